Background: an optimization exercise with open tools, aiming at small area and a short achievable clock period. Do not read the settings as production practice.
At most, simulation tests tie the RTL to the original design; equivalence was not proved.
The runs stand in the order in which they began. Some may have run side by side, so a run need not build on the results above it, and the first need not be the original design.
Not every run is shown, and edits may drop behaviour that the tests do not exercise.
Only the layout flow was run in runs 2, 10, 13, 14, 17 to 19 and 22; the RTL was not checked for function there.
Power is estimated from default activity; no workload was simulated.

<file path="design/flow/design.v">
`timescale 1ns / 1ps
module mux(in0, in1, select, out);
    input wire select; 
    input wire [7:0] in0;
    input wire [7:0] in1;
    output reg[7:0] out;
    always @(*)
    begin
        if(select == 0)
        begin
            out <= in0;
        end
        else begin
            out <= in1;
        end
    end
endmodule
`timescale 1ns / 1ps
module mux32bit(in0, in1, select, out);
    input wire select; 
    input wire [31:0] in0;
    input wire [25:0] in1;
    output reg[31:0] out;
    always @(*)
    begin
        if(select == 0)
        begin
            out <= in0;
        end
        else begin
            out <= {{6{1'b0}},in1};
        end
    end
endmodule 
`timescale 1ns / 1ps
module mux64bit(in0, in1, select, out);
    input wire select; 
    input wire [63:0] in0;
    input wire [63:0] in1;
    output reg[63:0] out;
    always @(*)
    begin
        if(select == 0)
        begin
            out <= in0;
        end
        else begin
            out <= in1;
        end
    end
endmodule 
`timescale 1ns / 1ps
module control_unit(
    input [31:0] instruction,
    output reg 	     TypeDetect,  
    output reg       ALUSrc,     
    output reg       MemToReg,   
    output reg       MemToVecReg,  
    output reg       RegWriteEnable,   
    output reg       VecRegWriteEnable,  
    output reg       VecWrite,    
    output reg       MemWrite,   
    output reg       Branch,     
    output reg [5:0] ALUOp,      
    output reg       Jump        
);
wire [5:0] opcode;
assign opcode = instruction [31:26];
reg [15:0]  controlSignal;
always @(*)
begin
    case (opcode)
    6'b000000: controlSignal = 16'b0010010000000000;  
    6'b000001: controlSignal = 16'b0010010000000010;  
    6'b000010: controlSignal = 16'b0010010000000100;  
    6'b000100: controlSignal = 16'b0010010000001000;  
    6'b000101: controlSignal = 16'b0010010000001010;  
    6'b000110: controlSignal = 16'b0010010000001100;  
    6'b001000: controlSignal = 16'b0010010000010000;  
    6'b001001: controlSignal = 16'b0010010000010010;  
    6'b001010: controlSignal = 16'b0010010000010100;  
    6'b001011: controlSignal = 16'b0010010000010110;  
    6'b010000: controlSignal = 16'b0100000000100000;  
    6'b010001: controlSignal = 16'b0100000000100010;  
    6'b010010: controlSignal = 16'b0100000000100100;  
    6'b001101: controlSignal = 16'b0011010000000000;  
    6'b001110: controlSignal = 16'b0011010000001000;  
    6'b001111: controlSignal = 16'b0011010000001100;  
    6'b100011: controlSignal = 16'b0011000010010110;  
    6'b011111: controlSignal = 16'b0011000010010100;  
    6'b101101: controlSignal = 16'b1001000000000000;  
    6'b101110: controlSignal = 16'b0001000100000000;  
    6'b100101: controlSignal = 16'b0001100000000000;  
    6'b100110: controlSignal = 16'b0001001000000000;  
    6'b101000: controlSignal = 16'b0011010000010100;  
    6'b110000: controlSignal = 16'b0000000011100001;  
    6'b101100: controlSignal = 16'b0000001100000000;  
    6'b101111: controlSignal = 16'b1000100000000000;  
    default:   controlSignal = 16'b0000000000000000;  
    endcase
end
always @(*)
    begin
	MemToVecReg = controlSignal[15];
	VecRegWriteEnable = controlSignal[14];
	TypeDetect = controlSignal[13];
        ALUSrc   = controlSignal[12];
        MemToReg = controlSignal[11];
        RegWriteEnable = controlSignal[10];
        MemWrite = controlSignal[9];
        VecWrite  = controlSignal[8];
        Branch   = controlSignal[7];
        ALUOp    = controlSignal[6:1];
        Jump     = controlSignal[0];
    end
endmodule
`timescale 1ns / 1ps
module ProgramCounter(
    input clk,
    input reset,
    input zero,
    input branch,
    input jump,
    input [31:0] regAddress,
    output reg [31:0] pc 
);
    wire [31:0] pcPlus4;
    wire [1:0] pcControl;
    assign pcPlus4 = pc + 4;
    assign pcControl = (jump | (branch==1 & zero == 1)) ? 2'b01 : 2'b00;
    always @(posedge clk)
    begin
        if(reset == 1)
            pc <= 32'h00000000;
        else
        begin
            case(pcControl)
                2'b01: pc <= regAddress;                                                     
                default: pc <= pcPlus4;                                                      
            endcase
        end
    end
endmodule
`timescale 1ns / 1ps
module Register_File(
        clk,
        read_addr1,
        read_addr2,
        read_data1,
        read_data2,
        write_addr,
        write_data,
        write_enable
    );
input wire clk;
input wire [4:0]  read_addr1;
input wire [4:0]  read_addr2;
input wire [4:0]  write_addr;
input wire [7:0] write_data;
input wire        write_enable;
output reg [7:0] read_data1;
output reg [7:0] read_data2;
    reg [7:0] Register_File [30:0];  
always @(*)
    begin
    read_data1 = 8'b00000000;
    read_data2 = 8'b00000000;
    if (read_addr1 != 5'b11111) begin
        read_data1 = Register_File[read_addr1];
    end 
    if (read_addr2 != 5'b11111) begin
        read_data2 = Register_File[read_addr2]; 
    end
    end
always @(posedge(clk))
    begin
    if (write_enable) begin
        if (write_addr != 5'b11111) begin
            Register_File[write_addr] <= write_data;   
        end
    end
   end
endmodule
`timescale 1ns / 1ps
module VectorRegisterFile(
        clk,
        read_data1,
        read_data2,
	read_addr1,
	read_addr2,
        write_data,
	write_addr,
        write_enable
    );
input wire clk;
input wire [63:0] write_data;
input wire        write_enable;
input wire [4:0] write_addr;
input wire [4:0] read_addr1;
input wire [4:0] read_addr2;
output reg [63:0] read_data1;
output reg [63:0] read_data2;
reg [63:0] Register_File [2:0];  
always @(*)
    begin
     read_data1 = {64{1'b0}};
     read_data2 = {64{1'b0}};
     if (read_addr1 < 5'd3) begin
	    read_data1 = Register_File[read_addr1[1:0]];
    	end	
     if (read_addr2 < 5'd3) begin
    	read_data2 = Register_File[read_addr2[1:0]];	
    	end
end
always @(posedge(clk))
    begin
        if (write_enable) begin
    	    if (write_addr < 5'd3) begin
    	        Register_File[write_addr[1:0]] <= write_data;  
    	    end 
        end
    end
endmodule
`timescale 1ns / 1ps
module ALU(clk,a, b, alufn, enable, otp, zero, overflow);
    input wire clk;
    input wire [7:0] a;
    input wire [7:0] b;
    input wire [5:0] alufn;  
    input wire 	     enable;
    output reg [7:0] otp;
    output reg zero;  
    output reg overflow;
    always @(*)
    begin
	otp = {8{1'b0}};
	zero = 1'b0;
	overflow = 1'b0;
	if(enable) begin
        casex(alufn)
            6'b0000xx: begin
        if(alufn[1:0] == 2'b00)
            begin  
                otp = a + b;
                zero = (otp==0)?1:0;
                if ((a >= 0 && b >= 0 && otp < 0) || (a < 0 && b < 0 && otp >= 0))
                    overflow = 1;
                else
                    overflow = 0;
            end
        else if(alufn[1:0] == 2'b01)  
            begin
                otp = a-b;
                zero = (otp==0)?1:0;
                if ((a >= 0 && b < 0 && otp < 0) || (a < 0 && b >= 0 && otp > 0))
                    overflow = 1;
                else
                    overflow = 0;
            end
        else if (alufn[1:0] == 2'b10)  
            begin
                otp = a*b;
                zero = (otp==0)?1:0;
                overflow = 0;
            end
    end
            6'b0001xx: begin
        case (alufn[1:0])
        2'b00:  
            begin
                otp = a & b;
                overflow = 0;
                zero = (otp==0)?1:0;
            end
        2'b01:  
            begin
                otp = a | b;
                overflow = 0;
                zero = (otp==0)?1:0;
            end
        2'b10:   
                begin
                    otp = a ^ b;
                    overflow = 0;
                    zero = (otp==0)?1:0;
                end
        endcase
    end
            6'b0010xx: begin
        case(alufn[1:0])
        2'b00:  
            begin
                otp = a<<b;
                zero = (otp == 0)?1:0;
                overflow = 0;
            end
        2'b01:  
            begin
                otp = a>>b;
                zero = (otp == 0)?1:0;
                overflow = 0;
            end
        2'b10:  
            begin
                otp = (a<b)? 1:0;
                zero = (otp == 0 && a!=b)?1:0;
                overflow = 0;
            end
	2'b11:  
	    begin
		otp = (a==b)?1:0;
		zero = (otp==0)?1:0;
		overflow = 0;
	    end
        endcase
    end
            default:
            begin 
                otp = {8{1'b0}};
            end
        endcase
    end
    else begin
	otp = {8{1'b0}};
	end
end
endmodule
module VPU(
    input wire clk,
    input wire [63:0] a,
    input wire [63:0] b,
    input wire 	      enable,
    input wire [5:0] opCode,  
    output reg [63:0] out);
    reg [31:0] temp;
    always @(*) begin
	out = {64{1'b0}};
	temp = {32{1'b0}};
	if (enable) begin
	case(opCode)
	6'b010000: begin
	out[7:0] = a[7:0] + b[7:0];
	out[15:8] = a[15:8] + b[15:8];
	out[23:16] = a[23:16] + b[23:16];
	out[31:24] = a[31:24] + b[31:24];
	out[39:32] = a[39:32] + b[39:32];
	out[47:40] = a[47:40] + b[47:40];
	out[55:48] = a[55:48] + b[55:48];
	out[63:56] = a[63:56] + b[63:56];
	end
	6'b010001: begin
	out[7:0] = a[7:0] - b[7:0];
	out[15:8] = a[15:8] - b[15:8];
	out[23:16] = a[23:16] - b[23:16];
	out[31:24] = a[31:24] - b[31:24];
	out[39:32] = a[39:32] - b[39:32];
	out[47:40] = a[47:40] - b[47:40];
	out[55:48] = a[55:48] - b[55:48];
	out[63:56] = a[63:56] - b[63:56];
	end
	6'b010010: begin
	temp[15:0] = a[7:0]*b[7:0];
	temp[31:16] = temp[15:0];
	temp[15:0] = a[15:8]*b[15:8];
	temp[31:16] = temp[31:16] + temp[15:0];
	temp[15:0] = a[23:16]*b[23:16];
	temp[31:16] = temp[31:16] + temp[15:0];
	temp[15:0] = a[31:24]*b[31:24];
	temp[31:16] = temp[31:16] + temp[15:0];
	temp[15:0] = a[39:32]*b[39:32];
	temp[31:16] = temp[31:16] + temp[15:0];
	temp[15:0] = a[47:40]*b[47:40];
	temp[31:16] = temp[31:16] + temp[15:0];
	temp[15:0] = a[55:48]*b[55:48];
	temp[31:16] = temp[31:16] + temp[15:0];
	temp[15:0] = a[63:56]*b[63:56];
	temp[31:16] = temp[31:16] + temp[15:0];
	out[7:0] = temp[23:16];
	end
endcase
end
else begin
out = {64{1'b0}};
end
end
endmodule
`timescale 1ns / 1ps
module CPU( input clk,
	input rst,
	input wire [31:0] inst,
	input wire [63:0]	main_memory_input_data_path,
	output reg[63:0] main_memory_output_data_path,
	output wire[31:0] pc_inst_addr,
	output wire		Vector_Write_Access, 
	output wire		Memory_Write_Access,
	output wire		Load_Vector_Flag,
	output wire 		Load_Word_Flag,
	output wire[11:0]	Main_Memory_Address
	);
	wire[31:0]	instruction;
    	wire[31:0]	reg_data1;
	reg[31:0]	temp_reg_data1;
	wire[5:0]		Opcode;
	wire		Branch_Control;
	wire		Jump_Control;
	wire		Word_Reg_Write_Enable;
	wire		Vect_Reg_Write_Enable;
	wire		Vector_vs_Word;
	wire		Reg_Imm_Flag;
	wire[4:0]	destination_reg;
	wire[4:0] 	source_reg1;
	wire[4:0] 	source_reg2;
	wire[7:0] 	operand1;
	wire[7:0]	temp_operand2;
	wire[7:0] 	operand2;
	wire[7:0] 	alu_output_word;
	wire[7:0]	data_to_wordreg;
	wire[63:0] 	vect_operand1;
	wire[63:0]	vect_operand2;
	wire[63:0]	vpu_vec_output;
	wire[63:0]	data_to_vec_reg;
	wire 		zero;
	wire		overflow;
	wire[63:0] 	vector_output_memory;
	wire[7:0]	word_output_memory;
	wire[63:0]	vector_input_memory;
	wire[7:0]	word_input_memory;
	wire		Reg_Address_Read;
ProgramCounter prc(.clk(clk),
	.reset(rst),
	.zero(zero),
	.branch(Branch_Control),
	.jump(Jump_Control),
	.regAddress(reg_data1),
	.pc(pc_inst_addr)
);
assign instruction = inst;
control_unit control_signal(.instruction(instruction),
	.ALUOp(Opcode),
	.VecWrite(Vector_Write_Access),
	.MemWrite(Memory_Write_Access),
	.Branch(Branch_Control),
	.Jump(Jump_Control),
	.RegWriteEnable(Word_Reg_Write_Enable),
	.VecRegWriteEnable(Vect_Reg_Write_Enable),
	.MemToVecReg(Load_Vector_Flag),
	.MemToReg(Load_Word_Flag),
	.TypeDetect(Vector_vs_Word),
	.ALUSrc(Reg_Imm_Flag)
);
mux32bit RegAddselect(.select(Jump_Control),
	.in0(temp_reg_data1),
	.in1(instruction[25:0]),
	.out(reg_data1)
);
assign destination_reg = instruction[25:21];
assign source_reg1 = instruction[20:16];
assign source_reg2 = instruction[15:11];
assign word_output_memory = main_memory_input_data_path[7:0];
assign vector_output_memory = main_memory_input_data_path;
assign Reg_Address_Read = Load_Word_Flag & Load_Vector_Flag;
mux DataToReg(.select(Load_Word_Flag),
	.in0(alu_output_word),
	.in1(word_output_memory),
	.out(data_to_wordreg)
);
mux64bit VectToReg(.select(Load_Vector_Flag),
	.in0(vpu_vec_output),
	.in1(vector_output_memory),
	.out(data_to_vec_reg)
);
Register_File reg_value_retrival_And_Update(.clk(clk),
		.read_addr1(source_reg1),
		.read_addr2(source_reg2),
		.read_data1(operand1),
		.read_data2(temp_operand2),
		.write_addr(destination_reg),
		.write_data(data_to_wordreg),
		.write_enable(((Word_Reg_Write_Enable & !Vect_Reg_Write_Enable) | Load_Word_Flag) & !Reg_Address_Read)
);
mux decision_between_immediate_reg(.select(Reg_Imm_Flag),
	.in0(temp_operand2),
	.in1(instruction[15:8]),
	.out(operand2)
);
VectorRegisterFile vect_value_retrival_And_Update(.clk(clk),
		.read_addr1(source_reg1),
		.read_addr2(source_reg2),
		.read_data1(vect_operand1),
		.read_data2(vect_operand2),
		.write_addr(destination_reg),
		.write_data(data_to_vec_reg),
		.write_enable(((Vect_Reg_Write_Enable & !Word_Reg_Write_Enable) | Load_Vector_Flag) & !Reg_Address_Read)
);
ALU alu(.clk(clk),
	.a(operand1), 
	.b(operand2), 	
	.alufn(Opcode), 
	.enable(Vector_vs_Word), 
	.otp(alu_output_word), 
	.zero(zero), 
	.overflow(overflow)
);
VPU vpu(.clk(clk),
	.a(vect_operand1),
	.b(vect_operand2),
	.enable((!Vector_vs_Word) & (Vect_Reg_Write_Enable)),
	.opCode(Opcode),
	.out(vpu_vec_output)
);
assign vector_input_memory = vect_operand1;
assign word_input_memory = operand1;
always @(posedge clk) begin
	if (Load_Word_Flag & !Memory_Write_Access & Load_Vector_Flag & !Vector_Write_Access) begin
		temp_reg_data1 <= main_memory_input_data_path[31:0];
	end
end
always @(*) 
    begin
    main_memory_output_data_path = {64{1'b0}};
    if(!Load_Word_Flag & Memory_Write_Access & !Load_Vector_Flag & !Vector_Write_Access) begin
	main_memory_output_data_path[63:8] = 56'h00000000000000;
        main_memory_output_data_path[7:0] = word_input_memory;
    end 
    else if (!Load_Word_Flag & !Memory_Write_Access & !Load_Vector_Flag & Vector_Write_Access) begin
	main_memory_output_data_path = vector_input_memory;
    end
    else if ((!Load_Word_Flag & Memory_Write_Access & !Load_Vector_Flag & Vector_Write_Access)) begin
	main_memory_output_data_path[63:32] = 32'h00000000;
	main_memory_output_data_path[31:0] = pc_inst_addr;
	end
end
assign Main_Memory_Address = instruction[11:0];
endmodule
</file>
<file path="design/flow/run.sh">
#!/bin/bash
# synth_recipe.tcl (not shown) runs the flow's synth.tcl, then flattens the netlist and writes it again
# the make line also repeats each setting of config.mk as NAME=value (left out here)
make -C /OpenROAD-flow-scripts/flow DESIGN_CONFIG=/design/flow/config.mk WORK_HOME=/design/flow/orfs CLKGATE_MAP_FILE= SYNTH_SCRIPT=/design/flow/synth_recipe.tcl finish
</file>
<file path="design/flow/config.mk">
export PLATFORM = sky130hd
export DESIGN_NAME = CPU
export DESIGN_NICKNAME = CPU
export VERILOG_FILES = /design/flow/design.v
export SDC_FILE = /design/flow/constraint.sdc
export NUM_CORES = 4
export LEC_CHECK = 0
export CAP_MARGIN = 20
export CORE_MARGIN = 2
export CORE_UTILIZATION = 40
export SLEW_MARGIN = 20
</file>
<file path="design/flow/constraint.sdc">
create_clock -name core_clock -period 12.0 [get_ports {clk}]
set_input_delay 2.4000 -clock core_clock [delete_from_list [all_inputs] [get_ports {clk}]]
set_output_delay 2.4000 -clock core_clock [all_outputs]
set_load 0.01 [all_outputs]
</file>
==> summary.md, run 1 <==
| Metric | Value |
|---|---|
| Status | `finished clean` |
| Clock skew | `roughly 0.035 ns` |
| Die footprint | `slightly above 100000 µm²` |
| Placement Cell Area | `approximately 43000 µm²` |
| Cells after Synth | `around 3700` |
| Area delta synth->final | `14.2%` |
| Worst Setup End Kind | `register` |
| EDFF count, synth | `~470` |
| #FFs+latches synth | `approximately 500` |
| CP bufs+invs | `8` |
| Internal Power | `approximately 3.3 mW` |
| Via-per-instance ratio | `roughly 5.8` |
| Final Cycle Share | `90.7%` |
| DP HPWL | `101 mm` |
| Hold slack | `0.499 ns` |
| Buffers on Ports | `roughly 210` |
| CTS H-tree depth | `2` |
| Setup CP Type | `in2reg` |
| Hold Startpoint | `temp_reg_data1[30]` |
| Row cnt | `around 120` |
| Vias | `29800` |
| # setup viols final | `0` |
| Nets | `between 4000 and 5000` |
| First drt pass iteration count | `5` |
| Post-Route WL | `135 mm` |
| Total GRT Usage | `between 20% and 30%` |
| DRC | `0` |
| Register area share after synthesis | `around 37%` |
| Tot Pwr | `approximately 4.7 mW` |
| Fin area | `around 45000 µm²` |
| Post-CTS Hold Fix Bufs | `0` |
| PD cells | `roughly 100 nW/µm²` |
| Worst-path clk slew | `about 0.06 ns` |
| Endpoints failing hold | `0` |
| Area of the mapped netlist | `~40000 µm²` |
| Pin count of the biggest net entering global routing | `65` |
| Worst hold path class | `reg2reg` |
| Worst EP required | `between 10 and 15 ns` |
| Routed len/inst | `~26 µm` |
| Starting Density | `40.3%` |
| Worst setup SP type | `input pin` |
| Sw frac | `between 20% and 30%` |
| Sequential cell area | `14800 µm²` |
| Iter 0 DRT Violations | `3073` |
| Flop pwr share | `41.5%` |
| Warnings from Yosys | `10` |
| Fmax achieved | `just over 0.09 GHz` |
| I/O pins | `between 200 and 250` |
| CTS tree | `done` |
| Total grt overflow | `0` |
| CP most frequent cell | `fa_1` |
| CP Max Fanout | `a little over 50` |
| Worst VDD drop | `0.106 mV` |
| Lkg Pwr | `about 17 nW` |
| Synth cell types | `between 80 and 90` |
| Root Driver | `clkbuf_16` |
| CP max-delay cell | `fa_1` |
| Post-DRT Antenna Nets | `0` |
| Pre-CTS WS | `approximately 0.48 ns` |
| First-pass GRT wire length | `roughly 200 mm` |
| Mapped Nets | `about 4200` |
| Later-pin clock latency in the skew report | `roughly 0.68 ns` |
| Power share of the combinational group | `a little over a fifth` |
| Placer congestion estimate | `around 0.95` |
| Setup TNS | `0 ns` |
| Psw | `roughly 1.4 mW` |
| CTS Buffer Depth | `3` |
| Worst path arrival time | `~11 ns` |
| Top_reg_cell synth | `edfxtp_1` |
| Avg Cell Area, Syn | `~11 µm²` |
| Post-CTS Setup Bufs | `0` |
| Core Area | `between 90000 and 100000 µm²` |
| CTS Sinks | `just over 500` |
| RSZ-0062 raised after global routing | `false` |
| FILL cells | `roughly 9100` |
| Die W | `roughly 320 µm` |
| Vias in the first global route | `about 29000` |
| Chip height | `between 300 and 400 µm` |
| CTS buffer count | `55` |
| Max-Cap Viols | `0` |
| Post-synth ARST share | `0%` |
| Max-slew violation count | `0` |
| Slew HR | `about a quarter` |
| Clock power frac | `between 30 and 40%` |
| CP max stage delay | `0.61 ns` |
| Multi-input logic area | `22500 µm²` |
| Fin crit period | `10.89 ns` |
| Layout cells sized above 1 | `between 10% and 20%` |
| Setup crit start | `inst[20]` |
| Post-CTS Resized | `0` |
| Initial antenna violation count | `1` |
| Post-route setup slack | `1.11 ns` |
| CP top delay family | `adder cells` |
| Worst slew pin tran | `1.14 ns` |
sequential cells by signal (all words and copies together) (netlist names):
name / cells
reg_value_retrival_And_Update.Register_File: 248
vect_value_retrival_And_Update.Register_File: 192
prc.pc: 32
temp_reg_data1: 32
synthesized netlist by cell type, drive strengths merged, types with 17 or more instances:
master / number / area share (%)
nand2: 338 / 3.2
a21oi: 90 / 1.1
clkbuf: 79 / 0.75
a21o: 45 / 0.85
mux4: 119 / 6.9
nor3: 33 / 0.46
and3: 17 / 0.27
fa: 172 / 8.7
xor2: 92 / 2.0
a31oi: 20 / 0.32
o22ai: 18 / 0.28
nand2b: 92 / 1.5
edfxtp: 472 / 36
mux2: 68 / 1.9
dfxtp: 32 / 1.6
a211oi: 17 / 0.35
inv: 340 / 3.2
ha: 246 / 7.8
a22oi: 28 / 0.53
o211ai: 107 / 2.2
buf: 113 / 2.0
nor2: 376 / 3.6
nor2b: 37 / 0.59
nand3: 41 / 0.52
o21ai: 166 / 2.1
a2111oi: 17 / 0.49
xnor2: 184 / 4.1
mux2i: 126 / 3.2
per-stage QoR:
stage / instances / utilization [%]
after floorplan: 3655 / -
after global placement: 5074 / 44.1
after detailed placement: 5074 / 44.1
after CTS: 5178 / 46.0
after global routing: 5180 / 46.0
final: 5181 / 46.0
power groups by stage:
stage | clock, mW | sequential, mW | combinational, mW
floorplan | 0 | 2.00 | 0.647
global placement | 0 | 2.00 | 0.994
detailed placement | 0 | 2.00 | 0.996
CTS | 1.78 | 1.96 | 1.00
global route | 1.84 | 1.96 | 1.09
finish | 1.75 | 1.96 | 1.01
routing by layer:
| layer | global-route usage (%) | share of wire [%] | wire length [µm] | vias up |
|---|---|---|---|---|
| met5 | 0 | 0 | 0 | - |
| met4 | 7.21 | 2.7 | 3680 | 0 |
| met3 | 3.72 | 7.0 | 9410 | 164 |
| met2 | 41.1 | 45 | 60800 | 1275 |
| met1 | 37.6 | 45 | 60700 | 15100 |
| li1 | - | - | - | 13300 |
cell usage in the layout, fill, tap and decap left out, types with 28 or more instances in the layout:
cell type and count:
edfxtp_1 472, nor2_1 369, nand2_1 337, inv_1 334, ha_1 246, clkdlybuf4s50_1 203, xnor2_1 184, fa_1 172
o21ai_0 159, mux2i_1 126, buf_4 109, mux4_2 105, o211ai_1 93, nand2b_1 92, xor2_1 92, a21oi_1 89
mux2_2 68, clkbuf_16 55, a21o_1 45, nand3_1 41, nor2b_1 37, dfxtp_1 32, a22oi_1 28
final timing paths:
check	endpoint	slack, ns	cells past startpoint
hold reg to reg	prc.pc[30]	0.50	2
setup / recovery	vect_value_retrival_And_Update.Register_File[2][7]	1.11	30
setup reg to reg	vect_value_retrival_And_Update.Register_File[2][7]	3.63	26
hold / removal	prc.pc[30]	0.50	2
kinds of logic after synthesis:
| logic type | after synthesis | share of synthesized area (%) |
|---|---|---|
| AOI/OAI and AO/OA | 594 | 10.2 |
| DFF | 504 | 37.5 |
| adders and majority gates | 418 | 16.5 |
| muxes | 313 | 12.0 |
| buffers and inverters | 535 | 5.97 |
| and+or+nand+nor | 1011 | 11.4 |
| xor gates and xnor gates | 280 | 6.35 |
worst reg2reg max path: stages, from the launching register on:
cell	delay (ns)
edfxtp_1	0.38
mux2_2	0.29
o211ai_1	0.47
nor2_1	0.14
fa_1	0.57
inv_1	0.06
fa_1	0.50
fa_1	0.57
inv_1	0.06
fa_1	0.48
fa_1	0.62
fa_1	0.44
fa_1	0.51
fa_1	0.44
fa_1	0.49
inv_1	0.05
fa_1	0.48
inv_1	0.05
ha_1	0.32
a21o_1	0.18
a21oi_1	0.18
xnor2_1	0.15
xnor2_1	0.15
xnor2_1	0.15
xnor2_1	0.15
xnor2_1	0.15
o21ai_1	0.10
cell type report:
class,instances,area share (%)
inverters,343,2.85
clock buffers,68,3.20
repair buffers,325,6.73
flip-flops and latches,504,32.8
clock inverters,36,0.882
diodes,2,0.0111
well taps,1287,3.57
multi-input cells,2616,49.9
==> run 2, diff against run 1 <==
==> design/flow/design.v (replaced) <==
`timescale 1ns / 1ps
module smul(input wire [7:0] a, input wire [7:0] b, output wire [7:0] y);
  wire pp1 = a[0] & b[0];
  wire pp2 = a[0] & b[1];
  wire pp3 = a[0] & b[2];
  wire pp4 = a[0] & b[3];
  wire pp5 = a[0] & b[4];
  wire pp6 = a[0] & b[5];
  wire pp7 = a[0] & b[6];
  wire pp8 = a[0] & b[7];
  wire pp9 = a[1] & b[0];
  wire pp10 = a[1] & b[1];
  wire pp11 = a[1] & b[2];
  wire pp12 = a[1] & b[3];
  wire pp13 = a[1] & b[4];
  wire pp14 = a[1] & b[5];
  wire pp15 = a[1] & b[6];
  wire pp16 = a[2] & b[0];
  wire pp17 = a[2] & b[1];
  wire pp18 = a[2] & b[2];
  wire pp19 = a[2] & b[3];
  wire pp20 = a[2] & b[4];
  wire pp21 = a[2] & b[5];
  wire pp22 = a[3] & b[0];
  wire pp23 = a[3] & b[1];
  wire pp24 = a[3] & b[2];
  wire pp25 = a[3] & b[3];
  wire pp26 = a[3] & b[4];
  wire pp27 = a[4] & b[0];
  wire pp28 = a[4] & b[1];
  wire pp29 = a[4] & b[2];
  wire pp30 = a[4] & b[3];
  wire pp31 = a[5] & b[0];
  wire pp32 = a[5] & b[1];
  wire pp33 = a[5] & b[2];
  wire pp34 = a[6] & b[0];
  wire pp35 = a[6] & b[1];
  wire pp36 = a[7] & b[0];
  wire a37 = pp3 ^ pp10;
  wire s38 = a37 ^ pp16;
  wire o39 = a37 ? pp16 : pp3;
  wire a40 = pp4 ^ pp11;
  wire b41 = pp17 ^ pp22;
  wire q42 = a40 ^ b41;
  wire o44 = a40 ? pp17 : pp4;
  wire s43 = q42 ^ o39;
  wire y45 = q42 ? o39 : pp22;
  wire a46 = pp5 ^ pp12;
  wire b47 = pp18 ^ pp23;
  wire q48 = a46 ^ b47;
  wire o50 = a46 ? pp18 : pp5;
  wire s49 = q48 ^ pp27;
  wire y51 = q48 ? pp27 : pp23;
  wire a52 = o44 ^ y45;
  wire s53 = a52 ^ s49;
  wire o54 = a52 ? s49 : o44;
  wire a55 = pp6 ^ pp13;
  wire b56 = pp19 ^ pp24;
  wire q57 = a55 ^ b56;
  wire o59 = a55 ? pp19 : pp6;
  wire s58 = q57 ^ pp28;
  wire y60 = q57 ? pp28 : pp24;
  wire a61 = pp31 ^ o50;
  wire b62 = y51 ^ s58;
  wire q63 = a61 ^ b62;
  wire o65 = a61 ? y51 : pp31;
  wire s64 = q63 ^ o54;
  wire y66 = q63 ? o54 : s58;
  wire a67 = pp7 ^ pp14;
  wire b68 = pp20 ^ pp25;
  wire q69 = a67 ^ b68;
  wire o71 = a67 ? pp20 : pp7;
  wire s70 = q69 ^ pp29;
  wire y72 = q69 ? pp29 : pp25;
  wire a73 = pp32 ^ pp34;
  wire b74 = o59 ^ y60;
  wire q75 = a73 ^ b74;
  wire o77 = a73 ? o59 : pp32;
  wire s76 = q75 ^ s70;
  wire y78 = q75 ? s70 : y60;
  wire a79 = o65 ^ s76;
  wire s80 = a79 ^ y66;
  wire o81 = a79 ? y66 : o65;
  wire x82 = pp8 ^ pp15;
  wire x83 = pp21 ^ pp26;
  wire x84 = pp30 ^ pp33;
  wire x85 = pp35 ^ pp36;
  wire x86 = x82 ^ x83;
  wire x87 = x84 ^ x85;
  wire x88 = o71 ^ x86;
  wire x89 = x87 ^ o77;
  wire x90 = y72 ^ x88;
  wire x91 = x89 ^ x90;
  wire x92 = x91 ^ y78;
  wire x93 = x92 ^ o81;
  wire [7:0] rx = {x93, s80, s64, s53, s43, s38, pp2, pp1};
  wire [7:0] ry = {1'b0, 1'b0, 1'b0, 1'b0, 1'b0, 1'b0, pp9, 1'b0};
  assign y = rx + ry;
endmodule
module vdot_tree(input wire [63:0] a, input wire [63:0] b, output wire [7:0] y);
  wire pp1 = a[0] & b[0];
  wire pp2 = a[0] & b[1];
  wire pp3 = a[0] & b[2];
  wire pp4 = a[0] & b[3];
  wire pp5 = a[0] & b[4];
  wire pp6 = a[0] & b[5];
  wire pp7 = a[0] & b[6];
  wire pp8 = a[0] & b[7];
  wire pp9 = a[1] & b[0];
  wire pp10 = a[1] & b[1];
  wire pp11 = a[1] & b[2];
  wire pp12 = a[1] & b[3];
  wire pp13 = a[1] & b[4];
  wire pp14 = a[1] & b[5];
  wire pp15 = a[1] & b[6];
  wire pp16 = a[2] & b[0];
  wire pp17 = a[2] & b[1];
  wire pp18 = a[2] & b[2];
  wire pp19 = a[2] & b[3];
  wire pp20 = a[2] & b[4];
  wire pp21 = a[2] & b[5];
  wire pp22 = a[3] & b[0];
  wire pp23 = a[3] & b[1];
  wire pp24 = a[3] & b[2];
  wire pp25 = a[3] & b[3];
  wire pp26 = a[3] & b[4];
  wire pp27 = a[4] & b[0];
  wire pp28 = a[4] & b[1];
  wire pp29 = a[4] & b[2];
  wire pp30 = a[4] & b[3];
  wire pp31 = a[5] & b[0];
  wire pp32 = a[5] & b[1];
  wire pp33 = a[5] & b[2];
  wire pp34 = a[6] & b[0];
  wire pp35 = a[6] & b[1];
  wire pp36 = a[7] & b[0];
  wire pp37 = a[8] & b[8];
  wire pp38 = a[8] & b[9];
  wire pp39 = a[8] & b[10];
  wire pp40 = a[8] & b[11];
  wire pp41 = a[8] & b[12];
  wire pp42 = a[8] & b[13];
  wire pp43 = a[8] & b[14];
  wire pp44 = a[8] & b[15];
  wire pp45 = a[9] & b[8];
  wire pp46 = a[9] & b[9];
  wire pp47 = a[9] & b[10];
  wire pp48 = a[9] & b[11];
  wire pp49 = a[9] & b[12];
  wire pp50 = a[9] & b[13];
  wire pp51 = a[9] & b[14];
  wire pp52 = a[10] & b[8];
  wire pp53 = a[10] & b[9];
  wire pp54 = a[10] & b[10];
  wire pp55 = a[10] & b[11];
  wire pp56 = a[10] & b[12];
  wire pp57 = a[10] & b[13];
  wire pp58 = a[11] & b[8];
  wire pp59 = a[11] & b[9];
  wire pp60 = a[11] & b[10];
  wire pp61 = a[11] & b[11];
  wire pp62 = a[11] & b[12];
  wire pp63 = a[12] & b[8];
  wire pp64 = a[12] & b[9];
  wire pp65 = a[12] & b[10];
  wire pp66 = a[12] & b[11];
  wire pp67 = a[13] & b[8];
  wire pp68 = a[13] & b[9];
  wire pp69 = a[13] & b[10];
  wire pp70 = a[14] & b[8];
  wire pp71 = a[14] & b[9];
  wire pp72 = a[15] & b[8];
  wire pp73 = a[16] & b[16];
  wire pp74 = a[16] & b[17];
  wire pp75 = a[16] & b[18];
  wire pp76 = a[16] & b[19];
  wire pp77 = a[16] & b[20];
  wire pp78 = a[16] & b[21];
  wire pp79 = a[16] & b[22];
  wire pp80 = a[16] & b[23];
  wire pp81 = a[17] & b[16];
  wire pp82 = a[17] & b[17];
  wire pp83 = a[17] & b[18];
  wire pp84 = a[17] & b[19];
  wire pp85 = a[17] & b[20];
  wire pp86 = a[17] & b[21];
  wire pp87 = a[17] & b[22];
  wire pp88 = a[18] & b[16];
  wire pp89 = a[18] & b[17];
  wire pp90 = a[18] & b[18];
  wire pp91 = a[18] & b[19];
  wire pp92 = a[18] & b[20];
  wire pp93 = a[18] & b[21];
  wire pp94 = a[19] & b[16];
  wire pp95 = a[19] & b[17];
  wire pp96 = a[19] & b[18];
  wire pp97 = a[19] & b[19];
  wire pp98 = a[19] & b[20];
  wire pp99 = a[20] & b[16];
  wire pp100 = a[20] & b[17];
  wire pp101 = a[20] & b[18];
  wire pp102 = a[20] & b[19];
  wire pp103 = a[21] & b[16];
  wire pp104 = a[21] & b[17];
  wire pp105 = a[21] & b[18];
  wire pp106 = a[22] & b[16];
  wire pp107 = a[22] & b[17];
  wire pp108 = a[23] & b[16];
  wire pp109 = a[24] & b[24];
  wire pp110 = a[24] & b[25];
  wire pp111 = a[24] & b[26];
  wire pp112 = a[24] & b[27];
  wire pp113 = a[24] & b[28];
  wire pp114 = a[24] & b[29];
  wire pp115 = a[24] & b[30];
  wire pp116 = a[24] & b[31];
  wire pp117 = a[25] & b[24];
  wire pp118 = a[25] & b[25];
  wire pp119 = a[25] & b[26];
  wire pp120 = a[25] & b[27];
  wire pp121 = a[25] & b[28];
  wire pp122 = a[25] & b[29];
  wire pp123 = a[25] & b[30];
  wire pp124 = a[26] & b[24];
  wire pp125 = a[26] & b[25];
  wire pp126 = a[26] & b[26];
  wire pp127 = a[26] & b[27];
  wire pp128 = a[26] & b[28];
  wire pp129 = a[26] & b[29];
  wire pp130 = a[27] & b[24];
  wire pp131 = a[27] & b[25];
  wire pp132 = a[27] & b[26];
  wire pp133 = a[27] & b[27];
  wire pp134 = a[27] & b[28];
  wire pp135 = a[28] & b[24];
  wire pp136 = a[28] & b[25];
  wire pp137 = a[28] & b[26];
  wire pp138 = a[28] & b[27];
  wire pp139 = a[29] & b[24];
  wire pp140 = a[29] & b[25];
  wire pp141 = a[29] & b[26];
  wire pp142 = a[30] & b[24];
  wire pp143 = a[30] & b[25];
  wire pp144 = a[31] & b[24];
  wire pp145 = a[32] & b[32];
  wire pp146 = a[32] & b[33];
  wire pp147 = a[32] & b[34];
  wire pp148 = a[32] & b[35];
  wire pp149 = a[32] & b[36];
  wire pp150 = a[32] & b[37];
  wire pp151 = a[32] & b[38];
  wire pp152 = a[32] & b[39];
  wire pp153 = a[33] & b[32];
  wire pp154 = a[33] & b[33];
  wire pp155 = a[33] & b[34];
  wire pp156 = a[33] & b[35];
  wire pp157 = a[33] & b[36];
  wire pp158 = a[33] & b[37];
  wire pp159 = a[33] & b[38];
  wire pp160 = a[34] & b[32];
  wire pp161 = a[34] & b[33];
  wire pp162 = a[34] & b[34];
  wire pp163 = a[34] & b[35];
  wire pp164 = a[34] & b[36];
  wire pp165 = a[34] & b[37];
  wire pp166 = a[35] & b[32];
  wire pp167 = a[35] & b[33];
  wire pp168 = a[35] & b[34];
  wire pp169 = a[35] & b[35];
  wire pp170 = a[35] & b[36];
  wire pp171 = a[36] & b[32];
  wire pp172 = a[36] & b[33];
  wire pp173 = a[36] & b[34];
  wire pp174 = a[36] & b[35];
  wire pp175 = a[37] & b[32];
  wire pp176 = a[37] & b[33];
  wire pp177 = a[37] & b[34];
  wire pp178 = a[38] & b[32];
  wire pp179 = a[38] & b[33];
  wire pp180 = a[39] & b[32];
  wire pp181 = a[40] & b[40];
  wire pp182 = a[40] & b[41];
  wire pp183 = a[40] & b[42];
  wire pp184 = a[40] & b[43];
  wire pp185 = a[40] & b[44];
  wire pp186 = a[40] & b[45];
  wire pp187 = a[40] & b[46];
  wire pp188 = a[40] & b[47];
  wire pp189 = a[41] & b[40];
  wire pp190 = a[41] & b[41];
  wire pp191 = a[41] & b[42];
  wire pp192 = a[41] & b[43];
  wire pp193 = a[41] & b[44];
  wire pp194 = a[41] & b[45];
  wire pp195 = a[41] & b[46];
  wire pp196 = a[42] & b[40];
  wire pp197 = a[42] & b[41];
  wire pp198 = a[42] & b[42];
  wire pp199 = a[42] & b[43];
  wire pp200 = a[42] & b[44];
  wire pp201 = a[42] & b[45];
  wire pp202 = a[43] & b[40];
  wire pp203 = a[43] & b[41];
  wire pp204 = a[43] & b[42];
  wire pp205 = a[43] & b[43];
  wire pp206 = a[43] & b[44];
  wire pp207 = a[44] & b[40];
  wire pp208 = a[44] & b[41];
  wire pp209 = a[44] & b[42];
  wire pp210 = a[44] & b[43];
  wire pp211 = a[45] & b[40];
  wire pp212 = a[45] & b[41];
  wire pp213 = a[45] & b[42];
  wire pp214 = a[46] & b[40];
  wire pp215 = a[46] & b[41];
  wire pp216 = a[47] & b[40];
  wire pp217 = a[48] & b[48];
  wire pp218 = a[48] & b[49];
  wire pp219 = a[48] & b[50];
  wire pp220 = a[48] & b[51];
  wire pp221 = a[48] & b[52];
  wire pp222 = a[48] & b[53];
  wire pp223 = a[48] & b[54];
  wire pp224 = a[48] & b[55];
  wire pp225 = a[49] & b[48];
  wire pp226 = a[49] & b[49];
  wire pp227 = a[49] & b[50];
  wire pp228 = a[49] & b[51];
  wire pp229 = a[49] & b[52];
  wire pp230 = a[49] & b[53];
  wire pp231 = a[49] & b[54];
  wire pp232 = a[50] & b[48];
  wire pp233 = a[50] & b[49];
  wire pp234 = a[50] & b[50];
  wire pp235 = a[50] & b[51];
  wire pp236 = a[50] & b[52];
  wire pp237 = a[50] & b[53];
  wire pp238 = a[51] & b[48];
  wire pp239 = a[51] & b[49];
  wire pp240 = a[51] & b[50];
  wire pp241 = a[51] & b[51];
  wire pp242 = a[51] & b[52];
  wire pp243 = a[52] & b[48];
  wire pp244 = a[52] & b[49];
  wire pp245 = a[52] & b[50];
  wire pp246 = a[52] & b[51];
  wire pp247 = a[53] & b[48];
  wire pp248 = a[53] & b[49];
  wire pp249 = a[53] & b[50];
  wire pp250 = a[54] & b[48];
  wire pp251 = a[54] & b[49];
  wire pp252 = a[55] & b[48];
  wire pp253 = a[56] & b[56];
  wire pp254 = a[56] & b[57];
  wire pp255 = a[56] & b[58];
  wire pp256 = a[56] & b[59];
  wire pp257 = a[56] & b[60];
  wire pp258 = a[56] & b[61];
  wire pp259 = a[56] & b[62];
  wire pp260 = a[56] & b[63];
  wire pp261 = a[57] & b[56];
  wire pp262 = a[57] & b[57];
  wire pp263 = a[57] & b[58];
  wire pp264 = a[57] & b[59];
  wire pp265 = a[57] & b[60];
  wire pp266 = a[57] & b[61];
  wire pp267 = a[57] & b[62];
  wire pp268 = a[58] & b[56];
  wire pp269 = a[58] & b[57];
  wire pp270 = a[58] & b[58];
  wire pp271 = a[58] & b[59];
  wire pp272 = a[58] & b[60];
  wire pp273 = a[58] & b[61];
  wire pp274 = a[59] & b[56];
  wire pp275 = a[59] & b[57];
  wire pp276 = a[59] & b[58];
  wire pp277 = a[59] & b[59];
  wire pp278 = a[59] & b[60];
  wire pp279 = a[60] & b[56];
  wire pp280 = a[60] & b[57];
  wire pp281 = a[60] & b[58];
  wire pp282 = a[60] & b[59];
  wire pp283 = a[61] & b[56];
  wire pp284 = a[61] & b[57];
  wire pp285 = a[61] & b[58];
  wire pp286 = a[62] & b[56];
  wire pp287 = a[62] & b[57];
  wire pp288 = a[63] & b[56];
  wire a289 = pp1 ^ pp37;
  wire b290 = pp73 ^ pp109;
  wire q291 = a289 ^ b290;
  wire o293 = a289 ? pp73 : pp1;
  wire s292 = q291 ^ pp145;
  wire y294 = q291 ? pp145 : pp109;
  wire a295 = pp181 ^ pp217;
  wire s296 = a295 ^ pp253;
  wire o297 = a295 ? pp253 : pp181;
  wire a298 = pp2 ^ pp9;
  wire b299 = pp38 ^ pp45;
  wire q300 = a298 ^ b299;
  wire o302 = a298 ? pp38 : pp2;
  wire s301 = q300 ^ pp74;
  wire y303 = q300 ? pp74 : pp45;
  wire a304 = pp81 ^ pp110;
  wire b305 = pp117 ^ pp146;
  wire q306 = a304 ^ b305;
  wire o308 = a304 ? pp117 : pp81;
  wire s307 = q306 ^ pp153;
  wire y309 = q306 ? pp153 : pp146;
  wire a310 = pp182 ^ pp189;
  wire b311 = pp218 ^ pp225;
  wire q312 = a310 ^ b311;
  wire o314 = a310 ? pp218 : pp182;
  wire s313 = q312 ^ pp254;
  wire y315 = q312 ? pp254 : pp225;
  wire a316 = pp261 ^ o293;
  wire b317 = o297 ^ y294;
  wire q318 = a316 ^ b317;
  wire o320 = a316 ? o297 : pp261;
  wire s319 = q318 ^ s301;
  wire y321 = q318 ? s301 : y294;
  wire a322 = s307 ^ s313;
  wire s323 = a322 ^ s319;
  wire o324 = a322 ? s319 : s307;
  wire a325 = pp3 ^ pp10;
  wire b326 = pp16 ^ pp39;
  wire q327 = a325 ^ b326;
  wire o329 = a325 ? pp16 : pp3;
  wire s328 = q327 ^ pp46;
  wire y330 = q327 ? pp46 : pp39;
  wire a331 = pp52 ^ pp75;
  wire b332 = pp82 ^ pp88;
  wire q333 = a331 ^ b332;
  wire o335 = a331 ? pp82 : pp52;
  wire s334 = q333 ^ pp111;
  wire y336 = q333 ? pp111 : pp88;
  wire a337 = pp118 ^ pp124;
  wire b338 = pp147 ^ pp154;
  wire q339 = a337 ^ b338;
  wire o341 = a337 ? pp147 : pp118;
  wire s340 = q339 ^ pp160;
  wire y342 = q339 ? pp160 : pp154;
  wire a343 = pp183 ^ pp190;
  wire b344 = pp196 ^ pp219;
  wire q345 = a343 ^ b344;
  wire o347 = a343 ? pp196 : pp183;
  wire s346 = q345 ^ pp226;
  wire y348 = q345 ? pp226 : pp219;
  wire a349 = pp232 ^ pp255;
  wire b350 = pp262 ^ pp268;
  wire q351 = a349 ^ b350;
  wire o353 = a349 ? pp262 : pp232;
  wire s352 = q351 ^ o302;
  wire y354 = q351 ? o302 : pp268;
  wire a355 = o308 ^ o314;
  wire b356 = y303 ^ y309;
  wire q357 = a355 ^ b356;
  wire o359 = a355 ? y303 : o308;
  wire s358 = q357 ^ y315;
  wire y360 = q357 ? y315 : y309;
  wire a361 = s328 ^ s334;
  wire b362 = s340 ^ s346;
  wire q363 = a361 ^ b362;
  wire o365 = a361 ? s340 : s328;
  wire s364 = q363 ^ s352;
  wire y366 = q363 ? s352 : s346;
  wire a367 = o320 ^ y321;
  wire b368 = s358 ^ s364;
  wire q369 = a367 ^ b368;
  wire o371 = a367 ? s358 : o320;
  wire s370 = q369 ^ o324;
  wire y372 = q369 ? o324 : s364;
  wire a373 = pp4 ^ pp11;
  wire b374 = pp17 ^ pp22;
  wire q375 = a373 ^ b374;
  wire o377 = a373 ? pp17 : pp4;
  wire s376 = q375 ^ pp40;
  wire y378 = q375 ? pp40 : pp22;
  wire a379 = pp47 ^ pp53;
  wire b380 = pp58 ^ pp76;
  wire q381 = a379 ^ b380;
  wire o383 = a379 ? pp58 : pp47;
  wire s382 = q381 ^ pp83;
  wire y384 = q381 ? pp83 : pp76;
  wire a385 = pp89 ^ pp94;
  wire b386 = pp112 ^ pp119;
  wire q387 = a385 ^ b386;
  wire o389 = a385 ? pp112 : pp89;
  wire s388 = q387 ^ pp125;
  wire y390 = q387 ? pp125 : pp119;
  wire a391 = pp130 ^ pp148;
  wire b392 = pp155 ^ pp161;
  wire q393 = a391 ^ b392;
  wire o395 = a391 ? pp155 : pp130;
  wire s394 = q393 ^ pp166;
  wire y396 = q393 ? pp166 : pp161;
  wire a397 = pp184 ^ pp191;
  wire b398 = pp197 ^ pp202;
  wire q399 = a397 ^ b398;
  wire o401 = a397 ? pp197 : pp184;
  wire s400 = q399 ^ pp220;
  wire y402 = q399 ? pp220 : pp202;
  wire a403 = pp227 ^ pp233;
  wire b404 = pp238 ^ pp256;
  wire q405 = a403 ^ b404;
  wire o407 = a403 ? pp238 : pp227;
  wire s406 = q405 ^ pp263;
  wire y408 = q405 ? pp263 : pp256;
  wire a409 = pp269 ^ pp274;
  wire b410 = o329 ^ o335;
  wire q411 = a409 ^ b410;
  wire o413 = a409 ? o329 : pp269;
  wire s412 = q411 ^ o341;
  wire y414 = q411 ? o341 : o335;
  wire a415 = o347 ^ o353;
  wire b416 = y330 ^ y336;
  wire q417 = a415 ^ b416;
  wire o419 = a415 ? y330 : o347;
  wire s418 = q417 ^ y342;
  wire y420 = q417 ? y342 : y336;
  wire a421 = y348 ^ y354;
  wire b422 = s376 ^ s382;
  wire q423 = a421 ^ b422;
  wire o425 = a421 ? s376 : y348;
  wire s424 = q423 ^ s388;
  wire y426 = q423 ? s388 : s382;
  wire a427 = s394 ^ s400;
  wire b428 = s406 ^ o359;
  wire q429 = a427 ^ b428;
  wire o431 = a427 ? s406 : s394;
  wire s430 = q429 ^ s412;
  wire y432 = q429 ? s412 : o359;
  wire a433 = o365 ^ y360;
  wire b434 = s418 ^ y366;
  wire q435 = a433 ^ b434;
  wire o437 = a433 ? s418 : o365;
  wire s436 = q435 ^ s424;
  wire y438 = q435 ? s424 : y366;
  wire a439 = s430 ^ o371;
  wire s440 = a439 ^ y372;
  wire o441 = a439 ? y372 : s430;
  wire a442 = pp5 ^ pp12;
  wire b443 = pp18 ^ pp23;
  wire q444 = a442 ^ b443;
  wire o446 = a442 ? pp18 : pp5;
  wire s445 = q444 ^ pp27;
  wire y447 = q444 ? pp27 : pp23;
  wire a448 = pp41 ^ pp48;
  wire b449 = pp54 ^ pp59;
  wire q450 = a448 ^ b449;
  wire o452 = a448 ? pp54 : pp41;
  wire s451 = q450 ^ pp63;
  wire y453 = q450 ? pp63 : pp59;
  wire a454 = pp77 ^ pp84;
  wire b455 = pp90 ^ pp95;
  wire q456 = a454 ^ b455;
  wire o458 = a454 ? pp90 : pp77;
  wire s457 = q456 ^ pp99;
  wire y459 = q456 ? pp99 : pp95;
  wire a460 = pp113 ^ pp120;
  wire b461 = pp126 ^ pp131;
  wire q462 = a460 ^ b461;
  wire o464 = a460 ? pp126 : pp113;
  wire s463 = q462 ^ pp135;
  wire y465 = q462 ? pp135 : pp131;
  wire a466 = pp149 ^ pp156;
  wire b467 = pp162 ^ pp167;
  wire q468 = a466 ^ b467;
  wire o470 = a466 ? pp162 : pp149;
  wire s469 = q468 ^ pp171;
  wire y471 = q468 ? pp171 : pp167;
  wire a472 = pp185 ^ pp192;
  wire b473 = pp198 ^ pp203;
  wire q474 = a472 ^ b473;
  wire o476 = a472 ? pp198 : pp185;
  wire s475 = q474 ^ pp207;
  wire y477 = q474 ? pp207 : pp203;
  wire a478 = pp221 ^ pp228;
  wire b479 = pp234 ^ pp239;
  wire q480 = a478 ^ b479;
  wire o482 = a478 ? pp234 : pp221;
  wire s481 = q480 ^ pp243;
  wire y483 = q480 ? pp243 : pp239;
  wire a484 = pp257 ^ pp264;
  wire b485 = pp270 ^ pp275;
  wire q486 = a484 ^ b485;
  wire o488 = a484 ? pp270 : pp257;
  wire s487 = q486 ^ pp279;
  wire y489 = q486 ? pp279 : pp275;
  wire a490 = o377 ^ o383;
  wire b491 = o389 ^ o395;
  wire q492 = a490 ^ b491;
  wire o494 = a490 ? o389 : o377;
  wire s493 = q492 ^ o401;
  wire y495 = q492 ? o401 : o395;
  wire a496 = o407 ^ o413;
  wire b497 = y378 ^ y384;
  wire q498 = a496 ^ b497;
  wire o500 = a496 ? y378 : o407;
  wire s499 = q498 ^ y390;
  wire y501 = q498 ? y390 : y384;
  wire a502 = y396 ^ y402;
  wire b503 = y408 ^ s445;
  wire q504 = a502 ^ b503;
  wire o506 = a502 ? y408 : y396;
  wire s505 = q504 ^ s451;
  wire y507 = q504 ? s451 : s445;
  wire a508 = s457 ^ s463;
  wire b509 = s469 ^ s475;
  wire q510 = a508 ^ b509;
  wire o512 = a508 ? s469 : s457;
  wire s511 = q510 ^ s481;
  wire y513 = q510 ? s481 : s475;
  wire a514 = s487 ^ o419;
  wire b515 = y414 ^ o425;
  wire q516 = a514 ^ b515;
  wire o518 = a514 ? y414 : s487;
  wire s517 = q516 ^ s493;
  wire y519 = q516 ? s493 : o425;
  wire a520 = o431 ^ y420;
  wire b521 = s499 ^ y426;
  wire q522 = a520 ^ b521;
  wire o524 = a520 ? s499 : o431;
  wire s523 = q522 ^ s505;
  wire y525 = q522 ? s505 : y426;
  wire a526 = s511 ^ y432;
  wire b527 = o437 ^ s517;
  wire q528 = a526 ^ b527;
  wire o530 = a526 ? o437 : s511;
  wire s529 = q528 ^ y438;
  wire y531 = q528 ? y438 : s517;
  wire a532 = s523 ^ o441;
  wire s533 = a532 ^ s529;
  wire o534 = a532 ? s529 : s523;
  wire a535 = pp6 ^ pp13;
  wire b536 = pp19 ^ pp24;
  wire q537 = a535 ^ b536;
  wire o539 = a535 ? pp19 : pp6;
  wire s538 = q537 ^ pp28;
  wire y540 = q537 ? pp28 : pp24;
  wire a541 = pp31 ^ pp42;
  wire b542 = pp49 ^ pp55;
  wire q543 = a541 ^ b542;
  wire o545 = a541 ? pp49 : pp31;
  wire s544 = q543 ^ pp60;
  wire y546 = q543 ? pp60 : pp55;
  wire a547 = pp64 ^ pp67;
  wire b548 = pp78 ^ pp85;
  wire q549 = a547 ^ b548;
  wire o551 = a547 ? pp78 : pp64;
  wire s550 = q549 ^ pp91;
  wire y552 = q549 ? pp91 : pp85;
  wire a553 = pp96 ^ pp100;
  wire b554 = pp103 ^ pp114;
  wire q555 = a553 ^ b554;
  wire o557 = a553 ? pp103 : pp96;
  wire s556 = q555 ^ pp121;
  wire y558 = q555 ? pp121 : pp114;
  wire a559 = pp127 ^ pp132;
  wire b560 = pp136 ^ pp139;
  wire q561 = a559 ^ b560;
  wire o563 = a559 ? pp136 : pp127;
  wire s562 = q561 ^ pp150;
  wire y564 = q561 ? pp150 : pp139;
  wire a565 = pp157 ^ pp163;
  wire b566 = pp168 ^ pp172;
  wire q567 = a565 ^ b566;
  wire o569 = a565 ? pp168 : pp157;
  wire s568 = q567 ^ pp175;
  wire y570 = q567 ? pp175 : pp172;
  wire a571 = pp186 ^ pp193;
  wire b572 = pp199 ^ pp204;
  wire q573 = a571 ^ b572;
  wire o575 = a571 ? pp199 : pp186;
  wire s574 = q573 ^ pp208;
  wire y576 = q573 ? pp208 : pp204;
  wire a577 = pp211 ^ pp222;
  wire b578 = pp229 ^ pp235;
  wire q579 = a577 ^ b578;
  wire o581 = a577 ? pp229 : pp211;
  wire s580 = q579 ^ pp240;
  wire y582 = q579 ? pp240 : pp235;
  wire a583 = pp244 ^ pp247;
  wire b584 = pp258 ^ pp265;
  wire q585 = a583 ^ b584;
  wire o587 = a583 ? pp258 : pp244;
  wire s586 = q585 ^ pp271;
  wire y588 = q585 ? pp271 : pp265;
  wire a589 = pp276 ^ pp280;
  wire b590 = pp283 ^ o446;
  wire q591 = a589 ^ b590;
  wire o593 = a589 ? pp283 : pp276;
  wire s592 = q591 ^ o452;
  wire y594 = q591 ? o452 : o446;
  wire a595 = o458 ^ o464;
  wire b596 = o470 ^ o476;
  wire q597 = a595 ^ b596;
  wire o599 = a595 ? o470 : o458;
  wire s598 = q597 ^ o482;
  wire y600 = q597 ? o482 : o476;
  wire a601 = o488 ^ y447;
  wire b602 = y453 ^ y459;
  wire q603 = a601 ^ b602;
  wire o605 = a601 ? y453 : o488;
  wire s604 = q603 ^ y465;
  wire y606 = q603 ? y465 : y459;
  wire a607 = y471 ^ y477;
  wire b608 = y483 ^ y489;
  wire q609 = a607 ^ b608;
  wire o611 = a607 ? y483 : y471;
  wire s610 = q609 ^ s538;
  wire y612 = q609 ? s538 : y489;
  wire a613 = s544 ^ s550;
  wire b614 = s556 ^ s562;
  wire q615 = a613 ^ b614;
  wire o617 = a613 ? s556 : s544;
  wire s616 = q615 ^ s568;
  wire y618 = q615 ? s568 : s562;
  wire a619 = s574 ^ s580;
  wire b620 = s586 ^ o494;
  wire q621 = a619 ^ b620;
  wire o623 = a619 ? s586 : s574;
  wire s622 = q621 ^ o500;
  wire y624 = q621 ? o500 : o494;
  wire a625 = y495 ^ o506;
  wire b626 = s592 ^ s598;
  wire q627 = a625 ^ b626;
  wire o629 = a625 ? s592 : y495;
  wire s628 = q627 ^ o512;
  wire y630 = q627 ? o512 : s598;
  wire a631 = o518 ^ y501;
  wire b632 = s604 ^ s610;
  wire q633 = a631 ^ b632;
  wire o635 = a631 ? s604 : o518;
  wire s634 = q633 ^ y507;
  wire y636 = q633 ? y507 : s610;
  wire a637 = y513 ^ s616;
  wire b638 = s622 ^ y519;
  wire q639 = a637 ^ b638;
  wire o641 = a637 ? s622 : y513;
  wire s640 = q639 ^ o524;
  wire y642 = q639 ? o524 : y519;
  wire a643 = s628 ^ o530;
  wire b644 = y525 ^ s634;
  wire q645 = a643 ^ b644;
  wire o647 = a643 ? y525 : s628;
  wire s646 = q645 ^ y531;
  wire y648 = q645 ? y531 : s634;
  wire a649 = s640 ^ o534;
  wire s650 = a649 ^ s646;
  wire o651 = a649 ? s646 : s640;
  wire a652 = pp7 ^ pp14;
  wire b653 = pp20 ^ pp25;
  wire q654 = a652 ^ b653;
  wire o656 = a652 ? pp20 : pp7;
  wire s655 = q654 ^ pp29;
  wire y657 = q654 ? pp29 : pp25;
  wire a658 = pp32 ^ pp34;
  wire b659 = pp43 ^ pp50;
  wire q660 = a658 ^ b659;
  wire o662 = a658 ? pp43 : pp32;
  wire s661 = q660 ^ pp56;
  wire y663 = q660 ? pp56 : pp50;
  wire a664 = pp61 ^ pp65;
  wire b665 = pp68 ^ pp70;
  wire q666 = a664 ^ b665;
  wire o668 = a664 ? pp68 : pp61;
  wire s667 = q666 ^ pp79;
  wire y669 = q666 ? pp79 : pp70;
  wire a670 = pp86 ^ pp92;
  wire b671 = pp97 ^ pp101;
  wire q672 = a670 ^ b671;
  wire o674 = a670 ? pp97 : pp86;
  wire s673 = q672 ^ pp104;
  wire y675 = q672 ? pp104 : pp101;
  wire a676 = pp106 ^ pp115;
  wire b677 = pp122 ^ pp128;
  wire q678 = a676 ^ b677;
  wire o680 = a676 ? pp122 : pp106;
  wire s679 = q678 ^ pp133;
  wire y681 = q678 ? pp133 : pp128;
  wire a682 = pp137 ^ pp140;
  wire b683 = pp142 ^ pp151;
  wire q684 = a682 ^ b683;
  wire o686 = a682 ? pp142 : pp137;
  wire s685 = q684 ^ pp158;
  wire y687 = q684 ? pp158 : pp151;
  wire a688 = pp164 ^ pp169;
  wire b689 = pp173 ^ pp176;
  wire q690 = a688 ^ b689;
  wire o692 = a688 ? pp173 : pp164;
  wire s691 = q690 ^ pp178;
  wire y693 = q690 ? pp178 : pp176;
  wire a694 = pp187 ^ pp194;
  wire b695 = pp200 ^ pp205;
  wire q696 = a694 ^ b695;
  wire o698 = a694 ? pp200 : pp187;
  wire s697 = q696 ^ pp209;
  wire y699 = q696 ? pp209 : pp205;
  wire a700 = pp212 ^ pp214;
  wire b701 = pp223 ^ pp230;
  wire q702 = a700 ^ b701;
  wire o704 = a700 ? pp223 : pp212;
  wire s703 = q702 ^ pp236;
  wire y705 = q702 ? pp236 : pp230;
  wire a706 = pp241 ^ pp245;
  wire b707 = pp248 ^ pp250;
  wire q708 = a706 ^ b707;
  wire o710 = a706 ? pp248 : pp241;
  wire s709 = q708 ^ pp259;
  wire y711 = q708 ? pp259 : pp250;
  wire a712 = pp266 ^ pp272;
  wire b713 = pp277 ^ pp281;
  wire q714 = a712 ^ b713;
  wire o716 = a712 ? pp277 : pp266;
  wire s715 = q714 ^ pp284;
  wire y717 = q714 ? pp284 : pp281;
  wire a718 = pp286 ^ o539;
  wire b719 = o545 ^ o551;
  wire q720 = a718 ^ b719;
  wire o722 = a718 ? o545 : pp286;
  wire s721 = q720 ^ o557;
  wire y723 = q720 ? o557 : o551;
  wire a724 = o563 ^ o569;
  wire b725 = o575 ^ o581;
  wire q726 = a724 ^ b725;
  wire o728 = a724 ? o575 : o563;
  wire s727 = q726 ^ o587;
  wire y729 = q726 ? o587 : o581;
  wire a730 = o593 ^ y540;
  wire b731 = y546 ^ y552;
  wire q732 = a730 ^ b731;
  wire o734 = a730 ? y546 : o593;
  wire s733 = q732 ^ y558;
  wire y735 = q732 ? y558 : y552;
  wire a736 = y564 ^ y570;
  wire b737 = y576 ^ y582;
  wire q738 = a736 ^ b737;
  wire o740 = a736 ? y576 : y564;
  wire s739 = q738 ^ y588;
  wire y741 = q738 ? y588 : y582;
  wire a742 = s655 ^ s661;
  wire b743 = s667 ^ s673;
  wire q744 = a742 ^ b743;
  wire o746 = a742 ? s667 : s655;
  wire s745 = q744 ^ s679;
  wire y747 = q744 ? s679 : s673;
  wire a748 = s685 ^ s691;
  wire b749 = s697 ^ s703;
  wire q750 = a748 ^ b749;
  wire o752 = a748 ? s697 : s685;
  wire s751 = q750 ^ s709;
  wire y753 = q750 ? s709 : s703;
  wire a754 = s715 ^ o599;
  wire b755 = y594 ^ y600;
  wire q756 = a754 ^ b755;
  wire o758 = a754 ? y594 : s715;
  wire s757 = q756 ^ o605;
  wire y759 = q756 ? o605 : y600;
  wire a760 = o611 ^ s721;
  wire b761 = s727 ^ o617;
  wire q762 = a760 ^ b761;
  wire o764 = a760 ? s727 : o611;
  wire s763 = q762 ^ o623;
  wire y765 = q762 ? o623 : o617;
  wire a766 = y606 ^ y612;
  wire b767 = s733 ^ s739;
  wire q768 = a766 ^ b767;
  wire o770 = a766 ? s733 : y606;
  wire s769 = q768 ^ y618;
  wire y771 = q768 ? y618 : s739;
  wire a772 = s745 ^ s751;
  wire b773 = y624 ^ o629;
  wire q774 = a772 ^ b773;
  wire o776 = a772 ? y624 : s745;
  wire s775 = q774 ^ o635;
  wire y777 = q774 ? o635 : o629;
  wire a778 = y630 ^ s757;
  wire b779 = o641 ^ s763;
  wire q780 = a778 ^ b779;
  wire o782 = a778 ? o641 : y630;
  wire s781 = q780 ^ y636;
  wire y783 = q780 ? y636 : s763;
  wire a784 = s769 ^ s775;
  wire b785 = o647 ^ y642;
  wire q786 = a784 ^ b785;
  wire o788 = a784 ? o647 : s769;
  wire s787 = q786 ^ s781;
  wire y789 = q786 ? s781 : y642;
  wire a790 = y648 ^ s787;
  wire s791 = a790 ^ o651;
  wire o792 = a790 ? o651 : y648;
  wire x793 = pp8 ^ pp15;
  wire x794 = pp21 ^ pp26;
  wire x795 = pp30 ^ pp33;
  wire x796 = pp35 ^ pp36;
  wire x797 = pp44 ^ pp51;
  wire x798 = pp57 ^ pp62;
  wire x799 = pp66 ^ pp69;
  wire x800 = pp71 ^ pp72;
  wire x801 = pp80 ^ pp87;
  wire x802 = pp93 ^ pp98;
  wire x803 = pp102 ^ pp105;
  wire x804 = pp107 ^ pp108;
  wire x805 = pp116 ^ pp123;
  wire x806 = pp129 ^ pp134;
  wire x807 = pp138 ^ pp141;
  wire x808 = pp143 ^ pp144;
  wire x809 = pp152 ^ pp159;
  wire x810 = pp165 ^ pp170;
  wire x811 = pp174 ^ pp177;
  wire x812 = pp179 ^ pp180;
  wire x813 = pp188 ^ pp195;
  wire x814 = pp201 ^ pp206;
  wire x815 = pp210 ^ pp213;
  wire x816 = pp215 ^ pp216;
  wire x817 = pp224 ^ pp231;
  wire x818 = pp237 ^ pp242;
  wire x819 = pp246 ^ pp249;
  wire x820 = pp251 ^ pp252;
  wire x821 = pp260 ^ pp267;
  wire x822 = pp273 ^ pp278;
  wire x823 = pp282 ^ pp285;
  wire x824 = pp287 ^ pp288;
  wire x825 = x793 ^ x794;
  wire x826 = x795 ^ x796;
  wire x827 = x797 ^ x798;
  wire x828 = x799 ^ x800;
  wire x829 = x801 ^ x802;
  wire x830 = x803 ^ x804;
  wire x831 = x805 ^ x806;
  wire x832 = x807 ^ x808;
  wire x833 = x809 ^ x810;
  wire x834 = x811 ^ x812;
  wire x835 = x813 ^ x814;
  wire x836 = x815 ^ x816;
  wire x837 = x817 ^ x818;
  wire x838 = x819 ^ x820;
  wire x839 = x821 ^ x822;
  wire x840 = x823 ^ x824;
  wire x841 = o656 ^ o662;
  wire x842 = o668 ^ o674;
  wire x843 = o680 ^ o686;
  wire x844 = o692 ^ o698;
  wire x845 = o704 ^ o710;
  wire x846 = o716 ^ x825;
  wire x847 = x826 ^ x827;
  wire x848 = x828 ^ x829;
  wire x849 = x830 ^ x831;
  wire x850 = x832 ^ x833;
  wire x851 = x834 ^ x835;
  wire x852 = x836 ^ x837;
  wire x853 = x838 ^ x839;
  wire x854 = x840 ^ y657;
  wire x855 = y663 ^ y669;
  wire x856 = y675 ^ y681;
  wire x857 = y687 ^ y693;
  wire x858 = y699 ^ y705;
  wire x859 = y711 ^ y717;
  wire x860 = x841 ^ x842;
  wire x861 = x843 ^ x844;
  wire x862 = x845 ^ x846;
  wire x863 = x847 ^ x848;
  wire x864 = x849 ^ x850;
  wire x865 = x851 ^ x852;
  wire x866 = x853 ^ o722;
  wire x867 = o728 ^ x854;
  wire x868 = x855 ^ x856;
  wire x869 = x857 ^ x858;
  wire x870 = x859 ^ x860;
  wire x871 = x861 ^ x862;
  wire x872 = x863 ^ x864;
  wire x873 = x865 ^ y723;
  wire x874 = y729 ^ o734;
  wire x875 = o740 ^ x866;
  wire x876 = x867 ^ x868;
  wire x877 = x869 ^ x870;
  wire x878 = o746 ^ o752;
  wire x879 = x871 ^ x872;
  wire x880 = o758 ^ y735;
  wire x881 = y741 ^ x873;
  wire x882 = x874 ^ x875;
  wire x883 = x876 ^ x877;
  wire x884 = y747 ^ y753;
  wire x885 = x878 ^ x879;
  wire x886 = o764 ^ x880;
  wire x887 = x881 ^ x882;
  wire x888 = x883 ^ x884;
  wire x889 = x885 ^ y759;
  wire x890 = o770 ^ x886;
  wire x891 = x887 ^ y765;
  wire x892 = o776 ^ x888;
  wire x893 = x889 ^ x890;
  wire x894 = y771 ^ x891;
  wire x895 = x892 ^ y777;
  wire x896 = o782 ^ x893;
  wire x897 = x894 ^ x895;
  wire x898 = x896 ^ y783;
  wire x899 = o788 ^ x897;
  wire x900 = x898 ^ x899;
  wire x901 = y789 ^ x900;
  wire x902 = x901 ^ o792;
  wire [7:0] rx = {x902, s791, s650, s533, s436, s370, s323, s296};
  wire [7:0] ry = {1'b0, 1'b0, 1'b0, 1'b0, s440, 1'b0, 1'b0, s292};
  assign y = rx + ry;
endmodule
`timescale 1ns / 1ps
module CPU( input clk,
	input rst,
	input wire [31:0] inst,
	input wire [63:0]	main_memory_input_data_path,
	output reg[63:0] main_memory_output_data_path,
	output wire[31:0] pc_inst_addr,
	output wire		Vector_Write_Access,
	output wire		Memory_Write_Access,
	output wire		Load_Vector_Flag,
	output wire 		Load_Word_Flag,
	output wire[11:0]	Main_Memory_Address
	);
	wire [5:0] op  = inst[31:26];
	wire [4:0] rd  = inst[25:21];
	wire [4:0] rs1 = inst[20:16];
	wire [4:0] rs2 = inst[15:11];
	wire [7:0] imm = inst[15:8];
	wire [63:0] mem = main_memory_input_data_path;
	wire op_add  = op == 6'b000000;
	wire op_sub  = op == 6'b000001;
	wire op_mul  = op == 6'b000010;
	wire op_and  = op == 6'b000100;
	wire op_or   = op == 6'b000101;
	wire op_xor  = op == 6'b000110;
	wire op_sll  = op == 6'b001000;
	wire op_srl  = op == 6'b001001;
	wire op_slt  = op == 6'b001010;
	wire op_seq  = op == 6'b001011;
	wire op_addi = op == 6'b001101;
	wire op_andi = op == 6'b001110;
	wire op_xori = op == 6'b001111;
	wire op_slti = op == 6'b101000;
	wire op_vadd = op == 6'b010000;
	wire op_vsub = op == 6'b010001;
	wire op_vdot = op == 6'b010010;
	wire op_lw   = op == 6'b100101;
	wire op_lv   = op == 6'b101101;
	wire op_sw   = op == 6'b100110;
	wire op_sv   = op == 6'b101110;
	wire op_rar  = op == 6'b101111;
	wire op_raw  = op == 6'b101100;
	wire op_beq  = op == 6'b100011;
	wire op_bgt  = op == 6'b011111;
	wire op_jmp  = op == 6'b110000;
	assign Load_Word_Flag      = op_lw | op_rar;
	assign Load_Vector_Flag    = op_lv | op_rar;
	assign Memory_Write_Access = op_sw | op_raw;
	assign Vector_Write_Access = op_sv | op_raw;
	assign Main_Memory_Address = inst[11:0];
	wire imm_sel = op_addi | op_andi | op_xori | op_slti | op_beq | op_bgt;
	wire s_we = op_add | op_sub | op_mul | op_and | op_or | op_xor | op_sll | op_srl |
	            op_slt | op_seq | op_addi | op_andi | op_xori | op_slti | op_lw;
	wire v_we = op_vadd | op_vsub | op_vdot | op_lv;
	reg [7:0]  R [0:30];
	reg [63:0] V [0:2];
	reg [31:0] T;
	reg [31:0] PC;
	assign pc_inst_addr = PC;
	reg [7:0] A, B;
	integer i;
	always @(*) begin
		A = 8'd0;
		B = 8'd0;
		for (i = 0; i < 31; i = i + 1) begin
			A = A | (R[i] & {8{rs1 == i}});
			B = B | (R[i] & {8{rs2 == i}});
		end
	end
	wire nva = op_sw | op_raw;
	wire [63:0] VA = (V[0] & {64{rs1 == 5'd0 && !nva}}) |
	                 (V[1] & {64{rs1 == 5'd1 && !nva}}) |
	                 (V[2] & {64{rs1 == 5'd2 && !nva}});
	wire [63:0] VB = (V[0] & {64{rs2 == 5'd0}}) |
	                 (V[1] & {64{rs2 == 5'd1}}) |
	                 (V[2] & {64{rs2 == 5'd2}});
	always @(*) begin
		main_memory_output_data_path = VA;
		main_memory_output_data_path[7:0] = VA[7:0] | (A & {8{op_sw}}) | (PC[7:0] & {8{op_raw}});
		main_memory_output_data_path[31:8] = VA[31:8] | (PC[31:8] & {24{op_raw}});
	end
	wire [7:0] B2 = imm_sel ? imm : B;
	wire do_sub = !(op_add | op_addi);
	wire [9:0] dsum = {1'b0, A, 1'b1} + {1'b0, B2 ^ {8{do_sub}}, do_sub};
	wire [8:0] diff = dsum[9:1];
	wire lt = !diff[8];               
	wire eq = (A == B2);
	wire [7:0] prod;
	smul u_mul(.a(A), .b(B), .y(prod));
	wire [7:0] shl = (B[7:3] != 5'd0) ? 8'd0 : (A << B[2:0]);
	wire [7:0] shr = (B[7:3] != 5'd0) ? 8'd0 : (A >> B[2:0]);
	reg [7:0] alu;
	always @(*) begin
		alu = 8'd0;
		if (op_add | op_addi | op_sub) alu = diff[7:0];
		if (op_mul)                    alu = prod;
		if (op_and | op_andi)          alu = A & B2;
		if (op_or)                     alu = A | B2;
		if (op_xor | op_xori)          alu = A ^ B2;
		if (op_sll)                    alu = shl;
		if (op_srl)                    alu = shr;
		if (op_slt | op_slti)          alu = {7'd0, lt};
		if (op_seq)                    alu = {7'd0, eq};
	end
	wire [7:0] s_wdata = op_lw ? mem[7:0] : alu;
	reg [63:0] vaddsub;
	wire [7:0] dot;
	vdot_tree u_dot(.a(VA), .b(VB), .y(dot));
	reg [8:0] lsum;
	integer k;
	always @(*) begin
		for (k = 0; k < 8; k = k + 1) begin
			lsum = {VA[8*k +: 8], 1'b1} + {VB[8*k +: 8] ^ {8{op_vsub}}, op_vsub};
			vaddsub[8*k +: 8] = lsum[8:1];
		end
	end
	wire [63:0] v_wdata = op_lv ? mem : (op_vdot ? {56'd0, dot} : vaddsub);
	wire taken = (op_beq & !eq) | (op_bgt & !lt & !eq);
	always @(posedge clk) begin
		if (rst) PC <= 32'd0;
		else if (op_jmp) PC <= {6'd0, inst[25:0]};
		else if (taken) PC <= T;
		else PC <= PC + 32'd4;
	end
	always @(posedge clk)
		if (op_rar) T <= mem[31:0];
	integer j;
	always @(posedge clk) begin
		for (j = 0; j < 31; j = j + 1)
			if (s_we && rd == j) R[j] <= s_wdata;
		for (j = 0; j < 3; j = j + 1)
			if (v_we && rd == j) V[j] <= v_wdata;
	end
endmodule
==> design/flow/flow/run.sh (new file) <==
#!/bin/bash
set -euo pipefail
bash standard.sh "BUFFER_PORTS_ARGS=-buffer_cell sky130_fd_sc_hd__buf_2" finish > standard_flow.log 2>&1
==> design/flow/standard.sh (new file) <==
#!/bin/bash
# synth_recipe.tcl (not shown) runs the flow's synth.tcl, then flattens the netlist and writes it again
# the make line also repeats each setting of config.mk as NAME=value (left out here)
make -C /OpenROAD-flow-scripts/flow DESIGN_CONFIG=/design/flow/config.mk WORK_HOME=/design/flow/orfs CLKGATE_MAP_FILE= SYNTH_SCRIPT=/design/flow/synth_recipe.tcl "${@:-finish}"
--- a/design/flow/config.mk
+++ b/design/flow/config.mk
@@ -8,4 +8,6 @@
 export CAP_MARGIN = 20
 export CORE_MARGIN = 2
 export CORE_UTILIZATION = 40
+export CTS_BUF_LIST = sky130_fd_sc_hd__clkbuf_2 sky130_fd_sc_hd__clkbuf_4 sky130_fd_sc_hd__clkbuf_8
+export SETUP_SLACK_MARGIN = 5
 export SLEW_MARGIN = 20
removed: design/flow/run.sh
==> summary.md, run 2 <==
| Metric | Value |
|---|---|
| Worst path arrival time | `8.23 ns (was 11.30 ns)` |
| Clock power frac | `36.5% (was 37.1%)` |
| CTS buffer count | `89 (was 55)` |
| CTS Buffer Depth | `3 (unchanged)` |
| Multi-input logic area | `25900 µm² (was 22500 µm²)` |
| Top reg by flops | `R (was reg_value_retrival_And_Update.Register_File)` |
| Synth area leader | `edfxtp_1 (unchanged)` |
| Root Driver | `clkbuf_8 (was clkbuf_16)` |
| CTS Sinks | `504 (unchanged)` |
| CP most frequent cell | `xnor2_2 (was fa_1)` |
| # setup viols final | `0 (unchanged)` |
| Synth top area cells | `edfxtp_1, xnor2_1, xor2_1 (was edfxtp_1, fa_1, ha_1)` |
| Power share of the combinational group | `22.4% (was 21.4%)` |
| Die W | `320 µm (was 318 µm)` |
| Worst setup SP type | `input pin (unchanged)` |
| Total grt overflow | `0 (unchanged)` |
| Placer congestion estimate | `0.989 (was 0.950)` |
| Worst hold path class | `reg2reg (unchanged)` |
| Most frequent cells in the layout | `edfxtp_1, nand2_1, xnor2_1 (was edfxtp_1, nor2_1, nand2_1)` |
| CP max-delay cell | `xnor3_2 (was fa_1)` |
| Lkg Pwr | `19.1 nW (was 17.5 nW)` |
| Cells after Synth | `3939 (was 3655)` |
| CTS H-tree depth | `3 (was 2)` |
| Row cnt | `115 (unchanged)` |
| Flop pwr share | `41.1% (was 41.5%)` |
| Most frequent cell after synthesis | `edfxtp_1 (unchanged)` |
| RSZ-0062 raised after global routing | `true (was false)` |
| I/O pins | `210 (unchanged)` |
| Die footprint | `102000 µm² (was 101000 µm²)` |
| CTS tree | `done (unchanged)` |
| Nets | `4466 (was 4361)` |
| Worst r2r path cells | `19 (was 26)` |
| Psw | `1.51 mW (was 1.38 mW)` |
| Vias in the first global route | `35100 (was 29400)` |
| Iter 0 DRT Violations | `5615 (was 3073)` |
| Most frequent cells after synthesis | `edfxtp_1, xnor2_1, nand2_1, nand3_1, nor2_1 (was edfxtp_1, nor2_1, nand2_1, inv_1, ha_1)` |
| Post-Route WL | `189 mm (was 135 mm)` |
| FILL cells | `8865 (was 9149)` |
| Post-CTS Hold Fix Bufs | `0 (unchanged)` |
| Layout cells sized above 1 | `27.4% (was 11.8%)` |
| Tot Pwr | `4.76 mW (was 4.72 mW)` |
| Max-Cap Viols | `0 (unchanged)` |
| Fin crit period | `7.61 ns (was 10.89 ns)` |
| Post-DRT Antenna Nets | `0 (unchanged)` |
| Starting Density | `40.5% (was 40.3%)` |
| Max-slew violation count | `0 (unchanged)` |
| First drt pass iteration count | `8 (was 5)` |
| Worst-path clk slew | `0.07 ns (was 0.06 ns)` |
| CP Max Fanout | `36 (was 51)` |
| First-pass GRT wire length | `258 mm (was 197 mm)` |
| #FFs+latches synth | `504 (unchanged)` |
| Via-per-instance ratio | `6.70 (was 5.76)` |
| Top-area cell type share of the netlist area | `35.5% (was 35.9%)` |
| Setup CP Type | `in2reg (unchanged)` |
| Synth cell types | `110 (was 82)` |
| DP HPWL | `120 mm (was 101 mm)` |
| Area delta synth->final | `23.5% (was 14.2%)` |
| Register area share after synthesis | `37.1% (was 37.5%)` |
| Internal Power | `3.26 mW (was 3.34 mW)` |
| Slew HR | `18.0% (was 23.9%)` |
| Total GRT Usage | `35.1% (was 26.1%)` |
| Sequential cell area | `14800 µm² (unchanged)` |
| CP max stage delay | `0.49 ns (was 0.61 ns)` |
| Endpoints failing hold | `0 (unchanged)` |
| Setup crit start | `inst[13] (was inst[20])` |
| Post-synth ARST share | `0% (unchanged)` |
| Crit path capture | `V[0][7] (was vect_value_retrival_And_Update.Register_File[2][7])` |
| Core Area | `98600 µm² (was 98100 µm²)` |
| Final Cycle Share | `63.4% (was 90.7%)` |
| Buffers on Ports | `209 (unchanged)` |
| EDFF count, synth | `472 (unchanged)` |
| Warnings from Yosys | `3 (was 10)` |
| Initial antenna violation count | `10 (was 1)` |
| Pin count of the biggest net entering global routing | `65 (unchanged)` |
| Reg-to-reg endpoint | `V[0][7] (was vect_value_retrival_And_Update.Register_File[2][7])` |
| Worst VDD drop | `0.0877 mV (was 0.106 mV)` |
| PD cells | `96.7 nW/µm² (was 105 nW/µm²)` |
| Chip height | `320 µm (was 318 µm)` |
| Cell Chain, Critical Path | `buf_2 > buf_8 > nor3_4 > buf_12 > o21ai_2 > buf_6 > or3b_1 > xnor3_1 > xnor2_1 > xnor3_1 > xnor3_2 > xnor2_2 > xnor2_2 > maj3_2 > maj3_2 > xnor3_2 > xnor2_4 > nor3b_2 > xor3_1 > xnor2_2 > nand2_1 > a21oi_2` |
| Top Registers | `R (248), V (192) (was reg_value_retrival_And_Update.Register_File (248), vect_value_retrival_And_Update.Register_File (192))` |
| Largest register FFs | `248 (unchanged)` |
| Mapped Nets | `4123 (was 4171)` |
| Routed len/inst | `33.4 µm (was 26.0 µm)` |
| Sw frac | `31.6% (was 29.3%)` |
| Worst slew pin tran | `1.23 ns (was 1.14 ns)` |
| Avg Cell Area, Syn | `10.1 µm² (was 10.8 µm²)` |
| Worst Setup End Kind | `register (unchanged)` |
| Area of the mapped netlist | `39900 µm² (was 39500 µm²)` |
| Worst reg2reg setup slack | `6.15 ns (was 3.63 ns)` |
| Status | `finished clean (unchanged)` |
| Worst R2R Start | `V[0][35]` |
| DRC | `0 (unchanged)` |
| Worst EP required | `12.63 ns (was 12.41 ns)` |
| Top_reg_cell synth | `edfxtp_1 (unchanged)` |
| Clock skew | `0.0569 ns (was 0.0349 ns)` |
| Fmax achieved | `0.131 GHz (was 0.0919 GHz)` |
| Most common cell after layout, fill and taps aside | `edfxtp_1 (unchanged)` |
| Vias | `37800 (was 29800)` |
| Later-pin clock latency in the skew report | `0.80 ns (was 0.68 ns)` |
| Setup TNS | `0 ns (unchanged)` |
==> run 2: cell types whose count changed in the layout (fill, tap and decap cells not counted), moves of 104 or more <==
cell             previous run  this run
clkdlybuf4s50_1           203         0
mux4_2                    105         1
buf_2                       2       195
inv_1                     334        53
xnor2_1                   184       322
nor2_1                    369       165
ha_1                      246        86
nand3_1                    41       286
fa_1                      172         0
==> run 2: power groups by stage <==
stage / logic, mW / registers [mW] / clock network (mW)
global route: 1.09 / 1.96 / 1.81
finish: 1.07 / 1.96 / 1.74
global placement: 0.819 / 2.00 / 0
detailed placement: 0.822 / 2.00 / 0
CTS: 0.961 / 1.96 / 1.74
floorplan: 0.567 / 1.99 / 0
==> run 2: through the flow <==
stage,hold WS (ns),cells,utilization [%],area (µm²),setup WS [ns]
6_report,0.566,5643,50.0,49300,4.39
5_1_grt,0.591,5638,50.0,49300,4.32
4_1_cts,0.564,5575,48.5,47800,4.51
3_5_place_dp,0.549,5268,43.1,42500,2.42
3_3_place_gp,0.541,5268,43.1,42500,2.49
2_1_floorplan,0.524,3939,-,40700,4.36
==> run 2: cell families (layout without fill, tap and decap cells) <==
group	Yosys count	count (layout)	synth area share [%]
xor gates and xnor gates	658	658	17.7
and+or+nand+nor	1280	1285	16.0
adders and majority gates	238	238	6.57
other	0	8	0
muxes	140	140	3.70
DFF	504	504	37.1
buffers and inverters	325	727	3.98
AOI/OAI and AO/OA	794	796	14.9
==> run 2: worst max-delay path, delay by kind of cell <==
family / cells / cell delay (ns)
AOI/OAI and AO/OA: 2 / 0.32
adders and majority gates: 2 / 0.74
buffers and inverters: 4 / 0.72
xor gates and xnor gates: 10 / 2.95
and+or+nand+nor: 4 / 1.03
==> run 2: how the worst min path moves through the flow <==
stage	start	to	slack (ns)	cells after the start
2_1_floorplan	T[25]	PC[25]	0.52	2
3_3_place_gp	T[12]	PC[12]	0.54	2
3_5_place_dp	T[16]	PC[16]	0.55	2
4_1_cts	T[16]	PC[16]	0.56	2
5_1_grt	T[8]	PC[8]	0.59	2
6_report	T[4]	PC[4]	0.57	2
==> run 2: cell type report <==
type	instances	area share (%)
multi-input combinational	3117	52.5
inverter	57	0.467
tap	1287	3.27
timing repair buffer	513	9.85
clock inverter	40	0.833
clock buffer	117	2.93
sequential	504	30.1
antenna	8	0.0406
==> run 2: timing repair <==
item / in CTS / in global routing
setup endpoints to repair: 357 / 149
resized for setup: 366 / 182
pin swaps: 85 / 74
cloned: 28 / 7
setup buffers: 122 / 53
==> run 2: routing by layer <==
layer	global-route usage [%]	wire, µm	vias up
li1	-	-	15500
met1	46.1	70600	18400
met2	50.3	76900	3195
met3	12.1	28100	738
met4	19.6	12900	6
met5	0	111	-
==> run 3, diff against run 2 <==
==> design/flow/design.v (replaced) <==
`timescale 1ns / 1ps
module smul(input wire [7:0] a, input wire [7:0] b, output wire [7:0] y);
  wire pp1 = a[0] & b[0];
  wire pp2 = a[0] & b[1];
  wire pp3 = a[0] & b[2];
  wire pp4 = a[0] & b[3];
  wire pp5 = a[0] & b[4];
  wire pp6 = a[0] & b[5];
  wire pp7 = a[0] & b[6];
  wire pp8 = a[0] & b[7];
  wire pp9 = a[1] & b[0];
  wire pp10 = a[1] & b[1];
  wire pp11 = a[1] & b[2];
  wire pp12 = a[1] & b[3];
  wire pp13 = a[1] & b[4];
  wire pp14 = a[1] & b[5];
  wire pp15 = a[1] & b[6];
  wire pp16 = a[2] & b[0];
  wire pp17 = a[2] & b[1];
  wire pp18 = a[2] & b[2];
  wire pp19 = a[2] & b[3];
  wire pp20 = a[2] & b[4];
  wire pp21 = a[2] & b[5];
  wire pp22 = a[3] & b[0];
  wire pp23 = a[3] & b[1];
  wire pp24 = a[3] & b[2];
  wire pp25 = a[3] & b[3];
  wire pp26 = a[3] & b[4];
  wire pp27 = a[4] & b[0];
  wire pp28 = a[4] & b[1];
  wire pp29 = a[4] & b[2];
  wire pp30 = a[4] & b[3];
  wire pp31 = a[5] & b[0];
  wire pp32 = a[5] & b[1];
  wire pp33 = a[5] & b[2];
  wire pp34 = a[6] & b[0];
  wire pp35 = a[6] & b[1];
  wire pp36 = a[7] & b[0];
  wire h39 = pp3 ^ pp10;
  wire s37 = h39 ^ pp16;
  wire c38 = h39 ? pp16 : pp3;
  wire h42 = pp4 ^ pp11;
  wire s40 = h42 ^ pp17;
  wire c41 = h42 ? pp17 : pp4;
  wire h45 = pp22 ^ c38;
  wire s43 = h45 ^ s40;
  wire c44 = h45 ? s40 : pp22;
  wire h48 = pp5 ^ pp12;
  wire s46 = h48 ^ pp18;
  wire c47 = h48 ? pp18 : pp5;
  wire h51 = pp23 ^ pp27;
  wire s49 = h51 ^ c41;
  wire c50 = h51 ? c41 : pp23;
  wire h54 = s46 ^ c44;
  wire s52 = h54 ^ s49;
  wire c53 = h54 ? s49 : s46;
  wire h57 = pp6 ^ pp13;
  wire s55 = h57 ^ pp19;
  wire c56 = h57 ? pp19 : pp6;
  wire h60 = pp24 ^ pp28;
  wire s58 = h60 ^ pp31;
  wire c59 = h60 ? pp31 : pp24;
  wire h63 = c47 ^ s55;
  wire s61 = h63 ^ s58;
  wire c62 = h63 ? s58 : c47;
  wire h66 = c50 ^ s61;
  wire s64 = h66 ^ c53;
  wire c65 = h66 ? c53 : c50;
  wire h69 = pp7 ^ pp14;
  wire s67 = h69 ^ pp20;
  wire c68 = h69 ? pp20 : pp7;
  wire h72 = pp25 ^ pp29;
  wire s70 = h72 ^ pp32;
  wire c71 = h72 ? pp32 : pp25;
  wire h75 = pp34 ^ c56;
  wire s73 = h75 ^ c59;
  wire c74 = h75 ? c59 : pp34;
  wire h78 = s67 ^ s70;
  wire s76 = h78 ^ c62;
  wire c77 = h78 ? c62 : s67;
  wire h81 = s73 ^ s76;
  wire s79 = h81 ^ c65;
  wire c80 = h81 ? c65 : s73;
  wire x82 = pp8 ^ pp15;
  wire x83 = pp21 ^ pp26;
  wire x84 = pp30 ^ pp33;
  wire x85 = pp35 ^ pp36;
  wire x86 = x82 ^ x83;
  wire x87 = x84 ^ x85;
  wire x88 = c68 ^ c71;
  wire x89 = x86 ^ x87;
  wire x90 = x88 ^ x89;
  wire x91 = c74 ^ x90;
  wire x92 = x91 ^ c77;
  wire x93 = x92 ^ c80;
  wire [7:0] rx = {x93, s79, s64, s52, s43, s37, pp2, pp1};
  wire [7:0] ry = {1'b0, 1'b0, 1'b0, 1'b0, 1'b0, 1'b0, pp9, 1'b0};
  assign y = rx + ry;
endmodule
module vdot_tree(input wire [63:0] a, input wire [63:0] b, output wire [7:0] y);
  wire pp1 = a[0] & b[0];
  wire pp2 = a[0] & b[1];
  wire pp3 = a[0] & b[2];
  wire pp4 = a[0] & b[3];
  wire pp5 = a[0] & b[4];
  wire pp6 = a[0] & b[5];
  wire pp7 = a[0] & b[6];
  wire pp8 = a[0] & b[7];
  wire pp9 = a[1] & b[0];
  wire pp10 = a[1] & b[1];
  wire pp11 = a[1] & b[2];
  wire pp12 = a[1] & b[3];
  wire pp13 = a[1] & b[4];
  wire pp14 = a[1] & b[5];
  wire pp15 = a[1] & b[6];
  wire pp16 = a[2] & b[0];
  wire pp17 = a[2] & b[1];
  wire pp18 = a[2] & b[2];
  wire pp19 = a[2] & b[3];
  wire pp20 = a[2] & b[4];
  wire pp21 = a[2] & b[5];
  wire pp22 = a[3] & b[0];
  wire pp23 = a[3] & b[1];
  wire pp24 = a[3] & b[2];
  wire pp25 = a[3] & b[3];
  wire pp26 = a[3] & b[4];
  wire pp27 = a[4] & b[0];
  wire pp28 = a[4] & b[1];
  wire pp29 = a[4] & b[2];
  wire pp30 = a[4] & b[3];
  wire pp31 = a[5] & b[0];
  wire pp32 = a[5] & b[1];
  wire pp33 = a[5] & b[2];
  wire pp34 = a[6] & b[0];
  wire pp35 = a[6] & b[1];
  wire pp36 = a[7] & b[0];
  wire pp37 = a[8] & b[8];
  wire pp38 = a[8] & b[9];
  wire pp39 = a[8] & b[10];
  wire pp40 = a[8] & b[11];
  wire pp41 = a[8] & b[12];
  wire pp42 = a[8] & b[13];
  wire pp43 = a[8] & b[14];
  wire pp44 = a[8] & b[15];
  wire pp45 = a[9] & b[8];
  wire pp46 = a[9] & b[9];
  wire pp47 = a[9] & b[10];
  wire pp48 = a[9] & b[11];
  wire pp49 = a[9] & b[12];
  wire pp50 = a[9] & b[13];
  wire pp51 = a[9] & b[14];
  wire pp52 = a[10] & b[8];
  wire pp53 = a[10] & b[9];
  wire pp54 = a[10] & b[10];
  wire pp55 = a[10] & b[11];
  wire pp56 = a[10] & b[12];
  wire pp57 = a[10] & b[13];
  wire pp58 = a[11] & b[8];
  wire pp59 = a[11] & b[9];
  wire pp60 = a[11] & b[10];
  wire pp61 = a[11] & b[11];
  wire pp62 = a[11] & b[12];
  wire pp63 = a[12] & b[8];
  wire pp64 = a[12] & b[9];
  wire pp65 = a[12] & b[10];
  wire pp66 = a[12] & b[11];
  wire pp67 = a[13] & b[8];
  wire pp68 = a[13] & b[9];
  wire pp69 = a[13] & b[10];
  wire pp70 = a[14] & b[8];
  wire pp71 = a[14] & b[9];
  wire pp72 = a[15] & b[8];
  wire pp73 = a[16] & b[16];
  wire pp74 = a[16] & b[17];
  wire pp75 = a[16] & b[18];
  wire pp76 = a[16] & b[19];
  wire pp77 = a[16] & b[20];
  wire pp78 = a[16] & b[21];
  wire pp79 = a[16] & b[22];
  wire pp80 = a[16] & b[23];
  wire pp81 = a[17] & b[16];
  wire pp82 = a[17] & b[17];
  wire pp83 = a[17] & b[18];
  wire pp84 = a[17] & b[19];
  wire pp85 = a[17] & b[20];
  wire pp86 = a[17] & b[21];
  wire pp87 = a[17] & b[22];
  wire pp88 = a[18] & b[16];
  wire pp89 = a[18] & b[17];
  wire pp90 = a[18] & b[18];
  wire pp91 = a[18] & b[19];
  wire pp92 = a[18] & b[20];
  wire pp93 = a[18] & b[21];
  wire pp94 = a[19] & b[16];
  wire pp95 = a[19] & b[17];
  wire pp96 = a[19] & b[18];
  wire pp97 = a[19] & b[19];
  wire pp98 = a[19] & b[20];
  wire pp99 = a[20] & b[16];
  wire pp100 = a[20] & b[17];
  wire pp101 = a[20] & b[18];
  wire pp102 = a[20] & b[19];
  wire pp103 = a[21] & b[16];
  wire pp104 = a[21] & b[17];
  wire pp105 = a[21] & b[18];
  wire pp106 = a[22] & b[16];
  wire pp107 = a[22] & b[17];
  wire pp108 = a[23] & b[16];
  wire pp109 = a[24] & b[24];
  wire pp110 = a[24] & b[25];
  wire pp111 = a[24] & b[26];
  wire pp112 = a[24] & b[27];
  wire pp113 = a[24] & b[28];
  wire pp114 = a[24] & b[29];
  wire pp115 = a[24] & b[30];
  wire pp116 = a[24] & b[31];
  wire pp117 = a[25] & b[24];
  wire pp118 = a[25] & b[25];
  wire pp119 = a[25] & b[26];
  wire pp120 = a[25] & b[27];
  wire pp121 = a[25] & b[28];
  wire pp122 = a[25] & b[29];
  wire pp123 = a[25] & b[30];
  wire pp124 = a[26] & b[24];
  wire pp125 = a[26] & b[25];
  wire pp126 = a[26] & b[26];
  wire pp127 = a[26] & b[27];
  wire pp128 = a[26] & b[28];
  wire pp129 = a[26] & b[29];
  wire pp130 = a[27] & b[24];
  wire pp131 = a[27] & b[25];
  wire pp132 = a[27] & b[26];
  wire pp133 = a[27] & b[27];
  wire pp134 = a[27] & b[28];
  wire pp135 = a[28] & b[24];
  wire pp136 = a[28] & b[25];
  wire pp137 = a[28] & b[26];
  wire pp138 = a[28] & b[27];
  wire pp139 = a[29] & b[24];
  wire pp140 = a[29] & b[25];
  wire pp141 = a[29] & b[26];
  wire pp142 = a[30] & b[24];
  wire pp143 = a[30] & b[25];
  wire pp144 = a[31] & b[24];
  wire pp145 = a[32] & b[32];
  wire pp146 = a[32] & b[33];
  wire pp147 = a[32] & b[34];
  wire pp148 = a[32] & b[35];
  wire pp149 = a[32] & b[36];
  wire pp150 = a[32] & b[37];
  wire pp151 = a[32] & b[38];
  wire pp152 = a[32] & b[39];
  wire pp153 = a[33] & b[32];
  wire pp154 = a[33] & b[33];
  wire pp155 = a[33] & b[34];
  wire pp156 = a[33] & b[35];
  wire pp157 = a[33] & b[36];
  wire pp158 = a[33] & b[37];
  wire pp159 = a[33] & b[38];
  wire pp160 = a[34] & b[32];
  wire pp161 = a[34] & b[33];
  wire pp162 = a[34] & b[34];
  wire pp163 = a[34] & b[35];
  wire pp164 = a[34] & b[36];
  wire pp165 = a[34] & b[37];
  wire pp166 = a[35] & b[32];
  wire pp167 = a[35] & b[33];
  wire pp168 = a[35] & b[34];
  wire pp169 = a[35] & b[35];
  wire pp170 = a[35] & b[36];
  wire pp171 = a[36] & b[32];
  wire pp172 = a[36] & b[33];
  wire pp173 = a[36] & b[34];
  wire pp174 = a[36] & b[35];
  wire pp175 = a[37] & b[32];
  wire pp176 = a[37] & b[33];
  wire pp177 = a[37] & b[34];
  wire pp178 = a[38] & b[32];
  wire pp179 = a[38] & b[33];
  wire pp180 = a[39] & b[32];
  wire pp181 = a[40] & b[40];
  wire pp182 = a[40] & b[41];
  wire pp183 = a[40] & b[42];
  wire pp184 = a[40] & b[43];
  wire pp185 = a[40] & b[44];
  wire pp186 = a[40] & b[45];
  wire pp187 = a[40] & b[46];
  wire pp188 = a[40] & b[47];
  wire pp189 = a[41] & b[40];
  wire pp190 = a[41] & b[41];
  wire pp191 = a[41] & b[42];
  wire pp192 = a[41] & b[43];
  wire pp193 = a[41] & b[44];
  wire pp194 = a[41] & b[45];
  wire pp195 = a[41] & b[46];
  wire pp196 = a[42] & b[40];
  wire pp197 = a[42] & b[41];
  wire pp198 = a[42] & b[42];
  wire pp199 = a[42] & b[43];
  wire pp200 = a[42] & b[44];
  wire pp201 = a[42] & b[45];
  wire pp202 = a[43] & b[40];
  wire pp203 = a[43] & b[41];
  wire pp204 = a[43] & b[42];
  wire pp205 = a[43] & b[43];
  wire pp206 = a[43] & b[44];
  wire pp207 = a[44] & b[40];
  wire pp208 = a[44] & b[41];
  wire pp209 = a[44] & b[42];
  wire pp210 = a[44] & b[43];
  wire pp211 = a[45] & b[40];
  wire pp212 = a[45] & b[41];
  wire pp213 = a[45] & b[42];
  wire pp214 = a[46] & b[40];
  wire pp215 = a[46] & b[41];
  wire pp216 = a[47] & b[40];
  wire pp217 = a[48] & b[48];
  wire pp218 = a[48] & b[49];
  wire pp219 = a[48] & b[50];
  wire pp220 = a[48] & b[51];
  wire pp221 = a[48] & b[52];
  wire pp222 = a[48] & b[53];
  wire pp223 = a[48] & b[54];
  wire pp224 = a[48] & b[55];
  wire pp225 = a[49] & b[48];
  wire pp226 = a[49] & b[49];
  wire pp227 = a[49] & b[50];
  wire pp228 = a[49] & b[51];
  wire pp229 = a[49] & b[52];
  wire pp230 = a[49] & b[53];
  wire pp231 = a[49] & b[54];
  wire pp232 = a[50] & b[48];
  wire pp233 = a[50] & b[49];
  wire pp234 = a[50] & b[50];
  wire pp235 = a[50] & b[51];
  wire pp236 = a[50] & b[52];
  wire pp237 = a[50] & b[53];
  wire pp238 = a[51] & b[48];
  wire pp239 = a[51] & b[49];
  wire pp240 = a[51] & b[50];
  wire pp241 = a[51] & b[51];
  wire pp242 = a[51] & b[52];
  wire pp243 = a[52] & b[48];
  wire pp244 = a[52] & b[49];
  wire pp245 = a[52] & b[50];
  wire pp246 = a[52] & b[51];
  wire pp247 = a[53] & b[48];
  wire pp248 = a[53] & b[49];
  wire pp249 = a[53] & b[50];
  wire pp250 = a[54] & b[48];
  wire pp251 = a[54] & b[49];
  wire pp252 = a[55] & b[48];
  wire pp253 = a[56] & b[56];
  wire pp254 = a[56] & b[57];
  wire pp255 = a[56] & b[58];
  wire pp256 = a[56] & b[59];
  wire pp257 = a[56] & b[60];
  wire pp258 = a[56] & b[61];
  wire pp259 = a[56] & b[62];
  wire pp260 = a[56] & b[63];
  wire pp261 = a[57] & b[56];
  wire pp262 = a[57] & b[57];
  wire pp263 = a[57] & b[58];
  wire pp264 = a[57] & b[59];
  wire pp265 = a[57] & b[60];
  wire pp266 = a[57] & b[61];
  wire pp267 = a[57] & b[62];
  wire pp268 = a[58] & b[56];
  wire pp269 = a[58] & b[57];
  wire pp270 = a[58] & b[58];
  wire pp271 = a[58] & b[59];
  wire pp272 = a[58] & b[60];
  wire pp273 = a[58] & b[61];
  wire pp274 = a[59] & b[56];
  wire pp275 = a[59] & b[57];
  wire pp276 = a[59] & b[58];
  wire pp277 = a[59] & b[59];
  wire pp278 = a[59] & b[60];
  wire pp279 = a[60] & b[56];
  wire pp280 = a[60] & b[57];
  wire pp281 = a[60] & b[58];
  wire pp282 = a[60] & b[59];
  wire pp283 = a[61] & b[56];
  wire pp284 = a[61] & b[57];
  wire pp285 = a[61] & b[58];
  wire pp286 = a[62] & b[56];
  wire pp287 = a[62] & b[57];
  wire pp288 = a[63] & b[56];
  wire h291 = pp1 ^ pp37;
  wire s289 = h291 ^ pp73;
  wire c290 = h291 ? pp73 : pp1;
  wire h294 = pp109 ^ pp145;
  wire s292 = h294 ^ pp181;
  wire c293 = h294 ? pp181 : pp109;
  wire h297 = pp217 ^ pp253;
  wire s295 = h297 ^ s289;
  wire c296 = h297 ? s289 : pp217;
  wire h300 = pp2 ^ pp9;
  wire s298 = h300 ^ pp38;
  wire c299 = h300 ? pp38 : pp2;
  wire h303 = pp45 ^ pp74;
  wire s301 = h303 ^ pp81;
  wire c302 = h303 ? pp81 : pp45;
  wire h306 = pp110 ^ pp117;
  wire s304 = h306 ^ pp146;
  wire c305 = h306 ? pp146 : pp110;
  wire h309 = pp153 ^ pp182;
  wire s307 = h309 ^ pp189;
  wire c308 = h309 ? pp189 : pp153;
  wire h312 = pp218 ^ pp225;
  wire s310 = h312 ^ pp254;
  wire c311 = h312 ? pp254 : pp218;
  wire h315 = pp261 ^ c290;
  wire s313 = h315 ^ c293;
  wire c314 = h315 ? c293 : pp261;
  wire h318 = s298 ^ s301;
  wire s316 = h318 ^ s304;
  wire c317 = h318 ? s304 : s298;
  wire h321 = s307 ^ s310;
  wire s319 = h321 ^ c296;
  wire c320 = h321 ? c296 : s307;
  wire h324 = s313 ^ s316;
  wire s322 = h324 ^ s319;
  wire c323 = h324 ? s319 : s313;
  wire h327 = pp3 ^ pp10;
  wire s325 = h327 ^ pp16;
  wire c326 = h327 ? pp16 : pp3;
  wire h330 = pp39 ^ pp46;
  wire s328 = h330 ^ pp52;
  wire c329 = h330 ? pp52 : pp39;
  wire h333 = pp75 ^ pp82;
  wire s331 = h333 ^ pp88;
  wire c332 = h333 ? pp88 : pp75;
  wire h336 = pp111 ^ pp118;
  wire s334 = h336 ^ pp124;
  wire c335 = h336 ? pp124 : pp111;
  wire h339 = pp147 ^ pp154;
  wire s337 = h339 ^ pp160;
  wire c338 = h339 ? pp160 : pp147;
  wire h342 = pp183 ^ pp190;
  wire s340 = h342 ^ pp196;
  wire c341 = h342 ? pp196 : pp183;
  wire h345 = pp219 ^ pp226;
  wire s343 = h345 ^ pp232;
  wire c344 = h345 ? pp232 : pp219;
  wire h348 = pp255 ^ pp262;
  wire s346 = h348 ^ pp268;
  wire c347 = h348 ? pp268 : pp255;
  wire h351 = c299 ^ c302;
  wire s349 = h351 ^ c305;
  wire c350 = h351 ? c305 : c299;
  wire h354 = c308 ^ c311;
  wire s352 = h354 ^ s325;
  wire c353 = h354 ? s325 : c308;
  wire h357 = s328 ^ s331;
  wire s355 = h357 ^ s334;
  wire c356 = h357 ? s334 : s328;
  wire h360 = s337 ^ s340;
  wire s358 = h360 ^ s343;
  wire c359 = h360 ? s343 : s337;
  wire h363 = s346 ^ c314;
  wire s361 = h363 ^ c317;
  wire c362 = h363 ? c317 : s346;
  wire h366 = s349 ^ s352;
  wire s364 = h366 ^ s355;
  wire c365 = h366 ? s355 : s349;
  wire h369 = s358 ^ c320;
  wire s367 = h369 ^ s361;
  wire c368 = h369 ? s361 : s358;
  wire h372 = s364 ^ c323;
  wire s370 = h372 ^ s367;
  wire c371 = h372 ? s367 : s364;
  wire h375 = pp4 ^ pp11;
  wire s373 = h375 ^ pp17;
  wire c374 = h375 ? pp17 : pp4;
  wire h378 = pp22 ^ pp40;
  wire s376 = h378 ^ pp47;
  wire c377 = h378 ? pp47 : pp22;
  wire h381 = pp53 ^ pp58;
  wire s379 = h381 ^ pp76;
  wire c380 = h381 ? pp76 : pp53;
  wire h384 = pp83 ^ pp89;
  wire s382 = h384 ^ pp94;
  wire c383 = h384 ? pp94 : pp83;
  wire h387 = pp112 ^ pp119;
  wire s385 = h387 ^ pp125;
  wire c386 = h387 ? pp125 : pp112;
  wire h390 = pp130 ^ pp148;
  wire s388 = h390 ^ pp155;
  wire c389 = h390 ? pp155 : pp130;
  wire h393 = pp161 ^ pp166;
  wire s391 = h393 ^ pp184;
  wire c392 = h393 ? pp184 : pp161;
  wire h396 = pp191 ^ pp197;
  wire s394 = h396 ^ pp202;
  wire c395 = h396 ? pp202 : pp191;
  wire h399 = pp220 ^ pp227;
  wire s397 = h399 ^ pp233;
  wire c398 = h399 ? pp233 : pp220;
  wire h402 = pp238 ^ pp256;
  wire s400 = h402 ^ pp263;
  wire c401 = h402 ? pp263 : pp238;
  wire h405 = pp269 ^ pp274;
  wire s403 = h405 ^ c326;
  wire c404 = h405 ? c326 : pp269;
  wire h408 = c329 ^ c332;
  wire s406 = h408 ^ c335;
  wire c407 = h408 ? c335 : c329;
  wire h411 = c338 ^ c341;
  wire s409 = h411 ^ c344;
  wire c410 = h411 ? c344 : c338;
  wire h414 = c347 ^ s373;
  wire s412 = h414 ^ s376;
  wire c413 = h414 ? s376 : c347;
  wire h417 = s379 ^ s382;
  wire s415 = h417 ^ s385;
  wire c416 = h417 ? s385 : s379;
  wire h420 = s388 ^ s391;
  wire s418 = h420 ^ s394;
  wire c419 = h420 ? s394 : s388;
  wire h423 = s397 ^ s400;
  wire s421 = h423 ^ c350;
  wire c422 = h423 ? c350 : s397;
  wire h426 = c353 ^ c356;
  wire s424 = h426 ^ c359;
  wire c425 = h426 ? c359 : c353;
  wire h429 = s403 ^ s406;
  wire s427 = h429 ^ s409;
  wire c428 = h429 ? s409 : s403;
  wire h432 = s412 ^ s415;
  wire s430 = h432 ^ s418;
  wire c431 = h432 ? s418 : s412;
  wire h435 = c362 ^ s421;
  wire s433 = h435 ^ c365;
  wire c434 = h435 ? c365 : c362;
  wire h438 = s424 ^ s427;
  wire s436 = h438 ^ s430;
  wire c437 = h438 ? s430 : s424;
  wire h441 = c368 ^ s433;
  wire s439 = h441 ^ s436;
  wire c440 = h441 ? s436 : c368;
  wire h444 = pp5 ^ pp12;
  wire s442 = h444 ^ pp18;
  wire c443 = h444 ? pp18 : pp5;
  wire h447 = pp23 ^ pp27;
  wire s445 = h447 ^ pp41;
  wire c446 = h447 ? pp41 : pp23;
  wire h450 = pp48 ^ pp54;
  wire s448 = h450 ^ pp59;
  wire c449 = h450 ? pp59 : pp48;
  wire h453 = pp63 ^ pp77;
  wire s451 = h453 ^ pp84;
  wire c452 = h453 ? pp84 : pp63;
  wire h456 = pp90 ^ pp95;
  wire s454 = h456 ^ pp99;
  wire c455 = h456 ? pp99 : pp90;
  wire h459 = pp113 ^ pp120;
  wire s457 = h459 ^ pp126;
  wire c458 = h459 ? pp126 : pp113;
  wire h462 = pp131 ^ pp135;
  wire s460 = h462 ^ pp149;
  wire c461 = h462 ? pp149 : pp131;
  wire h465 = pp156 ^ pp162;
  wire s463 = h465 ^ pp167;
  wire c464 = h465 ? pp167 : pp156;
  wire h468 = pp171 ^ pp185;
  wire s466 = h468 ^ pp192;
  wire c467 = h468 ? pp192 : pp171;
  wire h471 = pp198 ^ pp203;
  wire s469 = h471 ^ pp207;
  wire c470 = h471 ? pp207 : pp198;
  wire h474 = pp221 ^ pp228;
  wire s472 = h474 ^ pp234;
  wire c473 = h474 ? pp234 : pp221;
  wire h477 = pp239 ^ pp243;
  wire s475 = h477 ^ pp257;
  wire c476 = h477 ? pp257 : pp239;
  wire h480 = pp264 ^ pp270;
  wire s478 = h480 ^ pp275;
  wire c479 = h480 ? pp275 : pp264;
  wire h483 = pp279 ^ c374;
  wire s481 = h483 ^ c377;
  wire c482 = h483 ? c377 : pp279;
  wire h486 = c380 ^ c383;
  wire s484 = h486 ^ c386;
  wire c485 = h486 ? c386 : c380;
  wire h489 = c389 ^ c392;
  wire s487 = h489 ^ c395;
  wire c488 = h489 ? c395 : c389;
  wire h492 = c398 ^ c401;
  wire s490 = h492 ^ s442;
  wire c491 = h492 ? s442 : c398;
  wire h495 = s445 ^ s448;
  wire s493 = h495 ^ s451;
  wire c494 = h495 ? s451 : s445;
  wire h498 = s454 ^ s457;
  wire s496 = h498 ^ s460;
  wire c497 = h498 ? s460 : s454;
  wire h501 = s463 ^ s466;
  wire s499 = h501 ^ s469;
  wire c500 = h501 ? s469 : s463;
  wire h504 = s472 ^ s475;
  wire s502 = h504 ^ s478;
  wire c503 = h504 ? s478 : s472;
  wire h507 = c404 ^ c407;
  wire s505 = h507 ^ c410;
  wire c506 = h507 ? c410 : c404;
  wire h510 = c413 ^ c416;
  wire s508 = h510 ^ c419;
  wire c509 = h510 ? c419 : c413;
  wire h513 = s481 ^ s484;
  wire s511 = h513 ^ s487;
  wire c512 = h513 ? s487 : s481;
  wire h516 = s490 ^ s493;
  wire s514 = h516 ^ s496;
  wire c515 = h516 ? s496 : s490;
  wire h519 = s499 ^ s502;
  wire s517 = h519 ^ c422;
  wire c518 = h519 ? c422 : s499;
  wire h522 = c425 ^ c428;
  wire s520 = h522 ^ s505;
  wire c521 = h522 ? s505 : c425;
  wire h525 = c431 ^ s508;
  wire s523 = h525 ^ s511;
  wire c524 = h525 ? s511 : c431;
  wire h528 = s514 ^ s517;
  wire s526 = h528 ^ c434;
  wire c527 = h528 ? c434 : s514;
  wire h531 = s520 ^ c437;
  wire s529 = h531 ^ s523;
  wire c530 = h531 ? s523 : s520;
  wire h534 = s526 ^ s529;
  wire s532 = h534 ^ c440;
  wire c533 = h534 ? c440 : s526;
  wire h537 = pp6 ^ pp13;
  wire s535 = h537 ^ pp19;
  wire c536 = h537 ? pp19 : pp6;
  wire h540 = pp24 ^ pp28;
  wire s538 = h540 ^ pp31;
  wire c539 = h540 ? pp31 : pp24;
  wire h543 = pp42 ^ pp49;
  wire s541 = h543 ^ pp55;
  wire c542 = h543 ? pp55 : pp42;
  wire h546 = pp60 ^ pp64;
  wire s544 = h546 ^ pp67;
  wire c545 = h546 ? pp67 : pp60;
  wire h549 = pp78 ^ pp85;
  wire s547 = h549 ^ pp91;
  wire c548 = h549 ? pp91 : pp78;
  wire h552 = pp96 ^ pp100;
  wire s550 = h552 ^ pp103;
  wire c551 = h552 ? pp103 : pp96;
  wire h555 = pp114 ^ pp121;
  wire s553 = h555 ^ pp127;
  wire c554 = h555 ? pp127 : pp114;
  wire h558 = pp132 ^ pp136;
  wire s556 = h558 ^ pp139;
  wire c557 = h558 ? pp139 : pp132;
  wire h561 = pp150 ^ pp157;
  wire s559 = h561 ^ pp163;
  wire c560 = h561 ? pp163 : pp150;
  wire h564 = pp168 ^ pp172;
  wire s562 = h564 ^ pp175;
  wire c563 = h564 ? pp175 : pp168;
  wire h567 = pp186 ^ pp193;
  wire s565 = h567 ^ pp199;
  wire c566 = h567 ? pp199 : pp186;
  wire h570 = pp204 ^ pp208;
  wire s568 = h570 ^ pp211;
  wire c569 = h570 ? pp211 : pp204;
  wire h573 = pp222 ^ pp229;
  wire s571 = h573 ^ pp235;
  wire c572 = h573 ? pp235 : pp222;
  wire h576 = pp240 ^ pp244;
  wire s574 = h576 ^ pp247;
  wire c575 = h576 ? pp247 : pp240;
  wire h579 = pp258 ^ pp265;
  wire s577 = h579 ^ pp271;
  wire c578 = h579 ? pp271 : pp258;
  wire h582 = pp276 ^ pp280;
  wire s580 = h582 ^ pp283;
  wire c581 = h582 ? pp283 : pp276;
  wire h585 = c443 ^ c446;
  wire s583 = h585 ^ c449;
  wire c584 = h585 ? c449 : c443;
  wire h588 = c452 ^ c455;
  wire s586 = h588 ^ c458;
  wire c587 = h588 ? c458 : c452;
  wire h591 = c461 ^ c464;
  wire s589 = h591 ^ c467;
  wire c590 = h591 ? c467 : c461;
  wire h594 = c470 ^ c473;
  wire s592 = h594 ^ c476;
  wire c593 = h594 ? c476 : c470;
  wire h597 = c479 ^ s535;
  wire s595 = h597 ^ s538;
  wire c596 = h597 ? s538 : c479;
  wire h600 = s541 ^ s544;
  wire s598 = h600 ^ s547;
  wire c599 = h600 ? s547 : s541;
  wire h603 = s550 ^ s553;
  wire s601 = h603 ^ s556;
  wire c602 = h603 ? s556 : s550;
  wire h606 = s559 ^ s562;
  wire s604 = h606 ^ s565;
  wire c605 = h606 ? s565 : s559;
  wire h609 = s568 ^ s571;
  wire s607 = h609 ^ s574;
  wire c608 = h609 ? s574 : s568;
  wire h612 = s577 ^ s580;
  wire s610 = h612 ^ c482;
  wire c611 = h612 ? c482 : s577;
  wire h615 = c485 ^ c488;
  wire s613 = h615 ^ c491;
  wire c614 = h615 ? c491 : c485;
  wire h618 = c494 ^ c497;
  wire s616 = h618 ^ c500;
  wire c617 = h618 ? c500 : c494;
  wire h621 = c503 ^ s583;
  wire s619 = h621 ^ s586;
  wire c620 = h621 ? s586 : c503;
  wire h624 = s589 ^ s592;
  wire s622 = h624 ^ s595;
  wire c623 = h624 ? s595 : s589;
  wire h627 = s598 ^ s601;
  wire s625 = h627 ^ s604;
  wire c626 = h627 ? s604 : s598;
  wire h630 = s607 ^ c506;
  wire s628 = h630 ^ c509;
  wire c629 = h630 ? c509 : s607;
  wire h633 = c512 ^ s610;
  wire s631 = h633 ^ c515;
  wire c632 = h633 ? c515 : c512;
  wire h636 = s613 ^ s616;
  wire s634 = h636 ^ s619;
  wire c635 = h636 ? s619 : s613;
  wire h639 = s622 ^ s625;
  wire s637 = h639 ^ c518;
  wire c638 = h639 ? c518 : s622;
  wire h642 = c521 ^ c524;
  wire s640 = h642 ^ s628;
  wire c641 = h642 ? s628 : c521;
  wire h645 = s631 ^ s634;
  wire s643 = h645 ^ s637;
  wire c644 = h645 ? s637 : s631;
  wire h648 = c527 ^ s640;
  wire s646 = h648 ^ c530;
  wire c647 = h648 ? c530 : c527;
  wire h651 = s643 ^ s646;
  wire s649 = h651 ^ c533;
  wire c650 = h651 ? c533 : s643;
  wire h654 = pp7 ^ pp14;
  wire s652 = h654 ^ pp20;
  wire c653 = h654 ? pp20 : pp7;
  wire h657 = pp25 ^ pp29;
  wire s655 = h657 ^ pp32;
  wire c656 = h657 ? pp32 : pp25;
  wire h660 = pp34 ^ pp43;
  wire s658 = h660 ^ pp50;
  wire c659 = h660 ? pp50 : pp34;
  wire h663 = pp56 ^ pp61;
  wire s661 = h663 ^ pp65;
  wire c662 = h663 ? pp65 : pp56;
  wire h666 = pp68 ^ pp70;
  wire s664 = h666 ^ pp79;
  wire c665 = h666 ? pp79 : pp68;
  wire h669 = pp86 ^ pp92;
  wire s667 = h669 ^ pp97;
  wire c668 = h669 ? pp97 : pp86;
  wire h672 = pp101 ^ pp104;
  wire s670 = h672 ^ pp106;
  wire c671 = h672 ? pp106 : pp101;
  wire h675 = pp115 ^ pp122;
  wire s673 = h675 ^ pp128;
  wire c674 = h675 ? pp128 : pp115;
  wire h678 = pp133 ^ pp137;
  wire s676 = h678 ^ pp140;
  wire c677 = h678 ? pp140 : pp133;
  wire h681 = pp142 ^ pp151;
  wire s679 = h681 ^ pp158;
  wire c680 = h681 ? pp158 : pp142;
  wire h684 = pp164 ^ pp169;
  wire s682 = h684 ^ pp173;
  wire c683 = h684 ? pp173 : pp164;
  wire h687 = pp176 ^ pp178;
  wire s685 = h687 ^ pp187;
  wire c686 = h687 ? pp187 : pp176;
  wire h690 = pp194 ^ pp200;
  wire s688 = h690 ^ pp205;
  wire c689 = h690 ? pp205 : pp194;
  wire h693 = pp209 ^ pp212;
  wire s691 = h693 ^ pp214;
  wire c692 = h693 ? pp214 : pp209;
  wire h696 = pp223 ^ pp230;
  wire s694 = h696 ^ pp236;
  wire c695 = h696 ? pp236 : pp223;
  wire h699 = pp241 ^ pp245;
  wire s697 = h699 ^ pp248;
  wire c698 = h699 ? pp248 : pp241;
  wire h702 = pp250 ^ pp259;
  wire s700 = h702 ^ pp266;
  wire c701 = h702 ? pp266 : pp250;
  wire h705 = pp272 ^ pp277;
  wire s703 = h705 ^ pp281;
  wire c704 = h705 ? pp281 : pp272;
  wire h708 = pp284 ^ pp286;
  wire s706 = h708 ^ c536;
  wire c707 = h708 ? c536 : pp284;
  wire h711 = c539 ^ c542;
  wire s709 = h711 ^ c545;
  wire c710 = h711 ? c545 : c539;
  wire h714 = c548 ^ c551;
  wire s712 = h714 ^ c554;
  wire c713 = h714 ? c554 : c548;
  wire h717 = c557 ^ c560;
  wire s715 = h717 ^ c563;
  wire c716 = h717 ? c563 : c557;
  wire h720 = c566 ^ c569;
  wire s718 = h720 ^ c572;
  wire c719 = h720 ? c572 : c566;
  wire h723 = c575 ^ c578;
  wire s721 = h723 ^ c581;
  wire c722 = h723 ? c581 : c575;
  wire h726 = s652 ^ s655;
  wire s724 = h726 ^ s658;
  wire c725 = h726 ? s658 : s652;
  wire h729 = s661 ^ s664;
  wire s727 = h729 ^ s667;
  wire c728 = h729 ? s667 : s661;
  wire h732 = s670 ^ s673;
  wire s730 = h732 ^ s676;
  wire c731 = h732 ? s676 : s670;
  wire h735 = s679 ^ s682;
  wire s733 = h735 ^ s685;
  wire c734 = h735 ? s685 : s679;
  wire h738 = s688 ^ s691;
  wire s736 = h738 ^ s694;
  wire c737 = h738 ? s694 : s688;
  wire h741 = s697 ^ s700;
  wire s739 = h741 ^ s703;
  wire c740 = h741 ? s703 : s697;
  wire h744 = c584 ^ c587;
  wire s742 = h744 ^ c590;
  wire c743 = h744 ? c590 : c584;
  wire h747 = c593 ^ c596;
  wire s745 = h747 ^ c599;
  wire c746 = h747 ? c599 : c593;
  wire h750 = c602 ^ c605;
  wire s748 = h750 ^ c608;
  wire c749 = h750 ? c608 : c602;
  wire h753 = s706 ^ s709;
  wire s751 = h753 ^ s712;
  wire c752 = h753 ? s712 : s706;
  wire h756 = s715 ^ s718;
  wire s754 = h756 ^ s721;
  wire c755 = h756 ? s721 : s715;
  wire h759 = s724 ^ s727;
  wire s757 = h759 ^ s730;
  wire c758 = h759 ? s730 : s724;
  wire h762 = s733 ^ s736;
  wire s760 = h762 ^ s739;
  wire c761 = h762 ? s739 : s733;
  wire h765 = c611 ^ c614;
  wire s763 = h765 ^ c617;
  wire c764 = h765 ? c617 : c611;
  wire h768 = c620 ^ s742;
  wire s766 = h768 ^ c623;
  wire c767 = h768 ? c623 : c620;
  wire h771 = c626 ^ s745;
  wire s769 = h771 ^ s748;
  wire c770 = h771 ? s748 : c626;
  wire h774 = s751 ^ s754;
  wire s772 = h774 ^ s757;
  wire c773 = h774 ? s757 : s751;
  wire h777 = s760 ^ c629;
  wire s775 = h777 ^ c632;
  wire c776 = h777 ? c632 : s760;
  wire h780 = c635 ^ s763;
  wire s778 = h780 ^ s766;
  wire c779 = h780 ? s766 : c635;
  wire h783 = s769 ^ s772;
  wire s781 = h783 ^ c638;
  wire c782 = h783 ? c638 : s769;
  wire h786 = c641 ^ s775;
  wire s784 = h786 ^ s778;
  wire c785 = h786 ? s778 : c641;
  wire h789 = c644 ^ s781;
  wire s787 = h789 ^ c647;
  wire c788 = h789 ? c647 : c644;
  wire h792 = s784 ^ s787;
  wire s790 = h792 ^ c650;
  wire c791 = h792 ? c650 : s784;
  wire x793 = pp8 ^ pp15;
  wire x794 = pp21 ^ pp26;
  wire x795 = pp30 ^ pp33;
  wire x796 = pp35 ^ pp36;
  wire x797 = pp44 ^ pp51;
  wire x798 = pp57 ^ pp62;
  wire x799 = pp66 ^ pp69;
  wire x800 = pp71 ^ pp72;
  wire x801 = pp80 ^ pp87;
  wire x802 = pp93 ^ pp98;
  wire x803 = pp102 ^ pp105;
  wire x804 = pp107 ^ pp108;
  wire x805 = pp116 ^ pp123;
  wire x806 = pp129 ^ pp134;
  wire x807 = pp138 ^ pp141;
  wire x808 = pp143 ^ pp144;
  wire x809 = pp152 ^ pp159;
  wire x810 = pp165 ^ pp170;
  wire x811 = pp174 ^ pp177;
  wire x812 = pp179 ^ pp180;
  wire x813 = pp188 ^ pp195;
  wire x814 = pp201 ^ pp206;
  wire x815 = pp210 ^ pp213;
  wire x816 = pp215 ^ pp216;
  wire x817 = pp224 ^ pp231;
  wire x818 = pp237 ^ pp242;
  wire x819 = pp246 ^ pp249;
  wire x820 = pp251 ^ pp252;
  wire x821 = pp260 ^ pp267;
  wire x822 = pp273 ^ pp278;
  wire x823 = pp282 ^ pp285;
  wire x824 = pp287 ^ pp288;
  wire x825 = x793 ^ x794;
  wire x826 = x795 ^ x796;
  wire x827 = x797 ^ x798;
  wire x828 = x799 ^ x800;
  wire x829 = x801 ^ x802;
  wire x830 = x803 ^ x804;
  wire x831 = x805 ^ x806;
  wire x832 = x807 ^ x808;
  wire x833 = x809 ^ x810;
  wire x834 = x811 ^ x812;
  wire x835 = x813 ^ x814;
  wire x836 = x815 ^ x816;
  wire x837 = x817 ^ x818;
  wire x838 = x819 ^ x820;
  wire x839 = x821 ^ x822;
  wire x840 = x823 ^ x824;
  wire x841 = c653 ^ c656;
  wire x842 = c659 ^ c662;
  wire x843 = c665 ^ c668;
  wire x844 = c671 ^ c674;
  wire x845 = c677 ^ c680;
  wire x846 = c683 ^ c686;
  wire x847 = c689 ^ c692;
  wire x848 = c695 ^ c698;
  wire x849 = c701 ^ c704;
  wire x850 = x825 ^ x826;
  wire x851 = x827 ^ x828;
  wire x852 = x829 ^ x830;
  wire x853 = x831 ^ x832;
  wire x854 = x833 ^ x834;
  wire x855 = x835 ^ x836;
  wire x856 = x837 ^ x838;
  wire x857 = x839 ^ x840;
  wire x858 = x841 ^ x842;
  wire x859 = x843 ^ x844;
  wire x860 = x845 ^ x846;
  wire x861 = x847 ^ x848;
  wire x862 = x849 ^ x850;
  wire x863 = x851 ^ x852;
  wire x864 = x853 ^ x854;
  wire x865 = x855 ^ x856;
  wire x866 = x857 ^ c707;
  wire x867 = c710 ^ c713;
  wire x868 = c716 ^ c719;
  wire x869 = c722 ^ c725;
  wire x870 = c728 ^ c731;
  wire x871 = c734 ^ c737;
  wire x872 = c740 ^ x858;
  wire x873 = x859 ^ x860;
  wire x874 = x861 ^ x862;
  wire x875 = x863 ^ x864;
  wire x876 = x865 ^ x866;
  wire x877 = x867 ^ x868;
  wire x878 = x869 ^ x870;
  wire x879 = x871 ^ x872;
  wire x880 = x873 ^ x874;
  wire x881 = x875 ^ c743;
  wire x882 = c746 ^ c749;
  wire x883 = c752 ^ c755;
  wire x884 = x876 ^ x877;
  wire x885 = c758 ^ c761;
  wire x886 = x878 ^ x879;
  wire x887 = x880 ^ x881;
  wire x888 = x882 ^ x883;
  wire x889 = x884 ^ x885;
  wire x890 = x886 ^ c764;
  wire x891 = x887 ^ c767;
  wire x892 = c770 ^ x888;
  wire x893 = c773 ^ x889;
  wire x894 = x890 ^ x891;
  wire x895 = x892 ^ x893;
  wire x896 = c776 ^ x894;
  wire x897 = c779 ^ x895;
  wire x898 = x896 ^ x897;
  wire x899 = c782 ^ c785;
  wire x900 = x898 ^ x899;
  wire x901 = c788 ^ x900;
  wire x902 = x901 ^ c791;
  wire [7:0] rx = {x902, s790, s649, s532, c371, s370, s322, s292};
  wire [7:0] ry = {1'b0, 1'b0, 1'b0, 1'b0, s439, 1'b0, 1'b0, s295};
  assign y = rx + ry;
endmodule
`timescale 1ns / 1ps
module CPU( input clk,
	input rst,
	input wire [31:0] inst,
	input wire [63:0]	main_memory_input_data_path,
	output reg[63:0] main_memory_output_data_path,
	output wire[31:0] pc_inst_addr,
	output wire		Vector_Write_Access,
	output wire		Memory_Write_Access,
	output wire		Load_Vector_Flag,
	output wire 		Load_Word_Flag,
	output wire[11:0]	Main_Memory_Address
	);
	wire [5:0] op  = inst[31:26];
	wire [4:0] rd  = inst[25:21];
	wire [4:0] rs1 = inst[20:16];
	wire [4:0] rs2 = inst[15:11];
	wire [7:0] imm = inst[15:8];
	wire [63:0] mem = main_memory_input_data_path;
	wire op_add  = op == 6'b000000;
	wire op_sub  = op == 6'b000001;
	wire op_mul  = op == 6'b000010;
	wire op_and  = op == 6'b000100;
	wire op_or   = op == 6'b000101;
	wire op_xor  = op == 6'b000110;
	wire op_sll  = op == 6'b001000;
	wire op_srl  = op == 6'b001001;
	wire op_slt  = op == 6'b001010;
	wire op_seq  = op == 6'b001011;
	wire op_addi = op == 6'b001101;
	wire op_andi = op == 6'b001110;
	wire op_xori = op == 6'b001111;
	wire op_slti = op == 6'b101000;
	wire op_vadd = op == 6'b010000;
	wire op_vsub = op == 6'b010001;
	wire op_vdot = op == 6'b010010;
	wire op_lw   = op == 6'b100101;
	wire op_lv   = op == 6'b101101;
	wire op_sw   = op == 6'b100110;
	wire op_sv   = op == 6'b101110;
	wire op_rar  = op == 6'b101111;
	wire op_raw  = op == 6'b101100;
	wire op_beq  = op == 6'b100011;
	wire op_bgt  = op == 6'b011111;
	wire op_jmp  = op == 6'b110000;
	assign Load_Word_Flag      = op_lw | op_rar;
	assign Load_Vector_Flag    = op_lv | op_rar;
	assign Memory_Write_Access = op_sw | op_raw;
	assign Vector_Write_Access = op_sv | op_raw;
	assign Main_Memory_Address = inst[11:0];
	wire imm_sel = op_addi | op_andi | op_xori | op_slti | op_beq | op_bgt;
	wire s_we = op_add | op_sub | op_mul | op_and | op_or | op_xor | op_sll | op_srl |
	            op_slt | op_seq | op_addi | op_andi | op_xori | op_slti | op_lw;
	wire v_we = op_vadd | op_vsub | op_vdot | op_lv;
	reg [7:0]  R [0:30];
	reg [63:0] V [0:2];
	reg [31:0] T;
	reg [31:0] PC;
	assign pc_inst_addr = PC;
	reg [7:0] A, B;
	integer i;
	always @(*) begin
		A = 8'd0;
		B = 8'd0;
		for (i = 0; i < 31; i = i + 1) begin
			A = A | (R[i] & {8{rs1 == i}});
			B = B | (R[i] & {8{rs2 == i}});
		end
	end
	wire nva = op_sw | op_raw;
	wire [63:0] VA = (V[0] & {64{rs1 == 5'd0 && !nva}}) |
	                 (V[1] & {64{rs1 == 5'd1 && !nva}}) |
	                 (V[2] & {64{rs1 == 5'd2 && !nva}});
	wire [63:0] VB = (V[0] & {64{rs2 == 5'd0}}) |
	                 (V[1] & {64{rs2 == 5'd1}}) |
	                 (V[2] & {64{rs2 == 5'd2}});
	always @(*) begin
		main_memory_output_data_path = VA;
		main_memory_output_data_path[7:0] = VA[7:0] | (A & {8{op_sw}}) | (PC[7:0] & {8{op_raw}});
		main_memory_output_data_path[31:8] = VA[31:8] | (PC[31:8] & {24{op_raw}});
	end
	wire [7:0] B2 = imm_sel ? imm : B;
	wire do_sub = !(op_add | op_addi);
	wire [7:0] b2x = B2 ^ {8{do_sub}};
	reg [8:0] dc;
	reg [7:0] diff;
	integer d;
	always @(*) begin
		dc[0] = do_sub;
		for (d = 0; d < 8; d = d + 1) begin
			diff[d] = A[d] ^ b2x[d] ^ dc[d];
			dc[d+1] = (A[d] ^ b2x[d]) ? dc[d] : A[d];
		end
	end
	wire lt = !dc[8];                 
	wire eq = (A == B2);
	wire [7:0] prod;
	smul u_mul(.a(A), .b(B), .y(prod));
	wire [7:0] shl = (B[7:3] != 5'd0) ? 8'd0 : (A << B[2:0]);
	wire [7:0] shr = (B[7:3] != 5'd0) ? 8'd0 : (A >> B[2:0]);
	reg [7:0] alu;
	always @(*) begin
		alu = 8'd0;
		if (op_add | op_addi | op_sub) alu = diff;
		if (op_mul)                    alu = prod;
		if (op_and | op_andi)          alu = A & B2;
		if (op_or)                     alu = A | B2;
		if (op_xor | op_xori)          alu = A ^ B2;
		if (op_sll)                    alu = shl;
		if (op_srl)                    alu = shr;
		if (op_slt | op_slti)          alu = {7'd0, lt};
		if (op_seq)                    alu = {7'd0, eq};
	end
	wire [7:0] s_wdata = op_lw ? mem[7:0] : alu;
	reg [63:0] vaddsub;
	wire [7:0] dot;
	vdot_tree u_dot(.a(VA), .b(VB), .y(dot));
	integer k, m;
	reg [8:0] cy;
	reg [7:0] bb;
	always @(*) begin
		for (k = 0; k < 8; k = k + 1) begin
			bb = VB[8*k +: 8] ^ {8{op_vsub}};
			cy[0] = op_vsub;
			for (m = 0; m < 8; m = m + 1) begin
				vaddsub[8*k+m] = VA[8*k+m] ^ bb[m] ^ cy[m];
				cy[m+1] = (VA[8*k+m] ^ bb[m]) ? cy[m] : VA[8*k+m];
			end
		end
	end
	wire [63:0] v_wdata = op_lv ? mem : (op_vdot ? {56'd0, dot} : vaddsub);
	wire taken = (op_beq & !eq) | (op_bgt & !lt & !eq);
	always @(posedge clk) begin
		if (rst) PC <= 32'd0;
		else if (op_jmp) PC <= {6'd0, inst[25:0]};
		else if (taken) PC <= T;
		else PC <= PC + 32'd4;
	end
	always @(posedge clk)
		if (op_rar) T <= mem[31:0];
	integer j;
	always @(posedge clk) begin
		for (j = 0; j < 31; j = j + 1)
			if (s_we && rd == j) R[j] <= s_wdata;
		for (j = 0; j < 3; j = j + 1)
			if (v_we && rd == j) V[j] <= v_wdata;
	end
endmodule
--- a/design/flow/config.mk
+++ b/design/flow/config.mk
@@ -11,3 +11,4 @@
 export CTS_BUF_LIST = sky130_fd_sc_hd__clkbuf_2 sky130_fd_sc_hd__clkbuf_4 sky130_fd_sc_hd__clkbuf_8
 export SETUP_SLACK_MARGIN = 5
 export SLEW_MARGIN = 20
+export SYNTH_HIERARCHICAL = 1
==> summary.md, run 3 <==
| Metric | Value |
|---|---|
| Status | `finished clean (unchanged)` |
| Register area share after synthesis | `39.6% (was 37.1%)` |
| EDFF count, synth | `472 (unchanged)` |
| First drt pass iteration count | `7 (was 8)` |
| Max-Cap Viols | `0 (unchanged)` |
| DRC | `0 (unchanged)` |
| Starting Density | `40.2% (was 40.5%)` |
| FILL cells | `8389 (was 8865)` |
| Placer congestion estimate | `1.04 (was 0.989)` |
| Post-route setup slack | `4.26 ns (was 4.39 ns)` |
| DP HPWL | `116 mm (was 120 mm)` |
| Max-slew violation count | `0 (unchanged)` |
| Vias in the first global route | `32200 (was 35100)` |
| Nets | `4369 (was 4466)` |
| Top-area cell type share of the netlist area | `37.9% (was 35.5%)` |
| CP Max Fanout | `9 (was 36)` |
| Lkg Pwr | `18.6 nW (was 19.1 nW)` |
| Most frequent cell after synthesis | `nand2_1 (was edfxtp_1)` |
| Total GRT Usage | `35.3% (was 35.1%)` |
| PD cells | `99.4 nW/µm² (was 96.7 nW/µm²)` |
| Post-synth ARST share | `0% (unchanged)` |
| Vias | `36100 (was 37800)` |
| Most frequent cells in the layout | `nand2_1, edfxtp_1, buf_4 (was edfxtp_1, nand2_1, xnor2_1)` |
| Slew HR | `17.8% (was 18.0%)` |
| Core Area | `93000 µm² (was 98600 µm²)` |
| Fin crit period | `7.74 ns (was 7.61 ns)` |
| CTS tree | `done (unchanged)` |
| Avg Cell Area, Syn | `10.2 µm² (was 10.1 µm²)` |
| Row cnt | `112 (was 115)` |
| Synth area leader | `edfxtp_1 (unchanged)` |
| Most common cell after layout, fill and taps aside | `nand2_1 (was edfxtp_1)` |
| Setup TNS | `0 ns (unchanged)` |
| Buffers on Ports | `209 (unchanged)` |
| CTS H-tree depth | `3 (unchanged)` |
| Worst setup SP type | `input pin (unchanged)` |
| Pre-CTS WS | `2.19 ns (was 2.42 ns)` |
| #FFs+latches synth | `504 (unchanged)` |
| Post-Route WL | `179 mm (was 189 mm)` |
| Die footprint | `96000 µm² (was 102000 µm²)` |
| Final Cycle Share | `64.5% (was 63.4%)` |
| Top_reg_cell synth | `edfxtp_1 (unchanged)` |
| Clock skew | `0.0489 ns (was 0.0569 ns)` |
| CTS Buffer Depth | `3 (unchanged)` |
| Area delta synth->final | `27.5% (was 23.5%)` |
| Post-DRT Antenna Nets | `0 (unchanged)` |
| Final Util | `51.3% (was 50.0%)` |
| CP max stage delay | `0.49 ns (about the same)` |
| CP max-delay cell | `xnor3_1 (was xnor3_2)` |
| Worst hold path class | `reg2reg (unchanged)` |
| Top reg by flops | `R (unchanged)` |
| Pin count of the biggest net entering global routing | `65 (unchanged)` |
| Largest register FFs | `248 (unchanged)` |
| Via-per-instance ratio | `6.48 (was 6.70)` |
| Total grt overflow | `0 (unchanged)` |
| Later-pin clock latency in the skew report | `0.79 ns (was 0.80 ns)` |
| Root Driver | `clkbuf_8 (unchanged)` |
| Fmax achieved | `0.129 GHz (was 0.131 GHz)` |
| Routed len/inst | `32.2 µm (was 33.4 µm)` |
| Synth cell types | `98 (was 110)` |
| Chip height | `310 µm (was 320 µm)` |
| Layout cells sized above 1 | `29.1% (was 27.4%)` |
| RSZ-0062 raised after global routing | `true (unchanged)` |
| Cell Chain, Critical Path | `buf_8 > or3_4 > nor3_4 > buf_12 > buf_12 > buf_4 > a221o_2 > buf_4 > buf_4 > a22oi_1 > o21ai_1 > xnor3_1 > xnor3_1 > xnor3_2 > xor2_2 > xnor2_2 > xor2_2 > xnor2_2 > maj3_2 > a211oi_4 > xnor2_2 > nand2_1 > o31a_1 > o31ai_4 (was buf_2 > buf_8 > nor3_4 > buf_12 > o21ai_2 > buf_6 > or3b_1 > xnor3_1 > xnor2_1 > xnor3_1 > xnor3_2 > xnor2_2 > xnor2_2 > maj3_2 > maj3_2 > xnor3_2 > xnor2_4 > nor3b_2 > xor3_1 > xnor2_2 > nand2_1 > a21oi_2)` |
| Worst Setup End Kind | `register (unchanged)` |
| CP bufs+invs | `6 (was 4)` |
| Cells after Synth | `3674 (was 3939)` |
| CTS buffer count | `89 (unchanged)` |
| Die W | `310 µm (was 320 µm)` |
| Mapped Nets | `3798 (was 4123)` |
| Top Registers | `R (248), V (192) (unchanged)` |
| Worst path arrival time | `8.32 ns (was 8.23 ns)` |
| First-pass GRT wire length | `241 mm (was 258 mm)` |
| Worst EP required | `12.58 ns (was 12.63 ns)` |
| Worst-path clk slew | `0.06 ns (was 0.07 ns)` |
| Warnings from Yosys | `9 (was 3)` |
| Area of the mapped netlist | `37400 µm² (was 39900 µm²)` |
| Worst VDD drop | `0.0736 mV (was 0.0877 mV)` |
| Endpoints failing hold | `0 (unchanged)` |
| # setup viols final | `0 (unchanged)` |
| CTS Sinks | `504 (unchanged)` |
| Worst slew pin tran | `1.23 ns (about the same)` |
| Most frequent cells after synthesis | `nand2_1, edfxtp_1, xnor2_1, a22oi_1, nor2_1 (was edfxtp_1, xnor2_1, nand2_1, nand3_1, nor2_1)` |
| Initial antenna violation count | `16 (was 10)` |
| Synth top area cells | `edfxtp_1, xnor2_1, nand2_1 (was edfxtp_1, xnor2_1, xor2_1)` |
| Setup CP Type | `in2reg (unchanged)` |
| I/O pins | `210 (unchanged)` |
| Iter 0 DRT Violations | `6018 (was 5615)` |
| Tot Pwr | `4.74 mW (was 4.76 mW)` |
| CP top delay family | `XOR/XNOR gates (unchanged)` |
[run 3: kinds of logic after synthesis]
kind of cell	synth area share (%)
AND/OR/NAND/NOR	16.5
AO/OA/AOI/OAI	14.5
adder cells (fa/ha/maj)	5.98
multiplexers	1.32
buffers and inverters	3.96
XOR/XNOR	18.2
flip-flops	39.6
[run 3: cell type report]
class,instances,area (µm²),area share (%)
Antenna cell,10,25.0,0.0525
Tap cell,1254,1570,3.29
Clock inverter,41,343,0.719
Clock buffer,114,1440,3.01
Timing Repair inverter,1,5.00,0.0105
Sequential cell,504,14800,31.1
Timing Repair Buffer,691,6180,12.9
Inverter,96,427,0.895
Multi-Input combinational cell,2862,22900,48.0
[run 3: power breakdown]
part	switching [mW]	internal, mW
clock	0.797	0.878
combinational	0.648	0.459
sequential	0.0104	1.95
total	1.46	3.28
[run 3: per-stage QoR]
stage | hold WS (ns) | cell area [µm²] | std cells
5_1_grt | 0.481 | 47700 | 5567
3_3_place_gp | 0.453 | 40300 | 5034
3_5_place_dp | 0.458 | 40300 | 5034
2_1_floorplan | 0.448 | 38100 | 3674
6_report | 0.467 | 47700 | 5573
4_1_cts | 0.468 | 45600 | 5426
[run 3: final timing paths]
check	startpoint	to	depth (start not counted)	slack [ns]
min reg2reg	T[14]	PC[14]	1	0.47
min	T[14]	PC[14]	1	0.47
max reg2reg	R[27][2]	R[21][7]	18	6.48
max	inst[14]	V[2][7]	24	4.26
[run 3: routing by layer]
layer | track usage (%) | vias to the layer above | part of all wire, %
met2 | 50.1 | 3037 | 41
met3 | 12.2 | 691 | 15
met4 | 16.9 | 18 | 6.1
li1 | - | 14800 | -
met1 | 47.9 | 17500 | 38
met5 | 0 | - | 0.17
[run 3: timing repair]
action,in CTS,in global routing
pin swaps,117,88
cloned,22,14
setup endpoints to repair,330,270
gates resized for setup,298,194
hold endpoints to repair,0,0
buffers inserted,215,121
hold buffers,0,0
[run 3: modules after synthesis, one instance, submodules excluded]
module     flops+latches  cell area (µm²)  cells inside  copies in the design
CPU                  504            28600          2693                     1
smul                   0              931           112                     1
vdot_tree              0             7870           869                     1
==> run 4, diff against run 3 <==
--- a/design/flow/config.mk
+++ b/design/flow/config.mk
@@ -11,4 +11,3 @@
 export CTS_BUF_LIST = sky130_fd_sc_hd__clkbuf_2 sky130_fd_sc_hd__clkbuf_4 sky130_fd_sc_hd__clkbuf_8
 export SETUP_SLACK_MARGIN = 5
 export SLEW_MARGIN = 20
-export SYNTH_HIERARCHICAL = 1
==> summary.md, run 4 <==
| Metric | Value |
|---|---|
| Status | `finished clean (unchanged)` |
| CTS tree | `done (unchanged)` |
| CP Max Fanout | `43 (was 9)` |
| Buffers on Ports | `209 (unchanged)` |
| Worst path arrival time | `4.95 ns (was 8.32 ns)` |
| Worst hold path class | `reg2reg (unchanged)` |
| Clock power frac | `36.6% (was 35.3%)` |
| Top Registers | `R (248), V (192) (unchanged)` |
| Lkg Pwr | `18.1 nW (was 18.6 nW)` |
| Starting Density | `40.5% (was 40.2%)` |
| Top-area cell type share of the netlist area | `37.4% (was 37.9%)` |
| Post-Route WL | `181 mm (was 179 mm)` |
| Post-DRT Antenna Nets | `0 (unchanged)` |
| Layout cells sized above 1 | `29.9% (was 29.1%)` |
| Setup crit start | `inst[17] (was inst[14])` |
| CTS Sinks | `504 (unchanged)` |
| Sw frac | `30.4% (was 30.7%)` |
| #FFs+latches synth | `504 (unchanged)` |
| I/O pins | `210 (unchanged)` |
| EDFF count, synth | `472 (unchanged)` |
| DP HPWL | `113 mm (was 116 mm)` |
| Internal Power | `3.33 mW (was 3.28 mW)` |
| Iter 0 DRT Violations | `5763 (was 6018)` |
| CTS H-tree depth | `3 (unchanged)` |
| GR peak layer | `met2 (unchanged)` |
| Worst EP required | `9.60 ns (was 12.58 ns)` |
| # setup viols final | `0 (unchanged)` |
| Worst-path clk slew | `0.06 ns (about the same)` |
| Routed len/inst | `31.8 µm (was 32.2 µm)` |
| Area of the mapped netlist | `37900 µm² (was 37400 µm²)` |
| Pin count of the biggest net entering global routing | `71 (was 65)` |
| Total GRT Usage | `34.2% (was 35.3%)` |
| Area delta synth->final | `27.6% (was 27.5%)` |
| Flop pwr share | `40.9% (was 41.3%)` |
| Worst VDD drop | `0.104 mV (was 0.0736 mV)` |
| Fin crit period | `7.35 ns (was 7.74 ns)` |
| Worst hold path depth | `2 (was 1)` |
| Vias | `36700 (was 36100)` |
| Worst slew pin tran | `1.16 ns (was 1.23 ns)` |
| Worst setup SP type | `input pin (unchanged)` |
| FILL cells | `8440 (was 8389)` |
| DP Cell Count | `5137 (was 5034)` |
| Most frequent cells after synthesis | `nand2_1, xnor2_1, edfxtp_1, and3_1, maj3_1 (was nand2_1, edfxtp_1, xnor2_1, a22oi_1, nor2_1)` |
| Root Driver | `clkbuf_8 (unchanged)` |
| Nets | `4485 (was 4369)` |
| Synth cell types | `102 (was 98)` |
| Core Area | `93600 µm² (was 93000 µm²)` |
| Die W | `312 µm (was 310 µm)` |
| Top reg by flops | `R (unchanged)` |
| Mapped Nets | `3965 (was 3798)` |
| Most frequent cells in the layout | `nand2_1, edfxtp_1, xnor2_1 (was nand2_1, edfxtp_1, buf_4)` |
| Hold slack | `0.570 ns (was 0.467 ns)` |
| Post-synth ARST share | `0% (unchanged)` |
| Routing usage on met2 | `54.1% (was 50.1%)` |
| Top_reg_cell synth | `edfxtp_1 (unchanged)` |
| Placer congestion estimate | `1.03 (was 1.04)` |
| PD cells | `98.7 nW/µm² (was 99.4 nW/µm²)` |
| Power share of the combinational group | `22.5% (was 23.4%)` |
| Worst reg2reg setup slack | `6.65 ns (was 6.48 ns)` |
| Setup TNS | `0 ns (unchanged)` |
| Worst r2r path cells | `20 (was 18)` |
| Met3 track demand over resource | `8.03% (was 12.2%)` |
| Sequential cell area | `14800 µm² (unchanged)` |
| Max-Cap Viols | `0 (unchanged)` |
| Tot Pwr | `4.78 mW (was 4.74 mW)` |
| Synth top area cells | `edfxtp_1, xnor2_1, nand2_1 (unchanged)` |
| CTS Buffer Depth | `3 (unchanged)` |
| Vias in the first global route | `33800 (was 32200)` |
| Endpoints failing hold | `0 (unchanged)` |
| Synth area leader | `edfxtp_1 (unchanged)` |
| Largest register FFs | `248 (unchanged)` |
| First drt pass iteration count | `7 (unchanged)` |
| Final Cycle Share | `61.2% (was 64.5%)` |
| Most frequent cell after synthesis | `nand2_1 (unchanged)` |
| Grt met1 use | `42.5% (was 47.9%)` |
| Cell Count, Final, Fillers Out | `5698 (was 5573)` |
| Initial antenna violation count | `7 (was 16)` |
| Multi-input logic area | `23500 µm² (was 22900 µm²)` |
| RSZ-0062 raised after global routing | `true (unchanged)` |
| Die footprint | `97300 µm² (was 96000 µm²)` |
| Avg Cell Area, Syn | `9.86 µm² (was 10.2 µm²)` |
| Row cnt | `112 (unchanged)` |
| CTS buffer count | `88 (was 89)` |
| Hold Startpoint | `T[20] (was T[14])` |
| Worst Setup End Kind | `output port (was register)` |
| Most common cell after layout, fill and taps aside | `nand2_1 (unchanged)` |
| Worst hold endpoint | `PC[20] (was PC[14])` |
| Chip height | `312 µm (was 310 µm)` |
| Warnings from Yosys | `3 (was 9)` |
| Psw | `1.45 mW (was 1.46 mW)` |
| Slew HR | `22.7% (was 17.8%)` |
| Clock skew | `0.0649 ns (was 0.0489 ns)` |
| Reg-to-reg endpoint | `PC[10] (was R[21][7])` |
| First-pass GRT wire length | `243 mm (was 241 mm)` |
| Via-per-instance ratio | `6.45 (was 6.48)` |
| Register area share after synthesis | `39.1% (was 39.6%)` |
| Worst R2R Start | `R[14][3] (was R[27][2])` |
| Max-slew violation count | `0 (unchanged)` |
| Later-pin clock latency in the skew report | `0.76 ns (was 0.79 ns)` |
| Cells after Synth | `3845 (was 3674)` |
| Total grt overflow | `0 (unchanged)` |
| Fmax achieved | `0.136 GHz (was 0.129 GHz)` |
| Setup CP Type | `in2out (was in2reg)` |
| DRC | `0 (unchanged)` |
==> run 4: power by group through the flow <==
stage / logic (mW) / registers (mW) / clock network [mW]
4_1_cts: 0.880 / 1.95 / 1.74
3_5_place_dp: 0.769 / 1.99 / 0
3_3_place_gp: 0.766 / 1.99 / 0
2_1_floorplan: 0.518 / 1.99 / 0
5_1_grt: 1.11 / 1.96 / 1.82
6_report: 1.07 / 1.96 / 1.75
==> run 4: cells by family (layout without fill, tap and decap cells) <==
group                    count (synthesis)  count (layout)  share of synthesized area [%]
flip-flops                             504             504                           39.1
AND/OR/NAND/NOR                       1322            1330                           17.0
AO/OA/AOI/OAI                          682             684                           13.7
buffers and inverters                  361             946                           4.45
adder cells (fa/ha/maj)                236             236                           6.43
other                                    0               4                              0
multiplexers                            70              70                           2.01
XOR/XNOR                               670             670                           17.3
==> run 4: through the flow <==
stage | utilization (%) | worst slack [ns] | area, µm²
2_1_floorplan | - | 4.99 | 38100
3_3_place_gp | 43.0 | 2.79 | 40200
3_5_place_dp | 43.0 | 2.69 | 40200
4_1_cts | 48.4 | 4.73 | 45300
5_1_grt | 51.7 | 4.66 | 48400
6_report | 51.7 | 4.65 | 48400
==> run 4: area by class of cell <==
cell class              instances  area share, %
inverters                      91          0.721
clock buffers                 120           3.03
clock inverters                45          0.830
diodes                          4         0.0207
well taps                    1254           3.24
multi-input cells            2990           48.5
flip-flops and latches        504           30.6
repair buffers                690           13.0
==> run 4: worst max-delay path by stage <==
stage                                           end  slack (ns)  cells past startpoint
detailed placement                          R[5][7]        2.69                     20
global placement                            R[5][7]        2.79                     18
finish              main_memory_output_data_path[4]        4.65                      9
floorplan                                   V[0][7]        4.99                     22
global route        main_memory_output_data_path[4]        4.66                      9
CTS                 main_memory_output_data_path[4]        4.73                      9
==> run 4: routing by layer <==
layer | part of all wire, % | wire, µm
met5 | 0.012 | 22
met4 | 8.0 | 14600
met3 | 12 | 21500
met2 | 44 | 80300
met1 | 36 | 64600
==> run 4: repair_timing <==
| action | in CTS | in global routing |
|---|---|---|
| buffers inserted | 174 | 172 |
| setup endpoints to repair | 345 | 156 |
| gates cloned | 22 | 23 |
| hold buffers | 0 | 0 |
| resized for setup | 313 | 265 |
| pin swaps | 103 | 137 |
==> run 4: worst max-delay path: stages <==
cell and delay [ns]:
buf_12 0.21, nor2b_4 0.12, buf_12 0.18, and3_4 0.25, a2111oi_4 0.32, nand4_1 0.14, or4_4 0.69, a221o_1 0.35
buf_2 0.15
==> run 5, diff against run 4 <==
==> design/flow/flow/run.sh (replaced) <==
#!/bin/bash
set -euo pipefail
bash standard.sh "BUFFER_PORTS_ARGS=-buffer_cell sky130_fd_sc_hd__buf_2" \
  "CTS_ARGS=-sink_clustering_enable -repair_clock_nets -dont_use_dummy_load -buf_list {sky130_fd_sc_hd__clkbuf_2 sky130_fd_sc_hd__clkbuf_4 sky130_fd_sc_hd__clkbuf_8}" \
  finish > standard_flow.log 2>&1
==> summary.md, run 5 <==
| Metric | Value |
|---|---|
| Pin count of the biggest net entering global routing | `71 (unchanged)` |
| Clock skew | `0.0949 ns (was 0.0649 ns)` |
| Die W | `312 µm (unchanged)` |
| CP top delay family | `simple AND/OR/NAND/NOR gates (unchanged)` |
| Worst path arrival time | `4.80 ns (was 4.95 ns)` |
| Placer congestion estimate | `1.03 (unchanged)` |
| Synth area leader | `edfxtp_1 (unchanged)` |
| RSZ-0062 raised after global routing | `true (unchanged)` |
| Cell Chain, Critical Path | `buf_8 > or3_4 > buf_6 > nor2_4 > buf_12 > a2111oi_4 > nand4_1 > or3_4 > buf_12 > a221o_1 > buf_2 (was buf_12 > nor2b_4 > buf_12 > and3_4 > a2111oi_4 > nand4_1 > or4_4 > a221o_1 > buf_2)` |
| CP bufs+invs | `5 (was 3)` |
| CP max-delay cell | `or3_4 (was or4_4)` |
| CP max stage delay | `0.44 ns (was 0.69 ns)` |
| Buffers on Ports | `209 (unchanged)` |
| FILL cells | `8513 (was 8440)` |
| Worst slew pin tran | `1.21 ns (was 1.16 ns)` |
| Warnings from Yosys | `3 (unchanged)` |
| Post-synth ARST share | `0% (unchanged)` |
| First-pass GRT wire length | `244 mm (was 243 mm)` |
| Nets | `4454 (was 4485)` |
| #FFs+latches synth | `504 (unchanged)` |
| Most frequent cells after synthesis | `nand2_1, xnor2_1, edfxtp_1, and3_1, maj3_1 (unchanged)` |
| Avg Cell Area, Syn | `9.86 µm² (unchanged)` |
| Status | `finished clean (unchanged)` |
| # setup viols final | `0 (unchanged)` |
| Hold Startpoint | `T[20] (unchanged)` |
| Iter 0 DRT Violations | `5366 (was 5763)` |
| Routed len/inst | `32.2 µm (was 31.8 µm)` |
| Area of the mapped netlist | `37900 µm² (unchanged)` |
| Top reg by flops | `R (unchanged)` |
| Root Driver | `clkbuf_8 (unchanged)` |
| Post-CTS Hold Fix Bufs | `0 (unchanged)` |
| Worst hold path class | `reg2reg (unchanged)` |
| Fin area | `47500 µm² (was 48400 µm²)` |
| Cell Count, Final, Fillers Out | `5590 (was 5698)` |
| CTS Buffer Depth | `3 (unchanged)` |
| Placement Cell Area | `40200 µm² (unchanged)` |
| Worst VDD drop | `0.0731 mV (was 0.104 mV)` |
| Top Registers | `R (248), V (192) (unchanged)` |
| CTS H-tree depth | `3 (unchanged)` |
| Setup CP Type | `in2out (unchanged)` |
| Register area share after synthesis | `39.1% (unchanged)` |
| Worst EP required | `9.60 ns (about the same)` |
| Max-slew violation count | `0 (unchanged)` |
| Total grt overflow | `0 (unchanged)` |
| Row cnt | `112 (unchanged)` |
| Sw frac | `30.7% (was 30.4%)` |
| Most frequent cell after synthesis | `nand2_1 (unchanged)` |
| Worst-path clk slew | `0.06 ns (about the same)` |
| Synth top area cells | `edfxtp_1, xnor2_1, nand2_1 (unchanged)` |
| Lkg Pwr | `17.6 nW (was 18.1 nW)` |
| Slew HR | `19.1% (was 22.7%)` |
| Mapped Nets | `3965 (unchanged)` |
| Fmax achieved | `0.139 GHz (was 0.136 GHz)` |
| Max-Cap Viols | `0 (unchanged)` |
| Synth cell types | `102 (unchanged)` |
| Tot Pwr | `4.35 mW (was 4.78 mW)` |
| PD cells | `91.5 nW/µm² (was 98.7 nW/µm²)` |
| Setup TNS | `0 ns (unchanged)` |
| Largest register FFs | `248 (unchanged)` |
| Area delta synth->final | `25.3% (was 27.6%)` |
| Core Area | `93600 µm² (unchanged)` |
| Top_reg_cell synth | `edfxtp_1 (unchanged)` |
| CTS tree | `done (unchanged)` |
| Later-pin clock latency in the skew report | `0.75 ns (was 0.76 ns)` |
| Starting Density | `40.5% (unchanged)` |
| Layout cells sized above 1 | `29.0% (was 29.9%)` |
| Initial antenna violation count | `5 (was 7)` |
| Endpoints failing hold | `0 (unchanged)` |
| Post-DRT Antenna Nets | `0 (unchanged)` |
| Total GRT Usage | `34.4% (was 34.2%)` |
| Crit path depth | `11 (was 9)` |
| Cells after Synth | `3845 (unchanged)` |
| DRC | `0 (unchanged)` |
| Chip height | `312 µm (unchanged)` |
| EDFF count, synth | `472 (unchanged)` |
| Setup crit start | `inst[19] (was inst[17])` |
| DP HPWL | `113 mm (unchanged)` |
| Post-Route WL | `180 mm (was 181 mm)` |
| Worst hold path depth | `2 (unchanged)` |
| Worst r2r path cells | `20 (unchanged)` |
| Top-area cell type share of the netlist area | `37.4% (unchanged)` |
| Vias in the first global route | `33900 (was 33800)` |
| Flop pwr share | `45.0% (was 40.9%)` |
| Via-per-instance ratio | `6.50 (was 6.45)` |
| Fin crit period | `7.20 ns (was 7.35 ns)` |
| Worst R2R Start | `R[14][3] (unchanged)` |
| First drt pass iteration count | `8 (was 7)` |
| Most common cell after layout, fill and taps aside | `nand2_1 (unchanged)` |
| CP Max Fanout | `29 (was 43)` |
| Die footprint | `97300 µm² (unchanged)` |
| Vias | `36300 (was 36700)` |
| Final Cycle Share | `60.0% (was 61.2%)` |
| Most frequent cells in the layout | `nand2_1, edfxtp_1, xnor2_1 (unchanged)` |
| Worst setup SP type | `input pin (unchanged)` |
| Clock power frac | `30.8% (was 36.6%)` |
| Power share of the combinational group | `24.2% (was 22.5%)` |
| DP Cell Count | `5137 (unchanged)` |
| Internal Power | `3.01 mW (was 3.33 mW)` |
| CTS Sinks | `504 (unchanged)` |
| I/O pins | `210 (unchanged)` |
| Worst Setup End Kind | `output port (unchanged)` |
| CTS buffer count | `88 (unchanged)` |
| Psw | `1.33 mW (was 1.45 mW)` |
| Hold slack | `0.569 ns (was 0.570 ns)` |
==> run 5: cell counts after synthesis <==
Identical to the previous run, type by type.
==> run 5: power groups by stage <==
stage / registers, mW / logic [mW] / clock network [mW]
final: 1.96 / 1.05 / 1.34
after global routing: 1.96 / 1.08 / 1.40
after CTS: 1.96 / 0.895 / 1.33
after detailed placement: 1.99 / 0.769 / 0
after global placement: 1.99 / 0.766 / 0
after floorplan: 1.99 / 0.518 / 0
==> run 5: worst paths after layout <==
path | to | slack (ns)
setup / recovery | main_memory_output_data_path[1] | 4.80
hold / removal | PC[20] | 0.57
setup reg to reg | PC[31] | 6.70
hold reg to reg | PC[20] | 0.57
==> run 5: cells by family after synthesis <==
kind of cell               Yosys count  share of synthesized area (%)
muxes                               70                           2.01
buffers and inverters              361                           4.45
AOI/OAI and AO/OA                  682                           13.7
adders and majority gates          236                           6.43
xor gates and xnor gates           670                           17.3
DFF                                504                           39.1
and+or+nand+nor                   1322                           17.0
==> run 5: area by class of cell <==
class | instances | area, µm² | share of cell area (%)
Antenna cell | 4 | 10.0 | 0.0211
Timing Repair Buffer | 657 | 6060 | 12.8
Sequential cell | 504 | 14800 | 31.2
Multi-Input combinational cell | 2992 | 23500 | 49.5
Clock buffer | 88 | 1210 | 2.55
Inverter | 91 | 345 | 0.727
Tap cell | 1254 | 1570 | 3.30
==> run 5: through the flow <==
step	utilization, %	setup WS [ns]
floorplan	-	4.99
global placement	43.0	2.79
detailed placement	43.0	2.69
CTS	47.7	4.75
global route	50.7	4.78
finish	50.7	4.80
==> run 5: per-layer routing <==
layer,part of all wire [%],track usage (%)
met1,36,42.4
met5,0.027,0
met3,12,8.22
met4,8.2,21.6
met2,44,54.1
==> run 5: what timing repair did <==
action / CTS / global route
pin swaps: 103 / 112
setup buffers: 165 / 152
gates resized for setup: 345 / 243
hold endpoints to repair: 0 / 0
endpoints found under the setup margin: 348 / 153
gates cloned: 25 / 18
==> run 5: worst min-delay path, delay by kind of cell, from the launching register on <==
kind	cells	cell delay (ns)
flops	1	0.32
compound gates	2	0.21
==> run 6, diff against run 5 <==
==> design/flow/config.mk (replaced) <==
export PLATFORM = sky130hd
export DESIGN_NAME = CPU
export DESIGN_NICKNAME = CPU
export VERILOG_FILES = /design/flow/design.v
export SDC_FILE = /design/flow/constraint.sdc
export NUM_CORES = 4
export LEC_CHECK = 0
export ABC_AREA = 1
export CAP_MARGIN = 20
export CORE_MARGIN = 2
export CORE_UTILIZATION = 40
export SETUP_SLACK_MARGIN = 5
export SLEW_MARGIN = 20
==> summary.md, run 6 <==
| Metric | Value |
|---|---|
| First drt pass iteration count | `7 (was 8)` |
| Status | `finished clean (unchanged)` |
| Most common cell after layout, fill and taps aside | `nand2_1 (unchanged)` |
| Max-slew violation count | `0 (unchanged)` |
| Placement Cell Area | `43200 µm² (was 40200 µm²)` |
| CP Max Fanout | `6 (was 29)` |
| Worst EP required | `9.60 ns (about the same)` |
| Pre-CTS WS | `3.21 ns (was 2.69 ns)` |
| #FFs+latches synth | `504 (unchanged)` |
| Worst r2r path cells | `24 (was 20)` |
| Post-synth ARST share | `0% (unchanged)` |
| Later-pin clock latency in the skew report | `0.73 ns (was 0.75 ns)` |
| CP max-delay cell | `a211oi_2 (was or3_4)` |
| Area of the mapped netlist | `40700 µm² (was 37900 µm²)` |
| Row cnt | `117 (was 112)` |
| Worst slew pin tran | `1.20 ns (was 1.21 ns)` |
| Most frequent cells in the layout | `nand2_1, inv_1, edfxtp_1 (was nand2_1, edfxtp_1, xnor2_1)` |
| Pin count of the biggest net entering global routing | `86 (was 71)` |
| Worst path arrival time | `4.65 ns (was 4.80 ns)` |
| Post-Route WL | `195 mm (was 180 mm)` |
| Synth cell types | `71 (was 102)` |
| CTS H-tree depth | `3 (unchanged)` |
| Synth top area cells | `edfxtp_1, nand2_1, inv_1 (was edfxtp_1, xnor2_1, nand2_1)` |
| Worst reg2reg setup slack | `7.03 ns (was 6.70 ns)` |
| Vias | `43700 (was 36300)` |
| CTS Buffer Depth | `3 (unchanged)` |
| Worst R2R Start | `R[2][4] (was R[14][3])` |
| CP bufs+invs | `5 (unchanged)` |
| Fmax achieved | `0.142 GHz (was 0.139 GHz)` |
| Worst Setup End Kind | `output port (unchanged)` |
| EDFF count, synth | `472 (unchanged)` |
| Chip height | `323 µm (was 312 µm)` |
| CP top delay family | `buffers and inverters (was simple AND/OR/NAND/NOR gates)` |
| Mux contribution to synthesized area | `0.0768% (was 2.01%)` |
| Top Registers | `R (248), V (192) (unchanged)` |
| Largest register FFs | `248 (unchanged)` |
| Total grt overflow | `0 (unchanged)` |
| Placer congestion estimate | `1.05 (was 1.03)` |
| # setup viols final | `0 (unchanged)` |
| Clock skew | `0.0888 ns (was 0.0949 ns)` |
| Starting Density | `40.2% (was 40.5%)` |
| Die footprint | `104000 µm² (was 97300 µm²)` |
| Top reg by flops | `R (unchanged)` |
| Crit path depth | `13 (was 11)` |
| Buffers on Ports | `209 (unchanged)` |
| Cells after Synth | `5886 (was 3845)` |
| Worst setup SP type | `input pin (unchanged)` |
| Warnings from Yosys | `3 (unchanged)` |
| Worst VDD drop | `0.0737 mV (was 0.0731 mV)` |
| Largest family of logic cells by synthesized area | `simple AND/OR/NAND/NOR gates (was XOR/XNOR gates)` |
| Die W | `323 µm (was 312 µm)` |
| CTS tree | `done (unchanged)` |
| Post-Synth XOR/XNOR Area | `6.13% (was 17.3%)` |
| CTS buffer count | `89 (was 88)` |
| Synth Area in Compound Gates | `11.0% (was 13.7%)` |
| Avg Cell Area, Syn | `6.92 µm² (was 9.86 µm²)` |
| Endpoints failing hold | `0 (unchanged)` |
| Most frequent cell after synthesis | `nand2_1 (unchanged)` |
| Setup TNS | `0 ns (unchanged)` |
| Worst-path clk slew | `0.05 ns (was 0.06 ns)` |
| Total GRT Usage | `35.6% (was 34.4%)` |
| Crit path capture | `main_memory_output_data_path[2] (was main_memory_output_data_path[1])` |
| RSZ-0062 raised after global routing | `true (unchanged)` |
| Top_reg_cell synth | `edfxtp_1 (unchanged)` |
| Fin area | `48200 µm² (was 47500 µm²)` |
| Setup CP Type | `in2out (unchanged)` |
| Final Cycle Share | `58.7% (was 60.0%)` |
| Most frequent cells after synthesis | `nand2_1, inv_1, edfxtp_1, nand3_1, nor2_1 (was nand2_1, xnor2_1, edfxtp_1, and3_1, maj3_1)` |
| Reg-to-reg endpoint | `R[1][6] (was PC[31])` |
| CP max stage delay | `0.35 ns (was 0.44 ns)` |
| Initial antenna violation count | `6 (was 5)` |
| I/O pins | `210 (unchanged)` |
| Root Driver | `clkbuf_8 (unchanged)` |
| Mapped Nets | `6006 (was 3965)` |
| DRC | `0 (unchanged)` |
| Layout cells sized above 1 | `17.4% (was 29.0%)` |
| Top-area cell type share of the netlist area | `34.8% (was 37.4%)` |
| CTS Sinks | `504 (unchanged)` |
| Post-DRT Antenna Nets | `0 (unchanged)` |
| Iter 0 DRT Violations | `5725 (was 5366)` |
| Post-Synth Simple-Gate Area | `37.0% (was 17.0%)` |
| Nets | `6415 (was 4454)` |
| Register area share after synthesis | `36.4% (was 39.1%)` |
| Slew HR | `19.7% (was 19.1%)` |
| FILL cells | `10300 (was 8513)` |
| Area delta synth->final | `18.3% (was 25.3%)` |
| Cell Chain, Critical Path | `buf_4 > nor2_4 > buf_12 > nand3_4 > clkinvlp_4 > nand2_1 > nand4_1 > a211oi_2 > nand3_1 > buf_6 > a21oi_4 > o21ai_1 > buf_2 (was buf_8 > or3_4 > buf_6 > nor2_4 > buf_12 > a2111oi_4 > nand4_1 > or3_4 > buf_12 > a221o_1 > buf_2)` |
| Vias in the first global route | `38700 (was 33900)` |
| Core Area | `101000 µm² (was 93600 µm²)` |
| Worst hold path class | `reg2reg (unchanged)` |
| Via-per-instance ratio | `5.70 (was 6.50)` |
| Synth area leader | `edfxtp_1 (unchanged)` |
| DP HPWL | `145 mm (was 113 mm)` |
| Lkg Pwr | `22.3 nW (was 17.6 nW)` |
| Routed len/inst | `25.4 µm (was 32.2 µm)` |
| PD cells | `85.8 nW/µm² (was 91.5 nW/µm²)` |
| First-pass GRT wire length | `267 mm (was 244 mm)` |
| Fin crit period | `7.05 ns (was 7.20 ns)` |
| Setup crit start | `inst[19] (unchanged)` |
| Adder-cell share of the synthesized area | `0.676% (was 6.43%)` |
| Max-Cap Viols | `0 (unchanged)` |
| Post-route setup slack | `4.95 ns (was 4.80 ns)` |
run 6: cell count changes after synthesis, sizes merged, moves of 74 or more:
cell / before / now
nor2: 163 / 348
a21oi: 72 / 151
xnor2: 528 / 60
and3: 205 / 2
o21ai: 135 / 268
xor2: 95 / 215
nand2: 567 / 2472
a221o: 86 / 1
maj3: 214 / 0
nand4: 58 / 132
clkbuf: 125 / 33
nand3: 116 / 470
inv: 91 / 699
run 6: logic make-up (layout without fill, tap and decap cells):
kind of cell / after synthesis / count (layout)
AO/OA/AOI/OAI: 713 / 713
XOR/XNOR: 275 / 275
adder cells (fa/ha/maj): 22 / 22
buffers and inverters: 845 / 1246
flip-flops: 504 / 504
multiplexers: 3 / 3
other: 0 / 4
AND/OR/NAND/NOR: 3524 / 3530
run 6: area by class of cell:
type | instances | area (µm²) | area share [%]
Antenna cell | 4 | 10.0 | 0.0208
Timing Repair inverter | 2 | 16.3 | 0.0337
Tap cell | 1368 | 1710 | 3.55
Sequential cell | 504 | 14800 | 30.7
Timing Repair Buffer | 447 | 3410 | 7.08
Multi-Input combinational cell | 4543 | 24200 | 50.2
Inverter | 708 | 2810 | 5.84
Clock buffer | 89 | 1220 | 2.54
run 6: worst min path at each step:
stage                from  cells after the start  slack [ns]      to
floorplan           T[18]                      2        0.44  PC[18]
global placement    T[13]                      2        0.47  PC[13]
detailed placement  T[20]                      2        0.47  PC[20]
CTS                 T[13]                      2        0.48  PC[13]
global route        T[18]                      2        0.51  PC[18]
finish              T[13]                      2        0.48  PC[13]
run 6: per-layer routing:
metal  track usage [%]  part of all wire [%]
met5                 0                0.0056
met4              17.2                   5.5
met3              7.43                    11
met2              54.9                    43
met1              47.5                    40
run 6: power breakdown:
group / internal (mW) / switching (mW) / total, mW
Sequential: 1.96 / 0.00996 / 1.97
Combinational: 0.256 / 0.581 / 0.837
Clock: 0.649 / 0.683 / 1.33
run 6: per-stage QoR:
| stage | hold slack, ns | utilization, % | power, mW | instances |
|---|---|---|---|---|
| detailed placement | 0.472 | 42.5 | 2.71 | 7382 |
| CTS | 0.482 | 45.1 | 4.07 | 7535 |
| global route | 0.511 | 47.5 | 4.27 | 7661 |
| finish | 0.477 | 47.5 | 4.13 | 7665 |
| floorplan | 0.444 | - | 2.45 | 5886 |
| global placement | 0.471 | 42.5 | 2.71 | 7381 |
run 6: worst register-to-register path, cell delays in order, from the launching register on:
cell and delay [ns]:
edfxtp_1 0.54, a221oi_4 0.45, nand4_1 0.58, a211oi_2 0.41
nand2_2 0.19, buf_4 0.20, nand2_1 0.05, inv_1 0.05
or2_2 0.31, nand2_1 0.10, inv_1 0.04, nand2_1 0.08
nand2_1 0.06, nand3_1 0.08, nand3_1 0.11, nand2_1 0.11
inv_1 0.04, nand2_1 0.08, nand2_1 0.10, xor2_1 0.15
nand2_1 0.06, nand2_1 0.08, nor4_4 0.25, nand4_1 0.17
buf_6 0.25
run 6: timing repair:
| item | CTS | global route |
|---|---|---|
| endpoints found under the setup margin | 354 | 308 |
| hold buffers | 0 | 0 |
| setup buffers | 59 | 116 |
| pin swaps | 30 | 54 |
| cloned | 5 | 9 |
| resized for setup | 213 | 266 |
==> run 7, diff against run 6 <==
==> design/flow/flow/run.sh (replaced) <==
#!/bin/bash
set -euo pipefail
bash standard.sh "BUFFER_PORTS_ARGS=-buffer_cell sky130_fd_sc_hd__buf_2" \
  "CTS_ARGS=-sink_clustering_enable -repair_clock_nets -dont_use_dummy_load -buf_list {sky130_fd_sc_hd__clkbuf_2 sky130_fd_sc_hd__clkbuf_4 sky130_fd_sc_hd__clkbuf_8}" \
  SETUP_SLACK_MARGIN=6 finish > standard_flow.log 2>&1
==> summary.md, run 7 <==
| Metric | Value |
|---|---|
| Metal1 wirelength | `81.9 mm (was 78.4 mm)` |
| Chip height | `323 µm (unchanged)` |
| Mux contribution to synthesized area | `0.0768% (unchanged)` |
| Synth area leader | `edfxtp_1 (unchanged)` |
| Nets | `6834 (was 6415)` |
| Row cnt | `117 (unchanged)` |
| Worst-path clk slew | `0.06 ns (was 0.05 ns)` |
| Synth top area cells | `edfxtp_1, nand2_1, inv_1 (unchanged)` |
| CTS H-tree depth | `3 (unchanged)` |
| Psw | `1.46 mW (was 1.27 mW)` |
| Via-per-instance ratio | `5.85 (was 5.70)` |
| #FFs+latches synth | `504 (unchanged)` |
| Layout cells sized above 1 | `33.7% (was 17.4%)` |
| Tot Pwr | `4.51 mW (was 4.13 mW)` |
| Lkg Pwr | `26.2 nW (was 22.3 nW)` |
| Top_reg_cell synth | `edfxtp_1 (unchanged)` |
| Die W | `323 µm (unchanged)` |
| Worst EP required | `9.60 ns (about the same)` |
| Highest routed metal layer | `met5 (unchanged)` |
| Area of the mapped netlist | `40700 µm² (unchanged)` |
| Routed len/inst | `26.8 µm (was 25.4 µm)` |
| Sw frac | `32.3% (was 30.8%)` |
| Metal2 WL | `91.3 mm (was 84.6 mm)` |
| Most frequent cell after synthesis | `nand2_1 (unchanged)` |
| Worst VDD drop | `0.0733 mV (was 0.0737 mV)` |
| Slew HR | `24.8% (was 19.7%)` |
| Later-pin clock latency in the skew report | `0.76 ns (was 0.73 ns)` |
| Top Registers | `R (248), V (192) (unchanged)` |
| Pin count of the biggest net entering global routing | `65 (was 86)` |
| Vias in the first global route | `42300 (was 38700)` |
| Synth cell types | `71 (unchanged)` |
| Fmax achieved | `0.145 GHz (was 0.142 GHz)` |
| Post-Synth Simple-Gate Area | `37.0% (unchanged)` |
| Area delta synth->final | `41.8% (was 18.3%)` |
| Max-Cap Viols | `0 (unchanged)` |
| Placer congestion estimate | `1.06 (was 1.05)` |
| Most common cell after layout, fill and taps aside | `nand2_1 (unchanged)` |
| Fin crit period | `6.91 ns (was 7.05 ns)` |
| Clock skew | `0.110 ns (was 0.0888 ns)` |
| Top-area cell type share of the netlist area | `34.8% (unchanged)` |
| Flop pwr share | `43.5% (was 47.5%)` |
| # setup viols final | `0 (unchanged)` |
| Adder-cell share of the synthesized area | `0.676% (unchanged)` |
| Most frequent cells after synthesis | `nand2_1, inv_1, edfxtp_1, nand3_1, nor2_1 (unchanged)` |
| Endpoints failing hold | `0 (unchanged)` |
| Total GRT Usage | `39.1% (was 35.6%)` |
| CTS tree | `done (unchanged)` |
| Total grt overflow | `0 (unchanged)` |
| Final Cycle Share | `57.6% (was 58.7%)` |
| Root Driver | `clkbuf_8 (unchanged)` |
| Avg Cell Area, Syn | `6.92 µm² (unchanged)` |
| DRC | `0 (unchanged)` |
| Register area share after synthesis | `36.4% (unchanged)` |
| Mapped Nets | `6006 (unchanged)` |
| Largest register FFs | `248 (unchanged)` |
| Setup TNS | `0 ns (unchanged)` |
| CTS buffer count | `90 (was 89)` |
| Buffers on Ports | `209 (unchanged)` |
| PD cells | `78.1 nW/µm² (was 85.8 nW/µm²)` |
| Post-DRT Antenna Nets | `0 (unchanged)` |
| Worst slew pin tran | `1.13 ns (was 1.20 ns)` |
| Internal Power | `3.05 mW (was 2.86 mW)` |
| Initial antenna violation count | `8 (was 6)` |
| Worst setup SP type | `input pin (unchanged)` |
| Most frequent cells in the layout | `nand2_1, inv_1, edfxtp_1 (unchanged)` |
| CTS Sinks | `504 (unchanged)` |
| Iter 0 DRT Violations | `5783 (was 5725)` |
| Post-CTS Hold Fix Bufs | `0 (unchanged)` |
| Core Area | `101000 µm² (unchanged)` |
| Starting Density | `40.2% (unchanged)` |
| Cells after Synth | `5886 (unchanged)` |
| Worst hold path class | `reg2reg (unchanged)` |
| Clock power frac | `30.1% (was 32.2%)` |
| Post-Synth XOR/XNOR Area | `6.13% (unchanged)` |
| Worst Setup End Kind | `output port (unchanged)` |
| RSZ-0062 raised after global routing | `true (unchanged)` |
| CP Max Fanout | `5 (was 6)` |
| Warnings from Yosys | `3 (unchanged)` |
| Met3 wire len | `26.0 mm (was 21.1 mm)` |
| Status | `finished clean (unchanged)` |
| First-pass GRT wire length | `292 mm (was 267 mm)` |
| First drt pass iteration count | `6 (was 7)` |
| Largest family of logic cells by synthesized area | `simple AND/OR/NAND/NOR gates (unchanged)` |
| Setup CP Type | `in2out (unchanged)` |
| Worst path arrival time | `4.51 ns (was 4.65 ns)` |
| DP HPWL | `143 mm (was 145 mm)` |
| Post-Route WL | `217 mm (was 195 mm)` |
| EDFF count, synth | `472 (unchanged)` |
| Power share of the combinational group | `26.4% (was 20.3%)` |
| CTS Buffer Depth | `3 (unchanged)` |
| Post-synth ARST share | `0% (unchanged)` |
| Max-slew violation count | `0 (unchanged)` |
| Die footprint | `104000 µm² (unchanged)` |
| I/O pins | `210 (unchanged)` |
| Top reg by flops | `R (unchanged)` |
| Synth Area in Compound Gates | `11.0% (unchanged)` |
| Vias | `47300 (was 43700)` |
run 7: changes by cell type in the layout (fill, tap and decap cells not counted), moves of 56 or more:
cell	previous run	this run
nand2_4	9	108
nor2_1	304	248
buf_4	194	386
buf_6	12	181
buf_12	24	81
o21ai_0	191	117
nand2_2	72	339
nand3_1	336	279
nand2_1	2390	2017
run 7: what timing repair did:
| item | CTS | global route |
|---|---|---|
| cloned | 42 | 12 |
| pin swaps | 214 | 284 |
| endpoints found under the setup margin | 460 | 415 |
| resized for setup | 1016 | 744 |
| buffers inserted | 408 | 148 |
run 7: critical path: stages:
cell	delay, ns
buf_12	0.13
clkinv_8	0.05
nor2_4	0.04
buf_6	0.13
nand3_4	0.12
clkinvlp_4	0.18
a22o_1	0.26
a221oi_4	0.22
nand2_2	0.10
nor3_4	0.27
nand3_4	0.22
inv_2	0.12
o221ai_2	0.08
buf_2	0.16
run 7: layout make-up:
class	count	area [µm²]
fill	9290	43700
multi-input combinational	4562	28700
sequential	504	14800
timing repair buffer	844	8350
inverter	708	2930
tap	1368	1710
clock buffer	90	1240
timing repair inverter	4	45.0
antenna	5	12.5
run 7: final timing paths:
| check | cells after the start | slack, ns | startpoint | end |
|---|---|---|---|---|
| setup / recovery | 14 | 5.09 | inst[17] | main_memory_output_data_path[5] |
| hold / removal | 2 | 0.46 | T[17] | PC[17] |
| setup reg to reg | 25 | 7.33 | R[0][4] | R[15][4] |
| hold reg to reg | 2 | 0.46 | T[17] | PC[17] |
run 7: power groups by stage:
stage               logic (mW)  clock network, mW  registers (mW)
floorplan                0.468                  0            2.00
global placement         0.718                  0            2.00
detailed placement       0.718                  0            2.00
CTS                       1.01               1.36            1.96
global route              1.24               1.43            1.96
finish                    1.19               1.36            1.96
run 7: metrics by stage:
step | area (µm²) | utilization (%) | instances | setup slack (ns) | hold slack [ns]
finish | 57800 | 56.9 | 8085 | 5.09 | 0.463
global route | 57700 | 56.9 | 8080 | 5.07 | 0.496
CTS | 53500 | 52.7 | 7919 | 5.19 | 0.463
detailed placement | 43500 | 42.9 | 7379 | 3.16 | 0.467
global placement | 43500 | 42.8 | 7379 | 3.31 | 0.454
floorplan | 41200 | - | 5886 | 5.60 | 0.444
run 7: metal layers:
metal / up-vias / GRT usage [%]
li1: 21000 / -
met1: 22400 / 50.4
met2: 3066 / 59.2
met3: 847 / 8.82
met4: 8 / 24.6
met5: - / 0
run 7: kinds of logic after synthesis:
logic type	Yosys count
AO/OA/AOI/OAI	713
flip-flops	504
AND/OR/NAND/NOR	3524
adder cells (fa/ha/maj)	22
buffers and inverters	845
XOR/XNOR	275
multiplexers	3
==> run 8, diff against run 7 <==
==> design/flow/flow/run.sh (replaced) <==
#!/bin/bash
set -euo pipefail
bash standard.sh "BUFFER_PORTS_ARGS=-buffer_cell sky130_fd_sc_hd__buf_2" \
  "CTS_ARGS=-sink_clustering_enable -repair_clock_nets -dont_use_dummy_load -buf_list {sky130_fd_sc_hd__clkbuf_2 sky130_fd_sc_hd__clkbuf_4 sky130_fd_sc_hd__clkbuf_8}" \
  finish > standard_flow.log 2>&1
--- a/design/flow/config.mk
+++ b/design/flow/config.mk
@@ -8,6 +8,6 @@
 export ABC_AREA = 1
 export CAP_MARGIN = 20
 export CORE_MARGIN = 2
-export CORE_UTILIZATION = 40
+export CORE_UTILIZATION = 50
 export SETUP_SLACK_MARGIN = 5
 export SLEW_MARGIN = 20
==> summary.md, run 8 <==
| Metric | Value |
|---|---|
| Status | `finished clean (unchanged)` |
| Post-CTS Hold Fix Bufs | `0 (unchanged)` |
| Buffers on Ports | `209 (unchanged)` |
| Total grt overflow | `0 (unchanged)` |
| CTS Sinks | `504 (unchanged)` |
| Setup CP Type | `in2out (unchanged)` |
| Clock skew | `0.136 ns (was 0.110 ns)` |
| Routed len/inst | `26.1 µm (was 26.8 µm)` |
| Layout cells sized above 1 | `17.6% (was 33.7%)` |
| I/O pins | `210 (unchanged)` |
| Top_reg_cell synth | `edfxtp_1 (unchanged)` |
| Final Util | `59.5% (was 56.9%)` |
| Worst hold endpoint | `PC[18] (was PC[17])` |
| FILL cells | `7568 (was 9290)` |
| Worst slew pin tran | `1.19 ns (was 1.13 ns)` |
| Mapped Nets | `6006 (unchanged)` |
| Post-DRT Antenna Nets | `0 (unchanged)` |
| # setup viols final | `0 (unchanged)` |
| #FFs+latches synth | `504 (unchanged)` |
| Iter 0 DRT Violations | `6406 (was 5783)` |
| DRC | `0 (unchanged)` |
| Top-area cell type share of the netlist area | `34.8% (unchanged)` |
| Register area share after synthesis | `36.4% (unchanged)` |
| Worst hold path class | `reg2reg (unchanged)` |
| Sequential cell area | `14800 µm² (unchanged)` |
| First-pass GRT wire length | `259 mm (was 292 mm)` |
| Core Area | `80500 µm² (was 101000 µm²)` |
| Most frequent cell after synthesis | `nand2_1 (unchanged)` |
| Die footprint | `83800 µm² (was 104000 µm²)` |
| Row cnt | `104 (was 117)` |
| Area of the mapped netlist | `40700 µm² (unchanged)` |
| RSZ-0062 raised after global routing | `true (unchanged)` |
| Worst setup SP type | `input pin (unchanged)` |
| Most frequent cells in the layout | `nand2_1, inv_1, edfxtp_1 (unchanged)` |
| Cells after Synth | `5886 (unchanged)` |
| Die W | `289 µm (was 323 µm)` |
| CP max stage delay | `0.70 ns (was 0.27 ns)` |
| Hold slack | `0.481 ns (was 0.463 ns)` |
| Synth cell types | `71 (unchanged)` |
| Worst reg2reg setup slack | `7.06 ns (was 7.33 ns)` |
| CP bufs+invs | `4 (was 6)` |
| Worst EP required | `9.60 ns (about the same)` |
| DP Cell Count | `7082 (was 7379)` |
| Hold Startpoint | `T[18] (was T[17])` |
| Post-route setup slack | `4.94 ns (was 5.09 ns)` |
| CP max-delay cell | `nor3_4 (unchanged)` |
| Avg Cell Area, Syn | `6.92 µm² (unchanged)` |
| Most common cell after layout, fill and taps aside | `nand2_1 (unchanged)` |
| Cell Chain, Critical Path | `buf_4 > inv_4 > nand2_2 > nor3_4 > nand2_1 > o2111ai_1 > nor2_1 > nand4_1 > buf_6 > a21oi_4 > o21ai_0 > buf_2 (was buf_12 > clkinv_8 > nor2_4 > buf_6 > nand3_4 > clkinvlp_4 > a22o_1 > a221oi_4 > nand2_2 > nor3_4 > nand3_4 > inv_2 > o221ai_2 > buf_2)` |
| Fin crit period | `7.06 ns (was 6.91 ns)` |
| PD cells | `86.5 nW/µm² (was 78.1 nW/µm²)` |
| Nets | `6429 (was 6834)` |
| Chip height | `289 µm (was 323 µm)` |
| Reg-to-reg endpoint | `PC[12] (was R[15][4])` |
| Synth area leader | `edfxtp_1 (unchanged)` |
| Pin count of the biggest net entering global routing | `68 (was 65)` |
| Worst VDD drop | `0.0743 mV (was 0.0733 mV)` |
| Max-slew violation count | `0 (unchanged)` |
| Lkg Pwr | `22.4 nW (was 26.2 nW)` |
| Multi-input logic area | `24100 µm² (was 28700 µm²)` |
| CTS Buffer Depth | `3 (unchanged)` |
| Warnings from Yosys | `3 (unchanged)` |
| Endpoints failing hold | `0 (unchanged)` |
| Final Cycle Share | `58.8% (was 57.6%)` |
| Largest register FFs | `248 (unchanged)` |
| Total GRT Usage | `42.9% (was 39.1%)` |
| Post-synth ARST share | `0% (unchanged)` |
| CTS H-tree depth | `3 (unchanged)` |
| First drt pass iteration count | `8 (was 6)` |
| Vias in the first global route | `38800 (was 42300)` |
| Max-Cap Viols | `0 (unchanged)` |
| CP top delay family | `simple AND/OR/NAND/NOR gates (was buffers and inverters)` |
| Setup TNS | `0 ns (unchanged)` |
| Fmax achieved | `0.142 GHz (was 0.145 GHz)` |
| Worst-path clk slew | `0.05 ns (was 0.06 ns)` |
| Cell Count, Final, Fillers Out | `7373 (was 8085)` |
| CTS buffer count | `90 (unchanged)` |
| Post-Route WL | `193 mm (was 217 mm)` |
| CP Max Fanout | `13 (was 5)` |
| Via-per-instance ratio | `6.12 (was 5.85)` |
| Top Registers | `R (248), V (192) (unchanged)` |
| Worst r2r path cells | `24 (was 25)` |
| Root Driver | `clkbuf_8 (unchanged)` |
| Area delta synth->final | `17.7% (was 41.8%)` |
| EDFF count, synth | `472 (unchanged)` |
| Most frequent cells after synthesis | `nand2_1, inv_1, edfxtp_1, nand3_1, nor2_1 (unchanged)` |
| CTS tree | `done (unchanged)` |
| Worst hold path depth | `2 (unchanged)` |
| Pre-CTS WS | `3.00 ns (was 3.16 ns)` |
| Worst path arrival time | `4.66 ns (was 4.51 ns)` |
| Later-pin clock latency in the skew report | `0.76 ns (about the same)` |
| DP HPWL | `136 mm (was 143 mm)` |
| Placer congestion estimate | `1.09 (was 1.06)` |
| Synth top area cells | `edfxtp_1, nand2_1, inv_1 (unchanged)` |
| Slew HR | `20.2% (was 24.8%)` |
| Starting Density | `50.6% (was 40.2%)` |
| Worst R2R Start | `R[0][4] (unchanged)` |
| Top reg by flops | `R (unchanged)` |
| Worst Setup End Kind | `output port (unchanged)` |
| Vias | `45100 (was 47300)` |
| Initial antenna violation count | `7 (was 8)` |
[run 8: worst max path at each step]
stage              from                         endpoint  slack [ns]  cells after the start
2_1_floorplan  inst[20]                          R[0][6]        5.39                     24
3_3_place_gp   inst[12]                           PC[13]        2.76                     37
3_5_place_dp   inst[12]                           PC[13]        3.00                     37
4_1_cts        inst[16]  main_memory_output_data_path[6]        4.90                     14
5_1_grt        inst[19]                          V[1][7]        4.91                     37
6_report       inst[16]  main_memory_output_data_path[0]        4.94                     12
[run 8: worst register-to-register path, stage by stage, from the launching register on]
cell        delay, ns
edfxtp_1         0.54
a221oi_4         0.37
nand4_1          0.48
a211oi_2         0.37
nand2_2          0.19
buf_4            0.21
nand2_1          0.06
o21ai_2          0.09
xor2_1           0.19
or2_2            0.33
nand2_1          0.08
nand2_1          0.08
nand2_1          0.07
nand2_1          0.09
nand2_1          0.09
nand2_1          0.06
nand2_1          0.15
nand2_1          0.12
nand2_4          0.10
buf_12           0.15
clkinvlp_4       0.17
buf_4            0.20
buf_4            0.17
o21ai_0          0.32
o22ai_1          0.11
[run 8: area by class of cell]
cell class                      count  area share, %
Multi-Input combinational cell   4546           50.2
Sequential cell                   504           30.9
Clock buffer                       90           2.58
Tap cell                         1060           2.77
Timing Repair Buffer              458           7.61
Inverter                          708           5.86
Timing Repair inverter              1         0.0157
Antenna cell                        6         0.0313
[run 8: report_power, final]
| group | internal, mW | leakage [nW] | total [mW] | switching (mW) |
|---|---|---|---|---|
| registers | 1.95 | 4.60 | 1.96 | 0.00909 |
| logic | 0.253 | 17.1 | 0.834 | 0.581 |
| clock network | 0.656 | 0.647 | 1.35 | 0.693 |
[run 8: metal layers]
layer	track usage, %	wire (µm)	vias up
met2	62.5	78500	3448
met1	57.7	72400	20700
met3	11.4	27900	750
met4	24.4	14000	6
li1	-	-	20200
met5	0	28	-
[run 8: repair_timing]
| action | CTS | global route |
|---|---|---|
| setup endpoints to repair | 304 | 188 |
| pin swaps | 33 | 48 |
| gates cloned | 7 | 15 |
| resized for setup | 213 | 243 |
| setup buffers | 81 | 90 |
[run 8: cell families after synthesis]
family | count (synthesis) | share of synthesized area [%]
flip-flops | 504 | 36.4
adder cells (fa/ha/maj) | 22 | 0.676
AO/OA/AOI/OAI | 713 | 11.0
buffers and inverters | 845 | 8.71
XOR/XNOR | 275 | 6.13
AND/OR/NAND/NOR | 3524 | 37.0
multiplexers | 3 | 0.0768
[run 8: through the flow]
stage	total power, mW	cell area (µm²)
global route	4.25	47900
global placement	2.69	42800
finish	4.15	47900
floorplan	2.45	40700
CTS	4.05	45800
detailed placement	2.70	42800
==> run 9, diff against run 8 <==
--- a/design/flow/config.mk
+++ b/design/flow/config.mk
@@ -8,6 +8,6 @@
 export ABC_AREA = 1
 export CAP_MARGIN = 20
 export CORE_MARGIN = 2
-export CORE_UTILIZATION = 50
-export SETUP_SLACK_MARGIN = 5
+export CORE_UTILIZATION = 40
+export SETUP_SLACK_MARGIN = 4.5
 export SLEW_MARGIN = 20
==> summary.md, run 9 <==
| Metric | Value |
|---|---|
| Status | `finished clean (unchanged)` |
| Top reg by flops | `R (unchanged)` |
| Cells after Synth | `5886 (unchanged)` |
| CTS H-tree depth | `3 (unchanged)` |
| I/O pins | `210 (unchanged)` |
| Post-Route WL | `191 mm (was 193 mm)` |
| Largest family of logic cells by synthesized area | `simple AND/OR/NAND/NOR gates (unchanged)` |
| Most frequent cells after synthesis | `nand2_1, inv_1, edfxtp_1, nand3_1, nor2_1 (unchanged)` |
| Buffers on Ports | `209 (unchanged)` |
| Initial antenna violation count | `3 (was 7)` |
| CTS tree | `done (unchanged)` |
| Synth area leader | `edfxtp_1 (unchanged)` |
| Vias | `43000 (was 45100)` |
| Met3 track demand over resource | `7.00% (was 11.4%)` |
| Top-area cell type share of the netlist area | `34.8% (unchanged)` |
| Fin crit period | `7.53 ns (was 7.06 ns)` |
| GR peak layer | `met2 (unchanged)` |
| Most frequent cell after synthesis | `nand2_1 (unchanged)` |
| Area delta synth->final | `12.0% (was 17.7%)` |
| Clock skew | `0.0978 ns (was 0.136 ns)` |
| Setup CP Type | `in2out (unchanged)` |
| CTS Sinks | `504 (unchanged)` |
| Post-synth ARST share | `0% (unchanged)` |
| FILL cells | `10400 (was 7568)` |
| Worst hold path depth | `2 (unchanged)` |
| Mux contribution to synthesized area | `0.0768% (unchanged)` |
| Synth top area cells | `edfxtp_1, nand2_1, inv_1 (unchanged)` |
| Clock power frac | `32.7% (was 32.5%)` |
| Total GRT Usage | `35.3% (was 42.9%)` |
| Fin area | `45600 µm² (was 47900 µm²)` |
| Slew HR | `19.5% (was 20.2%)` |
| Max-slew violation count | `0 (unchanged)` |
| Later-pin clock latency in the skew report | `0.73 ns (was 0.76 ns)` |
| Power share of the combinational group | `19.0% (was 20.1%)` |
| Setup TNS | `0 ns (unchanged)` |
| DRC | `0 (unchanged)` |
| Sw frac | `30.6% (was 30.9%)` |
| Register area share after synthesis | `36.4% (unchanged)` |
| Die footprint | `104000 µm² (was 83800 µm²)` |
| First drt pass iteration count | `7 (was 8)` |
| DP HPWL | `145 mm (was 136 mm)` |
| Synth cell types | `71 (unchanged)` |
| CTS buffer count | `89 (was 90)` |
| Adder-cell share of the synthesized area | `0.676% (unchanged)` |
| Root Driver | `clkbuf_8 (unchanged)` |
| Final Cycle Share | `62.7% (was 58.8%)` |
| Worst EP required | `9.60 ns (about the same)` |
| Endpoints failing hold | `0 (unchanged)` |
| Die W | `323 µm (was 289 µm)` |
| Worst slew pin tran | `1.20 ns (was 1.19 ns)` |
| Top Registers | `R (248), V (192) (unchanged)` |
| PD cells | `89.1 nW/µm² (was 86.5 nW/µm²)` |
| Pin count of the biggest net entering global routing | `86 (was 68)` |
| #FFs+latches synth | `504 (unchanged)` |
| # setup viols final | `0 (unchanged)` |
| Mapped Nets | `6006 (unchanged)` |
| Lkg Pwr | `21.4 nW (was 22.4 nW)` |
| Fmax achieved | `0.133 GHz (was 0.142 GHz)` |
| Iter 0 DRT Violations | `5693 (was 6406)` |
| Hold slack | `0.480 ns (was 0.481 ns)` |
| First-pass GRT wire length | `265 mm (was 259 mm)` |
| Layout cells sized above 1 | `12.8% (was 17.6%)` |
| Most common cell after layout, fill and taps aside | `nand2_1 (unchanged)` |
| RSZ-0062 raised after global routing | `false (was true)` |
| Worst VDD drop | `0.0746 mV (was 0.0743 mV)` |
| Chip height | `323 µm (was 289 µm)` |
| Worst r2r path cells | `22 (was 24)` |
| EDFF count, synth | `472 (unchanged)` |
| Nets | `6281 (was 6429)` |
| Internal Power | `2.82 mW (was 2.86 mW)` |
| Max-Cap Viols | `0 (unchanged)` |
| Worst hold path class | `reg2reg (unchanged)` |
| Post-Synth Simple-Gate Area | `37.0% (unchanged)` |
| Placer congestion estimate | `1.05 (was 1.09)` |
| CTS Buffer Depth | `3 (unchanged)` |
| Synth Area in Compound Gates | `11.0% (unchanged)` |
| Post-CTS Hold Fix Bufs | `0 (unchanged)` |
| Flop pwr share | `48.3% (was 47.3%)` |
| Worst-path clk slew | `0.06 ns (was 0.05 ns)` |
| Worst Setup End Kind | `output port (unchanged)` |
| Placement Cell Area | `43200 µm² (was 42800 µm²)` |
| Post-Synth XOR/XNOR Area | `6.13% (unchanged)` |
| Routing usage on met2 | `54.6% (was 62.5%)` |
| Grt met1 use | `47.4% (was 57.7%)` |
| Total grt overflow | `0 (unchanged)` |
| Largest register FFs | `248 (unchanged)` |
| Worst path arrival time | `5.13 ns (was 4.66 ns)` |
| Row cnt | `117 (was 104)` |
| Avg Cell Area, Syn | `6.92 µm² (unchanged)` |
| Worst setup SP type | `input pin (unchanged)` |
| Routed len/inst | `25.3 µm (was 26.1 µm)` |
| DP Cell Count | `7382 (was 7082)` |
| Area of the mapped netlist | `40700 µm² (unchanged)` |
| CP Max Fanout | `5 (was 13)` |
| Starting Density | `40.2% (was 50.6%)` |
| Warnings from Yosys | `3 (unchanged)` |
| Post-DRT Antenna Nets | `0 (unchanged)` |
| Psw | `1.24 mW (was 1.28 mW)` |
| Core Area | `101000 µm² (was 80500 µm²)` |
| Cell Count, Final, Fillers Out | `7533 (was 7373)` |
| Vias in the first global route | `38400 (was 38800)` |
| Via-per-instance ratio | `5.71 (was 6.12)` |
| Most frequent cells in the layout | `nand2_1, inv_1, edfxtp_1 (unchanged)` |
| Top_reg_cell synth | `edfxtp_1 (unchanged)` |
run 9: cell counts after synthesis:
No cell type changed its count.
run 9: power groups by stage:
stage	sequential, mW	combinational [mW]	clock (mW)
floorplan	2.00	0.454	0
global placement	2.00	0.713	0
detailed placement	2.00	0.714	0
CTS	1.96	0.735	1.34
global route	1.96	0.833	1.41
finish	1.97	0.772	1.33
run 9: stage by stage:
step | utilization (%) | power (mW) | worst slack [ns]
2_1_floorplan | - | 2.45 | 5.39
3_3_place_gp | 42.5 | 2.71 | 3.23
3_5_place_dp | 42.5 | 2.71 | 3.21
4_1_cts | 44.2 | 4.04 | 4.49
5_1_grt | 45.0 | 4.20 | 4.48
6_report | 45.0 | 4.06 | 4.47
run 9: cell families (layout without fill, tap and decap cells):
kind of cell | after synthesis | after routing
adder cells (fa/ha/maj) | 22 | 22
XOR/XNOR | 275 | 275
flip-flops | 504 | 504
multiplexers | 3 | 3
other | 0 | 6
AO/OA/AOI/OAI | 713 | 713
AND/OR/NAND/NOR | 3524 | 3528
buffers and inverters | 845 | 1114
run 9: final timing paths:
check / startpoint / end / slack, ns
max: inst[16] / main_memory_output_data_path[4] / 4.47
min: T[18] / PC[18] / 0.48
max reg2reg: R[2][4] / R[1][6] / 6.92
min reg2reg: T[18] / PC[18] / 0.48
run 9: timing repair:
action                     4_1_cts  5_1_grt
pin swaps                        9       13
buffers inserted                20       30
cloned                           3        2
resized for setup               63      108
setup endpoints to repair      266      272
run 9: final cells by class:
cell class              count  area, µm²  share of cell area, %
multi-input cells        4541      23100                   50.5
flip-flops and latches    504      14800                   32.5
inverters                 708       2720                   5.95
repair buffers            316       2080                   4.55
well taps                1368       1710                   3.75
clock buffers              89       1220                   2.68
diodes                      6       15.0                 0.0329
repair inverters            1       7.51                 0.0165
run 9: worst max-delay path, cell delays in order:
cell and delay [ns]:
buf_2 0.18, inv_2 0.13, nand2_1 0.17, nor2_1 0.12
nand2_2 0.25, clkinvlp_4 0.29, a221oi_1 0.33, nand3_1 0.35
nor3_4 0.50, o221ai_1 0.21, buf_2 0.18
run 9: metal layers:
layer / routed length, µm / vias up
li1: - / 19800
met1: 78200 / 20300
met5: 11 / -
met4: 9800 / 2
met2: 83000 / 2384
met3: 19600 / 459
==> run 10, diff against run 9 <==
--- a/design/flow/design.v
+++ b/design/flow/design.v
@@ -1,41 +1,41 @@
 `timescale 1ns / 1ps
 module smul(input wire [7:0] a, input wire [7:0] b, output wire [7:0] y);
-  wire pp1 = a[0] & b[0];
-  wire pp2 = a[0] & b[1];
-  wire pp3 = a[0] & b[2];
-  wire pp4 = a[0] & b[3];
-  wire pp5 = a[0] & b[4];
-  wire pp6 = a[0] & b[5];
-  wire pp7 = a[0] & b[6];
-  wire pp8 = a[0] & b[7];
-  wire pp9 = a[1] & b[0];
-  wire pp10 = a[1] & b[1];
-  wire pp11 = a[1] & b[2];
-  wire pp12 = a[1] & b[3];
-  wire pp13 = a[1] & b[4];
-  wire pp14 = a[1] & b[5];
-  wire pp15 = a[1] & b[6];
-  wire pp16 = a[2] & b[0];
-  wire pp17 = a[2] & b[1];
-  wire pp18 = a[2] & b[2];
-  wire pp19 = a[2] & b[3];
-  wire pp20 = a[2] & b[4];
-  wire pp21 = a[2] & b[5];
-  wire pp22 = a[3] & b[0];
-  wire pp23 = a[3] & b[1];
-  wire pp24 = a[3] & b[2];
-  wire pp25 = a[3] & b[3];
-  wire pp26 = a[3] & b[4];
-  wire pp27 = a[4] & b[0];
-  wire pp28 = a[4] & b[1];
-  wire pp29 = a[4] & b[2];
-  wire pp30 = a[4] & b[3];
-  wire pp31 = a[5] & b[0];
-  wire pp32 = a[5] & b[1];
-  wire pp33 = a[5] & b[2];
-  wire pp34 = a[6] & b[0];
-  wire pp35 = a[6] & b[1];
-  wire pp36 = a[7] & b[0];
+  wire pp1 = ~(a[0] & b[0]);
+  wire pp2 = ~(a[0] & b[1]);
+  wire pp3 = ~(a[0] & b[2]);
+  wire pp4 = ~(a[0] & b[3]);
+  wire pp5 = ~(a[0] & b[4]);
+  wire pp6 = ~(a[0] & b[5]);
+  wire pp7 = ~(a[0] & b[6]);
+  wire pp8 = ~(a[0] & b[7]);
+  wire pp9 = ~(a[1] & b[0]);
+  wire pp10 = ~(a[1] & b[1]);
+  wire pp11 = ~(a[1] & b[2]);
+  wire pp12 = ~(a[1] & b[3]);
+  wire pp13 = ~(a[1] & b[4]);
+  wire pp14 = ~(a[1] & b[5]);
+  wire pp15 = ~(a[1] & b[6]);
+  wire pp16 = ~(a[2] & b[0]);
+  wire pp17 = ~(a[2] & b[1]);
+  wire pp18 = ~(a[2] & b[2]);
+  wire pp19 = ~(a[2] & b[3]);
+  wire pp20 = ~(a[2] & b[4]);
+  wire pp21 = ~(a[2] & b[5]);
+  wire pp22 = ~(a[3] & b[0]);
+  wire pp23 = ~(a[3] & b[1]);
+  wire pp24 = ~(a[3] & b[2]);
+  wire pp25 = ~(a[3] & b[3]);
+  wire pp26 = ~(a[3] & b[4]);
+  wire pp27 = ~(a[4] & b[0]);
+  wire pp28 = ~(a[4] & b[1]);
+  wire pp29 = ~(a[4] & b[2]);
+  wire pp30 = ~(a[4] & b[3]);
+  wire pp31 = ~(a[5] & b[0]);
+  wire pp32 = ~(a[5] & b[1]);
+  wire pp33 = ~(a[5] & b[2]);
+  wire pp34 = ~(a[6] & b[0]);
+  wire pp35 = ~(a[6] & b[1]);
+  wire pp36 = ~(a[7] & b[0]);
   wire h39 = pp3 ^ pp10;
   wire s37 = h39 ^ pp16;
   wire c38 = h39 ? pp16 : pp3;
@@ -93,299 +93,299 @@
   wire x91 = c74 ^ x90;
   wire x92 = x91 ^ c77;
   wire x93 = x92 ^ c80;
-  wire [7:0] rx = {x93, s79, s64, s52, s43, s37, pp2, pp1};
-  wire [7:0] ry = {1'b0, 1'b0, 1'b0, 1'b0, 1'b0, 1'b0, pp9, 1'b0};
+  wire [7:0] rx = {~x93, ~s79, ~s64, ~s52, ~s43, ~s37, ~pp2, ~pp1};
+  wire [7:0] ry = {1'b0, 1'b0, 1'b0, 1'b0, 1'b0, 1'b0, ~pp9, 1'b0};
   assign y = rx + ry;
 endmodule
 module vdot_tree(input wire [63:0] a, input wire [63:0] b, output wire [7:0] y);
-  wire pp1 = a[0] & b[0];
-  wire pp2 = a[0] & b[1];
-  wire pp3 = a[0] & b[2];
-  wire pp4 = a[0] & b[3];
-  wire pp5 = a[0] & b[4];
-  wire pp6 = a[0] & b[5];
-  wire pp7 = a[0] & b[6];
-  wire pp8 = a[0] & b[7];
-  wire pp9 = a[1] & b[0];
-  wire pp10 = a[1] & b[1];
-  wire pp11 = a[1] & b[2];
-  wire pp12 = a[1] & b[3];
-  wire pp13 = a[1] & b[4];
-  wire pp14 = a[1] & b[5];
-  wire pp15 = a[1] & b[6];
-  wire pp16 = a[2] & b[0];
-  wire pp17 = a[2] & b[1];
-  wire pp18 = a[2] & b[2];
-  wire pp19 = a[2] & b[3];
-  wire pp20 = a[2] & b[4];
-  wire pp21 = a[2] & b[5];
-  wire pp22 = a[3] & b[0];
-  wire pp23 = a[3] & b[1];
-  wire pp24 = a[3] & b[2];
-  wire pp25 = a[3] & b[3];
-  wire pp26 = a[3] & b[4];
-  wire pp27 = a[4] & b[0];
-  wire pp28 = a[4] & b[1];
-  wire pp29 = a[4] & b[2];
-  wire pp30 = a[4] & b[3];
-  wire pp31 = a[5] & b[0];
-  wire pp32 = a[5] & b[1];
-  wire pp33 = a[5] & b[2];
-  wire pp34 = a[6] & b[0];
-  wire pp35 = a[6] & b[1];
-  wire pp36 = a[7] & b[0];
-  wire pp37 = a[8] & b[8];
-  wire pp38 = a[8] & b[9];
-  wire pp39 = a[8] & b[10];
-  wire pp40 = a[8] & b[11];
-  wire pp41 = a[8] & b[12];
-  wire pp42 = a[8] & b[13];
-  wire pp43 = a[8] & b[14];
-  wire pp44 = a[8] & b[15];
-  wire pp45 = a[9] & b[8];
-  wire pp46 = a[9] & b[9];
-  wire pp47 = a[9] & b[10];
-  wire pp48 = a[9] & b[11];
-  wire pp49 = a[9] & b[12];
-  wire pp50 = a[9] & b[13];
-  wire pp51 = a[9] & b[14];
-  wire pp52 = a[10] & b[8];
-  wire pp53 = a[10] & b[9];
-  wire pp54 = a[10] & b[10];
-  wire pp55 = a[10] & b[11];
-  wire pp56 = a[10] & b[12];
-  wire pp57 = a[10] & b[13];
-  wire pp58 = a[11] & b[8];
-  wire pp59 = a[11] & b[9];
-  wire pp60 = a[11] & b[10];
-  wire pp61 = a[11] & b[11];
-  wire pp62 = a[11] & b[12];
-  wire pp63 = a[12] & b[8];
-  wire pp64 = a[12] & b[9];
-  wire pp65 = a[12] & b[10];
-  wire pp66 = a[12] & b[11];
-  wire pp67 = a[13] & b[8];
-  wire pp68 = a[13] & b[9];
-  wire pp69 = a[13] & b[10];
-  wire pp70 = a[14] & b[8];
-  wire pp71 = a[14] & b[9];
-  wire pp72 = a[15] & b[8];
-  wire pp73 = a[16] & b[16];
-  wire pp74 = a[16] & b[17];
-  wire pp75 = a[16] & b[18];
-  wire pp76 = a[16] & b[19];
-  wire pp77 = a[16] & b[20];
-  wire pp78 = a[16] & b[21];
-  wire pp79 = a[16] & b[22];
-  wire pp80 = a[16] & b[23];
-  wire pp81 = a[17] & b[16];
-  wire pp82 = a[17] & b[17];
-  wire pp83 = a[17] & b[18];
-  wire pp84 = a[17] & b[19];
-  wire pp85 = a[17] & b[20];
-  wire pp86 = a[17] & b[21];
-  wire pp87 = a[17] & b[22];
-  wire pp88 = a[18] & b[16];
-  wire pp89 = a[18] & b[17];
-  wire pp90 = a[18] & b[18];
-  wire pp91 = a[18] & b[19];
-  wire pp92 = a[18] & b[20];
-  wire pp93 = a[18] & b[21];
-  wire pp94 = a[19] & b[16];
-  wire pp95 = a[19] & b[17];
-  wire pp96 = a[19] & b[18];
-  wire pp97 = a[19] & b[19];
-  wire pp98 = a[19] & b[20];
-  wire pp99 = a[20] & b[16];
-  wire pp100 = a[20] & b[17];
-  wire pp101 = a[20] & b[18];
-  wire pp102 = a[20] & b[19];
-  wire pp103 = a[21] & b[16];
-  wire pp104 = a[21] & b[17];
-  wire pp105 = a[21] & b[18];
-  wire pp106 = a[22] & b[16];
-  wire pp107 = a[22] & b[17];
-  wire pp108 = a[23] & b[16];
-  wire pp109 = a[24] & b[24];
-  wire pp110 = a[24] & b[25];
-  wire pp111 = a[24] & b[26];
-  wire pp112 = a[24] & b[27];
-  wire pp113 = a[24] & b[28];
-  wire pp114 = a[24] & b[29];
-  wire pp115 = a[24] & b[30];
-  wire pp116 = a[24] & b[31];
-  wire pp117 = a[25] & b[24];
-  wire pp118 = a[25] & b[25];
-  wire pp119 = a[25] & b[26];
-  wire pp120 = a[25] & b[27];
-  wire pp121 = a[25] & b[28];
-  wire pp122 = a[25] & b[29];
-  wire pp123 = a[25] & b[30];
-  wire pp124 = a[26] & b[24];
-  wire pp125 = a[26] & b[25];
-  wire pp126 = a[26] & b[26];
-  wire pp127 = a[26] & b[27];
-  wire pp128 = a[26] & b[28];
-  wire pp129 = a[26] & b[29];
-  wire pp130 = a[27] & b[24];
-  wire pp131 = a[27] & b[25];
-  wire pp132 = a[27] & b[26];
-  wire pp133 = a[27] & b[27];
-  wire pp134 = a[27] & b[28];
-  wire pp135 = a[28] & b[24];
-  wire pp136 = a[28] & b[25];
-  wire pp137 = a[28] & b[26];
-  wire pp138 = a[28] & b[27];
-  wire pp139 = a[29] & b[24];
-  wire pp140 = a[29] & b[25];
-  wire pp141 = a[29] & b[26];
-  wire pp142 = a[30] & b[24];
-  wire pp143 = a[30] & b[25];
-  wire pp144 = a[31] & b[24];
-  wire pp145 = a[32] & b[32];
-  wire pp146 = a[32] & b[33];
-  wire pp147 = a[32] & b[34];
-  wire pp148 = a[32] & b[35];
-  wire pp149 = a[32] & b[36];
-  wire pp150 = a[32] & b[37];
-  wire pp151 = a[32] & b[38];
-  wire pp152 = a[32] & b[39];
-  wire pp153 = a[33] & b[32];
-  wire pp154 = a[33] & b[33];
-  wire pp155 = a[33] & b[34];
-  wire pp156 = a[33] & b[35];
-  wire pp157 = a[33] & b[36];
-  wire pp158 = a[33] & b[37];
-  wire pp159 = a[33] & b[38];
-  wire pp160 = a[34] & b[32];
-  wire pp161 = a[34] & b[33];
-  wire pp162 = a[34] & b[34];
-  wire pp163 = a[34] & b[35];
-  wire pp164 = a[34] & b[36];
-  wire pp165 = a[34] & b[37];
-  wire pp166 = a[35] & b[32];
-  wire pp167 = a[35] & b[33];
-  wire pp168 = a[35] & b[34];
-  wire pp169 = a[35] & b[35];
-  wire pp170 = a[35] & b[36];
-  wire pp171 = a[36] & b[32];
-  wire pp172 = a[36] & b[33];
-  wire pp173 = a[36] & b[34];
-  wire pp174 = a[36] & b[35];
-  wire pp175 = a[37] & b[32];
-  wire pp176 = a[37] & b[33];
-  wire pp177 = a[37] & b[34];
-  wire pp178 = a[38] & b[32];
-  wire pp179 = a[38] & b[33];
-  wire pp180 = a[39] & b[32];
-  wire pp181 = a[40] & b[40];
-  wire pp182 = a[40] & b[41];
-  wire pp183 = a[40] & b[42];
-  wire pp184 = a[40] & b[43];
-  wire pp185 = a[40] & b[44];
-  wire pp186 = a[40] & b[45];
-  wire pp187 = a[40] & b[46];
-  wire pp188 = a[40] & b[47];
-  wire pp189 = a[41] & b[40];
-  wire pp190 = a[41] & b[41];
-  wire pp191 = a[41] & b[42];
-  wire pp192 = a[41] & b[43];
-  wire pp193 = a[41] & b[44];
-  wire pp194 = a[41] & b[45];
-  wire pp195 = a[41] & b[46];
-  wire pp196 = a[42] & b[40];
-  wire pp197 = a[42] & b[41];
-  wire pp198 = a[42] & b[42];
-  wire pp199 = a[42] & b[43];
-  wire pp200 = a[42] & b[44];
-  wire pp201 = a[42] & b[45];
-  wire pp202 = a[43] & b[40];
-  wire pp203 = a[43] & b[41];
-  wire pp204 = a[43] & b[42];
-  wire pp205 = a[43] & b[43];
-  wire pp206 = a[43] & b[44];
-  wire pp207 = a[44] & b[40];
-  wire pp208 = a[44] & b[41];
-  wire pp209 = a[44] & b[42];
-  wire pp210 = a[44] & b[43];
-  wire pp211 = a[45] & b[40];
-  wire pp212 = a[45] & b[41];
-  wire pp213 = a[45] & b[42];
-  wire pp214 = a[46] & b[40];
-  wire pp215 = a[46] & b[41];
-  wire pp216 = a[47] & b[40];
-  wire pp217 = a[48] & b[48];
-  wire pp218 = a[48] & b[49];
-  wire pp219 = a[48] & b[50];
-  wire pp220 = a[48] & b[51];
-  wire pp221 = a[48] & b[52];
-  wire pp222 = a[48] & b[53];
-  wire pp223 = a[48] & b[54];
-  wire pp224 = a[48] & b[55];
-  wire pp225 = a[49] & b[48];
-  wire pp226 = a[49] & b[49];
-  wire pp227 = a[49] & b[50];
-  wire pp228 = a[49] & b[51];
-  wire pp229 = a[49] & b[52];
-  wire pp230 = a[49] & b[53];
-  wire pp231 = a[49] & b[54];
-  wire pp232 = a[50] & b[48];
-  wire pp233 = a[50] & b[49];
-  wire pp234 = a[50] & b[50];
-  wire pp235 = a[50] & b[51];
-  wire pp236 = a[50] & b[52];
-  wire pp237 = a[50] & b[53];
-  wire pp238 = a[51] & b[48];
-  wire pp239 = a[51] & b[49];
-  wire pp240 = a[51] & b[50];
-  wire pp241 = a[51] & b[51];
-  wire pp242 = a[51] & b[52];
-  wire pp243 = a[52] & b[48];
-  wire pp244 = a[52] & b[49];
-  wire pp245 = a[52] & b[50];
-  wire pp246 = a[52] & b[51];
-  wire pp247 = a[53] & b[48];
-  wire pp248 = a[53] & b[49];
-  wire pp249 = a[53] & b[50];
-  wire pp250 = a[54] & b[48];
-  wire pp251 = a[54] & b[49];
-  wire pp252 = a[55] & b[48];
-  wire pp253 = a[56] & b[56];
-  wire pp254 = a[56] & b[57];
-  wire pp255 = a[56] & b[58];
-  wire pp256 = a[56] & b[59];
-  wire pp257 = a[56] & b[60];
-  wire pp258 = a[56] & b[61];
-  wire pp259 = a[56] & b[62];
-  wire pp260 = a[56] & b[63];
-  wire pp261 = a[57] & b[56];
-  wire pp262 = a[57] & b[57];
-  wire pp263 = a[57] & b[58];
-  wire pp264 = a[57] & b[59];
-  wire pp265 = a[57] & b[60];
-  wire pp266 = a[57] & b[61];
-  wire pp267 = a[57] & b[62];
-  wire pp268 = a[58] & b[56];
-  wire pp269 = a[58] & b[57];
-  wire pp270 = a[58] & b[58];
-  wire pp271 = a[58] & b[59];
-  wire pp272 = a[58] & b[60];
-  wire pp273 = a[58] & b[61];
-  wire pp274 = a[59] & b[56];
-  wire pp275 = a[59] & b[57];
-  wire pp276 = a[59] & b[58];
-  wire pp277 = a[59] & b[59];
-  wire pp278 = a[59] & b[60];
-  wire pp279 = a[60] & b[56];
-  wire pp280 = a[60] & b[57];
-  wire pp281 = a[60] & b[58];
-  wire pp282 = a[60] & b[59];
-  wire pp283 = a[61] & b[56];
-  wire pp284 = a[61] & b[57];
-  wire pp285 = a[61] & b[58];
-  wire pp286 = a[62] & b[56];
-  wire pp287 = a[62] & b[57];
-  wire pp288 = a[63] & b[56];
+  wire pp1 = ~(a[0] & b[0]);
+  wire pp2 = ~(a[0] & b[1]);
+  wire pp3 = ~(a[0] & b[2]);
+  wire pp4 = ~(a[0] & b[3]);
+  wire pp5 = ~(a[0] & b[4]);
+  wire pp6 = ~(a[0] & b[5]);
+  wire pp7 = ~(a[0] & b[6]);
+  wire pp8 = ~(a[0] & b[7]);
+  wire pp9 = ~(a[1] & b[0]);
+  wire pp10 = ~(a[1] & b[1]);
+  wire pp11 = ~(a[1] & b[2]);
+  wire pp12 = ~(a[1] & b[3]);
+  wire pp13 = ~(a[1] & b[4]);
+  wire pp14 = ~(a[1] & b[5]);
+  wire pp15 = ~(a[1] & b[6]);
+  wire pp16 = ~(a[2] & b[0]);
+  wire pp17 = ~(a[2] & b[1]);
+  wire pp18 = ~(a[2] & b[2]);
+  wire pp19 = ~(a[2] & b[3]);
+  wire pp20 = ~(a[2] & b[4]);
+  wire pp21 = ~(a[2] & b[5]);
+  wire pp22 = ~(a[3] & b[0]);
+  wire pp23 = ~(a[3] & b[1]);
+  wire pp24 = ~(a[3] & b[2]);
+  wire pp25 = ~(a[3] & b[3]);
+  wire pp26 = ~(a[3] & b[4]);
+  wire pp27 = ~(a[4] & b[0]);
+  wire pp28 = ~(a[4] & b[1]);
+  wire pp29 = ~(a[4] & b[2]);
+  wire pp30 = ~(a[4] & b[3]);
+  wire pp31 = ~(a[5] & b[0]);
+  wire pp32 = ~(a[5] & b[1]);
+  wire pp33 = ~(a[5] & b[2]);
+  wire pp34 = ~(a[6] & b[0]);
+  wire pp35 = ~(a[6] & b[1]);
+  wire pp36 = ~(a[7] & b[0]);
+  wire pp37 = ~(a[8] & b[8]);
+  wire pp38 = ~(a[8] & b[9]);
+  wire pp39 = ~(a[8] & b[10]);
+  wire pp40 = ~(a[8] & b[11]);
+  wire pp41 = ~(a[8] & b[12]);
+  wire pp42 = ~(a[8] & b[13]);
+  wire pp43 = ~(a[8] & b[14]);
+  wire pp44 = ~(a[8] & b[15]);
+  wire pp45 = ~(a[9] & b[8]);
+  wire pp46 = ~(a[9] & b[9]);
+  wire pp47 = ~(a[9] & b[10]);
+  wire pp48 = ~(a[9] & b[11]);
+  wire pp49 = ~(a[9] & b[12]);
+  wire pp50 = ~(a[9] & b[13]);
+  wire pp51 = ~(a[9] & b[14]);
+  wire pp52 = ~(a[10] & b[8]);
+  wire pp53 = ~(a[10] & b[9]);
+  wire pp54 = ~(a[10] & b[10]);
+  wire pp55 = ~(a[10] & b[11]);
+  wire pp56 = ~(a[10] & b[12]);
+  wire pp57 = ~(a[10] & b[13]);
+  wire pp58 = ~(a[11] & b[8]);
+  wire pp59 = ~(a[11] & b[9]);
+  wire pp60 = ~(a[11] & b[10]);
+  wire pp61 = ~(a[11] & b[11]);
+  wire pp62 = ~(a[11] & b[12]);
+  wire pp63 = ~(a[12] & b[8]);
+  wire pp64 = ~(a[12] & b[9]);
+  wire pp65 = ~(a[12] & b[10]);
+  wire pp66 = ~(a[12] & b[11]);
+  wire pp67 = ~(a[13] & b[8]);
+  wire pp68 = ~(a[13] & b[9]);
+  wire pp69 = ~(a[13] & b[10]);
+  wire pp70 = ~(a[14] & b[8]);
+  wire pp71 = ~(a[14] & b[9]);
+  wire pp72 = ~(a[15] & b[8]);
+  wire pp73 = ~(a[16] & b[16]);
+  wire pp74 = ~(a[16] & b[17]);
+  wire pp75 = ~(a[16] & b[18]);
+  wire pp76 = ~(a[16] & b[19]);
+  wire pp77 = ~(a[16] & b[20]);
+  wire pp78 = ~(a[16] & b[21]);
+  wire pp79 = ~(a[16] & b[22]);
+  wire pp80 = ~(a[16] & b[23]);
+  wire pp81 = ~(a[17] & b[16]);
+  wire pp82 = ~(a[17] & b[17]);
+  wire pp83 = ~(a[17] & b[18]);
+  wire pp84 = ~(a[17] & b[19]);
+  wire pp85 = ~(a[17] & b[20]);
+  wire pp86 = ~(a[17] & b[21]);
+  wire pp87 = ~(a[17] & b[22]);
+  wire pp88 = ~(a[18] & b[16]);
+  wire pp89 = ~(a[18] & b[17]);
+  wire pp90 = ~(a[18] & b[18]);
+  wire pp91 = ~(a[18] & b[19]);
+  wire pp92 = ~(a[18] & b[20]);
+  wire pp93 = ~(a[18] & b[21]);
+  wire pp94 = ~(a[19] & b[16]);
+  wire pp95 = ~(a[19] & b[17]);
+  wire pp96 = ~(a[19] & b[18]);
+  wire pp97 = ~(a[19] & b[19]);
+  wire pp98 = ~(a[19] & b[20]);
+  wire pp99 = ~(a[20] & b[16]);
+  wire pp100 = ~(a[20] & b[17]);
+  wire pp101 = ~(a[20] & b[18]);
+  wire pp102 = ~(a[20] & b[19]);
+  wire pp103 = ~(a[21] & b[16]);
+  wire pp104 = ~(a[21] & b[17]);
+  wire pp105 = ~(a[21] & b[18]);
+  wire pp106 = ~(a[22] & b[16]);
+  wire pp107 = ~(a[22] & b[17]);
+  wire pp108 = ~(a[23] & b[16]);
+  wire pp109 = ~(a[24] & b[24]);
+  wire pp110 = ~(a[24] & b[25]);
+  wire pp111 = ~(a[24] & b[26]);
+  wire pp112 = ~(a[24] & b[27]);
+  wire pp113 = ~(a[24] & b[28]);
+  wire pp114 = ~(a[24] & b[29]);
+  wire pp115 = ~(a[24] & b[30]);
+  wire pp116 = ~(a[24] & b[31]);
+  wire pp117 = ~(a[25] & b[24]);
+  wire pp118 = ~(a[25] & b[25]);
+  wire pp119 = ~(a[25] & b[26]);
+  wire pp120 = ~(a[25] & b[27]);
+  wire pp121 = ~(a[25] & b[28]);
+  wire pp122 = ~(a[25] & b[29]);
+  wire pp123 = ~(a[25] & b[30]);
+  wire pp124 = ~(a[26] & b[24]);
+  wire pp125 = ~(a[26] & b[25]);
+  wire pp126 = ~(a[26] & b[26]);
+  wire pp127 = ~(a[26] & b[27]);
+  wire pp128 = ~(a[26] & b[28]);
+  wire pp129 = ~(a[26] & b[29]);
+  wire pp130 = ~(a[27] & b[24]);
+  wire pp131 = ~(a[27] & b[25]);
+  wire pp132 = ~(a[27] & b[26]);
+  wire pp133 = ~(a[27] & b[27]);
+  wire pp134 = ~(a[27] & b[28]);
+  wire pp135 = ~(a[28] & b[24]);
+  wire pp136 = ~(a[28] & b[25]);
+  wire pp137 = ~(a[28] & b[26]);
+  wire pp138 = ~(a[28] & b[27]);
+  wire pp139 = ~(a[29] & b[24]);
+  wire pp140 = ~(a[29] & b[25]);
+  wire pp141 = ~(a[29] & b[26]);
+  wire pp142 = ~(a[30] & b[24]);
+  wire pp143 = ~(a[30] & b[25]);
+  wire pp144 = ~(a[31] & b[24]);
+  wire pp145 = ~(a[32] & b[32]);
+  wire pp146 = ~(a[32] & b[33]);
+  wire pp147 = ~(a[32] & b[34]);
+  wire pp148 = ~(a[32] & b[35]);
+  wire pp149 = ~(a[32] & b[36]);
+  wire pp150 = ~(a[32] & b[37]);
+  wire pp151 = ~(a[32] & b[38]);
+  wire pp152 = ~(a[32] & b[39]);
+  wire pp153 = ~(a[33] & b[32]);
+  wire pp154 = ~(a[33] & b[33]);
+  wire pp155 = ~(a[33] & b[34]);
+  wire pp156 = ~(a[33] & b[35]);
+  wire pp157 = ~(a[33] & b[36]);
+  wire pp158 = ~(a[33] & b[37]);
+  wire pp159 = ~(a[33] & b[38]);
+  wire pp160 = ~(a[34] & b[32]);
+  wire pp161 = ~(a[34] & b[33]);
+  wire pp162 = ~(a[34] & b[34]);
+  wire pp163 = ~(a[34] & b[35]);
+  wire pp164 = ~(a[34] & b[36]);
+  wire pp165 = ~(a[34] & b[37]);
+  wire pp166 = ~(a[35] & b[32]);
+  wire pp167 = ~(a[35] & b[33]);
+  wire pp168 = ~(a[35] & b[34]);
+  wire pp169 = ~(a[35] & b[35]);
+  wire pp170 = ~(a[35] & b[36]);
+  wire pp171 = ~(a[36] & b[32]);
+  wire pp172 = ~(a[36] & b[33]);
+  wire pp173 = ~(a[36] & b[34]);
+  wire pp174 = ~(a[36] & b[35]);
+  wire pp175 = ~(a[37] & b[32]);
+  wire pp176 = ~(a[37] & b[33]);
+  wire pp177 = ~(a[37] & b[34]);
+  wire pp178 = ~(a[38] & b[32]);
+  wire pp179 = ~(a[38] & b[33]);
+  wire pp180 = ~(a[39] & b[32]);
+  wire pp181 = ~(a[40] & b[40]);
+  wire pp182 = ~(a[40] & b[41]);
+  wire pp183 = ~(a[40] & b[42]);
+  wire pp184 = ~(a[40] & b[43]);
+  wire pp185 = ~(a[40] & b[44]);
+  wire pp186 = ~(a[40] & b[45]);
+  wire pp187 = ~(a[40] & b[46]);
+  wire pp188 = ~(a[40] & b[47]);
+  wire pp189 = ~(a[41] & b[40]);
+  wire pp190 = ~(a[41] & b[41]);
+  wire pp191 = ~(a[41] & b[42]);
+  wire pp192 = ~(a[41] & b[43]);
+  wire pp193 = ~(a[41] & b[44]);
+  wire pp194 = ~(a[41] & b[45]);
+  wire pp195 = ~(a[41] & b[46]);
+  wire pp196 = ~(a[42] & b[40]);
+  wire pp197 = ~(a[42] & b[41]);
+  wire pp198 = ~(a[42] & b[42]);
+  wire pp199 = ~(a[42] & b[43]);
+  wire pp200 = ~(a[42] & b[44]);
+  wire pp201 = ~(a[42] & b[45]);
+  wire pp202 = ~(a[43] & b[40]);
+  wire pp203 = ~(a[43] & b[41]);
+  wire pp204 = ~(a[43] & b[42]);
+  wire pp205 = ~(a[43] & b[43]);
+  wire pp206 = ~(a[43] & b[44]);
+  wire pp207 = ~(a[44] & b[40]);
+  wire pp208 = ~(a[44] & b[41]);
+  wire pp209 = ~(a[44] & b[42]);
+  wire pp210 = ~(a[44] & b[43]);
+  wire pp211 = ~(a[45] & b[40]);
+  wire pp212 = ~(a[45] & b[41]);
+  wire pp213 = ~(a[45] & b[42]);
+  wire pp214 = ~(a[46] & b[40]);
+  wire pp215 = ~(a[46] & b[41]);
+  wire pp216 = ~(a[47] & b[40]);
+  wire pp217 = ~(a[48] & b[48]);
+  wire pp218 = ~(a[48] & b[49]);
+  wire pp219 = ~(a[48] & b[50]);
+  wire pp220 = ~(a[48] & b[51]);
+  wire pp221 = ~(a[48] & b[52]);
+  wire pp222 = ~(a[48] & b[53]);
+  wire pp223 = ~(a[48] & b[54]);
+  wire pp224 = ~(a[48] & b[55]);
+  wire pp225 = ~(a[49] & b[48]);
+  wire pp226 = ~(a[49] & b[49]);
+  wire pp227 = ~(a[49] & b[50]);
+  wire pp228 = ~(a[49] & b[51]);
+  wire pp229 = ~(a[49] & b[52]);
+  wire pp230 = ~(a[49] & b[53]);
+  wire pp231 = ~(a[49] & b[54]);
+  wire pp232 = ~(a[50] & b[48]);
+  wire pp233 = ~(a[50] & b[49]);
+  wire pp234 = ~(a[50] & b[50]);
+  wire pp235 = ~(a[50] & b[51]);
+  wire pp236 = ~(a[50] & b[52]);
+  wire pp237 = ~(a[50] & b[53]);
+  wire pp238 = ~(a[51] & b[48]);
+  wire pp239 = ~(a[51] & b[49]);
+  wire pp240 = ~(a[51] & b[50]);
+  wire pp241 = ~(a[51] & b[51]);
+  wire pp242 = ~(a[51] & b[52]);
+  wire pp243 = ~(a[52] & b[48]);
+  wire pp244 = ~(a[52] & b[49]);
+  wire pp245 = ~(a[52] & b[50]);
+  wire pp246 = ~(a[52] & b[51]);
+  wire pp247 = ~(a[53] & b[48]);
+  wire pp248 = ~(a[53] & b[49]);
+  wire pp249 = ~(a[53] & b[50]);
+  wire pp250 = ~(a[54] & b[48]);
+  wire pp251 = ~(a[54] & b[49]);
+  wire pp252 = ~(a[55] & b[48]);
+  wire pp253 = ~(a[56] & b[56]);
+  wire pp254 = ~(a[56] & b[57]);
+  wire pp255 = ~(a[56] & b[58]);
+  wire pp256 = ~(a[56] & b[59]);
+  wire pp257 = ~(a[56] & b[60]);
+  wire pp258 = ~(a[56] & b[61]);
+  wire pp259 = ~(a[56] & b[62]);
+  wire pp260 = ~(a[56] & b[63]);
+  wire pp261 = ~(a[57] & b[56]);
+  wire pp262 = ~(a[57] & b[57]);
+  wire pp263 = ~(a[57] & b[58]);
+  wire pp264 = ~(a[57] & b[59]);
+  wire pp265 = ~(a[57] & b[60]);
+  wire pp266 = ~(a[57] & b[61]);
+  wire pp267 = ~(a[57] & b[62]);
+  wire pp268 = ~(a[58] & b[56]);
+  wire pp269 = ~(a[58] & b[57]);
+  wire pp270 = ~(a[58] & b[58]);
+  wire pp271 = ~(a[58] & b[59]);
+  wire pp272 = ~(a[58] & b[60]);
+  wire pp273 = ~(a[58] & b[61]);
+  wire pp274 = ~(a[59] & b[56]);
+  wire pp275 = ~(a[59] & b[57]);
+  wire pp276 = ~(a[59] & b[58]);
+  wire pp277 = ~(a[59] & b[59]);
+  wire pp278 = ~(a[59] & b[60]);
+  wire pp279 = ~(a[60] & b[56]);
+  wire pp280 = ~(a[60] & b[57]);
+  wire pp281 = ~(a[60] & b[58]);
+  wire pp282 = ~(a[60] & b[59]);
+  wire pp283 = ~(a[61] & b[56]);
+  wire pp284 = ~(a[61] & b[57]);
+  wire pp285 = ~(a[61] & b[58]);
+  wire pp286 = ~(a[62] & b[56]);
+  wire pp287 = ~(a[62] & b[57]);
+  wire pp288 = ~(a[63] & b[56]);
   wire h291 = pp1 ^ pp37;
   wire s289 = h291 ^ pp73;
   wire c290 = h291 ? pp73 : pp1;
@@ -1000,8 +1000,8 @@
   wire x900 = x898 ^ x899;
   wire x901 = c788 ^ x900;
   wire x902 = x901 ^ c791;
-  wire [7:0] rx = {x902, s790, s649, s532, c371, s370, s322, s292};
-  wire [7:0] ry = {1'b0, 1'b0, 1'b0, 1'b0, s439, 1'b0, 1'b0, s295};
+  wire [7:0] rx = {~x902, ~s790, ~s649, ~s532, ~c371, ~s370, ~s322, ~s292};
+  wire [7:0] ry = {1'b0, 1'b0, 1'b0, 1'b0, ~s439, 1'b0, 1'b0, ~s295};
   assign y = rx + ry;
 endmodule
 `timescale 1ns / 1ps
--- a/design/flow/config.mk
+++ b/design/flow/config.mk
@@ -9,5 +9,5 @@
 export CAP_MARGIN = 20
 export CORE_MARGIN = 2
 export CORE_UTILIZATION = 40
-export SETUP_SLACK_MARGIN = 4.5
+export SETUP_SLACK_MARGIN = 5
 export SLEW_MARGIN = 20
==> summary.md, run 10 <==
| Metric | Value |
|---|---|
| Die footprint | `105000 µm² (was 104000 µm²)` |
| Post-Synth XOR/XNOR Area | `6.07% (was 6.13%)` |
| Max-Cap Viols | `0 (unchanged)` |
| Post-Synth Simple-Gate Area | `37.6% (was 37.0%)` |
| Buffers on Ports | `209 (unchanged)` |
| Cells after Synth | `5960 (was 5886)` |
| FILL cells | `10300 (was 10400)` |
| EDFF count, synth | `472 (unchanged)` |
| Lkg Pwr | `23.0 nW (was 21.4 nW)` |
| Top Registers | `R (248), V (192) (unchanged)` |
| Most frequent cells after synthesis | `nand2_1, inv_1, edfxtp_1, nand3_1, nor2_1 (unchanged)` |
| Die W | `324 µm (was 323 µm)` |
| Setup CP Type | `in2out (unchanged)` |
| Worst path arrival time | `4.63 ns (was 5.13 ns)` |
| Max-slew violation count | `0 (unchanged)` |
| Via-per-instance ratio | `5.75 (was 5.71)` |
| Largest register FFs | `248 (unchanged)` |
| Final Cycle Share | `58.6% (was 62.7%)` |
| Vias | `44600 (was 43000)` |
| Status | `finished clean (unchanged)` |
| Most common cell after layout, fill and taps aside | `nand2_1 (unchanged)` |
| Synth top area cells | `edfxtp_1, nand2_1, inv_1 (unchanged)` |
| Mux contribution to synthesized area | `0.0489% (was 0.0768%)` |
| Final Util | `48.5% (was 45.0%)` |
| Row cnt | `117 (unchanged)` |
| CP Max Fanout | `10 (was 5)` |
| Slew HR | `18.8% (was 19.5%)` |
| Placer congestion estimate | `1.06 (was 1.05)` |
| I/O pins | `210 (unchanged)` |
| Pin count of the biggest net entering global routing | `65 (was 86)` |
| DP HPWL | `145 mm (about the same)` |
| Layout cells sized above 1 | `18.8% (was 12.8%)` |
| Post-Route WL | `200 mm (was 191 mm)` |
| Clock skew | `0.0940 ns (was 0.0978 ns)` |
| Vias in the first global route | `39800 (was 38400)` |
| Total GRT Usage | `36.3% (was 35.3%)` |
| CTS tree | `done (unchanged)` |
| Worst slew pin tran | `1.21 ns (was 1.20 ns)` |
| Root Driver | `clkbuf_8 (unchanged)` |
| Core Area | `102000 µm² (was 101000 µm²)` |
| Iter 0 DRT Violations | `5650 (was 5693)` |
| Area delta synth->final | `20.3% (was 12.0%)` |
| Avg Cell Area, Syn | `6.87 µm² (was 6.92 µm²)` |
| Worst hold path class | `reg2reg (unchanged)` |
| Hold slack | `0.465 ns (was 0.480 ns)` |
| CTS buffer count | `87 (was 89)` |
| Mapped Nets | `6080 (was 6006)` |
| Top reg by flops | `R (unchanged)` |
| Top-area cell type share of the netlist area | `34.6% (was 34.8%)` |
| Top_reg_cell synth | `edfxtp_1 (unchanged)` |
| Fin crit period | `7.03 ns (was 7.53 ns)` |
| Adder-cell share of the synthesized area | `0.673% (was 0.676%)` |
| Synth area leader | `edfxtp_1 (unchanged)` |
| Post-CTS Hold Fix Bufs | `0 (unchanged)` |
| Post-DRT Antenna Nets | `0 (unchanged)` |
| Warnings from Yosys | `3 (unchanged)` |
| RSZ-0062 raised after global routing | `true (was false)` |
| Chip height | `324 µm (was 323 µm)` |
| Later-pin clock latency in the skew report | `0.74 ns (was 0.73 ns)` |
| CTS H-tree depth | `3 (unchanged)` |
| Initial antenna violation count | `5 (was 3)` |
| Worst-path clk slew | `0.05 ns (was 0.06 ns)` |
| Synth cell types | `72 (was 71)` |
| Worst Setup End Kind | `output port (unchanged)` |
| CTS Sinks | `504 (unchanged)` |
| Synth Area in Compound Gates | `10.7% (was 11.0%)` |
| Worst setup SP type | `input pin (unchanged)` |
| Pre-CTS WS | `3.16 ns (was 3.21 ns)` |
| First-pass GRT wire length | `274 mm (was 265 mm)` |
| Fmax achieved | `0.142 GHz (was 0.133 GHz)` |
| First drt pass iteration count | `7 (unchanged)` |
| Sequential cell area | `14800 µm² (unchanged)` |
| Multi-input logic area | `24700 µm² (was 23100 µm²)` |
| PD cells | `83.4 nW/µm² (was 89.1 nW/µm²)` |
| Starting Density | `40.3% (was 40.2%)` |
| Endpoints failing hold | `0 (unchanged)` |
| Setup TNS | `0 ns (unchanged)` |
| Register area share after synthesis | `36.2% (was 36.4%)` |
| Largest family of logic cells by synthesized area | `simple AND/OR/NAND/NOR gates (unchanged)` |
| Most frequent cell after synthesis | `nand2_1 (unchanged)` |
| Most frequent cells in the layout | `nand2_1, inv_1, edfxtp_1 (unchanged)` |
| Post-synth ARST share | `0% (unchanged)` |
| # setup viols final | `0 (unchanged)` |
| Total grt overflow | `0 (unchanged)` |
| Nets | `6514 (was 6281)` |
| Worst EP required | `9.60 ns (about the same)` |
| Area of the mapped netlist | `40900 µm² (was 40700 µm²)` |
| Routed len/inst | `25.7 µm (was 25.3 µm)` |
| #FFs+latches synth | `504 (unchanged)` |
| Worst VDD drop | `0.0712 mV (was 0.0746 mV)` |
| DRC | `0 (unchanged)` |
| CTS Buffer Depth | `3 (unchanged)` |
| Post-route setup slack | `4.97 ns (was 4.47 ns)` |
[run 10: cell types whose count changed in the layout (fill, tap and decap cells not counted), moves of 18 or more]
cell     previous run  this run
nand3_2            84        59
nand3_1           364       330
a21oi_2            20        46
nand2_2            44       104
nand2_1          2425      2379
inv_1             612       573
nand3_4            22        73
a21oi_4             0        18
buf_4              87       212
[run 10: area by class of cell]
cell class	count	share of cell area (%)
multi-input cells	4604	50.2
flip-flops and latches	504	30.1
repair buffers	480	7.91
inverters	715	5.84
well taps	1368	3.48
clock buffers	87	2.43
repair inverters	2	0.0356
diodes	4	0.0203
[run 10: logic make-up (layout without fill, tap and decap cells)]
logic type | Yosys count | after routing
mux | 2 | 2
flops | 504 | 504
xor+xnor | 281 | 281
compound gates | 708 | 708
simple gates | 3585 | 3591
fa+ha+maj | 22 | 22
other cells | 0 | 4
buf+inv | 858 | 1284
[run 10: per-stage QoR]
stage | power (mW) | cell area (µm²) | std cells
3_3_place_gp | 2.67 | 43300 | 7446
4_1_cts | 4.03 | 46700 | 7628
2_1_floorplan | 2.43 | 40900 | 5960
5_1_grt | 4.23 | 49200 | 7761
3_5_place_dp | 2.67 | 43300 | 7446
6_report | 4.11 | 49200 | 7764
[run 10: repair_timing]
item | in CTS | in global routing
buffers inserted | 84 | 125
gates cloned | 11 | 7
pin swaps | 42 | 65
gates resized for setup | 249 | 297
setup endpoints to repair | 337 | 294
[run 10: path summary, 6_finish.rpt]
path | from | endpoint | slack, ns | cells past startpoint
worst max-delay path | inst[20] | main_memory_output_data_path[1] | 4.97 | 16
worst min-delay path | T[8] | PC[8] | 0.47 | 2
worst max register to register | R[3][2] | R[3][3] | 7.20 | 22
worst min register to register | T[8] | PC[8] | 0.47 | 2
[run 10: power breakdown]
group / internal [mW] / switching [mW]
Clock: 0.636 / 0.682
Combinational: 0.254 / 0.567
Sequential: 1.96 / 0.0106
Total: 2.85 / 1.26
[run 10: metal layers]
metal | track usage [%] | up-vias | wire length [µm] | part of all wire [%]
li1 | - | 20400 | - | -
met1 | 49.8 | 21000 | 81300 | 41
met2 | 54.8 | 2653 | 83800 | 42
met3 | 8.03 | 523 | 24300 | 12
met4 | 16.0 | 4 | 10100 | 5.0
met5 | 0 | - | 22 | 0.011
[run 10: critical path, cell delays in order]
cell and delay (ns):
buf_16 0.12, buf_4 0.13, nor2_4 0.05, nand2_1 0.08, buf_6 0.17, clkinvlp_4 0.17
a22oi_2 0.24, o221ai_1 0.14, inv_1 0.07, nand2_1 0.07, nor3_2 0.21, nand3b_1 0.12
buf_6 0.17, clkinvlp_4 0.14, o221ai_4 0.16, buf_6 0.16
==> run 11, diff against run 10 <==
--- a/design/flow/design.v
+++ b/design/flow/design.v
@@ -1,41 +1,41 @@
 `timescale 1ns / 1ps
 module smul(input wire [7:0] a, input wire [7:0] b, output wire [7:0] y);
-  wire pp1 = ~(a[0] & b[0]);
-  wire pp2 = ~(a[0] & b[1]);
-  wire pp3 = ~(a[0] & b[2]);
-  wire pp4 = ~(a[0] & b[3]);
-  wire pp5 = ~(a[0] & b[4]);
-  wire pp6 = ~(a[0] & b[5]);
-  wire pp7 = ~(a[0] & b[6]);
-  wire pp8 = ~(a[0] & b[7]);
-  wire pp9 = ~(a[1] & b[0]);
-  wire pp10 = ~(a[1] & b[1]);
-  wire pp11 = ~(a[1] & b[2]);
-  wire pp12 = ~(a[1] & b[3]);
-  wire pp13 = ~(a[1] & b[4]);
-  wire pp14 = ~(a[1] & b[5]);
-  wire pp15 = ~(a[1] & b[6]);
-  wire pp16 = ~(a[2] & b[0]);
-  wire pp17 = ~(a[2] & b[1]);
-  wire pp18 = ~(a[2] & b[2]);
-  wire pp19 = ~(a[2] & b[3]);
-  wire pp20 = ~(a[2] & b[4]);
-  wire pp21 = ~(a[2] & b[5]);
-  wire pp22 = ~(a[3] & b[0]);
-  wire pp23 = ~(a[3] & b[1]);
-  wire pp24 = ~(a[3] & b[2]);
-  wire pp25 = ~(a[3] & b[3]);
-  wire pp26 = ~(a[3] & b[4]);
-  wire pp27 = ~(a[4] & b[0]);
-  wire pp28 = ~(a[4] & b[1]);
-  wire pp29 = ~(a[4] & b[2]);
-  wire pp30 = ~(a[4] & b[3]);
-  wire pp31 = ~(a[5] & b[0]);
-  wire pp32 = ~(a[5] & b[1]);
-  wire pp33 = ~(a[5] & b[2]);
-  wire pp34 = ~(a[6] & b[0]);
-  wire pp35 = ~(a[6] & b[1]);
-  wire pp36 = ~(a[7] & b[0]);
+  wire pp1 = a[0] & b[0];
+  wire pp2 = a[0] & b[1];
+  wire pp3 = a[0] & b[2];
+  wire pp4 = a[0] & b[3];
+  wire pp5 = a[0] & b[4];
+  wire pp6 = a[0] & b[5];
+  wire pp7 = a[0] & b[6];
+  wire pp8 = a[0] & b[7];
+  wire pp9 = a[1] & b[0];
+  wire pp10 = a[1] & b[1];
+  wire pp11 = a[1] & b[2];
+  wire pp12 = a[1] & b[3];
+  wire pp13 = a[1] & b[4];
+  wire pp14 = a[1] & b[5];
+  wire pp15 = a[1] & b[6];
+  wire pp16 = a[2] & b[0];
+  wire pp17 = a[2] & b[1];
+  wire pp18 = a[2] & b[2];
+  wire pp19 = a[2] & b[3];
+  wire pp20 = a[2] & b[4];
+  wire pp21 = a[2] & b[5];
+  wire pp22 = a[3] & b[0];
+  wire pp23 = a[3] & b[1];
+  wire pp24 = a[3] & b[2];
+  wire pp25 = a[3] & b[3];
+  wire pp26 = a[3] & b[4];
+  wire pp27 = a[4] & b[0];
+  wire pp28 = a[4] & b[1];
+  wire pp29 = a[4] & b[2];
+  wire pp30 = a[4] & b[3];
+  wire pp31 = a[5] & b[0];
+  wire pp32 = a[5] & b[1];
+  wire pp33 = a[5] & b[2];
+  wire pp34 = a[6] & b[0];
+  wire pp35 = a[6] & b[1];
+  wire pp36 = a[7] & b[0];
   wire h39 = pp3 ^ pp10;
   wire s37 = h39 ^ pp16;
   wire c38 = h39 ? pp16 : pp3;
@@ -93,299 +93,299 @@
   wire x91 = c74 ^ x90;
   wire x92 = x91 ^ c77;
   wire x93 = x92 ^ c80;
-  wire [7:0] rx = {~x93, ~s79, ~s64, ~s52, ~s43, ~s37, ~pp2, ~pp1};
-  wire [7:0] ry = {1'b0, 1'b0, 1'b0, 1'b0, 1'b0, 1'b0, ~pp9, 1'b0};
+  wire [7:0] rx = {x93, s79, s64, s52, s43, s37, pp2, pp1};
+  wire [7:0] ry = {1'b0, 1'b0, 1'b0, 1'b0, 1'b0, 1'b0, pp9, 1'b0};
   assign y = rx + ry;
 endmodule
 module vdot_tree(input wire [63:0] a, input wire [63:0] b, output wire [7:0] y);
-  wire pp1 = ~(a[0] & b[0]);
-  wire pp2 = ~(a[0] & b[1]);
-  wire pp3 = ~(a[0] & b[2]);
-  wire pp4 = ~(a[0] & b[3]);
-  wire pp5 = ~(a[0] & b[4]);
-  wire pp6 = ~(a[0] & b[5]);
-  wire pp7 = ~(a[0] & b[6]);
-  wire pp8 = ~(a[0] & b[7]);
-  wire pp9 = ~(a[1] & b[0]);
-  wire pp10 = ~(a[1] & b[1]);
-  wire pp11 = ~(a[1] & b[2]);
-  wire pp12 = ~(a[1] & b[3]);
-  wire pp13 = ~(a[1] & b[4]);
-  wire pp14 = ~(a[1] & b[5]);
-  wire pp15 = ~(a[1] & b[6]);
-  wire pp16 = ~(a[2] & b[0]);
-  wire pp17 = ~(a[2] & b[1]);
-  wire pp18 = ~(a[2] & b[2]);
-  wire pp19 = ~(a[2] & b[3]);
-  wire pp20 = ~(a[2] & b[4]);
-  wire pp21 = ~(a[2] & b[5]);
-  wire pp22 = ~(a[3] & b[0]);
-  wire pp23 = ~(a[3] & b[1]);
-  wire pp24 = ~(a[3] & b[2]);
-  wire pp25 = ~(a[3] & b[3]);
-  wire pp26 = ~(a[3] & b[4]);
-  wire pp27 = ~(a[4] & b[0]);
-  wire pp28 = ~(a[4] & b[1]);
-  wire pp29 = ~(a[4] & b[2]);
-  wire pp30 = ~(a[4] & b[3]);
-  wire pp31 = ~(a[5] & b[0]);
-  wire pp32 = ~(a[5] & b[1]);
-  wire pp33 = ~(a[5] & b[2]);
-  wire pp34 = ~(a[6] & b[0]);
-  wire pp35 = ~(a[6] & b[1]);
-  wire pp36 = ~(a[7] & b[0]);
-  wire pp37 = ~(a[8] & b[8]);
-  wire pp38 = ~(a[8] & b[9]);
-  wire pp39 = ~(a[8] & b[10]);
-  wire pp40 = ~(a[8] & b[11]);
-  wire pp41 = ~(a[8] & b[12]);
-  wire pp42 = ~(a[8] & b[13]);
-  wire pp43 = ~(a[8] & b[14]);
-  wire pp44 = ~(a[8] & b[15]);
-  wire pp45 = ~(a[9] & b[8]);
-  wire pp46 = ~(a[9] & b[9]);
-  wire pp47 = ~(a[9] & b[10]);
-  wire pp48 = ~(a[9] & b[11]);
-  wire pp49 = ~(a[9] & b[12]);
-  wire pp50 = ~(a[9] & b[13]);
-  wire pp51 = ~(a[9] & b[14]);
-  wire pp52 = ~(a[10] & b[8]);
-  wire pp53 = ~(a[10] & b[9]);
-  wire pp54 = ~(a[10] & b[10]);
-  wire pp55 = ~(a[10] & b[11]);
-  wire pp56 = ~(a[10] & b[12]);
-  wire pp57 = ~(a[10] & b[13]);
-  wire pp58 = ~(a[11] & b[8]);
-  wire pp59 = ~(a[11] & b[9]);
-  wire pp60 = ~(a[11] & b[10]);
-  wire pp61 = ~(a[11] & b[11]);
-  wire pp62 = ~(a[11] & b[12]);
-  wire pp63 = ~(a[12] & b[8]);
-  wire pp64 = ~(a[12] & b[9]);
-  wire pp65 = ~(a[12] & b[10]);
-  wire pp66 = ~(a[12] & b[11]);
-  wire pp67 = ~(a[13] & b[8]);
-  wire pp68 = ~(a[13] & b[9]);
-  wire pp69 = ~(a[13] & b[10]);
-  wire pp70 = ~(a[14] & b[8]);
-  wire pp71 = ~(a[14] & b[9]);
-  wire pp72 = ~(a[15] & b[8]);
-  wire pp73 = ~(a[16] & b[16]);
-  wire pp74 = ~(a[16] & b[17]);
-  wire pp75 = ~(a[16] & b[18]);
-  wire pp76 = ~(a[16] & b[19]);
-  wire pp77 = ~(a[16] & b[20]);
-  wire pp78 = ~(a[16] & b[21]);
-  wire pp79 = ~(a[16] & b[22]);
-  wire pp80 = ~(a[16] & b[23]);
-  wire pp81 = ~(a[17] & b[16]);
-  wire pp82 = ~(a[17] & b[17]);
-  wire pp83 = ~(a[17] & b[18]);
-  wire pp84 = ~(a[17] & b[19]);
-  wire pp85 = ~(a[17] & b[20]);
-  wire pp86 = ~(a[17] & b[21]);
-  wire pp87 = ~(a[17] & b[22]);
-  wire pp88 = ~(a[18] & b[16]);
-  wire pp89 = ~(a[18] & b[17]);
-  wire pp90 = ~(a[18] & b[18]);
-  wire pp91 = ~(a[18] & b[19]);
-  wire pp92 = ~(a[18] & b[20]);
-  wire pp93 = ~(a[18] & b[21]);
-  wire pp94 = ~(a[19] & b[16]);
-  wire pp95 = ~(a[19] & b[17]);
-  wire pp96 = ~(a[19] & b[18]);
-  wire pp97 = ~(a[19] & b[19]);
-  wire pp98 = ~(a[19] & b[20]);
-  wire pp99 = ~(a[20] & b[16]);
-  wire pp100 = ~(a[20] & b[17]);
-  wire pp101 = ~(a[20] & b[18]);
-  wire pp102 = ~(a[20] & b[19]);
-  wire pp103 = ~(a[21] & b[16]);
-  wire pp104 = ~(a[21] & b[17]);
-  wire pp105 = ~(a[21] & b[18]);
-  wire pp106 = ~(a[22] & b[16]);
-  wire pp107 = ~(a[22] & b[17]);
-  wire pp108 = ~(a[23] & b[16]);
-  wire pp109 = ~(a[24] & b[24]);
-  wire pp110 = ~(a[24] & b[25]);
-  wire pp111 = ~(a[24] & b[26]);
-  wire pp112 = ~(a[24] & b[27]);
-  wire pp113 = ~(a[24] & b[28]);
-  wire pp114 = ~(a[24] & b[29]);
-  wire pp115 = ~(a[24] & b[30]);
-  wire pp116 = ~(a[24] & b[31]);
-  wire pp117 = ~(a[25] & b[24]);
-  wire pp118 = ~(a[25] & b[25]);
-  wire pp119 = ~(a[25] & b[26]);
-  wire pp120 = ~(a[25] & b[27]);
-  wire pp121 = ~(a[25] & b[28]);
-  wire pp122 = ~(a[25] & b[29]);
-  wire pp123 = ~(a[25] & b[30]);
-  wire pp124 = ~(a[26] & b[24]);
-  wire pp125 = ~(a[26] & b[25]);
-  wire pp126 = ~(a[26] & b[26]);
-  wire pp127 = ~(a[26] & b[27]);
-  wire pp128 = ~(a[26] & b[28]);
-  wire pp129 = ~(a[26] & b[29]);
-  wire pp130 = ~(a[27] & b[24]);
-  wire pp131 = ~(a[27] & b[25]);
-  wire pp132 = ~(a[27] & b[26]);
-  wire pp133 = ~(a[27] & b[27]);
-  wire pp134 = ~(a[27] & b[28]);
-  wire pp135 = ~(a[28] & b[24]);
-  wire pp136 = ~(a[28] & b[25]);
-  wire pp137 = ~(a[28] & b[26]);
-  wire pp138 = ~(a[28] & b[27]);
-  wire pp139 = ~(a[29] & b[24]);
-  wire pp140 = ~(a[29] & b[25]);
-  wire pp141 = ~(a[29] & b[26]);
-  wire pp142 = ~(a[30] & b[24]);
-  wire pp143 = ~(a[30] & b[25]);
-  wire pp144 = ~(a[31] & b[24]);
-  wire pp145 = ~(a[32] & b[32]);
-  wire pp146 = ~(a[32] & b[33]);
-  wire pp147 = ~(a[32] & b[34]);
-  wire pp148 = ~(a[32] & b[35]);
-  wire pp149 = ~(a[32] & b[36]);
-  wire pp150 = ~(a[32] & b[37]);
-  wire pp151 = ~(a[32] & b[38]);
-  wire pp152 = ~(a[32] & b[39]);
-  wire pp153 = ~(a[33] & b[32]);
-  wire pp154 = ~(a[33] & b[33]);
-  wire pp155 = ~(a[33] & b[34]);
-  wire pp156 = ~(a[33] & b[35]);
-  wire pp157 = ~(a[33] & b[36]);
-  wire pp158 = ~(a[33] & b[37]);
-  wire pp159 = ~(a[33] & b[38]);
-  wire pp160 = ~(a[34] & b[32]);
-  wire pp161 = ~(a[34] & b[33]);
-  wire pp162 = ~(a[34] & b[34]);
-  wire pp163 = ~(a[34] & b[35]);
-  wire pp164 = ~(a[34] & b[36]);
-  wire pp165 = ~(a[34] & b[37]);
-  wire pp166 = ~(a[35] & b[32]);
-  wire pp167 = ~(a[35] & b[33]);
-  wire pp168 = ~(a[35] & b[34]);
-  wire pp169 = ~(a[35] & b[35]);
-  wire pp170 = ~(a[35] & b[36]);
-  wire pp171 = ~(a[36] & b[32]);
-  wire pp172 = ~(a[36] & b[33]);
-  wire pp173 = ~(a[36] & b[34]);
-  wire pp174 = ~(a[36] & b[35]);
-  wire pp175 = ~(a[37] & b[32]);
-  wire pp176 = ~(a[37] & b[33]);
-  wire pp177 = ~(a[37] & b[34]);
-  wire pp178 = ~(a[38] & b[32]);
-  wire pp179 = ~(a[38] & b[33]);
-  wire pp180 = ~(a[39] & b[32]);
-  wire pp181 = ~(a[40] & b[40]);
-  wire pp182 = ~(a[40] & b[41]);
-  wire pp183 = ~(a[40] & b[42]);
-  wire pp184 = ~(a[40] & b[43]);
-  wire pp185 = ~(a[40] & b[44]);
-  wire pp186 = ~(a[40] & b[45]);
-  wire pp187 = ~(a[40] & b[46]);
-  wire pp188 = ~(a[40] & b[47]);
-  wire pp189 = ~(a[41] & b[40]);
-  wire pp190 = ~(a[41] & b[41]);
-  wire pp191 = ~(a[41] & b[42]);
-  wire pp192 = ~(a[41] & b[43]);
-  wire pp193 = ~(a[41] & b[44]);
-  wire pp194 = ~(a[41] & b[45]);
-  wire pp195 = ~(a[41] & b[46]);
-  wire pp196 = ~(a[42] & b[40]);
-  wire pp197 = ~(a[42] & b[41]);
-  wire pp198 = ~(a[42] & b[42]);
-  wire pp199 = ~(a[42] & b[43]);
-  wire pp200 = ~(a[42] & b[44]);
-  wire pp201 = ~(a[42] & b[45]);
-  wire pp202 = ~(a[43] & b[40]);
-  wire pp203 = ~(a[43] & b[41]);
-  wire pp204 = ~(a[43] & b[42]);
-  wire pp205 = ~(a[43] & b[43]);
-  wire pp206 = ~(a[43] & b[44]);
-  wire pp207 = ~(a[44] & b[40]);
-  wire pp208 = ~(a[44] & b[41]);
-  wire pp209 = ~(a[44] & b[42]);
-  wire pp210 = ~(a[44] & b[43]);
-  wire pp211 = ~(a[45] & b[40]);
-  wire pp212 = ~(a[45] & b[41]);
-  wire pp213 = ~(a[45] & b[42]);
-  wire pp214 = ~(a[46] & b[40]);
-  wire pp215 = ~(a[46] & b[41]);
-  wire pp216 = ~(a[47] & b[40]);
-  wire pp217 = ~(a[48] & b[48]);
-  wire pp218 = ~(a[48] & b[49]);
-  wire pp219 = ~(a[48] & b[50]);
-  wire pp220 = ~(a[48] & b[51]);
-  wire pp221 = ~(a[48] & b[52]);
-  wire pp222 = ~(a[48] & b[53]);
-  wire pp223 = ~(a[48] & b[54]);
-  wire pp224 = ~(a[48] & b[55]);
-  wire pp225 = ~(a[49] & b[48]);
-  wire pp226 = ~(a[49] & b[49]);
-  wire pp227 = ~(a[49] & b[50]);
-  wire pp228 = ~(a[49] & b[51]);
-  wire pp229 = ~(a[49] & b[52]);
-  wire pp230 = ~(a[49] & b[53]);
-  wire pp231 = ~(a[49] & b[54]);
-  wire pp232 = ~(a[50] & b[48]);
-  wire pp233 = ~(a[50] & b[49]);
-  wire pp234 = ~(a[50] & b[50]);
-  wire pp235 = ~(a[50] & b[51]);
-  wire pp236 = ~(a[50] & b[52]);
-  wire pp237 = ~(a[50] & b[53]);
-  wire pp238 = ~(a[51] & b[48]);
-  wire pp239 = ~(a[51] & b[49]);
-  wire pp240 = ~(a[51] & b[50]);
-  wire pp241 = ~(a[51] & b[51]);
-  wire pp242 = ~(a[51] & b[52]);
-  wire pp243 = ~(a[52] & b[48]);
-  wire pp244 = ~(a[52] & b[49]);
-  wire pp245 = ~(a[52] & b[50]);
-  wire pp246 = ~(a[52] & b[51]);
-  wire pp247 = ~(a[53] & b[48]);
-  wire pp248 = ~(a[53] & b[49]);
-  wire pp249 = ~(a[53] & b[50]);
-  wire pp250 = ~(a[54] & b[48]);
-  wire pp251 = ~(a[54] & b[49]);
-  wire pp252 = ~(a[55] & b[48]);
-  wire pp253 = ~(a[56] & b[56]);
-  wire pp254 = ~(a[56] & b[57]);
-  wire pp255 = ~(a[56] & b[58]);
-  wire pp256 = ~(a[56] & b[59]);
-  wire pp257 = ~(a[56] & b[60]);
-  wire pp258 = ~(a[56] & b[61]);
-  wire pp259 = ~(a[56] & b[62]);
-  wire pp260 = ~(a[56] & b[63]);
-  wire pp261 = ~(a[57] & b[56]);
-  wire pp262 = ~(a[57] & b[57]);
-  wire pp263 = ~(a[57] & b[58]);
-  wire pp264 = ~(a[57] & b[59]);
-  wire pp265 = ~(a[57] & b[60]);
-  wire pp266 = ~(a[57] & b[61]);
-  wire pp267 = ~(a[57] & b[62]);
-  wire pp268 = ~(a[58] & b[56]);
-  wire pp269 = ~(a[58] & b[57]);
-  wire pp270 = ~(a[58] & b[58]);
-  wire pp271 = ~(a[58] & b[59]);
-  wire pp272 = ~(a[58] & b[60]);
-  wire pp273 = ~(a[58] & b[61]);
-  wire pp274 = ~(a[59] & b[56]);
-  wire pp275 = ~(a[59] & b[57]);
-  wire pp276 = ~(a[59] & b[58]);
-  wire pp277 = ~(a[59] & b[59]);
-  wire pp278 = ~(a[59] & b[60]);
-  wire pp279 = ~(a[60] & b[56]);
-  wire pp280 = ~(a[60] & b[57]);
-  wire pp281 = ~(a[60] & b[58]);
-  wire pp282 = ~(a[60] & b[59]);
-  wire pp283 = ~(a[61] & b[56]);
-  wire pp284 = ~(a[61] & b[57]);
-  wire pp285 = ~(a[61] & b[58]);
-  wire pp286 = ~(a[62] & b[56]);
-  wire pp287 = ~(a[62] & b[57]);
-  wire pp288 = ~(a[63] & b[56]);
+  wire pp1 = a[0] & b[0];
+  wire pp2 = a[0] & b[1];
+  wire pp3 = a[0] & b[2];
+  wire pp4 = a[0] & b[3];
+  wire pp5 = a[0] & b[4];
+  wire pp6 = a[0] & b[5];
+  wire pp7 = a[0] & b[6];
+  wire pp8 = a[0] & b[7];
+  wire pp9 = a[1] & b[0];
+  wire pp10 = a[1] & b[1];
+  wire pp11 = a[1] & b[2];
+  wire pp12 = a[1] & b[3];
+  wire pp13 = a[1] & b[4];
+  wire pp14 = a[1] & b[5];
+  wire pp15 = a[1] & b[6];
+  wire pp16 = a[2] & b[0];
+  wire pp17 = a[2] & b[1];
+  wire pp18 = a[2] & b[2];
+  wire pp19 = a[2] & b[3];
+  wire pp20 = a[2] & b[4];
+  wire pp21 = a[2] & b[5];
+  wire pp22 = a[3] & b[0];
+  wire pp23 = a[3] & b[1];
+  wire pp24 = a[3] & b[2];
+  wire pp25 = a[3] & b[3];
+  wire pp26 = a[3] & b[4];
+  wire pp27 = a[4] & b[0];
+  wire pp28 = a[4] & b[1];
+  wire pp29 = a[4] & b[2];
+  wire pp30 = a[4] & b[3];
+  wire pp31 = a[5] & b[0];
+  wire pp32 = a[5] & b[1];
+  wire pp33 = a[5] & b[2];
+  wire pp34 = a[6] & b[0];
+  wire pp35 = a[6] & b[1];
+  wire pp36 = a[7] & b[0];
+  wire pp37 = a[8] & b[8];
+  wire pp38 = a[8] & b[9];
+  wire pp39 = a[8] & b[10];
+  wire pp40 = a[8] & b[11];
+  wire pp41 = a[8] & b[12];
+  wire pp42 = a[8] & b[13];
+  wire pp43 = a[8] & b[14];
+  wire pp44 = a[8] & b[15];
+  wire pp45 = a[9] & b[8];
+  wire pp46 = a[9] & b[9];
+  wire pp47 = a[9] & b[10];
+  wire pp48 = a[9] & b[11];
+  wire pp49 = a[9] & b[12];
+  wire pp50 = a[9] & b[13];
+  wire pp51 = a[9] & b[14];
+  wire pp52 = a[10] & b[8];
+  wire pp53 = a[10] & b[9];
+  wire pp54 = a[10] & b[10];
+  wire pp55 = a[10] & b[11];
+  wire pp56 = a[10] & b[12];
+  wire pp57 = a[10] & b[13];
+  wire pp58 = a[11] & b[8];
+  wire pp59 = a[11] & b[9];
+  wire pp60 = a[11] & b[10];
+  wire pp61 = a[11] & b[11];
+  wire pp62 = a[11] & b[12];
+  wire pp63 = a[12] & b[8];
+  wire pp64 = a[12] & b[9];
+  wire pp65 = a[12] & b[10];
+  wire pp66 = a[12] & b[11];
+  wire pp67 = a[13] & b[8];
+  wire pp68 = a[13] & b[9];
+  wire pp69 = a[13] & b[10];
+  wire pp70 = a[14] & b[8];
+  wire pp71 = a[14] & b[9];
+  wire pp72 = a[15] & b[8];
+  wire pp73 = a[16] & b[16];
+  wire pp74 = a[16] & b[17];
+  wire pp75 = a[16] & b[18];
+  wire pp76 = a[16] & b[19];
+  wire pp77 = a[16] & b[20];
+  wire pp78 = a[16] & b[21];
+  wire pp79 = a[16] & b[22];
+  wire pp80 = a[16] & b[23];
+  wire pp81 = a[17] & b[16];
+  wire pp82 = a[17] & b[17];
+  wire pp83 = a[17] & b[18];
+  wire pp84 = a[17] & b[19];
+  wire pp85 = a[17] & b[20];
+  wire pp86 = a[17] & b[21];
+  wire pp87 = a[17] & b[22];
+  wire pp88 = a[18] & b[16];
+  wire pp89 = a[18] & b[17];
+  wire pp90 = a[18] & b[18];
+  wire pp91 = a[18] & b[19];
+  wire pp92 = a[18] & b[20];
+  wire pp93 = a[18] & b[21];
+  wire pp94 = a[19] & b[16];
+  wire pp95 = a[19] & b[17];
+  wire pp96 = a[19] & b[18];
+  wire pp97 = a[19] & b[19];
+  wire pp98 = a[19] & b[20];
+  wire pp99 = a[20] & b[16];
+  wire pp100 = a[20] & b[17];
+  wire pp101 = a[20] & b[18];
+  wire pp102 = a[20] & b[19];
+  wire pp103 = a[21] & b[16];
+  wire pp104 = a[21] & b[17];
+  wire pp105 = a[21] & b[18];
+  wire pp106 = a[22] & b[16];
+  wire pp107 = a[22] & b[17];
+  wire pp108 = a[23] & b[16];
+  wire pp109 = a[24] & b[24];
+  wire pp110 = a[24] & b[25];
+  wire pp111 = a[24] & b[26];
+  wire pp112 = a[24] & b[27];
+  wire pp113 = a[24] & b[28];
+  wire pp114 = a[24] & b[29];
+  wire pp115 = a[24] & b[30];
+  wire pp116 = a[24] & b[31];
+  wire pp117 = a[25] & b[24];
+  wire pp118 = a[25] & b[25];
+  wire pp119 = a[25] & b[26];
+  wire pp120 = a[25] & b[27];
+  wire pp121 = a[25] & b[28];
+  wire pp122 = a[25] & b[29];
+  wire pp123 = a[25] & b[30];
+  wire pp124 = a[26] & b[24];
+  wire pp125 = a[26] & b[25];
+  wire pp126 = a[26] & b[26];
+  wire pp127 = a[26] & b[27];
+  wire pp128 = a[26] & b[28];
+  wire pp129 = a[26] & b[29];
+  wire pp130 = a[27] & b[24];
+  wire pp131 = a[27] & b[25];
+  wire pp132 = a[27] & b[26];
+  wire pp133 = a[27] & b[27];
+  wire pp134 = a[27] & b[28];
+  wire pp135 = a[28] & b[24];
+  wire pp136 = a[28] & b[25];
+  wire pp137 = a[28] & b[26];
+  wire pp138 = a[28] & b[27];
+  wire pp139 = a[29] & b[24];
+  wire pp140 = a[29] & b[25];
+  wire pp141 = a[29] & b[26];
+  wire pp142 = a[30] & b[24];
+  wire pp143 = a[30] & b[25];
+  wire pp144 = a[31] & b[24];
+  wire pp145 = a[32] & b[32];
+  wire pp146 = a[32] & b[33];
+  wire pp147 = a[32] & b[34];
+  wire pp148 = a[32] & b[35];
+  wire pp149 = a[32] & b[36];
+  wire pp150 = a[32] & b[37];
+  wire pp151 = a[32] & b[38];
+  wire pp152 = a[32] & b[39];
+  wire pp153 = a[33] & b[32];
+  wire pp154 = a[33] & b[33];
+  wire pp155 = a[33] & b[34];
+  wire pp156 = a[33] & b[35];
+  wire pp157 = a[33] & b[36];
+  wire pp158 = a[33] & b[37];
+  wire pp159 = a[33] & b[38];
+  wire pp160 = a[34] & b[32];
+  wire pp161 = a[34] & b[33];
+  wire pp162 = a[34] & b[34];
+  wire pp163 = a[34] & b[35];
+  wire pp164 = a[34] & b[36];
+  wire pp165 = a[34] & b[37];
+  wire pp166 = a[35] & b[32];
+  wire pp167 = a[35] & b[33];
+  wire pp168 = a[35] & b[34];
+  wire pp169 = a[35] & b[35];
+  wire pp170 = a[35] & b[36];
+  wire pp171 = a[36] & b[32];
+  wire pp172 = a[36] & b[33];
+  wire pp173 = a[36] & b[34];
+  wire pp174 = a[36] & b[35];
+  wire pp175 = a[37] & b[32];
+  wire pp176 = a[37] & b[33];
+  wire pp177 = a[37] & b[34];
+  wire pp178 = a[38] & b[32];
+  wire pp179 = a[38] & b[33];
+  wire pp180 = a[39] & b[32];
+  wire pp181 = a[40] & b[40];
+  wire pp182 = a[40] & b[41];
+  wire pp183 = a[40] & b[42];
+  wire pp184 = a[40] & b[43];
+  wire pp185 = a[40] & b[44];
+  wire pp186 = a[40] & b[45];
+  wire pp187 = a[40] & b[46];
+  wire pp188 = a[40] & b[47];
+  wire pp189 = a[41] & b[40];
+  wire pp190 = a[41] & b[41];
+  wire pp191 = a[41] & b[42];
+  wire pp192 = a[41] & b[43];
+  wire pp193 = a[41] & b[44];
+  wire pp194 = a[41] & b[45];
+  wire pp195 = a[41] & b[46];
+  wire pp196 = a[42] & b[40];
+  wire pp197 = a[42] & b[41];
+  wire pp198 = a[42] & b[42];
+  wire pp199 = a[42] & b[43];
+  wire pp200 = a[42] & b[44];
+  wire pp201 = a[42] & b[45];
+  wire pp202 = a[43] & b[40];
+  wire pp203 = a[43] & b[41];
+  wire pp204 = a[43] & b[42];
+  wire pp205 = a[43] & b[43];
+  wire pp206 = a[43] & b[44];
+  wire pp207 = a[44] & b[40];
+  wire pp208 = a[44] & b[41];
+  wire pp209 = a[44] & b[42];
+  wire pp210 = a[44] & b[43];
+  wire pp211 = a[45] & b[40];
+  wire pp212 = a[45] & b[41];
+  wire pp213 = a[45] & b[42];
+  wire pp214 = a[46] & b[40];
+  wire pp215 = a[46] & b[41];
+  wire pp216 = a[47] & b[40];
+  wire pp217 = a[48] & b[48];
+  wire pp218 = a[48] & b[49];
+  wire pp219 = a[48] & b[50];
+  wire pp220 = a[48] & b[51];
+  wire pp221 = a[48] & b[52];
+  wire pp222 = a[48] & b[53];
+  wire pp223 = a[48] & b[54];
+  wire pp224 = a[48] & b[55];
+  wire pp225 = a[49] & b[48];
+  wire pp226 = a[49] & b[49];
+  wire pp227 = a[49] & b[50];
+  wire pp228 = a[49] & b[51];
+  wire pp229 = a[49] & b[52];
+  wire pp230 = a[49] & b[53];
+  wire pp231 = a[49] & b[54];
+  wire pp232 = a[50] & b[48];
+  wire pp233 = a[50] & b[49];
+  wire pp234 = a[50] & b[50];
+  wire pp235 = a[50] & b[51];
+  wire pp236 = a[50] & b[52];
+  wire pp237 = a[50] & b[53];
+  wire pp238 = a[51] & b[48];
+  wire pp239 = a[51] & b[49];
+  wire pp240 = a[51] & b[50];
+  wire pp241 = a[51] & b[51];
+  wire pp242 = a[51] & b[52];
+  wire pp243 = a[52] & b[48];
+  wire pp244 = a[52] & b[49];
+  wire pp245 = a[52] & b[50];
+  wire pp246 = a[52] & b[51];
+  wire pp247 = a[53] & b[48];
+  wire pp248 = a[53] & b[49];
+  wire pp249 = a[53] & b[50];
+  wire pp250 = a[54] & b[48];
+  wire pp251 = a[54] & b[49];
+  wire pp252 = a[55] & b[48];
+  wire pp253 = a[56] & b[56];
+  wire pp254 = a[56] & b[57];
+  wire pp255 = a[56] & b[58];
+  wire pp256 = a[56] & b[59];
+  wire pp257 = a[56] & b[60];
+  wire pp258 = a[56] & b[61];
+  wire pp259 = a[56] & b[62];
+  wire pp260 = a[56] & b[63];
+  wire pp261 = a[57] & b[56];
+  wire pp262 = a[57] & b[57];
+  wire pp263 = a[57] & b[58];
+  wire pp264 = a[57] & b[59];
+  wire pp265 = a[57] & b[60];
+  wire pp266 = a[57] & b[61];
+  wire pp267 = a[57] & b[62];
+  wire pp268 = a[58] & b[56];
+  wire pp269 = a[58] & b[57];
+  wire pp270 = a[58] & b[58];
+  wire pp271 = a[58] & b[59];
+  wire pp272 = a[58] & b[60];
+  wire pp273 = a[58] & b[61];
+  wire pp274 = a[59] & b[56];
+  wire pp275 = a[59] & b[57];
+  wire pp276 = a[59] & b[58];
+  wire pp277 = a[59] & b[59];
+  wire pp278 = a[59] & b[60];
+  wire pp279 = a[60] & b[56];
+  wire pp280 = a[60] & b[57];
+  wire pp281 = a[60] & b[58];
+  wire pp282 = a[60] & b[59];
+  wire pp283 = a[61] & b[56];
+  wire pp284 = a[61] & b[57];
+  wire pp285 = a[61] & b[58];
+  wire pp286 = a[62] & b[56];
+  wire pp287 = a[62] & b[57];
+  wire pp288 = a[63] & b[56];
   wire h291 = pp1 ^ pp37;
   wire s289 = h291 ^ pp73;
   wire c290 = h291 ? pp73 : pp1;
@@ -1000,8 +1000,8 @@
   wire x900 = x898 ^ x899;
   wire x901 = c788 ^ x900;
   wire x902 = x901 ^ c791;
-  wire [7:0] rx = {~x902, ~s790, ~s649, ~s532, ~c371, ~s370, ~s322, ~s292};
-  wire [7:0] ry = {1'b0, 1'b0, 1'b0, 1'b0, ~s439, 1'b0, 1'b0, ~s295};
+  wire [7:0] rx = {x902, s790, s649, s532, c371, s370, s322, s292};
+  wire [7:0] ry = {1'b0, 1'b0, 1'b0, 1'b0, s439, 1'b0, 1'b0, s295};
   assign y = rx + ry;
 endmodule
 `timescale 1ns / 1ps
@@ -1063,16 +1063,38 @@
 	reg [31:0] T;
 	reg [31:0] PC;
 	assign pc_inst_addr = PC;
-	reg [7:0] A, B;
-	integer i;
-	always @(*) begin
-		A = 8'd0;
-		B = 8'd0;
-		for (i = 0; i < 31; i = i + 1) begin
-			A = A | (R[i] & {8{rs1 == i}});
-			B = B | (R[i] & {8{rs2 == i}});
+	wire [255:0] rf;
+	genvar g;
+	generate
+		for (g = 0; g < 31; g = g + 1) begin : rf_flat
+			assign rf[8*g +: 8] = R[g];
 		end
-	end
+	endgenerate
+	assign rf[255:248] = 8'd0;
+	function [7:0] rdmux(input [255:0] x, input [4:0] s);
+		reg [63:0] l1;
+		reg [15:0] l2;
+		integer q;
+		begin
+			for (q = 0; q < 8; q = q + 1)
+				case (s[1:0])
+					2'd0: l1[8*q +: 8] = x[32*q +: 8];
+					2'd1: l1[8*q +: 8] = x[32*q + 8 +: 8];
+					2'd2: l1[8*q +: 8] = x[32*q + 16 +: 8];
+					default: l1[8*q +: 8] = x[32*q + 24 +: 8];
+				endcase
+			for (q = 0; q < 2; q = q + 1)
+				case (s[3:2])
+					2'd0: l2[8*q +: 8] = l1[32*q +: 8];
+					2'd1: l2[8*q +: 8] = l1[32*q + 8 +: 8];
+					2'd2: l2[8*q +: 8] = l1[32*q + 16 +: 8];
+					default: l2[8*q +: 8] = l1[32*q + 24 +: 8];
+				endcase
+			rdmux = s[4] ? l2[15:8] : l2[7:0];
+		end
+	endfunction
+	wire [7:0] A = rdmux(rf, rs1);
+	wire [7:0] B = rdmux(rf, rs2);
 	wire nva = op_sw | op_raw;
 	wire [63:0] VA = (V[0] & {64{rs1 == 5'd0 && !nva}}) |
 	                 (V[1] & {64{rs1 == 5'd1 && !nva}}) |
==> design/flow/flow/run.sh (replaced) <==
#!/bin/bash
set -euo pipefail
bash standard.sh "BUFFER_PORTS_ARGS=-buffer_cell sky130_fd_sc_hd__buf_2" \
  "CTS_ARGS=-sink_clustering_enable -repair_clock_nets -dont_use_dummy_load -sink_clustering_size 16 -sink_clustering_max_diameter 50 -buf_list {sky130_fd_sc_hd__clkbuf_2 sky130_fd_sc_hd__clkbuf_4 sky130_fd_sc_hd__clkbuf_8}" \
  finish > standard_flow.log 2>&1
==> summary.md, run 11 <==
| Metric | Value |
|---|---|
| Pre-CTS WS | `2.53 ns (was 3.16 ns)` |
| Nets | `6140 (was 6514)` |
| Synth top area cells | `edfxtp_1, nand2_1, nand3_1 (was edfxtp_1, nand2_1, inv_1)` |
| Placer congestion estimate | `0.969 (was 1.06)` |
| Worst hold path class | `reg2reg (unchanged)` |
| DRC | `0 (unchanged)` |
| Top reg by flops | `R (unchanged)` |
| Avg Cell Area, Syn | `7.21 µm² (was 6.87 µm²)` |
| RSZ-0062 raised after global routing | `true (unchanged)` |
| Initial antenna violation count | `5 (unchanged)` |
| DP HPWL | `117 mm (was 145 mm)` |
| CP max stage delay | `0.41 ns (was 0.24 ns)` |
| Worst setup SP type | `input pin (unchanged)` |
| Register area share after synthesis | `36.7% (was 36.2%)` |
| Starting Density | `40.4% (was 40.3%)` |
| Pin count of the biggest net entering global routing | `84 (was 65)` |
| Final Util | `47.8% (was 48.5%)` |
| Via-per-instance ratio | `5.79 (was 5.75)` |
| Endpoints failing hold | `0 (unchanged)` |
| Setup TNS | `0 ns (unchanged)` |
| Row cnt | `116 (was 117)` |
| Post-synth ARST share | `0% (unchanged)` |
| Top_reg_cell synth | `edfxtp_1 (unchanged)` |
| Synth cell types | `68 (was 72)` |
| Setup CP Type | `in2out (unchanged)` |
| Max-slew violation count | `0 (unchanged)` |
| Final Cycle Share | `58.8% (was 58.6%)` |
| Post-Synth Simple-Gate Area | `34.9% (was 37.6%)` |
| Top Registers | `R (248), V (192) (unchanged)` |
| Post-CTS Hold Fix Bufs | `0 (unchanged)` |
| Die footprint | `103000 µm² (was 105000 µm²)` |
| Post-Synth XOR/XNOR Area | `7.07% (was 6.07%)` |
| Warnings from Yosys | `3 (unchanged)` |
| CTS H-tree depth | `2 (was 3)` |
| Cell Count, Final, Fillers Out | `7315 (was 7764)` |
| First drt pass iteration count | `7 (unchanged)` |
| Adder-cell share of the synthesized area | `0.930% (was 0.673%)` |
| Clock skew | `0.126 ns (was 0.0940 ns)` |
| Synth Area in Compound Gates | `11.8% (was 10.7%)` |
| Layout cells sized above 1 | `16.8% (was 18.8%)` |
| Slew HR | `24.0% (was 18.8%)` |
| Most frequent cells in the layout | `nand2_1, inv_1, edfxtp_1 (unchanged)` |
| Max-Cap Viols | `0 (unchanged)` |
| Total GRT Usage | `31.4% (was 36.3%)` |
| Most frequent cell after synthesis | `nand2_1 (unchanged)` |
| First-pass GRT wire length | `243 mm (was 274 mm)` |
| Iter 0 DRT Violations | `4882 (was 5650)` |
| Lkg Pwr | `21.5 nW (was 23.0 nW)` |
| Vias | `42400 (was 44600)` |
| CTS Buffer Depth | `3 (unchanged)` |
| Worst slew pin tran | `1.14 ns (was 1.21 ns)` |
| Area delta synth->final | `18.4% (was 20.3%)` |
| Most common cell after layout, fill and taps aside | `nand2_1 (unchanged)` |
| CTS Sinks | `504 (unchanged)` |
| CTS buffer count | `57 (was 87)` |
| Cell Chain, Critical Path | `buf_16 > buf_12 > inv_2 > nand2_4 > buf_4 > clkinv_2 > a221oi_1 > nand3_1 > o21ai_1 > nand2_1 > nand2_2 > o21ai_0 > buf_2 (was buf_16 > buf_4 > nor2_4 > nand2_1 > buf_6 > clkinvlp_4 > a22oi_2 > o221ai_1 > inv_1 > nand2_1 > nor3_2 > nand3b_1 > buf_6 > clkinvlp_4 > o221ai_4 > buf_6)` |
| Post-DRT Antenna Nets | `0 (unchanged)` |
| Fin crit period | `7.06 ns (was 7.03 ns)` |
| Largest register FFs | `248 (unchanged)` |
| Worst Setup End Kind | `output port (unchanged)` |
| Worst VDD drop | `0.0846 mV (was 0.0712 mV)` |
| # setup viols final | `0 (unchanged)` |
| CP Max Fanout | `13 (was 10)` |
| Most frequent cells after synthesis | `nand2_1, inv_1, nand3_1, edfxtp_1, o21ai_0 (was nand2_1, inv_1, edfxtp_1, nand3_1, nor2_1)` |
| Post-route setup slack | `4.94 ns (was 4.97 ns)` |
| Status | `finished clean (unchanged)` |
| Total grt overflow | `0 (unchanged)` |
| Fin area | `47800 µm² (was 49200 µm²)` |
| Buffers on Ports | `209 (unchanged)` |
| Post-Route WL | `174 mm (was 200 mm)` |
| Hold slack | `0.503 ns (was 0.465 ns)` |
| Fmax achieved | `0.142 GHz (about the same)` |
| CP bufs+invs | `6 (was 8)` |
| PD cells | `81.2 nW/µm² (was 83.4 nW/µm²)` |
| Mux contribution to synthesized area | `0.149% (was 0.0489%)` |
| Setup crit start | `inst[16] (was inst[20])` |
| Placement Cell Area | `42200 µm² (was 43300 µm²)` |
| Core Area | `100000 µm² (was 102000 µm²)` |
| Worst-path clk slew | `0.07 ns (was 0.05 ns)` |
| Hold Startpoint | `T[31] (was T[8])` |
| Vias in the first global route | `37800 (was 39800)` |
| Chip height | `322 µm (was 324 µm)` |
| CTS tree | `done (unchanged)` |
| Worst path arrival time | `4.66 ns (was 4.63 ns)` |
| I/O pins | `210 (unchanged)` |
| Worst R2R Start | `R[0][0] (was R[3][2])` |
| CP max-delay cell | `a221oi_1 (was a22oi_2)` |
| DP Cell Count | `6942 (was 7446)` |
| Routed len/inst | `23.7 µm (was 25.7 µm)` |
| Top-area cell type share of the netlist area | `35.1% (was 34.6%)` |
| Mapped Nets | `5726 (was 6080)` |
| Later-pin clock latency in the skew report | `0.78 ns (was 0.74 ns)` |
| Die W | `322 µm (was 324 µm)` |
| Synth area leader | `edfxtp_1 (unchanged)` |
| Tot Pwr | `3.88 mW (was 4.11 mW)` |
| Largest family of logic cells by synthesized area | `simple AND/OR/NAND/NOR gates (unchanged)` |
| Worst EP required | `9.60 ns (about the same)` |
| Root Driver | `clkbuf_8 (unchanged)` |
| EDFF count, synth | `472 (unchanged)` |
| CP top delay family | `buffers and inverters (unchanged)` |
| Cells after Synth | `5602 (was 5960)` |
| #FFs+latches synth | `504 (unchanged)` |
| Area of the mapped netlist | `40400 µm² (was 40900 µm²)` |
-- run 11: changes by cell type after synthesis, sizes merged, moves of 95 or more --
cell    previous run  this run
nand2           2500      2141
nor2             386       225
inv              699       546
o211ai            10       124
nand3            461       560
a21oi            192        97
-- run 11: worst paths after layout --
check	endpoint	slack [ns]	cells past startpoint
min	PC[31]	0.50	2
min reg2reg	PC[31]	0.50	2
max reg2reg	R[5][6]	7.23	30
max	main_memory_output_data_path[7]	4.94	13
-- run 11: cell type report --
cell class              instances  area, µm²
repair inverters                2       13.8
inverters                     554       2180
diodes                          3       7.51
multi-input cells            4344      23700
fillers                      9862      52200
clock buffers                  57        785
flip-flops and latches        504      14800
repair buffers                553       4710
well taps                    1298       1620
-- run 11: power breakdown --
group	internal, mW	total, mW	leakage [nW]	switching [mW]
combinational	0.284	0.891	16.4	0.606
clock	0.417	1.03	0.410	0.613
sequential	1.95	1.96	4.60	0.00885
total	2.65	3.88	21.5	1.23
-- run 11: cells by family (layout without fill, tap and decap cells) --
logic type                 Yosys count  count (layout)
and+or+nand+nor                   3213            3234
DFF                                504             504
adders and majority gates           28              28
AOI/OAI and AO/OA                  757             757
buffers and inverters              775            1166
xor gates and xnor gates           319             319
muxes                                6               6
other                                0               3
-- run 11: worst reg2reg max path: cells and delay by family (launching register included) --
family / cells / cell delay [ns]
and+or+nand+nor: 19 / 2.27
buffers and inverters: 5 / 0.59
AOI/OAI and AO/OA: 5 / 0.91
DFF: 1 / 0.40
xor gates and xnor gates: 1 / 0.18
-- run 11: repair_timing --
action | 4_1_cts | 5_1_grt
gates cloned | 24 | 20
setup buffers | 82 | 187
pin swaps | 31 | 108
resized for setup | 193 | 207
setup endpoints to repair | 393 | 202
-- run 11: per-layer routing --
| metal | up-vias | wire [µm] | track usage [%] |
|---|---|---|---|
| met5 | - | 27 | 0 |
| met4 | 4 | 12000 | 17.3 |
| met3 | 552 | 19100 | 5.67 |
| met2 | 2443 | 76500 | 50.3 |
| met1 | 19700 | 65900 | 40.2 |
| li1 | 19600 | - | - |
==> run 12, diff against run 11 <==
==> design/flow/flow/run.sh (replaced) <==
#!/bin/bash
set -euo pipefail
bash standard.sh "BUFFER_PORTS_ARGS=-buffer_cell sky130_fd_sc_hd__buf_2" \
  "CTS_ARGS=-sink_clustering_enable -repair_clock_nets -dont_use_dummy_load -buf_list {sky130_fd_sc_hd__clkbuf_2 sky130_fd_sc_hd__clkbuf_4 sky130_fd_sc_hd__clkbuf_8}" \
  finish > standard_flow.log 2>&1
==> summary.md, run 12 <==
| Metric | Value |
|---|---|
| Iter 0 DRT Violations | `4927 (was 4882)` |
| Worst hold path class | `reg2reg (unchanged)` |
| Top-area cell type share of the netlist area | `35.1% (unchanged)` |
| Routed len/inst | `23.6 µm (was 23.7 µm)` |
| Pre-CTS WS | `2.53 ns (unchanged)` |
| Worst-path clk slew | `0.06 ns (was 0.07 ns)` |
| Worst EP required | `9.60 ns (about the same)` |
| Post-synth ARST share | `0% (unchanged)` |
| Worst path arrival time | `4.63 ns (was 4.66 ns)` |
| Area delta synth->final | `18.9% (was 18.4%)` |
| CTS buffer count | `87 (was 57)` |
| Fmax achieved | `0.142 GHz (about the same)` |
| Avg Cell Area, Syn | `7.21 µm² (unchanged)` |
| Lkg Pwr | `21.5 nW (about the same)` |
| Later-pin clock latency in the skew report | `0.74 ns (was 0.78 ns)` |
| Max-slew violation count | `0 (unchanged)` |
| First drt pass iteration count | `8 (was 7)` |
| CTS Buffer Depth | `3 (unchanged)` |
| CTS H-tree depth | `3 (was 2)` |
| Worst R2R Start | `R[10][2] (was R[0][0])` |
| Hold slack | `0.472 ns (was 0.503 ns)` |
| I/O pins | `210 (unchanged)` |
| Area of the mapped netlist | `40400 µm² (unchanged)` |
| Row cnt | `116 (unchanged)` |
| Total grt overflow | `0 (unchanged)` |
| Pin count of the biggest net entering global routing | `84 (unchanged)` |
| Register area share after synthesis | `36.7% (unchanged)` |
| Mapped Nets | `5726 (unchanged)` |
| Via-per-instance ratio | `5.79 (about the same)` |
| Worst setup SP type | `input pin (unchanged)` |
| Die footprint | `103000 µm² (unchanged)` |
| Root Driver | `clkbuf_8 (unchanged)` |
| Top_reg_cell synth | `edfxtp_1 (unchanged)` |
| Worst reg2reg setup slack | `7.28 ns (was 7.23 ns)` |
| Max-Cap Viols | `0 (unchanged)` |
| Warnings from Yosys | `3 (unchanged)` |
| Final Util | `48.0% (was 47.8%)` |
| Cells after Synth | `5602 (unchanged)` |
| Initial antenna violation count | `7 (was 5)` |
| Synth top area cells | `edfxtp_1, nand2_1, nand3_1 (unchanged)` |
| PD cells | `86.6 nW/µm² (was 81.2 nW/µm²)` |
| Setup TNS | `0 ns (unchanged)` |
| RSZ-0062 raised after global routing | `true (unchanged)` |
| Buffers on Ports | `209 (unchanged)` |
| Slew HR | `25.4% (was 24.0%)` |
| Total GRT Usage | `31.8% (was 31.4%)` |
| CTS tree | `done (unchanged)` |
| Hold Startpoint | `T[25] (was T[31])` |
| DRC | `0 (unchanged)` |
| Worst hold path depth | `2 (unchanged)` |
| DP Cell Count | `6942 (unchanged)` |
| Layout cells sized above 1 | `17.0% (was 16.8%)` |
| Vias | `42400 (about the same)` |
| Post-DRT Antenna Nets | `0 (unchanged)` |
| Post-Route WL | `173 mm (was 174 mm)` |
| Most common cell after layout, fill and taps aside | `nand2_1 (unchanged)` |
| Setup CP Type | `in2out (unchanged)` |
| Worst slew pin tran | `1.12 ns (was 1.14 ns)` |
| Status | `finished clean (unchanged)` |
| Core Area | `100000 µm² (unchanged)` |
| # setup viols final | `0 (unchanged)` |
| Final Cycle Share | `58.6% (was 58.8%)` |
| Post-route setup slack | `4.97 ns (was 4.94 ns)` |
| Top reg by flops | `R (unchanged)` |
| Starting Density | `40.4% (unchanged)` |
| Most frequent cells in the layout | `nand2_1, inv_1, edfxtp_1 (unchanged)` |
| Largest register FFs | `248 (unchanged)` |
| EDFF count, synth | `472 (unchanged)` |
| Fin crit period | `7.03 ns (was 7.06 ns)` |
| Most frequent cells after synthesis | `nand2_1, inv_1, nand3_1, edfxtp_1, o21ai_0 (unchanged)` |
| Chip height | `322 µm (unchanged)` |
| Post-CTS Hold Fix Bufs | `0 (unchanged)` |
| Worst r2r path cells | `21 (was 30)` |
| CTS Sinks | `504 (unchanged)` |
| Synth area leader | `edfxtp_1 (unchanged)` |
| Cell Count, Final, Fillers Out | `7319 (was 7315)` |
| Worst VDD drop | `0.0726 mV (was 0.0846 mV)` |
| First-pass GRT wire length | `245 mm (was 243 mm)` |
| #FFs+latches synth | `504 (unchanged)` |
| Clock skew | `0.109 ns (was 0.126 ns)` |
| Worst hold endpoint | `PC[25] (was PC[31])` |
| Die W | `322 µm (unchanged)` |
| Synth cell types | `68 (unchanged)` |
| Vias in the first global route | `38100 (was 37800)` |
| Placer congestion estimate | `0.969 (unchanged)` |
| Reg-to-reg endpoint | `R[2][3] (was R[5][6])` |
| Most frequent cell after synthesis | `nand2_1 (unchanged)` |
| DP HPWL | `117 mm (unchanged)` |
| Top Registers | `R (248), V (192) (unchanged)` |
| Worst Setup End Kind | `output port (unchanged)` |
| CP Max Fanout | `15 (was 13)` |
| FILL cells | `9860 (was 9862)` |
| Nets | `6143 (was 6140)` |
| Endpoints failing hold | `0 (unchanged)` |
[run 12: cell counts after synthesis]
No cell type changed its count.
[run 12: where the power goes]
part	switching (mW)	total (mW)	internal, mW
Combinational	0.604	0.882	0.278
Sequential	0.00885	1.96	1.95
Clock	0.675	1.31	0.635
Total	1.29	4.15	2.87
[run 12: metrics by stage]
step	area (µm²)	total power, mW
2_1_floorplan	40400	2.49
3_3_place_gp	42200	2.74
3_5_place_dp	42200	2.74
4_1_cts	45500	4.08
5_1_grt	48000	4.29
6_report	48000	4.15
[run 12: worst max-delay path: stages]
cell       delay (ns)
buf_8            0.15
inv_4            0.15
nand2_8          0.13
inv_6            0.14
clkbuf_16        0.21
nand2_1          0.07
nand3_1          0.10
o211ai_1         0.09
nand3_1          0.20
o21ai_2          0.10
nand2_1          0.09
nand2_2          0.17
o21ai_0          0.40
buf_2            0.21
[run 12: area by class of cell]
class	instances	area [µm²]	share of cell area (%)
repair inverters	1	5.00	0.0104
inverters	554	2180	4.54
diodes	4	10.0	0.0209
flip-flops and latches	504	14800	30.9
multi-input cells	4344	23700	49.4
well taps	1298	1620	3.38
clock buffers	87	1200	2.50
repair buffers	527	4420	9.22
[run 12: what timing repair did]
action | in CTS | in global routing
pin swaps | 42 | 106
setup endpoints to repair | 392 | 199
setup buffers | 87 | 163
cloned | 24 | 12
resized for setup | 191 | 224
[run 12: worst max path at each step]
| stage | from | slack [ns] | endpoint |
|---|---|---|---|
| final | inst[17] | 4.97 | main_memory_output_data_path[7] |
| after global routing | inst[29] | 4.79 | V[0][7] |
| after CTS | inst[12] | 4.88 | V[0][7] |
| after detailed placement | inst[18] | 2.53 | V[2][7] |
| after global placement | inst[18] | 2.66 | V[0][7] |
| after floorplan | inst[11] | 5.11 | V[0][7] |
[run 12: routing by layer]
metal	track usage (%)	vias up	part of all wire [%]
met5	0	-	0.027
met4	17.5	6	6.9
met3	5.85	570	11
met2	50.7	2499	44
met1	40.6	19700	38
li1	-	19600	-
[run 12: kinds of logic (layout without fill, tap and decap cells)]
group | count (synthesis) | after routing | synth area share [%]
DFF | 504 | 504 | 36.7
and+or+nand+nor | 3213 | 3234 | 34.9
xor gates and xnor gates | 319 | 319 | 7.07
adders and majority gates | 28 | 28 | 0.930
muxes | 6 | 6 | 0.149
other | 0 | 4 | 0
buffers and inverters | 775 | 1169 | 8.41
AOI/OAI and AO/OA | 757 | 757 | 11.8
--- run 13: outline of the changes from run 12 ---
design/flow/design.v: 1176 -> 1038 lines; modules unchanged: 2
  vdot_tree: edited, 907 -> 769 lines, shown in part
==> module vdot_tree as of run 13, first 63 of 769 lines <==
module vdot_tree(input wire [63:0] a, input wire [63:0] b, output wire [7:0] y);
  wire pp1 = a[0] & b[0];
  wire pp2 = a[0] & b[1];
  wire pp3 = a[0] & b[2];
  wire pp4 = a[0] & b[3];
  wire pp5 = a[0] & b[4];
  wire pp6 = a[0] & b[5];
  wire pp7 = a[0] & b[6];
  wire pp8 = a[0] & b[7];
  wire pp9 = a[1] & b[0];
  wire pp10 = a[1] & b[1];
  wire pp11 = a[1] & b[2];
  wire pp12 = a[1] & b[3];
  wire pp13 = a[1] & b[4];
  wire pp14 = a[1] & b[5];
  wire pp15 = a[1] & b[6];
  wire pp16 = a[2] & b[0];
  wire pp17 = a[2] & b[1];
  wire pp18 = a[2] & b[2];
  wire pp19 = a[2] & b[3];
  wire pp20 = a[2] & b[4];
  wire pp21 = a[2] & b[5];
  wire pp22 = a[3] & b[0];
  wire pp23 = a[3] & b[1];
  wire pp24 = a[3] & b[2];
  wire pp25 = a[3] & b[3];
  wire pp26 = a[3] & b[4];
  wire pp27 = a[4] & b[0];
  wire pp28 = a[4] & b[1];
  wire pp29 = a[4] & b[2];
  wire pp30 = a[4] & b[3];
  wire pp31 = a[5] & b[0];
  wire pp32 = a[5] & b[1];
  wire pp33 = a[5] & b[2];
  wire pp34 = a[6] & b[0];
  wire pp35 = a[6] & b[1];
  wire pp36 = a[7] & b[0];
  wire pp37 = a[8] & b[8];
  wire pp38 = a[8] & b[9];
  wire pp39 = a[8] & b[10];
  wire pp40 = a[8] & b[11];
  wire pp41 = a[8] & b[12];
  wire pp42 = a[8] & b[13];
  wire pp43 = a[8] & b[14];
  wire pp44 = a[8] & b[15];
  wire pp45 = a[9] & b[8];
  wire pp46 = a[9] & b[9];
  wire pp47 = a[9] & b[10];
  wire pp48 = a[9] & b[11];
  wire pp49 = a[9] & b[12];
  wire pp50 = a[9] & b[13];
  wire pp51 = a[9] & b[14];
  wire pp52 = a[10] & b[8];
  wire pp53 = a[10] & b[9];
  wire pp54 = a[10] & b[10];
  wire pp55 = a[10] & b[11];
  wire pp56 = a[10] & b[12];
  wire pp57 = a[10] & b[13];
  wire pp58 = a[11] & b[8];
  wire pp59 = a[11] & b[9];
  wire pp60 = a[11] & b[10];
  wire pp61 = a[11] & b[11];
  wire pp62 = a[11] & b[12];
==> summary.md, run 13 <==
| Metric | Value |
|---|---|
| Status | `finished clean (unchanged)` |
| CTS Sinks | `504 (unchanged)` |
| Post-synth ARST share | `0% (unchanged)` |
| CP Max Fanout | `7 (was 15)` |
| Clock power frac | `32.3% (was 31.5%)` |
| CP max-delay cell | `fa_2 (was o21ai_0)` |
| Post-Synth XOR/XNOR Area | `7.09% (was 7.07%)` |
| Pre-CTS WS | `2.42 ns (was 2.53 ns)` |
| Flop pwr share | `47.2% (about the same)` |
| Crit path capture | `V[0][7] (was main_memory_output_data_path[7])` |
| Top reg by flops | `R (unchanged)` |
| CTS H-tree depth | `3 (unchanged)` |
| Later-pin clock latency in the skew report | `0.80 ns (was 0.74 ns)` |
| Synth area leader | `edfxtp_1 (unchanged)` |
| Worst r2r path cells | `31 (was 21)` |
| Vias | `35600 (was 42400)` |
| CTS tree | `done (unchanged)` |
| Die W | `310 µm (was 322 µm)` |
| Worst Setup End Kind | `register (was output port)` |
| Total grt overflow | `0 (unchanged)` |
| Vias in the first global route | `33900 (was 38100)` |
| Lkg Pwr | `20.3 nW (was 21.5 nW)` |
| First-pass GRT wire length | `222 mm (was 245 mm)` |
| Worst-path clk slew | `0.06 ns (about the same)` |
| Area of the mapped netlist | `37500 µm² (was 40400 µm²)` |
| DRC | `0 (unchanged)` |
| Setup CP Type | `in2reg (was in2out)` |
| CTS Buffer Depth | `3 (unchanged)` |
| Setup TNS | `0 ns (unchanged)` |
| Most common cell after layout, fill and taps aside | `nand2_1 (unchanged)` |
| Routed len/inst | `24.5 µm (was 23.6 µm)` |
| Avg Cell Area, Syn | `8.03 µm² (was 7.21 µm²)` |
| Clock skew | `0.129 ns (was 0.109 ns)` |
| PD cells | `92.1 nW/µm² (was 86.6 nW/µm²)` |
| Setup crit start | `inst[19] (was inst[17])` |
| Worst hold path class | `reg2reg (unchanged)` |
| Most frequent cells in the layout | `nand2_1, inv_1, edfxtp_1 (unchanged)` |
| FILL cells | `8902 (was 9860)` |
| Post-Route WL | `156 mm (was 173 mm)` |
| Psw | `1.28 mW (was 1.29 mW)` |
| CP max stage delay | `0.56 ns (was 0.40 ns)` |
| Worst slew pin tran | `1.13 ns (was 1.12 ns)` |
| CTS buffer count | `91 (was 87)` |
| I/O pins | `210 (unchanged)` |
| Most frequent cells after synthesis | `nand2_1, inv_1, edfxtp_1, nand3_1, nor2_1 (was nand2_1, inv_1, nand3_1, edfxtp_1, o21ai_0)` |
| Reg-to-reg endpoint | `V[0][7] (was R[2][3])` |
| Largest register FFs | `248 (unchanged)` |
| Final Cycle Share | `60.8% (was 58.6%)` |
| Row cnt | `112 (was 116)` |
| Core Area | `93200 µm² (was 100000 µm²)` |
| Post-Synth Simple-Gate Area | `26.9% (was 34.9%)` |
| Mux contribution to synthesized area | `0.0533% (was 0.149%)` |
| Tot Pwr | `4.16 mW (was 4.15 mW)` |
| Area delta synth->final | `20.4% (was 18.9%)` |
| First drt pass iteration count | `8 (unchanged)` |
| Top-area cell type share of the netlist area | `37.8% (was 35.1%)` |
| Max-Cap Viols | `0 (unchanged)` |
| Worst path arrival time | `7.84 ns (was 4.63 ns)` |
| Fmax achieved | `0.137 GHz (was 0.142 GHz)` |
| Top_reg_cell synth | `edfxtp_1 (unchanged)` |
| Starting Density | `40.3% (was 40.4%)` |
| Sw frac | `30.8% (was 31.0%)` |
| #FFs+latches synth | `504 (unchanged)` |
| Worst setup SP type | `input pin (unchanged)` |
| Layout cells sized above 1 | `20.0% (was 17.0%)` |
| Die footprint | `96300 µm² (was 103000 µm²)` |
| Max-slew violation count | `0 (unchanged)` |
| Synth Area in Compound Gates | `9.55% (was 11.8%)` |
| Endpoints failing hold | `0 (unchanged)` |
| Top Registers | `R (248), V (192) (unchanged)` |
| RSZ-0062 raised after global routing | `true (unchanged)` |
| Adder-cell share of the synthesized area | `8.20% (was 0.930%)` |
| Cell Count, Final, Fillers Out | `6361 (was 7319)` |
| Warnings from Yosys | `3 (unchanged)` |
| Worst EP required | `12.55 ns (was 9.60 ns)` |
| Root Driver | `clkbuf_8 (unchanged)` |
| Most frequent cell after synthesis | `nand2_1 (unchanged)` |
| Nets | `5362 (was 6143)` |
| Post-route setup slack | `4.70 ns (was 4.97 ns)` |
| Cells after Synth | `4674 (was 5602)` |
| Internal Power | `2.88 mW (was 2.87 mW)` |
| Pin count of the biggest net entering global routing | `67 (was 84)` |
| Largest family of logic cells by synthesized area | `simple AND/OR/NAND/NOR gates (unchanged)` |
| Synth cell types | `76 (was 68)` |
| Worst R2R Start | `V[2][25] (was R[10][2])` |
| Total GRT Usage | `31.7% (was 31.8%)` |
| Register area share after synthesis | `39.5% (was 36.7%)` |
| Buffers on Ports | `209 (unchanged)` |
| Chip height | `310 µm (was 322 µm)` |
| Post-DRT Antenna Nets | `0 (unchanged)` |
| Fin crit period | `7.30 ns (was 7.03 ns)` |
| Iter 0 DRT Violations | `4657 (was 4927)` |
| Via-per-instance ratio | `5.59 (was 5.79)` |
| DP Cell Count | `6013 (was 6942)` |
| Power share of the combinational group | `20.5% (was 21.2%)` |
| Slew HR | `24.5% (was 25.4%)` |
| # setup viols final | `0 (unchanged)` |
| Initial antenna violation count | `9 (was 7)` |
| Worst reg2reg setup slack | `6.86 ns (was 7.28 ns)` |
| Synth top area cells | `edfxtp_1, nand2_1, fa_1 (was edfxtp_1, nand2_1, nand3_1)` |
| EDFF count, synth | `472 (unchanged)` |
| DP HPWL | `101 mm (was 117 mm)` |
| Worst VDD drop | `0.0766 mV (was 0.0726 mV)` |
| Mapped Nets | `4932 (was 5726)` |
| Placer congestion estimate | `0.976 (was 0.969)` |
-- run 13: changes by cell type after synthesis, sizes merged, moves of 32 or more --
cell and delta:
xor2 -32, nand3 -220, nand2 -490, fa +134, nor2 +54, a21boi -51, o211ai -68, nand4 -192
buf -45
-- run 13: layer usage --
metal,global-route usage (%),vias up,part of all wire [%]
li1,-,16000,-
met1,39.2,16900,37
met2,51.0,2129,45
met3,7.05,509,11
met4,18.6,4,6.9
met5,0,-,0.014
-- run 13: power groups by stage --
stage	Combinational [mW]	Sequential, mW	Clock (mW)
2_1_floorplan	0.482	2.00	0
3_3_place_gp	0.707	2.00	0
3_5_place_dp	0.714	2.00	0
4_1_cts	0.802	1.96	1.35
5_1_grt	0.917	1.96	1.41
6_report	0.854	1.96	1.35
-- run 13: cell families (layout without fill, tap and decap cells) --
family / count (synthesis) / in the layout
AND/OR/NAND/NOR: 2369 / 2383
adder cells (fa/ha/maj): 164 / 164
other: 0 / 5
AO/OA/AOI/OAI: 599 / 599
buffers and inverters: 739 / 1153
multiplexers: 2 / 2
XOR/XNOR: 297 / 297
flip-flops: 504 / 504
-- run 13: through the flow --
step | util (%) | cell area [µm²] | hold slack (ns)
2_1_floorplan | - | 38000 | 0.456
3_3_place_gp | 42.8 | 39900 | 0.466
3_5_place_dp | 42.8 | 39900 | 0.472
4_1_cts | 47.6 | 44400 | 0.419
5_1_grt | 48.5 | 45200 | 0.459
6_report | 48.5 | 45200 | 0.434
-- run 13: worst min-delay path by stage --
stage | slack (ns) | start | cells after the start | endpoint
after floorplan | 0.46 | T[28] | 2 | PC[28]
after global placement | 0.47 | T[31] | 2 | PC[31]
after detailed placement | 0.47 | T[31] | 2 | PC[31]
after CTS | 0.42 | T[16] | 2 | PC[16]
after global routing | 0.46 | T[2] | 2 | PC[2]
final | 0.43 | T[31] | 2 | PC[31]
-- run 13: timing repair --
item                                    in CTS  in global routing
endpoints found under the setup margin     334                231
hold buffers                                 0                  0
pin swaps                                   90                 58
gates resized for setup                    290                104
buffers inserted                           174                 40
cloned                                      34                  4
-- run 13: worst max-delay path: cells and delay by family --
| family | cells | cell delay (ns) |
|---|---|---|
| XOR/XNOR | 3 | 0.52 |
| AO/OA/AOI/OAI | 2 | 0.31 |
| adder cells (fa/ha/maj) | 4 | 1.72 |
| AND/OR/NAND/NOR | 19 | 1.91 |
| buffers and inverters | 10 | 0.97 |
-- run 13: cell type report --
class | count | area, µm² | share of cell area, %
Multi-Input combinational cell | 3445 | 21100 | 46.6
Sequential cell | 504 | 14800 | 32.8
Timing Repair Buffer | 471 | 3880 | 8.58
Inverter | 576 | 2330 | 5.17
Tap cell | 1254 | 1570 | 3.47
Clock buffer | 91 | 1250 | 2.77
Timing Repair inverter | 15 | 280 | 0.620
Antenna cell | 5 | 12.5 | 0.0277
==> run 14: too many edits to list; what changed since run 13 <==
design/flow/design.v: 1038 -> 1024 lines; modules unchanged: 2
  vdot_tree: edited, 769 -> 755 lines, shown in part
==> module vdot_tree as of run 14, first 63 of 755 lines <==
module vdot_tree(input wire [63:0] a, input wire [63:0] b, output wire [7:0] y);
  wire pp1 = a[0] & b[0];
  wire pp2 = a[0] & b[1];
  wire pp3 = a[0] & b[2];
  wire pp4 = a[0] & b[3];
  wire pp5 = a[0] & b[4];
  wire pp6 = a[0] & b[5];
  wire pp7 = a[0] & b[6];
  wire pp8 = a[0] & b[7];
  wire pp9 = a[1] & b[0];
  wire pp10 = a[1] & b[1];
  wire pp11 = a[1] & b[2];
  wire pp12 = a[1] & b[3];
  wire pp13 = a[1] & b[4];
  wire pp14 = a[1] & b[5];
  wire pp15 = a[1] & b[6];
  wire pp16 = a[2] & b[0];
  wire pp17 = a[2] & b[1];
  wire pp18 = a[2] & b[2];
  wire pp19 = a[2] & b[3];
  wire pp20 = a[2] & b[4];
  wire pp21 = a[2] & b[5];
  wire pp22 = a[3] & b[0];
  wire pp23 = a[3] & b[1];
  wire pp24 = a[3] & b[2];
  wire pp25 = a[3] & b[3];
  wire pp26 = a[3] & b[4];
  wire pp27 = a[4] & b[0];
  wire pp28 = a[4] & b[1];
  wire pp29 = a[4] & b[2];
  wire pp30 = a[4] & b[3];
  wire pp31 = a[5] & b[0];
  wire pp32 = a[5] & b[1];
  wire pp33 = a[5] & b[2];
  wire pp34 = a[6] & b[0];
  wire pp35 = a[6] & b[1];
  wire pp36 = a[7] & b[0];
  wire pp37 = a[8] & b[8];
  wire pp38 = a[8] & b[9];
  wire pp39 = a[8] & b[10];
  wire pp40 = a[8] & b[11];
  wire pp41 = a[8] & b[12];
  wire pp42 = a[8] & b[13];
  wire pp43 = a[8] & b[14];
  wire pp44 = a[8] & b[15];
  wire pp45 = a[9] & b[8];
  wire pp46 = a[9] & b[9];
  wire pp47 = a[9] & b[10];
  wire pp48 = a[9] & b[11];
  wire pp49 = a[9] & b[12];
  wire pp50 = a[9] & b[13];
  wire pp51 = a[9] & b[14];
  wire pp52 = a[10] & b[8];
  wire pp53 = a[10] & b[9];
  wire pp54 = a[10] & b[10];
  wire pp55 = a[10] & b[11];
  wire pp56 = a[10] & b[12];
  wire pp57 = a[10] & b[13];
  wire pp58 = a[11] & b[8];
  wire pp59 = a[11] & b[9];
  wire pp60 = a[11] & b[10];
  wire pp61 = a[11] & b[11];
  wire pp62 = a[11] & b[12];
==> summary.md, run 14 <==
| Metric | Value |
|---|---|
| Die W | `307 µm (was 310 µm)` |
| Max-Cap Viols | `0 (unchanged)` |
| Most frequent cells in the layout | `nand2_1, inv_1, edfxtp_1 (unchanged)` |
| Post-CTS Hold Fix Bufs | `0 (unchanged)` |
| Synth area leader | `edfxtp_1 (unchanged)` |
| Max-slew violation count | `0 (unchanged)` |
| Later-pin clock latency in the skew report | `0.73 ns (was 0.80 ns)` |
| Most frequent cell after synthesis | `nand2_1 (unchanged)` |
| RSZ-0062 raised after global routing | `true (unchanged)` |
| Worst path arrival time | `8.32 ns (was 7.84 ns)` |
| Status | `finished clean (unchanged)` |
| Routed len/inst | `23.5 µm (was 24.5 µm)` |
| Fmax achieved | `0.127 GHz (was 0.137 GHz)` |
| Worst hold path depth | `2 (unchanged)` |
| Starting Density | `40.2% (was 40.3%)` |
| Worst r2r path cells | `31 (unchanged)` |
| Endpoints failing hold | `0 (unchanged)` |
| Top-area cell type share of the netlist area | `38.5% (was 37.8%)` |
| Tot Pwr | `4.12 mW (was 4.16 mW)` |
| CTS Sinks | `504 (unchanged)` |
| Top reg by flops | `R (unchanged)` |
| Total GRT Usage | `30.1% (was 31.7%)` |
| #FFs+latches synth | `504 (unchanged)` |
| Cells after Synth | `4578 (was 4674)` |
| Synth cell types | `64 (was 76)` |
| CP max-delay cell | `fa_2 (unchanged)` |
| Buffers on Ports | `209 (unchanged)` |
| Top Registers | `R (248), V (192) (unchanged)` |
| Hold slack | `0.459 ns (was 0.434 ns)` |
| Mapped Nets | `4850 (was 4932)` |
| Largest register FFs | `248 (unchanged)` |
| Via-per-instance ratio | `5.56 (was 5.59)` |
| Cell Count, Final, Fillers Out | `6151 (was 6361)` |
| Setup CP Type | `in2reg (unchanged)` |
| EDFF count, synth | `472 (unchanged)` |
| Top_reg_cell synth | `edfxtp_1 (unchanged)` |
| Fin crit period | `7.85 ns (was 7.30 ns)` |
| Pin count of the biggest net entering global routing | `67 (unchanged)` |
| Initial antenna violation count | `6 (was 9)` |
| Total grt overflow | `0 (unchanged)` |
| Most common cell after layout, fill and taps aside | `nand2_1 (unchanged)` |
| # setup viols final | `0 (unchanged)` |
| CTS Buffer Depth | `3 (unchanged)` |
| Vias | `34200 (was 35600)` |
| Row cnt | `111 (was 112)` |
| Area delta synth->final | `19.3% (was 20.4%)` |
| Post-Route WL | `144 mm (was 156 mm)` |
| Clock power frac | `31.5% (was 32.3%)` |
| Post-synth ARST share | `0% (unchanged)` |
| Warnings from Yosys | `3 (unchanged)` |
| Worst slew pin tran | `1.14 ns (was 1.13 ns)` |
| Worst-path clk slew | `0.06 ns (about the same)` |
| Die footprint | `94500 µm² (was 96300 µm²)` |
| Clock skew | `0.117 ns (was 0.129 ns)` |
| Area of the mapped netlist | `36800 µm² (was 37500 µm²)` |
| Placer congestion estimate | `0.934 (was 0.976)` |
| Lkg Pwr | `19.4 nW (was 20.3 nW)` |
| Final Cycle Share | `65.5% (was 60.8%)` |
| Worst EP required | `12.47 ns (was 12.55 ns)` |
| I/O pins | `210 (unchanged)` |
| Post-DRT Antenna Nets | `0 (unchanged)` |
| Worst setup SP type | `input pin (unchanged)` |
| Sw frac | `30.4% (was 30.8%)` |
| Root Driver | `clkbuf_8 (unchanged)` |
| Worst hold path class | `reg2reg (unchanged)` |
| Worst reg2reg setup slack | `6.32 ns (was 6.86 ns)` |
| CP max stage delay | `0.54 ns (was 0.56 ns)` |
| Avg Cell Area, Syn | `8.05 µm² (was 8.03 µm²)` |
| Flop pwr share | `47.7% (was 47.2%)` |
| Internal Power | `2.87 mW (was 2.88 mW)` |
| Nets | `5235 (was 5362)` |
| First drt pass iteration count | `6 (was 8)` |
| PD cells | `93.7 nW/µm² (was 92.1 nW/µm²)` |
| Chip height | `307 µm (was 310 µm)` |
| Slew HR | `23.5% (was 24.5%)` |
| CTS H-tree depth | `3 (unchanged)` |
| Vias in the first global route | `32700 (was 33900)` |
| CTS tree | `done (unchanged)` |
| Most frequent cells after synthesis | `nand2_1, inv_1, edfxtp_1, nand3_1, nor2_1 (unchanged)` |
| CTS buffer count | `88 (was 91)` |
| Power share of the combinational group | `20.8% (was 20.5%)` |
| Synth top area cells | `edfxtp_1, nand2_1, fa_1 (unchanged)` |
| CP most frequent cell | `inv_2` |
| Register area share after synthesis | `40.2% (was 39.5%)` |
| Iter 0 DRT Violations | `3871 (was 4657)` |
| Core Area | `91500 µm² (was 93200 µm²)` |
| Worst Setup End Kind | `register (unchanged)` |
| Psw | `1.25 mW (was 1.28 mW)` |
| Layout cells sized above 1 | `19.0% (was 20.0%)` |
| Setup TNS | `0 ns (unchanged)` |
| Worst VDD drop | `0.0813 mV (was 0.0766 mV)` |
| CP Max Fanout | `7 (unchanged)` |
| DRC | `0 (unchanged)` |
| DP Cell Count | `5851 (was 6013)` |
| First-pass GRT wire length | `211 mm (was 222 mm)` |
| DP HPWL | `96.2 mm (was 101 mm)` |
[run 14: cell types whose count changed after synthesis, moves of 17 or more]
cell     before   now
buf_6        33    16
a21oi_1     103   129
nand3_2      42    23
nand3_1     294   320
inv_1       531   556
buf_2        35    59
nand2_1    1617  1542
[run 14: kinds of logic (layout without fill, tap and decap cells)]
logic type,Yosys count,after routing,synth area share [%]
XOR/XNOR,301,301,7.16
multiplexers,2,2,0.0543
adder cells (fa/ha/maj),178,178,9.12
AO/OA/AOI/OAI,597,598,9.61
AND/OR/NAND/NOR,2246,2250,25.3
other,0,4,0
buffers and inverters,750,1128,8.58
flip-flops,504,504,40.2
[run 14: final cells by class]
class / count / area (µm²)
timing repair inverter: 6 / 87.6
multi-input combinational: 3329 / 20400
inverter: 584 / 2390
clock buffer: 88 / 1210
timing repair buffer: 450 / 3550
fill: 8700 / 47600
sequential: 504 / 14800
antenna: 4 / 10.0
tap: 1186 / 1480
[run 14: power by group through the flow]
stage / registers, mW / clock network, mW / logic [mW]
6_report: 1.96 / 1.30 / 0.857
5_1_grt: 1.96 / 1.38 / 0.930
3_3_place_gp: 2.00 / 0 / 0.714
2_1_floorplan: 2.00 / 0 / 0.482
3_5_place_dp: 2.00 / 0 / 0.722
4_1_cts: 1.96 / 1.31 / 0.806
[run 14: final timing paths]
path | start | endpoint
worst max-delay path | inst[26] | V[1][7]
worst min-delay path | T[11] | PC[11]
worst max register to register | V[1][8] | V[1][7]
worst min register to register | T[11] | PC[11]
[run 14: stage by stage]
step           util (%)  setup slack (ns)  instance area, µm²
6_report           48.0              4.15               44000
5_1_grt            48.0              3.91               44000
4_1_cts            47.0              4.37               43000
3_5_place_dp       42.7              2.08               39100
3_3_place_gp       42.7              2.18               39000
2_1_floorplan         -              3.97               37100
[run 14: repair_timing]
item / 4_1_cts / 5_1_grt
endpoints found under the setup margin: 334 / 157
setup buffers: 134 / 53
gates cloned: 18 / 3
resized for setup: 328 / 122
pin swaps: 101 / 37
[run 14: worst max-delay path, delay by kind of cell]
kind	cells	cell delay [ns]
AOI/OAI and AO/OA	3	0.53
xor gates and xnor gates	3	0.52
adders and majority gates	6	2.51
buffers and inverters	13	0.86
and+or+nand+nor	13	1.48
[run 14: layer usage]
| layer | global-route usage (%) | up-vias | part of all wire (%) |
|---|---|---|---|
| li1 | - | 15500 | - |
| met1 | 40.6 | 16400 | 40 |
| met2 | 47.9 | 1878 | 45 |
| met3 | 5.09 | 374 | 9.6 |
| met4 | 12.8 | 0 | 4.8 |
| met5 | 0 | - | 0 |
## Run 15: large edit since run 14, in outline
design/flow/design.v: 1024 -> 1062 lines; modules unchanged: 2
  vdot_tree: edited, 755 -> 793 lines, shown in part
==> module vdot_tree as of run 15, first 63 of 793 lines <==
module vdot_tree(input wire [63:0] a, input wire [63:0] b, output wire [7:0] y);
  wire pp1 = a[0] & b[0];
  wire pp2 = a[0] & b[1];
  wire pp3 = a[0] & b[2];
  wire pp4 = a[0] & b[3];
  wire pp5 = a[0] & b[4];
  wire pp6 = a[0] & b[5];
  wire pp7 = a[0] & b[6];
  wire pp8 = a[0] & b[7];
  wire pp9 = a[1] & b[0];
  wire pp10 = a[1] & b[1];
  wire pp11 = a[1] & b[2];
  wire pp12 = a[1] & b[3];
  wire pp13 = a[1] & b[4];
  wire pp14 = a[1] & b[5];
  wire pp15 = a[1] & b[6];
  wire pp16 = a[2] & b[0];
  wire pp17 = a[2] & b[1];
  wire pp18 = a[2] & b[2];
  wire pp19 = a[2] & b[3];
  wire pp20 = a[2] & b[4];
  wire pp21 = a[2] & b[5];
  wire pp22 = a[3] & b[0];
  wire pp23 = a[3] & b[1];
  wire pp24 = a[3] & b[2];
  wire pp25 = a[3] & b[3];
  wire pp26 = a[3] & b[4];
  wire pp27 = a[4] & b[0];
  wire pp28 = a[4] & b[1];
  wire pp29 = a[4] & b[2];
  wire pp30 = a[4] & b[3];
  wire pp31 = a[5] & b[0];
  wire pp32 = a[5] & b[1];
  wire pp33 = a[5] & b[2];
  wire pp34 = a[6] & b[0];
  wire pp35 = a[6] & b[1];
  wire pp36 = a[7] & b[0];
  wire pp37 = a[8] & b[8];
  wire pp38 = a[8] & b[9];
  wire pp39 = a[8] & b[10];
  wire pp40 = a[8] & b[11];
  wire pp41 = a[8] & b[12];
  wire pp42 = a[8] & b[13];
  wire pp43 = a[8] & b[14];
  wire pp44 = a[8] & b[15];
  wire pp45 = a[9] & b[8];
  wire pp46 = a[9] & b[9];
  wire pp47 = a[9] & b[10];
  wire pp48 = a[9] & b[11];
  wire pp49 = a[9] & b[12];
  wire pp50 = a[9] & b[13];
  wire pp51 = a[9] & b[14];
  wire pp52 = a[10] & b[8];
  wire pp53 = a[10] & b[9];
  wire pp54 = a[10] & b[10];
  wire pp55 = a[10] & b[11];
  wire pp56 = a[10] & b[12];
  wire pp57 = a[10] & b[13];
  wire pp58 = a[11] & b[8];
  wire pp59 = a[11] & b[9];
  wire pp60 = a[11] & b[10];
  wire pp61 = a[11] & b[11];
  wire pp62 = a[11] & b[12];
--- a/design/flow/config.mk
+++ b/design/flow/config.mk
@@ -5,7 +5,6 @@
 export SDC_FILE = /design/flow/constraint.sdc
 export NUM_CORES = 4
 export LEC_CHECK = 0
-export ABC_AREA = 1
 export CAP_MARGIN = 20
 export CORE_MARGIN = 2
 export CORE_UTILIZATION = 40
==> summary.md, run 15 <==
| Metric | Value |
|---|---|
| Warnings from Yosys | `3 (unchanged)` |
| Pin count of the biggest net entering global routing | `61 (was 67)` |
| Via-per-instance ratio | `6.07 (was 5.56)` |
| Routed len/inst | `28.2 µm (was 23.5 µm)` |
| Worst hold path class | `reg2reg (unchanged)` |
| CP Max Fanout | `6 (was 7)` |
| CTS tree | `done (unchanged)` |
| CTS Buffer Depth | `3 (unchanged)` |
| Worst slew pin tran | `1.18 ns (was 1.14 ns)` |
| Top-area cell type share of the netlist area | `37.8% (was 38.5%)` |
| PD cells | `95.4 nW/µm² (was 93.7 nW/µm²)` |
| Synth top area cells | `edfxtp_1, xnor2_1, fa_1 (was edfxtp_1, nand2_1, fa_1)` |
| CP max stage delay | `0.55 ns (was 0.54 ns)` |
| Worst VDD drop | `0.146 mV (was 0.0813 mV)` |
| I/O pins | `210 (unchanged)` |
| Root Driver | `clkbuf_8 (unchanged)` |
| Mapped Nets | `3926 (was 4850)` |
| Worst R2R Start | `V[1][1] (was V[1][8])` |
| Most frequent cell after synthesis | `edfxtp_1 (was nand2_1)` |
| Most frequent cells in the layout | `edfxtp_1, nand2_1, nor2_1 (was nand2_1, inv_1, edfxtp_1)` |
| Hold Startpoint | `T[11] (unchanged)` |
| Avg Cell Area, Syn | `10.1 µm² (was 8.05 µm²)` |
| Starting Density | `40.3% (was 40.2%)` |
| Fin crit period | `7.94 ns (was 7.85 ns)` |
| Worst Setup End Kind | `register (unchanged)` |
| Cell Count, Final, Fillers Out | `5289 (was 6151)` |
| Reg-to-reg endpoint | `V[1][6] (was V[1][7])` |
| Endpoints failing hold | `0 (unchanged)` |
| Later-pin clock latency in the skew report | `0.75 ns (was 0.73 ns)` |
| Area delta synth->final | `18.8% (was 19.3%)` |
| DRC | `0 (unchanged)` |
| Worst-path clk slew | `0.05 ns (was 0.06 ns)` |
| Row cnt | `112 (was 111)` |
| Clock skew | `0.0691 ns (was 0.117 ns)` |
| Post-DRT Antenna Nets | `0 (unchanged)` |
| Cells after Synth | `3691 (was 4578)` |
| First-pass GRT wire length | `211 mm (about the same)` |
| Slew HR | `21.4% (was 23.5%)` |
| Post-Route WL | `149 mm (was 144 mm)` |
| Placer congestion estimate | `1.00 (was 0.934)` |
| DP Cell Count | `5007 (was 5851)` |
| Register area share after synthesis | `39.5% (was 40.2%)` |
| Max-Cap Viols | `0 (unchanged)` |
| # setup viols final | `0 (unchanged)` |
| Synth area leader | `edfxtp_1 (unchanged)` |
| Worst r2r path cells | `24 (was 31)` |
| Vias in the first global route | `30700 (was 32700)` |
| FILL cells | `8674 (was 8700)` |
| Largest register FFs | `248 (unchanged)` |
| Total grt overflow | `0 (unchanged)` |
| Worst hold endpoint | `PC[11] (unchanged)` |
| Iter 0 DRT Violations | `3956 (was 3871)` |
| DP HPWL | `98.7 mm (was 96.2 mm)` |
| Core Area | `93000 µm² (was 91500 µm²)` |
| Top Registers | `R (248), V (192) (unchanged)` |
| Buffers on Ports | `209 (unchanged)` |
| Nets | `4270 (was 5235)` |
| Max-slew violation count | `0 (unchanged)` |
| Top_reg_cell synth | `edfxtp_1 (unchanged)` |
| Initial antenna violation count | `6 (unchanged)` |
| Vias | `32100 (was 34200)` |
| Fmax achieved | `0.126 GHz (was 0.127 GHz)` |
| CTS Sinks | `504 (unchanged)` |
| Die W | `310 µm (was 307 µm)` |
| Most frequent cells after synthesis | `edfxtp_1, nand2_1, nor2_1, xnor2_1, o21ai_0 (was nand2_1, inv_1, edfxtp_1, nand3_1, nor2_1)` |
| Post-synth ARST share | `0% (unchanged)` |
| Area of the mapped netlist | `37500 µm² (was 36800 µm²)` |
| Worst EP required | `12.50 ns (was 12.47 ns)` |
| Worst setup SP type | `input pin (unchanged)` |
| Final Cycle Share | `66.2% (was 65.5%)` |
| CP max-delay cell | `fa_1 (was fa_2)` |
| Post-CTS Hold Fix Bufs | `0 (unchanged)` |
| EDFF count, synth | `472 (unchanged)` |
| Most common cell after layout, fill and taps aside | `edfxtp_1 (was nand2_1)` |
| Worst path arrival time | `8.44 ns (was 8.32 ns)` |
| CP most frequent cell | `xnor2_1 (was inv_2)` |
| Status | `finished clean (unchanged)` |
| Chip height | `310 µm (was 307 µm)` |
| Final Util | `47.8% (was 48.0%)` |
| CTS H-tree depth | `3 (unchanged)` |
| Setup CP Type | `in2reg (unchanged)` |
| Total GRT Usage | `30.1% (about the same)` |
| Lkg Pwr | `15.9 nW (was 19.4 nW)` |
| CTS buffer count | `90 (was 88)` |
| Worst hold path depth | `2 (unchanged)` |
| Layout cells sized above 1 | `23.0% (was 19.0%)` |
| Synth cell types | `106 (was 64)` |
| #FFs+latches synth | `504 (unchanged)` |
| Setup TNS | `0 ns (unchanged)` |
| RSZ-0062 raised after global routing | `true (unchanged)` |
| First drt pass iteration count | `10 (was 6)` |
| Worst reg2reg setup slack | `6.12 ns (was 6.32 ns)` |
| Top reg by flops | `R (unchanged)` |
| Die footprint | `96100 µm² (was 94500 µm²)` |
==> run 15: cell count changes after synthesis, moves of 65 or more <==
cell / previous run / this run
mux4_2: 0 / 66
inv_1: 556 / 141
nand2_1: 1542 / 467
xor2_1: 218 / 84
nand3_1: 320 / 39
nor2_1: 251 / 394
mux2i_1: 2 / 178
xnor2_1: 83 / 331
nand2b_1: 0 / 65
==> run 15: worst max path at each step <==
stage / startpoint / to / slack, ns / cells past startpoint
2_1_floorplan: inst[16] / V[0][7] / 3.74 / 29
3_3_place_gp: inst[12] / V[0][7] / 2.39 / 25
3_5_place_dp: inst[12] / V[1][7] / 2.37 / 25
4_1_cts: inst[11] / V[1][7] / 4.25 / 26
5_1_grt: inst[11] / V[1][7] / 3.93 / 29
6_report: inst[11] / V[1][7] / 4.06 / 27
==> run 15: cell families after synthesis <==
kind of cell / share of synthesized area [%]
and+or+nand+nor: 14.3
AOI/OAI and AO/OA: 12.2
DFF: 39.5
xor gates and xnor gates: 10.9
buffers and inverters: 4.71
muxes: 9.33
adders and majority gates: 8.92
==> run 15: power by group <==
part	switching [mW]	internal, mW
clock network	0.680	0.656
logic	0.579	0.371
registers	0.0101	1.95
total	1.27	2.97
==> run 15: stage by stage <==
| stage | hold WS (ns) | setup slack (ns) | cell area [µm²] | power [mW] |
|---|---|---|---|---|
| 4_1_cts | 0.560 | 4.25 | 43700 | 4.19 |
| 3_3_place_gp | 0.530 | 2.39 | 39900 | 2.77 |
| 2_1_floorplan | 0.505 | 3.74 | 38000 | 2.54 |
| 6_report | 0.559 | 4.06 | 44500 | 4.24 |
| 3_5_place_dp | 0.548 | 2.37 | 39900 | 2.78 |
| 5_1_grt | 0.587 | 3.93 | 44500 | 4.36 |
==> run 15: repair_timing <==
action,CTS,global route
setup endpoints to repair,348,212
gates cloned,24,6
buffers inserted,118,42
resized for setup,197,100
pin swaps,79,60
==> run 15: layout make-up <==
class | count | area [µm²] | share of cell area (%)
diodes | 2 | 5.00 | 0.0112
multi-input cells | 2811 | 22100 | 49.6
clock buffers | 90 | 1240 | 2.78
inverters | 154 | 603 | 1.36
well taps | 1254 | 1570 | 3.53
repair buffers | 474 | 4190 | 9.42
flip-flops and latches | 504 | 14800 | 33.3
==> run 15: routing by layer <==
layer  vias to the layer above  part of all wire [%]  track usage [%]
met5                         -                 0.032                0
met4                         6                   5.7             15.5
met3                       417                   9.6             5.69
met2                      1948                    47             48.6
met1                     15800                    38             38.5
li1                      13900                     -                -
==> run 15: worst max-delay path, delay by kind of cell <==
kind                       cells  cell delay (ns)
buffers and inverters          9             1.19
and+or+nand+nor                4             1.02
adders and majority gates      3             1.41
AOI/OAI and AO/OA              2             0.35
xor gates and xnor gates       9             2.04
==> run 16, diff against run 15 <==
--- a/design/flow/config.mk
+++ b/design/flow/config.mk
@@ -5,6 +5,7 @@
 export SDC_FILE = /design/flow/constraint.sdc
 export NUM_CORES = 4
 export LEC_CHECK = 0
+export ABC_AREA = 1
 export CAP_MARGIN = 20
 export CORE_MARGIN = 2
 export CORE_UTILIZATION = 40
==> summary.md, run 16 <==
| Metric | Value |
|---|---|
| Cell Count, Final, Fillers Out | `6297 (was 5289)` |
| Post-route setup slack | `4.78 ns (was 4.06 ns)` |
| Max-slew violation count | `0 (unchanged)` |
| Sequential cell area | `14800 µm² (unchanged)` |
| Initial antenna violation count | `8 (was 6)` |
| Clock power frac | `32.2% (was 31.5%)` |
| Vias in the first global route | `32700 (was 30700)` |
| Worst EP required | `12.37 ns (was 12.50 ns)` |
| Die footprint | `95800 µm² (was 96100 µm²)` |
| Worst-path clk slew | `0.05 ns (about the same)` |
| Worst R2R Start | `V[1][16] (was V[1][1])` |
| Placement Cell Area | `39600 µm² (was 39900 µm²)` |
| Root Driver | `clkbuf_8 (unchanged)` |
| Most common cell after layout, fill and taps aside | `nand2_1 (was edfxtp_1)` |
| Multi-input logic area | `20900 µm² (was 22100 µm²)` |
| Synth area leader | `edfxtp_1 (unchanged)` |
| Later-pin clock latency in the skew report | `0.79 ns (was 0.75 ns)` |
| Hold Startpoint | `T[15] (was T[11])` |
| #FFs+latches synth | `504 (unchanged)` |
| Placer congestion estimate | `0.968 (was 1.00)` |
| Post-Route WL | `143 mm (was 149 mm)` |
| FILL cells | `8871 (was 8674)` |
| Total GRT Usage | `29.3% (was 30.1%)` |
| Synth top area cells | `edfxtp_1, nand2_1, fa_1 (was edfxtp_1, xnor2_1, fa_1)` |
| CTS H-tree depth | `3 (unchanged)` |
| Setup TNS | `0 ns (unchanged)` |
| Sw frac | `30.3% (was 29.9%)` |
| DP Cell Count | `6025 (was 5007)` |
| Setup crit start | `inst[17] (was inst[11])` |
| Warnings from Yosys | `3 (unchanged)` |
| PD cells | `92.5 nW/µm² (was 95.4 nW/µm²)` |
| Final Cycle Share | `60.2% (was 66.2%)` |
| DRC | `0 (unchanged)` |
| Worst VDD drop | `0.0778 mV (was 0.146 mV)` |
| Avg Cell Area, Syn | `7.98 µm² (was 10.1 µm²)` |
| Flop pwr share | `48.0% (was 46.1%)` |
| Most frequent cells after synthesis | `nand2_1, inv_1, edfxtp_1, nand3_1, nor2_1 (was edfxtp_1, nand2_1, nor2_1, xnor2_1, o21ai_0)` |
| CP max-delay cell | `fa_1 (unchanged)` |
| Worst r2r path cells | `33 (was 24)` |
| CTS Buffer Depth | `3 (unchanged)` |
| CP Max Fanout | `20 (was 6)` |
| Worst Setup End Kind | `register (unchanged)` |
| Final Util | `47.6% (was 47.8%)` |
| Worst setup SP type | `input pin (unchanged)` |
| First-pass GRT wire length | `208 mm (was 211 mm)` |
| Worst path arrival time | `7.59 ns (was 8.44 ns)` |
| Post-DRT Antenna Nets | `0 (unchanged)` |
| Post-synth ARST share | `0% (unchanged)` |
| Psw | `1.24 mW (was 1.27 mW)` |
| Register area share after synthesis | `39.7% (was 39.5%)` |
| Pin count of the biggest net entering global routing | `65 (was 61)` |
| CTS buffer count | `89 (was 90)` |
| Fmax achieved | `0.138 GHz (was 0.126 GHz)` |
| Iter 0 DRT Violations | `4146 (was 3956)` |
| Buffers on Ports | `209 (unchanged)` |
| Top-area cell type share of the netlist area | `38.0% (was 37.8%)` |
| Row cnt | `112 (unchanged)` |
| Nets | `5278 (was 4270)` |
| Top reg by flops | `R (unchanged)` |
| # setup viols final | `0 (unchanged)` |
| Tot Pwr | `4.09 mW (was 4.24 mW)` |
| Mapped Nets | `4915 (was 3926)` |
| Power share of the combinational group | `19.8% (was 22.4%)` |
| EDFF count, synth | `472 (unchanged)` |
| Vias | `34800 (was 32100)` |
| DP HPWL | `96.8 mm (was 98.7 mm)` |
| Total grt overflow | `0 (unchanged)` |
| Internal Power | `2.85 mW (was 2.97 mW)` |
| Fin area | `44200 µm² (was 44500 µm²)` |
| Starting Density | `40.2% (was 40.3%)` |
| CTS tree | `done (unchanged)` |
| Most frequent cell after synthesis | `nand2_1 (was edfxtp_1)` |
| Top_reg_cell synth | `edfxtp_1 (unchanged)` |
| Largest register FFs | `248 (unchanged)` |
| Endpoints failing hold | `0 (unchanged)` |
| RSZ-0062 raised after global routing | `true (unchanged)` |
| Worst hold path depth | `2 (unchanged)` |
| Worst hold path class | `reg2reg (unchanged)` |
| Fin crit period | `7.22 ns (was 7.94 ns)` |
| Worst hold endpoint | `PC[15] (was PC[11])` |
| First drt pass iteration count | `6 (was 10)` |
| Reg-to-reg endpoint | `V[0][7] (was V[1][6])` |
| Lkg Pwr | `19.2 nW (was 15.9 nW)` |
| I/O pins | `210 (unchanged)` |
| CTS Sinks | `504 (unchanged)` |
| Worst reg2reg setup slack | `6.99 ns (was 6.12 ns)` |
| Top Registers | `R (248), V (192) (unchanged)` |
| Area of the mapped netlist | `37300 µm² (was 37500 µm²)` |
| Via-per-instance ratio | `5.52 (was 6.07)` |
| CP max stage delay | `0.54 ns (was 0.55 ns)` |
| Max-Cap Viols | `0 (unchanged)` |
| Slew HR | `26.4% (was 21.4%)` |
| Status | `finished clean (unchanged)` |
| Most frequent cells in the layout | `nand2_1, edfxtp_1, inv_1 (was edfxtp_1, nand2_1, nor2_1)` |
| Layout cells sized above 1 | `19.1% (was 23.0%)` |
| Synth cell types | `70 (was 106)` |
| Core Area | `92900 µm² (was 93000 µm²)` |
| Cells after Synth | `4680 (was 3691)` |
| Routed len/inst | `22.8 µm (was 28.2 µm)` |
| Die W | `310 µm (about the same)` |
| Chip height | `310 µm (about the same)` |
| Clock skew | `0.166 ns (was 0.0691 ns)` |
| Pre-CTS WS | `2.77 ns (was 2.37 ns)` |
| Hold slack | `0.435 ns (was 0.559 ns)` |
| CP most frequent cell | `nand2_1 (was xnor2_1)` |
| Setup CP Type | `in2reg (unchanged)` |
| Worst slew pin tran | `1.10 ns (was 1.18 ns)` |
| Area delta synth->final | `18.4% (was 18.8%)` |
## run 16: critical path: cells and delay by family
kind / cells / cell delay (ns)
and+or+nand+nor: 22 / 2.32
adders and majority gates: 3 / 1.42
buffers and inverters: 10 / 1.06
xor gates and xnor gates: 1 / 0.17
AOI/OAI and AO/OA: 2 / 0.14
## run 16: repair_timing
action / in CTS / in global routing
pin swaps: 100 / 52
endpoints found under the setup margin: 303 / 245
cloned: 19 / 3
resized for setup: 272 / 145
hold buffers: 0 / 0
setup buffers: 121 / 37
## run 16: worst max-delay path by stage
stage,end,cells past startpoint
2_1_floorplan,V[0][7],36
3_3_place_gp,V[0][7],36
3_5_place_dp,V[1][7],36
4_1_cts,main_memory_output_data_path[6],9
5_1_grt,V[1][7],43
6_report,V[1][7],38
## run 16: power by group through the flow
| stage | Sequential, mW | Clock, mW | Combinational, mW |
|---|---|---|---|
| after global routing | 1.96 | 1.40 | 0.881 |
| after CTS | 1.96 | 1.33 | 0.772 |
| after detailed placement | 2.00 | 0 | 0.714 |
| after global placement | 2.00 | 0 | 0.708 |
| final | 1.96 | 1.32 | 0.811 |
| after floorplan | 1.99 | 0 | 0.487 |
## run 16: layout make-up
cell class	count	share of cell area [%]
multi-input cells	3477	47.3
clock buffers	89	2.77
diodes	2	0.0113
flip-flops and latches	504	33.5
inverters	539	5.04
repair buffers	425	7.66
repair inverters	7	0.167
well taps	1254	3.55
## run 16: logic make-up (layout without fill, tap and decap cells)
kind of cell	count (synthesis)	count (layout)	synth area share, %
multiplexers	3	3	0.0804
adder cells (fa/ha/maj)	141	141	7.01
AO/OA/AOI/OAI	617	617	9.79
buffers and inverters	703	1060	8.34
AND/OR/NAND/NOR	2388	2392	27.3
flip-flops	504	504	39.7
XOR/XNOR	324	324	7.76
other	0	2	0
## run 16: routing by layer
| metal | routed length (µm) | track usage, % | vias up | share of wire [%] |
|---|---|---|---|---|
| li1 | - | - | 15900 | - |
| met1 | 57000 | 39.1 | 16600 | 40 |
| met2 | 65700 | 47.4 | 1849 | 46 |
| met3 | 14500 | 4.99 | 354 | 10 |
| met4 | 6160 | 11.6 | 4 | 4.3 |
| met5 | 21 | 0 | - | 0.015 |
## Run 17: large edit since run 16, in outline
design/flow/design.v: 1062 -> 1104 lines; modules unchanged: 2
  vdot_tree: edited, 793 -> 835 lines, shown in part
==> module vdot_tree as of run 17, first 63 of 835 lines <==
module vdot_tree(input wire [63:0] a, input wire [63:0] b, output wire [7:0] y);
  wire pp1 = a[0] & b[0];
  wire pp2 = a[0] & b[1];
  wire pp3 = a[0] & b[2];
  wire pp4 = a[0] & b[3];
  wire pp5 = a[0] & b[4];
  wire pp6 = a[0] & b[5];
  wire pp7 = a[0] & b[6];
  wire pp8 = a[0] & b[7];
  wire pp9 = a[1] & b[0];
  wire pp10 = a[1] & b[1];
  wire pp11 = a[1] & b[2];
  wire pp12 = a[1] & b[3];
  wire pp13 = a[1] & b[4];
  wire pp14 = a[1] & b[5];
  wire pp15 = a[1] & b[6];
  wire pp16 = a[2] & b[0];
  wire pp17 = a[2] & b[1];
  wire pp18 = a[2] & b[2];
  wire pp19 = a[2] & b[3];
  wire pp20 = a[2] & b[4];
  wire pp21 = a[2] & b[5];
  wire pp22 = a[3] & b[0];
  wire pp23 = a[3] & b[1];
  wire pp24 = a[3] & b[2];
  wire pp25 = a[3] & b[3];
  wire pp26 = a[3] & b[4];
  wire pp27 = a[4] & b[0];
  wire pp28 = a[4] & b[1];
  wire pp29 = a[4] & b[2];
  wire pp30 = a[4] & b[3];
  wire pp31 = a[5] & b[0];
  wire pp32 = a[5] & b[1];
  wire pp33 = a[5] & b[2];
  wire pp34 = a[6] & b[0];
  wire pp35 = a[6] & b[1];
  wire pp36 = a[7] & b[0];
  wire pp37 = a[8] & b[8];
  wire pp38 = a[8] & b[9];
  wire pp39 = a[8] & b[10];
  wire pp40 = a[8] & b[11];
  wire pp41 = a[8] & b[12];
  wire pp42 = a[8] & b[13];
  wire pp43 = a[8] & b[14];
  wire pp44 = a[8] & b[15];
  wire pp45 = a[9] & b[8];
  wire pp46 = a[9] & b[9];
  wire pp47 = a[9] & b[10];
  wire pp48 = a[9] & b[11];
  wire pp49 = a[9] & b[12];
  wire pp50 = a[9] & b[13];
  wire pp51 = a[9] & b[14];
  wire pp52 = a[10] & b[8];
  wire pp53 = a[10] & b[9];
  wire pp54 = a[10] & b[10];
  wire pp55 = a[10] & b[11];
  wire pp56 = a[10] & b[12];
  wire pp57 = a[10] & b[13];
  wire pp58 = a[11] & b[8];
  wire pp59 = a[11] & b[9];
  wire pp60 = a[11] & b[10];
  wire pp61 = a[11] & b[11];
  wire pp62 = a[11] & b[12];
==> summary.md, run 17 <==
| Metric | Value |
|---|---|
| Flop pwr share | `46.9% (was 48.0%)` |
| Most frequent cells in the layout | `nand2_1, inv_1, edfxtp_1 (was nand2_1, edfxtp_1, inv_1)` |
| Worst-path clk slew | `0.05 ns (about the same)` |
| CP Max Fanout | `12 (was 20)` |
| Synth cell types | `66 (was 70)` |
| Worst slew pin tran | `1.07 ns (was 1.10 ns)` |
| Fin crit period | `7.16 ns (was 7.22 ns)` |
| Worst path arrival time | `4.76 ns (was 7.59 ns)` |
| Placement Cell Area | `40700 µm² (was 39600 µm²)` |
| Placer congestion estimate | `0.963 (was 0.968)` |
| Top reg by flops | `R (unchanged)` |
| CTS tree | `done (unchanged)` |
| Buffers on Ports | `209 (unchanged)` |
| CTS H-tree depth | `3 (unchanged)` |
| Worst EP required | `9.60 ns (was 12.37 ns)` |
| Area of the mapped netlist | `38200 µm² (was 37300 µm²)` |
| Vias | `38600 (was 34800)` |
| Synth top area cells | `edfxtp_1, nand2_1, nand3_1 (was edfxtp_1, nand2_1, fa_1)` |
| Vias in the first global route | `35300 (was 32700)` |
| Fmax achieved | `0.140 GHz (was 0.138 GHz)` |
| Chip height | `313 µm (was 310 µm)` |
| Worst r2r path cells | `36 (was 33)` |
| Largest register FFs | `248 (unchanged)` |
| Setup TNS | `0 ns (unchanged)` |
| Mapped Nets | `5281 (was 4915)` |
| Most frequent cell after synthesis | `nand2_1 (unchanged)` |
| Clock power frac | `31.5% (was 32.2%)` |
| Power share of the combinational group | `21.6% (was 19.8%)` |
| Status | `finished clean (unchanged)` |
| PD cells | `89.0 nW/µm² (was 92.5 nW/µm²)` |
| Psw | `1.29 mW (was 1.24 mW)` |
| Avg Cell Area, Syn | `7.51 µm² (was 7.98 µm²)` |
| CP bufs+invs | `3 (was 10)` |
| Pin count of the biggest net entering global routing | `58 (was 65)` |
| CP top delay family | `simple AND/OR/NAND/NOR gates (unchanged)` |
| Crit path depth | `8 (was 38)` |
| Iter 0 DRT Violations | `4631 (was 4146)` |
| Worst hold path depth | `2 (unchanged)` |
| Register area share after synthesis | `38.8% (was 39.7%)` |
| EDFF count, synth | `472 (unchanged)` |
| Sw frac | `30.8% (was 30.3%)` |
| CTS buffer count | `89 (unchanged)` |
| CP max-delay cell | `clkinvlp_4 (was fa_1)` |
| Core Area | `94900 µm² (was 92900 µm²)` |
| Cells after Synth | `5087 (was 4680)` |
| Later-pin clock latency in the skew report | `0.77 ns (was 0.79 ns)` |
| Most frequent cells after synthesis | `nand2_1, nand3_1, inv_1, edfxtp_1, o21ai_0 (was nand2_1, inv_1, edfxtp_1, nand3_1, nor2_1)` |
| #FFs+latches synth | `504 (unchanged)` |
| First-pass GRT wire length | `223 mm (was 208 mm)` |
| DP HPWL | `105 mm (was 96.8 mm)` |
| Root Driver | `clkbuf_8 (unchanged)` |
| Endpoints failing hold | `0 (unchanged)` |
| CTS Buffer Depth | `3 (unchanged)` |
| Total GRT Usage | `30.2% (was 29.3%)` |
| Max-Cap Viols | `0 (unchanged)` |
| Worst Setup End Kind | `output port (was register)` |
| Die footprint | `98000 µm² (was 95800 µm²)` |
| CTS Sinks | `504 (unchanged)` |
| Final Cycle Share | `59.6% (was 60.2%)` |
| Fin area | `47000 µm² (was 44200 µm²)` |
| Initial antenna violation count | `8 (unchanged)` |
| Worst hold path class | `reg2reg (unchanged)` |
| Most common cell after layout, fill and taps aside | `nand2_1 (unchanged)` |
| Top_reg_cell synth | `edfxtp_1 (unchanged)` |
| Tot Pwr | `4.18 mW (was 4.09 mW)` |
| Starting Density | `40.3% (was 40.2%)` |
| Warnings from Yosys | `3 (unchanged)` |
| Hold slack | `0.486 ns (was 0.435 ns)` |
| Total grt overflow | `0 (unchanged)` |
| Clock skew | `0.107 ns (was 0.166 ns)` |
| Layout cells sized above 1 | `20.3% (was 19.1%)` |
| # setup viols final | `0 (unchanged)` |
| Row cnt | `113 (was 112)` |
| Internal Power | `2.89 mW (was 2.85 mW)` |
| CP max stage delay | `0.48 ns (was 0.54 ns)` |
| I/O pins | `210 (unchanged)` |
| Synth area leader | `edfxtp_1 (unchanged)` |
| Multi-input logic area | `22600 µm² (was 20900 µm²)` |
| Via-per-instance ratio | `5.70 (was 5.52)` |
| Die W | `313 µm (was 310 µm)` |
| Routed len/inst | `23.3 µm (was 22.8 µm)` |
| Worst VDD drop | `0.0765 mV (was 0.0778 mV)` |
| Top Registers | `R (248), V (192) (unchanged)` |
| RSZ-0062 raised after global routing | `true (unchanged)` |
| Setup CP Type | `in2out (was in2reg)` |
| Slew HR | `28.7% (was 26.4%)` |
| DRC | `0 (unchanged)` |
| FILL cells | `8999 (was 8871)` |
| Lkg Pwr | `21.1 nW (was 19.2 nW)` |
| Cell Chain, Critical Path | `buf_2 > nand2_2 > clkinvlp_4 > a31oi_1 > nand4_1 > nand2_2 > o221ai_1 > buf_2` |
| Nets | `5698 (was 5278)` |
| Top-area cell type share of the netlist area | `37.1% (was 38.0%)` |
| Area delta synth->final | `22.9% (was 18.4%)` |
| Final Util | `49.5% (was 47.6%)` |
| Worst setup SP type | `input pin (unchanged)` |
| Post-Route WL | `158 mm (was 143 mm)` |
| Post-synth ARST share | `0% (unchanged)` |
| Sequential cell area | `14800 µm² (unchanged)` |
| Post-DRT Antenna Nets | `0 (unchanged)` |
| First drt pass iteration count | `7 (was 6)` |
| Max-slew violation count | `0 (unchanged)` |
[run 17: changes by cell type after synthesis, moves of 26 or more]
| cell | delta |
|---|---|
| nand2_1 | +140 |
| buf_2 | +51 |
| fa_1 | -41 |
| buf_6 | -26 |
| inv_1 | +39 |
| nand3_1 | +231 |
| o211ai_1 | +56 |
[run 17: logic make-up (layout without fill, tap and decap cells)]
logic type,Yosys count,after routing,synth area share [%]
simple gates,2756,2761,30.9
buf+inv,759,1169,8.17
compound gates,665,665,10.4
flops,504,504,38.8
xor+xnor,302,302,6.98
fa+ha+maj,96,96,4.60
mux,5,5,0.134
other cells,0,6,0
[run 17: power by group through the flow]
| stage | clock, mW | combinational (mW) | sequential, mW |
|---|---|---|---|
| global route | 1.39 | 0.968 | 1.96 |
| global placement | 0 | 0.734 | 2.00 |
| floorplan | 0 | 0.492 | 2.00 |
| detailed placement | 0 | 0.741 | 2.00 |
| CTS | 1.32 | 0.806 | 1.96 |
| finish | 1.32 | 0.902 | 1.96 |
[run 17: final timing paths]
kind	slack, ns	end	from
setup reg to reg	7.13	V[0][7]	V[2][2]
hold reg to reg	0.49	PC[27]	T[27]
hold / removal	0.49	PC[27]	T[27]
setup / recovery	4.84	main_memory_output_data_path[3]	inst[18]
[run 17: routing by layer]
| metal | track usage [%] | routed length [µm] | vias up |
|---|---|---|---|
| met5 | 0 | 13 | - |
| met4 | 12.2 | 6870 | 2 |
| met3 | 6.00 | 18300 | 393 |
| met2 | 46.9 | 69800 | 2314 |
| met1 | 41.2 | 62900 | 18300 |
| li1 | - | - | 17600 |
[run 17: repair_timing]
action / 4_1_cts / 5_1_grt
resized for setup: 215 / 362
buffers inserted: 97 / 98
pin swaps: 42 / 136
hold buffers: 0 / 0
gates cloned: 18 / 23
endpoints found under the setup margin: 333 / 249
[run 17: final cells by class]
type	instances	share of cell area, %
Inverter	575	4.77
Timing Repair inverter	4	0.0826
Tap cell	1265	3.37
Sequential cell	504	31.5
Antenna cell	6	0.0320
Multi-Input combinational cell	3829	48.1
Clock buffer	89	2.61
Timing Repair Buffer	501	9.51
[run 17: per-stage QoR]
step | instances | setup WS (ns)
after floorplan | 5087 | 5.00
after global placement | 6440 | 3.09
after detailed placement | 6441 | 2.96
after CTS | 6645 | 4.91
after global routing | 6771 | 4.68
final | 6773 | 4.84
[run 17: worst reg2reg max path, delay by kind of cell (launching register included)]
| family | cells | cell delay (ns) |
|---|---|---|
| AO/OA/AOI/OAI | 4 | 0.24 |
| XOR/XNOR | 2 | 0.31 |
| flip-flops | 1 | 0.40 |
| AND/OR/NAND/NOR | 25 | 2.61 |
| adder cells (fa/ha/maj) | 2 | 0.84 |
| buffers and inverters | 3 | 0.23 |
==> run 18, diff against run 17 <==
==> design/flow/design.v (replaced) <==
`timescale 1ns / 1ps
module smul(input wire [7:0] a, input wire [7:0] b, output wire [7:0] y);
  wire pp1 = a[0] & b[0];
  wire pp2 = a[0] & b[1];
  wire pp3 = a[0] & b[2];
  wire pp4 = a[0] & b[3];
  wire pp5 = a[0] & b[4];
  wire pp6 = a[0] & b[5];
  wire pp7 = a[0] & b[6];
  wire pp8 = a[0] & b[7];
  wire pp9 = a[1] & b[0];
  wire pp10 = a[1] & b[1];
  wire pp11 = a[1] & b[2];
  wire pp12 = a[1] & b[3];
  wire pp13 = a[1] & b[4];
  wire pp14 = a[1] & b[5];
  wire pp15 = a[1] & b[6];
  wire pp16 = a[2] & b[0];
  wire pp17 = a[2] & b[1];
  wire pp18 = a[2] & b[2];
  wire pp19 = a[2] & b[3];
  wire pp20 = a[2] & b[4];
  wire pp21 = a[2] & b[5];
  wire pp22 = a[3] & b[0];
  wire pp23 = a[3] & b[1];
  wire pp24 = a[3] & b[2];
  wire pp25 = a[3] & b[3];
  wire pp26 = a[3] & b[4];
  wire pp27 = a[4] & b[0];
  wire pp28 = a[4] & b[1];
  wire pp29 = a[4] & b[2];
  wire pp30 = a[4] & b[3];
  wire pp31 = a[5] & b[0];
  wire pp32 = a[5] & b[1];
  wire pp33 = a[5] & b[2];
  wire pp34 = a[6] & b[0];
  wire pp35 = a[6] & b[1];
  wire pp36 = a[7] & b[0];
  wire h39 = pp3 ^ pp10;
  wire s37 = h39 ^ pp16;
  wire c38 = h39 ? pp16 : pp3;
  wire h42 = pp4 ^ pp11;
  wire s40 = h42 ^ pp17;
  wire c41 = h42 ? pp17 : pp4;
  wire h45 = pp22 ^ c38;
  wire s43 = h45 ^ s40;
  wire c44 = h45 ? s40 : pp22;
  wire h48 = pp5 ^ pp12;
  wire s46 = h48 ^ pp18;
  wire c47 = h48 ? pp18 : pp5;
  wire h51 = pp23 ^ pp27;
  wire s49 = h51 ^ c41;
  wire c50 = h51 ? c41 : pp23;
  wire h54 = s46 ^ c44;
  wire s52 = h54 ^ s49;
  wire c53 = h54 ? s49 : s46;
  wire h57 = pp6 ^ pp13;
  wire s55 = h57 ^ pp19;
  wire c56 = h57 ? pp19 : pp6;
  wire h60 = pp24 ^ pp28;
  wire s58 = h60 ^ pp31;
  wire c59 = h60 ? pp31 : pp24;
  wire h63 = c47 ^ s55;
  wire s61 = h63 ^ s58;
  wire c62 = h63 ? s58 : c47;
  wire h66 = c50 ^ s61;
  wire s64 = h66 ^ c53;
  wire c65 = h66 ? c53 : c50;
  wire h69 = pp7 ^ pp14;
  wire s67 = h69 ^ pp20;
  wire c68 = h69 ? pp20 : pp7;
  wire h72 = pp25 ^ pp29;
  wire s70 = h72 ^ pp32;
  wire c71 = h72 ? pp32 : pp25;
  wire h75 = pp34 ^ c56;
  wire s73 = h75 ^ c59;
  wire c74 = h75 ? c59 : pp34;
  wire h78 = s67 ^ s70;
  wire s76 = h78 ^ c62;
  wire c77 = h78 ? c62 : s67;
  wire h81 = s73 ^ s76;
  wire s79 = h81 ^ c65;
  wire c80 = h81 ? c65 : s73;
  wire x82 = pp8 ^ pp15;
  wire x83 = pp21 ^ pp26;
  wire x84 = pp30 ^ pp33;
  wire x85 = pp35 ^ pp36;
  wire x86 = x82 ^ x83;
  wire x87 = x84 ^ x85;
  wire x88 = c68 ^ c71;
  wire x89 = x86 ^ x87;
  wire x90 = x88 ^ x89;
  wire x91 = c74 ^ x90;
  wire x92 = x91 ^ c77;
  wire x93 = x92 ^ c80;
  wire [7:0] rx = {x93, s79, s64, s52, s43, s37, pp2, pp1};
  wire [7:0] ry = {1'b0, 1'b0, 1'b0, 1'b0, 1'b0, 1'b0, pp9, 1'b0};
  assign y = rx + ry;
endmodule
module vdot_tree(input wire [63:0] a, input wire [63:0] b, output wire [7:0] y);
  wire pp1 = a[0] & b[0];
  wire pp2 = a[0] & b[1];
  wire pp3 = a[0] & b[2];
  wire pp4 = a[0] & b[3];
  wire pp5 = a[0] & b[4];
  wire pp6 = a[0] & b[5];
  wire pp7 = a[0] & b[6];
  wire pp8 = a[0] & b[7];
  wire pp9 = a[1] & b[0];
  wire pp10 = a[1] & b[1];
  wire pp11 = a[1] & b[2];
  wire pp12 = a[1] & b[3];
  wire pp13 = a[1] & b[4];
  wire pp14 = a[1] & b[5];
  wire pp15 = a[1] & b[6];
  wire pp16 = a[2] & b[0];
  wire pp17 = a[2] & b[1];
  wire pp18 = a[2] & b[2];
  wire pp19 = a[2] & b[3];
  wire pp20 = a[2] & b[4];
  wire pp21 = a[2] & b[5];
  wire pp22 = a[3] & b[0];
  wire pp23 = a[3] & b[1];
  wire pp24 = a[3] & b[2];
  wire pp25 = a[3] & b[3];
  wire pp26 = a[3] & b[4];
  wire pp27 = a[4] & b[0];
  wire pp28 = a[4] & b[1];
  wire pp29 = a[4] & b[2];
  wire pp30 = a[4] & b[3];
  wire pp31 = a[5] & b[0];
  wire pp32 = a[5] & b[1];
  wire pp33 = a[5] & b[2];
  wire pp34 = a[6] & b[0];
  wire pp35 = a[6] & b[1];
  wire pp36 = a[7] & b[0];
  wire pp37 = a[8] & b[8];
  wire pp38 = a[8] & b[9];
  wire pp39 = a[8] & b[10];
  wire pp40 = a[8] & b[11];
  wire pp41 = a[8] & b[12];
  wire pp42 = a[8] & b[13];
  wire pp43 = a[8] & b[14];
  wire pp44 = a[8] & b[15];
  wire pp45 = a[9] & b[8];
  wire pp46 = a[9] & b[9];
  wire pp47 = a[9] & b[10];
  wire pp48 = a[9] & b[11];
  wire pp49 = a[9] & b[12];
  wire pp50 = a[9] & b[13];
  wire pp51 = a[9] & b[14];
  wire pp52 = a[10] & b[8];
  wire pp53 = a[10] & b[9];
  wire pp54 = a[10] & b[10];
  wire pp55 = a[10] & b[11];
  wire pp56 = a[10] & b[12];
  wire pp57 = a[10] & b[13];
  wire pp58 = a[11] & b[8];
  wire pp59 = a[11] & b[9];
  wire pp60 = a[11] & b[10];
  wire pp61 = a[11] & b[11];
  wire pp62 = a[11] & b[12];
  wire pp63 = a[12] & b[8];
  wire pp64 = a[12] & b[9];
  wire pp65 = a[12] & b[10];
  wire pp66 = a[12] & b[11];
  wire pp67 = a[13] & b[8];
  wire pp68 = a[13] & b[9];
  wire pp69 = a[13] & b[10];
  wire pp70 = a[14] & b[8];
  wire pp71 = a[14] & b[9];
  wire pp72 = a[15] & b[8];
  wire pp73 = a[16] & b[16];
  wire pp74 = a[16] & b[17];
  wire pp75 = a[16] & b[18];
  wire pp76 = a[16] & b[19];
  wire pp77 = a[16] & b[20];
  wire pp78 = a[16] & b[21];
  wire pp79 = a[16] & b[22];
  wire pp80 = a[16] & b[23];
  wire pp81 = a[17] & b[16];
  wire pp82 = a[17] & b[17];
  wire pp83 = a[17] & b[18];
  wire pp84 = a[17] & b[19];
  wire pp85 = a[17] & b[20];
  wire pp86 = a[17] & b[21];
  wire pp87 = a[17] & b[22];
  wire pp88 = a[18] & b[16];
  wire pp89 = a[18] & b[17];
  wire pp90 = a[18] & b[18];
  wire pp91 = a[18] & b[19];
  wire pp92 = a[18] & b[20];
  wire pp93 = a[18] & b[21];
  wire pp94 = a[19] & b[16];
  wire pp95 = a[19] & b[17];
  wire pp96 = a[19] & b[18];
  wire pp97 = a[19] & b[19];
  wire pp98 = a[19] & b[20];
  wire pp99 = a[20] & b[16];
  wire pp100 = a[20] & b[17];
  wire pp101 = a[20] & b[18];
  wire pp102 = a[20] & b[19];
  wire pp103 = a[21] & b[16];
  wire pp104 = a[21] & b[17];
  wire pp105 = a[21] & b[18];
  wire pp106 = a[22] & b[16];
  wire pp107 = a[22] & b[17];
  wire pp108 = a[23] & b[16];
  wire pp109 = a[24] & b[24];
  wire pp110 = a[24] & b[25];
  wire pp111 = a[24] & b[26];
  wire pp112 = a[24] & b[27];
  wire pp113 = a[24] & b[28];
  wire pp114 = a[24] & b[29];
  wire pp115 = a[24] & b[30];
  wire pp116 = a[24] & b[31];
  wire pp117 = a[25] & b[24];
  wire pp118 = a[25] & b[25];
  wire pp119 = a[25] & b[26];
  wire pp120 = a[25] & b[27];
  wire pp121 = a[25] & b[28];
  wire pp122 = a[25] & b[29];
  wire pp123 = a[25] & b[30];
  wire pp124 = a[26] & b[24];
  wire pp125 = a[26] & b[25];
  wire pp126 = a[26] & b[26];
  wire pp127 = a[26] & b[27];
  wire pp128 = a[26] & b[28];
  wire pp129 = a[26] & b[29];
  wire pp130 = a[27] & b[24];
  wire pp131 = a[27] & b[25];
  wire pp132 = a[27] & b[26];
  wire pp133 = a[27] & b[27];
  wire pp134 = a[27] & b[28];
  wire pp135 = a[28] & b[24];
  wire pp136 = a[28] & b[25];
  wire pp137 = a[28] & b[26];
  wire pp138 = a[28] & b[27];
  wire pp139 = a[29] & b[24];
  wire pp140 = a[29] & b[25];
  wire pp141 = a[29] & b[26];
  wire pp142 = a[30] & b[24];
  wire pp143 = a[30] & b[25];
  wire pp144 = a[31] & b[24];
  wire pp145 = a[32] & b[32];
  wire pp146 = a[32] & b[33];
  wire pp147 = a[32] & b[34];
  wire pp148 = a[32] & b[35];
  wire pp149 = a[32] & b[36];
  wire pp150 = a[32] & b[37];
  wire pp151 = a[32] & b[38];
  wire pp152 = a[32] & b[39];
  wire pp153 = a[33] & b[32];
  wire pp154 = a[33] & b[33];
  wire pp155 = a[33] & b[34];
  wire pp156 = a[33] & b[35];
  wire pp157 = a[33] & b[36];
  wire pp158 = a[33] & b[37];
  wire pp159 = a[33] & b[38];
  wire pp160 = a[34] & b[32];
  wire pp161 = a[34] & b[33];
  wire pp162 = a[34] & b[34];
  wire pp163 = a[34] & b[35];
  wire pp164 = a[34] & b[36];
  wire pp165 = a[34] & b[37];
  wire pp166 = a[35] & b[32];
  wire pp167 = a[35] & b[33];
  wire pp168 = a[35] & b[34];
  wire pp169 = a[35] & b[35];
  wire pp170 = a[35] & b[36];
  wire pp171 = a[36] & b[32];
  wire pp172 = a[36] & b[33];
  wire pp173 = a[36] & b[34];
  wire pp174 = a[36] & b[35];
  wire pp175 = a[37] & b[32];
  wire pp176 = a[37] & b[33];
  wire pp177 = a[37] & b[34];
  wire pp178 = a[38] & b[32];
  wire pp179 = a[38] & b[33];
  wire pp180 = a[39] & b[32];
  wire pp181 = a[40] & b[40];
  wire pp182 = a[40] & b[41];
  wire pp183 = a[40] & b[42];
  wire pp184 = a[40] & b[43];
  wire pp185 = a[40] & b[44];
  wire pp186 = a[40] & b[45];
  wire pp187 = a[40] & b[46];
  wire pp188 = a[40] & b[47];
  wire pp189 = a[41] & b[40];
  wire pp190 = a[41] & b[41];
  wire pp191 = a[41] & b[42];
  wire pp192 = a[41] & b[43];
  wire pp193 = a[41] & b[44];
  wire pp194 = a[41] & b[45];
  wire pp195 = a[41] & b[46];
  wire pp196 = a[42] & b[40];
  wire pp197 = a[42] & b[41];
  wire pp198 = a[42] & b[42];
  wire pp199 = a[42] & b[43];
  wire pp200 = a[42] & b[44];
  wire pp201 = a[42] & b[45];
  wire pp202 = a[43] & b[40];
  wire pp203 = a[43] & b[41];
  wire pp204 = a[43] & b[42];
  wire pp205 = a[43] & b[43];
  wire pp206 = a[43] & b[44];
  wire pp207 = a[44] & b[40];
  wire pp208 = a[44] & b[41];
  wire pp209 = a[44] & b[42];
  wire pp210 = a[44] & b[43];
  wire pp211 = a[45] & b[40];
  wire pp212 = a[45] & b[41];
  wire pp213 = a[45] & b[42];
  wire pp214 = a[46] & b[40];
  wire pp215 = a[46] & b[41];
  wire pp216 = a[47] & b[40];
  wire pp217 = a[48] & b[48];
  wire pp218 = a[48] & b[49];
  wire pp219 = a[48] & b[50];
  wire pp220 = a[48] & b[51];
  wire pp221 = a[48] & b[52];
  wire pp222 = a[48] & b[53];
  wire pp223 = a[48] & b[54];
  wire pp224 = a[48] & b[55];
  wire pp225 = a[49] & b[48];
  wire pp226 = a[49] & b[49];
  wire pp227 = a[49] & b[50];
  wire pp228 = a[49] & b[51];
  wire pp229 = a[49] & b[52];
  wire pp230 = a[49] & b[53];
  wire pp231 = a[49] & b[54];
  wire pp232 = a[50] & b[48];
  wire pp233 = a[50] & b[49];
  wire pp234 = a[50] & b[50];
  wire pp235 = a[50] & b[51];
  wire pp236 = a[50] & b[52];
  wire pp237 = a[50] & b[53];
  wire pp238 = a[51] & b[48];
  wire pp239 = a[51] & b[49];
  wire pp240 = a[51] & b[50];
  wire pp241 = a[51] & b[51];
  wire pp242 = a[51] & b[52];
  wire pp243 = a[52] & b[48];
  wire pp244 = a[52] & b[49];
  wire pp245 = a[52] & b[50];
  wire pp246 = a[52] & b[51];
  wire pp247 = a[53] & b[48];
  wire pp248 = a[53] & b[49];
  wire pp249 = a[53] & b[50];
  wire pp250 = a[54] & b[48];
  wire pp251 = a[54] & b[49];
  wire pp252 = a[55] & b[48];
  wire pp253 = a[56] & b[56];
  wire pp254 = a[56] & b[57];
  wire pp255 = a[56] & b[58];
  wire pp256 = a[56] & b[59];
  wire pp257 = a[56] & b[60];
  wire pp258 = a[56] & b[61];
  wire pp259 = a[56] & b[62];
  wire pp260 = a[56] & b[63];
  wire pp261 = a[57] & b[56];
  wire pp262 = a[57] & b[57];
  wire pp263 = a[57] & b[58];
  wire pp264 = a[57] & b[59];
  wire pp265 = a[57] & b[60];
  wire pp266 = a[57] & b[61];
  wire pp267 = a[57] & b[62];
  wire pp268 = a[58] & b[56];
  wire pp269 = a[58] & b[57];
  wire pp270 = a[58] & b[58];
  wire pp271 = a[58] & b[59];
  wire pp272 = a[58] & b[60];
  wire pp273 = a[58] & b[61];
  wire pp274 = a[59] & b[56];
  wire pp275 = a[59] & b[57];
  wire pp276 = a[59] & b[58];
  wire pp277 = a[59] & b[59];
  wire pp278 = a[59] & b[60];
  wire pp279 = a[60] & b[56];
  wire pp280 = a[60] & b[57];
  wire pp281 = a[60] & b[58];
  wire pp282 = a[60] & b[59];
  wire pp283 = a[61] & b[56];
  wire pp284 = a[61] & b[57];
  wire pp285 = a[61] & b[58];
  wire pp286 = a[62] & b[56];
  wire pp287 = a[62] & b[57];
  wire pp288 = a[63] & b[56];
  wire s289 = pp1 ^ pp37 ^ pp73;
  wire c290 = (pp1 & pp37) | (pp1 & pp73) | (pp37 & pp73);
  wire s291 = pp109 ^ pp145 ^ pp181;
  wire c292 = (pp109 & pp145) | (pp109 & pp181) | (pp145 & pp181);
  wire s293 = pp217 ^ pp253 ^ s289;
  wire c294 = (pp217 & pp253) | (pp217 & s289) | (pp253 & s289);
  wire s295 = pp2 ^ pp9 ^ pp38;
  wire c296 = (pp2 & pp9) | (pp2 & pp38) | (pp9 & pp38);
  wire s297 = pp45 ^ pp74 ^ pp81;
  wire c298 = (pp45 & pp74) | (pp45 & pp81) | (pp74 & pp81);
  wire s299 = pp110 ^ pp117 ^ pp146;
  wire c300 = (pp110 & pp117) | (pp110 & pp146) | (pp117 & pp146);
  wire s301 = pp153 ^ pp182 ^ pp189;
  wire c302 = (pp153 & pp182) | (pp153 & pp189) | (pp182 & pp189);
  wire s303 = pp218 ^ pp225 ^ pp254;
  wire c304 = (pp218 & pp225) | (pp218 & pp254) | (pp225 & pp254);
  wire s305 = pp261 ^ c290 ^ c292;
  wire c306 = (pp261 & c290) | (pp261 & c292) | (c290 & c292);
  wire s307 = s295 ^ s297 ^ s299;
  wire c308 = (s295 & s297) | (s295 & s299) | (s297 & s299);
  wire h311 = s301 ^ s303;
  wire s309 = h311 ^ c294;
  wire c310 = h311 ? c294 : s301;
  wire h314 = s305 ^ s307;
  wire s312 = h314 ^ s309;
  wire c313 = h314 ? s309 : s305;
  wire s315 = pp3 ^ pp10 ^ pp16;
  wire c316 = (pp3 & pp10) | (pp3 & pp16) | (pp10 & pp16);
  wire s317 = pp39 ^ pp46 ^ pp52;
  wire c318 = (pp39 & pp46) | (pp39 & pp52) | (pp46 & pp52);
  wire s319 = pp75 ^ pp82 ^ pp88;
  wire c320 = (pp75 & pp82) | (pp75 & pp88) | (pp82 & pp88);
  wire s321 = pp111 ^ pp118 ^ pp124;
  wire c322 = (pp111 & pp118) | (pp111 & pp124) | (pp118 & pp124);
  wire s323 = pp147 ^ pp154 ^ pp160;
  wire c324 = (pp147 & pp154) | (pp147 & pp160) | (pp154 & pp160);
  wire s325 = pp183 ^ pp190 ^ pp196;
  wire c326 = (pp183 & pp190) | (pp183 & pp196) | (pp190 & pp196);
  wire s327 = pp219 ^ pp226 ^ pp232;
  wire c328 = (pp219 & pp226) | (pp219 & pp232) | (pp226 & pp232);
  wire s329 = pp255 ^ pp262 ^ pp268;
  wire c330 = (pp255 & pp262) | (pp255 & pp268) | (pp262 & pp268);
  wire s331 = c296 ^ c298 ^ c300;
  wire c332 = (c296 & c298) | (c296 & c300) | (c298 & c300);
  wire s333 = c302 ^ c304 ^ s315;
  wire c334 = (c302 & c304) | (c302 & s315) | (c304 & s315);
  wire s335 = s317 ^ s319 ^ s321;
  wire c336 = (s317 & s319) | (s317 & s321) | (s319 & s321);
  wire s337 = s323 ^ s325 ^ s327;
  wire c338 = (s323 & s325) | (s323 & s327) | (s325 & s327);
  wire h341 = s329 ^ c306;
  wire s339 = h341 ^ c308;
  wire c340 = h341 ? c308 : s329;
  wire h344 = s331 ^ s333;
  wire s342 = h344 ^ s335;
  wire c343 = h344 ? s335 : s331;
  wire h347 = s337 ^ c310;
  wire s345 = h347 ^ s339;
  wire c346 = h347 ? s339 : s337;
  wire h350 = s342 ^ c313;
  wire s348 = h350 ^ s345;
  wire c349 = h350 ? s345 : s342;
  wire s351 = pp4 ^ pp11 ^ pp17;
  wire c352 = (pp4 & pp11) | (pp4 & pp17) | (pp11 & pp17);
  wire s353 = pp22 ^ pp40 ^ pp47;
  wire c354 = (pp22 & pp40) | (pp22 & pp47) | (pp40 & pp47);
  wire s355 = pp53 ^ pp58 ^ pp76;
  wire c356 = (pp53 & pp58) | (pp53 & pp76) | (pp58 & pp76);
  wire s357 = pp83 ^ pp89 ^ pp94;
  wire c358 = (pp83 & pp89) | (pp83 & pp94) | (pp89 & pp94);
  wire s359 = pp112 ^ pp119 ^ pp125;
  wire c360 = (pp112 & pp119) | (pp112 & pp125) | (pp119 & pp125);
  wire s361 = pp130 ^ pp148 ^ pp155;
  wire c362 = (pp130 & pp148) | (pp130 & pp155) | (pp148 & pp155);
  wire s363 = pp161 ^ pp166 ^ pp184;
  wire c364 = (pp161 & pp166) | (pp161 & pp184) | (pp166 & pp184);
  wire s365 = pp191 ^ pp197 ^ pp202;
  wire c366 = (pp191 & pp197) | (pp191 & pp202) | (pp197 & pp202);
  wire s367 = pp220 ^ pp227 ^ pp233;
  wire c368 = (pp220 & pp227) | (pp220 & pp233) | (pp227 & pp233);
  wire s369 = pp238 ^ pp256 ^ pp263;
  wire c370 = (pp238 & pp256) | (pp238 & pp263) | (pp256 & pp263);
  wire s371 = pp269 ^ pp274 ^ c316;
  wire c372 = (pp269 & pp274) | (pp269 & c316) | (pp274 & c316);
  wire s373 = c318 ^ c320 ^ c322;
  wire c374 = (c318 & c320) | (c318 & c322) | (c320 & c322);
  wire s375 = c324 ^ c326 ^ c328;
  wire c376 = (c324 & c326) | (c324 & c328) | (c326 & c328);
  wire s377 = c330 ^ s351 ^ s353;
  wire c378 = (c330 & s351) | (c330 & s353) | (s351 & s353);
  wire s379 = s355 ^ s357 ^ s359;
  wire c380 = (s355 & s357) | (s355 & s359) | (s357 & s359);
  wire s381 = s361 ^ s363 ^ s365;
  wire c382 = (s361 & s363) | (s361 & s365) | (s363 & s365);
  wire h385 = s367 ^ s369;
  wire s383 = h385 ^ c332;
  wire c384 = h385 ? c332 : s367;
  wire h388 = c334 ^ c336;
  wire s386 = h388 ^ c338;
  wire c387 = h388 ? c338 : c334;
  wire h391 = s371 ^ s373;
  wire s389 = h391 ^ s375;
  wire c390 = h391 ? s375 : s371;
  wire h394 = s377 ^ s379;
  wire s392 = h394 ^ s381;
  wire c393 = h394 ? s381 : s377;
  wire h397 = c340 ^ s383;
  wire s395 = h397 ^ c343;
  wire c396 = h397 ? c343 : c340;
  wire h400 = s386 ^ s389;
  wire s398 = h400 ^ s392;
  wire c399 = h400 ? s392 : s386;
  wire h403 = c346 ^ s395;
  wire s401 = h403 ^ s398;
  wire c402 = h403 ? s398 : c346;
  wire s404 = pp5 ^ pp12 ^ pp18;
  wire c405 = (pp5 & pp12) | (pp5 & pp18) | (pp12 & pp18);
  wire s406 = pp23 ^ pp27 ^ pp41;
  wire c407 = (pp23 & pp27) | (pp23 & pp41) | (pp27 & pp41);
  wire s408 = pp48 ^ pp54 ^ pp59;
  wire c409 = (pp48 & pp54) | (pp48 & pp59) | (pp54 & pp59);
  wire s410 = pp63 ^ pp77 ^ pp84;
  wire c411 = (pp63 & pp77) | (pp63 & pp84) | (pp77 & pp84);
  wire s412 = pp90 ^ pp95 ^ pp99;
  wire c413 = (pp90 & pp95) | (pp90 & pp99) | (pp95 & pp99);
  wire s414 = pp113 ^ pp120 ^ pp126;
  wire c415 = (pp113 & pp120) | (pp113 & pp126) | (pp120 & pp126);
  wire s416 = pp131 ^ pp135 ^ pp149;
  wire c417 = (pp131 & pp135) | (pp131 & pp149) | (pp135 & pp149);
  wire s418 = pp156 ^ pp162 ^ pp167;
  wire c419 = (pp156 & pp162) | (pp156 & pp167) | (pp162 & pp167);
  wire s420 = pp171 ^ pp185 ^ pp192;
  wire c421 = (pp171 & pp185) | (pp171 & pp192) | (pp185 & pp192);
  wire s422 = pp198 ^ pp203 ^ pp207;
  wire c423 = (pp198 & pp203) | (pp198 & pp207) | (pp203 & pp207);
  wire s424 = pp221 ^ pp228 ^ pp234;
  wire c425 = (pp221 & pp228) | (pp221 & pp234) | (pp228 & pp234);
  wire s426 = pp239 ^ pp243 ^ pp257;
  wire c427 = (pp239 & pp243) | (pp239 & pp257) | (pp243 & pp257);
  wire s428 = pp264 ^ pp270 ^ pp275;
  wire c429 = (pp264 & pp270) | (pp264 & pp275) | (pp270 & pp275);
  wire s430 = pp279 ^ c352 ^ c354;
  wire c431 = (pp279 & c352) | (pp279 & c354) | (c352 & c354);
  wire s432 = c356 ^ c358 ^ c360;
  wire c433 = (c356 & c358) | (c356 & c360) | (c358 & c360);
  wire s434 = c362 ^ c364 ^ c366;
  wire c435 = (c362 & c364) | (c362 & c366) | (c364 & c366);
  wire s436 = c368 ^ c370 ^ s404;
  wire c437 = (c368 & c370) | (c368 & s404) | (c370 & s404);
  wire s438 = s406 ^ s408 ^ s410;
  wire c439 = (s406 & s408) | (s406 & s410) | (s408 & s410);
  wire s440 = s412 ^ s414 ^ s416;
  wire c441 = (s412 & s414) | (s412 & s416) | (s414 & s416);
  wire s442 = s418 ^ s420 ^ s422;
  wire c443 = (s418 & s420) | (s418 & s422) | (s420 & s422);
  wire s444 = s424 ^ s426 ^ s428;
  wire c445 = (s424 & s426) | (s424 & s428) | (s426 & s428);
  wire h448 = c372 ^ c374;
  wire s446 = h448 ^ c376;
  wire c447 = h448 ? c376 : c372;
  wire h451 = c378 ^ c380;
  wire s449 = h451 ^ c382;
  wire c450 = h451 ? c382 : c378;
  wire h454 = s430 ^ s432;
  wire s452 = h454 ^ s434;
  wire c453 = h454 ? s434 : s430;
  wire h457 = s436 ^ s438;
  wire s455 = h457 ^ s440;
  wire c456 = h457 ? s440 : s436;
  wire h460 = s442 ^ s444;
  wire s458 = h460 ^ c384;
  wire c459 = h460 ? c384 : s442;
  wire h463 = c387 ^ c390;
  wire s461 = h463 ^ s446;
  wire c462 = h463 ? s446 : c387;
  wire h466 = c393 ^ s449;
  wire s464 = h466 ^ s452;
  wire c465 = h466 ? s452 : c393;
  wire h469 = s455 ^ s458;
  wire s467 = h469 ^ c396;
  wire c468 = h469 ? c396 : s455;
  wire h472 = s461 ^ c399;
  wire s470 = h472 ^ s464;
  wire c471 = h472 ? s464 : s461;
  wire h475 = s467 ^ s470;
  wire s473 = h475 ^ c402;
  wire c474 = h475 ? c402 : s467;
  wire s476 = pp6 ^ pp13 ^ pp19;
  wire c477 = (pp6 & pp13) | (pp6 & pp19) | (pp13 & pp19);
  wire s478 = pp24 ^ pp28 ^ pp31;
  wire c479 = (pp24 & pp28) | (pp24 & pp31) | (pp28 & pp31);
  wire s480 = pp42 ^ pp49 ^ pp55;
  wire c481 = (pp42 & pp49) | (pp42 & pp55) | (pp49 & pp55);
  wire s482 = pp60 ^ pp64 ^ pp67;
  wire c483 = (pp60 & pp64) | (pp60 & pp67) | (pp64 & pp67);
  wire s484 = pp78 ^ pp85 ^ pp91;
  wire c485 = (pp78 & pp85) | (pp78 & pp91) | (pp85 & pp91);
  wire s486 = pp96 ^ pp100 ^ pp103;
  wire c487 = (pp96 & pp100) | (pp96 & pp103) | (pp100 & pp103);
  wire s488 = pp114 ^ pp121 ^ pp127;
  wire c489 = (pp114 & pp121) | (pp114 & pp127) | (pp121 & pp127);
  wire s490 = pp132 ^ pp136 ^ pp139;
  wire c491 = (pp132 & pp136) | (pp132 & pp139) | (pp136 & pp139);
  wire s492 = pp150 ^ pp157 ^ pp163;
  wire c493 = (pp150 & pp157) | (pp150 & pp163) | (pp157 & pp163);
  wire s494 = pp168 ^ pp172 ^ pp175;
  wire c495 = (pp168 & pp172) | (pp168 & pp175) | (pp172 & pp175);
  wire s496 = pp186 ^ pp193 ^ pp199;
  wire c497 = (pp186 & pp193) | (pp186 & pp199) | (pp193 & pp199);
  wire s498 = pp204 ^ pp208 ^ pp211;
  wire c499 = (pp204 & pp208) | (pp204 & pp211) | (pp208 & pp211);
  wire s500 = pp222 ^ pp229 ^ pp235;
  wire c501 = (pp222 & pp229) | (pp222 & pp235) | (pp229 & pp235);
  wire s502 = pp240 ^ pp244 ^ pp247;
  wire c503 = (pp240 & pp244) | (pp240 & pp247) | (pp244 & pp247);
  wire s504 = pp258 ^ pp265 ^ pp271;
  wire c505 = (pp258 & pp265) | (pp258 & pp271) | (pp265 & pp271);
  wire s506 = pp276 ^ pp280 ^ pp283;
  wire c507 = (pp276 & pp280) | (pp276 & pp283) | (pp280 & pp283);
  wire s508 = c405 ^ c407 ^ c409;
  wire c509 = (c405 & c407) | (c405 & c409) | (c407 & c409);
  wire s510 = c411 ^ c413 ^ c415;
  wire c511 = (c411 & c413) | (c411 & c415) | (c413 & c415);
  wire s512 = c417 ^ c419 ^ c421;
  wire c513 = (c417 & c419) | (c417 & c421) | (c419 & c421);
  wire s514 = c423 ^ c425 ^ c427;
  wire c515 = (c423 & c425) | (c423 & c427) | (c425 & c427);
  wire s516 = c429 ^ s476 ^ s478;
  wire c517 = (c429 & s476) | (c429 & s478) | (s476 & s478);
  wire s518 = s480 ^ s482 ^ s484;
  wire c519 = (s480 & s482) | (s480 & s484) | (s482 & s484);
  wire s520 = s486 ^ s488 ^ s490;
  wire c521 = (s486 & s488) | (s486 & s490) | (s488 & s490);
  wire s522 = s492 ^ s494 ^ s496;
  wire c523 = (s492 & s494) | (s492 & s496) | (s494 & s496);
  wire s524 = s498 ^ s500 ^ s502;
  wire c525 = (s498 & s500) | (s498 & s502) | (s500 & s502);
  wire h528 = s504 ^ s506;
  wire s526 = h528 ^ c431;
  wire c527 = h528 ? c431 : s504;
  wire h531 = c433 ^ c435;
  wire s529 = h531 ^ c437;
  wire c530 = h531 ? c437 : c433;
  wire h534 = c439 ^ c441;
  wire s532 = h534 ^ c443;
  wire c533 = h534 ? c443 : c439;
  wire h537 = c445 ^ s508;
  wire s535 = h537 ^ s510;
  wire c536 = h537 ? s510 : c445;
  wire h540 = s512 ^ s514;
  wire s538 = h540 ^ s516;
  wire c539 = h540 ? s516 : s512;
  wire h543 = s518 ^ s520;
  wire s541 = h543 ^ s522;
  wire c542 = h543 ? s522 : s518;
  wire h546 = s524 ^ c447;
  wire s544 = h546 ^ c450;
  wire c545 = h546 ? c450 : s524;
  wire h549 = c453 ^ s526;
  wire s547 = h549 ^ c456;
  wire c548 = h549 ? c456 : c453;
  wire h552 = s529 ^ s532;
  wire s550 = h552 ^ s535;
  wire c551 = h552 ? s535 : s529;
  wire h555 = s538 ^ s541;
  wire s553 = h555 ^ c459;
  wire c554 = h555 ? c459 : s538;
  wire h558 = c462 ^ c465;
  wire s556 = h558 ^ s544;
  wire c557 = h558 ? s544 : c462;
  wire h561 = s547 ^ s550;
  wire s559 = h561 ^ s553;
  wire c560 = h561 ? s553 : s547;
  wire h564 = c468 ^ s556;
  wire s562 = h564 ^ c471;
  wire c563 = h564 ? c471 : c468;
  wire h567 = s559 ^ s562;
  wire s565 = h567 ^ c474;
  wire c566 = h567 ? c474 : s559;
  wire h570 = pp7 ^ pp14;
  wire s568 = h570 ^ pp20;
  wire c569 = h570 ? pp20 : pp7;
  wire h573 = pp25 ^ pp29;
  wire s571 = h573 ^ pp32;
  wire c572 = h573 ? pp32 : pp25;
  wire h576 = pp34 ^ pp43;
  wire s574 = h576 ^ pp50;
  wire c575 = h576 ? pp50 : pp34;
  wire h579 = pp56 ^ pp61;
  wire s577 = h579 ^ pp65;
  wire c578 = h579 ? pp65 : pp56;
  wire h582 = pp68 ^ pp70;
  wire s580 = h582 ^ pp79;
  wire c581 = h582 ? pp79 : pp68;
  wire h585 = pp86 ^ pp92;
  wire s583 = h585 ^ pp97;
  wire c584 = h585 ? pp97 : pp86;
  wire h588 = pp101 ^ pp104;
  wire s586 = h588 ^ pp106;
  wire c587 = h588 ? pp106 : pp101;
  wire h591 = pp115 ^ pp122;
  wire s589 = h591 ^ pp128;
  wire c590 = h591 ? pp128 : pp115;
  wire h594 = pp133 ^ pp137;
  wire s592 = h594 ^ pp140;
  wire c593 = h594 ? pp140 : pp133;
  wire h597 = pp142 ^ pp151;
  wire s595 = h597 ^ pp158;
  wire c596 = h597 ? pp158 : pp142;
  wire h600 = pp164 ^ pp169;
  wire s598 = h600 ^ pp173;
  wire c599 = h600 ? pp173 : pp164;
  wire h603 = pp176 ^ pp178;
  wire s601 = h603 ^ pp187;
  wire c602 = h603 ? pp187 : pp176;
  wire h606 = pp194 ^ pp200;
  wire s604 = h606 ^ pp205;
  wire c605 = h606 ? pp205 : pp194;
  wire h609 = pp209 ^ pp212;
  wire s607 = h609 ^ pp214;
  wire c608 = h609 ? pp214 : pp209;
  wire h612 = pp223 ^ pp230;
  wire s610 = h612 ^ pp236;
  wire c611 = h612 ? pp236 : pp223;
  wire h615 = pp241 ^ pp245;
  wire s613 = h615 ^ pp248;
  wire c614 = h615 ? pp248 : pp241;
  wire h618 = pp250 ^ pp259;
  wire s616 = h618 ^ pp266;
  wire c617 = h618 ? pp266 : pp250;
  wire h621 = pp272 ^ pp277;
  wire s619 = h621 ^ pp281;
  wire c620 = h621 ? pp281 : pp272;
  wire h624 = pp284 ^ pp286;
  wire s622 = h624 ^ c477;
  wire c623 = h624 ? c477 : pp284;
  wire h627 = c479 ^ c481;
  wire s625 = h627 ^ c483;
  wire c626 = h627 ? c483 : c479;
  wire h630 = c485 ^ c487;
  wire s628 = h630 ^ c489;
  wire c629 = h630 ? c489 : c485;
  wire h633 = c491 ^ c493;
  wire s631 = h633 ^ c495;
  wire c632 = h633 ? c495 : c491;
  wire h636 = c497 ^ c499;
  wire s634 = h636 ^ c501;
  wire c635 = h636 ? c501 : c497;
  wire h639 = c503 ^ c505;
  wire s637 = h639 ^ c507;
  wire c638 = h639 ? c507 : c503;
  wire h642 = s568 ^ s571;
  wire s640 = h642 ^ s574;
  wire c641 = h642 ? s574 : s568;
  wire h645 = s577 ^ s580;
  wire s643 = h645 ^ s583;
  wire c644 = h645 ? s583 : s577;
  wire h648 = s586 ^ s589;
  wire s646 = h648 ^ s592;
  wire c647 = h648 ? s592 : s586;
  wire h651 = s595 ^ s598;
  wire s649 = h651 ^ s601;
  wire c650 = h651 ? s601 : s595;
  wire h654 = s604 ^ s607;
  wire s652 = h654 ^ s610;
  wire c653 = h654 ? s610 : s604;
  wire h657 = s613 ^ s616;
  wire s655 = h657 ^ s619;
  wire c656 = h657 ? s619 : s613;
  wire h660 = c509 ^ c511;
  wire s658 = h660 ^ c513;
  wire c659 = h660 ? c513 : c509;
  wire h663 = c515 ^ c517;
  wire s661 = h663 ^ c519;
  wire c662 = h663 ? c519 : c515;
  wire h666 = c521 ^ c523;
  wire s664 = h666 ^ c525;
  wire c665 = h666 ? c525 : c521;
  wire h669 = s622 ^ s625;
  wire s667 = h669 ^ s628;
  wire c668 = h669 ? s628 : s622;
  wire h672 = s631 ^ s634;
  wire s670 = h672 ^ s637;
  wire c671 = h672 ? s637 : s631;
  wire h675 = s640 ^ s643;
  wire s673 = h675 ^ s646;
  wire c674 = h675 ? s646 : s640;
  wire h678 = s649 ^ s652;
  wire s676 = h678 ^ s655;
  wire c677 = h678 ? s655 : s649;
  wire h681 = c527 ^ c530;
  wire s679 = h681 ^ c533;
  wire c680 = h681 ? c533 : c527;
  wire h684 = c536 ^ s658;
  wire s682 = h684 ^ c539;
  wire c683 = h684 ? c539 : c536;
  wire h687 = c542 ^ s661;
  wire s685 = h687 ^ s664;
  wire c686 = h687 ? s664 : c542;
  wire h690 = s667 ^ s670;
  wire s688 = h690 ^ s673;
  wire c689 = h690 ? s673 : s667;
  wire h693 = s676 ^ c545;
  wire s691 = h693 ^ c548;
  wire c692 = h693 ? c548 : s676;
  wire h696 = c551 ^ s679;
  wire s694 = h696 ^ s682;
  wire c695 = h696 ? s682 : c551;
  wire h699 = s685 ^ s688;
  wire s697 = h699 ^ c554;
  wire c698 = h699 ? c554 : s685;
  wire h702 = c557 ^ s691;
  wire s700 = h702 ^ s694;
  wire c701 = h702 ? s694 : c557;
  wire h705 = c560 ^ s697;
  wire s703 = h705 ^ c563;
  wire c704 = h705 ? c563 : c560;
  wire h708 = s700 ^ s703;
  wire s706 = h708 ^ c566;
  wire c707 = h708 ? c566 : s700;
  wire x709 = pp8 ^ pp15;
  wire x710 = pp21 ^ pp26;
  wire x711 = pp30 ^ pp33;
  wire x712 = pp35 ^ pp36;
  wire x713 = pp44 ^ pp51;
  wire x714 = pp57 ^ pp62;
  wire x715 = pp66 ^ pp69;
  wire x716 = pp71 ^ pp72;
  wire x717 = pp80 ^ pp87;
  wire x718 = pp93 ^ pp98;
  wire x719 = pp102 ^ pp105;
  wire x720 = pp107 ^ pp108;
  wire x721 = pp116 ^ pp123;
  wire x722 = pp129 ^ pp134;
  wire x723 = pp138 ^ pp141;
  wire x724 = pp143 ^ pp144;
  wire x725 = pp152 ^ pp159;
  wire x726 = pp165 ^ pp170;
  wire x727 = pp174 ^ pp177;
  wire x728 = pp179 ^ pp180;
  wire x729 = pp188 ^ pp195;
  wire x730 = pp201 ^ pp206;
  wire x731 = pp210 ^ pp213;
  wire x732 = pp215 ^ pp216;
  wire x733 = pp224 ^ pp231;
  wire x734 = pp237 ^ pp242;
  wire x735 = pp246 ^ pp249;
  wire x736 = pp251 ^ pp252;
  wire x737 = pp260 ^ pp267;
  wire x738 = pp273 ^ pp278;
  wire x739 = pp282 ^ pp285;
  wire x740 = pp287 ^ pp288;
  wire x741 = x709 ^ x710;
  wire x742 = x711 ^ x712;
  wire x743 = x713 ^ x714;
  wire x744 = x715 ^ x716;
  wire x745 = x717 ^ x718;
  wire x746 = x719 ^ x720;
  wire x747 = x721 ^ x722;
  wire x748 = x723 ^ x724;
  wire x749 = x725 ^ x726;
  wire x750 = x727 ^ x728;
  wire x751 = x729 ^ x730;
  wire x752 = x731 ^ x732;
  wire x753 = x733 ^ x734;
  wire x754 = x735 ^ x736;
  wire x755 = x737 ^ x738;
  wire x756 = x739 ^ x740;
  wire x757 = c569 ^ c572;
  wire x758 = c575 ^ c578;
  wire x759 = c581 ^ c584;
  wire x760 = c587 ^ c590;
  wire x761 = c593 ^ c596;
  wire x762 = c599 ^ c602;
  wire x763 = c605 ^ c608;
  wire x764 = c611 ^ c614;
  wire x765 = c617 ^ c620;
  wire x766 = x741 ^ x742;
  wire x767 = x743 ^ x744;
  wire x768 = x745 ^ x746;
  wire x769 = x747 ^ x748;
  wire x770 = x749 ^ x750;
  wire x771 = x751 ^ x752;
  wire x772 = x753 ^ x754;
  wire x773 = x755 ^ x756;
  wire x774 = x757 ^ x758;
  wire x775 = x759 ^ x760;
  wire x776 = x761 ^ x762;
  wire x777 = x763 ^ x764;
  wire x778 = x765 ^ x766;
  wire x779 = x767 ^ x768;
  wire x780 = x769 ^ x770;
  wire x781 = x771 ^ x772;
  wire x782 = x773 ^ c623;
  wire x783 = c626 ^ c629;
  wire x784 = c632 ^ c635;
  wire x785 = c638 ^ c641;
  wire x786 = c644 ^ c647;
  wire x787 = c650 ^ c653;
  wire x788 = c656 ^ x774;
  wire x789 = x775 ^ x776;
  wire x790 = x777 ^ x778;
  wire x791 = x779 ^ x780;
  wire x792 = x781 ^ x782;
  wire x793 = x783 ^ x784;
  wire x794 = x785 ^ x786;
  wire x795 = x787 ^ x788;
  wire x796 = x789 ^ x790;
  wire x797 = x791 ^ c659;
  wire x798 = c662 ^ c665;
  wire x799 = c668 ^ c671;
  wire x800 = x792 ^ x793;
  wire x801 = c674 ^ c677;
  wire x802 = x794 ^ x795;
  wire x803 = x796 ^ x797;
  wire x804 = x798 ^ x799;
  wire x805 = x800 ^ x801;
  wire x806 = x802 ^ c680;
  wire x807 = x803 ^ c683;
  wire x808 = c686 ^ x804;
  wire x809 = c689 ^ x805;
  wire x810 = x806 ^ x807;
  wire x811 = x808 ^ x809;
  wire x812 = c692 ^ x810;
  wire x813 = c695 ^ x811;
  wire x814 = x812 ^ x813;
  wire x815 = c698 ^ c701;
  wire x816 = x814 ^ x815;
  wire x817 = c704 ^ x816;
  wire x818 = x817 ^ c707;
  wire [7:0] rx = {x818, s706, s565, s473, c349, s348, s312, s291};
  wire [7:0] ry = {1'b0, 1'b0, 1'b0, 1'b0, s401, 1'b0, 1'b0, s293};
  assign y = rx + ry;
endmodule
`timescale 1ns / 1ps
module CPU( input clk,
	input rst,
	input wire [31:0] inst,
	input wire [63:0]	main_memory_input_data_path,
	output reg[63:0] main_memory_output_data_path,
	output wire[31:0] pc_inst_addr,
	output wire		Vector_Write_Access,
	output wire		Memory_Write_Access,
	output wire		Load_Vector_Flag,
	output wire 		Load_Word_Flag,
	output wire[11:0]	Main_Memory_Address
	);
	wire [5:0] op  = inst[31:26];
	wire [4:0] rd  = inst[25:21];
	wire [4:0] rs1 = inst[20:16];
	wire [4:0] rs2 = inst[15:11];
	wire [7:0] imm = inst[15:8];
	wire [63:0] mem = main_memory_input_data_path;
	wire op_add  = op == 6'b000000;
	wire op_sub  = op == 6'b000001;
	wire op_mul  = op == 6'b000010;
	wire op_and  = op == 6'b000100;
	wire op_or   = op == 6'b000101;
	wire op_xor  = op == 6'b000110;
	wire op_sll  = op == 6'b001000;
	wire op_srl  = op == 6'b001001;
	wire op_slt  = op == 6'b001010;
	wire op_seq  = op == 6'b001011;
	wire op_addi = op == 6'b001101;
	wire op_andi = op == 6'b001110;
	wire op_xori = op == 6'b001111;
	wire op_slti = op == 6'b101000;
	wire op_vadd = op == 6'b010000;
	wire op_vsub = op == 6'b010001;
	wire op_vdot = op == 6'b010010;
	wire op_lw   = op == 6'b100101;
	wire op_lv   = op == 6'b101101;
	wire op_sw   = op == 6'b100110;
	wire op_sv   = op == 6'b101110;
	wire op_rar  = op == 6'b101111;
	wire op_raw  = op == 6'b101100;
	wire op_beq  = op == 6'b100011;
	wire op_bgt  = op == 6'b011111;
	wire op_jmp  = op == 6'b110000;
	assign Load_Word_Flag      = op_lw | op_rar;
	assign Load_Vector_Flag    = op_lv | op_rar;
	assign Memory_Write_Access = op_sw | op_raw;
	assign Vector_Write_Access = op_sv | op_raw;
	assign Main_Memory_Address = inst[11:0];
	wire imm_sel = op_addi | op_andi | op_xori | op_slti | op_beq | op_bgt;
	wire s_we = op_add | op_sub | op_mul | op_and | op_or | op_xor | op_sll | op_srl |
	            op_slt | op_seq | op_addi | op_andi | op_xori | op_slti | op_lw;
	wire v_we = op_vadd | op_vsub | op_vdot | op_lv;
	reg [7:0]  R [0:30];
	reg [63:0] V [0:2];
	reg [31:0] T;
	reg [31:0] PC;
	assign pc_inst_addr = PC;
	wire [255:0] rf;
	genvar g;
	generate
		for (g = 0; g < 31; g = g + 1) begin : rf_flat
			assign rf[8*g +: 8] = R[g];
		end
	endgenerate
	assign rf[255:248] = 8'd0;
	function [7:0] rdmux(input [255:0] x, input [4:0] s);
		reg [63:0] l1;
		reg [15:0] l2;
		integer q;
		begin
			for (q = 0; q < 8; q = q + 1)
				case (s[1:0])
					2'd0: l1[8*q +: 8] = x[32*q +: 8];
					2'd1: l1[8*q +: 8] = x[32*q + 8 +: 8];
					2'd2: l1[8*q +: 8] = x[32*q + 16 +: 8];
					default: l1[8*q +: 8] = x[32*q + 24 +: 8];
				endcase
			for (q = 0; q < 2; q = q + 1)
				case (s[3:2])
					2'd0: l2[8*q +: 8] = l1[32*q +: 8];
					2'd1: l2[8*q +: 8] = l1[32*q + 8 +: 8];
					2'd2: l2[8*q +: 8] = l1[32*q + 16 +: 8];
					default: l2[8*q +: 8] = l1[32*q + 24 +: 8];
				endcase
			rdmux = s[4] ? l2[15:8] : l2[7:0];
		end
	endfunction
	wire [7:0] A = rdmux(rf, rs1);
	wire [7:0] B = rdmux(rf, rs2);
	wire nva = op_sw | op_raw;
	wire [63:0] VA = (V[0] & {64{rs1 == 5'd0 && !nva}}) |
	                 (V[1] & {64{rs1 == 5'd1 && !nva}}) |
	                 (V[2] & {64{rs1 == 5'd2 && !nva}});
	wire [63:0] VB = (V[0] & {64{rs2 == 5'd0}}) |
	                 (V[1] & {64{rs2 == 5'd1}}) |
	                 (V[2] & {64{rs2 == 5'd2}});
	always @(*) begin
		main_memory_output_data_path = VA;
		main_memory_output_data_path[7:0] = VA[7:0] | (A & {8{op_sw}}) | (PC[7:0] & {8{op_raw}});
		main_memory_output_data_path[31:8] = VA[31:8] | (PC[31:8] & {24{op_raw}});
	end
	wire [7:0] B2 = imm_sel ? imm : B;
	wire do_sub = !(op_add | op_addi);
	wire [7:0] b2x = B2 ^ {8{do_sub}};
	reg [8:0] dc;
	reg [7:0] diff;
	integer d;
	always @(*) begin
		dc[0] = do_sub;
		for (d = 0; d < 8; d = d + 1) begin
			diff[d] = A[d] ^ b2x[d] ^ dc[d];
			dc[d+1] = (A[d] ^ b2x[d]) ? dc[d] : A[d];
		end
	end
	wire lt = !dc[8];                 
	wire eq = (A == B2);
	wire [7:0] prod;
	smul u_mul(.a(A), .b(B), .y(prod));
	wire [7:0] shl = (B[7:3] != 5'd0) ? 8'd0 : (A << B[2:0]);
	wire [7:0] shr = (B[7:3] != 5'd0) ? 8'd0 : (A >> B[2:0]);
	reg [7:0] alu;
	always @(*) begin
		alu = 8'd0;
		if (op_add | op_addi | op_sub) alu = diff;
		if (op_mul)                    alu = prod;
		if (op_and | op_andi)          alu = A & B2;
		if (op_or)                     alu = A | B2;
		if (op_xor | op_xori)          alu = A ^ B2;
		if (op_sll)                    alu = shl;
		if (op_srl)                    alu = shr;
		if (op_slt | op_slti)          alu = {7'd0, lt};
		if (op_seq)                    alu = {7'd0, eq};
	end
	wire [7:0] s_wdata = op_lw ? mem[7:0] : alu;
	reg [63:0] vaddsub;
	wire [7:0] dot;
	vdot_tree u_dot(.a(VA), .b(VB), .y(dot));
	integer k, m;
	reg [8:0] cy;
	reg [7:0] bb;
	always @(*) begin
		for (k = 0; k < 8; k = k + 1) begin
			bb = VB[8*k +: 8] ^ {8{op_vsub}};
			cy[0] = op_vsub;
			for (m = 0; m < 8; m = m + 1) begin
				vaddsub[8*k+m] = VA[8*k+m] ^ bb[m] ^ cy[m];
				cy[m+1] = (VA[8*k+m] ^ bb[m]) ? cy[m] : VA[8*k+m];
			end
		end
	end
	wire [63:0] v_wdata = op_lv ? mem : (op_vdot ? {56'd0, dot} : vaddsub);
	wire taken = (op_beq & !eq) | (op_bgt & !lt & !eq);
	always @(posedge clk) begin
		if (rst) PC <= 32'd0;
		else if (op_jmp) PC <= {6'd0, inst[25:0]};
		else if (taken) PC <= T;
		else PC <= PC + 32'd4;
	end
	always @(posedge clk)
		if (op_rar) T <= mem[31:0];
	integer j;
	always @(posedge clk) begin
		for (j = 0; j < 31; j = j + 1)
			if (s_we && rd == j) R[j] <= s_wdata;
		for (j = 0; j < 3; j = j + 1)
			if (v_we && rd == j) V[j] <= v_wdata;
	end
endmodule
==> summary.md, run 18 <==
| Metric | Value |
|---|---|
| CP max stage delay | `0.57 ns (was 0.48 ns)` |
| Largest register FFs | `248 (unchanged)` |
| CP most frequent cell | `nand2_2` |
| CTS H-tree depth | `3 (unchanged)` |
| Area delta synth->final | `21.6% (was 22.9%)` |
| Synth top area cells | `edfxtp_1, nand2_1, inv_1 (was edfxtp_1, nand2_1, nand3_1)` |
| Core Area | `98700 µm² (was 94900 µm²)` |
| Synth area leader | `edfxtp_1 (unchanged)` |
| Row cnt | `115 (was 113)` |
| PD cells | `87.2 nW/µm² (was 89.0 nW/µm²)` |
| Mapped Nets | `5436 (was 5281)` |
| CP max-delay cell | `fa_1 (was clkinvlp_4)` |
| Worst r2r path cells | `21 (was 36)` |
| Setup TNS | `0 ns (unchanged)` |
| Warnings from Yosys | `3 (unchanged)` |
| Slew HR | `24.4% (was 28.7%)` |
| Post-synth ARST share | `0% (unchanged)` |
| Via-per-instance ratio | `5.76 (was 5.70)` |
| Total GRT Usage | `31.4% (was 30.2%)` |
| First drt pass iteration count | `9 (was 7)` |
| Worst reg2reg setup slack | `7.09 ns (was 7.13 ns)` |
| Worst setup SP type | `input pin (unchanged)` |
| Most frequent cell after synthesis | `nand2_1 (unchanged)` |
| Tot Pwr | `4.24 mW (was 4.18 mW)` |
| EDFF count, synth | `472 (unchanged)` |
| Worst hold path class | `reg2reg (unchanged)` |
| Vias | `40300 (was 38600)` |
| Worst slew pin tran | `1.13 ns (was 1.07 ns)` |
| Top reg by flops | `R (unchanged)` |
| Area of the mapped netlist | `40000 µm² (was 38200 µm²)` |
| Worst VDD drop | `0.0814 mV (was 0.0765 mV)` |
| Placer congestion estimate | `0.971 (was 0.963)` |
| Starting Density | `40.5% (was 40.3%)` |
| Pre-CTS WS | `2.77 ns (was 2.96 ns)` |
| Total grt overflow | `0 (unchanged)` |
| Worst R2R Start | `PC[4] (was V[2][2])` |
| Buffers on Ports | `209 (unchanged)` |
| Most common cell after layout, fill and taps aside | `nand2_1 (unchanged)` |
| Max-slew violation count | `0 (unchanged)` |
| CTS buffer count | `94 (was 89)` |
| CTS Sinks | `504 (unchanged)` |
| Iter 0 DRT Violations | `4962 (was 4631)` |
| Setup CP Type | `in2reg (was in2out)` |
| Synth cell types | `68 (was 66)` |
| Top_reg_cell synth | `edfxtp_1 (unchanged)` |
| Routed len/inst | `24.4 µm (was 23.3 µm)` |
| Endpoints failing hold | `0 (unchanged)` |
| Final Cycle Share | `58.6% (was 59.6%)` |
| Status | `finished clean (unchanged)` |
| I/O pins | `210 (unchanged)` |
| Fin crit period | `7.03 ns (was 7.16 ns)` |
| Register area share after synthesis | `37.1% (was 38.8%)` |
| Worst hold path depth | `2 (unchanged)` |
| Top-area cell type share of the netlist area | `35.5% (was 37.1%)` |
| #FFs+latches synth | `504 (unchanged)` |
| Initial antenna violation count | `6 (was 8)` |
| Worst EP required | `12.56 ns (was 9.60 ns)` |
| Worst path arrival time | `7.59 ns (was 4.76 ns)` |
| Lkg Pwr | `22.1 nW (was 21.1 nW)` |
| Vias in the first global route | `37100 (was 35300)` |
| Fmax achieved | `0.142 GHz (was 0.140 GHz)` |
| Post-Route WL | `170 mm (was 158 mm)` |
| Nets | `5915 (was 5698)` |
| Worst hold endpoint | `PC[19] (was PC[27])` |
| Hold Startpoint | `T[19] (was T[27])` |
| Setup crit start | `inst[15] (was inst[18])` |
| # setup viols final | `0 (unchanged)` |
| Worst-path clk slew | `0.05 ns (about the same)` |
| First-pass GRT wire length | `239 mm (was 223 mm)` |
| Die footprint | `102000 µm² (was 98000 µm²)` |
| Most frequent cells after synthesis | `nand2_1, inv_1, edfxtp_1, nand3_1, o21ai_0 (was nand2_1, nand3_1, inv_1, edfxtp_1, o21ai_0)` |
| Pin count of the biggest net entering global routing | `92 (was 58)` |
| Post-CTS Hold Fix Bufs | `0 (unchanged)` |
| FILL cells | `9520 (was 8999)` |
| Avg Cell Area, Syn | `7.64 µm² (was 7.51 µm²)` |
| DRC | `0 (unchanged)` |
| Layout cells sized above 1 | `21.1% (was 20.3%)` |
| CTS Buffer Depth | `3 (unchanged)` |
| Reg-to-reg endpoint | `PC[31] (was V[0][7])` |
| Hold slack | `0.457 ns (was 0.486 ns)` |
| Root Driver | `clkbuf_8 (unchanged)` |
| DP HPWL | `109 mm (was 105 mm)` |
| CTS tree | `done (unchanged)` |
| Die W | `320 µm (was 313 µm)` |
| Most frequent cells in the layout | `nand2_1, inv_1, edfxtp_1 (unchanged)` |
| RSZ-0062 raised after global routing | `true (unchanged)` |
| Clock skew | `0.103 ns (was 0.107 ns)` |
| Top Registers | `R (248), V (192) (unchanged)` |
| Post-route setup slack | `4.97 ns (was 4.84 ns)` |
| Chip height | `320 µm (was 313 µm)` |
| Max-Cap Viols | `0 (unchanged)` |
| CP Max Fanout | `6 (was 12)` |
| Later-pin clock latency in the skew report | `0.81 ns (was 0.77 ns)` |
| Worst Setup End Kind | `register (was output port)` |
| Post-DRT Antenna Nets | `0 (unchanged)` |
| Cells after Synth | `5231 (was 5087)` |
run 18: cell types whose count changed in the layout (fill, tap and decap cells not counted), moves of 39 or more:
cell and change:
nand3_1 -100, nand4_1 +119, nand3_2 -51, inv_2 +42
o21ai_0 +59, buf_4 +39
run 18: cell type report:
class / instances / area (µm²) / area share [%]
Clock buffer: 94 / 1290 / 2.66
Inverter: 650 / 2540 / 5.23
Timing Repair inverter: 2 / 23.8 / 0.0489
Sequential cell: 504 / 14800 / 30.5
Timing Repair Buffer: 564 / 5340 / 11.0
Tap cell: 1287 / 1610 / 3.31
Antenna cell: 5 / 12.5 / 0.0257
Multi-Input combinational cell: 3894 / 23000 / 47.2
run 18: through the flow:
step | utilization, % | area [µm²] | std cells
after global placement | 42.4 | 41900 | 6583
after global routing | 49.2 | 48600 | 6997
after detailed placement | 42.4 | 41900 | 6583
final | 49.2 | 48600 | 7000
after floorplan | - | 40100 | 5231
after CTS | 46.8 | 46200 | 6855
run 18: where the power goes:
group	leakage, nW	switching, mW	internal, mW	total [mW]
Combinational	16.8	0.604	0.287	0.891
Clock	0.676	0.704	0.683	1.39
Sequential	4.61	0.00708	1.95	1.96
run 18: worst max-delay path, delay by kind of cell:
kind / cells / cell delay, ns
AND/OR/NAND/NOR: 15 / 1.56
XOR/XNOR: 5 / 1.02
buffers and inverters: 9 / 1.10
adder cells (fa/ha/maj): 2 / 1.14
AO/OA/AOI/OAI: 2 / 0.33
run 18: how the worst max path moves through the flow:
stage	end	slack (ns)	cells after the start
2_1_floorplan	V[0][7]	4.92	35
3_3_place_gp	V[1][7]	2.80	42
3_5_place_dp	V[2][7]	2.77	42
4_1_cts	V[2][7]	5.00	36
5_1_grt	V[1][6]	4.75	34
6_report	V[1][6]	4.97	33
run 18: routing by layer:
layer	GRT usage, %	vias up	share of wire [%]
li1	-	18300	-
met1	41.0	19100	38
met2	51.0	2370	45
met3	5.36	513	11
met4	13.8	4	5.4
met5	0	-	0.015
run 18: cell families (layout without fill, tap and decap cells):
kind of cell,Yosys count,in the layout,share of synthesized area [%]
simple gates,2791,2806,31.8
buf+inv,848,1310,9.35
compound gates,692,692,10.4
flops,504,504,37.1
xor+xnor,285,285,6.29
fa+ha+maj,109,109,5.00
mux,2,2,0.0501
other cells,0,5,0
run 18: timing repair:
item | 4_1_cts | 5_1_grt
resized for setup | 228 | 258
setup endpoints to repair | 331 | 151
pin swaps | 71 | 158
endpoints found under the hold margin | 0 | 0
setup buffers | 147 | 122
cloned | 31 | 18
==> run 19, diff against run 18 <==
--- a/design/flow/design.v
+++ b/design/flow/design.v
@@ -480,444 +480,410 @@
   wire c380 = (s355 & s357) | (s355 & s359) | (s357 & s359);
   wire s381 = s361 ^ s363 ^ s365;
   wire c382 = (s361 & s363) | (s361 & s365) | (s363 & s365);
-  wire h385 = s367 ^ s369;
-  wire s383 = h385 ^ c332;
-  wire c384 = h385 ? c332 : s367;
-  wire h388 = c334 ^ c336;
-  wire s386 = h388 ^ c338;
-  wire c387 = h388 ? c338 : c334;
-  wire h391 = s371 ^ s373;
-  wire s389 = h391 ^ s375;
-  wire c390 = h391 ? s375 : s371;
-  wire h394 = s377 ^ s379;
-  wire s392 = h394 ^ s381;
-  wire c393 = h394 ? s381 : s377;
-  wire h397 = c340 ^ s383;
-  wire s395 = h397 ^ c343;
-  wire c396 = h397 ? c343 : c340;
-  wire h400 = s386 ^ s389;
-  wire s398 = h400 ^ s392;
-  wire c399 = h400 ? s392 : s386;
-  wire h403 = c346 ^ s395;
-  wire s401 = h403 ^ s398;
-  wire c402 = h403 ? s398 : c346;
-  wire s404 = pp5 ^ pp12 ^ pp18;
-  wire c405 = (pp5 & pp12) | (pp5 & pp18) | (pp12 & pp18);
-  wire s406 = pp23 ^ pp27 ^ pp41;
-  wire c407 = (pp23 & pp27) | (pp23 & pp41) | (pp27 & pp41);
-  wire s408 = pp48 ^ pp54 ^ pp59;
-  wire c409 = (pp48 & pp54) | (pp48 & pp59) | (pp54 & pp59);
-  wire s410 = pp63 ^ pp77 ^ pp84;
-  wire c411 = (pp63 & pp77) | (pp63 & pp84) | (pp77 & pp84);
-  wire s412 = pp90 ^ pp95 ^ pp99;
-  wire c413 = (pp90 & pp95) | (pp90 & pp99) | (pp95 & pp99);
-  wire s414 = pp113 ^ pp120 ^ pp126;
-  wire c415 = (pp113 & pp120) | (pp113 & pp126) | (pp120 & pp126);
-  wire s416 = pp131 ^ pp135 ^ pp149;
-  wire c417 = (pp131 & pp135) | (pp131 & pp149) | (pp135 & pp149);
-  wire s418 = pp156 ^ pp162 ^ pp167;
-  wire c419 = (pp156 & pp162) | (pp156 & pp167) | (pp162 & pp167);
-  wire s420 = pp171 ^ pp185 ^ pp192;
-  wire c421 = (pp171 & pp185) | (pp171 & pp192) | (pp185 & pp192);
-  wire s422 = pp198 ^ pp203 ^ pp207;
-  wire c423 = (pp198 & pp203) | (pp198 & pp207) | (pp203 & pp207);
-  wire s424 = pp221 ^ pp228 ^ pp234;
-  wire c425 = (pp221 & pp228) | (pp221 & pp234) | (pp228 & pp234);
-  wire s426 = pp239 ^ pp243 ^ pp257;
-  wire c427 = (pp239 & pp243) | (pp239 & pp257) | (pp243 & pp257);
-  wire s428 = pp264 ^ pp270 ^ pp275;
-  wire c429 = (pp264 & pp270) | (pp264 & pp275) | (pp270 & pp275);
-  wire s430 = pp279 ^ c352 ^ c354;
-  wire c431 = (pp279 & c352) | (pp279 & c354) | (c352 & c354);
-  wire s432 = c356 ^ c358 ^ c360;
-  wire c433 = (c356 & c358) | (c356 & c360) | (c358 & c360);
-  wire s434 = c362 ^ c364 ^ c366;
-  wire c435 = (c362 & c364) | (c362 & c366) | (c364 & c366);
-  wire s436 = c368 ^ c370 ^ s404;
-  wire c437 = (c368 & c370) | (c368 & s404) | (c370 & s404);
-  wire s438 = s406 ^ s408 ^ s410;
-  wire c439 = (s406 & s408) | (s406 & s410) | (s408 & s410);
-  wire s440 = s412 ^ s414 ^ s416;
-  wire c441 = (s412 & s414) | (s412 & s416) | (s414 & s416);
-  wire s442 = s418 ^ s420 ^ s422;
-  wire c443 = (s418 & s420) | (s418 & s422) | (s420 & s422);
-  wire s444 = s424 ^ s426 ^ s428;
-  wire c445 = (s424 & s426) | (s424 & s428) | (s426 & s428);
-  wire h448 = c372 ^ c374;
-  wire s446 = h448 ^ c376;
-  wire c447 = h448 ? c376 : c372;
-  wire h451 = c378 ^ c380;
-  wire s449 = h451 ^ c382;
-  wire c450 = h451 ? c382 : c378;
-  wire h454 = s430 ^ s432;
-  wire s452 = h454 ^ s434;
-  wire c453 = h454 ? s434 : s430;
-  wire h457 = s436 ^ s438;
-  wire s455 = h457 ^ s440;
-  wire c456 = h457 ? s440 : s436;
-  wire h460 = s442 ^ s444;
-  wire s458 = h460 ^ c384;
-  wire c459 = h460 ? c384 : s442;
-  wire h463 = c387 ^ c390;
-  wire s461 = h463 ^ s446;
-  wire c462 = h463 ? s446 : c387;
-  wire h466 = c393 ^ s449;
-  wire s464 = h466 ^ s452;
-  wire c465 = h466 ? s452 : c393;
-  wire h469 = s455 ^ s458;
-  wire s467 = h469 ^ c396;
-  wire c468 = h469 ? c396 : s455;
-  wire h472 = s461 ^ c399;
-  wire s470 = h472 ^ s464;
-  wire c471 = h472 ? s464 : s461;
-  wire h475 = s467 ^ s470;
-  wire s473 = h475 ^ c402;
-  wire c474 = h475 ? c402 : s467;
-  wire s476 = pp6 ^ pp13 ^ pp19;
-  wire c477 = (pp6 & pp13) | (pp6 & pp19) | (pp13 & pp19);
-  wire s478 = pp24 ^ pp28 ^ pp31;
-  wire c479 = (pp24 & pp28) | (pp24 & pp31) | (pp28 & pp31);
-  wire s480 = pp42 ^ pp49 ^ pp55;
-  wire c481 = (pp42 & pp49) | (pp42 & pp55) | (pp49 & pp55);
-  wire s482 = pp60 ^ pp64 ^ pp67;
-  wire c483 = (pp60 & pp64) | (pp60 & pp67) | (pp64 & pp67);
-  wire s484 = pp78 ^ pp85 ^ pp91;
-  wire c485 = (pp78 & pp85) | (pp78 & pp91) | (pp85 & pp91);
-  wire s486 = pp96 ^ pp100 ^ pp103;
-  wire c487 = (pp96 & pp100) | (pp96 & pp103) | (pp100 & pp103);
-  wire s488 = pp114 ^ pp121 ^ pp127;
-  wire c489 = (pp114 & pp121) | (pp114 & pp127) | (pp121 & pp127);
-  wire s490 = pp132 ^ pp136 ^ pp139;
-  wire c491 = (pp132 & pp136) | (pp132 & pp139) | (pp136 & pp139);
-  wire s492 = pp150 ^ pp157 ^ pp163;
-  wire c493 = (pp150 & pp157) | (pp150 & pp163) | (pp157 & pp163);
-  wire s494 = pp168 ^ pp172 ^ pp175;
-  wire c495 = (pp168 & pp172) | (pp168 & pp175) | (pp172 & pp175);
-  wire s496 = pp186 ^ pp193 ^ pp199;
-  wire c497 = (pp186 & pp193) | (pp186 & pp199) | (pp193 & pp199);
-  wire s498 = pp204 ^ pp208 ^ pp211;
-  wire c499 = (pp204 & pp208) | (pp204 & pp211) | (pp208 & pp211);
-  wire s500 = pp222 ^ pp229 ^ pp235;
-  wire c501 = (pp222 & pp229) | (pp222 & pp235) | (pp229 & pp235);
-  wire s502 = pp240 ^ pp244 ^ pp247;
-  wire c503 = (pp240 & pp244) | (pp240 & pp247) | (pp244 & pp247);
-  wire s504 = pp258 ^ pp265 ^ pp271;
-  wire c505 = (pp258 & pp265) | (pp258 & pp271) | (pp265 & pp271);
-  wire s506 = pp276 ^ pp280 ^ pp283;
-  wire c507 = (pp276 & pp280) | (pp276 & pp283) | (pp280 & pp283);
-  wire s508 = c405 ^ c407 ^ c409;
-  wire c509 = (c405 & c407) | (c405 & c409) | (c407 & c409);
-  wire s510 = c411 ^ c413 ^ c415;
-  wire c511 = (c411 & c413) | (c411 & c415) | (c413 & c415);
-  wire s512 = c417 ^ c419 ^ c421;
-  wire c513 = (c417 & c419) | (c417 & c421) | (c419 & c421);
-  wire s514 = c423 ^ c425 ^ c427;
-  wire c515 = (c423 & c425) | (c423 & c427) | (c425 & c427);
-  wire s516 = c429 ^ s476 ^ s478;
-  wire c517 = (c429 & s476) | (c429 & s478) | (s476 & s478);
-  wire s518 = s480 ^ s482 ^ s484;
-  wire c519 = (s480 & s482) | (s480 & s484) | (s482 & s484);
-  wire s520 = s486 ^ s488 ^ s490;
-  wire c521 = (s486 & s488) | (s486 & s490) | (s488 & s490);
-  wire s522 = s492 ^ s494 ^ s496;
-  wire c523 = (s492 & s494) | (s492 & s496) | (s494 & s496);
-  wire s524 = s498 ^ s500 ^ s502;
-  wire c525 = (s498 & s500) | (s498 & s502) | (s500 & s502);
-  wire h528 = s504 ^ s506;
-  wire s526 = h528 ^ c431;
-  wire c527 = h528 ? c431 : s504;
-  wire h531 = c433 ^ c435;
-  wire s529 = h531 ^ c437;
-  wire c530 = h531 ? c437 : c433;
-  wire h534 = c439 ^ c441;
-  wire s532 = h534 ^ c443;
-  wire c533 = h534 ? c443 : c439;
-  wire h537 = c445 ^ s508;
-  wire s535 = h537 ^ s510;
-  wire c536 = h537 ? s510 : c445;
-  wire h540 = s512 ^ s514;
-  wire s538 = h540 ^ s516;
-  wire c539 = h540 ? s516 : s512;
-  wire h543 = s518 ^ s520;
-  wire s541 = h543 ^ s522;
-  wire c542 = h543 ? s522 : s518;
-  wire h546 = s524 ^ c447;
-  wire s544 = h546 ^ c450;
-  wire c545 = h546 ? c450 : s524;
-  wire h549 = c453 ^ s526;
-  wire s547 = h549 ^ c456;
-  wire c548 = h549 ? c456 : c453;
-  wire h552 = s529 ^ s532;
-  wire s550 = h552 ^ s535;
-  wire c551 = h552 ? s535 : s529;
-  wire h555 = s538 ^ s541;
-  wire s553 = h555 ^ c459;
-  wire c554 = h555 ? c459 : s538;
-  wire h558 = c462 ^ c465;
-  wire s556 = h558 ^ s544;
-  wire c557 = h558 ? s544 : c462;
-  wire h561 = s547 ^ s550;
-  wire s559 = h561 ^ s553;
-  wire c560 = h561 ? s553 : s547;
-  wire h564 = c468 ^ s556;
-  wire s562 = h564 ^ c471;
-  wire c563 = h564 ? c471 : c468;
-  wire h567 = s559 ^ s562;
-  wire s565 = h567 ^ c474;
-  wire c566 = h567 ? c474 : s559;
-  wire h570 = pp7 ^ pp14;
-  wire s568 = h570 ^ pp20;
-  wire c569 = h570 ? pp20 : pp7;
-  wire h573 = pp25 ^ pp29;
-  wire s571 = h573 ^ pp32;
-  wire c572 = h573 ? pp32 : pp25;
-  wire h576 = pp34 ^ pp43;
-  wire s574 = h576 ^ pp50;
-  wire c575 = h576 ? pp50 : pp34;
-  wire h579 = pp56 ^ pp61;
-  wire s577 = h579 ^ pp65;
-  wire c578 = h579 ? pp65 : pp56;
-  wire h582 = pp68 ^ pp70;
-  wire s580 = h582 ^ pp79;
-  wire c581 = h582 ? pp79 : pp68;
-  wire h585 = pp86 ^ pp92;
-  wire s583 = h585 ^ pp97;
-  wire c584 = h585 ? pp97 : pp86;
-  wire h588 = pp101 ^ pp104;
-  wire s586 = h588 ^ pp106;
-  wire c587 = h588 ? pp106 : pp101;
-  wire h591 = pp115 ^ pp122;
-  wire s589 = h591 ^ pp128;
-  wire c590 = h591 ? pp128 : pp115;
-  wire h594 = pp133 ^ pp137;
-  wire s592 = h594 ^ pp140;
-  wire c593 = h594 ? pp140 : pp133;
-  wire h597 = pp142 ^ pp151;
-  wire s595 = h597 ^ pp158;
-  wire c596 = h597 ? pp158 : pp142;
-  wire h600 = pp164 ^ pp169;
-  wire s598 = h600 ^ pp173;
-  wire c599 = h600 ? pp173 : pp164;
-  wire h603 = pp176 ^ pp178;
-  wire s601 = h603 ^ pp187;
-  wire c602 = h603 ? pp187 : pp176;
-  wire h606 = pp194 ^ pp200;
-  wire s604 = h606 ^ pp205;
-  wire c605 = h606 ? pp205 : pp194;
-  wire h609 = pp209 ^ pp212;
-  wire s607 = h609 ^ pp214;
-  wire c608 = h609 ? pp214 : pp209;
-  wire h612 = pp223 ^ pp230;
-  wire s610 = h612 ^ pp236;
-  wire c611 = h612 ? pp236 : pp223;
-  wire h615 = pp241 ^ pp245;
-  wire s613 = h615 ^ pp248;
-  wire c614 = h615 ? pp248 : pp241;
-  wire h618 = pp250 ^ pp259;
-  wire s616 = h618 ^ pp266;
-  wire c617 = h618 ? pp266 : pp250;
-  wire h621 = pp272 ^ pp277;
-  wire s619 = h621 ^ pp281;
-  wire c620 = h621 ? pp281 : pp272;
-  wire h624 = pp284 ^ pp286;
-  wire s622 = h624 ^ c477;
-  wire c623 = h624 ? c477 : pp284;
-  wire h627 = c479 ^ c481;
-  wire s625 = h627 ^ c483;
-  wire c626 = h627 ? c483 : c479;
-  wire h630 = c485 ^ c487;
-  wire s628 = h630 ^ c489;
-  wire c629 = h630 ? c489 : c485;
-  wire h633 = c491 ^ c493;
-  wire s631 = h633 ^ c495;
-  wire c632 = h633 ? c495 : c491;
-  wire h636 = c497 ^ c499;
-  wire s634 = h636 ^ c501;
-  wire c635 = h636 ? c501 : c497;
-  wire h639 = c503 ^ c505;
-  wire s637 = h639 ^ c507;
-  wire c638 = h639 ? c507 : c503;
-  wire h642 = s568 ^ s571;
-  wire s640 = h642 ^ s574;
-  wire c641 = h642 ? s574 : s568;
-  wire h645 = s577 ^ s580;
-  wire s643 = h645 ^ s583;
-  wire c644 = h645 ? s583 : s577;
-  wire h648 = s586 ^ s589;
-  wire s646 = h648 ^ s592;
-  wire c647 = h648 ? s592 : s586;
-  wire h651 = s595 ^ s598;
-  wire s649 = h651 ^ s601;
-  wire c650 = h651 ? s601 : s595;
-  wire h654 = s604 ^ s607;
-  wire s652 = h654 ^ s610;
-  wire c653 = h654 ? s610 : s604;
-  wire h657 = s613 ^ s616;
-  wire s655 = h657 ^ s619;
-  wire c656 = h657 ? s619 : s613;
-  wire h660 = c509 ^ c511;
-  wire s658 = h660 ^ c513;
-  wire c659 = h660 ? c513 : c509;
-  wire h663 = c515 ^ c517;
-  wire s661 = h663 ^ c519;
-  wire c662 = h663 ? c519 : c515;
-  wire h666 = c521 ^ c523;
-  wire s664 = h666 ^ c525;
-  wire c665 = h666 ? c525 : c521;
-  wire h669 = s622 ^ s625;
-  wire s667 = h669 ^ s628;
-  wire c668 = h669 ? s628 : s622;
-  wire h672 = s631 ^ s634;
-  wire s670 = h672 ^ s637;
-  wire c671 = h672 ? s637 : s631;
-  wire h675 = s640 ^ s643;
-  wire s673 = h675 ^ s646;
-  wire c674 = h675 ? s646 : s640;
-  wire h678 = s649 ^ s652;
-  wire s676 = h678 ^ s655;
-  wire c677 = h678 ? s655 : s649;
-  wire h681 = c527 ^ c530;
-  wire s679 = h681 ^ c533;
-  wire c680 = h681 ? c533 : c527;
-  wire h684 = c536 ^ s658;
-  wire s682 = h684 ^ c539;
-  wire c683 = h684 ? c539 : c536;
-  wire h687 = c542 ^ s661;
-  wire s685 = h687 ^ s664;
-  wire c686 = h687 ? s664 : c542;
-  wire h690 = s667 ^ s670;
-  wire s688 = h690 ^ s673;
-  wire c689 = h690 ? s673 : s667;
-  wire h693 = s676 ^ c545;
-  wire s691 = h693 ^ c548;
-  wire c692 = h693 ? c548 : s676;
-  wire h696 = c551 ^ s679;
-  wire s694 = h696 ^ s682;
-  wire c695 = h696 ? s682 : c551;
-  wire h699 = s685 ^ s688;
-  wire s697 = h699 ^ c554;
-  wire c698 = h699 ? c554 : s685;
-  wire h702 = c557 ^ s691;
-  wire s700 = h702 ^ s694;
-  wire c701 = h702 ? s694 : c557;
-  wire h705 = c560 ^ s697;
-  wire s703 = h705 ^ c563;
-  wire c704 = h705 ? c563 : c560;
-  wire h708 = s700 ^ s703;
-  wire s706 = h708 ^ c566;
-  wire c707 = h708 ? c566 : s700;
-  wire x709 = pp8 ^ pp15;
-  wire x710 = pp21 ^ pp26;
-  wire x711 = pp30 ^ pp33;
-  wire x712 = pp35 ^ pp36;
-  wire x713 = pp44 ^ pp51;
-  wire x714 = pp57 ^ pp62;
-  wire x715 = pp66 ^ pp69;
-  wire x716 = pp71 ^ pp72;
-  wire x717 = pp80 ^ pp87;
-  wire x718 = pp93 ^ pp98;
-  wire x719 = pp102 ^ pp105;
-  wire x720 = pp107 ^ pp108;
-  wire x721 = pp116 ^ pp123;
-  wire x722 = pp129 ^ pp134;
-  wire x723 = pp138 ^ pp141;
-  wire x724 = pp143 ^ pp144;
-  wire x725 = pp152 ^ pp159;
-  wire x726 = pp165 ^ pp170;
-  wire x727 = pp174 ^ pp177;
-  wire x728 = pp179 ^ pp180;
-  wire x729 = pp188 ^ pp195;
-  wire x730 = pp201 ^ pp206;
-  wire x731 = pp210 ^ pp213;
-  wire x732 = pp215 ^ pp216;
-  wire x733 = pp224 ^ pp231;
-  wire x734 = pp237 ^ pp242;
-  wire x735 = pp246 ^ pp249;
-  wire x736 = pp251 ^ pp252;
-  wire x737 = pp260 ^ pp267;
-  wire x738 = pp273 ^ pp278;
-  wire x739 = pp282 ^ pp285;
-  wire x740 = pp287 ^ pp288;
-  wire x741 = x709 ^ x710;
-  wire x742 = x711 ^ x712;
-  wire x743 = x713 ^ x714;
-  wire x744 = x715 ^ x716;
-  wire x745 = x717 ^ x718;
-  wire x746 = x719 ^ x720;
-  wire x747 = x721 ^ x722;
-  wire x748 = x723 ^ x724;
-  wire x749 = x725 ^ x726;
-  wire x750 = x727 ^ x728;
-  wire x751 = x729 ^ x730;
-  wire x752 = x731 ^ x732;
-  wire x753 = x733 ^ x734;
-  wire x754 = x735 ^ x736;
-  wire x755 = x737 ^ x738;
-  wire x756 = x739 ^ x740;
-  wire x757 = c569 ^ c572;
-  wire x758 = c575 ^ c578;
-  wire x759 = c581 ^ c584;
-  wire x760 = c587 ^ c590;
-  wire x761 = c593 ^ c596;
-  wire x762 = c599 ^ c602;
-  wire x763 = c605 ^ c608;
-  wire x764 = c611 ^ c614;
-  wire x765 = c617 ^ c620;
-  wire x766 = x741 ^ x742;
-  wire x767 = x743 ^ x744;
-  wire x768 = x745 ^ x746;
-  wire x769 = x747 ^ x748;
-  wire x770 = x749 ^ x750;
-  wire x771 = x751 ^ x752;
-  wire x772 = x753 ^ x754;
-  wire x773 = x755 ^ x756;
-  wire x774 = x757 ^ x758;
-  wire x775 = x759 ^ x760;
-  wire x776 = x761 ^ x762;
-  wire x777 = x763 ^ x764;
-  wire x778 = x765 ^ x766;
-  wire x779 = x767 ^ x768;
-  wire x780 = x769 ^ x770;
-  wire x781 = x771 ^ x772;
-  wire x782 = x773 ^ c623;
-  wire x783 = c626 ^ c629;
-  wire x784 = c632 ^ c635;
-  wire x785 = c638 ^ c641;
-  wire x786 = c644 ^ c647;
-  wire x787 = c650 ^ c653;
-  wire x788 = c656 ^ x774;
-  wire x789 = x775 ^ x776;
-  wire x790 = x777 ^ x778;
-  wire x791 = x779 ^ x780;
-  wire x792 = x781 ^ x782;
-  wire x793 = x783 ^ x784;
-  wire x794 = x785 ^ x786;
-  wire x795 = x787 ^ x788;
-  wire x796 = x789 ^ x790;
-  wire x797 = x791 ^ c659;
-  wire x798 = c662 ^ c665;
-  wire x799 = c668 ^ c671;
-  wire x800 = x792 ^ x793;
-  wire x801 = c674 ^ c677;
-  wire x802 = x794 ^ x795;
-  wire x803 = x796 ^ x797;
-  wire x804 = x798 ^ x799;
-  wire x805 = x800 ^ x801;
-  wire x806 = x802 ^ c680;
-  wire x807 = x803 ^ c683;
-  wire x808 = c686 ^ x804;
-  wire x809 = c689 ^ x805;
-  wire x810 = x806 ^ x807;
-  wire x811 = x808 ^ x809;
-  wire x812 = c692 ^ x810;
-  wire x813 = c695 ^ x811;
-  wire x814 = x812 ^ x813;
-  wire x815 = c698 ^ c701;
-  wire x816 = x814 ^ x815;
-  wire x817 = c704 ^ x816;
-  wire x818 = x817 ^ c707;
-  wire [7:0] rx = {x818, s706, s565, s473, c349, s348, s312, s291};
-  wire [7:0] ry = {1'b0, 1'b0, 1'b0, 1'b0, s401, 1'b0, 1'b0, s293};
+  wire s383 = s367 ^ s369 ^ c332;
+  wire c384 = (s367 & s369) | (s367 & c332) | (s369 & c332);
+  wire h387 = c334 ^ c336;
+  wire s385 = h387 ^ c338;
+  wire c386 = h387 ? c338 : c334;
+  wire h390 = s371 ^ s373;
+  wire s388 = h390 ^ s375;
+  wire c389 = h390 ? s375 : s371;
+  wire h393 = s377 ^ s379;
+  wire s391 = h393 ^ s381;
+  wire c392 = h393 ? s381 : s377;
+  wire h396 = c340 ^ s383;
+  wire s394 = h396 ^ c343;
+  wire c395 = h396 ? c343 : c340;
+  wire h399 = s385 ^ s388;
+  wire s397 = h399 ^ s391;
+  wire c398 = h399 ? s391 : s385;
+  wire h402 = c346 ^ s394;
+  wire s400 = h402 ^ s397;
+  wire c401 = h402 ? s397 : c346;
+  wire s403 = pp5 ^ pp12 ^ pp18;
+  wire c404 = (pp5 & pp12) | (pp5 & pp18) | (pp12 & pp18);
+  wire s405 = pp23 ^ pp27 ^ pp41;
+  wire c406 = (pp23 & pp27) | (pp23 & pp41) | (pp27 & pp41);
+  wire s407 = pp48 ^ pp54 ^ pp59;
+  wire c408 = (pp48 & pp54) | (pp48 & pp59) | (pp54 & pp59);
+  wire s409 = pp63 ^ pp77 ^ pp84;
+  wire c410 = (pp63 & pp77) | (pp63 & pp84) | (pp77 & pp84);
+  wire s411 = pp90 ^ pp95 ^ pp99;
+  wire c412 = (pp90 & pp95) | (pp90 & pp99) | (pp95 & pp99);
+  wire s413 = pp113 ^ pp120 ^ pp126;
+  wire c414 = (pp113 & pp120) | (pp113 & pp126) | (pp120 & pp126);
+  wire s415 = pp131 ^ pp135 ^ pp149;
+  wire c416 = (pp131 & pp135) | (pp131 & pp149) | (pp135 & pp149);
+  wire s417 = pp156 ^ pp162 ^ pp167;
+  wire c418 = (pp156 & pp162) | (pp156 & pp167) | (pp162 & pp167);
+  wire s419 = pp171 ^ pp185 ^ pp192;
+  wire c420 = (pp171 & pp185) | (pp171 & pp192) | (pp185 & pp192);
+  wire s421 = pp198 ^ pp203 ^ pp207;
+  wire c422 = (pp198 & pp203) | (pp198 & pp207) | (pp203 & pp207);
+  wire s423 = pp221 ^ pp228 ^ pp234;
+  wire c424 = (pp221 & pp228) | (pp221 & pp234) | (pp228 & pp234);
+  wire s425 = pp239 ^ pp243 ^ pp257;
+  wire c426 = (pp239 & pp243) | (pp239 & pp257) | (pp243 & pp257);
+  wire s427 = pp264 ^ pp270 ^ pp275;
+  wire c428 = (pp264 & pp270) | (pp264 & pp275) | (pp270 & pp275);
+  wire s429 = pp279 ^ c352 ^ c354;
+  wire c430 = (pp279 & c352) | (pp279 & c354) | (c352 & c354);
+  wire s431 = c356 ^ c358 ^ c360;
+  wire c432 = (c356 & c358) | (c356 & c360) | (c358 & c360);
+  wire s433 = c362 ^ c364 ^ c366;
+  wire c434 = (c362 & c364) | (c362 & c366) | (c364 & c366);
+  wire s435 = c368 ^ c370 ^ s403;
+  wire c436 = (c368 & c370) | (c368 & s403) | (c370 & s403);
+  wire s437 = s405 ^ s407 ^ s409;
+  wire c438 = (s405 & s407) | (s405 & s409) | (s407 & s409);
+  wire s439 = s411 ^ s413 ^ s415;
+  wire c440 = (s411 & s413) | (s411 & s415) | (s413 & s415);
+  wire s441 = s417 ^ s419 ^ s421;
+  wire c442 = (s417 & s419) | (s417 & s421) | (s419 & s421);
+  wire s443 = s423 ^ s425 ^ s427;
+  wire c444 = (s423 & s425) | (s423 & s427) | (s425 & s427);
+  wire s445 = c372 ^ c374 ^ c376;
+  wire c446 = (c372 & c374) | (c372 & c376) | (c374 & c376);
+  wire h449 = c378 ^ c380;
+  wire s447 = h449 ^ c382;
+  wire c448 = h449 ? c382 : c378;
+  wire h452 = s429 ^ s431;
+  wire s450 = h452 ^ s433;
+  wire c451 = h452 ? s433 : s429;
+  wire h455 = s435 ^ s437;
+  wire s453 = h455 ^ s439;
+  wire c454 = h455 ? s439 : s435;
+  wire h458 = s441 ^ s443;
+  wire s456 = h458 ^ c384;
+  wire c457 = h458 ? c384 : s441;
+  wire h461 = c386 ^ c389;
+  wire s459 = h461 ^ s445;
+  wire c460 = h461 ? s445 : c386;
+  wire h464 = c392 ^ s447;
+  wire s462 = h464 ^ s450;
+  wire c463 = h464 ? s450 : c392;
+  wire h467 = s453 ^ s456;
+  wire s465 = h467 ^ c395;
+  wire c466 = h467 ? c395 : s453;
+  wire h470 = s459 ^ c398;
+  wire s468 = h470 ^ s462;
+  wire c469 = h470 ? s462 : s459;
+  wire h473 = s465 ^ s468;
+  wire s471 = h473 ^ c401;
+  wire c472 = h473 ? c401 : s465;
+  wire s474 = pp6 ^ pp13 ^ pp19;
+  wire c475 = (pp6 & pp13) | (pp6 & pp19) | (pp13 & pp19);
+  wire s476 = pp24 ^ pp28 ^ pp31;
+  wire c477 = (pp24 & pp28) | (pp24 & pp31) | (pp28 & pp31);
+  wire s478 = pp42 ^ pp49 ^ pp55;
+  wire c479 = (pp42 & pp49) | (pp42 & pp55) | (pp49 & pp55);
+  wire s480 = pp60 ^ pp64 ^ pp67;
+  wire c481 = (pp60 & pp64) | (pp60 & pp67) | (pp64 & pp67);
+  wire s482 = pp78 ^ pp85 ^ pp91;
+  wire c483 = (pp78 & pp85) | (pp78 & pp91) | (pp85 & pp91);
+  wire s484 = pp96 ^ pp100 ^ pp103;
+  wire c485 = (pp96 & pp100) | (pp96 & pp103) | (pp100 & pp103);
+  wire s486 = pp114 ^ pp121 ^ pp127;
+  wire c487 = (pp114 & pp121) | (pp114 & pp127) | (pp121 & pp127);
+  wire s488 = pp132 ^ pp136 ^ pp139;
+  wire c489 = (pp132 & pp136) | (pp132 & pp139) | (pp136 & pp139);
+  wire s490 = pp150 ^ pp157 ^ pp163;
+  wire c491 = (pp150 & pp157) | (pp150 & pp163) | (pp157 & pp163);
+  wire s492 = pp168 ^ pp172 ^ pp175;
+  wire c493 = (pp168 & pp172) | (pp168 & pp175) | (pp172 & pp175);
+  wire s494 = pp186 ^ pp193 ^ pp199;
+  wire c495 = (pp186 & pp193) | (pp186 & pp199) | (pp193 & pp199);
+  wire s496 = pp204 ^ pp208 ^ pp211;
+  wire c497 = (pp204 & pp208) | (pp204 & pp211) | (pp208 & pp211);
+  wire s498 = pp222 ^ pp229 ^ pp235;
+  wire c499 = (pp222 & pp229) | (pp222 & pp235) | (pp229 & pp235);
+  wire s500 = pp240 ^ pp244 ^ pp247;
+  wire c501 = (pp240 & pp244) | (pp240 & pp247) | (pp244 & pp247);
+  wire s502 = pp258 ^ pp265 ^ pp271;
+  wire c503 = (pp258 & pp265) | (pp258 & pp271) | (pp265 & pp271);
+  wire s504 = pp276 ^ pp280 ^ pp283;
+  wire c505 = (pp276 & pp280) | (pp276 & pp283) | (pp280 & pp283);
+  wire s506 = c404 ^ c406 ^ c408;
+  wire c507 = (c404 & c406) | (c404 & c408) | (c406 & c408);
+  wire s508 = c410 ^ c412 ^ c414;
+  wire c509 = (c410 & c412) | (c410 & c414) | (c412 & c414);
+  wire s510 = c416 ^ c418 ^ c420;
+  wire c511 = (c416 & c418) | (c416 & c420) | (c418 & c420);
+  wire s512 = c422 ^ c424 ^ c426;
+  wire c513 = (c422 & c424) | (c422 & c426) | (c424 & c426);
+  wire s514 = c428 ^ s474 ^ s476;
+  wire c515 = (c428 & s474) | (c428 & s476) | (s474 & s476);
+  wire s516 = s478 ^ s480 ^ s482;
+  wire c517 = (s478 & s480) | (s478 & s482) | (s480 & s482);
+  wire s518 = s484 ^ s486 ^ s488;
+  wire c519 = (s484 & s486) | (s484 & s488) | (s486 & s488);
+  wire s520 = s490 ^ s492 ^ s494;
+  wire c521 = (s490 & s492) | (s490 & s494) | (s492 & s494);
+  wire s522 = s496 ^ s498 ^ s500;
+  wire c523 = (s496 & s498) | (s496 & s500) | (s498 & s500);
+  wire s524 = s502 ^ s504 ^ c430;
+  wire c525 = (s502 & s504) | (s502 & c430) | (s504 & c430);
+  wire h528 = c432 ^ c434;
+  wire s526 = h528 ^ c436;
+  wire c527 = h528 ? c436 : c432;
+  wire h531 = c438 ^ c440;
+  wire s529 = h531 ^ c442;
+  wire c530 = h531 ? c442 : c438;
+  wire h534 = c444 ^ s506;
+  wire s532 = h534 ^ s508;
+  wire c533 = h534 ? s508 : c444;
+  wire h537 = s510 ^ s512;
+  wire s535 = h537 ^ s514;
+  wire c536 = h537 ? s514 : s510;
+  wire h540 = s516 ^ s518;
+  wire s538 = h540 ^ s520;
+  wire c539 = h540 ? s520 : s516;
+  wire h543 = s522 ^ c446;
+  wire s541 = h543 ^ c448;
+  wire c542 = h543 ? c448 : s522;
+  wire h546 = c451 ^ s524;
+  wire s544 = h546 ^ c454;
+  wire c545 = h546 ? c454 : c451;
+  wire h549 = s526 ^ s529;
+  wire s547 = h549 ^ s532;
+  wire c548 = h549 ? s532 : s526;
+  wire h552 = s535 ^ s538;
+  wire s550 = h552 ^ c457;
+  wire c551 = h552 ? c457 : s535;
+  wire h555 = c460 ^ c463;
+  wire s553 = h555 ^ s541;
+  wire c554 = h555 ? s541 : c460;
+  wire h558 = s544 ^ s547;
+  wire s556 = h558 ^ s550;
+  wire c557 = h558 ? s550 : s544;
+  wire h561 = c466 ^ s553;
+  wire s559 = h561 ^ c469;
+  wire c560 = h561 ? c469 : c466;
+  wire h564 = s556 ^ s559;
+  wire s562 = h564 ^ c472;
+  wire c563 = h564 ? c472 : s556;
+  wire s565 = pp7 ^ pp14 ^ pp20;
+  wire c566 = (pp7 & pp14) | (pp7 & pp20) | (pp14 & pp20);
+  wire s567 = pp25 ^ pp29 ^ pp32;
+  wire c568 = (pp25 & pp29) | (pp25 & pp32) | (pp29 & pp32);
+  wire s569 = pp34 ^ pp43 ^ pp50;
+  wire c570 = (pp34 & pp43) | (pp34 & pp50) | (pp43 & pp50);
+  wire s571 = pp56 ^ pp61 ^ pp65;
+  wire c572 = (pp56 & pp61) | (pp56 & pp65) | (pp61 & pp65);
+  wire s573 = pp68 ^ pp70 ^ pp79;
+  wire c574 = (pp68 & pp70) | (pp68 & pp79) | (pp70 & pp79);
+  wire s575 = pp86 ^ pp92 ^ pp97;
+  wire c576 = (pp86 & pp92) | (pp86 & pp97) | (pp92 & pp97);
+  wire s577 = pp101 ^ pp104 ^ pp106;
+  wire c578 = (pp101 & pp104) | (pp101 & pp106) | (pp104 & pp106);
+  wire s579 = pp115 ^ pp122 ^ pp128;
+  wire c580 = (pp115 & pp122) | (pp115 & pp128) | (pp122 & pp128);
+  wire s581 = pp133 ^ pp137 ^ pp140;
+  wire c582 = (pp133 & pp137) | (pp133 & pp140) | (pp137 & pp140);
+  wire s583 = pp142 ^ pp151 ^ pp158;
+  wire c584 = (pp142 & pp151) | (pp142 & pp158) | (pp151 & pp158);
+  wire s585 = pp164 ^ pp169 ^ pp173;
+  wire c586 = (pp164 & pp169) | (pp164 & pp173) | (pp169 & pp173);
+  wire s587 = pp176 ^ pp178 ^ pp187;
+  wire c588 = (pp176 & pp178) | (pp176 & pp187) | (pp178 & pp187);
+  wire s589 = pp194 ^ pp200 ^ pp205;
+  wire c590 = (pp194 & pp200) | (pp194 & pp205) | (pp200 & pp205);
+  wire s591 = pp209 ^ pp212 ^ pp214;
+  wire c592 = (pp209 & pp212) | (pp209 & pp214) | (pp212 & pp214);
+  wire s593 = pp223 ^ pp230 ^ pp236;
+  wire c594 = (pp223 & pp230) | (pp223 & pp236) | (pp230 & pp236);
+  wire s595 = pp241 ^ pp245 ^ pp248;
+  wire c596 = (pp241 & pp245) | (pp241 & pp248) | (pp245 & pp248);
+  wire s597 = pp250 ^ pp259 ^ pp266;
+  wire c598 = (pp250 & pp259) | (pp250 & pp266) | (pp259 & pp266);
+  wire s599 = pp272 ^ pp277 ^ pp281;
+  wire c600 = (pp272 & pp277) | (pp272 & pp281) | (pp277 & pp281);
+  wire s601 = pp284 ^ pp286 ^ c475;
+  wire c602 = (pp284 & pp286) | (pp284 & c475) | (pp286 & c475);
+  wire s603 = c477 ^ c479 ^ c481;
+  wire c604 = (c477 & c479) | (c477 & c481) | (c479 & c481);
+  wire s605 = c483 ^ c485 ^ c487;
+  wire c606 = (c483 & c485) | (c483 & c487) | (c485 & c487);
+  wire s607 = c489 ^ c491 ^ c493;
+  wire c608 = (c489 & c491) | (c489 & c493) | (c491 & c493);
+  wire s609 = c495 ^ c497 ^ c499;
+  wire c610 = (c495 & c497) | (c495 & c499) | (c497 & c499);
+  wire s611 = c501 ^ c503 ^ c505;
+  wire c612 = (c501 & c503) | (c501 & c505) | (c503 & c505);
+  wire s613 = s565 ^ s567 ^ s569;
+  wire c614 = (s565 & s567) | (s565 & s569) | (s567 & s569);
+  wire s615 = s571 ^ s573 ^ s575;
+  wire c616 = (s571 & s573) | (s571 & s575) | (s573 & s575);
+  wire s617 = s577 ^ s579 ^ s581;
+  wire c618 = (s577 & s579) | (s577 & s581) | (s579 & s581);
+  wire s619 = s583 ^ s585 ^ s587;
+  wire c620 = (s583 & s585) | (s583 & s587) | (s585 & s587);
+  wire s621 = s589 ^ s591 ^ s593;
+  wire c622 = (s589 & s591) | (s589 & s593) | (s591 & s593);
+  wire s623 = s595 ^ s597 ^ s599;
+  wire c624 = (s595 & s597) | (s595 & s599) | (s597 & s599);
+  wire s625 = c507 ^ c509 ^ c511;
+  wire c626 = (c507 & c509) | (c507 & c511) | (c509 & c511);
+  wire h629 = c513 ^ c515;
+  wire s627 = h629 ^ c517;
+  wire c628 = h629 ? c517 : c513;
+  wire h632 = c519 ^ c521;
+  wire s630 = h632 ^ c523;
+  wire c631 = h632 ? c523 : c519;
+  wire h635 = s601 ^ s603;
+  wire s633 = h635 ^ s605;
+  wire c634 = h635 ? s605 : s601;
+  wire h638 = s607 ^ s609;
+  wire s636 = h638 ^ s611;
+  wire c637 = h638 ? s611 : s607;
+  wire h641 = s613 ^ s615;
+  wire s639 = h641 ^ s617;
+  wire c640 = h641 ? s617 : s613;
+  wire h644 = s619 ^ s621;
+  wire s642 = h644 ^ s623;
+  wire c643 = h644 ? s623 : s619;
+  wire h647 = c525 ^ c527;
+  wire s645 = h647 ^ c530;
+  wire c646 = h647 ? c530 : c525;
+  wire h650 = c533 ^ s625;
+  wire s648 = h650 ^ c536;
+  wire c649 = h650 ? c536 : c533;
+  wire h653 = c539 ^ s627;
+  wire s651 = h653 ^ s630;
+  wire c652 = h653 ? s630 : c539;
+  wire h656 = s633 ^ s636;
+  wire s654 = h656 ^ s639;
+  wire c655 = h656 ? s639 : s633;
+  wire h659 = s642 ^ c542;
+  wire s657 = h659 ^ c545;
+  wire c658 = h659 ? c545 : s642;
+  wire h662 = c548 ^ s645;
+  wire s660 = h662 ^ s648;
+  wire c661 = h662 ? s648 : c548;
+  wire h665 = s651 ^ s654;
+  wire s663 = h665 ^ c551;
+  wire c664 = h665 ? c551 : s651;
+  wire h668 = c554 ^ s657;
+  wire s666 = h668 ^ s660;
+  wire c667 = h668 ? s660 : c554;
+  wire h671 = c557 ^ s663;
+  wire s669 = h671 ^ c560;
+  wire c670 = h671 ? c560 : c557;
+  wire h674 = s666 ^ s669;
+  wire s672 = h674 ^ c563;
+  wire c673 = h674 ? c563 : s666;
+  wire x675 = pp8 ^ pp15;
+  wire x676 = pp21 ^ pp26;
+  wire x677 = pp30 ^ pp33;
+  wire x678 = pp35 ^ pp36;
+  wire x679 = pp44 ^ pp51;
+  wire x680 = pp57 ^ pp62;
+  wire x681 = pp66 ^ pp69;
+  wire x682 = pp71 ^ pp72;
+  wire x683 = pp80 ^ pp87;
+  wire x684 = pp93 ^ pp98;
+  wire x685 = pp102 ^ pp105;
+  wire x686 = pp107 ^ pp108;
+  wire x687 = pp116 ^ pp123;
+  wire x688 = pp129 ^ pp134;
+  wire x689 = pp138 ^ pp141;
+  wire x690 = pp143 ^ pp144;
+  wire x691 = pp152 ^ pp159;
+  wire x692 = pp165 ^ pp170;
+  wire x693 = pp174 ^ pp177;
+  wire x694 = pp179 ^ pp180;
+  wire x695 = pp188 ^ pp195;
+  wire x696 = pp201 ^ pp206;
+  wire x697 = pp210 ^ pp213;
+  wire x698 = pp215 ^ pp216;
+  wire x699 = pp224 ^ pp231;
+  wire x700 = pp237 ^ pp242;
+  wire x701 = pp246 ^ pp249;
+  wire x702 = pp251 ^ pp252;
+  wire x703 = pp260 ^ pp267;
+  wire x704 = pp273 ^ pp278;
+  wire x705 = pp282 ^ pp285;
+  wire x706 = pp287 ^ pp288;
+  wire x707 = x675 ^ x676;
+  wire x708 = x677 ^ x678;
+  wire x709 = x679 ^ x680;
+  wire x710 = x681 ^ x682;
+  wire x711 = x683 ^ x684;
+  wire x712 = x685 ^ x686;
+  wire x713 = x687 ^ x688;
+  wire x714 = x689 ^ x690;
+  wire x715 = x691 ^ x692;
+  wire x716 = x693 ^ x694;
+  wire x717 = x695 ^ x696;
+  wire x718 = x697 ^ x698;
+  wire x719 = x699 ^ x700;
+  wire x720 = x701 ^ x702;
+  wire x721 = x703 ^ x704;
+  wire x722 = x705 ^ x706;
+  wire x723 = c566 ^ c568;
+  wire x724 = c570 ^ c572;
+  wire x725 = c574 ^ c576;
+  wire x726 = c578 ^ c580;
+  wire x727 = c582 ^ c584;
+  wire x728 = c586 ^ c588;
+  wire x729 = c590 ^ c592;
+  wire x730 = c594 ^ c596;
+  wire x731 = c598 ^ c600;
+  wire x732 = x707 ^ x708;
+  wire x733 = x709 ^ x710;
+  wire x734 = x711 ^ x712;
+  wire x735 = x713 ^ x714;
+  wire x736 = x715 ^ x716;
+  wire x737 = x717 ^ x718;
+  wire x738 = x719 ^ x720;
+  wire x739 = x721 ^ x722;
+  wire x740 = x723 ^ x724;
+  wire x741 = x725 ^ x726;
+  wire x742 = x727 ^ x728;
+  wire x743 = x729 ^ x730;
+  wire x744 = x731 ^ x732;
+  wire x745 = x733 ^ x734;
+  wire x746 = x735 ^ x736;
+  wire x747 = x737 ^ x738;
+  wire x748 = x739 ^ c602;
+  wire x749 = c604 ^ c606;
+  wire x750 = c608 ^ c610;
+  wire x751 = c612 ^ c614;
+  wire x752 = c616 ^ c618;
+  wire x753 = c620 ^ c622;
+  wire x754 = c624 ^ x740;
+  wire x755 = x741 ^ x742;
+  wire x756 = x743 ^ x744;
+  wire x757 = x745 ^ x746;
+  wire x758 = x747 ^ x748;
+  wire x759 = x749 ^ x750;
+  wire x760 = x751 ^ x752;
+  wire x761 = x753 ^ x754;
+  wire x762 = x755 ^ x756;
+  wire x763 = x757 ^ c626;
+  wire x764 = c628 ^ c631;
+  wire x765 = c634 ^ c637;
+  wire x766 = x758 ^ x759;
+  wire x767 = c640 ^ c643;
+  wire x768 = x760 ^ x761;
+  wire x769 = x762 ^ x763;
+  wire x770 = x764 ^ x765;
+  wire x771 = x766 ^ x767;
+  wire x772 = x768 ^ c646;
+  wire x773 = x769 ^ c649;
+  wire x774 = c652 ^ x770;
+  wire x775 = c655 ^ x771;
+  wire x776 = x772 ^ x773;
+  wire x777 = x774 ^ x775;
+  wire x778 = c658 ^ x776;
+  wire x779 = c661 ^ x777;
+  wire x780 = x778 ^ x779;
+  wire x781 = c664 ^ c667;
+  wire x782 = x780 ^ x781;
+  wire x783 = c670 ^ x782;
+  wire x784 = x783 ^ c673;
+  wire [7:0] rx = {x784, s672, s562, s471, c349, s348, s312, s291};
+  wire [7:0] ry = {1'b0, 1'b0, 1'b0, 1'b0, s400, 1'b0, 1'b0, s293};
   assign y = rx + ry;
 endmodule
 `timescale 1ns / 1ps
==> summary.md, run 19 <==
| Metric | Value |
|---|---|
| Row cnt | `111 (was 115)` |
| Most frequent cell after synthesis | `nand2_1 (unchanged)` |
| Most frequent cells in the layout | `nand2_1, inv_1, edfxtp_1 (unchanged)` |
| EDFF count, synth | `472 (unchanged)` |
| Slew HR | `16.8% (was 24.4%)` |
| Power share of the combinational group | `20.9% (was 21.0%)` |
| Root Driver | `clkbuf_8 (unchanged)` |
| Worst slew pin tran | `1.24 ns (was 1.13 ns)` |
| Mapped Nets | `4961 (was 5436)` |
| Crit path depth | `34 (was 33)` |
| #FFs+latches synth | `504 (unchanged)` |
| CP max-delay cell | `fa_1 (unchanged)` |
| Area delta synth->final | `20.1% (was 21.6%)` |
| Clock power frac | `32.1% (was 32.7%)` |
| Worst Setup End Kind | `register (unchanged)` |
| # setup viols final | `0 (unchanged)` |
| Post-synth ARST share | `0% (unchanged)` |
| Final Cycle Share | `62.1% (was 58.6%)` |
| CP bufs+invs | `7 (was 9)` |
| Buffers on Ports | `209 (unchanged)` |
| CTS buffer count | `91 (was 94)` |
| Psw | `1.29 mW (was 1.31 mW)` |
| Total grt overflow | `0 (unchanged)` |
| Hold slack | `0.462 ns (was 0.457 ns)` |
| CTS H-tree depth | `3 (unchanged)` |
| Flop pwr share | `46.9% (was 46.3%)` |
| Lkg Pwr | `19.8 nW (was 22.1 nW)` |
| CTS Buffer Depth | `3 (unchanged)` |
| Max-slew violation count | `0 (unchanged)` |
| CTS tree | `done (unchanged)` |
| FILL cells | `8767 (was 9520)` |
| Register area share after synthesis | `40.1% (was 37.1%)` |
| Top Registers | `R (248), V (192) (unchanged)` |
| First-pass GRT wire length | `212 mm (was 239 mm)` |
| Routed len/inst | `23.5 µm (was 24.4 µm)` |
| CP max stage delay | `0.53 ns (was 0.57 ns)` |
| Internal Power | `2.89 mW (was 2.92 mW)` |
| RSZ-0062 raised after global routing | `true (unchanged)` |
| Initial antenna violation count | `8 (was 6)` |
| Synth cell types | `62 (was 68)` |
| Starting Density | `40.3% (was 40.5%)` |
| Worst hold path depth | `2 (unchanged)` |
| Warnings from Yosys | `3 (unchanged)` |
| Via-per-instance ratio | `5.62 (was 5.76)` |
| Endpoints failing hold | `0 (unchanged)` |
| CP top delay family | `simple AND/OR/NAND/NOR gates (unchanged)` |
| DRC | `0 (unchanged)` |
| Post-Route WL | `148 mm (was 170 mm)` |
| Worst r2r path cells | `28 (was 21)` |
| Die W | `308 µm (was 320 µm)` |
| Most frequent cells after synthesis | `nand2_1, inv_1, edfxtp_1, nand3_1, nor2_1 (was nand2_1, inv_1, edfxtp_1, nand3_1, o21ai_0)` |
| Top_reg_cell synth | `edfxtp_1 (unchanged)` |
| CP Max Fanout | `10 (was 6)` |
| Most common cell after layout, fill and taps aside | `nand2_1 (unchanged)` |
| Clock skew | `0.120 ns (was 0.103 ns)` |
| Fin crit period | `7.45 ns (was 7.03 ns)` |
| Worst setup SP type | `input pin (unchanged)` |
| Chip height | `308 µm (was 320 µm)` |
| Iter 0 DRT Violations | `4458 (was 4962)` |
| Pin count of the biggest net entering global routing | `65 (was 92)` |
| Fmax achieved | `0.134 GHz (was 0.142 GHz)` |
| Total GRT Usage | `30.3% (was 31.4%)` |
| Max-Cap Viols | `0 (unchanged)` |
| Sw frac | `30.9% (was 31.0%)` |
| Post-DRT Antenna Nets | `0 (unchanged)` |
| Placer congestion estimate | `0.963 (was 0.971)` |
| Worst hold path class | `reg2reg (unchanged)` |
| Synth top area cells | `edfxtp_1, nand2_1, fa_1 (was edfxtp_1, nand2_1, inv_1)` |
| Nets | `5369 (was 5915)` |
| PD cells | `94.1 nW/µm² (was 87.2 nW/µm²)` |
| Vias | `35500 (was 40300)` |
| Cells after Synth | `4721 (was 5231)` |
| First drt pass iteration count | `6 (was 9)` |
| Avg Cell Area, Syn | `7.83 µm² (was 7.64 µm²)` |
| Area of the mapped netlist | `36900 µm² (was 40000 µm²)` |
| I/O pins | `210 (unchanged)` |
| Setup CP Type | `in2reg (unchanged)` |
| DP HPWL | `97.8 mm (was 109 mm)` |
| Largest register FFs | `248 (unchanged)` |
| Worst EP required | `12.51 ns (was 12.56 ns)` |
| Layout cells sized above 1 | `18.2% (was 21.1%)` |
| Die footprint | `94800 µm² (was 102000 µm²)` |
| Worst reg2reg setup slack | `6.79 ns (was 7.09 ns)` |
| Setup TNS | `0 ns (unchanged)` |
| Top reg by flops | `R (unchanged)` |
| CTS Sinks | `504 (unchanged)` |
| Vias in the first global route | `33000 (was 37100)` |
| CP most frequent cell | `nand2_1 (was nand2_2)` |
| Worst-path clk slew | `0.06 ns (was 0.05 ns)` |
| Synth area leader | `edfxtp_1 (unchanged)` |
| Worst VDD drop | `0.0840 mV (was 0.0814 mV)` |
| Worst path arrival time | `7.96 ns (was 7.59 ns)` |
| Core Area | `91700 µm² (was 98700 µm²)` |
| Status | `finished clean (unchanged)` |
| Top-area cell type share of the netlist area | `38.4% (was 35.5%)` |
| Later-pin clock latency in the skew report | `0.76 ns (was 0.81 ns)` |
run 19: per-stage QoR:
step / setup slack (ns) / power (mW) / instances / util [%] / area (µm²)
after floorplan: 4.47 / 2.49 / 4721 / - / 37400
after global placement: 2.63 / 2.73 / 6000 / 42.8 / 39300
after detailed placement: 2.58 / 2.73 / 6000 / 42.8 / 39300
after CTS: 4.79 / 4.11 / 6251 / 47.0 / 43100
after global routing: 4.32 / 4.32 / 6317 / 48.4 / 44400
final: 4.55 / 4.18 / 6319 / 48.4 / 44400
run 19: logic make-up (layout without fill, tap and decap cells):
group           after synthesis  count (layout)  synth area share, %
compound gates              606             606                 9.55
xor+xnor                    324             324                 7.68
fa+ha+maj                   143             143                 7.27
buf+inv                     726            1128                 8.27
flops                       504             504                 40.1
mux                           3               3               0.0813
other cells                   0               6                    0
simple gates               2415            2419                 27.0
run 19: power by group through the flow:
| stage | clock network [mW] | registers (mW) | logic [mW] |
|---|---|---|---|
| after floorplan | 0 | 2.00 | 0.493 |
| after global placement | 0 | 2.00 | 0.730 |
| after detailed placement | 0 | 2.00 | 0.738 |
| after CTS | 1.35 | 1.96 | 0.805 |
| after global routing | 1.42 | 1.96 | 0.942 |
| final | 1.34 | 1.96 | 0.875 |
run 19: final timing paths:
check                  to  startpoint
hold / removal      PC[4]        T[4]
hold reg to reg     PC[4]        T[4]
setup reg to reg  V[0][7]    V[0][16]
setup / recovery  V[0][7]    inst[16]
run 19: routing by layer:
layer | track usage [%] | share of wire [%] | up-vias
met5 | 0 | 0.028 | -
met4 | 13.4 | 5.0 | 6
met3 | 5.61 | 11 | 422
met2 | 47.7 | 44 | 2059
met1 | 40.6 | 39 | 16900
li1 | - | - | 16100
run 19: what timing repair did:
action                     CTS  global route
buffers inserted           137            58
cloned                      23             4
hold buffers                 0             0
setup endpoints to repair  368           264
pin swaps                   84            85
resized for setup          271           175
run 19: worst reg2reg max path, delay by kind of cell (launching register included):
kind / cells / cell delay [ns]
AOI/OAI and AO/OA: 3 / 0.44
xor gates and xnor gates: 6 / 1.16
and+or+nand+nor: 11 / 1.05
buffers and inverters: 5 / 0.31
DFF: 1 / 0.40
adders and majority gates: 3 / 1.58
run 19: layout make-up:
| class | count | area (µm²) | share of cell area [%] |
|---|---|---|---|
| diodes | 6 | 15.0 | 0.0338 |
| clock buffers | 91 | 1250 | 2.82 |
| inverters | 559 | 2280 | 5.15 |
| multi-input cells | 3495 | 20700 | 46.5 |
| flip-flops and latches | 504 | 14800 | 33.4 |
| well taps | 1186 | 1480 | 3.34 |
| repair buffers | 466 | 3670 | 8.27 |
| repair inverters | 12 | 208 | 0.468 |
==> run 20, diff against run 19 <==
==> design/flow/design.v: back to that of run 15 <==
--- a/design/flow/config.mk
+++ b/design/flow/config.mk
@@ -11,3 +11,4 @@
 export CORE_UTILIZATION = 40
 export SETUP_SLACK_MARGIN = 5
 export SLEW_MARGIN = 20
+export TNS_END_PERCENT = 0
==> summary.md, run 20 <==
| Metric | Value |
|---|---|
| Setup TNS | `0 ns (unchanged)` |
| Total GRT Usage | `29.9% (was 30.3%)` |
| Most frequent cells in the layout | `nand2_1, inv_1, edfxtp_1 (unchanged)` |
| Psw | `1.25 mW (was 1.29 mW)` |
| Avg Cell Area, Syn | `7.98 µm² (was 7.83 µm²)` |
| Final Cycle Share | `60.4% (was 62.1%)` |
| Synth cell types | `70 (was 62)` |
| Worst hold path class | `reg2reg (unchanged)` |
| Worst setup SP type | `input pin (unchanged)` |
| Worst slew pin tran | `1.09 ns (was 1.24 ns)` |
| Top_reg_cell synth | `edfxtp_1 (unchanged)` |
| Power share of the combinational group | `19.7% (was 20.9%)` |
| Multi-input logic area | `20600 µm² (was 20700 µm²)` |
| Slew HR | `27.1% (was 16.8%)` |
| Most frequent cell after synthesis | `nand2_1 (unchanged)` |
| PD cells | `94.0 nW/µm² (was 94.1 nW/µm²)` |
| Clock skew | `0.143 ns (was 0.120 ns)` |
| Worst r2r path cells | `30 (was 28)` |
| # setup viols final | `0 (unchanged)` |
| I/O pins | `210 (unchanged)` |
| Sequential cell area | `14800 µm² (unchanged)` |
| Initial antenna violation count | `7 (was 8)` |
| Post-Route WL | `146 mm (was 148 mm)` |
| Via-per-instance ratio | `5.52 (was 5.62)` |
| DRC | `0 (unchanged)` |
| Fmax achieved | `0.138 GHz (was 0.134 GHz)` |
| Cells after Synth | `4680 (was 4721)` |
| Flop pwr share | `47.7% (was 46.9%)` |
| Worst EP required | `9.60 ns (was 12.51 ns)` |
| Root Driver | `clkbuf_8 (unchanged)` |
| Nets | `5273 (was 5369)` |
| Die W | `310 µm (was 308 µm)` |
| CTS tree | `done (unchanged)` |
| Max-slew violation count | `0 (unchanged)` |
| Setup CP Type | `in2out (was in2reg)` |
| Endpoints failing hold | `0 (unchanged)` |
| Chip height | `310 µm (was 308 µm)` |
| #FFs+latches synth | `504 (unchanged)` |
| Pin count of the biggest net entering global routing | `51 (was 65)` |
| Most frequent cells after synthesis | `nand2_1, inv_1, edfxtp_1, nand3_1, nor2_1 (unchanged)` |
| Post-synth ARST share | `0% (unchanged)` |
| Top Registers | `R (248), V (192) (unchanged)` |
| Worst Setup End Kind | `output port (was register)` |
| CTS buffer count | `91 (unchanged)` |
| Synth top area cells | `edfxtp_1, nand2_1, fa_1 (unchanged)` |
| Post-DRT Antenna Nets | `0 (unchanged)` |
| Lkg Pwr | `19.1 nW (was 19.8 nW)` |
| Hold slack | `0.474 ns (was 0.462 ns)` |
| Area delta synth->final | `17.2% (was 20.1%)` |
| Placer congestion estimate | `0.968 (was 0.963)` |
| FILL cells | `9076 (was 8767)` |
| Hold Startpoint | `T[31] (was T[4])` |
| RSZ-0062 raised after global routing | `true (unchanged)` |
| Internal Power | `2.86 mW (was 2.89 mW)` |
| Top reg by flops | `R (unchanged)` |
| Largest register FFs | `248 (unchanged)` |
| Die footprint | `95800 µm² (was 94800 µm²)` |
| Starting Density | `40.2% (was 40.3%)` |
| Layout cells sized above 1 | `17.6% (was 18.2%)` |
| First drt pass iteration count | `6 (unchanged)` |
| EDFF count, synth | `472 (unchanged)` |
| Worst-path clk slew | `0.05 ns (was 0.06 ns)` |
| Buffers on Ports | `209 (unchanged)` |
| Top-area cell type share of the netlist area | `38.0% (was 38.4%)` |
| Sw frac | `30.4% (was 30.9%)` |
| Worst hold endpoint | `PC[31] (was PC[4])` |
| Max-Cap Viols | `0 (unchanged)` |
| Vias in the first global route | `32600 (was 33000)` |
| Vias | `34800 (was 35500)` |
| CTS Buffer Depth | `3 (unchanged)` |
| Synth area leader | `edfxtp_1 (unchanged)` |
| Row cnt | `112 (was 111)` |
| DP HPWL | `100 mm (was 97.8 mm)` |
| Worst path arrival time | `4.84 ns (was 7.96 ns)` |
| Worst R2R Start | `V[1][1] (was V[0][16])` |
| Most common cell after layout, fill and taps aside | `nand2_1 (unchanged)` |
| Routed len/inst | `23.2 µm (was 23.5 µm)` |
| Reg-to-reg endpoint | `V[0][7] (unchanged)` |
| Area of the mapped netlist | `37300 µm² (was 36900 µm²)` |
| First-pass GRT wire length | `211 mm (was 212 mm)` |
| Iter 0 DRT Violations | `4070 (was 4458)` |
| Status | `finished clean (unchanged)` |
| Worst reg2reg setup slack | `6.99 ns (was 6.79 ns)` |
| Worst VDD drop | `0.0718 mV (was 0.0840 mV)` |
| Worst hold path depth | `2 (unchanged)` |
| Fin crit period | `7.24 ns (was 7.45 ns)` |
| Mapped Nets | `4915 (was 4961)` |
| Core Area | `92900 µm² (was 91700 µm²)` |
| CP Max Fanout | `33 (was 10)` |
| Total grt overflow | `0 (unchanged)` |
| Register area share after synthesis | `39.7% (was 40.1%)` |
| Later-pin clock latency in the skew report | `0.78 ns (was 0.76 ns)` |
| Warnings from Yosys | `3 (unchanged)` |
| CTS Sinks | `504 (unchanged)` |
| Clock power frac | `32.6% (was 32.1%)` |
| CTS H-tree depth | `3 (unchanged)` |
## run 20: changes by cell type after synthesis, moves of 15 or more
cell and change:
a21oi_1 +15, buf_2 -17, buf_6 +16, clkbuf_1 -16
inv_1 -31, nand2_1 -34, nand3_2 +17, nor2_1 -34
o21ai_0 -31
## run 20: stage by stage
step | cell area (µm²) | cells | utilization (%) | worst slack (ns) | power (mW)
after global placement | 39500 | 6024 | 42.6 | 2.47 | 2.71
final | 43700 | 6296 | 47.1 | 4.76 | 4.11
after floorplan | 37600 | 4680 | - | 4.80 | 2.48
after detailed placement | 39500 | 6024 | 42.6 | 2.31 | 2.72
after global routing | 43700 | 6295 | 47.1 | 4.50 | 4.26
after CTS | 43000 | 6244 | 46.3 | 4.87 | 4.09
## run 20: what timing repair did
item / 4_1_cts / 5_1_grt
pin swaps: 86 / 56
setup buffers: 114 / 45
hold buffers: 0 / 0
cloned: 15 / 1
gates resized for setup: 208 / 100
setup endpoints to repair: 357 / 302
## run 20: worst max path at each step
stage               startpoint                               to  slack, ns  depth (start not counted)
global route          inst[13]                          V[0][7]       4.50                         40
floorplan             inst[11]                          V[0][7]       4.80                         36
detailed placement    inst[17]                          V[0][7]       2.31                         36
finish                inst[16]  main_memory_output_data_path[1]       4.76                         13
global placement      inst[17]                          V[0][7]       2.47                         36
CTS                   inst[16]  main_memory_output_data_path[4]       4.87                         14
## run 20: cell families (layout without fill, tap and decap cells)
kind of cell | after synthesis | after routing | synth area share (%)
XOR/XNOR | 324 | 324 | 7.76
AO/OA/AOI/OAI | 617 | 617 | 9.79
flip-flops | 504 | 504 | 39.7
other | 0 | 6 | 0
AND/OR/NAND/NOR | 2388 | 2391 | 27.3
multiplexers | 3 | 3 | 0.0804
adder cells (fa/ha/maj) | 141 | 141 | 7.01
buffers and inverters | 703 | 1056 | 8.34
## run 20: power groups by stage
stage / clock, mW / sequential (mW) / combinational, mW
3_5_place_dp: 0 / 2.00 / 0.722
5_1_grt: 1.42 / 1.96 / 0.879
3_3_place_gp: 0 / 2.00 / 0.715
6_report: 1.34 / 1.96 / 0.812
2_1_floorplan: 0 / 1.99 / 0.486
4_1_cts: 1.35 / 1.96 / 0.777
## run 20: per-layer routing
layer,global-route usage [%],vias to the layer above,part of all wire [%]
met1,39.7,16700,40
met3,5.89,334,10
li1,-,15900,-
met2,48.0,1874,46
met4,11.5,4,4.0
met5,0,-,0.018
## run 20: critical path, cell delays in order
cell and delay [ns]:
buf_6 0.10, buf_12 0.14, buf_4 0.14, nand2_4 0.25, inv_8 0.33, a21oi_1 0.11
nand2_1 0.16, nand2_1 0.07, o21ai_0 0.18, nand2_2 0.31, a21oi_4 0.32, o21ai_0 0.11
buf_2 0.16
## run 20: layout make-up
| class | instances | share of cell area (%) |
|---|---|---|
| Inverter | 539 | 4.95 |
| Sequential cell | 504 | 33.9 |
| Timing Repair Buffer | 422 | 7.54 |
| Tap cell | 1254 | 3.59 |
| Clock buffer | 91 | 2.86 |
| Antenna cell | 6 | 0.0343 |
| Multi-Input combinational cell | 3476 | 47.1 |
| Timing Repair inverter | 4 | 0.0915 |
==> run 21, diff against run 20 <==
--- a/design/flow/config.mk
+++ b/design/flow/config.mk
@@ -11,4 +11,4 @@
 export CORE_UTILIZATION = 40
 export SETUP_SLACK_MARGIN = 5
 export SLEW_MARGIN = 20
-export TNS_END_PERCENT = 0
+export TNS_END_PERCENT = 30
==> summary.md, run 21 <==
| Metric | Value |
|---|---|
| Most frequent cells after synthesis | `nand2_1, inv_1, edfxtp_1, nand3_1, nor2_1 (unchanged)` |
| Worst slew pin tran | `1.09 ns (about the same)` |
| Most frequent cell after synthesis | `nand2_1 (unchanged)` |
| Post-Synth XOR/XNOR Area | `7.76% (unchanged)` |
| Post-DRT Antenna Nets | `0 (unchanged)` |
| Sequential cell area | `14800 µm² (unchanged)` |
| Top_reg_cell synth | `edfxtp_1 (unchanged)` |
| Final Cycle Share | `59.9% (was 60.4%)` |
| Nets | `5291 (was 5273)` |
| Worst EP required | `12.36 ns (was 9.60 ns)` |
| Worst reg2reg setup slack | `7.07 ns (was 6.99 ns)` |
| Worst setup SP type | `input pin (unchanged)` |
| Clock power frac | `32.4% (was 32.6%)` |
| Clock skew | `0.108 ns (was 0.143 ns)` |
| Area of the mapped netlist | `37300 µm² (unchanged)` |
| Power share of the combinational group | `20.4% (was 19.7%)` |
| CTS tree | `done (unchanged)` |
| Vias in the first global route | `33000 (was 32600)` |
| Root Driver | `clkbuf_8 (unchanged)` |
| Worst path arrival time | `7.55 ns (was 4.84 ns)` |
| Buffers on Ports | `209 (unchanged)` |
| CTS Sinks | `504 (unchanged)` |
| Routed len/inst | `23.5 µm (was 23.2 µm)` |
| Placement Cell Area | `39600 µm² (was 39500 µm²)` |
| Internal Power | `2.88 mW (was 2.86 mW)` |
| Slew HR | `27.2% (was 27.1%)` |
| Cell Count, Final, Fillers Out | `6312 (was 6296)` |
| Fmax achieved | `0.139 GHz (was 0.138 GHz)` |
| DRC | `0 (unchanged)` |
| Fin crit period | `7.19 ns (was 7.24 ns)` |
| Initial antenna violation count | `11 (was 7)` |
| CTS Buffer Depth | `3 (unchanged)` |
| DP HPWL | `98.3 mm (was 100 mm)` |
| Max-slew violation count | `0 (unchanged)` |
| Die W | `310 µm (unchanged)` |
| PD cells | `93.2 nW/µm² (was 94.0 nW/µm²)` |
| Core Area | `92900 µm² (unchanged)` |
| Synth area leader | `edfxtp_1 (unchanged)` |
| Setup crit start | `inst[26] (was inst[16])` |
| Lkg Pwr | `19.4 nW (was 19.1 nW)` |
| Post-synth ARST share | `0% (unchanged)` |
| Worst R2R Start | `V[2][2] (was V[1][1])` |
| Die footprint | `95800 µm² (unchanged)` |
| First drt pass iteration count | `8 (was 6)` |
| #FFs+latches synth | `504 (unchanged)` |
| Final Util | `47.9% (was 47.1%)` |
| Top-area cell type share of the netlist area | `38.0% (unchanged)` |
| Reg-to-reg endpoint | `V[0][7] (unchanged)` |
| Placer congestion estimate | `0.967 (was 0.968)` |
| RSZ-0062 raised after global routing | `true (unchanged)` |
| Starting Density | `40.2% (unchanged)` |
| Max-Cap Viols | `0 (unchanged)` |
| Sw frac | `30.7% (was 30.4%)` |
| Fin area | `44500 µm² (was 43700 µm²)` |
| Post-Synth Simple-Gate Area | `27.3% (unchanged)` |
| Via-per-instance ratio | `5.58 (was 5.52)` |
| DP Cell Count | `6020 (was 6024)` |
| Row cnt | `112 (unchanged)` |
| Register area share after synthesis | `39.7% (unchanged)` |
| Worst-path clk slew | `0.05 ns (about the same)` |
| Most frequent cells in the layout | `nand2_1, edfxtp_1, inv_1 (was nand2_1, inv_1, edfxtp_1)` |
| First-pass GRT wire length | `212 mm (was 211 mm)` |
| Total grt overflow | `0 (unchanged)` |
| Synth Area in Compound Gates | `9.79% (unchanged)` |
| Most common cell after layout, fill and taps aside | `nand2_1 (unchanged)` |
| Top Registers | `R (248), V (192) (unchanged)` |
| Multi-input logic area | `20900 µm² (was 20600 µm²)` |
| Iter 0 DRT Violations | `4144 (was 4070)` |
| Post-CTS Hold Fix Bufs | `0 (unchanged)` |
| # setup viols final | `0 (unchanged)` |
| CP most frequent cell | `nand2_1` |
| Vias | `35200 (was 34800)` |
| Mapped Nets | `4915 (unchanged)` |
| Pre-CTS WS | `2.21 ns (was 2.31 ns)` |
| Status | `finished clean (unchanged)` |
| Warnings from Yosys | `3 (unchanged)` |
| Mux contribution to synthesized area | `0.0804% (unchanged)` |
| Flop pwr share | `47.3% (was 47.7%)` |
| I/O pins | `210 (unchanged)` |
| Worst r2r path cells | `34 (was 30)` |
| Setup CP Type | `in2reg (was in2out)` |
| Largest register FFs | `248 (unchanged)` |
| CTS H-tree depth | `3 (unchanged)` |
| Worst Setup End Kind | `register (was output port)` |
| Psw | `1.27 mW (was 1.25 mW)` |
| Adder-cell share of the synthesized area | `7.01% (unchanged)` |
| Later-pin clock latency in the skew report | `0.73 ns (was 0.78 ns)` |
| Post-route setup slack | `4.81 ns (was 4.76 ns)` |
| Chip height | `310 µm (unchanged)` |
| Synth cell types | `70 (unchanged)` |
| CP max-delay cell | `fa_1 (was inv_8)` |
| FILL cells | `8801 (was 9076)` |
| Avg Cell Area, Syn | `7.98 µm² (unchanged)` |
| Cells after Synth | `4680 (unchanged)` |
| Top reg by flops | `R (unchanged)` |
| Endpoints failing hold | `0 (unchanged)` |
| Synth top area cells | `edfxtp_1, nand2_1, fa_1 (unchanged)` |
| Setup TNS | `0 ns (unchanged)` |
| Crit path capture | `V[0][7] (was main_memory_output_data_path[1])` |
| CP Max Fanout | `8 (was 33)` |
| Layout cells sized above 1 | `19.4% (was 17.6%)` |
| Worst hold path class | `reg2reg (unchanged)` |
| Hold slack | `0.469 ns (was 0.474 ns)` |
| Post-Route WL | `148 mm (was 146 mm)` |
| Pin count of the biggest net entering global routing | `65 (was 51)` |
| Area delta synth->final | `19.2% (was 17.2%)` |
| Total GRT Usage | `30.1% (was 29.9%)` |
| Tot Pwr | `4.15 mW (was 4.11 mW)` |
| CTS buffer count | `91 (unchanged)` |
| Largest family of logic cells by synthesized area | `simple AND/OR/NAND/NOR gates (unchanged)` |
| EDFF count, synth | `472 (unchanged)` |
| Worst VDD drop | `0.0684 mV (was 0.0718 mV)` |
| CP max stage delay | `0.55 ns (was 0.33 ns)` |
## run 21: changes by cell type in the layout (fill, tap and decap cells not counted), moves of 6 or more
cell	before	now
nand2_1	1571	1541
nand2_2	47	70
inv_1	480	466
inv_2	31	45
buf_12	16	28
nand3_1	291	283
o21ai_0	239	232
fa_1	98	92
fa_2	17	23
## run 21: cells by family (layout without fill, tap and decap cells)
group                      Yosys count  in the layout
AOI/OAI and AO/OA                  617            617
and+or+nand+nor                   2388           2392
adders and majority gates          141            141
muxes                                3              3
xor gates and xnor gates           324            324
other                                0              4
DFF                                504            504
buffers and inverters              703           1073
## run 21: layer usage
layer  track usage [%]  up-vias  wire length, µm
li1                  -    15900                -
met2              47.7     1998            66800
met3              5.95      385            15900
met5                 0        -                7
met1              39.9    16900            58300
met4              13.2        2             6950
## run 21: power groups by stage
stage          Clock (mW)  Sequential, mW  Combinational (mW)
5_1_grt              1.42            1.96               0.912
2_1_floorplan           0            1.99               0.487
6_report             1.34            1.96               0.845
3_5_place_dp            0            2.00               0.724
4_1_cts              1.35            1.96               0.792
3_3_place_gp            0            2.00               0.717
## run 21: timing repair
item / CTS / global route
endpoints found under the hold margin: 0 / 0
cloned: 23 / 5
pin swaps: 84 / 99
setup endpoints to repair: 374 / 181
buffers inserted: 105 / 64
resized for setup: 244 / 184
## run 21: cell type report
class,instances,share of cell area (%)
Antenna cell,4,0.0225
Clock buffer,91,2.81
Inverter,539,4.94
Multi-Input combinational cell,3477,47.1
Sequential cell,504,33.3
Tap cell,1254,3.53
Timing Repair Buffer,433,7.95
Timing Repair inverter,10,0.396
## run 21: worst min-delay path by stage
stage / end / slack (ns) / cells past startpoint / from
2_1_floorplan: PC[30] / 0.47 / 2 / T[30]
3_3_place_gp: PC[0] / 0.48 / 2 / PC[0]
3_5_place_dp: PC[0] / 0.49 / 2 / PC[0]
4_1_cts: PC[30] / 0.48 / 2 / T[30]
5_1_grt: PC[0] / 0.51 / 2 / PC[0]
6_report: PC[30] / 0.47 / 2 / T[30]
## run 21: worst max-delay path: cells and delay by family
family                     cells  cell delay, ns
AOI/OAI and AO/OA              2            0.24
xor gates and xnor gates       2            0.35
adders and majority gates      2            1.06
buffers and inverters         10            0.86
and+or+nand+nor               26            2.57
==> run 22, diff against run 21 <==
--- a/design/flow/design.v
+++ b/design/flow/design.v
@@ -492,12 +492,12 @@
   wire h394 = s377 ^ s379;
   wire s392 = h394 ^ s381;
   wire c393 = h394 ? s381 : s377;
-  wire h397 = c340 ^ s383;
-  wire s395 = h397 ^ c343;
-  wire c396 = h397 ? c343 : c340;
-  wire h400 = s386 ^ s389;
+  wire h397 = s383 ^ c340;
+  wire s395 = h397 ^ s386;
+  wire c396 = h397 ? s386 : s383;
+  wire h400 = s389 ^ c343;
   wire s398 = h400 ^ s392;
-  wire c399 = h400 ? s392 : s386;
+  wire c399 = h400 ? s392 : s389;
   wire h403 = c346 ^ s395;
   wire s401 = h403 ^ s398;
   wire c402 = h403 ? s398 : c346;
@@ -558,21 +558,21 @@
   wire h460 = s442 ^ s444;
   wire s458 = h460 ^ c384;
   wire c459 = h460 ? c384 : s442;
-  wire h463 = c387 ^ c390;
-  wire s461 = h463 ^ s446;
-  wire c462 = h463 ? s446 : c387;
-  wire h466 = c393 ^ s449;
-  wire s464 = h466 ^ s452;
-  wire c465 = h466 ? s452 : c393;
+  wire h463 = s446 ^ c387;
+  wire s461 = h463 ^ c390;
+  wire c462 = h463 ? c390 : s446;
+  wire h466 = s449 ^ s452;
+  wire s464 = h466 ^ c393;
+  wire c465 = h466 ? c393 : s449;
   wire h469 = s455 ^ s458;
-  wire s467 = h469 ^ c396;
-  wire c468 = h469 ? c396 : s455;
-  wire h472 = s461 ^ c399;
+  wire s467 = h469 ^ s461;
+  wire c468 = h469 ? s461 : s455;
+  wire h472 = c396 ^ c399;
   wire s470 = h472 ^ s464;
-  wire c471 = h472 ? s464 : s461;
-  wire h475 = s467 ^ s470;
-  wire s473 = h475 ^ c402;
-  wire c474 = h475 ? c402 : s467;
+  wire c471 = h472 ? s464 : c396;
+  wire h475 = s467 ^ c402;
+  wire s473 = h475 ^ s470;
+  wire c474 = h475 ? s470 : s467;
   wire s476 = pp6 ^ pp13 ^ pp19;
   wire c477 = (pp6 & pp13) | (pp6 & pp19) | (pp13 & pp19);
   wire s478 = pp24 ^ pp28 ^ pp31;
@@ -642,29 +642,29 @@
   wire s541 = h543 ^ s522;
   wire c542 = h543 ? s522 : s518;
   wire h546 = s524 ^ c447;
-  wire s544 = h546 ^ c450;
-  wire c545 = h546 ? c450 : s524;
-  wire h549 = c453 ^ s526;
-  wire s547 = h549 ^ c456;
-  wire c548 = h549 ? c456 : c453;
-  wire h552 = s529 ^ s532;
-  wire s550 = h552 ^ s535;
-  wire c551 = h552 ? s535 : s529;
+  wire s544 = h546 ^ s526;
+  wire c545 = h546 ? s526 : s524;
+  wire h549 = c450 ^ c453;
+  wire s547 = h549 ^ s529;
+  wire c548 = h549 ? s529 : c450;
+  wire h552 = s532 ^ s535;
+  wire s550 = h552 ^ c456;
+  wire c551 = h552 ? c456 : s532;
   wire h555 = s538 ^ s541;
   wire s553 = h555 ^ c459;
   wire c554 = h555 ? c459 : s538;
-  wire h558 = c462 ^ c465;
-  wire s556 = h558 ^ s544;
-  wire c557 = h558 ? s544 : c462;
+  wire h558 = c462 ^ s544;
+  wire s556 = h558 ^ c465;
+  wire c557 = h558 ? c465 : c462;
   wire h561 = s547 ^ s550;
   wire s559 = h561 ^ s553;
   wire c560 = h561 ? s553 : s547;
   wire h564 = c468 ^ s556;
   wire s562 = h564 ^ c471;
   wire c563 = h564 ? c471 : c468;
-  wire h567 = s559 ^ s562;
-  wire s565 = h567 ^ c474;
-  wire c566 = h567 ? c474 : s559;
+  wire h567 = s559 ^ c474;
+  wire s565 = h567 ^ s562;
+  wire c566 = h567 ? s562 : s559;
   wire s568 = pp7 ^ pp14 ^ pp20;
   wire c569 = (pp7 & pp14) | (pp7 & pp20) | (pp14 & pp20);
   wire s570 = pp25 ^ pp29 ^ pp32;
@@ -746,24 +746,24 @@
   wire h648 = s622 ^ s624;
   wire s646 = h648 ^ s626;
   wire c647 = h648 ? s626 : s622;
-  wire h651 = c527 ^ c530;
-  wire s649 = h651 ^ c533;
-  wire c650 = h651 ? c533 : c527;
-  wire h654 = c536 ^ s628;
-  wire s652 = h654 ^ c539;
-  wire c653 = h654 ? c539 : c536;
-  wire h657 = c542 ^ s631;
-  wire s655 = h657 ^ s634;
-  wire c656 = h657 ? s634 : c542;
-  wire h660 = s637 ^ s640;
+  wire h651 = c527 ^ s628;
+  wire s649 = h651 ^ c530;
+  wire c650 = h651 ? c530 : c527;
+  wire h654 = c533 ^ c536;
+  wire s652 = h654 ^ s631;
+  wire c653 = h654 ? s631 : c533;
+  wire h657 = s634 ^ s637;
+  wire s655 = h657 ^ s640;
+  wire c656 = h657 ? s640 : s634;
+  wire h660 = c539 ^ c542;
   wire s658 = h660 ^ s643;
-  wire c659 = h660 ? s643 : s637;
+  wire c659 = h660 ? s643 : c539;
   wire h663 = s646 ^ c545;
-  wire s661 = h663 ^ c548;
-  wire c662 = h663 ? c548 : s646;
-  wire h666 = c551 ^ s649;
+  wire s661 = h663 ^ s649;
+  wire c662 = h663 ? s649 : s646;
+  wire h666 = c548 ^ c551;
   wire s664 = h666 ^ s652;
-  wire c665 = h666 ? s652 : c551;
+  wire c665 = h666 ? s652 : c548;
   wire h669 = s655 ^ s658;
   wire s667 = h669 ^ c554;
   wire c668 = h669 ? c554 : s655;
@@ -773,9 +773,9 @@
   wire h675 = c560 ^ s667;
   wire s673 = h675 ^ c563;
   wire c674 = h675 ? c563 : c560;
-  wire h678 = s670 ^ s673;
-  wire s676 = h678 ^ c566;
-  wire c677 = h678 ? c566 : s670;
+  wire h678 = s670 ^ c566;
+  wire s676 = h678 ^ s673;
+  wire c677 = h678 ? s673 : s670;
   wire x679 = pp8 ^ pp15;
   wire x680 = pp21 ^ pp26;
   wire x681 = pp30 ^ pp33;
@@ -824,23 +824,23 @@
   wire x724 = x705 ^ x706;
   wire x725 = x707 ^ x708;
   wire x726 = x709 ^ x710;
-  wire x727 = c569 ^ c571;
-  wire x728 = c573 ^ c575;
-  wire x729 = c577 ^ c579;
-  wire x730 = c581 ^ c583;
-  wire x731 = c585 ^ c587;
-  wire x732 = c589 ^ c591;
-  wire x733 = c593 ^ c595;
-  wire x734 = c597 ^ c599;
-  wire x735 = c601 ^ c603;
-  wire x736 = x711 ^ x712;
-  wire x737 = x713 ^ x714;
-  wire x738 = x715 ^ x716;
-  wire x739 = x717 ^ x718;
-  wire x740 = x719 ^ x720;
-  wire x741 = x721 ^ x722;
-  wire x742 = x723 ^ x724;
-  wire x743 = x725 ^ x726;
+  wire x727 = x711 ^ x712;
+  wire x728 = x713 ^ x714;
+  wire x729 = x715 ^ x716;
+  wire x730 = x717 ^ x718;
+  wire x731 = x719 ^ x720;
+  wire x732 = x721 ^ x722;
+  wire x733 = x723 ^ x724;
+  wire x734 = x725 ^ x726;
+  wire x735 = c569 ^ c571;
+  wire x736 = c573 ^ c575;
+  wire x737 = c577 ^ c579;
+  wire x738 = c581 ^ c583;
+  wire x739 = c585 ^ c587;
+  wire x740 = c589 ^ c591;
+  wire x741 = c593 ^ c595;
+  wire x742 = c597 ^ c599;
+  wire x743 = c601 ^ c603;
   wire x744 = x727 ^ x728;
   wire x745 = x729 ^ x730;
   wire x746 = x731 ^ x732;
@@ -849,40 +849,40 @@
   wire x749 = x737 ^ x738;
   wire x750 = x739 ^ x740;
   wire x751 = x741 ^ x742;
-  wire x752 = x743 ^ c605;
-  wire x753 = c607 ^ c609;
-  wire x754 = c611 ^ c613;
-  wire x755 = c615 ^ c617;
-  wire x756 = c619 ^ c621;
-  wire x757 = c623 ^ c625;
-  wire x758 = c627 ^ x744;
-  wire x759 = x745 ^ x746;
-  wire x760 = x747 ^ x748;
-  wire x761 = x749 ^ x750;
-  wire x762 = x751 ^ x752;
+  wire x752 = x743 ^ x744;
+  wire x753 = x745 ^ x746;
+  wire x754 = x747 ^ x748;
+  wire x755 = x749 ^ x750;
+  wire x756 = x751 ^ c605;
+  wire x757 = c607 ^ c609;
+  wire x758 = c611 ^ c613;
+  wire x759 = c615 ^ c617;
+  wire x760 = c619 ^ c621;
+  wire x761 = c623 ^ c625;
+  wire x762 = c627 ^ x752;
   wire x763 = x753 ^ x754;
   wire x764 = x755 ^ x756;
   wire x765 = x757 ^ x758;
   wire x766 = x759 ^ x760;
-  wire x767 = x761 ^ c629;
-  wire x768 = c632 ^ c635;
-  wire x769 = c638 ^ c641;
-  wire x770 = x762 ^ x763;
-  wire x771 = c644 ^ c647;
-  wire x772 = x764 ^ x765;
-  wire x773 = x766 ^ x767;
+  wire x767 = x761 ^ x762;
+  wire x768 = x763 ^ c629;
+  wire x769 = x764 ^ x765;
+  wire x770 = c632 ^ c635;
+  wire x771 = c638 ^ c641;
+  wire x772 = x766 ^ c644;
+  wire x773 = c647 ^ x767;
   wire x774 = x768 ^ x769;
   wire x775 = x770 ^ x771;
-  wire x776 = x772 ^ c650;
-  wire x777 = x773 ^ c653;
-  wire x778 = c656 ^ x774;
-  wire x779 = c659 ^ x775;
+  wire x776 = x772 ^ x773;
+  wire x777 = c650 ^ x774;
+  wire x778 = x775 ^ c653;
+  wire x779 = c656 ^ c659;
   wire x780 = x776 ^ x777;
   wire x781 = x778 ^ x779;
   wire x782 = c662 ^ x780;
   wire x783 = c665 ^ x781;
-  wire x784 = x782 ^ x783;
-  wire x785 = c668 ^ c671;
+  wire x784 = x782 ^ c668;
+  wire x785 = x783 ^ c671;
   wire x786 = x784 ^ x785;
   wire x787 = c674 ^ x786;
   wire x788 = x787 ^ c677;
--- a/design/flow/config.mk
+++ b/design/flow/config.mk
@@ -11,4 +11,3 @@
 export CORE_UTILIZATION = 40
 export SETUP_SLACK_MARGIN = 5
 export SLEW_MARGIN = 20
-export TNS_END_PERCENT = 30
==> summary.md, run 22 <==
| Metric | Value |
|---|---|
| Placer congestion estimate | `0.977 (was 0.967)` |
| CTS Buffer Depth | `3 (unchanged)` |
| Worst path arrival time | `7.62 ns (was 7.55 ns)` |
| Total grt overflow | `0 (unchanged)` |
| Worst VDD drop | `0.0749 mV (was 0.0684 mV)` |
| CP max-delay cell | `fa_2 (was fa_1)` |
| Pre-CTS WS | `2.77 ns (was 2.21 ns)` |
| Top_reg_cell synth | `edfxtp_1 (unchanged)` |
| Setup crit start | `inst[19] (was inst[26])` |
| Die footprint | `97400 µm² (was 95800 µm²)` |
| Die W | `312 µm (was 310 µm)` |
| Synth area leader | `edfxtp_1 (unchanged)` |
| # setup viols final | `0 (unchanged)` |
| First-pass GRT wire length | `212 mm (about the same)` |
| CTS tree | `done (unchanged)` |
| Later-pin clock latency in the skew report | `0.79 ns (was 0.73 ns)` |
| Mapped Nets | `5074 (was 4915)` |
| CP max stage delay | `0.64 ns (was 0.55 ns)` |
| CTS H-tree depth | `3 (unchanged)` |
| Mux contribution to synthesized area | `0% (was 0.0804%)` |
| Synth top area cells | `edfxtp_1, nand2_1, fa_1 (unchanged)` |
| Top-area cell type share of the netlist area | `37.3% (was 38.0%)` |
| Avg Cell Area, Syn | `7.85 µm² (was 7.98 µm²)` |
| Worst slew pin tran | `1.20 ns (was 1.09 ns)` |
| First drt pass iteration count | `8 (unchanged)` |
| I/O pins | `210 (unchanged)` |
| Area of the mapped netlist | `38000 µm² (was 37300 µm²)` |
| Psw | `1.28 mW (was 1.27 mW)` |
| Nets | `5484 (was 5291)` |
| #FFs+latches synth | `504 (unchanged)` |
| Setup TNS | `0 ns (unchanged)` |
| Power share of the combinational group | `20.5% (was 20.4%)` |
| Clock power frac | `32.3% (was 32.4%)` |
| DRC | `0 (unchanged)` |
| Worst r2r path cells | `28 (was 34)` |
| Most frequent cells in the layout | `nand2_1, inv_1, edfxtp_1 (was nand2_1, edfxtp_1, inv_1)` |
| Post-Synth Simple-Gate Area | `29.0% (was 27.3%)` |
| Worst EP required | `12.52 ns (was 12.36 ns)` |
| CTS buffer count | `90 (was 91)` |
| PD cells | `90.9 nW/µm² (was 93.2 nW/µm²)` |
| EDFF count, synth | `472 (unchanged)` |
| Worst-path clk slew | `0.06 ns (was 0.05 ns)` |
| Multi-input logic area | `21400 µm² (was 20900 µm²)` |
| CP Max Fanout | `8 (unchanged)` |
| Worst Setup End Kind | `register (unchanged)` |
| Top Registers | `R (248), V (192) (unchanged)` |
| Worst hold path depth | `2 (unchanged)` |
| Via-per-instance ratio | `5.55 (was 5.58)` |
| Hold slack | `0.461 ns (was 0.469 ns)` |
| Final Cycle Share | `59.1% (was 59.9%)` |
| Worst setup SP type | `input pin (unchanged)` |
| Vias | `36200 (was 35200)` |
| Starting Density | `40.1% (was 40.2%)` |
| Row cnt | `113 (was 112)` |
| Lkg Pwr | `20.6 nW (was 19.4 nW)` |
| Vias in the first global route | `32800 (was 33000)` |
| Pin count of the biggest net entering global routing | `65 (unchanged)` |
| Core Area | `94600 µm² (was 92900 µm²)` |
| DP HPWL | `97.9 mm (was 98.3 mm)` |
| Synth cell types | `72 (was 70)` |
| Register area share after synthesis | `39.0% (was 39.7%)` |
| Buffers on Ports | `209 (unchanged)` |
| CTS Sinks | `504 (unchanged)` |
| Adder-cell share of the synthesized area | `6.84% (was 7.01%)` |
| RSZ-0062 raised after global routing | `true (unchanged)` |
| CP most frequent cell | `nand2_1 (unchanged)` |
| FILL cells | `9066 (was 8801)` |
| Fmax achieved | `0.141 GHz (was 0.139 GHz)` |
| Synth Area in Compound Gates | `9.20% (was 9.79%)` |
| Initial antenna violation count | `10 (was 11)` |
| Most frequent cells after synthesis | `nand2_1, inv_1, edfxtp_1, nand3_1, nor2_1 (unchanged)` |
| Sw frac | `30.8% (was 30.7%)` |
| Most frequent cell after synthesis | `nand2_1 (unchanged)` |
| Max-slew violation count | `0 (unchanged)` |
| Post-DRT Antenna Nets | `0 (unchanged)` |
| Largest register FFs | `248 (unchanged)` |
| Area delta synth->final | `20.4% (was 19.2%)` |
| Internal Power | `2.88 mW (about the same)` |
| Cells after Synth | `4840 (was 4680)` |
| Iter 0 DRT Violations | `4422 (was 4144)` |
| Top reg by flops | `R (unchanged)` |
| Post-Route WL | `152 mm (was 148 mm)` |
| Flop pwr share | `47.2% (was 47.3%)` |
| Layout cells sized above 1 | `20.4% (was 19.4%)` |
| Status | `finished clean (unchanged)` |
| Final Util | `48.3% (was 47.9%)` |
| Post-CTS Hold Fix Bufs | `0 (unchanged)` |
| Root Driver | `clkbuf_8 (unchanged)` |
| Most common cell after layout, fill and taps aside | `nand2_1 (unchanged)` |
| Worst hold path class | `reg2reg (unchanged)` |
| Post-Synth XOR/XNOR Area | `7.00% (was 7.76%)` |
| Total GRT Usage | `29.3% (was 30.1%)` |
| Chip height | `312 µm (was 310 µm)` |
| Largest family of logic cells by synthesized area | `simple AND/OR/NAND/NOR gates (unchanged)` |
| Max-Cap Viols | `0 (unchanged)` |
| Warnings from Yosys | `3 (unchanged)` |
| Slew HR | `19.3% (was 27.2%)` |
| Clock skew | `0.116 ns (was 0.108 ns)` |
| Sequential cell area | `14800 µm² (unchanged)` |
| Post-synth ARST share | `0% (unchanged)` |
| Routed len/inst | `23.4 µm (was 23.5 µm)` |
| Fin crit period | `7.10 ns (was 7.19 ns)` |
| Post-route setup slack | `4.90 ns (was 4.81 ns)` |
| Setup CP Type | `in2reg (unchanged)` |
| Hold Startpoint | `T[15] (was T[30])` |
| Worst R2R Start | `V[1][11] (was V[2][2])` |
| Endpoints failing hold | `0 (unchanged)` |
run 22: area by class of cell:
class / instances / share of cell area (%)
multi-input combinational: 3586 / 46.9
sequential: 504 / 32.4
timing repair buffer: 463 / 8.62
inverter: 591 / 5.23
tap: 1265 / 3.46
clock buffer: 90 / 2.71
timing repair inverter: 14 / 0.632
antenna: 5 / 0.0274
run 22: per-layer routing:
layer,routed length [µm],vias up,GRT usage (%)
met5,56,-,0
met4,7160,10,11.1
met3,16700,381,5.95
met2,66500,2083,45.1
met1,62000,17200,40.7
li1,-,16400,-
run 22: logic make-up after synthesis:
| group | Yosys count |
|---|---|
| DFF | 504 |
| buffers and inverters | 757 |
| and+or+nand+nor | 2540 |
| xor gates and xnor gates | 299 |
| AOI/OAI and AO/OA | 600 |
| adders and majority gates | 140 |
run 22: worst paths after layout:
path                  end  slack (ns)
setup / recovery  V[1][7]        4.90
hold / removal     PC[15]        0.46
hold reg to reg    PC[15]        0.46
setup reg to reg  V[1][7]        7.10
run 22: power groups by stage:
stage	clock (mW)	combinational, mW	sequential [mW]
finish	1.34	0.851	1.96
floorplan	0	0.483	2.00
CTS	1.35	0.773	1.96
detailed placement	0	0.711	2.00
global placement	0	0.703	2.00
global route	1.42	0.914	1.96
run 22: through the flow:
step / cell area (µm²) / power [mW] / cells
after floorplan: 38200 / 2.48 / 4840
after global placement: 40000 / 2.70 / 6186
after detailed placement: 40000 / 2.71 / 6186
after CTS: 43100 / 4.08 / 6361
after global routing: 45700 / 4.29 / 6515
final: 45700 / 4.15 / 6518
run 22: timing repair:
item                                   in CTS  in global routing
pin swaps                                  42                146
endpoints found under the hold margin       0                  0
gates cloned                               20                 13
buffers inserted                           65                139
resized for setup                         201                326
setup endpoints to repair                 364                238
run 22: worst max-delay path, delay by kind of cell:
kind	cells	cell delay, ns
adders and majority gates	2	1.13
and+or+nand+nor	17	1.96
AOI/OAI and AO/OA	6	0.96
buffers and inverters	10	1.01
xor gates and xnor gates	1	0.12
==> run 23, diff against run 22 <==
==> design/flow/design.v: back to that of run 15 <==
--- a/design/flow/config.mk
+++ b/design/flow/config.mk
@@ -9,5 +9,6 @@
 export CAP_MARGIN = 20
 export CORE_MARGIN = 2
 export CORE_UTILIZATION = 40
+export PLACE_DENSITY = 0.5
 export SETUP_SLACK_MARGIN = 5
 export SLEW_MARGIN = 20
==> summary.md, run 23 <==
| Metric | Value |
|---|---|
| Status | `finished clean (unchanged)` |
| Vias in the first global route | `32000 (was 32800)` |
| CP max-delay cell | `fa_2 (unchanged)` |
| CTS Buffer Depth | `3 (unchanged)` |
| Area delta synth->final | `21.2% (was 20.4%)` |
| Area of the mapped netlist | `37300 µm² (was 38000 µm²)` |
| Die W | `310 µm (was 312 µm)` |
| Top_reg_cell synth | `edfxtp_1 (unchanged)` |
| Row cnt | `112 (was 113)` |
| Lkg Pwr | `19.7 nW (was 20.6 nW)` |
| I/O pins | `210 (unchanged)` |
| Routed len/inst | `24.3 µm (was 23.4 µm)` |
| Endpoints failing hold | `0 (unchanged)` |
| DRC | `0 (unchanged)` |
| Worst VDD drop | `0.0883 mV (was 0.0749 mV)` |
| Nets | `5330 (was 5484)` |
| DP Cell Count | `6025 (was 6186)` |
| Final Cycle Share | `59.8% (was 59.1%)` |
| Max-Cap Viols | `0 (unchanged)` |
| Largest register FFs | `248 (unchanged)` |
| Post-Route WL | `154 mm (was 152 mm)` |
| DP HPWL | `103 mm (was 97.9 mm)` |
| Hold slack | `0.390 ns (was 0.461 ns)` |
| Worst path arrival time | `7.72 ns (was 7.62 ns)` |
| Fmax achieved | `0.139 GHz (was 0.141 GHz)` |
| Setup TNS | `0 ns (unchanged)` |
| Worst setup SP type | `input pin (unchanged)` |
| Worst Setup End Kind | `register (unchanged)` |
| CTS tree | `done (unchanged)` |
| Fin area | `45300 µm² (was 45700 µm²)` |
| Pre-CTS WS | `2.16 ns (was 2.77 ns)` |
| Top reg by flops | `R (unchanged)` |
| # setup viols final | `0 (unchanged)` |
| Worst r2r path cells | `32 (was 28)` |
| Synth area leader | `edfxtp_1 (unchanged)` |
| Most frequent cells in the layout | `nand2_1, edfxtp_1, inv_1 (was nand2_1, inv_1, edfxtp_1)` |
| Worst-path clk slew | `0.06 ns (about the same)` |
| Most frequent cell after synthesis | `nand2_1 (unchanged)` |
| Via-per-instance ratio | `5.48 (was 5.55)` |
| CP most frequent cell | `nand2_2 (was nand2_1)` |
| Most frequent cells after synthesis | `nand2_1, inv_1, edfxtp_1, nand3_1, nor2_1 (unchanged)` |
| Worst slew pin tran | `1.22 ns (was 1.20 ns)` |
| CP max stage delay | `0.58 ns (was 0.64 ns)` |
| Buffers on Ports | `209 (unchanged)` |
| Slew HR | `18.4% (was 19.3%)` |
| Hold Startpoint | `T[27] (was T[15])` |
| Fin crit period | `7.18 ns (was 7.10 ns)` |
| Placer congestion estimate | `1.01 (was 0.977)` |
| Synth top area cells | `edfxtp_1, nand2_1, fa_1 (unchanged)` |
| Worst R2R Start | `V[2][2] (was V[1][11])` |
| Top Registers | `R (248), V (192) (unchanged)` |
| Post-DRT Antenna Nets | `0 (unchanged)` |
| Post-synth ARST share | `0% (unchanged)` |
| Chip height | `310 µm (was 312 µm)` |
| Max-slew violation count | `0 (unchanged)` |
| CP Max Fanout | `10 (was 8)` |
| Iter 0 DRT Violations | `3569 (was 4422)` |
| Mapped Nets | `4915 (was 5074)` |
| EDFF count, synth | `472 (unchanged)` |
| Root Driver | `clkbuf_8 (unchanged)` |
| First-pass GRT wire length | `219 mm (was 212 mm)` |
| Total grt overflow | `0 (unchanged)` |
| Cells after Synth | `4680 (was 4840)` |
| Register area share after synthesis | `39.7% (was 39.0%)` |
| Warnings from Yosys | `3 (unchanged)` |
| Post-CTS Hold Fix Bufs | `0 (unchanged)` |
| Most common cell after layout, fill and taps aside | `nand2_1 (unchanged)` |
| Worst reg2reg setup slack | `7.06 ns (was 7.10 ns)` |
| Die footprint | `95800 µm² (was 97400 µm²)` |
| Setup crit start | `inst[17] (was inst[19])` |
| Worst hold path depth | `2 (unchanged)` |
| Layout cells sized above 1 | `21.2% (was 20.4%)` |
| Starting Density | `40.2% (was 40.1%)` |
| Total GRT Usage | `31.5% (was 29.3%)` |
| Initial antenna violation count | `4 (was 10)` |
| Post-route setup slack | `4.82 ns (was 4.90 ns)` |
| PD cells | `92.7 nW/µm² (was 90.9 nW/µm²)` |
| Tot Pwr | `4.20 mW (was 4.15 mW)` |
| Avg Cell Area, Syn | `7.98 µm² (was 7.85 µm²)` |
| Pin count of the biggest net entering global routing | `64 (was 65)` |
| Cell Count, Final, Fillers Out | `6350 (was 6518)` |
| #FFs+latches synth | `504 (unchanged)` |
| Later-pin clock latency in the skew report | `0.81 ns (was 0.79 ns)` |
| First drt pass iteration count | `6 (was 8)` |
| CTS H-tree depth | `3 (unchanged)` |
| Setup CP Type | `in2reg (unchanged)` |
| Clock skew | `0.156 ns (was 0.116 ns)` |
| Vias | `34800 (was 36200)` |
| Worst hold path class | `reg2reg (unchanged)` |
| Synth cell types | `70 (was 72)` |
| CTS buffer count | `94 (was 90)` |
| Final Util | `48.7% (was 48.3%)` |
| CTS Sinks | `504 (unchanged)` |
| RSZ-0062 raised after global routing | `true (unchanged)` |
| Worst EP required | `12.54 ns (was 12.52 ns)` |
| Placement Cell Area | `39600 µm² (was 40000 µm²)` |
| Worst hold endpoint | `PC[27] (was PC[15])` |
| Core Area | `92900 µm² (was 94600 µm²)` |
| Reg-to-reg endpoint | `V[2][7] (was V[1][7])` |
| Top-area cell type share of the netlist area | `38.0% (was 37.3%)` |
-- run 23: cell families after synthesis --
family / Yosys count / synth area share [%]
and+or+nand+nor: 2388 / 27.3
buffers and inverters: 703 / 8.34
AOI/OAI and AO/OA: 617 / 9.79
DFF: 504 / 39.7
xor gates and xnor gates: 324 / 7.76
adders and majority gates: 141 / 7.01
muxes: 3 / 0.0804
-- run 23: critical path, delay by kind of cell --
kind | cells | cell delay (ns)
simple gates | 21 | 2.14
fa+ha+maj | 3 | 1.57
xor+xnor | 1 | 0.21
compound gates | 2 | 0.30
buf+inv | 11 | 1.06
-- run 23: timing repair --
action	CTS	global route
gates resized for setup	299	207
pin swaps	110	90
setup buffers	136	64
endpoints found under the hold margin	0	0
endpoints found under the setup margin	437	204
gates cloned	22	5
-- run 23: layout make-up --
| cell class | count | area [µm²] |
|---|---|---|
| timing repair buffer | 473 | 4070 |
| inverter | 539 | 2230 |
| clock buffer | 94 | 1290 |
| sequential | 504 | 14800 |
| multi-input combinational | 3477 | 21200 |
| tap | 1254 | 1570 |
| fill | 9211 | 47700 |
| timing repair inverter | 6 | 103 |
| antenna | 3 | 7.51 |
-- run 23: worst max path at each step --
stage | depth (start not counted) | endpoint
3_3_place_gp | 34 | V[0][6]
3_5_place_dp | 36 | V[1][7]
2_1_floorplan | 36 | V[0][7]
6_report | 38 | V[2][7]
5_1_grt | 40 | V[2][7]
4_1_cts | 39 | V[2][7]
-- run 23: report_power, final --
group	switching (mW)	leakage (nW)	internal [mW]	total [mW]
Combinational	0.588	14.4	0.272	0.860
Clock	0.691	0.676	0.683	1.37
Sequential	0.00793	4.63	1.95	1.96
-- run 23: metal layers --
layer	track usage, %	share of wire, %	routed length (µm)	vias up
met5	0	0.0084	13	-
met4	8.47	2.6	3990	2
met3	5.62	9.9	15300	244
met2	45.9	42	64700	1719
met1	47.6	46	70400	16800
li1	-	-	-	16000
==> run 24, diff against run 23 <==
--- a/design/flow/config.mk
+++ b/design/flow/config.mk
@@ -9,6 +9,6 @@
 export CAP_MARGIN = 20
 export CORE_MARGIN = 2
 export CORE_UTILIZATION = 40
-export PLACE_DENSITY = 0.5
+export PLACE_DENSITY = 0.75
 export SETUP_SLACK_MARGIN = 5
 export SLEW_MARGIN = 20
==> summary.md, run 24 <==
| Metric | Value |
|---|---|
| Avg Cell Area, Syn | `7.98 µm² (unchanged)` |
| Endpoints failing hold | `0 (unchanged)` |
| CP max-delay cell | `fa_1 (was fa_2)` |
| CTS H-tree depth | `3 (unchanged)` |
| Largest family of logic cells by synthesized area | `simple AND/OR/NAND/NOR gates (unchanged)` |
| Cells after Synth | `4680 (unchanged)` |
| Iter 0 DRT Violations | `5017 (was 3569)` |
| CP top delay family | `simple AND/OR/NAND/NOR gates (unchanged)` |
| Total GRT Usage | `29.7% (was 31.5%)` |
| Final Cycle Share | `60.4% (was 59.8%)` |
| Worst path arrival time | `7.75 ns (was 7.72 ns)` |
| Post-Synth XOR/XNOR Area | `7.76% (unchanged)` |
| Top reg by flops | `R (unchanged)` |
| Placer congestion estimate | `0.995 (was 1.01)` |
| Most frequent cells after synthesis | `nand2_1, inv_1, edfxtp_1, nand3_1, nor2_1 (unchanged)` |
| FILL cells | `8523 (was 9211)` |
| Max-Cap Viols | `0 (unchanged)` |
| Vias | `36200 (was 34800)` |
| Chip height | `310 µm (unchanged)` |
| Layout cells sized above 1 | `18.6% (was 21.2%)` |
| I/O pins | `210 (unchanged)` |
| Later-pin clock latency in the skew report | `0.76 ns (was 0.81 ns)` |
| Post-synth ARST share | `0% (unchanged)` |
| CP bufs+invs | `11 (unchanged)` |
| Die footprint | `95800 µm² (unchanged)` |
| Synth top area cells | `edfxtp_1, nand2_1, fa_1 (unchanged)` |
| Register area share after synthesis | `39.7% (unchanged)` |
| Crit path depth | `40 (was 38)` |
| Slew HR | `25.6% (was 18.4%)` |
| Post-route setup slack | `4.75 ns (was 4.82 ns)` |
| PD cells | `93.4 nW/µm² (was 92.7 nW/µm²)` |
| #FFs+latches synth | `504 (unchanged)` |
| Worst-path clk slew | `0.06 ns (about the same)` |
| Most frequent cells in the layout | `nand2_1, inv_1, edfxtp_1 (was nand2_1, edfxtp_1, inv_1)` |
| CP most frequent cell | `nand2_1 (was nand2_2)` |
| Top Registers | `R (248), V (192) (unchanged)` |
| CTS Sinks | `504 (unchanged)` |
| Reg-to-reg endpoint | `V[0][7] (was V[2][7])` |
| Clock skew | `0.0959 ns (was 0.156 ns)` |
| Pre-CTS WS | `2.53 ns (was 2.16 ns)` |
| Mapped Nets | `4915 (unchanged)` |
| Area delta synth->final | `18.7% (was 21.2%)` |
| Row cnt | `112 (unchanged)` |
| Area of the mapped netlist | `37300 µm² (unchanged)` |
| Worst r2r path cells | `32 (unchanged)` |
| First drt pass iteration count | `6 (unchanged)` |
| Final Util | `47.7% (was 48.7%)` |
| Adder-cell share of the synthesized area | `7.01% (unchanged)` |
| Largest register FFs | `248 (unchanged)` |
| Worst reg2reg setup slack | `7.07 ns (was 7.06 ns)` |
| Via-per-instance ratio | `5.75 (was 5.48)` |
| Setup TNS | `0 ns (unchanged)` |
| Multi-input logic area | `20800 µm² (was 21200 µm²)` |
| Top_reg_cell synth | `edfxtp_1 (unchanged)` |
| Worst R2R Start | `V[1][0] (was V[2][2])` |
| Vias in the first global route | `34200 (was 32000)` |
| Placement Cell Area | `39600 µm² (about the same)` |
| Worst Setup End Kind | `register (unchanged)` |
| Warnings from Yosys | `3 (unchanged)` |
| CTS Buffer Depth | `3 (unchanged)` |
| Most common cell after layout, fill and taps aside | `nand2_1 (unchanged)` |
| Sequential cell area | `14800 µm² (unchanged)` |
| Status | `finished clean (unchanged)` |
| Worst hold path class | `reg2reg (unchanged)` |
| Die W | `310 µm (unchanged)` |
| EDFF count, synth | `472 (unchanged)` |
| Top-area cell type share of the netlist area | `38.0% (unchanged)` |
| Worst slew pin tran | `1.12 ns (was 1.22 ns)` |
| RSZ-0062 raised after global routing | `true (unchanged)` |
| Pin count of the biggest net entering global routing | `65 (was 64)` |
| # setup viols final | `0 (unchanged)` |
| Fin crit period | `7.25 ns (was 7.18 ns)` |
| Nets | `5282 (was 5330)` |
| Total grt overflow | `0 (unchanged)` |
| Starting Density | `40.2% (unchanged)` |
| Synth area leader | `edfxtp_1 (unchanged)` |
| Crit path capture | `V[0][7] (was V[2][7])` |
| Max-slew violation count | `0 (unchanged)` |
| CTS tree | `done (unchanged)` |
| Setup crit start | `inst[16] (was inst[17])` |
| Mux contribution to synthesized area | `0.0804% (unchanged)` |
| Buffers on Ports | `209 (unchanged)` |
| CP max stage delay | `0.53 ns (was 0.58 ns)` |
| Fmax achieved | `0.138 GHz (was 0.139 GHz)` |
| Post-CTS Hold Fix Bufs | `0 (unchanged)` |
| Tot Pwr | `4.14 mW (was 4.20 mW)` |
| DRC | `0 (unchanged)` |
| Most frequent cell after synthesis | `nand2_1 (unchanged)` |
| Fin area | `44300 µm² (was 45300 µm²)` |
| DP HPWL | `94.5 mm (was 103 mm)` |
| Worst VDD drop | `0.0771 mV (was 0.0883 mV)` |
| Post-Synth Simple-Gate Area | `27.3% (unchanged)` |
| Core Area | `92900 µm² (unchanged)` |
| Lkg Pwr | `19.3 nW (was 19.7 nW)` |
| Worst EP required | `12.51 ns (was 12.54 ns)` |
| Synth Area in Compound Gates | `9.79% (unchanged)` |
| Setup CP Type | `in2reg (unchanged)` |
| Worst setup SP type | `input pin (unchanged)` |
| Initial antenna violation count | `14 (was 4)` |
| Root Driver | `clkbuf_8 (unchanged)` |
| Post-Route WL | `146 mm (was 154 mm)` |
| Routed len/inst | `23.1 µm (was 24.3 µm)` |
| Synth cell types | `70 (unchanged)` |
| First-pass GRT wire length | `211 mm (was 219 mm)` |
| CTS buffer count | `89 (was 94)` |
| CP Max Fanout | `22 (was 10)` |
| Post-DRT Antenna Nets | `0 (unchanged)` |
run 24: cell counts after synthesis:
No cell type changed its count.
run 24: cells by family (layout without fill, tap and decap cells):
| group | count (synthesis) | after routing |
|---|---|---|
| compound gates | 617 | 617 |
| xor+xnor | 324 | 324 |
| fa+ha+maj | 141 | 141 |
| buf+inv | 703 | 1065 |
| flops | 504 | 504 |
| mux | 3 | 3 |
| other cells | 0 | 4 |
| simple gates | 2388 | 2391 |
run 24: what timing repair did:
action | CTS | global route
setup buffers | 119 | 34
cloned | 27 | 3
endpoints found under the setup margin | 272 | 136
gates resized for setup | 259 | 112
pin swaps | 75 | 65
run 24: final cells by class:
type	count	share of cell area, %
sequential	504	33.4
inverter	539	4.92
timing repair buffer	430	8.24
multi-input combinational	3476	46.9
timing repair inverter	7	0.217
antenna	4	0.0226
clock buffer	89	2.76
tap	1254	3.54
run 24: how the worst min path moves through the flow:
stage	startpoint	end	slack, ns	cells past startpoint
global route	T[8]	PC[8]	0.51	2
finish	PC[0]	PC[0]	0.49	2
detailed placement	PC[0]	PC[0]	0.49	2
CTS	PC[0]	PC[0]	0.49	2
floorplan	T[30]	PC[30]	0.47	2
global placement	T[30]	PC[30]	0.48	2
run 24: per-layer routing:
layer  track usage [%]  share of wire [%]  vias up
met5                 0              0.056        -
met4              15.7                5.9       12
li1                  -                  -    15900
met1              38.1                 36    17000
met3              7.58                 14      606
met2              45.9                 44     2703
run 24: where the power goes:
group	leakage, nW	total, mW	switching [mW]	internal [mW]
Combinational	14.0	0.840	0.574	0.265
Sequential	4.63	1.96	0.00897	1.95
Clock	0.640	1.34	0.689	0.650
Total	19.3	4.14	1.27	2.87
run 24: worst reg2reg max path, delay by kind of cell, from the launching register on:
| family | cells | cell delay, ns |
|---|---|---|
| DFF | 1 | 0.44 |
| and+or+nand+nor | 16 | 1.68 |
| buffers and inverters | 8 | 0.59 |
| AOI/OAI and AO/OA | 5 | 0.84 |
| xor gates and xnor gates | 1 | 0.18 |
| adders and majority gates | 2 | 1.03 |
run 24: per-stage QoR:
stage / hold slack (ns) / std cells
6_report: 0.493 / 6303
3_5_place_dp: 0.487 / 6026
4_1_cts: 0.494 / 6261
3_3_place_gp: 0.478 / 6025
2_1_floorplan: 0.468 / 4680
5_1_grt: 0.512 / 6301

## afterwards: timing with drivers on the ports
How much do the figures lean on ideal ports? The routed layouts below were timed once more, with nothing changed but the port constraints. Step 1 assumes that a clkbuf_16 drives the clock port and a buf_2 every other input. Step 2 also shifts input and output timing later by t, the mid clock arrival at the registers, as if the neighbouring blocks saw the same clock. a / b / c = no drivers / after step 1 / after step 2; a / b = the first two.
run	shift t [ns]	setup WS [ns]	worst setup path after step 2	worst data-port slew with drivers (ns)
run 1	0.722	1.114 / 1.148 / 0.427	input to register	0.11
run 2	0.840	4.392 / 4.306 / 3.466	input to register	0.23
run 3	0.834	4.259 / 4.257 / 3.423	input to register	0.16
run 4	0.801	4.652 / 4.422 / 4.012	input to register	0.25
run 5	0.773	4.802 / 4.628 / 4.022	input to register	0.24
run 6	0.754	4.951 / 4.898 / 4.336	input to register	0.09
run 7	0.775	5.090 / 5.028 / 4.543	input to register	0.08
run 8	0.751	4.942 / 4.876 / 4.332	input to register	0.14
run 9	0.752	4.471 / 4.416 / 4.004	input to register	0.06
run 10	0.761	4.969 / 4.874 / 4.286	input to register	0.09
run 11	0.767	4.943 / 4.757 / 4.344	input to register	0.19
run 12	0.748	4.966 / 4.921 / 4.386	input to register	0.12
run 13	0.802	4.703 / 4.635 / 3.833	input to register	0.22
run 14	0.741	4.146 / 4.149 / 3.409	input to register	0.09
run 15	0.779	4.058 / 4.028 / 3.249	input to register	0.24
run 16	0.772	4.780 / 4.742 / 3.970	input to register	0.14
run 17	0.772	4.842 / 4.793 / 4.138	input to register	0.10
run 18	0.797	4.972 / 4.905 / 4.172	input to register	0.11
run 19	0.763	4.547 / 4.554 / 3.790	input to register	0.10
run 20	0.765	4.757 / 4.719 / 3.960	input to register	0.11
run 21	0.748	4.807 / 4.796 / 4.087	input to register	0.12
run 22	0.796	4.903 / 4.819 / 4.079	input to register	0.18
run 23	0.801	4.822 / 4.837 / 4.036	input to register	0.09
run 24	0.777	4.751 / 4.738 / 3.961	input to register	0.16
After both steps setup and hold are still met in every run listed. The setup slack of run 2, which loses most, moves by -0.086 ns with the drivers and by -0.926 ns with both steps.
